Source: an optimization exercise on an open RTL-to-GDS flow (aim: small area). Production flows keep margins and buffers that such runs may drop. Where RTL was checked, it was by simulation tests only, not by an equivalence proof against the original. The runs stand in the order in which they began. Some may have run side by side, so a run need not build on the results above it, and the first need not be the original design. Not every run is shown, and edits may drop behaviour that the tests do not exercise. For runs 1 to 7, 23 to 28, 30 and 31, only the layout was checked, not whether the RTL still works. Power figures rest on the tool's default switching activity, not on a simulated workload.

File: design/flow/design.v
module sequencer(
    input  logic CLK100MHZ,
    input  logic rst,
    input  logic BTNU, BTND, BTNL, BTNR, BTNC, CPU_RESETN,
    input  logic SW15,SW14,SW13,SW12,SW11,SW10,SW9,SW8,SW7,SW6,SW5,SW4,SW3,SW2,SW1,SW0,
    output logic [15:0] LED,
    output logic LED16_R,
    output logic LED17_R, LED17_G, LED17_B,
    output logic [7:0] AN,
    output logic DP,CG,CF,CE,CD,CC,CB,CA,
    output logic AUD_PWM,
    output logic AUD_SD
);
localparam logic PLAY = 1'b0, STOP = 1'b1;
localparam logic [1:0] STEP = 2'd0, SETTING_NAME = 2'd1, SETTING_VALUE = 2'd2;
localparam logic [2:0] SIGNAL = 3'd5, NOTE = 3'd6;
localparam logic[7:0] A_SSEG = 8'h77, B_SSEG = 8'h7C, C_SSEG = 8'h39, D_SSEG = 8'h5E,
                      E_SSEG = 8'h79, F_SSEG = 8'h71, G_SSEG = 8'h3D, H_SSEG = 8'h76,
                      I_SSEG = 8'h30, K_SSEG = 8'h75, N_SSEG = 8'h37, L_SSEG = 8'h38,
                      O_SSEG = 8'h3F, P_SSEG = 8'h73, Q_SSEG = 8'h6F, R_SSEG = 8'h33,
                      S_SSEG = 8'h6D, T_SSEG = 8'h78, U_SSEG = 8'h3E, V_SSEG = 8'h3E,
                      Y_SSEG = 8'h6E, DP_SSEG = 8'h80;
localparam logic[7:0] ZERO_SSEG = 8'h3F, ONE_SSEG = 8'h06, TWO_SSEG = 8'h5B, THREE_SSEG = 8'h4F,
                      FOUR_SSEG = 8'h66, FIVE_SSEG = 8'h6D, SIX_SSEG = 8'h7D, SEVEN_SSEG = 8'h07,
                      EIGHT_SSEG = 8'h7F, NINE_SSEG = 8'h6F;
logic meta, reset;
always_ff @(posedge CLK100MHZ) begin
  meta  <= rst;
  reset <= rst | meta;
end
logic [7:0] refresh;
always_ff @(posedge CLK100MHZ)
  if (rst) refresh <= 8'd0;
  else     refresh <= refresh + 8'd1;
wire tick0 = (refresh[3:0] == 4'd0);    
wire tick9 = (refresh[3:0] == 4'd9);    
wire [5:0] btn_in = {CPU_RESETN, BTNC, BTNR, BTNL, BTND, BTNU};
logic [5:0] db;
logic [1:0] wcnt [0:5];
logic [5:0] dn;
logic [5:0] pulse;
genvar gb;
generate
  for (gb = 0; gb < 6; gb = gb + 1) begin : g_btn
    wire d = btn_in[gb] ^ db[gb];
    always_ff @(posedge CLK100MHZ) begin
      if (rst) begin
        db[gb]   <= 1'b0;
        wcnt[gb] <= 2'd0;
      end
      else if (!d)
        wcnt[gb] <= 2'd0;
      else if (wcnt[gb] == 2'd0)
        wcnt[gb] <= 2'd1;
      else if (tick0) begin
        wcnt[gb] <= wcnt[gb] + 2'd1;
        if (wcnt[gb] == 2'd3) db[gb] <= ~db[gb];
      end
    end
    always_ff @(posedge CLK100MHZ)
      if (tick0) dn[gb] <= ~db[gb];
    assign pulse[gb] = db[gb] & dn[gb] & tick9;
  end
endgenerate
wire UP = pulse[0], DOWN = pulse[1], LEFT = pulse[2], RIGHT = pulse[3];
wire CENTER = pulse[4], RESET = pulse[5];
logic playState, playStateNext;
always_ff @(posedge CLK100MHZ) begin
  if (rst) begin
    playState     <= STOP;
    playStateNext <= STOP;
    LED16_R       <= 1'b1;
  end
  else begin
    playState <= RESET ? STOP : playStateNext;
    if (CENTER) playStateNext <= ~playState;
    LED16_R <= playState;
  end
end
wire playing = (playState == PLAY);
logic [11:0] tempoCnt;
logic [12:0] blinkCnt;
always_ff @(posedge CLK100MHZ) begin
  if (reset) begin
    tempoCnt <= 12'd0;
    blinkCnt <= 13'd0;
  end
  else begin
    tempoCnt <= (tempoCnt == 12'd4000) ? 12'd0 : tempoCnt + 12'd1;
    blinkCnt <= (blinkCnt == 13'd7164) ? 13'd0 : blinkCnt + 13'd1;
  end
end
wire tempoTick  = (tempoCnt == 12'd4000);
wire tempoTick4 = (tempoCnt == 12'd3);    
wire blinkTick  = (blinkCnt == 13'd7164);
logic [3:0] audioStepState;
always_ff @(posedge CLK100MHZ)
  if (rst) audioStepState <= 4'd0;
  else if (tempoTick && playing) audioStepState <= audioStepState + 4'd1;
logic [3:0] menuStepState;
logic [2:0] menuHorizontalState;
logic [1:0] menuVerticalState;
logic [4:0] noteIndex [0:15];
logic [15:0] sigArr;      
wire inValue = (menuVerticalState == SETTING_VALUE);
wire [4:0] curNote = noteIndex[menuStepState];
wire noteWr = inValue && (menuHorizontalState == NOTE) && (LEFT ^ RIGHT);
wire [4:0] noteWData = rst ? 5'd3 : (RIGHT ? curNote + 5'd1 : curNote - 5'd1);
wire sigTgl = inValue && (menuHorizontalState == SIGNAL) && (UP ^ DOWN);
always_ff @(posedge CLK100MHZ) begin
  if (rst) begin
    menuStepState       <= 4'd0;
    menuHorizontalState <= NOTE;
    menuVerticalState   <= STEP;
  end
  else begin
    case (menuVerticalState)
      STEP: begin
        if (LEFT)       menuStepState <= menuStepState - 4'd1;
        else if (RIGHT) menuStepState <= menuStepState + 4'd1;
        if (DOWN) menuVerticalState <= SETTING_NAME;
      end
      SETTING_NAME: begin
        if (DOWN)    menuVerticalState <= SETTING_VALUE;
        else if (UP) menuVerticalState <= STEP;
        if (RIGHT)     menuHorizontalState <= (menuHorizontalState == 3'd6) ? 3'd0 : menuHorizontalState + 3'd1;
        else if (LEFT) menuHorizontalState <= (menuHorizontalState == 3'd0) ? 3'd6 : menuHorizontalState - 3'd1;
      end
      default: begin
        if (UP) menuVerticalState <= SETTING_NAME;
      end
    endcase
  end
end
genvar gs;
generate
  for (gs = 0; gs < 16; gs = gs + 1) begin : g_step
    always_ff @(posedge CLK100MHZ)
      if (rst || (noteWr && menuStepState == gs)) noteIndex[gs] <= noteWData;
    always_ff @(posedge CLK100MHZ)
      if (rst) sigArr[gs] <= gs[0];
      else if (sigTgl && (4'd15 - menuStepState) == gs) sigArr[gs] <= ~sigArr[gs];
  end
endgenerate
logic [3:0] dispHi;
logic [4:0] dispLo;
always_ff @(posedge CLK100MHZ) begin
  if (rst) begin
    dispHi <= 4'd0;
    dispLo <= 5'd0;
  end
  else begin
    case (menuVerticalState)
      STEP: begin
        dispHi <= 4'd15;
        dispLo <= {1'b1, menuStepState};
      end
      SETTING_NAME: begin
        dispHi <= {1'b1, menuHorizontalState};
        dispLo <= 5'd0;
      end
      default: begin
        if (menuHorizontalState == NOTE) begin
          if (curNote < 5'd12) dispLo <= curNote + 5'd1;
        end
        else if (menuHorizontalState == SIGNAL)
          dispLo <= sigArr[menuStepState] ? 5'd14 : 5'd13;
      end
    endcase
  end
end
function automatic logic [7:0] hiSeg(input logic [3:0] c, input logic [1:0] p);
  hiSeg = 8'h00;
  if ({c, p} == 6'd32) hiSeg = 8'h80;
  else if ({c, p} == 6'd33) hiSeg = 8'h38;
  else if ({c, p} == 6'd34) hiSeg = 8'h3F;
  else if ({c, p} == 6'd35) hiSeg = 8'h3E;
  else if ({c, p} == 6'd36) hiSeg = 8'h75;
  else if ({c, p} == 6'd37) hiSeg = 8'h78;
  else if ({c, p} == 6'd38) hiSeg = 8'h78;
  else if ({c, p} == 6'd39) hiSeg = 8'h77;
  else if ({c, p} == 6'd40) hiSeg = 8'h6E;
  else if ({c, p} == 6'd41) hiSeg = 8'h39;
  else if ({c, p} == 6'd42) hiSeg = 8'h79;
  else if ({c, p} == 6'd43) hiSeg = 8'h5E;
  else if ({c, p} == 6'd44) hiSeg = 8'h80;
  else if ({c, p} == 6'd45) hiSeg = 8'h6D;
  else if ({c, p} == 6'd46) hiSeg = 8'h3E;
  else if ({c, p} == 6'd47) hiSeg = 8'h6D;
  else if ({c, p} == 6'd48) hiSeg = 8'h80;
  else if ({c, p} == 6'd49) hiSeg = 8'h38;
  else if ({c, p} == 6'd50) hiSeg = 8'h79;
  else if ({c, p} == 6'd51) hiSeg = 8'h33;
  else if ({c, p} == 6'd52) hiSeg = 8'h80;
  else if ({c, p} == 6'd53) hiSeg = 8'h3D;
  else if ({c, p} == 6'd54) hiSeg = 8'h30;
  else if ({c, p} == 6'd55) hiSeg = 8'h6D;
  else if ({c, p} == 6'd56) hiSeg = 8'h79;
  else if ({c, p} == 6'd57) hiSeg = 8'h78;
  else if ({c, p} == 6'd58) hiSeg = 8'h3F;
  else if ({c, p} == 6'd59) hiSeg = 8'h37;
  else if ({c, p} == 6'd60) hiSeg = 8'h73;
  else if ({c, p} == 6'd61) hiSeg = 8'h79;
  else if ({c, p} == 6'd62) hiSeg = 8'h78;
  else if ({c, p} == 6'd63) hiSeg = 8'h6D;
endfunction
function automatic logic [7:0] loSeg(input logic [4:0] c, input logic [1:0] p);
  loSeg = 8'h00;
  if ({c, p} == 7'd7) loSeg = 8'h77;
  else if ({c, p} == 7'd8) loSeg = 8'h73;
  else if ({c, p} == 7'd9) loSeg = 8'h76;
  else if ({c, p} == 7'd10) loSeg = 8'h6D;
  else if ({c, p} == 7'd11) loSeg = 8'h77;
  else if ({c, p} == 7'd15) loSeg = 8'h7C;
  else if ({c, p} == 7'd19) loSeg = 8'h39;
  else if ({c, p} == 7'd20) loSeg = 8'h73;
  else if ({c, p} == 7'd21) loSeg = 8'h76;
  else if ({c, p} == 7'd22) loSeg = 8'h6D;
  else if ({c, p} == 7'd23) loSeg = 8'h39;
  else if ({c, p} == 7'd27) loSeg = 8'h5E;
  else if ({c, p} == 7'd28) loSeg = 8'h73;
  else if ({c, p} == 7'd29) loSeg = 8'h76;
  else if ({c, p} == 7'd30) loSeg = 8'h6D;
  else if ({c, p} == 7'd31) loSeg = 8'h5E;
  else if ({c, p} == 7'd35) loSeg = 8'h79;
  else if ({c, p} == 7'd39) loSeg = 8'h71;
  else if ({c, p} == 7'd40) loSeg = 8'h73;
  else if ({c, p} == 7'd41) loSeg = 8'h76;
  else if ({c, p} == 7'd42) loSeg = 8'h6D;
  else if ({c, p} == 7'd43) loSeg = 8'h71;
  else if ({c, p} == 7'd47) loSeg = 8'h3D;
  else if ({c, p} == 7'd48) loSeg = 8'h73;
  else if ({c, p} == 7'd49) loSeg = 8'h76;
  else if ({c, p} == 7'd50) loSeg = 8'h6D;
  else if ({c, p} == 7'd51) loSeg = 8'h3D;
  else if ({c, p} == 7'd53) loSeg = 8'h37;
  else if ({c, p} == 7'd54) loSeg = 8'h30;
  else if ({c, p} == 7'd55) loSeg = 8'h6D;
  else if ({c, p} == 7'd57) loSeg = 8'h33;
  else if ({c, p} == 7'd58) loSeg = 8'h6F;
  else if ({c, p} == 7'd59) loSeg = 8'h6D;
  else if ({c, p} == 7'd64) loSeg = 8'h06;
  else if ({c, p} == 7'd65) loSeg = 8'h80;
  else if ({c, p} == 7'd66) loSeg = 8'h80;
  else if ({c, p} == 7'd67) loSeg = 8'h80;
  else if ({c, p} == 7'd68) loSeg = 8'h5B;
  else if ({c, p} == 7'd69) loSeg = 8'h80;
  else if ({c, p} == 7'd70) loSeg = 8'h80;
  else if ({c, p} == 7'd71) loSeg = 8'h80;
  else if ({c, p} == 7'd72) loSeg = 8'h4F;
  else if ({c, p} == 7'd73) loSeg = 8'h80;
  else if ({c, p} == 7'd74) loSeg = 8'h80;
  else if ({c, p} == 7'd75) loSeg = 8'h80;
  else if ({c, p} == 7'd76) loSeg = 8'h66;
  else if ({c, p} == 7'd77) loSeg = 8'h80;
  else if ({c, p} == 7'd78) loSeg = 8'h80;
  else if ({c, p} == 7'd79) loSeg = 8'h80;
  else if ({c, p} == 7'd80) loSeg = 8'h6D;
  else if ({c, p} == 7'd81) loSeg = 8'h80;
  else if ({c, p} == 7'd82) loSeg = 8'h80;
  else if ({c, p} == 7'd83) loSeg = 8'h80;
  else if ({c, p} == 7'd84) loSeg = 8'h7D;
  else if ({c, p} == 7'd85) loSeg = 8'h80;
  else if ({c, p} == 7'd86) loSeg = 8'h80;
  else if ({c, p} == 7'd87) loSeg = 8'h80;
  else if ({c, p} == 7'd88) loSeg = 8'h07;
  else if ({c, p} == 7'd89) loSeg = 8'h80;
  else if ({c, p} == 7'd90) loSeg = 8'h80;
  else if ({c, p} == 7'd91) loSeg = 8'h80;
  else if ({c, p} == 7'd92) loSeg = 8'h7F;
  else if ({c, p} == 7'd93) loSeg = 8'h80;
  else if ({c, p} == 7'd94) loSeg = 8'h80;
  else if ({c, p} == 7'd95) loSeg = 8'h80;
  else if ({c, p} == 7'd96) loSeg = 8'h6F;
  else if ({c, p} == 7'd97) loSeg = 8'h80;
  else if ({c, p} == 7'd98) loSeg = 8'h80;
  else if ({c, p} == 7'd99) loSeg = 8'h80;
  else if ({c, p} == 7'd100) loSeg = 8'h3F;
  else if ({c, p} == 7'd101) loSeg = 8'h06;
  else if ({c, p} == 7'd102) loSeg = 8'h80;
  else if ({c, p} == 7'd103) loSeg = 8'h80;
  else if ({c, p} == 7'd104) loSeg = 8'h06;
  else if ({c, p} == 7'd105) loSeg = 8'h06;
  else if ({c, p} == 7'd106) loSeg = 8'h80;
  else if ({c, p} == 7'd107) loSeg = 8'h80;
  else if ({c, p} == 7'd108) loSeg = 8'h5B;
  else if ({c, p} == 7'd109) loSeg = 8'h06;
  else if ({c, p} == 7'd110) loSeg = 8'h80;
  else if ({c, p} == 7'd111) loSeg = 8'h80;
  else if ({c, p} == 7'd112) loSeg = 8'h4F;
  else if ({c, p} == 7'd113) loSeg = 8'h06;
  else if ({c, p} == 7'd114) loSeg = 8'h80;
  else if ({c, p} == 7'd115) loSeg = 8'h80;
  else if ({c, p} == 7'd116) loSeg = 8'h66;
  else if ({c, p} == 7'd117) loSeg = 8'h06;
  else if ({c, p} == 7'd118) loSeg = 8'h80;
  else if ({c, p} == 7'd119) loSeg = 8'h80;
  else if ({c, p} == 7'd120) loSeg = 8'h6D;
  else if ({c, p} == 7'd121) loSeg = 8'h06;
  else if ({c, p} == 7'd122) loSeg = 8'h80;
  else if ({c, p} == 7'd123) loSeg = 8'h80;
  else if ({c, p} == 7'd124) loSeg = 8'h7D;
  else if ({c, p} == 7'd125) loSeg = 8'h06;
  else if ({c, p} == 7'd126) loSeg = 8'h80;
  else if ({c, p} == 7'd127) loSeg = 8'h80;
endfunction
logic [2:0] sel;
logic [7:0] seg;
assign sel = refresh[7:5];
assign seg = sel[2] ? hiSeg(dispHi, sel[1:0]) : loSeg(dispLo, sel[1:0]);
assign AN = ~(8'd1 << sel);
assign {DP,CG,CF,CE,CD,CC,CB,CA} = ~seg;
always_ff @(posedge CLK100MHZ)
  LED <= {SW15,SW14,SW13,SW12,SW11,SW10,SW9,SW8,SW7,SW6,SW5,SW4,SW3,SW2,SW1,SW0};
always_ff @(posedge CLK100MHZ) begin
  if (rst) begin
    LED17_R <= 1'b0;
    LED17_G <= 1'b0;
    LED17_B <= 1'b0;
  end
  else if (blinkTick) begin
    if (playing) begin
      LED17_R <= ~LED17_G;
      LED17_G <= ~LED17_B;
      LED17_B <= LED17_G;
    end
    else begin
      LED17_R <= 1'b0;
      LED17_G <= 1'b0;
      LED17_B <= 1'b0;
    end
  end
end
function automatic logic [18:0] fccwOf(input logic [3:0] c);
  fccwOf = 19'd0;
  if (c == 4'd0) fccwOf = 19'd4724;
  else if (c == 4'd1) fccwOf = 19'd5005;
  else if (c == 4'd2) fccwOf = 19'd5303;
  else if (c == 4'd3) fccwOf = 19'd5618;
  else if (c == 4'd4) fccwOf = 19'd5952;
  else if (c == 4'd5) fccwOf = 19'd6306;
  else if (c == 4'd6) fccwOf = 19'd6681;
  else if (c == 4'd7) fccwOf = 19'd7079;
  else if (c == 4'd8) fccwOf = 19'd7500;
  else if (c == 4'd9) fccwOf = 19'd7946;
  else if (c == 4'd10) fccwOf = 19'd8418;
  else if (c == 4'd11) fccwOf = 19'd8919;
  else if (c == 4'd15) fccwOf = 19'd514724;
endfunction
logic [3:0] fcode;       
logic [3:0] fcodeLag;    
wire [4:0] audNote = noteIndex[audioStepState];
always_ff @(posedge CLK100MHZ) begin
  if (rst) begin
    fcode    <= 4'd14;
    fcodeLag <= 4'd14;
  end
  else begin
    if (tempoTick)
      fcode <= LED[4'd15 - audioStepState] ? ((audNote < 5'd12) ? audNote[3:0] : 4'd12) : 4'd15;
    if (tempoTick4)
      fcodeLag <= fcode;
  end
end
wire soundOn = ~(fcode[3] & fcode[2] & fcode[1]);
logic [29:0] phase;
always_ff @(posedge CLK100MHZ)
  if (reset) phase <= 30'd0;
  else       phase <= phase + {11'd0, fccwOf(fcodeLag)};
logic [2:0] sigDly, enDly;
always_ff @(posedge CLK100MHZ) begin
  sigDly <= {sigDly[1:0], sigArr[audioStepState]};
  enDly  <= {enDly[1] , enDly[0] & ~reset, soundOn & playing};
end
function automatic logic [14:0] qsin(input logic [6:0] j);
  case (j)
    7'd0: qsin = 15'd0;
    7'd1: qsin = 15'd706;
    7'd2: qsin = 15'd1413;
    7'd3: qsin = 15'd2119;
    7'd4: qsin = 15'd2823;
    7'd5: qsin = 15'd3525;
    7'd6: qsin = 15'd4225;
    7'd7: qsin = 15'd4923;
    7'd8: qsin = 15'd5618;
    7'd9: qsin = 15'd6310;
    7'd10: qsin = 15'd6997;
    7'd11: qsin = 15'd7681;
    7'd12: qsin = 15'd8360;
    7'd13: qsin = 15'd9034;
    7'd14: qsin = 15'd9702;
    7'd15: qsin = 15'd10364;
    7'd16: qsin = 15'd11021;
    7'd17: qsin = 15'd11670;
    7'd18: qsin = 15'd12313;
    7'd19: qsin = 15'd12948;
    7'd20: qsin = 15'd13576;
    7'd21: qsin = 15'd14195;
    7'd22: qsin = 15'd14806;
    7'd23: qsin = 15'd15408;
    7'd24: qsin = 15'd16000;
    7'd25: qsin = 15'd16583;
    7'd26: qsin = 15'd17156;
    7'd27: qsin = 15'd17718;
    7'd28: qsin = 15'd18270;
    7'd29: qsin = 15'd18811;
    7'd30: qsin = 15'd19341;
    7'd31: qsin = 15'd19858;
    7'd32: qsin = 15'd20364;
    7'd33: qsin = 15'd20858;
    7'd34: qsin = 15'd21338;
    7'd35: qsin = 15'd21807;
    7'd36: qsin = 15'd22262;
    7'd37: qsin = 15'd22704;
    7'd38: qsin = 15'd23132;
    7'd39: qsin = 15'd23546;
    7'd40: qsin = 15'd23946;
    7'd41: qsin = 15'd24331;
    7'd42: qsin = 15'd24702;
    7'd43: qsin = 15'd25058;
    7'd44: qsin = 15'd25399;
    7'd45: qsin = 15'd25724;
    7'd46: qsin = 15'd26034;
    7'd47: qsin = 15'd26329;
    7'd48: qsin = 15'd26608;
    7'd49: qsin = 15'd26869;
    7'd50: qsin = 15'd27116;
    7'd51: qsin = 15'd27346;
    7'd52: qsin = 15'd27559;
    7'd53: qsin = 15'd27756;
    7'd54: qsin = 15'd27936;
    7'd55: qsin = 15'd28100;
    7'd56: qsin = 15'd28246;
    7'd57: qsin = 15'd28376;
    7'd58: qsin = 15'd28487;
    7'd59: qsin = 15'd28583;
    7'd60: qsin = 15'd28661;
    7'd61: qsin = 15'd28721;
    7'd62: qsin = 15'd28765;
    7'd63: qsin = 15'd28791;
    7'd64: qsin = 15'd28799;
    default: qsin = 15'd0;
  endcase
endfunction
wire [7:0] addr = phase[29:22];
wire [6:0] qidx = addr[6] ? (7'd64 - {1'b0, addr[5:0]}) : {1'b0, addr[5:0]};
wire [14:0] mag = sigDly[2] ? 15'd4394 : qsin(qidx);
wire zeroPt = ~sigDly[2] & (addr == 8'd128);
wire en = enDly[2] & ~zeroPt;
wire [15:0] dacIn = {~(en & addr[7]), en ? (mag ^ {15{addr[7]}}) : 15'd0};
logic [16:0] acc;
always_ff @(posedge CLK100MHZ)
  if (reset) acc <= 17'd0;
  else       acc <= {1'b0, acc[15:0]} + {1'b0, dacIn};
assign AUD_PWM = acc[16];
assign AUD_SD  = 1'b1;
endmodule
File: design/flow/run.sh
#!/bin/bash
# synth_recipe.tcl (not shown) runs the flow's synth.tcl, then flattens the netlist and writes it again
# the make line also repeats each setting of config.mk as NAME=value (left out here)
make -C /OpenROAD-flow-scripts/flow DESIGN_CONFIG=/design/flow/config.mk WORK_HOME=/design/flow/orfs CLKGATE_MAP_FILE= SYNTH_SCRIPT=/design/flow/synth_recipe.tcl finish
File: design/flow/config.mk
export PLATFORM = sky130hd
export DESIGN_NAME = sequencer
export DESIGN_NICKNAME = sequencer
export VERILOG_FILES = /design/flow/design.v
export SDC_FILE = /design/flow/constraint.sdc
export NUM_CORES = 4
export LEC_CHECK = 0
export CAP_MARGIN = 20
export CORE_AREA = 10 10 320 320
export DIE_AREA = 0 0 330 330
export SLEW_MARGIN = 20
File: design/flow/constraint.sdc
create_clock -name core_clock -period 10.0 [get_ports {CLK100MHZ}]
set_input_delay 2.0000 -clock core_clock [delete_from_list [all_inputs] [get_ports {CLK100MHZ}]]
set_output_delay 2.0000 -clock core_clock [all_outputs]
set_load 0.01 [all_outputs]
==> results of run 1 <==
[area by class of cell]
class | count | area, sq um
Clock buffer | 43 | 830
Fill cell | 10500 | 75800
Sequential cell | 260 | 6070
Timing Repair Buffer | 90 | 821
Tap cell | 1265 | 1580
Clock inverter | 11 | 173
Inverter | 69 | 259
Multi-Input combinational cell | 1485 | 9580
[per-layer routing]
metal  up-vias  share of wire (%)  global-route usage (%)
met5         -                  0                       0
met4         0                2.4                    2.19
met3        92                7.1                    1.57
met2       560                 46                    13.7
met1      6912                 45                    11.1
li1       7077                  -                       -
[worst max-delay path by stage]
stage | start | endpoint | slack [ps] | cells past startpoint
4_1_cts | phase[22]$_SDFF_PP0_ | acc[15]$_SDFF_PP0_ | 3530 | 21
3_5_place_dp | phase[22]$_SDFF_PP0_ | acc[15]$_SDFF_PP0_ | 3570 | 21
2_1_floorplan | phase[22]$_SDFF_PP0_ | acc[15]$_SDFF_PP0_ | 4800 | 24
3_3_place_gp | phase[22]$_SDFF_PP0_ | acc[15]$_SDFF_PP0_ | 3560 | 21
6_report | phase[22]$_SDFF_PP0_ | acc[15]$_SDFF_PP0_ | 3350 | 21
5_1_grt | phase[22]$_SDFF_PP0_ | acc[15]$_SDFF_PP0_ | 2930 | 21
[synthesized netlist by cell type (all sizes together) (55+ instances only)]
| master | number | share of area, % |
|---|---|---|
| a21oi | 144 | 4.4 |
| clkbuf | 99 | 2.3 |
| dfxtp | 174 | 21 |
| edfxtp | 86 | 16 |
| ha | 79 | 6.0 |
| inv | 66 | 1.5 |
| nand2 | 205 | 4.7 |
| nand3 | 65 | 2.0 |
| nor2 | 233 | 5.3 |
| nor3 | 56 | 1.7 |
| o21ai | 119 | 3.6 |
| xor2 | 55 | 3.1 |
[worst register-to-register path: stages, from the launching register on]
cell and delay (ps):
dfxtp_1 310, buf_4 320, clkinv_1 390, ha_1 620, and2b_2 400, xor2_2 130, buf_4 300, inv_1 410
nor2_1 430, o22ai_1 120, o311ai_0 460, and3_4 290, mux2i_1 180, ha_1 250, a21oi_1 190, o2111ai_1 260
o21ai_0 300, a31oi_1 170, a21o_1 220, a211o_1 290, a21oi_1 160, mux2_2 340
[power breakdown]
| group | switching [uW] | internal (uW) |
|---|---|---|
| logic | 69.5 | 44.9 |
| clock network | 452 | 679 |
| registers | 21.7 | 1130 |
[layout by cell type, fill, tap and decap left out, types with 10 or more instances in the layout]
cell	synthesis	layout
nand2_1	204	204
nor2b_1	31	31
a211oi_1	25	25
mux4_2	17	17
xnor2_1	36	36
xor2_1	52	52
ha_1	79	79
clkbuf_16	0	30
nand3b_1	12	12
buf_4	4	30
a21oi_1	144	144
clkbuf_1	98	10
o211ai_1	18	18
edfxtp_1	86	86
o21ai_0	116	116
and2_1	10	10
a21o_1	10	10
nand3_1	65	65
o22ai_1	17	17
mux2i_1	34	34
inv_1	65	65
nor3_1	56	56
o31ai_1	16	16
nand4_1	14	14
clkdlybuf4s50_1	0	59
nand2b_1	21	21
a22oi_1	25	25
dfxtp_1	174	173
and3_1	19	19
a31oi_1	23	23
a221oi_1	17	17
nor2_1	231	231
a222oi_1	14	14
[stage by stage]
stage	cell area, sq um	utilization [%]	power, uW	hold slack, ps	instances
floorplan	16500	-	1230	310	1955
global placement	18300	19.2	1280	316	3169
detailed placement	18300	19.2	1290	313	3169
CTS	19300	20.3	2430	327	3223
global route	19300	20.3	2490	329	3223
finish	19300	20.3	2390	326	3223
[sequential cells by signal (all words and copies together), names as in the netlist, 5 cells and up]
register,flops
noteIndex,80
phase,30
acc,17
LED,16
sigArr,16
blinkCnt,13
tempoCnt,12
wcnt,12
refresh,8
db,6
dn,6
dispLo,5
[logic make-up (layout without fill, tap and decap cells)]
family          count (synthesis)  count (layout)  share of synthesized area, %
simple gates                  711             711                          19.8
compound gates                539             539                          21.9
flops                         260             260                          36.8
buf+inv                       210             213                          5.10
xor+xnor                       92              92                          5.07
fa+ha+maj                      81              81                          6.24
mux                            61              61                          5.09
other cells                     1               1                        0.0227
==> results_dict.tcl, run 1 <==
set metrics [dict create \
    timing.fmax_mhz 150 \
    die-width_um 330 \
    yosysUniqueCellTypes 93 \
    min_delay_path_depth 0 \
    viasPerCell 4.54 \
    critical_path_required_ps 10460 \
    worst_pin_slew_ps 1060 \
    die_y_um 330 \
    drv_cap 0 \
    pre_cts_ws_ps 3570 \
    cp.arrival_ps 7110 \
    nNetsFinal 2040 \
    htreeDepth 1 \
    ys_seq_elements 260 \
    path_class "reg2reg" \
    maxSlewHeadroom_pct 29.1 \
    cts_buffers 29 \
    grt_pass1_vias 13800 \
    syn_nets 2060 \
    syn-cell-area_sq_mm 0.0165 \
    clk_path_buf_depth 3 \
    seq_area_frac_synth_pct 36.8 \
    setup_viol 0 \
    hp-class "reg2reg" \
    cts-hold-fix-buffers 0 \
    hpwl_mm 32.6 \
    grt_max_degree 59 \
    critical_path_buf_inv_count 4 \
    wl_mm 47.6 \
    ys.flop_type "dfxtp_1" \
    grtUsageTotal_pct 8.36 \
    syn_inst 1955 \
    syn2layout_area_growth_pct 17.2 \
    post_cts.repair.setup_buffers 0 \
    num_vias 14600 \
    synth-warning-count 3 \
    synth_edf_count 86 \
    crit_fanout 29 \
    power.density_mw_per_mm2 124 \
    async_reset_ff_share_pct 0 \
    timing.rr.end "acc[15]$_SDFF_PP0_" \
    drc_errors 0 \
    die_area_sq_mm 0.109 \
    hold_path_end "sigDly[2]$_DFF_P_" \
    antenna_found_initial 0 \
    start_util_pct 17.3 \
    grt_first_pass_wirelength_mm 76.2 \
    hp-start "sigDly[1]$_DFF_P_" \
    clockRootBuffer "clkbuf_16" \
    cp-end-kind "flop" \
    dr.pass1.iters 9 \
    clock_skew_ps 19.4 \
    wl_per_cell_um 14.8 \
    grt_setup_unrepaired "no" \
    clk_latency_ps 580 \
    outcome "complete, no violations" \
    drtIter0Drc 1614 \
    peakVddDrop_v 0.000131 \
    fin_crit_sh_pct 66.5 \
    rr_worst_depth 21 \
    core-area_sq_mm 0.0952 \
    start_kind "flop" \
    cpPeakStageDelay_ps 620 \
    reg2reg_from "phase[22]$_SDFF_PP0_" \
    cts.sinks 260 \
    slowest_stage "ha_1" \
    layout-drive-gt1-share_pct 6.95 \
    row_count 113 \
    final_antenna_net_count 0 \
    finalCriticalPeriod_ps 6650 \
    tns_ps 0 \
    clk_pin_slew_ps 60 \
    hold_viol_final 0 \
    cts_tree "built" \
    postSynthAreaPerCell_sq_um 8.43 \
    maxSlewViolCount 0 \
    rrSetupSlack_ps 3350 \
    p_leak_uw 0.00688 \
    cp_top_family "compound AO/OA/AOI/OAI gates" \
    cts_resized 0 \
    port_buffers 60 \
    gp_congestion 0.916 \
    crit_chain "buf_4 -> clkinv_1 -> ha_1 -> and2b_2 -> xor2_2 -> buf_4 -> inv_1 -> nor2_1 -> o22ai_1 -> o311ai_0 -> and3_4 -> mux2i_1 -> ha_1 -> a21oi_1 -> o2111ai_1 -> o21ai_0 -> a31oi_1 -> a21o_1 -> a211o_1 -> a21oi_1 -> mux2_2" \
    num_io_pins 62 \
    antenna_cells 0 \
    fin_ws_ps 3350 \
    grt_overflow_total 0 \
]
==> inputs of run 2 (changes only) <==
--- a/design/flow/design.v
+++ b/design/flow/design.v
@@ -31,5 +31,7 @@
 logic [7:0] refresh;
+wire [7:0] refreshInc;
+ha_chain #(8) u_refresh(.a(refresh), .ci(1'b1), .s(refreshInc), .co());
 always_ff @(posedge CLK100MHZ)
   if (rst) refresh <= 8'd0;
-  else     refresh <= refresh + 8'd1;
+  else     refresh <= refreshInc;
 wire tick0 = (refresh[3:0] == 4'd0);    
@@ -80,21 +82,22 @@
 wire playing = (playState == PLAY);
+localparam logic [11:0] TEMPO_LAST = 12'd105;     
+localparam logic [11:0] TEMPO_2    = 12'd2;       
+localparam logic [12:0] BLINK_LAST = 13'd5664;    
 logic [11:0] tempoCnt;
 logic [12:0] blinkCnt;
+wire tempoTick  = (tempoCnt == TEMPO_LAST);
+wire tempoTick3 = (tempoCnt == TEMPO_2);    
+wire blinkTick  = (blinkCnt == BLINK_LAST);
 always_ff @(posedge CLK100MHZ) begin
-  if (reset) begin
-    tempoCnt <= 12'd0;
-    blinkCnt <= 13'd0;
-  end
-  else begin
-    tempoCnt <= (tempoCnt == 12'd4000) ? 12'd0 : tempoCnt + 12'd1;
-    blinkCnt <= (blinkCnt == 13'd7164) ? 13'd0 : blinkCnt + 13'd1;
-  end
+  if (reset || tempoTick) tempoCnt <= 12'd0;
+  else tempoCnt <= {tempoCnt[10:0], ~(tempoCnt[11] ^ tempoCnt[5] ^ tempoCnt[3] ^ tempoCnt[0])};
+  if (reset || blinkTick) blinkCnt <= 13'd0;
+  else blinkCnt <= {blinkCnt[11:0], ~(blinkCnt[12] ^ blinkCnt[2])};
 end
-wire tempoTick  = (tempoCnt == 12'd4000);
-wire tempoTick4 = (tempoCnt == 12'd3);    
-wire blinkTick  = (blinkCnt == 13'd7164);
 logic [3:0] audioStepState;
+wire [3:0] audioStepInc;
+ha_chain #(4) u_astep(.a(audioStepState), .ci(tempoTick & playing), .s(audioStepInc), .co());
 always_ff @(posedge CLK100MHZ)
   if (rst) audioStepState <= 4'd0;
-  else if (tempoTick && playing) audioStepState <= audioStepState + 4'd1;
+  else     audioStepState <= audioStepInc;
 logic [3:0] menuStepState;
@@ -107,3 +110,12 @@
 wire noteWr = inValue && (menuHorizontalState == NOTE) && (LEFT ^ RIGHT);
-wire [4:0] noteWData = rst ? 5'd3 : (RIGHT ? curNote + 5'd1 : curNote - 5'd1);
+wire [4:0] noteT = curNote ^ {5{~RIGHT}};
+wire [4:0] noteU;
+ha_chain #(5) u_note(.a(noteT), .ci(1'b1), .s(noteU), .co());
+wire [4:0] noteWData = rst ? 5'd3 : (noteU ^ {5{~RIGHT}});
+wire inStep = (menuVerticalState == STEP);
+wire stepDec = inStep & LEFT;
+wire [3:0] stepT = menuStepState ^ {4{stepDec}};
+wire [3:0] stepU;
+ha_chain #(4) u_step(.a(stepT), .ci(inStep & (LEFT | RIGHT)), .s(stepU), .co());
+wire [3:0] stepNext = stepU ^ {4{stepDec}};
 wire sigTgl = inValue && (menuHorizontalState == SIGNAL) && (UP ^ DOWN);
@@ -116,6 +128,5 @@
   else begin
+    menuStepState <= stepNext;
     case (menuVerticalState)
       STEP: begin
-        if (LEFT)       menuStepState <= menuStepState - 4'd1;
-        else if (RIGHT) menuStepState <= menuStepState + 4'd1;
         if (DOWN) menuVerticalState <= SETTING_NAME;
@@ -360,3 +371,3 @@
       fcode <= LED[4'd15 - audioStepState] ? ((audNote < 5'd12) ? audNote[3:0] : 4'd12) : 4'd15;
-    if (tempoTick4)
+    if (tempoTick3)
       fcodeLag <= fcode;
@@ -365,6 +376,21 @@
 wire soundOn = ~(fcode[3] & fcode[2] & fcode[1]);
-logic [29:0] phase;
-always_ff @(posedge CLK100MHZ)
-  if (reset) phase <= 30'd0;
-  else       phase <= phase + {11'd0, fccwOf(fcodeLag)};
+logic [18:0] phaseLo;
+logic [10:0] phaseHi;
+logic phaseCy;
+wire [18:0] phaseLoSum;
+wire [10:0] phaseHiSum;
+wire phaseLoCo;
+fa_chain #(19) u_phlo(.a(phaseLo), .b(fccwOf(fcodeLag)), .ci(1'b0), .s(phaseLoSum), .co(phaseLoCo));
+ha_chain #(11) u_phhi(.a(phaseHi), .ci(phaseCy), .s(phaseHiSum), .co());
+always_ff @(posedge CLK100MHZ) begin
+  phaseCy <= phaseLoCo;
+  if (reset) begin
+    phaseLo <= 19'd0;
+    phaseHi <= 11'd0;
+  end
+  else begin
+    phaseLo <= phaseLoSum;
+    phaseHi <= phaseHiSum;
+  end
+end
 logic [2:0] sigDly, enDly;
@@ -444,3 +470,3 @@
 endfunction
-wire [7:0] addr = phase[29:22];
+wire [7:0] addr = phaseHi[10:3];
 wire [6:0] qidx = addr[6] ? (7'd64 - {1'b0, addr[5:0]}) : {1'b0, addr[5:0]};
@@ -451,5 +477,8 @@
 logic [16:0] acc;
+wire [15:0] accSum;
+wire accCo;
+fa_chain #(16) u_acc(.a(acc[15:0]), .b(dacIn), .ci(1'b0), .s(accSum), .co(accCo));
 always_ff @(posedge CLK100MHZ)
   if (reset) acc <= 17'd0;
-  else       acc <= {1'b0, acc[15:0]} + {1'b0, dacIn};
+  else       acc <= {accCo, accSum};
 assign AUD_PWM = acc[16];
@@ -457 +486,36 @@
 endmodule
+module ha_chain #(parameter W = 8) (
+  input  logic [W-1:0] a,
+  input  logic ci,
+  output logic [W-1:0] s,
+  output logic co
+);
+  logic [W:0] c;
+  assign c[0] = ci;
+  genvar i;
+  generate
+    for (i = 0; i < W; i = i + 1) begin : g
+      assign s[i]   = a[i] ^ c[i];
+      assign c[i+1] = a[i] & c[i];
+    end
+  endgenerate
+  assign co = c[W];
+endmodule
+module fa_chain #(parameter W = 8) (
+  input  logic [W-1:0] a,
+  input  logic [W-1:0] b,
+  input  logic ci,
+  output logic [W-1:0] s,
+  output logic co
+);
+  logic [W:0] c;
+  assign c[0] = ci;
+  genvar i;
+  generate
+    for (i = 0; i < W; i = i + 1) begin : g
+      assign s[i]   = a[i] ^ b[i] ^ c[i];
+      assign c[i+1] = (a[i] & b[i]) | (c[i] & (a[i] ^ b[i]));
+    end
+  endgenerate
+  assign co = c[W];
+endmodule
--- a/design/flow/config.mk
+++ b/design/flow/config.mk
@@ -7,2 +7,3 @@
 export LEC_CHECK = 0
+export ABC_AREA = 1
 export CAP_MARGIN = 20
==> results_dict.tcl, run 2 <==
set metrics [dict create \
    synth_most_common_cell "inv_1" \
    p_leak_uw 0.00733 \
    grt_first_pass_wirelength_mm 70.5 \
    clk_pin_slew_ps 60 \
    synth_fa_ha_area_share_pct 9.42 \
    seq_area_frac_synth_pct 40.3 \
    wl_per_cell_um 13.3 \
    syn_inst 2004 \
    port_buffers 60 \
    cp-end-kind "flop" \
    critical_path_required_ps 10450 \
    peakVddDrop_v 0.000116 \
    yosysUniqueCellTypes 61 \
    hpwl_mm 33.8 \
    synthXorXnorAreaFrac_pct 0.919 \
    synth_top_family_by_area "simple AND/OR/NAND/NOR gates" \
    holdWs_ps 332 \
    cts_resized 0 \
    core-area_sq_mm 0.0952 \
    final_util_pct 19.2 \
    grt_setup_unrepaired "no" \
    crit_top_cell "fa_1" \
    syn2layout_area_growth_pct 20.7 \
    die-width_um 330 \
    wl_mm 44.4 \
    hold_viol_final 0 \
    clk_latency_ps 580 \
    maxSlewViolCount 0 \
    outcome "complete, no violations" \
    clk_path_buf_depth 3 \
    crit_fanout 10 \
    power.density_mw_per_mm2 135 \
    synth_compound_area_share_pct 14.9 \
    largest-register "noteIndex" \
    synth_commonest_cells "inv_1 (340), nand2_1 (328), nor2_1 (276)" \
    timing.fmax_mhz 111 \
    final_antenna_net_count 0 \
    power_uw 2470 \
    start_kind "flop" \
    layout-drive-gt1-share_pct 4.86 \
    htreeDepth 1 \
    ys.flop_type "dfxtp_1" \
    grt_pass1_vias 13100 \
    setup_viol 0 \
    reg.largest.list "noteIndex (80), phaseLo (19), acc (17)" \
    grt_max_degree 49 \
    drc_errors 0 \
    synth_area_leaders "dfxtp_1 (23%), edfxtp_1 (17%), inv_1 (8.4%)" \
    dr.pass1.iters 6 \
    nNetsFinal 2170 \
    clockRootBuffer "clkbuf_16" \
    num_io_pins 62 \
    cts_tree "built" \
    fin_crit_sh_pct 90.1 \
    drtIter0Drc 1204 \
    synth-simple-area-share_pct 23.9 \
    synth_edf_count 86 \
    synth_top_cell_area_share_pct 23.2 \
    gp_congestion 0.937 \
    start_util_pct 15.9 \
    path_class "reg2reg" \
    finalCriticalPeriod_ps 9010 \
    grt_overflow_total 0 \
    cts.sinks 261 \
    slowest_stage "dfxtp_1" \
    maxSlewHeadroom_pct 44.0 \
    cts-hold-fix-buffers 0 \
    die_y_um 330 \
    postSynthAreaPerCell_sq_um 7.54 \
    cts_buffers 31 \
    final_cell_mix "inv_1 (340), nand2_1 (328), nor2_1 (276)" \
    drv_cap 0 \
    cp.arrival_ps 9460 \
    antenna_cells 0 \
    largest_reg_flops 80 \
    clock_skew_ps 19.9 \
    syn_nets 2122 \
    row_count 113 \
    num_vias 13700 \
    synth_mux_area_share_pct 0.132 \
    worst_pin_slew_ps 831 \
    synth-warning-count 3 \
    synth_top_area_cell "dfxtp_1" \
    post_cts.repair.setup_buffers 0 \
    mostFrequentLayoutCell "inv_1" \
    syn-cell-area_sq_mm 0.0151 \
    viasPerCell 4.10 \
    antenna_found_initial 5 \
    tns_ps 0 \
    ys_seq_elements 261 \
    grtUsageTotal_pct 7.88 \
    async_reset_ff_share_pct 0 \
    fillers 10600 \
    hp-class "reg2reg" \
    cpPeakStageDelay_ps 450 \
    die_area_sq_mm 0.109 \
]
==> run 2: power by group <==
group,total (uW),internal (uW),leakage (uW),switching [uW]
registers,1150,1130,0.00224,19.9
logic,121,39.8,0.00457,81.6
clock network,1190,713,0.000517,479
total,2470,1890,0.00733,580
==> run 2: per-layer routing <==
metal	global-route usage (%)	vias to the layer above	part of all wire, %
met3	1.35	101	6.9
met4	2.50	8	2.9
li1	-	6755	-
met5	0	-	0.083
met2	13.4	502	47
met1	9.99	6322	43
==> run 2: critical path, delay by kind of cell (launching register included) <==
family | cells | cell delay [ps]
simple gates | 9 | 750
flops | 1 | 450
buf+inv | 6 | 720
compound gates | 5 | 570
fa+ha+maj | 18 | 6400
==> run 2: cell type report <==
cell class              count  area, sq um  share of cell area (%)
clock buffers              33          793                    4.35
clock inverters            25          303                    1.66
inverters                 354         1330                    7.28
multi-input cells        1331         7450                    40.9
flip-flops and latches    261         6090                    33.4
well taps                1265         1580                    8.68
repair buffers             73          693                    3.80
==> run 2: worst paths after layout <==
path / from / endpoint / slack, ps / depth (start not counted)
worst min-delay path: enDly[1]$_DFF_P_ / enDly[2]$_DFF_P_ / 330 / 0
worst max register to register: phaseHi[3]$_SDFF_PP0_ / acc[15]$_SDFF_PP0_ / 990 / 38
worst min register to register: enDly[1]$_DFF_P_ / enDly[2]$_DFF_P_ / 330 / 0
worst max-delay path: phaseHi[3]$_SDFF_PP0_ / acc[15]$_SDFF_PP0_ / 990 / 38
==> run 2: logic make-up after synthesis <==
| logic type | after synthesis |
|---|---|
| and+or+nand+nor | 851 |
| buffers and inverters | 412 |
| AOI/OAI and AO/OA | 368 |
| DFF | 261 |
| adders and majority gates | 94 |
| xor gates and xnor gates | 15 |
| muxes | 2 |
| other | 1 |
==> run 2: per-stage QoR <==
step                setup slack (ps)  instances  area, sq um
global route                     406       3342        18200
global placement                1050       3284        17100
finish                           991       3342        18200
detailed placement               981       3284        17100
CTS                              954       3342        18200
floorplan                       1600       2004        15100
==> inputs of run 3 (changes only) <==
--- a/design/flow/config.mk
+++ b/design/flow/config.mk
@@ -9,4 +9,4 @@
 export CAP_MARGIN = 20
-export CORE_AREA = 10 10 320 320
-export DIE_AREA = 0 0 330 330
+export CORE_AREA = 10 10 190 190
+export DIE_AREA = 0 0 200 200
 export SLEW_MARGIN = 20
==> results_dict.tcl, run 3 <==
set metrics [dict create \
    reg.largest.list "noteIndex (80), phaseLo (19), acc (17)" \
    power.switching_uw 532 \
    yosysUniqueCellTypes 61 \
    maxSlewHeadroom_pct 30.7 \
    cts_tree "built" \
    p_leak_uw 0.00729 \
    peakVddDrop_v 0.000146 \
    clock_skew_ps 18.0 \
    hp-class "reg2reg" \
    wl_mm 43.0 \
    ys_seq_elements 261 \
    layout-drive-gt1-share_pct 4.21 \
    grt_first_pass_wirelength_mm 69.4 \
    rrSetupSlack_ps 620 \
    nNetsFinal 2165 \
    seqPwrFrac_pct 48.0 \
    syn_nets 2122 \
    slowest_stage "dfxtp_1" \
    crit_fanout 10 \
    mostFrequentLayoutCell "inv_1" \
    die_y_um 200 \
    num_vias 13700 \
    cts_resized 0 \
    cpPeakStageDelay_ps 470 \
    tns_ps 0 \
    synth_most_common_cell "inv_1" \
    pwr-share-clk_pct 47.1 \
    drtIter0Drc 1423 \
    largest-register "noteIndex" \
    postSynthAreaPerCell_sq_um 7.54 \
    antenna_cells 0 \
    path_class "reg2reg" \
    outcome "complete, no violations" \
    sw_frac_of_total_pct 22.1 \
    syn2layout_area_growth_pct 13.2 \
    start_kind "flop" \
    synth_edf_count 86 \
    htreeDepth 1 \
    cts_buffers 29 \
    async_reset_ff_share_pct 0 \
    core-area_sq_mm 0.0318 \
    synth_top_cell_area_share_pct 23.2 \
    final_cell_mix "inv_1 (340), nand2_1 (328), nor2_1 (276)" \
    fin_crit_sh_pct 93.8 \
    synth-warning-count 3 \
    drc_errors 0 \
    clk_pin_slew_ps 60 \
    timing.rr.end "acc[15]$_SDFF_PP0_" \
    cp_top_family "adder cells" \
    rr_worst_depth 37 \
    post_cts.repair.setup_buffers 0 \
    die_area_sq_mm 0.0400 \
    crit_top_cell "fa_1" \
    finalCriticalPeriod_ps 9380 \
    port_buffers 60 \
    clk_path_buf_depth 3 \
    syn_inst 2004 \
    grt_pass1_vias 13100 \
    dr.pass1.iters 7 \
    hp-start "sigDly[1]$_DFF_P_" \
    wl_per_cell_um 17.2 \
    min_delay_path_depth 0 \
    num_io_pins 62 \
    cts-hold-fix-buffers 0 \
    critical_path_buf_inv_count 5 \
    pre_cts_ws_ps 707 \
    start_util_pct 47.5 \
    grt_max_degree 50 \
    grt_overflow_total 0 \
    worst_pin_slew_ps 1030 \
    final_antenna_net_count 0 \
    maxSlewViolCount 0 \
    grt_setup_unrepaired "no" \
    combPwrFrac_pct 4.9 \
    power_uw 2410 \
    reg2reg_from "phaseHi[3]$_SDFF_PP0_" \
    intPower_uw 1870 \
    placed_cells 2451 \
    cts.sinks 261 \
    synth_top_area_cell "dfxtp_1" \
    row_count 65 \
    cp-end-kind "flop" \
    antenna_found_initial 0 \
    hold_path_end "sigDly[2]$_DFF_P_" \
    power.density_mw_per_mm2 141 \
    seq_area_frac_synth_pct 40.3 \
    grtUsageTotal_pct 21.5 \
    setup_viol 0 \
    timing.fmax_mhz 107 \
    ys.flop_type "dfxtp_1" \
    placed_area_sq_mm 0.0161 \
    synth_area_leaders "dfxtp_1 (23%), edfxtp_1 (17%), inv_1 (8.4%)" \
    fin_ws_ps 621 \
    hold_viol_final 0 \
    die-width_um 200 \
    viasPerCell 5.47 \
    clockRootBuffer "clkbuf_16" \
    syn-cell-area_sq_mm 0.0151 \
    fin_area_sq_mm 0.0171 \
    clk_latency_ps 540 \
    synth_commonest_cells "inv_1 (340), nand2_1 (328), nor2_1 (276)" \
    hpwl_mm 32.3 \
    drv_cap 0 \
    largest_reg_flops 80 \
    final_cells 2503 \
    critical_path_required_ps 10380 \
    cp.arrival_ps 9760 \
    gp_congestion 0.949 \
]
[run 3: cell count changes in the layout (fill, tap and decap cells not counted)]
cell / previous run / this run
clkinvlp_4: 7 / 0
clkinv_4: 3 / 1
inv_16: 1 / 0
inv_6: 3 / 4
clkbuf_1: 1 / 6
clkbuf_8: 1 / 3
clkbuf_16: 31 / 30
clkinv_2: 4 / 1
buf_4: 13 / 10
[run 3: cells by family after synthesis]
family	Yosys count	share of synthesized area (%)
AO/OA/AOI/OAI	368	14.9
AND/OR/NAND/NOR	851	23.9
buffers and inverters	412	10.4
adder cells (fa/ha/maj)	94	9.42
flip-flops	261	40.3
XOR/XNOR	15	0.919
multiplexers	2	0.132
other	1	0.0248
[run 3: area by class of cell]
cell class                 instances  area, sq um
tap                              435          544
fill                            3013        14700
inverter                         354         1330
sequential                       261         6090
clock inverter                    13          206
multi-input combinational       1331         7450
timing repair buffer              70          671
clock buffer                      39          815
[run 3: power by group through the flow]
stage	registers, uW	clock network [uW]	logic (uW)
CTS	1150	1160	118
global placement	1180	0	116
finish	1160	1130	117
global route	1160	1210	132
floorplan	1170	0	74.7
detailed placement	1180	0	118
[run 3: metal layers]
metal | vias to the layer above | share of wire (%) | track usage (%)
met3 | 104 | 6.7 | 2.88
met1 | 6349 | 44 | 28.5
met4 | 0 | 2.9 | 6.03
li1 | 6744 | - | -
met2 | 504 | 46 | 35.9
met5 | - | 0 | 0
[run 3: how the worst max path moves through the flow]
stage | start | to | slack, ps | cells after the start
final | phaseHi[3]$_SDFF_PP0_ | acc[15]$_SDFF_PP0_ | 620 | 37
after global routing | phaseHi[3]$_SDFF_PP0_ | acc[15]$_SDFF_PP0_ | 90 | 37
after CTS | phaseHi[3]$_SDFF_PP0_ | acc[15]$_SDFF_PP0_ | 690 | 37
after detailed placement | phaseHi[3]$_SDFF_PP0_ | acc[15]$_SDFF_PP0_ | 710 | 37
after global placement | phaseHi[3]$_SDFF_PP0_ | acc[15]$_SDFF_PP0_ | 790 | 37
after floorplan | phaseHi[3]$_SDFF_PP0_ | acc[15]$_SDFF_PP0_ | 1600 | 37
[run 3: per-stage QoR]
step           util, %  hold slack (ps)
3_3_place_gp      50.6              312
2_1_floorplan        -              310
5_1_grt           53.8              329
3_5_place_dp      50.6              314
4_1_cts           53.8              328
6_report          53.8              325
==> inputs of run 4 (changes only) <==
--- a/design/flow/design.v
+++ b/design/flow/design.v
@@ -46,16 +46,9 @@
   for (gb = 0; gb < 6; gb = gb + 1) begin : g_btn
-    wire d = btn_in[gb] ^ db[gb];
+    wire d  = (btn_in[gb] ^ db[gb]) & ~rst;
+    wire c1 = wcnt[gb][1];
+    wire c0 = wcnt[gb][0];
     always_ff @(posedge CLK100MHZ) begin
-      if (rst) begin
-        db[gb]   <= 1'b0;
-        wcnt[gb] <= 2'd0;
-      end
-      else if (!d)
-        wcnt[gb] <= 2'd0;
-      else if (wcnt[gb] == 2'd0)
-        wcnt[gb] <= 2'd1;
-      else if (tick0) begin
-        wcnt[gb] <= wcnt[gb] + 2'd1;
-        if (wcnt[gb] == 2'd3) db[gb] <= ~db[gb];
-      end
+      wcnt[gb][1] <= d & (c1 ^ (tick0 & c0));
+      wcnt[gb][0] <= d & (~(c1 | c0) | (c0 ^ tick0));
+      db[gb]      <= ~rst & (db[gb] ^ (d & tick0 & c1 & c0));
     end
@@ -105,6 +98,5 @@
 logic [1:0] menuVerticalState;
-logic [4:0] noteIndex [0:15];
 logic [15:0] sigArr;      
 wire inValue = (menuVerticalState == SETTING_VALUE);
-wire [4:0] curNote = noteIndex[menuStepState];
+logic [4:0] curNote;      
 wire noteWr = inValue && (menuHorizontalState == NOTE) && (LEFT ^ RIGHT);
@@ -113,3 +105,3 @@
 ha_chain #(5) u_note(.a(noteT), .ci(1'b1), .s(noteU), .co());
-wire [4:0] noteWData = rst ? 5'd3 : (noteU ^ {5{~RIGHT}});
+wire [4:0] noteNew = noteU ^ {5{~RIGHT}};
 wire inStep = (menuVerticalState == STEP);
@@ -149,4 +141,2 @@
     always_ff @(posedge CLK100MHZ)
-      if (rst || (noteWr && menuStepState == gs)) noteIndex[gs] <= noteWData;
-    always_ff @(posedge CLK100MHZ)
       if (rst) sigArr[gs] <= gs[0];
@@ -155,2 +145,34 @@
 endgenerate
+logic [4:0] ring [0:15];
+logic curNoteValid;
+logic ringClr;
+logic [4:0] audNote;
+wire [3:0] ringStep = refresh[3:0];
+wire hitM = (ringStep == menuStepState);
+wire hitA = (ringStep == audioStepState);
+wire [4:0] ringOut = ringClr ? 5'd3 : ring[0];
+wire ownM = hitM & curNoteValid;
+wire [4:0] ringIn = ownM ? (noteWr ? noteNew : curNote) : ringOut;
+wire stepMove = inStep & (LEFT | RIGHT);
+always_ff @(posedge CLK100MHZ) begin
+  for (int k = 0; k < 15; k = k + 1) ring[k] <= ring[k+1];
+  ring[15] <= ringIn;
+end
+always_ff @(posedge CLK100MHZ) begin
+  if (rst) begin
+    ringClr      <= 1'b1;
+    curNote      <= 5'd3;
+    curNoteValid <= 1'b1;
+    audNote      <= 5'd3;
+  end
+  else begin
+    if (ringStep == 4'd15) ringClr <= 1'b0;
+    if (noteWr) curNote <= noteNew;
+    else if (hitM & ~curNoteValid) curNote <= ringOut;
+    if (stepMove) curNoteValid <= 1'b0;
+    else if (hitM) curNoteValid <= 1'b1;
+    if (hitA) audNote <= ringIn;
+    else if (noteWr && menuStepState == audioStepState) audNote <= noteNew;
+  end
+end
 logic [3:0] dispHi;
@@ -362,3 +384,2 @@
 logic [3:0] fcodeLag;    
-wire [4:0] audNote = noteIndex[audioStepState];
 always_ff @(posedge CLK100MHZ) begin
--- a/design/flow/config.mk
+++ b/design/flow/config.mk
@@ -9,4 +9,4 @@
 export CAP_MARGIN = 20
-export CORE_AREA = 10 10 190 190
-export DIE_AREA = 0 0 200 200
+export CORE_AREA = 10 10 320 320
+export DIE_AREA = 0 0 330 330
 export SLEW_MARGIN = 20
==> results_dict.tcl, run 4 <==
set metrics [dict create \
    outcome "complete, no violations" \
    final_antenna_net_count 0 \
    worst_pin_slew_ps 870 \
    path_class "reg2reg" \
    wl_mm 35.0 \
    crit_fanout 9 \
    hold_viol_final 0 \
    port_buffers 60 \
    grt_max_degree 52 \
    ys_seq_elements 273 \
    tns_ps 0 \
    cts.sinks 273 \
    syn2layout_area_growth_pct 22.1 \
    maxSlewViolCount 0 \
    post_cts.repair.setup_buffers 0 \
    peakVddDrop_v 0.000122 \
    cts_resized 0 \
    timing.fmax_mhz 109 \
    cts_buffers 30 \
    synth_top_family_by_area "simple AND/OR/NAND/NOR gates" \
    power_uw 2400 \
    antenna_found_initial 5 \
    gp_congestion 0.896 \
    setup_viol 0 \
    slowest_stage "dfxtp_1" \
    power.density_mw_per_mm2 143 \
    synth_top_area_cell "dfxtp_1" \
    die-width_um 330 \
    row_count 113 \
    drc_errors 0 \
    synth_commonest_cells "inv_1 (290), dfxtp_1 (267), nor2_1 (263)" \
    num_vias 11800 \
    largest-register "ring" \
    synthXorXnorAreaFrac_pct 2.48 \
    synth_edf_count 6 \
    critical_path_buf_inv_count 7 \
    synth_mux_area_share_pct 0.438 \
    drtIter0Drc 706 \
    clock_skew_ps 56.5 \
    drv_cap 0 \
    finalCriticalPeriod_ps 9210 \
    wl_per_cell_um 11.1 \
    start_kind "flop" \
    reg.largest.list "ring (80), phaseLo (19), acc (17)" \
    hp-class "reg2reg" \
    p_leak_uw 0.00665 \
    die_area_sq_mm 0.109 \
    cts-hold-fix-buffers 0 \
    clockRootBuffer "clkbuf_16" \
    dr.pass1.iters 5 \
    postSynthAreaPerCell_sq_um 7.56 \
    synth_compound_area_share_pct 13.9 \
    cp.arrival_ps 9620 \
    fillers 10700 \
    mostFrequentLayoutCell "inv_1" \
    start_util_pct 14.4 \
    async_reset_ff_share_pct 0 \
    grt_first_pass_wirelength_mm 57.6 \
    synth_top_cell_area_share_pct 39.0 \
    fin_crit_sh_pct 92.1 \
    syn-cell-area_sq_mm 0.0137 \
    final_cell_mix "inv_1 (290), dfxtp_1 (267), nor2_1 (263)" \
    syn_inst 1812 \
    maxSlewHeadroom_pct 41.8 \
    core-area_sq_mm 0.0952 \
    cpPeakStageDelay_ps 570 \
    synth_most_common_cell "inv_1" \
    synth-warning-count 3 \
    viasPerCell 3.74 \
    seq_area_frac_synth_pct 40.3 \
    cts_tree "built" \
    die_y_um 330 \
    crit_top_cell "fa_1" \
    nNetsFinal 1968 \
    htreeDepth 1 \
    yosysUniqueCellTypes 59 \
    clk_pin_slew_ps 60 \
    hpwl_mm 26.3 \
    grt_setup_unrepaired "no" \
    largest_reg_flops 80 \
    synth_area_leaders "dfxtp_1 (39%), inv_1 (7.9%), nor2_1 (7.2%)" \
    syn_nets 1924 \
    grt_pass1_vias 11400 \
    synth_fa_ha_area_share_pct 9.85 \
    grt_overflow_total 0 \
    layout-drive-gt1-share_pct 4.63 \
    critical_path_required_ps 10410 \
    clk_path_buf_depth 3 \
    ys.flop_type "dfxtp_1" \
    cp-end-kind "flop" \
    num_io_pins 62 \
    antenna_cells 0 \
    synth-simple-area-share_pct 22.7 \
    grtUsageTotal_pct 6.29 \
    cp_top_family "adder cells" \
    clk_latency_ps 590 \
]
[run 4: final timing paths]
| check | slack [ps] | from | end | cells after the start |
|---|---|---|---|---|
| worst max-delay path | 790 | phaseHi[3]$_SDFF_PP0_ | acc[15]$_SDFF_PP0_ | 35 |
| worst max register to register | 790 | phaseHi[3]$_SDFF_PP0_ | acc[15]$_SDFF_PP0_ | 35 |
| worst min register to register | 320 | ring[6][4]$_DFF_P_ | ring[5][4]$_DFF_P_ | 0 |
| worst min-delay path | 320 | ring[6][4]$_DFF_P_ | ring[5][4]$_DFF_P_ | 0 |
[run 4: metal layers]
metal	vias to the layer above	global-route usage (%)	routed length [um]
met3	84	1.35	1860
met2	329	10.3	15700
met5	-	0	8
met1	5364	8.15	16300
li1	5981	-	-
met4	2	2.11	1090
[run 4: area by class of cell]
cell class                 instances  area, sq um  area share [%]
clock buffer                      38          801            4.79
clock inverter                    16          246            1.47
inverter                         301         1130            6.77
multi-input combinational       1180         6770            40.5
sequential                       273         5530            33.0
tap                             1265         1580            9.46
timing repair buffer              70          671            4.01
[run 4: metrics by stage]
stage / area (sq um) / hold WS, ps / instances / setup slack (ps) / util, %
after floorplan: 13700 / 310 / 1812 / 1490 / -
after global placement: 15700 / 310 / 3089 / 950 / 16.5
after detailed placement: 15700 / 312 / 3089 / 843 / 16.5
after CTS: 16700 / 325 / 3143 / 814 / 17.6
after global routing: 16700 / 329 / 3143 / 246 / 17.6
final: 16700 / 324 / 3143 / 795 / 17.6
[run 4: kinds of logic (layout without fill, tap and decap cells)]
logic type	count (synthesis)	after routing
other	1	1
buffers and inverters	359	425
xor gates and xnor gates	37	37
and+or+nand+nor	726	726
DFF	273	273
muxes	6	6
adders and majority gates	88	88
AOI/OAI and AO/OA	322	322
[run 4: worst register-to-register path: cells and delay by family (launching register included)]
kind | cells | cell delay [ps]
adders and majority gates | 18 | 6310
and+or+nand+nor | 6 | 610
buffers and inverters | 7 | 850
DFF | 1 | 570
AOI/OAI and AO/OA | 4 | 730
[run 4: power by group]
| part | internal, uW | leakage [uW] | switching (uW) |
|---|---|---|---|
| sequential | 1130 | 0.00222 | 15.0 |
| combinational | 38.7 | 0.00393 | 62.7 |
| clock | 699 | 0.000506 | 454 |
==> inputs of run 5 (changes only) <==
--- a/design/flow/config.mk
+++ b/design/flow/config.mk
@@ -9,4 +9,5 @@
 export CAP_MARGIN = 20
-export CORE_AREA = 10 10 320 320
-export DIE_AREA = 0 0 330 330
+export CORE_AREA = 10 10 190 190
+export CTS_BUF_LIST = sky130_fd_sc_hd__clkbuf_4
+export DIE_AREA = 0 0 200 200
 export SLEW_MARGIN = 20
==> results_dict.tcl, run 5 <==
set metrics [dict create \
    setup_viol 0 \
    seq_area_frac_synth_pct 40.3 \
    critical_path_required_ps 10500 \
    crit_top_cell "fa_1" \
    mostFrequentLayoutCell "inv_1" \
    cts_tree "built" \
    reg.largest.list "ring (80), phaseLo (19), acc (17)" \
    cts-hold-fix-buffers 0 \
    htreeDepth 3 \
    maxSlewViolCount 0 \
    core-area_sq_mm 0.0318 \
    hp-start "ring[10][1]$_DFF_P_" \
    timing.fmax_mhz 111 \
    power_uw 2210 \
    syn2layout_area_growth_pct 13.6 \
    synth-warning-count 3 \
    ys.flop_type "dfxtp_1" \
    yosysUniqueCellTypes 59 \
    viasPerCell 5.06 \
    postSynthAreaPerCell_sq_um 7.56 \
    path_class "reg2reg" \
    die_y_um 200 \
    clk_pin_slew_ps 70 \
    start_util_pct 43.1 \
    cp.arrival_ps 9540 \
    port_buffers 60 \
    synth_top_family_by_area "simple AND/OR/NAND/NOR gates" \
    synth_most_common_cell "inv_1" \
    grt_max_degree 52 \
    hpwl_mm 24.9 \
    ys_seq_elements 273 \
    nNetsFinal 2012 \
    maxSlewHeadroom_pct 48.0 \
    worst_pin_slew_ps 778 \
    cpPeakStageDelay_ps 560 \
    wl_per_cell_um 14.2 \
    drc_errors 0 \
    syn-cell-area_sq_mm 0.0137 \
    final_cell_mix "inv_1 (290), dfxtp_1 (266), nor2_1 (263)" \
    clockRootBuffer "clkbuf_4" \
    outcome "complete, no violations" \
    hp-class "reg2reg" \
    cts_buffers 73 \
    row_count 65 \
    grt_overflow_total 0 \
    synthXorXnorAreaFrac_pct 2.48 \
    largest_reg_flops 80 \
    synth_commonest_cells "inv_1 (290), dfxtp_1 (267), nor2_1 (263)" \
    slowest_stage "dfxtp_1" \
    grtUsageTotal_pct 17.3 \
    start_kind "flop" \
    grt_first_pass_wirelength_mm 57.6 \
    gp_congestion 0.925 \
    wl_mm 33.9 \
    die_area_sq_mm 0.0400 \
    startpoint "phaseHi[3]$_SDFF_PP0_" \
    syn_nets 1924 \
    synth_fa_ha_area_share_pct 9.85 \
    synth_mux_area_share_pct 0.438 \
    fin_crit_sh_pct 90.5 \
    num_io_pins 62 \
    finalCriticalPeriod_ps 9050 \
    die-width_um 200 \
    drv_cap 0 \
    cts_resized 0 \
    cts.sinks 273 \
    drtIter0Drc 970 \
    p_leak_uw 0.00669 \
    peakVddDrop_v 0.000104 \
    clk_path_buf_depth 3 \
    hold_viol_final 0 \
    syn_inst 1812 \
    clk_latency_ps 660 \
    synth_top_area_cell "dfxtp_1" \
    async_reset_ff_share_pct 0 \
    cp-end-kind "flop" \
    crit_fanout 9 \
    post_cts.repair.setup_buffers 0 \
    synth-simple-area-share_pct 22.7 \
    num_vias 12100 \
    largest-register "ring" \
    final_antenna_net_count 0 \
    grt_pass1_vias 12000 \
    power.density_mw_per_mm2 142 \
    synth_area_leaders "dfxtp_1 (39%), inv_1 (7.9%), nor2_1 (7.2%)" \
    antenna_found_initial 1 \
    dr.pass1.iters 5 \
    layout-drive-gt1-share_pct 7.85 \
    synth_compound_area_share_pct 13.9 \
    clock_skew_ps 38.9 \
    reg2reg_from "phaseHi[3]$_SDFF_PP0_" \
    tns_ps 0 \
    synth_edf_count 6 \
    synth_top_cell_area_share_pct 39.0 \
    grt_setup_unrepaired "no" \
]
## run 5: logic make-up after synthesis
logic type / after synthesis
AND/OR/NAND/NOR: 726
buffers and inverters: 359
AO/OA/AOI/OAI: 322
flip-flops: 273
adder cells (fa/ha/maj): 88
XOR/XNOR: 37
multiplexers: 6
other: 1
## run 5: cell type report
cell class / count / area (sq um)
Multi-Input combinational cell: 1180 / 6770
Clock buffer: 102 / 766
Clock inverter: 21 / 150
Timing Repair Buffer: 71 / 678
Sequential cell: 273 / 5530
Fill cell: 3163 / 16200
Antenna cell: 1 / 2.50
Tap cell: 435 / 544
Inverter: 301 / 1130
## run 5: power breakdown
| part | switching, uW | total (uW) | internal [uW] |
|---|---|---|---|
| clock | 439 | 962 | 523 |
| combinational | 60.2 | 98.8 | 38.6 |
| sequential | 16.5 | 1140 | 1130 |
| total | 516 | 2210 | 1690 |
## run 5: critical path: cells and delay by family (launching register included)
| family | cells | cell delay, ps |
|---|---|---|
| adders and majority gates | 18 | 6300 |
| DFF | 1 | 560 |
| and+or+nand+nor | 6 | 640 |
| buffers and inverters | 6 | 740 |
| AOI/OAI and AO/OA | 4 | 630 |
## run 5: layer usage
metal  GRT usage, %  part of all wire [%]  vias up
met5              0                     0        -
met4           7.43                   2.9        0
met3           4.29                   7.1       79
met2           27.7                    45      391
met1           21.8                    45     5490
li1               -                     -     6112
## run 5: path summary, 6_finish.rpt
path | to | slack, ps | depth (start not counted)
worst min-delay path | ring[9][1]$_DFF_P_ | 290 | 0
worst max-delay path | acc[15]$_SDFF_PP0_ | 950 | 34
worst min register to register | ring[9][1]$_DFF_P_ | 290 | 0
worst max register to register | acc[15]$_SDFF_PP0_ | 950 | 34
## run 5: per-stage QoR
step	instance area [sq um]	instances	worst slack [ps]	hold slack, ps	utilization, %
3_5_place_dp	14600	2260	935	312	46.1
2_1_floorplan	13700	1812	1490	310	-
5_1_grt	15600	2384	402	303	49.0
3_3_place_gp	14600	2260	1030	311	46.1
6_report	15600	2384	954	295	49.0
4_1_cts	15600	2383	900	299	48.9
==> inputs of run 6 (changes only) <==
--- a/design/flow/config.mk
+++ b/design/flow/config.mk
@@ -10,3 +10,5 @@
 export CORE_AREA = 10 10 190 190
-export CTS_BUF_LIST = sky130_fd_sc_hd__clkbuf_4
+export CTS_BUF_LIST = sky130_fd_sc_hd__clkbuf_8
+export CTS_CLUSTER_DIAMETER = 60
+export CTS_CLUSTER_SIZE = 15
 export DIE_AREA = 0 0 200 200
==> results_dict.tcl, run 6 <==
set metrics [dict create \
    port_buffers 60 \
    crit_top_cell "fa_1" \
    rr_worst_depth 34 \
    path_depth 34 \
    start_util_pct 43.1 \
    grt_max_degree 52 \
    critical_path_required_ps 10460 \
    ys.flop_type "dfxtp_1" \
    cts-hold-fix-buffers 0 \
    setup_viol 0 \
    maxSlewViolCount 0 \
    regArea_sq_mm 0.00553 \
    grtUsageTotal_pct 17.0 \
    power.density_mw_per_mm2 131 \
    fillers 3151 \
    nNetsFinal 1966 \
    clock_skew_ps 44.6 \
    reg2reg_from "phaseHi[3]$_SDFF_PP0_" \
    fin_area_sq_mm 0.0152 \
    syn2layout_area_growth_pct 11.2 \
    die_y_um 200 \
    die-width_um 200 \
    viasPerCell 5.11 \
    grt_overflow_total 0 \
    gp_congestion 0.925 \
    syn_inst 1812 \
    htreeDepth 1 \
    wl_per_cell_um 14.5 \
    clk_latency_ps 610 \
    fin_crit_sh_pct 90.1 \
    timing.fmax_mhz 111 \
    cp_top_family "adder cells" \
    hp-class "reg2reg" \
    p_leak_uw 0.00644 \
    startpoint "phaseHi[3]$_SDFF_PP0_" \
    cpPeakStageDelay_ps 570 \
    yosysUniqueCellTypes 59 \
    core-area_sq_mm 0.0318 \
    postSynthAreaPerCell_sq_um 7.56 \
    clockRootBuffer "clkbuf_8" \
    largest-register "ring" \
    post_cts.repair.setup_buffers 0 \
    synth_area_leaders "dfxtp_1 (39%), inv_1 (7.9%), nor2_1 (7.2%)" \
    drc_errors 0 \
    path_class "reg2reg" \
    cts_tree "built" \
    row_count 65 \
    synth_most_common_cell "inv_1" \
    syn_nets 1924 \
    rrSetupSlack_ps 990 \
    num_io_pins 62 \
    synth_edf_count 6 \
    peakVddDrop_v 0.000118 \
    slowest_stage "dfxtp_1" \
    final_cell_mix "inv_1 (292), dfxtp_1 (266), nor2_1 (263)" \
    antenna_cells 0 \
    maxSlewHeadroom_pct 46.7 \
    wl_mm 33.4 \
    antenna_found_initial 0 \
    seq_area_frac_synth_pct 40.3 \
    synth_top_cell_area_share_pct 39.0 \
    grt_setup_unrepaired "no" \
    worst_pin_slew_ps 796 \
    timing.rr.end "acc[15]$_SDFF_PP0_" \
    multiInputGateArea_sq_mm 0.00677 \
    outcome "complete, no violations" \
    largest_reg_flops 80 \
    tns_ps 0 \
    final_antenna_net_count 0 \
    cp-endpoint "acc[15]$_SDFF_PP0_" \
    async_reset_ff_share_pct 0 \
    finalCriticalPeriod_ps 9010 \
    cp-end-kind "flop" \
    syn-cell-area_sq_mm 0.0137 \
    reg.largest.list "ring (80), phaseLo (19), acc (17)" \
    critical_path_buf_inv_count 6 \
    drv_cap 0 \
    hpwl_mm 24.9 \
    clk_path_buf_depth 3 \
    cts_resized 0 \
    holdWs_ps 303 \
    grt_pass1_vias 11400 \
    mostFrequentLayoutCell "inv_1" \
    dr.pass1.iters 6 \
    cp.arrival_ps 9470 \
    die_area_sq_mm 0.0400 \
    layout-drive-gt1-share_pct 4.39 \
    num_vias 11800 \
    drtIter0Drc 1086 \
    grt_first_pass_wirelength_mm 56.5 \
    hold_viol_final 0 \
    placed_area_sq_mm 0.0146 \
    ys_seq_elements 273 \
    cts.sinks 273 \
    start_kind "flop" \
    synth_top_area_cell "dfxtp_1" \
    crit_fanout 9 \
    synth_commonest_cells "inv_1 (290), dfxtp_1 (267), nor2_1 (263)" \
    cts_buffers 27 \
    clk_pin_slew_ps 90 \
    synth-warning-count 3 \
]
==> run 6: worst min path at each step <==
stage	cells after the start	end	startpoint	slack [ps]
after floorplan	0	enDly[2]$_DFF_P_	enDly[1]$_DFF_P_	310
after global placement	0	enDly[2]$_DFF_P_	enDly[1]$_DFF_P_	310
after detailed placement	0	ring[10][3]$_DFF_P_	ring[11][3]$_DFF_P_	310
after CTS	0	ring[5][3]$_DFF_P_	ring[6][3]$_DFF_P_	300
after global routing	0	ring[5][3]$_DFF_P_	ring[6][3]$_DFF_P_	300
final	0	ring[5][3]$_DFF_P_	ring[6][3]$_DFF_P_	300
==> run 6: area by class of cell <==
| type | instances | share of cell area, % |
|---|---|---|
| well taps | 435 | 3.57 |
| multi-input cells | 1180 | 44.4 |
| clock buffers | 27 | 2.44 |
| inverters | 301 | 7.43 |
| flip-flops and latches | 273 | 36.3 |
| clock inverters | 16 | 1.38 |
| repair buffers | 71 | 4.45 |
==> run 6: cells by family after synthesis <==
group,after synthesis,synth area share (%)
compound gates,322,13.9
xor+xnor,37,2.48
fa+ha+maj,88,9.85
buf+inv,359,10.3
flops,273,40.3
mux,6,0.438
other cells,1,0.0274
simple gates,726,22.7
==> run 6: power by group <==
part | internal [uW] | switching [uW]
sequential | 1130 | 16.1
combinational | 38.6 | 60.4
clock | 344 | 403
==> run 6: routing by layer <==
layer  part of all wire [%]  routed length (um)  track usage [%]  vias up
met2                     45               15000             27.5      339
met5                      0                   0                0        -
met4                    3.1                1050             5.66        0
li1                       -                   -                -     5967
met1                     46               15400             22.3     5386
met3                    5.8                1950             3.25       75
==> run 6: per-stage QoR <==
stage / std cells / util [%] / total power, uW / setup slack, ps
floorplan: 1812 / - / 1230 / 1490
detailed placement: 2260 / 46.1 / 1270 / 935
finish: 2303 / 47.9 / 1990 / 988
global placement: 2260 / 46.1 / 1270 / 1030
CTS: 2303 / 47.9 / 2030 / 948
global route: 2303 / 47.9 / 2080 / 433
==> inputs of run 7 (changes only) <==
--- a/design/flow/config.mk
+++ b/design/flow/config.mk
@@ -10,5 +10,5 @@
 export CORE_AREA = 10 10 190 190
-export CTS_BUF_LIST = sky130_fd_sc_hd__clkbuf_8
-export CTS_CLUSTER_DIAMETER = 60
-export CTS_CLUSTER_SIZE = 15
+export CTS_BUF_LIST = sky130_fd_sc_hd__clkbuf_4 sky130_fd_sc_hd__clkbuf_8
+export CTS_CLUSTER_DIAMETER = 50
+export CTS_CLUSTER_SIZE = 10
 export DIE_AREA = 0 0 200 200
==> results_dict.tcl, run 7 <==
set metrics [dict create \
    outcome "complete, no violations" \
    path_class "reg2reg" \
    grt_overflow_total 0 \
    timing.fmax_mhz 111 \
    clockRootBuffer "clkbuf_8" \
    synth_most_common_cell "inv_1" \
    final_antenna_net_count 0 \
    maxSlewHeadroom_pct 46.7 \
    crit_top_cell "fa_1" \
    die_y_um 200 \
    crit_fanout 9 \
    async_reset_ff_share_pct 0 \
    setup_viol 0 \
    cts_tree "built" \
    layout-drive-gt1-share_pct 5.21 \
    cts-hold-fix-buffers 0 \
    nNetsFinal 1976 \
    synth-simple-area-share_pct 22.7 \
    synth_mux_area_share_pct 0.438 \
    start_kind "flop" \
    clk_path_buf_depth 3 \
    hpwl_mm 24.9 \
    synth_fa_ha_area_share_pct 9.85 \
    synth_top_cell_area_share_pct 39.0 \
    wl_mm 33.5 \
    p_leak_uw 0.00652 \
    power.density_mw_per_mm2 136 \
    syn_nets 1924 \
    postSynthAreaPerCell_sq_um 7.56 \
    cts_buffers 37 \
    synth-warning-count 3 \
    clock_skew_ps 29.8 \
    synthXorXnorAreaFrac_pct 2.48 \
    reg2reg_from "phaseHi[3]$_SDFF_PP0_" \
    core-area_sq_mm 0.0318 \
    cp.arrival_ps 9410 \
    clk_latency_ps 550 \
    grt_setup_unrepaired "no" \
    hp-class "reg2reg" \
    pre_cts_ws_ps 935 \
    fin_crit_sh_pct 90.1 \
    maxSlewViolCount 0 \
    grt_max_degree 52 \
    htreeDepth 2 \
    hold_viol_final 0 \
    fin_ws_ps 985 \
    synth_commonest_cells "inv_1 (290), dfxtp_1 (267), nor2_1 (263)" \
    peakVddDrop_v 0.000104 \
    synth_top_area_cell "dfxtp_1" \
    port_buffers 60 \
    synth_compound_area_share_pct 13.9 \
    grtUsageTotal_pct 17.1 \
    syn_inst 1812 \
    holdWs_ps 308 \
    num_vias 11800 \
    post_cts.repair.setup_buffers 0 \
    slowest_stage "dfxtp_1" \
    die_area_sq_mm 0.0400 \
    cpPeakStageDelay_ps 560 \
    drtIter0Drc 1041 \
    mostFrequentLayoutCell "inv_1" \
    synth_edf_count 6 \
    grt_pass1_vias 11500 \
    largest-register "ring" \
    dr.pass1.iters 5 \
    worst_pin_slew_ps 796 \
    tns_ps 0 \
    ys_seq_elements 273 \
    final_cell_mix "inv_1 (290), dfxtp_1 (266), nor2_1 (263)" \
    row_count 65 \
    syn2layout_area_growth_pct 12.2 \
    num_io_pins 62 \
    drv_cap 0 \
    clk_pin_slew_ps 70 \
    viasPerCell 5.09 \
    synth_area_leaders "dfxtp_1 (39%), inv_1 (7.9%), nor2_1 (7.2%)" \
    syn-cell-area_sq_mm 0.0137 \
    drc_errors 0 \
    finalCriticalPeriod_ps 9010 \
    antenna_cells 0 \
    hp-start "ring[6][3]$_DFF_P_" \
    gp_congestion 0.925 \
    antenna_found_initial 0 \
    grt_first_pass_wirelength_mm 56.8 \
    yosysUniqueCellTypes 59 \
    synth_top_family_by_area "simple AND/OR/NAND/NOR gates" \
    cts.sinks 273 \
    start_util_pct 43.1 \
    critical_path_required_ps 10400 \
    largest_reg_flops 80 \
    cts_resized 0 \
    reg.largest.list "ring (80), phaseLo (19), acc (17)" \
    startpoint "phaseHi[3]$_SDFF_PP0_" \
    seq_area_frac_synth_pct 40.3 \
    final_util_pct 48.3 \
    cp-end-kind "flop" \
    ys.flop_type "dfxtp_1" \
    wl_per_cell_um 14.5 \
    die-width_um 200 \
]
## run 7: changes by cell type in the layout (fill, tap and decap cells not counted), sizes merged
| cell | previous run | this run |
|---|---|---|
| clkbuf | 27 | 47 |
| clkinv | 10 | 8 |
| inv | 301 | 299 |
| bufinv | 3 | 2 |
| clkinvlp | 3 | 2 |
## run 7: where the power goes
group | leakage (uW) | internal, uW | switching, uW
sequential | 0.00221 | 1130 | 16.1
combinational | 0.00393 | 38.6 | 60.5
clock | 0.000375 | 450 | 405
total | 0.00652 | 1620 | 482
## run 7: logic make-up after synthesis
group	after synthesis
AO/OA/AOI/OAI	322
XOR/XNOR	37
adder cells (fa/ha/maj)	88
buffers and inverters	359
flip-flops	273
multiplexers	6
other	1
AND/OR/NAND/NOR	726
## run 7: final timing paths
check                             to  slack [ps]  cells after the start
setup / recovery  acc[15]$_SDFF_PP0_         990                     34
hold reg to reg   ring[5][3]$_DFF_P_         310                      0
setup reg to reg  acc[15]$_SDFF_PP0_         990                     34
hold / removal    ring[5][3]$_DFF_P_         310                      0
## run 7: cell type report
class / count / area, sq um
fillers: 3133 / 16400
multi-input cells: 1180 / 6770
flip-flops and latches: 273 / 5530
inverters: 301 / 1130
repair buffers: 71 / 678
clock buffers: 47 / 603
well taps: 435 / 544
clock inverters: 10 / 123
## run 7: per-layer routing
layer  vias to the layer above  global-route usage [%]  share of wire [%]  wire length [um]
met3                        72                    3.65                6.0              2020
met5                         -                       0                  0                 0
li1                       5991                       -                  -                 -
met1                      5405                    22.2                 47             15600
met2                       335                    27.7                 45             14900
met4                         0                    5.80                2.9               958
## run 7: stage by stage
step | cell area (sq um) | instances | power, uW
after global placement | 14600 | 2260 | 1270
final | 15400 | 2317 | 2100
after detailed placement | 14600 | 2260 | 1270
after global routing | 15400 | 2317 | 2200
after CTS | 15400 | 2317 | 2140
after floorplan | 13700 | 1812 | 1230
## run 7: critical path: cells and delay by family (launching register included)
| kind | cells | cell delay (ps) |
|---|---|---|
| buf+inv | 6 | 730 |
| simple gates | 6 | 640 |
| flops | 1 | 560 |
| compound gates | 4 | 620 |
| fa+ha+maj | 18 | 6300 |
==> inputs of run 8 (changes only) <==
--- a/design/flow/design.v
+++ b/design/flow/design.v
@@ -1 +1,288 @@
+module disp_dec(input logic [2:0] sel, input logic [3:0] hi, input logic [4:0] lo, output logic [7:0] seg);
+  wire new_n21, new_n22, new_n23, new_n24, new_n25, new_n26, new_n27, new_n28, new_n29, new_n30, new_n31, new_n32, new_n33, new_n34, new_n35, new_n36, new_n37, new_n38, new_n39, new_n40, new_n41, new_n42, new_n43, new_n44, new_n45, new_n46, new_n47, new_n48, new_n49, new_n50, new_n51, new_n52, new_n53, new_n54, new_n55, new_n56, new_n57, new_n58, new_n59, new_n60, new_n61, new_n62, new_n63, new_n64, new_n65, new_n66, new_n67, new_n68, new_n69, new_n70, new_n71, new_n72, new_n73, new_n74, new_n75, new_n76, new_n77, new_n78, new_n79, new_n80, new_n81, new_n82, new_n83, new_n84, new_n85, new_n86, new_n87, new_n88, new_n89, new_n90, new_n91, new_n92, new_n93, new_n94, new_n95, new_n96, new_n97, new_n98, new_n100, new_n101, new_n102, new_n103, new_n104, new_n105, new_n106, new_n107, new_n108, new_n109, new_n110, new_n111, new_n112, new_n113, new_n114, new_n115, new_n116, new_n117, new_n118, new_n119, new_n120, new_n121, new_n122, new_n123, new_n124, new_n125, new_n126, new_n127, new_n128, new_n129, new_n130, new_n131, new_n132, new_n133, new_n134, new_n135, new_n136, new_n137, new_n138, new_n139, new_n140, new_n141, new_n142, new_n143, new_n144, new_n145, new_n146, new_n147, new_n148, new_n149, new_n150, new_n151, new_n153, new_n154, new_n155, new_n156, new_n157, new_n158, new_n159, new_n160, new_n161, new_n162, new_n163, new_n164, new_n165, new_n166, new_n167, new_n168, new_n169, new_n170, new_n171, new_n172, new_n173, new_n174, new_n175, new_n176, new_n177, new_n178, new_n179, new_n180, new_n181, new_n182, new_n183, new_n184, new_n185, new_n187, new_n188, new_n189, new_n190, new_n191, new_n192, new_n193, new_n194, new_n195, new_n196, new_n197, new_n198, new_n199, new_n200, new_n201, new_n202, new_n203, new_n204, new_n205, new_n206, new_n207, new_n208, new_n210, new_n211, new_n212, new_n213, new_n214, new_n215, new_n216, new_n217, new_n218, new_n219, new_n220, new_n221, new_n222, new_n223, new_n224, new_n225, new_n226, new_n227, new_n228, new_n229, new_n230, new_n231, new_n232, new_n233, new_n234, new_n235, new_n236, new_n237, new_n238, new_n239, new_n240, new_n241, new_n242, new_n244, new_n245, new_n246, new_n247, new_n248, new_n249, new_n250, new_n251, new_n252, new_n253, new_n254, new_n255, new_n256, new_n257, new_n258, new_n259, new_n260, new_n261, new_n262, new_n263, new_n264, new_n266, new_n267, new_n268, new_n269, new_n270, new_n271, new_n272, new_n273, new_n274, new_n275, new_n276, new_n277, new_n278, new_n279, new_n280, new_n281, new_n282, new_n283, new_n284, new_n285, new_n286, new_n287, new_n288, new_n289, new_n290, new_n291, new_n292, new_n293, new_n294, new_n295, new_n296, new_n298, new_n299, new_n300, new_n301, new_n302, new_n303;
+  assign new_n21 = ~sel[2] & ~lo[4];
+  assign new_n22 = ~lo[2] & new_n21;
+  assign new_n23 = ~lo[1] & new_n22;
+  assign new_n24 = lo[3] & new_n21;
+  assign new_n25 = lo[0] & new_n24;
+  assign new_n26 = ~new_n23 & ~new_n25;
+  assign new_n27 = ~sel[0] & ~new_n26;
+  assign new_n28 = ~sel[2] & ~lo[2];
+  assign new_n29 = ~sel[0] & new_n21;
+  assign new_n30 = ~new_n28 & ~new_n29;
+  assign new_n31 = ~lo[0] & ~lo[1];
+  assign new_n32 = ~lo[3] & new_n31;
+  assign new_n33 = ~new_n30 & new_n32;
+  assign new_n34 = ~sel[2] & lo[4];
+  assign new_n35 = ~lo[0] & lo[1];
+  assign new_n36 = lo[3] & new_n35;
+  assign new_n37 = ~lo[2] & ~new_n36;
+  assign new_n38 = ~lo[1] & lo[3];
+  assign new_n39 = lo[0] & new_n38;
+  assign new_n40 = lo[2] & ~new_n39;
+  assign new_n41 = new_n34 & ~new_n37;
+  assign new_n42 = ~new_n40 & new_n41;
+  assign new_n43 = ~new_n27 & ~new_n33;
+  assign new_n44 = ~new_n42 & new_n43;
+  assign new_n45 = sel[2] & hi[1];
+  assign new_n46 = hi[0] & new_n45;
+  assign new_n47 = ~sel[0] & sel[1];
+  assign new_n48 = hi[2] & new_n47;
+  assign new_n49 = new_n46 & new_n48;
+  assign new_n50 = lo[3] & ~new_n31;
+  assign new_n51 = sel[0] & ~sel[1];
+  assign new_n52 = ~sel[2] & new_n51;
+  assign new_n53 = ~new_n50 & new_n52;
+  assign new_n54 = ~hi[0] & new_n45;
+  assign new_n55 = ~new_n47 & ~new_n51;
+  assign new_n56 = new_n54 & new_n55;
+  assign new_n57 = ~sel[2] & lo[2];
+  assign new_n58 = lo[1] & ~lo[3];
+  assign new_n59 = sel[0] & new_n57;
+  assign new_n60 = new_n58 & new_n59;
+  assign new_n61 = lo[2] & new_n21;
+  assign new_n62 = lo[1] & lo[3];
+  assign new_n63 = lo[0] & new_n62;
+  assign new_n64 = new_n61 & new_n63;
+  assign new_n65 = ~sel[0] & ~sel[1];
+  assign new_n66 = ~sel[2] & new_n65;
+  assign new_n67 = sel[2] & hi[3];
+  assign new_n68 = ~new_n21 & ~new_n67;
+  assign new_n69 = ~new_n66 & new_n68;
+  assign new_n70 = ~new_n64 & ~new_n69;
+  assign new_n71 = new_n57 & new_n65;
+  assign new_n72 = ~lo[4] & new_n62;
+  assign new_n73 = new_n71 & new_n72;
+  assign new_n74 = new_n70 & ~new_n73;
+  assign new_n75 = lo[0] & new_n58;
+  assign new_n76 = ~new_n51 & ~new_n75;
+  assign new_n77 = new_n28 & ~new_n76;
+  assign new_n78 = ~lo[3] & new_n35;
+  assign new_n79 = new_n61 & new_n78;
+  assign new_n80 = ~sel[1] & ~hi[2];
+  assign new_n81 = new_n45 & new_n80;
+  assign new_n82 = sel[2] & ~hi[1];
+  assign new_n83 = sel[0] & sel[1];
+  assign new_n84 = ~sel[0] & ~hi[2];
+  assign new_n85 = sel[1] & ~hi[0];
+  assign new_n86 = sel[0] & hi[2];
+  assign new_n87 = ~new_n84 & ~new_n85;
+  assign new_n88 = ~new_n86 & new_n87;
+  assign new_n89 = new_n82 & ~new_n83;
+  assign new_n90 = ~new_n88 & new_n89;
+  assign new_n91 = ~new_n49 & ~new_n81;
+  assign new_n92 = ~new_n53 & ~new_n56;
+  assign new_n93 = ~new_n60 & ~new_n79;
+  assign new_n94 = new_n92 & new_n93;
+  assign new_n95 = ~new_n77 & new_n91;
+  assign new_n96 = ~new_n90 & new_n95;
+  assign new_n97 = new_n74 & new_n94;
+  assign new_n98 = new_n96 & new_n97;
+  assign seg[0] = new_n44 & new_n98;
+  assign new_n100 = ~hi[2] & new_n67;
+  assign new_n101 = hi[1] & new_n100;
+  assign new_n102 = hi[2] & new_n67;
+  assign new_n103 = ~hi[0] & new_n102;
+  assign new_n104 = ~new_n101 & ~new_n103;
+  assign new_n105 = new_n83 & ~new_n104;
+  assign new_n106 = new_n38 & new_n51;
+  assign new_n107 = ~lo[0] & new_n38;
+  assign new_n108 = ~sel[1] & new_n107;
+  assign new_n109 = ~new_n106 & ~new_n108;
+  assign new_n110 = new_n57 & ~new_n109;
+  assign new_n111 = lo[0] & new_n23;
+  assign new_n112 = ~lo[3] & new_n83;
+  assign new_n113 = new_n111 & new_n112;
+  assign new_n114 = new_n22 & new_n35;
+  assign new_n115 = lo[0] & ~lo[3];
+  assign new_n116 = new_n61 & new_n115;
+  assign new_n117 = ~new_n114 & ~new_n116;
+  assign new_n118 = ~sel[1] & ~new_n117;
+  assign new_n119 = new_n85 & new_n101;
+  assign new_n120 = ~sel[0] & lo[1];
+  assign new_n121 = ~new_n50 & ~new_n120;
+  assign new_n122 = ~sel[0] & new_n62;
+  assign new_n123 = ~sel[1] & new_n34;
+  assign new_n124 = ~new_n122 & new_n123;
+  assign new_n125 = ~new_n121 & new_n124;
+  assign new_n126 = ~new_n119 & ~new_n125;
+  assign new_n127 = new_n36 & new_n52;
+  assign new_n128 = new_n34 & new_n65;
+  assign new_n129 = ~lo[2] & new_n128;
+  assign new_n130 = hi[1] & new_n65;
+  assign new_n131 = new_n102 & new_n130;
+  assign new_n132 = hi[0] & new_n67;
+  assign new_n133 = sel[1] & ~hi[1];
+  assign new_n134 = sel[0] & ~hi[2];
+  assign new_n135 = new_n133 & ~new_n134;
+  assign new_n136 = new_n132 & new_n135;
+  assign new_n137 = new_n22 & new_n78;
+  assign new_n138 = sel[0] & new_n137;
+  assign new_n139 = new_n36 & new_n47;
+  assign new_n140 = lo[1] & new_n112;
+  assign new_n141 = ~new_n139 & ~new_n140;
+  assign new_n142 = new_n61 & ~new_n141;
+  assign new_n143 = ~new_n127 & ~new_n129;
+  assign new_n144 = ~new_n131 & ~new_n136;
+  assign new_n145 = new_n143 & new_n144;
+  assign new_n146 = ~new_n138 & new_n145;
+  assign new_n147 = ~new_n105 & ~new_n110;
+  assign new_n148 = ~new_n113 & ~new_n118;
+  assign new_n149 = new_n126 & ~new_n142;
+  assign new_n150 = new_n148 & new_n149;
+  assign new_n151 = new_n146 & new_n147;
+  assign seg[1] = ~new_n150 | ~new_n151;
+  assign new_n153 = lo[0] & ~lo[2];
+  assign new_n154 = new_n34 & ~new_n153;
+  assign new_n155 = ~new_n103 & ~new_n154;
+  assign new_n156 = new_n65 & ~new_n155;
+  assign new_n157 = new_n21 & ~new_n141;
+  assign new_n158 = sel[1] & ~lo[0];
+  assign new_n159 = new_n61 & new_n158;
+  assign new_n160 = lo[2] & new_n34;
+  assign new_n161 = ~sel[1] & new_n160;
+  assign new_n162 = ~new_n159 & ~new_n161;
+  assign new_n163 = lo[3] & ~new_n162;
+  assign new_n164 = ~hi[1] & new_n100;
+  assign new_n165 = new_n38 & new_n61;
+  assign new_n166 = ~new_n164 & ~new_n165;
+  assign new_n167 = sel[0] & ~new_n166;
+  assign new_n168 = ~new_n65 & new_n137;
+  assign new_n169 = lo[0] & ~new_n38;
+  assign new_n170 = new_n21 & new_n83;
+  assign new_n171 = new_n169 & new_n170;
+  assign new_n172 = ~new_n127 & ~new_n171;
+  assign new_n173 = ~lo[2] & ~new_n172;
+  assign new_n174 = ~new_n55 & new_n116;
+  assign new_n175 = hi[0] & new_n133;
+  assign new_n176 = hi[2] & new_n83;
+  assign new_n177 = ~new_n175 & ~new_n176;
+  assign new_n178 = new_n67 & ~new_n177;
+  assign new_n179 = ~new_n168 & ~new_n174;
+  assign new_n180 = ~new_n178 & new_n179;
+  assign new_n181 = new_n126 & ~new_n156;
+  assign new_n182 = ~new_n157 & ~new_n163;
+  assign new_n183 = ~new_n167 & ~new_n173;
+  assign new_n184 = new_n182 & new_n183;
+  assign new_n185 = new_n180 & new_n181;
+  assign seg[2] = ~new_n184 | ~new_n185;
+  assign new_n187 = ~new_n65 & ~new_n84;
+  assign new_n188 = ~hi[0] & ~new_n187;
+  assign new_n189 = ~new_n176 & ~new_n188;
+  assign new_n190 = new_n82 & ~new_n189;
+  assign new_n191 = ~sel[0] & new_n57;
+  assign new_n192 = new_n78 & new_n191;
+  assign new_n193 = ~sel[1] & new_n21;
+  assign new_n194 = sel[2] & ~hi[2];
+  assign new_n195 = new_n65 & new_n194;
+  assign new_n196 = ~sel[0] & ~new_n75;
+  assign new_n197 = sel[0] & ~new_n35;
+  assign new_n198 = new_n28 & ~new_n197;
+  assign new_n199 = ~new_n196 & new_n198;
+  assign new_n200 = new_n46 & ~new_n86;
+  assign new_n201 = new_n55 & new_n200;
+  assign new_n202 = ~new_n193 & ~new_n195;
+  assign new_n203 = ~new_n192 & new_n202;
+  assign new_n204 = new_n70 & new_n203;
+  assign new_n205 = ~new_n111 & ~new_n199;
+  assign new_n206 = ~new_n201 & new_n205;
+  assign new_n207 = ~new_n190 & new_n204;
+  assign new_n208 = new_n206 & new_n207;
+  assign seg[3] = new_n44 & new_n208;
+  assign new_n210 = ~new_n47 & new_n114;
+  assign new_n211 = ~hi[1] & new_n102;
+  assign new_n212 = ~sel[1] & ~hi[0];
+  assign new_n213 = sel[0] & ~new_n212;
+  assign new_n214 = ~new_n65 & new_n67;
+  assign new_n215 = ~new_n213 & new_n214;
+  assign new_n216 = ~lo[4] & new_n127;
+  assign new_n217 = lo[2] & new_n38;
+  assign new_n218 = lo[0] & ~new_n58;
+  assign new_n219 = new_n128 & new_n218;
+  assign new_n220 = ~new_n217 & new_n219;
+  assign new_n221 = hi[0] & new_n102;
+  assign new_n222 = ~sel[1] & new_n221;
+  assign new_n223 = new_n22 & new_n83;
+  assign new_n224 = lo[3] & new_n223;
+  assign new_n225 = ~new_n71 & ~new_n170;
+  assign new_n226 = new_n115 & ~new_n225;
+  assign new_n227 = new_n104 & ~new_n116;
+  assign new_n228 = sel[0] & ~new_n227;
+  assign new_n229 = new_n39 & new_n47;
+  assign new_n230 = ~new_n47 & new_n107;
+  assign new_n231 = ~new_n106 & ~new_n112;
+  assign new_n232 = ~new_n229 & new_n231;
+  assign new_n233 = ~new_n230 & new_n232;
+  assign new_n234 = new_n61 & ~new_n233;
+  assign new_n235 = ~new_n211 & ~new_n215;
+  assign new_n236 = ~new_n210 & new_n235;
+  assign new_n237 = ~new_n216 & ~new_n220;
+  assign new_n238 = ~new_n222 & ~new_n224;
+  assign new_n239 = ~new_n226 & new_n238;
+  assign new_n240 = new_n236 & new_n237;
+  assign new_n241 = new_n239 & new_n240;
+  assign new_n242 = ~new_n228 & ~new_n234;
+  assign seg[4] = ~new_n241 | ~new_n242;
+  assign new_n244 = ~new_n25 & ~new_n194;
+  assign new_n245 = new_n65 & ~new_n244;
+  assign new_n246 = new_n21 & ~new_n83;
+  assign new_n247 = ~new_n35 & new_n246;
+  assign new_n248 = new_n34 & ~new_n38;
+  assign new_n249 = ~new_n58 & new_n248;
+  assign new_n250 = ~new_n247 & ~new_n249;
+  assign new_n251 = ~lo[2] & ~new_n250;
+  assign new_n252 = new_n54 & new_n176;
+  assign new_n253 = ~new_n28 & ~new_n246;
+  assign new_n254 = new_n32 & ~new_n253;
+  assign new_n255 = new_n57 & new_n140;
+  assign new_n256 = new_n107 & new_n160;
+  assign new_n257 = ~new_n34 & ~new_n57;
+  assign new_n258 = new_n78 & ~new_n257;
+  assign new_n259 = ~new_n252 & ~new_n256;
+  assign new_n260 = ~new_n258 & new_n259;
+  assign new_n261 = ~new_n254 & ~new_n255;
+  assign new_n262 = new_n260 & new_n261;
+  assign new_n263 = new_n74 & ~new_n245;
+  assign new_n264 = ~new_n251 & new_n263;
+  assign seg[5] = new_n262 & new_n264;
+  assign new_n266 = hi[1] & new_n51;
+  assign new_n267 = new_n103 & ~new_n266;
+  assign new_n268 = lo[2] & ~new_n58;
+  assign new_n269 = ~new_n169 & ~new_n268;
+  assign new_n270 = new_n128 & ~new_n269;
+  assign new_n271 = ~new_n39 & ~new_n58;
+  assign new_n272 = new_n170 & ~new_n271;
+  assign new_n273 = ~new_n83 & new_n116;
+  assign new_n274 = new_n61 & ~new_n83;
+  assign new_n275 = ~new_n128 & ~new_n274;
+  assign new_n276 = new_n107 & ~new_n275;
+  assign new_n277 = new_n28 & new_n65;
+  assign new_n278 = new_n78 & new_n277;
+  assign new_n279 = sel[1] & new_n35;
+  assign new_n280 = new_n24 & new_n279;
+  assign new_n281 = hi[1] & new_n47;
+  assign new_n282 = new_n132 & new_n281;
+  assign new_n283 = new_n164 & new_n213;
+  assign new_n284 = ~new_n133 & new_n221;
+  assign new_n285 = ~new_n38 & ~new_n115;
+  assign new_n286 = new_n223 & ~new_n285;
+  assign new_n287 = ~new_n114 & ~new_n278;
+  assign new_n288 = ~new_n280 & ~new_n282;
+  assign new_n289 = new_n287 & new_n288;
+  assign new_n290 = ~new_n267 & ~new_n270;
+  assign new_n291 = ~new_n272 & ~new_n273;
+  assign new_n292 = ~new_n283 & ~new_n284;
+  assign new_n293 = ~new_n286 & new_n292;
+  assign new_n294 = new_n290 & new_n291;
+  assign new_n295 = ~new_n276 & new_n289;
+  assign new_n296 = new_n294 & new_n295;
+  assign seg[6] = ~new_n293 | ~new_n296;
+  assign new_n298 = ~lo[2] & new_n31;
+  assign new_n299 = lo[3] & ~new_n298;
+  assign new_n300 = sel[0] & ~new_n299;
+  assign new_n301 = ~sel[1] & ~new_n300;
+  assign new_n302 = new_n34 & ~new_n301;
+  assign new_n303 = new_n65 & new_n100;
+  assign seg[7] = new_n302 | new_n303;
+endmodule
 module sequencer(
@@ -15,3 +302,3 @@
 localparam logic [1:0] STEP = 2'd0, SETTING_NAME = 2'd1, SETTING_VALUE = 2'd2;
-localparam logic [2:0] SIGNAL = 3'd5, NOTE = 3'd6;
+localparam logic [2:0] SIGNAL = 3'd0, NOTE = 3'd5;
 localparam logic[7:0] A_SSEG = 8'h77, B_SSEG = 8'h7C, C_SSEG = 8'h39, D_SSEG = 8'h5E,
@@ -113,2 +400,20 @@
 wire sigTgl = inValue && (menuHorizontalState == SIGNAL) && (UP ^ DOWN);
+function automatic logic [2:0] hNext(input logic [2:0] h);
+  if (h == 3'd2)      hNext = 3'd4;
+  else if (h == 3'd4) hNext = 3'd6;
+  else if (h == 3'd6) hNext = 3'd1;
+  else if (h == 3'd1) hNext = 3'd3;
+  else if (h == 3'd3) hNext = 3'd0;
+  else if (h == 3'd0) hNext = 3'd5;
+  else                hNext = 3'd2;
+endfunction
+function automatic logic [2:0] hPrev(input logic [2:0] h);
+  if (h == 3'd4)      hPrev = 3'd2;
+  else if (h == 3'd6) hPrev = 3'd4;
+  else if (h == 3'd1) hPrev = 3'd6;
+  else if (h == 3'd3) hPrev = 3'd1;
+  else if (h == 3'd0) hPrev = 3'd3;
+  else if (h == 3'd5) hPrev = 3'd0;
+  else                hPrev = 3'd5;
+endfunction
 always_ff @(posedge CLK100MHZ) begin
@@ -128,4 +433,4 @@
         else if (UP) menuVerticalState <= STEP;
-        if (RIGHT)     menuHorizontalState <= (menuHorizontalState == 3'd6) ? 3'd0 : menuHorizontalState + 3'd1;
-        else if (LEFT) menuHorizontalState <= (menuHorizontalState == 3'd0) ? 3'd6 : menuHorizontalState - 3'd1;
+        if (RIGHT)     menuHorizontalState <= hNext(menuHorizontalState);
+        else if (LEFT) menuHorizontalState <= hPrev(menuHorizontalState);
       end
@@ -204,137 +509,2 @@
 end
-function automatic logic [7:0] hiSeg(input logic [3:0] c, input logic [1:0] p);
-  hiSeg = 8'h00;
-  if ({c, p} == 6'd32) hiSeg = 8'h80;
-  else if ({c, p} == 6'd33) hiSeg = 8'h38;
-  else if ({c, p} == 6'd34) hiSeg = 8'h3F;
-  else if ({c, p} == 6'd35) hiSeg = 8'h3E;
-  else if ({c, p} == 6'd36) hiSeg = 8'h75;
-  else if ({c, p} == 6'd37) hiSeg = 8'h78;
-  else if ({c, p} == 6'd38) hiSeg = 8'h78;
-  else if ({c, p} == 6'd39) hiSeg = 8'h77;
-  else if ({c, p} == 6'd40) hiSeg = 8'h6E;
-  else if ({c, p} == 6'd41) hiSeg = 8'h39;
-  else if ({c, p} == 6'd42) hiSeg = 8'h79;
-  else if ({c, p} == 6'd43) hiSeg = 8'h5E;
-  else if ({c, p} == 6'd44) hiSeg = 8'h80;
-  else if ({c, p} == 6'd45) hiSeg = 8'h6D;
-  else if ({c, p} == 6'd46) hiSeg = 8'h3E;
-  else if ({c, p} == 6'd47) hiSeg = 8'h6D;
-  else if ({c, p} == 6'd48) hiSeg = 8'h80;
-  else if ({c, p} == 6'd49) hiSeg = 8'h38;
-  else if ({c, p} == 6'd50) hiSeg = 8'h79;
-  else if ({c, p} == 6'd51) hiSeg = 8'h33;
-  else if ({c, p} == 6'd52) hiSeg = 8'h80;
-  else if ({c, p} == 6'd53) hiSeg = 8'h3D;
-  else if ({c, p} == 6'd54) hiSeg = 8'h30;
-  else if ({c, p} == 6'd55) hiSeg = 8'h6D;
-  else if ({c, p} == 6'd56) hiSeg = 8'h79;
-  else if ({c, p} == 6'd57) hiSeg = 8'h78;
-  else if ({c, p} == 6'd58) hiSeg = 8'h3F;
-  else if ({c, p} == 6'd59) hiSeg = 8'h37;
-  else if ({c, p} == 6'd60) hiSeg = 8'h73;
-  else if ({c, p} == 6'd61) hiSeg = 8'h79;
-  else if ({c, p} == 6'd62) hiSeg = 8'h78;
-  else if ({c, p} == 6'd63) hiSeg = 8'h6D;
-endfunction
-function automatic logic [7:0] loSeg(input logic [4:0] c, input logic [1:0] p);
-  loSeg = 8'h00;
-  if ({c, p} == 7'd7) loSeg = 8'h77;
-  else if ({c, p} == 7'd8) loSeg = 8'h73;
-  else if ({c, p} == 7'd9) loSeg = 8'h76;
-  else if ({c, p} == 7'd10) loSeg = 8'h6D;
-  else if ({c, p} == 7'd11) loSeg = 8'h77;
-  else if ({c, p} == 7'd15) loSeg = 8'h7C;
-  else if ({c, p} == 7'd19) loSeg = 8'h39;
-  else if ({c, p} == 7'd20) loSeg = 8'h73;
-  else if ({c, p} == 7'd21) loSeg = 8'h76;
-  else if ({c, p} == 7'd22) loSeg = 8'h6D;
-  else if ({c, p} == 7'd23) loSeg = 8'h39;
-  else if ({c, p} == 7'd27) loSeg = 8'h5E;
-  else if ({c, p} == 7'd28) loSeg = 8'h73;
-  else if ({c, p} == 7'd29) loSeg = 8'h76;
-  else if ({c, p} == 7'd30) loSeg = 8'h6D;
-  else if ({c, p} == 7'd31) loSeg = 8'h5E;
-  else if ({c, p} == 7'd35) loSeg = 8'h79;
-  else if ({c, p} == 7'd39) loSeg = 8'h71;
-  else if ({c, p} == 7'd40) loSeg = 8'h73;
-  else if ({c, p} == 7'd41) loSeg = 8'h76;
-  else if ({c, p} == 7'd42) loSeg = 8'h6D;
-  else if ({c, p} == 7'd43) loSeg = 8'h71;
-  else if ({c, p} == 7'd47) loSeg = 8'h3D;
-  else if ({c, p} == 7'd48) loSeg = 8'h73;
-  else if ({c, p} == 7'd49) loSeg = 8'h76;
-  else if ({c, p} == 7'd50) loSeg = 8'h6D;
-  else if ({c, p} == 7'd51) loSeg = 8'h3D;
-  else if ({c, p} == 7'd53) loSeg = 8'h37;
-  else if ({c, p} == 7'd54) loSeg = 8'h30;
-  else if ({c, p} == 7'd55) loSeg = 8'h6D;
-  else if ({c, p} == 7'd57) loSeg = 8'h33;
-  else if ({c, p} == 7'd58) loSeg = 8'h6F;
-  else if ({c, p} == 7'd59) loSeg = 8'h6D;
-  else if ({c, p} == 7'd64) loSeg = 8'h06;
-  else if ({c, p} == 7'd65) loSeg = 8'h80;
-  else if ({c, p} == 7'd66) loSeg = 8'h80;
-  else if ({c, p} == 7'd67) loSeg = 8'h80;
-  else if ({c, p} == 7'd68) loSeg = 8'h5B;
-  else if ({c, p} == 7'd69) loSeg = 8'h80;
-  else if ({c, p} == 7'd70) loSeg = 8'h80;
-  else if ({c, p} == 7'd71) loSeg = 8'h80;
-  else if ({c, p} == 7'd72) loSeg = 8'h4F;
-  else if ({c, p} == 7'd73) loSeg = 8'h80;
-  else if ({c, p} == 7'd74) loSeg = 8'h80;
-  else if ({c, p} == 7'd75) loSeg = 8'h80;
-  else if ({c, p} == 7'd76) loSeg = 8'h66;
-  else if ({c, p} == 7'd77) loSeg = 8'h80;
-  else if ({c, p} == 7'd78) loSeg = 8'h80;
-  else if ({c, p} == 7'd79) loSeg = 8'h80;
-  else if ({c, p} == 7'd80) loSeg = 8'h6D;
-  else if ({c, p} == 7'd81) loSeg = 8'h80;
-  else if ({c, p} == 7'd82) loSeg = 8'h80;
-  else if ({c, p} == 7'd83) loSeg = 8'h80;
-  else if ({c, p} == 7'd84) loSeg = 8'h7D;
-  else if ({c, p} == 7'd85) loSeg = 8'h80;
-  else if ({c, p} == 7'd86) loSeg = 8'h80;
-  else if ({c, p} == 7'd87) loSeg = 8'h80;
-  else if ({c, p} == 7'd88) loSeg = 8'h07;
-  else if ({c, p} == 7'd89) loSeg = 8'h80;
-  else if ({c, p} == 7'd90) loSeg = 8'h80;
-  else if ({c, p} == 7'd91) loSeg = 8'h80;
-  else if ({c, p} == 7'd92) loSeg = 8'h7F;
-  else if ({c, p} == 7'd93) loSeg = 8'h80;
-  else if ({c, p} == 7'd94) loSeg = 8'h80;
-  else if ({c, p} == 7'd95) loSeg = 8'h80;
-  else if ({c, p} == 7'd96) loSeg = 8'h6F;
-  else if ({c, p} == 7'd97) loSeg = 8'h80;
-  else if ({c, p} == 7'd98) loSeg = 8'h80;
-  else if ({c, p} == 7'd99) loSeg = 8'h80;
-  else if ({c, p} == 7'd100) loSeg = 8'h3F;
-  else if ({c, p} == 7'd101) loSeg = 8'h06;
-  else if ({c, p} == 7'd102) loSeg = 8'h80;
-  else if ({c, p} == 7'd103) loSeg = 8'h80;
-  else if ({c, p} == 7'd104) loSeg = 8'h06;
-  else if ({c, p} == 7'd105) loSeg = 8'h06;
-  else if ({c, p} == 7'd106) loSeg = 8'h80;
-  else if ({c, p} == 7'd107) loSeg = 8'h80;
-  else if ({c, p} == 7'd108) loSeg = 8'h5B;
-  else if ({c, p} == 7'd109) loSeg = 8'h06;
-  else if ({c, p} == 7'd110) loSeg = 8'h80;
-  else if ({c, p} == 7'd111) loSeg = 8'h80;
-  else if ({c, p} == 7'd112) loSeg = 8'h4F;
-  else if ({c, p} == 7'd113) loSeg = 8'h06;
-  else if ({c, p} == 7'd114) loSeg = 8'h80;
-  else if ({c, p} == 7'd115) loSeg = 8'h80;
-  else if ({c, p} == 7'd116) loSeg = 8'h66;
-  else if ({c, p} == 7'd117) loSeg = 8'h06;
-  else if ({c, p} == 7'd118) loSeg = 8'h80;
-  else if ({c, p} == 7'd119) loSeg = 8'h80;
-  else if ({c, p} == 7'd120) loSeg = 8'h6D;
-  else if ({c, p} == 7'd121) loSeg = 8'h06;
-  else if ({c, p} == 7'd122) loSeg = 8'h80;
-  else if ({c, p} == 7'd123) loSeg = 8'h80;
-  else if ({c, p} == 7'd124) loSeg = 8'h7D;
-  else if ({c, p} == 7'd125) loSeg = 8'h06;
-  else if ({c, p} == 7'd126) loSeg = 8'h80;
-  else if ({c, p} == 7'd127) loSeg = 8'h80;
-endfunction
 logic [2:0] sel;
@@ -342,3 +512,3 @@
 assign sel = refresh[7:5];
-assign seg = sel[2] ? hiSeg(dispHi, sel[1:0]) : loSeg(dispLo, sel[1:0]);
+disp_dec u_dec(.sel(sel), .hi(dispHi), .lo(dispLo), .seg(seg));
 assign AN = ~(8'd1 << sel);
--- a/design/flow/config.mk
+++ b/design/flow/config.mk
@@ -10,5 +10,5 @@
 export CORE_AREA = 10 10 190 190
-export CTS_BUF_LIST = sky130_fd_sc_hd__clkbuf_4 sky130_fd_sc_hd__clkbuf_8
-export CTS_CLUSTER_DIAMETER = 50
-export CTS_CLUSTER_SIZE = 10
+export CTS_BUF_LIST = sky130_fd_sc_hd__clkbuf_8
+export CTS_CLUSTER_DIAMETER = 60
+export CTS_CLUSTER_SIZE = 15
 export DIE_AREA = 0 0 200 200
==> results_dict.tcl, run 8 <==
set metrics [dict create \
    wl_mm 33.0 \
    antenna_found_initial 0 \
    cts_tree "built" \
    ys.flop_type "dfxtp_1" \
    cp-end-kind "flop" \
    syn_nets 1842 \
    grt_pass1_vias 10800 \
    syn2layout_area_growth_pct 10.2 \
    grt_max_degree 49 \
    finalCriticalPeriod_ps 9350 \
    fin_crit_sh_pct 93.5 \
    start_kind "flop" \
    mostFrequentLayoutCell "nand2_1" \
    layout-drive-gt1-share_pct 4.84 \
    seq_area_frac_synth_pct 41.7 \
    core-area_sq_mm 0.0318 \
    tns_ps 0 \
    die-width_um 200 \
    synth_most_common_cell "nand2_1" \
    viasPerCell 5.10 \
    async_reset_ff_share_pct 0 \
    maxSlewHeadroom_pct 43.0 \
    grt_first_pass_wirelength_mm 54.9 \
    synth_area_leaders "dfxtp_1 (40%), nand2_1 (8.2%), inv_1 (7.3%)" \
    drc_errors 0 \
    synth_edf_count 6 \
    hp-class "reg2reg" \
    final_antenna_net_count 0 \
    cts-hold-fix-buffers 0 \
    syn-cell-area_sq_mm 0.0133 \
    final_cell_mix "nand2_1 (288), dfxtp_1 (265), inv_1 (260)" \
    final_cells 2211 \
    nNetsFinal 1877 \
    synth_top_area_cell "dfxtp_1" \
    timing.fmax_mhz 107 \
    drtIter0Drc 1061 \
    largest_reg_flops 80 \
    cp_top_family "adder cells" \
    clock_skew_ps 24.4 \
    slowest_stage "fa_1" \
    outcome "complete, no violations" \
    synth_top_cell_area_share_pct 40.3 \
    cts_buffers 24 \
    power.density_mw_per_mm2 127 \
    hold_viol_final 0 \
    cts.sinks 273 \
    die_area_sq_mm 0.0400 \
    drv_cap 0 \
    htreeDepth 1 \
    gp_congestion 0.971 \
    row_count 65 \
    clk_path_buf_depth 3 \
    cp.arrival_ps 9760 \
    p_leak_uw 0.00610 \
    placed_cells 2175 \
    num_vias 11300 \
    syn_inst 1731 \
    post_cts.repair.setup_buffers 0 \
    path_class "reg2reg" \
    largest-register "ring" \
    yosysUniqueCellTypes 57 \
    antenna_cells 0 \
    worst_pin_slew_ps 855 \
    reg.largest.list "ring (80), phaseLo (19), acc (17)" \
    clockRootBuffer "clkbuf_8" \
    synth-warning-count 3 \
    dr.pass1.iters 5 \
    start_util_pct 41.7 \
    num_io_pins 62 \
    die_y_um 200 \
    setup_viol 0 \
    critical_path_buf_inv_count 6 \
    postSynthAreaPerCell_sq_um 7.66 \
    hpwl_mm 24.3 \
    grt_overflow_total 0 \
    maxSlewViolCount 0 \
    grt_setup_unrepaired "no" \
    crit_top_cell "fa_1" \
    port_buffers 60 \
    ys_seq_elements 273 \
    critical_path_required_ps 10410 \
    cpPeakStageDelay_ps 440 \
    synth_commonest_cells "nand2_1 (288), dfxtp_1 (267), inv_1 (257)" \
    peakVddDrop_v 0.0000920 \
    fillers 3181 \
    clk_pin_slew_ps 90 \
    clk_latency_ps 550 \
    crit_fanout 12 \
    wl_per_cell_um 14.9 \
    grtUsageTotal_pct 16.6 \
]
-- run 8: layer usage --
| metal | track usage [%] | part of all wire, % | up-vias |
|---|---|---|---|
| met5 | 0 | 0 | - |
| met4 | 5.95 | 2.8 | 0 |
| met3 | 2.60 | 6.0 | 72 |
| met2 | 26.2 | 44 | 365 |
| met1 | 22.5 | 47 | 5179 |
| li1 | - | - | 5653 |
-- run 8: layout make-up --
type | instances | area [sq um] | area share [%]
multi-input combinational | 1128 | 6400 | 43.9
sequential | 273 | 5530 | 37.9
inverter | 271 | 1020 | 7.00
timing repair buffer | 68 | 656 | 4.49
tap | 435 | 544 | 3.73
clock buffer | 26 | 358 | 2.45
clock inverter | 10 | 90.1 | 0.617
-- run 8: path summary, 6_finish.rpt --
| kind | startpoint | endpoint | cells after the start | slack, ps |
|---|---|---|---|---|
| worst max-delay path | phaseHi[3]$_SDFF_PP0_ | acc[15]$_SDFF_PP0_ | 37 | 650 |
| worst min-delay path | ring[6][2]$_DFF_P_ | ring[5][2]$_DFF_P_ | 0 | 320 |
| worst max register to register | phaseHi[3]$_SDFF_PP0_ | acc[15]$_SDFF_PP0_ | 37 | 650 |
| worst min register to register | ring[6][2]$_DFF_P_ | ring[5][2]$_DFF_P_ | 0 | 320 |
-- run 8: repair_timing --
action	CTS	global route
hold endpoints to repair	0	0
endpoints found under the setup margin	0	1
resized for setup	0	1
-- run 8: per-stage QoR --
step           util, %  instance area [sq um]  power, uW  hold slack (ps)  setup WS, ps
2_1_floorplan        -                  13300       1210              310          1280
3_3_place_gp      44.5                  14200       1250              311           647
3_5_place_dp      44.5                  14200       1250              312           479
4_1_cts           45.9                  14600       1880              327           489
5_1_grt           45.9                  14600       1940              332          9.48
6_report          45.9                  14600       1860              325           653
-- run 8: power breakdown --
group          switching, uW  internal [uW]
Clock                    358            269
Sequential              15.7           1120
Combinational           58.6           38.0
-- run 8: cells by family (layout without fill, tap and decap cells) --
| kind of cell | Yosys count | after routing | share of synthesized area, % |
|---|---|---|---|
| xor gates and xnor gates | 29 | 29 | 1.92 |
| other | 1 | 1 | 0.0283 |
| and+or+nand+nor | 712 | 712 | 23.3 |
| adders and majority gates | 87 | 87 | 10.1 |
| AOI/OAI and AO/OA | 296 | 296 | 12.7 |
| DFF | 273 | 273 | 41.7 |
| muxes | 3 | 3 | 0.227 |
| buffers and inverters | 330 | 375 | 10.0 |
==> inputs of run 9 (changes only) <==
==> design/flow/flow/run.sh (new file) <==
#!/bin/bash
# Own layout flow: the standard flow (standard.sh, which runs the standard synthesis and
# ORFS's make targets) with two changes:
# - the port buffers are sky130_fd_sc_hd__buf_1 (buffer_ports would pick a larger cell);
# - clock tree synthesis uses the standard arguments, clkbuf_8 buffers, clusters of at most
#   15 sinks, and no dummy loads.
# Everything else (floorplan, power grid, placement, routing) is the standard flow.
set -euo pipefail
bash standard.sh \
  "BUFFER_PORTS_ARGS=-buffer_cell sky130_fd_sc_hd__buf_1" \
  "CTS_ARGS=-sink_clustering_enable -repair_clock_nets -dont_use_dummy_load -sink_clustering_size 15 -sink_clustering_max_diameter 60 -buf_list sky130_fd_sc_hd__clkbuf_8" \
  finish > make_finish.log 2>&1
==> design/flow/standard.sh (new file) <==
#!/bin/bash
# synth_recipe.tcl (not shown) runs the flow's synth.tcl, then flattens the netlist and writes it again
# the make line also repeats each setting of config.mk as NAME=value (left out here)
make -C /OpenROAD-flow-scripts/flow DESIGN_CONFIG=/design/flow/config.mk WORK_HOME=/design/flow/orfs CLKGATE_MAP_FILE= SYNTH_SCRIPT=/design/flow/synth_recipe.tcl "${@:-finish}"
removed: design/flow/run.sh
==> results_dict.tcl, run 9 <==
set metrics [dict create \
    num_io_pins 62 \
    clk_pin_slew_ps 90 \
    syn_inst 1731 \
    outcome "complete, no violations" \
    core-area_sq_mm 0.0318 \
    drv_cap 0 \
    num_vias 11200 \
    grt_overflow_total 0 \
    timing.fmax_mhz 108 \
    clock_skew_ps 94.6 \
    power.density_mw_per_mm2 125 \
    cp-end-kind "flop" \
    cts.sinks 273 \
    synth_most_common_cell "nand2_1" \
    dr.pass1.iters 5 \
    grt_max_degree 49 \
    final_cell_mix "nand2_1 (288), dfxtp_1 (266), inv_1 (257)" \
    setup_viol 0 \
    postSynthAreaPerCell_sq_um 7.66 \
    antenna_cells 0 \
    row_count 65 \
    htreeDepth 1 \
    multiInputGateArea_sq_mm 0.00641 \
    ys.flop_type "dfxtp_1" \
    placed_area_sq_mm 0.0138 \
    crit_top_cell "fa_1" \
    maxSlewHeadroom_pct 36.6 \
    critical_path_required_ps 10400 \
    ys_seq_elements 273 \
    hp-start "ring[15][1]$_DFF_P_" \
    reg.largest.list "ring (80), phaseLo (19), acc (17)" \
    viasPerCell 5.09 \
    rr_worst_depth 37 \
    synth_edf_count 6 \
    yosysUniqueCellTypes 57 \
    hpwl_mm 24.2 \
    cpPeakStageDelay_ps 470 \
    synth-warning-count 3 \
    crit_fanout 12 \
    wl_mm 33.0 \
    rrSetupSlack_ps 730 \
    synth_top_area_cell "dfxtp_1" \
    cp.arrival_ps 9670 \
    finalCriticalPeriod_ps 9270 \
    timing.rr.end "acc[15]$_SDFF_PP0_" \
    syn2layout_area_growth_pct 6.91 \
    start_kind "flop" \
    syn-cell-area_sq_mm 0.0133 \
    hold_viol_final 0 \
    largest_reg_flops 80 \
    cts-hold-fix-buffers 0 \
    reg2reg_from "phaseHi[3]$_SDFF_PP0_" \
    gp_congestion 0.941 \
    tns_ps 0 \
    largest-register "ring" \
    syn_nets 1842 \
    p_leak_uw 0.00591 \
    clk_path_buf_depth 3 \
    path_class "reg2reg" \
    hp-class "reg2reg" \
    port_buffers 60 \
    cts_tree "built" \
    cts_buffers 25 \
    grt_setup_unrepaired "no" \
    maxSlewViolCount 0 \
    holdWs_ps 294 \
    grt_pass1_vias 10600 \
    peakVddDrop_v 0.0000868 \
    regArea_sq_mm 0.00553 \
    die-width_um 200 \
    die_y_um 200 \
    clockRootBuffer "clkbuf_8" \
    synth_area_leaders "dfxtp_1 (40%), nand2_1 (8.2%), inv_1 (7.3%)" \
    antenna_found_initial 0 \
    slowest_stage "dfxtp_1" \
    drtIter0Drc 915 \
    fin_area_sq_mm 0.0142 \
    clk_latency_ps 570 \
    fin_crit_sh_pct 92.7 \
    drc_errors 0 \
    seq_area_frac_synth_pct 41.7 \
    min_delay_path_depth 0 \
    hold_path_end "ring[14][1]$_DFF_P_" \
    final_util_pct 44.6 \
    async_reset_ff_share_pct 0 \
    worst_pin_slew_ps 951 \
    fin_ws_ps 728 \
    mostFrequentLayoutCell "nand2_1" \
    grtUsageTotal_pct 16.6 \
    start_util_pct 41.7 \
    nNetsFinal 1883 \
    pre_cts_ws_ps 622 \
    fillers 3260 \
    grt_first_pass_wirelength_mm 54.6 \
    final_antenna_net_count 0 \
    layout-drive-gt1-share_pct 4.69 \
    synth_commonest_cells "nand2_1 (288), dfxtp_1 (267), inv_1 (257)" \
    wl_per_cell_um 14.9 \
    synth_top_cell_area_share_pct 40.3 \
    die_area_sq_mm 0.0400 \
]
[run 9: what timing repair did]
item | in CTS | in global routing
setup buffers | 0 | 0
endpoints found under the hold margin | 0 | 0
gates resized for setup | 0 | 1
setup endpoints to repair | 0 | 1
[run 9: how the worst max path moves through the flow]
stage / to / slack (ps) / start
floorplan: acc[15]$_SDFF_PP0_ / 1280 / phaseHi[3]$_SDFF_PP0_
global placement: acc[15]$_SDFF_PP0_ / 680 / phaseHi[3]$_SDFF_PP0_
detailed placement: acc[15]$_SDFF_PP0_ / 620 / phaseHi[3]$_SDFF_PP0_
CTS: acc[15]$_SDFF_PP0_ / 590 / phaseHi[3]$_SDFF_PP0_
global route: acc[15]$_SDFF_PP0_ / 8 / phaseHi[3]$_SDFF_PP0_
finish: acc[15]$_SDFF_PP0_ / 730 / phaseHi[3]$_SDFF_PP0_
[run 9: final cells by class]
| cell class | instances | share of cell area (%) |
|---|---|---|
| timing repair buffer | 73 | 2.29 |
| inverter | 271 | 7.21 |
| clock buffer | 25 | 2.43 |
| multi-input combinational | 1128 | 45.2 |
| tap | 435 | 3.84 |
| sequential | 273 | 39.0 |
[run 9: power by group]
part	internal, uW	leakage [uW]	switching, uW	total [uW]
registers	1120	0.00221	15.4	1130
logic	27.4	0.00352	58.8	86.2
clock network	222	0.000180	334	556
[run 9: cells by family after synthesis]
kind of cell | after synthesis | synth area share [%]
multiplexers | 3 | 0.227
AO/OA/AOI/OAI | 296 | 12.7
XOR/XNOR | 29 | 1.92
other | 1 | 0.0283
AND/OR/NAND/NOR | 712 | 23.3
flip-flops | 273 | 41.7
buffers and inverters | 330 | 10.0
adder cells (fa/ha/maj) | 87 | 10.1
[run 9: worst max-delay path, delay by kind of cell (launching register included)]
kind                       cells  cell delay, ps
DFF                            1             470
adders and majority gates     18            6760
and+or+nand+nor               12            1120
buffers and inverters          6             600
AOI/OAI and AO/OA              1             200
[run 9: layer usage]
| metal | up-vias | share of wire, % | GRT usage, % |
|---|---|---|---|
| met4 | 0 | 2.3 | 4.88 |
| met2 | 340 | 44 | 26.1 |
| met5 | - | 0 | 0 |
| met1 | 5165 | 48 | 23.4 |
| met3 | 67 | 5.1 | 1.84 |
| li1 | 5660 | - | - |
[run 9: through the flow]
step           std cells  total power [uW]
2_1_floorplan       1731              1210
3_3_place_gp        2180              1240
3_5_place_dp        2180              1240
4_1_cts             2205              1800
5_1_grt             2205              1860
6_report            2205              1770
==> inputs of run 10 (changes only) <==
--- a/design/flow/design.v
+++ b/design/flow/design.v
@@ -363,3 +363,2 @@
 localparam logic [11:0] TEMPO_LAST = 12'd105;     
-localparam logic [11:0] TEMPO_2    = 12'd2;       
 localparam logic [12:0] BLINK_LAST = 13'd5664;    
@@ -368,3 +367,2 @@
 wire tempoTick  = (tempoCnt == TEMPO_LAST);
-wire tempoTick3 = (tempoCnt == TEMPO_2);    
 wire blinkTick  = (blinkCnt == BLINK_LAST);
@@ -553,15 +551,6 @@
 logic [3:0] fcode;       
-logic [3:0] fcodeLag;    
-always_ff @(posedge CLK100MHZ) begin
-  if (rst) begin
-    fcode    <= 4'd14;
-    fcodeLag <= 4'd14;
-  end
-  else begin
-    if (tempoTick)
-      fcode <= LED[4'd15 - audioStepState] ? ((audNote < 5'd12) ? audNote[3:0] : 4'd12) : 4'd15;
-    if (tempoTick3)
-      fcodeLag <= fcode;
-  end
-end
+always_ff @(posedge CLK100MHZ)
+  if (rst) fcode <= 4'd14;
+  else if (tempoTick)
+    fcode <= LED[4'd15 - audioStepState] ? ((audNote < 5'd12) ? audNote[3:0] : 4'd12) : 4'd15;
 wire soundOn = ~(fcode[3] & fcode[2] & fcode[1]);
@@ -569,3 +558,3 @@
 logic [10:0] phaseHi;
-logic phaseCy;
+logic [3:0] phaseCy;
 wire [18:0] phaseLoSum;
@@ -573,8 +562,8 @@
 wire phaseLoCo;
-fa_chain #(19) u_phlo(.a(phaseLo), .b(fccwOf(fcodeLag)), .ci(1'b0), .s(phaseLoSum), .co(phaseLoCo));
-ha_chain #(11) u_phhi(.a(phaseHi), .ci(phaseCy), .s(phaseHiSum), .co());
+fa_chain #(19) u_phlo(.a(phaseLo), .b(fccwOf(fcode)), .ci(1'b0), .s(phaseLoSum), .co(phaseLoCo));
+ha_chain #(11) u_phhi(.a(phaseHi), .ci(phaseCy[3]), .s(phaseHiSum), .co());
 always_ff @(posedge CLK100MHZ) begin
-  phaseCy <= phaseLoCo;
   if (reset) begin
     phaseLo <= 19'd0;
+    phaseCy <= 4'd0;
     phaseHi <= 11'd0;
@@ -583,2 +572,3 @@
     phaseLo <= phaseLoSum;
+    phaseCy <= {phaseCy[2:0], phaseLoCo};
     phaseHi <= phaseHiSum;
==> results_dict.tcl, run 10 <==
set metrics [dict create \
    grtUsageTotal_pct 15.9 \
    antenna_found_initial 0 \
    met3_usage_pct 2.24 \
    row_count 65 \
    maxSlewHeadroom_pct 36.5 \
    use_met1_pct 21.5 \
    cts_buffers 24 \
    num_io_pins 62 \
    drv_cap 0 \
    critical_path_required_ps 10380 \
    wl_per_cell_um 14.6 \
    cts.sinks 272 \
    synth_area_leaders "dfxtp_1 (41%), nand2_1 (7.3%), inv_1 (6.9%)" \
    setup_viol 0 \
    gp_congestion 0.908 \
    largest_reg_flops 80 \
    clock_skew_ps 77.6 \
    tns_ps 0 \
    mostFrequentLayoutCell "dfxtp_1" \
    synth_most_common_cell "dfxtp_1" \
    cp.arrival_ps 9730 \
    htreeDepth 1 \
    rr_worst_depth 37 \
    clk_path_buf_depth 3 \
    clockRootBuffer "clkbuf_8" \
    dr.pass1.iters 6 \
    wl_mm 31.6 \
    start_kind "flop" \
    p_leak_uw 0.00564 \
    grt_max_degree 53 \
    fillers 3283 \
    clk_pin_slew_ps 80 \
    syn_nets 1811 \
    power.density_mw_per_mm2 125 \
    die-width_um 200 \
    cpPeakStageDelay_ps 430 \
    crit_fanout 10 \
    syn_inst 1700 \
    final_cell_mix "dfxtp_1 (264), nand2_1 (254), inv_1 (241)" \
    post_cts.repair.setup_buffers 0 \
    drc_errors 0 \
    ys_seq_elements 272 \
    clk_latency_ps 590 \
    start_util_pct 41.3 \
    top_usage_layer "met2" \
    final_cells 2164 \
    yosysUniqueCellTypes 60 \
    num_vias 11000 \
    port_buffers 60 \
    syn2layout_area_growth_pct 6.26 \
    async_reset_ff_share_pct 0 \
    peakVddDrop_v 0.000123 \
    worst_pin_slew_ps 953 \
    cp-end-kind "flop" \
    synth_commonest_cells "dfxtp_1 (266), nand2_1 (254), inv_1 (241)" \
    drtIter0Drc 1005 \
    fin_crit_sh_pct 93.5 \
    cts_tree "built" \
    ys.flop_type "dfxtp_1" \
    antenna_cells 0 \
    grt_pass1_vias 10500 \
    grt_first_pass_wirelength_mm 52.7 \
    slowest_stage "fa_1" \
    outcome "complete, no violations" \
    viasPerCell 5.08 \
    maxSlewViolCount 0 \
    largest-register "ring" \
    final_antenna_net_count 0 \
    reg.largest.list "ring (80), phaseLo (19), acc (17)" \
    grt_overflow_total 0 \
    nNetsFinal 1842 \
    seq_area_frac_synth_pct 41.9 \
    layout-drive-gt1-share_pct 4.40 \
    crit_top_cell "fa_1" \
    pre_cts_ws_ps 486 \
    hp-class "reg2reg" \
    core-area_sq_mm 0.0318 \
    placed_cells 2140 \
    hpwl_mm 23.3 \
    postSynthAreaPerCell_sq_um 7.73 \
    die_y_um 200 \
    die_area_sq_mm 0.0400 \
    finalCriticalPeriod_ps 9350 \
    grtUsageMet2_pct 25.9 \
    synth_top_cell_area_share_pct 40.5 \
    fin_ws_ps 650 \
    cts-hold-fix-buffers 0 \
    timing.fmax_mhz 107 \
    syn-cell-area_sq_mm 0.0131 \
    synth_edf_count 6 \
    synth-warning-count 3 \
    hold_viol_final 0 \
    synth_top_area_cell "dfxtp_1" \
    path_class "reg2reg" \
    grt_setup_unrepaired "no" \
    min_delay_path_depth 0 \
]
## run 10: cell types whose count changed after synthesis, moves of 4 or more
cell	delta
a21oi_1	+4
buf_2	+5
clkbuf_1	-4
inv_1	-16
nand2_1	-34
nor2_1	+5
nor3_1	+4
o211ai_1	-6
o21ai_0	+15
o21ai_1	-4
o22ai_1	+4
## run 10: final timing paths
path,startpoint,endpoint,slack [ps]
min,ring[2][2]$_DFF_P_,ring[1][2]$_DFF_P_,260
max,phaseHi[3]$_SDFF_PP0_,acc[15]$_SDFF_PP0_,650
min reg2reg,ring[2][2]$_DFF_P_,ring[1][2]$_DFF_P_,260
max reg2reg,phaseHi[3]$_SDFF_PP0_,acc[15]$_SDFF_PP0_,650
## run 10: per-layer routing
layer  vias up  share of wire (%)  wire length [um]
met2       314                 45             14300
met3        60                5.1              1600
met1      5067                 47             15000
met4         0                2.2               694
met5         -                  0                 0
li1       5559                  -                 -
## run 10: area by class of cell
class | instances | area (sq um) | area share, %
multi-input combinational | 1113 | 6340 | 45.4
sequential | 272 | 5510 | 39.4
inverter | 251 | 943 | 6.76
tap | 435 | 544 | 3.90
clock buffer | 24 | 330 | 2.37
timing repair buffer | 69 | 294 | 2.11
## run 10: critical path: cells and delay by family, from the launching register on
kind / cells / cell delay, ps
adder cells (fa/ha/maj): 18 / 6790
AND/OR/NAND/NOR: 12 / 1170
buffers and inverters: 6 / 650
flip-flops: 1 / 410
AO/OA/AOI/OAI: 1 / 170
## run 10: timing repair
action	in CTS	in global routing
resized for setup	0	1
hold endpoints to repair	0	0
setup endpoints to repair	0	1
## run 10: report_power, final
group / leakage, uW / total [uW] / switching (uW) / internal, uW
clock: 0.000173 / 546 / 332 / 214
combinational: 0.00327 / 74.4 / 52.0 / 22.4
sequential: 0.00220 / 1120 / 13.2 / 1110
total: 0.00564 / 1740 / 398 / 1350
## run 10: kinds of logic after synthesis
kind of cell / after synthesis / share of synthesized area (%)
buf+inv: 315 / 9.83
fa+ha+maj: 87 / 10.2
compound gates: 311 / 13.4
xor+xnor: 29 / 1.93
other cells: 1 / 0.0285
flops: 272 / 41.9
simple gates: 685 / 22.7
## run 10: stage by stage
stage                     area, sq um  total power (uW)  hold slack [ps]  utilization (%)
final                           14000              1740              265             43.9
after global routing            14000              1830              273             43.9
after CTS                       14000              1770              263             43.9
after detailed placement        13600              1220              312             42.9
after global placement          13600              1220              311             42.9
after floorplan                 13100              1200              310                -
==> inputs of run 11 (changes only) <==
==> design/flow/flow/run.sh (replaced) <==
#!/bin/bash
# Own layout flow: the standard flow (standard.sh: the standard synthesis script and ORFS's
# make targets) with three changes:
# - ABC maps the combinational logic for area (dch -f; map -a) instead of ORFS's area script
#   (dch; map -B 0.9; buffer).  It runs after the flip-flops are mapped, so the registers,
#   their names and cells are the standard synthesis's.
# - the port buffers are sky130_fd_sc_hd__buf_1 (buffer_ports would pick a larger cell);
# - clock tree synthesis uses the standard arguments, clkbuf_8 buffers, clusters of at most
#   15 sinks, and no dummy loads.
# Every tool's output goes to the ORFS logs under orfs/logs and to make_finish.log here.
set -euo pipefail
work=$(pwd)
rm -rf "$work/scripts_local"
cp -r "$FLOW_HOME/scripts" "$work/scripts_local"
printf 'strash\ndch -f\nmap -a\ntopo\nstime -c\nupsize -c\ndnsize -c\n' > "$work/scripts_local/abc_area.script"
bash standard.sh \
  "SCRIPTS_DIR=$work/scripts_local" \
  "BUFFER_PORTS_ARGS=-buffer_cell sky130_fd_sc_hd__buf_1" \
  "CTS_ARGS=-sink_clustering_enable -repair_clock_nets -dont_use_dummy_load -sink_clustering_size 15 -sink_clustering_max_diameter 60 -buf_list sky130_fd_sc_hd__clkbuf_8" \
  finish > make_finish.log 2>&1
==> results_dict.tcl, run 11 <==
set metrics [dict create \
    layout-drive-gt1-share_pct 5.28 \
    multiInputGateArea_sq_mm 0.00615 \
    final_antenna_net_count 0 \
    post_cts.repair.setup_buffers 0 \
    cpPeakStageDelay_ps 430 \
    grt_setup_unrepaired "no" \
    drtIter0Drc 876 \
    wl_per_cell_um 15.2 \
    power_uw 1800 \
    hpwl_mm 23.7 \
    async_reset_ff_share_pct 0 \
    synth_top_area_cell "dfxtp_1" \
    largest_reg_flops 80 \
    critical_path_required_ps 10380 \
    clockRootBuffer "clkbuf_8" \
    peakVddDrop_v 0.000103 \
    fillers 3255 \
    syn_inst 1575 \
    clock_skew_ps 36.5 \
    synth_edf_count 6 \
    finalCriticalPeriod_ps 9430 \
    cts-hold-fix-buffers 0 \
    synth_top_cell_area_share_pct 42.2 \
    postSynthAreaPerCell_sq_um 8.01 \
    clk_pin_slew_ps 90 \
    ys.flop_type "dfxtp_1" \
    timing.rr.end "acc[15]$_SDFF_PP0_" \
    cp-endpoint "acc[15]$_SDFF_PP0_" \
    power.density_mw_per_mm2 131 \
    htreeDepth 1 \
    path_class "reg2reg" \
    grt_first_pass_wirelength_mm 53.0 \
    tns_ps 0 \
    die_area_sq_mm 0.0400 \
    wl_mm 32.0 \
    crit_top_cell "fa_1" \
    synth_commonest_cells "dfxtp_1 (266), nor2_1 (266), clkinv_1 (231)" \
    p_leak_uw 0.00494 \
    core-area_sq_mm 0.0318 \
    regArea_sq_mm 0.00551 \
    rrSetupSlack_ps 570 \
    row_count 65 \
    synth_area_leaders "dfxtp_1 (42%), nor2_1 (7.9%), clkinv_1 (6.9%)" \
    port_buffers 60 \
    grt_overflow_total 0 \
    seq_area_frac_synth_pct 43.6 \
    yosysUniqueCellTypes 55 \
    num_io_pins 62 \
    hp-class "reg2reg" \
    syn-cell-area_sq_mm 0.0126 \
    reg2reg_from "phaseHi[4]$_SDFF_PP0_" \
    worst_pin_slew_ps 990 \
    syn2layout_area_growth_pct 9.42 \
    cts_buffers 26 \
    gp_congestion 0.930 \
    ys_seq_elements 272 \
    grt_max_degree 56 \
    antenna_cells 0 \
    die-width_um 200 \
    drc_errors 0 \
    start_kind "flop" \
    die_y_um 200 \
    cts_tree "built" \
    maxSlewViolCount 0 \
    outcome "complete, no violations" \
    antenna_found_initial 0 \
    slowest_stage "fa_1" \
    cp.arrival_ps 9820 \
    start_util_pct 39.7 \
    grtUsageTotal_pct 16.0 \
    timing.fmax_mhz 106 \
    setup_viol 0 \
    dr.pass1.iters 6 \
    rr_worst_depth 32 \
    cp-end-kind "flop" \
    syn_nets 1686 \
    final_cell_mix "dfxtp_1 (265), nor2_1 (265), clkinv_1 (231)" \
    num_vias 10900 \
    startpoint "phaseHi[4]$_SDFF_PP0_" \
    clk_path_buf_depth 3 \
    grt_pass1_vias 10400 \
    clk_latency_ps 560 \
    nNetsFinal 1781 \
    cts_resized 0 \
    viasPerCell 5.21 \
    maxSlewHeadroom_pct 34.0 \
    fin_crit_sh_pct 94.3 \
    crit_fanout 5 \
    hold_viol_final 0 \
    cts.sinks 272 \
    drv_cap 0 \
    synth-warning-count 3 \
    reg.largest.list "ring (80), phaseLo (19), acc (17)" \
    largest-register "ring" \
]
[run 11: cells by family after synthesis]
logic type	after synthesis	share of synthesized area (%)
AND/OR/NAND/NOR	565	19.2
AO/OA/AOI/OAI	374	17.1
flip-flops	272	43.6
buffers and inverters	253	7.71
adder cells (fa/ha/maj)	87	10.6
XOR/XNOR	22	1.68
other	1	0.0297
multiplexers	1	0.0793
[run 11: power by group]
part	internal, uW	switching (uW)
Combinational	25.2	55.2
Sequential	1130	22.0
Clock	231	337
Total	1390	414
[run 11: worst min-delay path by stage]
| stage | slack, ps | end | from | cells past startpoint |
|---|---|---|---|---|
| global placement | 310 | ring[7][1]$_DFF_P_ | ring[8][1]$_DFF_P_ | 0 |
| finish | 310 | ring[9][0]$_DFF_P_ | ring[10][0]$_DFF_P_ | 0 |
| global route | 320 | ring[14][0]$_DFF_P_ | ring[15][0]$_DFF_P_ | 0 |
| floorplan | 310 | enDly[2]$_DFF_P_ | enDly[1]$_DFF_P_ | 0 |
| detailed placement | 310 | ring[0][4]$_DFF_P_ | ring[1][4]$_DFF_P_ | 0 |
| CTS | 320 | ring[9][0]$_DFF_P_ | ring[10][0]$_DFF_P_ | 0 |
[run 11: final cells by class]
type	count	share of cell area [%]
clock buffers	26	2.59
inverters	252	7.00
multi-input cells	1050	44.5
flip-flops and latches	272	39.9
well taps	435	3.94
repair buffers	68	2.08
[run 11: worst max-delay path, delay by kind of cell (launching register included)]
kind	cells	cell delay, ps
AO/OA/AOI/OAI	6	1030
adder cells (fa/ha/maj)	18	6880
flip-flops	1	420
AND/OR/NAND/NOR	4	620
buffers and inverters	4	300
[run 11: stage by stage]
step / utilization (%) / worst slack (ps) / hold slack [ps] / instance area (sq um) / instances
2_1_floorplan: - / 503 / 310 / 12600 / 1575
3_3_place_gp: 42.3 / 465 / 310 / 13400 / 2077
3_5_place_dp: 42.3 / 268 / 312 / 13400 / 2077
4_1_cts: 43.4 / 240 / 318 / 13800 / 2103
5_1_grt: 43.4 / 33.4 / 316 / 13800 / 2103
6_report: 43.4 / 565 / 315 / 13800 / 2103
[run 11: layer usage]
metal  up-vias  track usage [%]  share of wire (%)
met5         -                0                  0
li1       5452                -                  -
met4         0             5.13                2.9
met2       387             25.6                 44
met3        79             1.99                5.7
met1      5031             21.8                 47
==> inputs of run 12 (changes only) <==
--- a/design/flow/flow/run.sh
+++ b/design/flow/flow/run.sh
@@ -3,4 +3,4 @@
 # make targets) with three changes:
-# - ABC maps the combinational logic for area (dch -f; map -a) instead of ORFS's area script
-#   (dch; map -B 0.9; buffer).  It runs after the flip-flops are mapped, so the registers,
+# - ABC maps the combinational logic for area (resyn2 twice, &dch -f, &nf) instead of ORFS's
+#   area script (dch; map -B 0.9; buffer).  It runs after the flip-flops are mapped, so the registers,
 #   their names and cells are the standard synthesis's.
@@ -14,3 +14,12 @@
 cp -r "$FLOW_HOME/scripts" "$work/scripts_local"
-printf 'strash\ndch -f\nmap -a\ntopo\nstime -c\nupsize -c\ndnsize -c\n' > "$work/scripts_local/abc_area.script"
+cat > "$work/scripts_local/abc_area.script" <<'ABC'
+strash
+balance; rewrite; refactor; balance; rewrite; rewrite -z; balance; refactor -z; rewrite -z; balance
+balance; rewrite; refactor; balance; rewrite; rewrite -z; balance; refactor -z; rewrite -z; balance
+&get -n
+&dch -f
+&nf -R 1000
+&put
+topo
+ABC
 bash standard.sh \
==> results_dict.tcl, run 12 <==
set metrics [dict create \
    start_util_pct 38.5 \
    critical_path_required_ps 10380 \
    placed_cells 1841 \
    yosysUniqueCellTypes 56 \
    hp-class "reg2reg" \
    clockRootBuffer "clkbuf_8" \
    largest-register "ring" \
    synth_commonest_cells "dfxtp_1 (266), nor2_1 (148), o21ai_0 (103)" \
    path_depth 33 \
    drtIter0Drc 742 \
    finalCriticalPeriod_ps 9440 \
    core-area_sq_mm 0.0318 \
    grt_max_degree 65 \
    crit_top_cell "fa_1" \
    antenna_found_initial 0 \
    clk_path_buf_depth 3 \
    gp_congestion 0.935 \
    dr.pass1.iters 7 \
    min_delay_path_depth 0 \
    synth_fa_ha_area_share_pct 10.9 \
    ys_seq_elements 272 \
    drc_errors 0 \
    grt_first_pass_wirelength_mm 49.1 \
    final_antenna_net_count 0 \
    cts_tree "built" \
    port_buffers 60 \
    synth_top_family_by_area "simple AND/OR/NAND/NOR gates" \
    die_y_um 200 \
    num_vias 9904 \
    final_cells 1867 \
    tns_ps 0 \
    grt_setup_unrepaired "no" \
    wl_mm 29.0 \
    final_util_pct 42.8 \
    largest_reg_flops 80 \
    reg.largest.list "ring (80), phaseLo (19), acc (17)" \
    maxSlewViolCount 0 \
    crit_fanout 7 \
    layout-drive-gt1-share_pct 4.82 \
    power.switching_uw 387 \
    syn_nets 1432 \
    die_area_sq_mm 0.0400 \
    drv_cap 0 \
    syn_inst 1321 \
    hold_viol_final 0 \
    pre_cts_ws_ps 512 \
    synth_most_common_cell "dfxtp_1" \
    fin_ws_ps 556 \
    slowest_stage "fa_1" \
    seq_area_frac_synth_pct 44.9 \
    async_reset_ff_share_pct 0 \
    final_cell_mix "dfxtp_1 (265), nor2_1 (148), o21ai_0 (101)" \
    die-width_um 200 \
    synth-warning-count 3 \
    postSynthAreaPerCell_sq_um 9.28 \
    fin_crit_sh_pct 94.4 \
    cp-end-kind "flop" \
    clk_pin_slew_ps 70 \
    syn-cell-area_sq_mm 0.0123 \
    p_leak_uw 0.00489 \
    synth_top_area_cell "dfxtp_1" \
    clock_skew_ps 80.1 \
    mostFrequentLayoutCell "dfxtp_1" \
    fillers 3155 \
    grt_overflow_total 0 \
    synth_top_cell_area_share_pct 43.5 \
    syn2layout_area_growth_pct 11.0 \
    num_io_pins 62 \
    viasPerCell 5.30 \
    synth_compound_area_share_pct 15.7 \
    cts_buffers 25 \
    synthXorXnorAreaFrac_pct 4.57 \
    power.density_mw_per_mm2 130 \
    peakVddDrop_v 0.000101 \
    maxSlewHeadroom_pct 41.6 \
    nNetsFinal 1544 \
    hpwl_mm 21.0 \
    combPwrFrac_pct 3.7 \
    cp_top_family "adder cells" \
    rr_worst_depth 33 \
    worst_pin_slew_ps 870 \
    grt_pass1_vias 9549 \
    seqPwrFrac_pct 65.2 \
    synth_area_leaders "dfxtp_1 (43%), ha_1 (5.5%), fa_1 (5.4%)" \
    cts.sinks 272 \
    synth-simple-area-share_pct 19.9 \
    ys.flop_type "dfxtp_1" \
    setup_viol 0 \
    path_class "reg2reg" \
    start_kind "flop" \
    row_count 65 \
    pwr-share-clk_pct 31.0 \
    sw_frac_of_total_pct 21.9 \
    timing.fmax_mhz 106 \
    htreeDepth 1 \
    cpPeakStageDelay_ps 440 \
    grtUsageTotal_pct 14.7 \
    critical_path_buf_inv_count 4 \
    synth_edf_count 6 \
    wl_per_cell_um 15.6 \
    cp.arrival_ps 9820 \
    intPower_uw 1380 \
    outcome "complete, no violations" \
    synth_mux_area_share_pct 2.07 \
    clk_latency_ps 570 \
]
run 12: cell count changes after synthesis, moves of 15 or more:
cell | before | now
clkinv_1 | 231 | 59
nor2_1 | 266 | 148
nor2b_1 | 0 | 59
nand2_1 | 147 | 99
a21oi_1 | 132 | 94
o21ai_0 | 133 | 103
xnor2_1 | 9 | 36
nand2b_1 | 0 | 23
nand3_1 | 66 | 45
and2_0 | 0 | 20
xor2_1 | 12 | 28
and3_1 | 0 | 15
inv_2 | 15 | 0
nor3_1 | 37 | 52
run 12: power groups by stage:
stage / Sequential [uW] / Combinational, uW / Clock [uW]
final: 1150 / 65.6 / 549
after global routing: 1160 / 75.9 / 620
after CTS: 1150 / 66.8 / 580
after detailed placement: 1180 / 66.4 / 0
after global placement: 1180 / 64.9 / 0
after floorplan: 1170 / 38.6 / 0
run 12: area by class of cell:
type	instances	area [sq um]	area share, %
repair buffers	86	422	3.10
flip-flops and latches	272	5510	40.5
well taps	435	544	4.00
multi-input cells	989	6560	48.2
inverters	59	224	1.65
clock buffers	25	344	2.53
diodes	1	2.50	0.0184
run 12: worst paths after layout:
kind,start,end,slack [ps]
max,phaseHi[3]$_SDFF_PP0_,acc[15]$_SDFF_PP0_,560
min,ring[3][3]$_DFF_P_,ring[2][3]$_DFF_P_,330
max reg2reg,phaseHi[3]$_SDFF_PP0_,acc[15]$_SDFF_PP0_,560
min reg2reg,ring[3][3]$_DFF_P_,ring[2][3]$_DFF_P_,330
run 12: layer usage:
metal | routed length, um | vias to the layer above | GRT usage (%)
met5 | 0 | - | 0
met4 | 795 | 0 | 4.23
met3 | 1870 | 58 | 2.78
met2 | 12500 | 309 | 22.5
met1 | 13900 | 4645 | 20.6
li1 | - | 4892 | -
run 12: worst register-to-register path, delay by kind of cell (launching register included):
kind / cells / cell delay (ps)
adders and majority gates: 18 / 6980
AOI/OAI and AO/OA: 7 / 1050
buffers and inverters: 4 / 540
and+or+nand+nor: 4 / 380
DFF: 1 / 330
run 12: cells by family after synthesis:
group,count (synthesis)
simple gates,506
compound gates,317
flops,272
fa+ha+maj,87
xor+xnor,64
buf+inv,60
mux,14
other cells,1
run 12: timing repair:
| item | CTS | global route |
|---|---|---|
| gates resized for setup | 0 | 4 |
| setup buffers | 0 | 0 |
| hold buffers | 0 | 0 |
| endpoints found under the hold margin | 0 | 0 |
| endpoints found under the setup margin | 0 | 1 |
run 12: through the flow:
stage          total power, uW  cell area, sq um  hold WS [ps]
5_1_grt                   1850             13600           335
2_1_floorplan             1210             12300           310
6_report                  1770             13600           326
4_1_cts                   1800             13600           330
3_3_place_gp              1240             13200           310
3_5_place_dp              1240             13200           312
==> inputs of run 13 (changes only) <==
--- a/design/flow/design.v
+++ b/design/flow/design.v
@@ -581,69 +581,68 @@
 end
-function automatic logic [14:0] qsin(input logic [6:0] j);
+function automatic logic [14:0] qsin(input logic [5:0] j);
   case (j)
-    7'd0: qsin = 15'd0;
-    7'd1: qsin = 15'd706;
-    7'd2: qsin = 15'd1413;
-    7'd3: qsin = 15'd2119;
-    7'd4: qsin = 15'd2823;
-    7'd5: qsin = 15'd3525;
-    7'd6: qsin = 15'd4225;
-    7'd7: qsin = 15'd4923;
-    7'd8: qsin = 15'd5618;
-    7'd9: qsin = 15'd6310;
-    7'd10: qsin = 15'd6997;
-    7'd11: qsin = 15'd7681;
-    7'd12: qsin = 15'd8360;
-    7'd13: qsin = 15'd9034;
-    7'd14: qsin = 15'd9702;
-    7'd15: qsin = 15'd10364;
-    7'd16: qsin = 15'd11021;
-    7'd17: qsin = 15'd11670;
-    7'd18: qsin = 15'd12313;
-    7'd19: qsin = 15'd12948;
-    7'd20: qsin = 15'd13576;
-    7'd21: qsin = 15'd14195;
-    7'd22: qsin = 15'd14806;
-    7'd23: qsin = 15'd15408;
-    7'd24: qsin = 15'd16000;
-    7'd25: qsin = 15'd16583;
-    7'd26: qsin = 15'd17156;
-    7'd27: qsin = 15'd17718;
-    7'd28: qsin = 15'd18270;
-    7'd29: qsin = 15'd18811;
-    7'd30: qsin = 15'd19341;
-    7'd31: qsin = 15'd19858;
-    7'd32: qsin = 15'd20364;
-    7'd33: qsin = 15'd20858;
-    7'd34: qsin = 15'd21338;
-    7'd35: qsin = 15'd21807;
-    7'd36: qsin = 15'd22262;
-    7'd37: qsin = 15'd22704;
-    7'd38: qsin = 15'd23132;
-    7'd39: qsin = 15'd23546;
-    7'd40: qsin = 15'd23946;
-    7'd41: qsin = 15'd24331;
-    7'd42: qsin = 15'd24702;
-    7'd43: qsin = 15'd25058;
-    7'd44: qsin = 15'd25399;
-    7'd45: qsin = 15'd25724;
-    7'd46: qsin = 15'd26034;
-    7'd47: qsin = 15'd26329;
-    7'd48: qsin = 15'd26608;
-    7'd49: qsin = 15'd26869;
-    7'd50: qsin = 15'd27116;
-    7'd51: qsin = 15'd27346;
-    7'd52: qsin = 15'd27559;
-    7'd53: qsin = 15'd27756;
-    7'd54: qsin = 15'd27936;
-    7'd55: qsin = 15'd28100;
-    7'd56: qsin = 15'd28246;
-    7'd57: qsin = 15'd28376;
-    7'd58: qsin = 15'd28487;
-    7'd59: qsin = 15'd28583;
-    7'd60: qsin = 15'd28661;
-    7'd61: qsin = 15'd28721;
-    7'd62: qsin = 15'd28765;
-    7'd63: qsin = 15'd28791;
-    7'd64: qsin = 15'd28799;
+    6'd0: qsin = 15'd0;
+    6'd1: qsin = 15'd706;
+    6'd2: qsin = 15'd1413;
+    6'd3: qsin = 15'd2119;
+    6'd4: qsin = 15'd2823;
+    6'd5: qsin = 15'd3525;
+    6'd6: qsin = 15'd4225;
+    6'd7: qsin = 15'd4923;
+    6'd8: qsin = 15'd5618;
+    6'd9: qsin = 15'd6310;
+    6'd10: qsin = 15'd6997;
+    6'd11: qsin = 15'd7681;
+    6'd12: qsin = 15'd8360;
+    6'd13: qsin = 15'd9034;
+    6'd14: qsin = 15'd9702;
+    6'd15: qsin = 15'd10364;
+    6'd16: qsin = 15'd11021;
+    6'd17: qsin = 15'd11670;
+    6'd18: qsin = 15'd12313;
+    6'd19: qsin = 15'd12948;
+    6'd20: qsin = 15'd13576;
+    6'd21: qsin = 15'd14195;
+    6'd22: qsin = 15'd14806;
+    6'd23: qsin = 15'd15408;
+    6'd24: qsin = 15'd16000;
+    6'd25: qsin = 15'd16583;
+    6'd26: qsin = 15'd17156;
+    6'd27: qsin = 15'd17718;
+    6'd28: qsin = 15'd18270;
+    6'd29: qsin = 15'd18811;
+    6'd30: qsin = 15'd19341;
+    6'd31: qsin = 15'd19858;
+    6'd32: qsin = 15'd20364;
+    6'd33: qsin = 15'd20858;
+    6'd34: qsin = 15'd21338;
+    6'd35: qsin = 15'd21807;
+    6'd36: qsin = 15'd22262;
+    6'd37: qsin = 15'd22704;
+    6'd38: qsin = 15'd23132;
+    6'd39: qsin = 15'd23546;
+    6'd40: qsin = 15'd23946;
+    6'd41: qsin = 15'd24331;
+    6'd42: qsin = 15'd24702;
+    6'd43: qsin = 15'd25058;
+    6'd44: qsin = 15'd25399;
+    6'd45: qsin = 15'd25724;
+    6'd46: qsin = 15'd26034;
+    6'd47: qsin = 15'd26329;
+    6'd48: qsin = 15'd26608;
+    6'd49: qsin = 15'd26869;
+    6'd50: qsin = 15'd27116;
+    6'd51: qsin = 15'd27346;
+    6'd52: qsin = 15'd27559;
+    6'd53: qsin = 15'd27756;
+    6'd54: qsin = 15'd27936;
+    6'd55: qsin = 15'd28100;
+    6'd56: qsin = 15'd28246;
+    6'd57: qsin = 15'd28376;
+    6'd58: qsin = 15'd28487;
+    6'd59: qsin = 15'd28583;
+    6'd60: qsin = 15'd28661;
+    6'd61: qsin = 15'd28721;
+    6'd62: qsin = 15'd28765;
+    6'd63: qsin = 15'd28791;
     default: qsin = 15'd0;
@@ -651,5 +650,7 @@
 endfunction
+localparam logic [14:0] QPEAK = 15'd28799;
 wire [7:0] addr = phaseHi[10:3];
-wire [6:0] qidx = addr[6] ? (7'd64 - {1'b0, addr[5:0]}) : {1'b0, addr[5:0]};
-wire [14:0] mag = sigDly[2] ? 15'd4394 : qsin(qidx);
+wire [5:0] qidx = addr[6] ? (6'd0 - addr[5:0]) : addr[5:0];
+wire qpeak = addr[6] & (addr[5:0] == 6'd0);
+wire [14:0] mag = sigDly[2] ? 15'd4394 : (qpeak ? QPEAK : qsin(qidx));
 wire zeroPt = ~sigDly[2] & (addr == 8'd128);
==> results_dict.tcl, run 13 <==
set metrics [dict create \
    mostFrequentLayoutCell "dfxtp_1" \
    gp_congestion 0.937 \
    use_met1_pct 20.0 \
    synth_top_area_cell "dfxtp_1" \
    start_util_pct 38.3 \
    syn_inst 1316 \
    critical_path_required_ps 10340 \
    clk_pin_slew_ps 90 \
    drc_errors 0 \
    maxSlewViolCount 0 \
    wl_per_cell_um 15.5 \
    die-width_um 200 \
    clk_latency_ps 580 \
    ys.flop_type "dfxtp_1" \
    power.density_mw_per_mm2 132 \
    num_vias 9759 \
    grt_pass1_vias 9536 \
    antenna_found_initial 0 \
    postSynthAreaPerCell_sq_um 9.27 \
    layout-drive-gt1-share_pct 5.40 \
    synth_most_common_cell "dfxtp_1" \
    grt_first_pass_wirelength_mm 48.7 \
    maxSlewHeadroom_pct 39.6 \
    largest-register "ring" \
    multiInputGateArea_sq_mm 0.00657 \
    final_util_pct 42.8 \
    grtUsageMet2_pct 23.1 \
    clockRootBuffer "clkbuf_8" \
    slowest_stage "fa_1" \
    cp.arrival_ps 9800 \
    largest_reg_flops 80 \
    row_count 65 \
    critical_path_buf_inv_count 4 \
    grt_overflow_total 0 \
    clock_skew_ps 120 \
    port_buffers 60 \
    cts_tree "built" \
    synth_top_cell_area_share_pct 43.7 \
    cts.sinks 272 \
    nNetsFinal 1534 \
    hp-class "reg2reg" \
    setup_viol 0 \
    path_class "reg2reg" \
    crit_top_cell "fa_1" \
    antenna_cells 0 \
    fillers 3133 \
    cpPeakStageDelay_ps 430 \
    ys_seq_elements 272 \
    syn_nets 1422 \
    core-area_sq_mm 0.0318 \
    synth-warning-count 3 \
    num_io_pins 62 \
    crit_fanout 14 \
    syn2layout_area_growth_pct 11.7 \
    grtUsageTotal_pct 14.5 \
    synth_area_leaders "dfxtp_1 (44%), fa_1 (5.4%), ha_1 (5.0%)" \
    dr.pass1.iters 5 \
    timing.fmax_mhz 106 \
    drtIter0Drc 592 \
    hpwl_mm 20.6 \
    cp-end-kind "flop" \
    drv_cap 0 \
    power_uw 1790 \
    reg.largest.list "ring (80), phaseLo (19), acc (17)" \
    yosysUniqueCellTypes 60 \
    syn-cell-area_sq_mm 0.0122 \
    regArea_sq_mm 0.00551 \
    seq_area_frac_synth_pct 45.2 \
    p_leak_uw 0.00484 \
    htreeDepth 1 \
    synth_commonest_cells "dfxtp_1 (266), nor2_1 (154), nand2_1 (106)" \
    async_reset_ff_share_pct 0 \
    clk_path_buf_depth 3 \
    outcome "complete, no violations" \
    met3_usage_pct 2.53 \
    wl_mm 28.8 \
    worst_pin_slew_ps 906 \
    start_kind "flop" \
    finalCriticalPeriod_ps 9460 \
    hold_viol_final 0 \
    die_area_sq_mm 0.0400 \
    cp_top_family "adder cells" \
    grt_max_degree 89 \
    peakVddDrop_v 0.000101 \
    fin_crit_sh_pct 94.6 \
    synth_edf_count 6 \
    top_usage_layer "met2" \
    die_y_um 200 \
    final_cell_mix "dfxtp_1 (264), nor2_1 (152), nand2_1 (106)" \
    cts_buffers 25 \
    viasPerCell 5.24 \
    final_antenna_net_count 0 \
]
run 13: cell count changes after synthesis, sizes merged, moves of 5 or more:
cell   change
o21ai     -26
or3       -11
a21oi      -9
nand2      +7
nand3      +7
nor3       +7
nor2       +6
ha         -5
run 13: cell families after synthesis:
family,synth area share [%]
other,0.0308
AO/OA/AOI/OAI,15.4
adder cells (fa/ha/maj),10.4
multiplexers,1.93
buffers and inverters,1.97
flip-flops,45.2
AND/OR/NAND/NOR,20.7
XOR/XNOR,4.38
run 13: repair_timing:
action | CTS | global route
hold buffers | 0 | 0
resized for setup | 0 | 7
hold endpoints to repair | 0 | 0
setup buffers | 0 | 0
setup endpoints to repair | 0 | 1
run 13: cell type report:
type,count,area share (%)
Multi-Input combinational cell,981,48.2
Tap cell,435,3.99
Timing Repair Buffer,86,3.09
Clock buffer,25,2.53
Sequential cell,272,40.4
Inverter,62,1.74
run 13: power by group:
part | total [uW] | internal [uW] | switching, uW
Sequential | 1180 | 1150 | 24.6
Combinational | 68.8 | 26.4 | 42.3
Clock | 548 | 222 | 326
run 13: layer usage:
| metal | wire (um) | vias to the layer above |
|---|---|---|
| met5 | 0 | - |
| met4 | 541 | 0 |
| met3 | 1790 | 45 |
| met2 | 12800 | 312 |
| met1 | 13700 | 4541 |
| li1 | - | 4861 |
run 13: worst paths after layout:
kind / start / to / slack [ps] / depth (start not counted)
max: phaseHi[3]$_SDFF_PP0_ / acc[15]$_SDFF_PP0_ / 540 / 33
min: ring[7][0]$_DFF_P_ / ring[6][0]$_DFF_P_ / 230 / 0
max reg2reg: phaseHi[3]$_SDFF_PP0_ / acc[15]$_SDFF_PP0_ / 540 / 33
min reg2reg: ring[7][0]$_DFF_P_ / ring[6][0]$_DFF_P_ / 230 / 0
run 13: worst reg2reg max path, delay by kind of cell (launching register included):
kind            cells  cell delay, ps
fa+ha+maj          17            6520
compound gates      5             830
simple gates        5             720
buf+inv             4             500
xor+xnor            2             430
flops               1             320
run 13: per-stage QoR:
stage | TNS [ps] | hold WS (ps) | std cells | area, sq um | setup WS [ps]
CTS | 0 | 223 | 1861 | 13600 | 307
global placement | 0 | 310 | 1836 | 13200 | 423
detailed placement | 0 | 312 | 1836 | 13200 | 318
finish | 0 | 225 | 1861 | 13600 | 544
floorplan | 0 | 310 | 1316 | 12200 | 35.0
global route | -16.7 | 236 | 1861 | 13600 | -16.7
==> inputs of run 14 (changes only) <==
--- a/design/flow/flow/run.sh
+++ b/design/flow/flow/run.sh
@@ -27,3 +27,3 @@
   "BUFFER_PORTS_ARGS=-buffer_cell sky130_fd_sc_hd__buf_1" \
-  "CTS_ARGS=-sink_clustering_enable -repair_clock_nets -dont_use_dummy_load -sink_clustering_size 15 -sink_clustering_max_diameter 60 -buf_list sky130_fd_sc_hd__clkbuf_8" \
+  "CTS_ARGS=-sink_clustering_enable -repair_clock_nets -dont_use_dummy_load -sink_clustering_size 18 -sink_clustering_max_diameter 60 -buf_list sky130_fd_sc_hd__clkbuf_8" \
   finish > make_finish.log 2>&1
==> design/flow/config.mk (replaced) <==
export PLATFORM = sky130hd
export DESIGN_NAME = sequencer
export DESIGN_NICKNAME = sequencer
export VERILOG_FILES = /design/flow/design.v
export SDC_FILE = /design/flow/constraint.sdc
export NUM_CORES = 4
export LEC_CHECK = 0
export ABC_AREA = 1
export CAP_MARGIN = 5
export CORE_AREA = 10 10 190 190
export DIE_AREA = 0 0 200 200
export SLEW_MARGIN = 5
==> results_dict.tcl, run 14 <==
set metrics [dict create \
    hp-class "reg2reg" \
    final_cells 1860 \
    maxSlewViolCount 0 \
    synth_top_area_cell "dfxtp_1" \
    path_class "reg2reg" \
    start_kind "flop" \
    num_vias 9802 \
    synth_area_leaders "dfxtp_1 (44%), fa_1 (5.4%), ha_1 (5.0%)" \
    pwr-share-clk_pct 30.2 \
    grt_overflow_total 0 \
    gp_congestion 0.937 \
    row_count 65 \
    cpPeakStageDelay_ps 430 \
    wl_per_cell_um 15.5 \
    num_io_pins 62 \
    clockRootBuffer "clkbuf_8" \
    timing.fmax_mhz 105 \
    seq_area_frac_synth_pct 45.2 \
    cp_top_family "adder cells" \
    wl_mm 28.8 \
    peakVddDrop_v 0.000109 \
    syn-cell-area_sq_mm 0.0122 \
    fillers 3143 \
    hold_path_end "ring[12][2]$_DFF_P_" \
    post_cts.repair.setup_buffers 0 \
    async_reset_ff_share_pct 0 \
    hpwl_mm 20.6 \
    synth_commonest_cells "dfxtp_1 (266), nor2_1 (154), nand2_1 (106)" \
    drtIter0Drc 637 \
    clk_latency_ps 600 \
    sw_frac_of_total_pct 22.0 \
    grtUsageTotal_pct 14.5 \
    cts_tree "built" \
    synth-warning-count 3 \
    seqPwrFrac_pct 66.0 \
    hp-start "ring[13][2]$_DFF_P_" \
    clk_pin_slew_ps 80 \
    cp.arrival_ps 9790 \
    syn_inst 1316 \
    rr_worst_depth 31 \
    viasPerCell 5.27 \
    layout-drive-gt1-share_pct 5.40 \
    power.switching_uw 393 \
    nNetsFinal 1533 \
    maxSlewHeadroom_pct 19.2 \
    min_delay_path_depth 0 \
    critical_path_required_ps 10310 \
    antenna_found_initial 0 \
    reg2reg_from "phaseHi[4]$_SDFF_PP0_" \
    fin_crit_sh_pct 94.8 \
    ys.flop_type "dfxtp_1" \
    clock_skew_ps 147 \
    core-area_sq_mm 0.0318 \
    cts.sinks 272 \
    crit_fanout 14 \
    port_buffers 60 \
    drc_errors 0 \
    rrSetupSlack_ps 520 \
    die_y_um 200 \
    placed_cells 1836 \
    timing.rr.end "acc[15]$_SDFF_PP0_" \
    start_util_pct 38.3 \
    cts_buffers 24 \
    die-width_um 200 \
    synth_most_common_cell "dfxtp_1" \
    final_cell_mix "dfxtp_1 (264), nor2_1 (152), nand2_1 (106)" \
    ys_seq_elements 272 \
    combPwrFrac_pct 3.9 \
    finalCriticalPeriod_ps 9480 \
    synth_edf_count 6 \
    power.density_mw_per_mm2 131 \
    crit_top_cell "fa_1" \
    largest-register "ring" \
    die_area_sq_mm 0.0400 \
    mostFrequentLayoutCell "dfxtp_1" \
    syn2layout_area_growth_pct 11.7 \
    holdWs_ps 200 \
    worst_pin_slew_ps 1200 \
    intPower_uw 1390 \
    yosysUniqueCellTypes 60 \
    slowest_stage "fa_1" \
    critical_path_buf_inv_count 5 \
    reg.largest.list "ring (80), phaseLo (19), acc (17)" \
    htreeDepth 1 \
    cp-end-kind "flop" \
    largest_reg_flops 80 \
    p_leak_uw 0.00484 \
    grt_pass1_vias 9551 \
    final_antenna_net_count 0 \
    postSynthAreaPerCell_sq_um 9.27 \
    drv_cap 0 \
    setup_viol 0 \
    hold_viol_final 0 \
    grt_max_degree 89 \
    clk_path_buf_depth 3 \
    grt_first_pass_wirelength_mm 48.6 \
    syn_nets 1422 \
    dr.pass1.iters 5 \
    antenna_cells 0 \
    synth_top_cell_area_share_pct 43.7 \
    outcome "complete, no violations" \
]
-- run 14: how the worst max path moves through the flow --
| stage | depth (start not counted) | from | slack (ps) | to |
|---|---|---|---|---|
| CTS | 33 | phaseHi[4]$_SDFF_PP0_ | 290 | acc[15]$_SDFF_PP0_ |
| floorplan | 32 | phaseHi[3]$_SDFF_PP0_ | 30 | acc[15]$_SDFF_PP0_ |
| finish | 31 | phaseHi[4]$_SDFF_PP0_ | 520 | acc[15]$_SDFF_PP0_ |
| detailed placement | 33 | phaseHi[4]$_SDFF_PP0_ | 320 | acc[15]$_SDFF_PP0_ |
| global route | 31 | phaseHi[4]$_SDFF_PP0_ | -8 | acc[15]$_SDFF_PP0_ |
| global placement | 32 | phaseHi[4]$_SDFF_PP0_ | 420 | acc[15]$_SDFF_PP0_ |
-- run 14: layer usage --
metal / vias up / global-route usage (%) / wire length, um / part of all wire (%)
li1: 4859 / - / - / -
met1: 4548 / 19.9 / 13600 / 47
met2: 347 / 23.0 / 12700 / 44
met3: 48 / 2.66 / 1970 / 6.8
met4: 0 / 3.45 / 496 / 1.7
met5: - / 0 / 0 / 0
-- run 14: final cells by class --
type                            instances  area (sq um)  share of cell area, %
Clock buffer                           24           330                   2.43
Inverter                               62           241                   1.77
Multi-Input combinational cell        981          6570                   48.2
Sequential cell                       272          5510                   40.5
Tap cell                              435           544                   4.00
Timing Repair Buffer                   86           422                   3.10
-- run 14: stage by stage --
stage	util [%]	setup slack (ps)	setup TNS [ps]	instance area [sq um]	power, uW
after floorplan	-	35.0	0	12200	1240
after global placement	41.6	423	0	13200	1270
after detailed placement	41.6	318	0	13200	1270
after CTS	42.7	290	0	13600	1820
after global routing	42.8	-7.74	-7.74	13600	1870
final	42.8	520	0	13600	1790
-- run 14: kinds of logic (layout without fill, tap and decap cells) --
logic type,after synthesis,after routing,share of synthesized area [%]
AOI/OAI and AO/OA,299,299,15.4
other,1,1,0.0308
and+or+nand+nor,527,527,20.7
buffers and inverters,63,172,1.97
DFF,272,272,45.2
muxes,11,11,1.93
adders and majority gates,82,82,10.4
xor gates and xnor gates,61,61,4.38
-- run 14: power by group through the flow --
stage | sequential (uW) | combinational (uW) | clock, uW
floorplan | 1200 | 40.5 | 0
global placement | 1200 | 68.1 | 0
detailed placement | 1200 | 69.6 | 0
CTS | 1180 | 69.9 | 568
global route | 1190 | 78.8 | 605
finish | 1180 | 68.8 | 539
-- run 14: repair_timing --
| item | 4_1_cts | 5_1_grt |
|---|---|---|
| hold buffers | 0 | 0 |
| resized for setup | 0 | 9 |
| endpoints found under the setup margin | 0 | 1 |
==> inputs of run 15 (changes only) <==
--- a/design/flow/config.mk
+++ b/design/flow/config.mk
@@ -8,5 +8,6 @@
 export ABC_AREA = 1
-export CAP_MARGIN = 5
+export CAP_MARGIN = 20
 export CORE_AREA = 10 10 190 190
 export DIE_AREA = 0 0 200 200
-export SLEW_MARGIN = 5
+export GPL_TIMING_DRIVEN = 0
+export SLEW_MARGIN = 20
==> results_dict.tcl, run 15 <==
set metrics [dict create \
    outcome "complete, no violations" \
    synth_fa_ha_area_share_pct 10.4 \
    placed_cells 1819 \
    synth-simple-area-share_pct 20.7 \
    power.switching_uw 392 \
    power_uw 1790 \
    drtIter0Drc 648 \
    synth_compound_area_share_pct 15.4 \
    power.density_mw_per_mm2 129 \
    rr_worst_depth 34 \
    rrSetupSlack_ps 460 \
    core-area_sq_mm 0.0318 \
    grt_pass1_vias 9545 \
    synth_top_cell_area_share_pct 43.7 \
    ys.flop_type "dfxtp_1" \
    drv_cap 0 \
    fin_area_sq_mm 0.0138 \
    hold_path_end "ring[1][1]$_DFF_P_" \
    holdWs_ps 283 \
    reg.largest.list "ring (80), phaseLo (19), acc (17)" \
    largest_reg_flops 80 \
    pwr-share-clk_pct 30.1 \
    grt_overflow_total 0 \
    row_count 65 \
    clk_pin_slew_ps 100 \
    die-width_um 200 \
    worst_pin_slew_ps 941 \
    final_cells 1865 \
    peakVddDrop_v 0.0000988 \
    maxSlewViolCount 0 \
    nNetsFinal 1538 \
    synth_top_area_cell "dfxtp_1" \
    start_util_pct 38.3 \
    synthXorXnorAreaFrac_pct 4.38 \
    seq_area_frac_synth_pct 45.2 \
    finalCriticalPeriod_ps 9540 \
    wl_per_cell_um 15.1 \
    grt_setup_unrepaired "no" \
    clock_skew_ps 114 \
    slowest_stage "fa_1" \
    mostFrequentLayoutCell "dfxtp_1" \
    antenna_cells 0 \
    min_delay_path_depth 0 \
    die_y_um 200 \
    htreeDepth 1 \
    sw_frac_of_total_pct 21.9 \
    intPower_uw 1390 \
    clk_path_buf_depth 3 \
    setup_viol 0 \
    num_vias 9855 \
    critical_path_required_ps 10360 \
    async_reset_ff_share_pct 0 \
    cts_buffers 24 \
    syn-cell-area_sq_mm 0.0122 \
    reg2reg_from "phaseHi[3]$_SDFF_PP0_" \
    syn2layout_area_growth_pct 13.2 \
    grt_max_degree 65 \
    fillers 3131 \
    synth_most_common_cell "dfxtp_1" \
    clockRootBuffer "clkbuf_8" \
    hp-start "ring[2][1]$_DFF_P_" \
    hp-class "reg2reg" \
    p_leak_uw 0.00490 \
    start_kind "flop" \
    cpPeakStageDelay_ps 440 \
    combPwrFrac_pct 3.8 \
    num_io_pins 62 \
    synth_mux_area_share_pct 1.93 \
    hpwl_mm 19.5 \
    port_buffers 60 \
    fin_crit_sh_pct 95.4 \
    final_antenna_net_count 0 \
    dr.pass1.iters 5 \
    wl_mm 28.1 \
    yosysUniqueCellTypes 60 \
    cp.arrival_ps 9890 \
    drc_errors 0 \
    maxSlewHeadroom_pct 37.2 \
    synth_top_family_by_area "simple AND/OR/NAND/NOR gates" \
    hold_viol_final 0 \
    synth_edf_count 6 \
    cts_tree "built" \
    die_area_sq_mm 0.0400 \
    grt_first_pass_wirelength_mm 48.2 \
    cts.sinks 272 \
    synth_area_leaders "dfxtp_1 (44%), fa_1 (5.4%), ha_1 (5.0%)" \
    synth-warning-count 3 \
    cp-end-kind "flop" \
    syn_inst 1316 \
    crit_top_cell "fa_1" \
    crit_fanout 7 \
    timing.rr.end "acc[15]$_SDFF_PP0_" \
    placed_area_sq_mm 0.0132 \
    path_class "reg2reg" \
    synth_commonest_cells "dfxtp_1 (266), nor2_1 (154), nand2_1 (106)" \
    viasPerCell 5.28 \
    timing.fmax_mhz 105 \
    final_cell_mix "dfxtp_1 (263), nor2_1 (152), nand2_1 (105)" \
    clk_latency_ps 570 \
    syn_nets 1422 \
    grtUsageTotal_pct 14.3 \
    layout-drive-gt1-share_pct 6.57 \
    gp_congestion 0.914 \
    largest-register "ring" \
    seqPwrFrac_pct 66.1 \
    antenna_found_initial 0 \
    postSynthAreaPerCell_sq_um 9.27 \
    ys_seq_elements 272 \
]
-- run 15: through the flow --
step / TNS [ps] / setup slack [ps] / utilization, %
finish: 0 / 462 / 43.4
global route: 0 / 2.78 / 43.4
CTS: 0 / 44.2 / 43.0
detailed placement: -3700 / -1340 / 41.4
global placement: -4780 / -1570 / 40.9
floorplan: 0 / 35.0 / -
-- run 15: worst max-delay path by stage --
stage,from,to,slack [ps]
2_1_floorplan,phaseHi[3]$_SDFF_PP0_,acc[15]$_SDFF_PP0_,30
3_3_place_gp,phaseHi[3]$_SDFF_PP0_,acc[15]$_SDFF_PP0_,-1570
3_5_place_dp,phaseHi[3]$_SDFF_PP0_,acc[15]$_SDFF_PP0_,-1340
4_1_cts,phaseHi[4]$_SDFF_PP0_,acc[15]$_SDFF_PP0_,40
5_1_grt,phaseHi[4]$_SDFF_PP0_,acc[15]$_SDFF_PP0_,3
6_report,phaseHi[3]$_SDFF_PP0_,acc[15]$_SDFF_PP0_,460
-- run 15: cell type report --
| type | count | area, sq um | area share (%) |
|---|---|---|---|
| Buffer | 1 | 7.51 | 0.0544 |
| Clock buffer | 24 | 330 | 2.39 |
| Inverter | 62 | 241 | 1.75 |
| Multi-Input combinational cell | 984 | 6670 | 48.4 |
| Sequential cell | 272 | 5510 | 40.0 |
| Tap cell | 435 | 544 | 3.94 |
| Timing Repair Buffer | 87 | 488 | 3.54 |
-- run 15: power by group through the flow --
stage / logic (uW) / registers (uW) / clock network, uW
global placement: 63.3 / 1200 / 0
finish: 67.4 / 1180 / 538
global route: 77.7 / 1190 / 610
CTS: 68.1 / 1180 / 570
detailed placement: 67.6 / 1210 / 0
floorplan: 40.5 / 1200 / 0
-- run 15: metal layers --
layer  track usage (%)  routed length (um)  part of all wire, %
met5                 0                   0                    0
met4              4.32                 695                  2.5
met3              2.70                2000                  7.1
met2              22.0               12300                   44
met1              19.8               13100                   47
-- run 15: critical path: cells and delay by family, from the launching register on --
kind / cells / cell delay [ps]
fa+ha+maj: 17 / 6670
compound gates: 7 / 1150
simple gates: 5 / 600
buf+inv: 5 / 550
flops: 1 / 360
-- run 15: cell families after synthesis --
group / count (synthesis)
AND/OR/NAND/NOR: 527
flip-flops: 272
other: 1
adder cells (fa/ha/maj): 82
XOR/XNOR: 61
buffers and inverters: 63
AO/OA/AOI/OAI: 299
multiplexers: 11
-- run 15: repair_timing --
item	in CTS	in global routing
endpoints found under the hold margin	0	0
hold buffers	0	0
gates resized for setup	14	11
pin swaps	4	4
cloned	3	0
endpoints found under the setup margin	5	2
buffers inserted	9	10
==> inputs of run 16 (changes only) <==
--- a/design/flow/flow/run.sh
+++ b/design/flow/flow/run.sh
@@ -3,3 +3,3 @@
 # make targets) with three changes:
-# - ABC maps the combinational logic for area (resyn2 twice, &dch -f, &nf) instead of ORFS's
+# - ABC maps the combinational logic for area (resyn2 twice, &deepsyn, &dch -f, &nf) instead of ORFS's
 #   area script (dch; map -B 0.9; buffer).  It runs after the flip-flops are mapped, so the registers,
@@ -19,2 +19,3 @@
 &get -n
+&deepsyn -T 30
 &dch -f
@@ -27,3 +28,3 @@
   "BUFFER_PORTS_ARGS=-buffer_cell sky130_fd_sc_hd__buf_1" \
-  "CTS_ARGS=-sink_clustering_enable -repair_clock_nets -dont_use_dummy_load -sink_clustering_size 18 -sink_clustering_max_diameter 60 -buf_list sky130_fd_sc_hd__clkbuf_8" \
+  "CTS_ARGS=-sink_clustering_enable -repair_clock_nets -dont_use_dummy_load -sink_clustering_size 15 -sink_clustering_max_diameter 60 -buf_list sky130_fd_sc_hd__clkbuf_8" \
   finish > make_finish.log 2>&1
--- a/design/flow/config.mk
+++ b/design/flow/config.mk
@@ -10,4 +10,6 @@
 export CORE_AREA = 10 10 190 190
+export CTS_BUF_LIST = sky130_fd_sc_hd__clkbuf_8
+export CTS_CLUSTER_DIAMETER = 60
+export CTS_CLUSTER_SIZE = 15
 export DIE_AREA = 0 0 200 200
-export GPL_TIMING_DRIVEN = 0
 export SLEW_MARGIN = 20
==> results_dict.tcl, run 16 <==
set metrics [dict create \
    cp-end-kind "flop" \
    cts_buffers 25 \
    clk_latency_ps 560 \
    core-area_sq_mm 0.0318 \
    start_util_pct 37.3 \
    cp_top_family "adder cells" \
    synth_edf_count 6 \
    power_uw 1760 \
    clockRootBuffer "clkbuf_8" \
    largest_reg_flops 80 \
    final_cells 1840 \
    maxSlewViolCount 0 \
    async_reset_ff_share_pct 0 \
    crit_fanout 10 \
    syn_nets 1398 \
    viasPerCell 5.23 \
    ys.flop_type "dfxtp_1" \
    seq_area_frac_synth_pct 46.4 \
    layout-drive-gt1-share_pct 4.20 \
    cts_tree "built" \
    dr.pass1.iters 5 \
    final_antenna_net_count 0 \
    clock_skew_ps 52.5 \
    grt_setup_unrepaired "no" \
    grt_pass1_vias 9208 \
    clk_pin_slew_ps 90 \
    wl_mm 29.7 \
    syn-cell-area_sq_mm 0.0119 \
    htreeDepth 1 \
    gp_congestion 0.912 \
    maxSlewHeadroom_pct 30.6 \
    crit_top_cell "fa_1" \
    drtIter0Drc 595 \
    grtUsageTotal_pct 14.7 \
    grt_overflow_total 0 \
    peakVddDrop_v 0.000103 \
    tns_ps 0 \
    synth_most_common_cell "dfxtp_1" \
    antenna_found_initial 0 \
    start_kind "flop" \
    final_util_pct 41.6 \
    die-width_um 200 \
    finalCriticalPeriod_ps 9400 \
    ys_seq_elements 272 \
    port_buffers 60 \
    num_vias 9632 \
    mostFrequentLayoutCell "dfxtp_1" \
    critical_path_required_ps 10380 \
    timing.fmax_mhz 106 \
    die_y_um 200 \
    syn_inst 1292 \
    cpPeakStageDelay_ps 590 \
    path_class "reg2reg" \
    yosysUniqueCellTypes 61 \
    antenna_cells 0 \
    nNetsFinal 1513 \
    fin_crit_sh_pct 94.0 \
    min_delay_path_depth 0 \
    hpwl_mm 22.0 \
    slowest_stage "nor2_1" \
    largest-register "ring" \
    postSynthAreaPerCell_sq_um 9.19 \
    die_area_sq_mm 0.0400 \
    num_io_pins 62 \
    cts-hold-fix-buffers 0 \
    drc_errors 0 \
    grt_first_pass_wirelength_mm 48.2 \
    outcome "complete, no violations" \
    setup_viol 0 \
    clk_path_buf_depth 3 \
    rr_worst_depth 30 \
    synth_commonest_cells "dfxtp_1 (266), nor2_1 (169), nand2_1 (108)" \
    placed_cells 1813 \
    power.density_mw_per_mm2 133 \
    reg.largest.list "ring (80), phaseLo (19), acc (17)" \
    row_count 65 \
    drv_cap 0 \
    final_cell_mix "dfxtp_1 (265), nor2_1 (169), nand2_1 (108)" \
    cp.arrival_ps 9780 \
    grt_max_degree 68 \
    hp-class "reg2reg" \
    critical_path_buf_inv_count 5 \
    holdWs_ps 305 \
    cts.sinks 272 \
    wl_per_cell_um 16.1 \
    p_leak_uw 0.00472 \
    synth-warning-count 3 \
    hold_viol_final 0 \
    syn2layout_area_growth_pct 11.3 \
    path_depth 30 \
    worst_pin_slew_ps 1030 \
    synth_top_area_cell "dfxtp_1" \
    synth_top_cell_area_share_pct 44.8 \
    synth_area_leaders "dfxtp_1 (45%), fa_1 (5.6%), nor2_1 (5.3%)" \
]
[run 16: cell families after synthesis]
kind of cell               share of synthesized area, %
AOI/OAI and AO/OA                                  15.9
muxes                                             0.590
adders and majority gates                          10.7
xor gates and xnor gates                           3.69
and+or+nand+nor                                    20.4
buffers and inverters                              2.31
DFF                                                46.4
other                                            0.0316
[run 16: where the power goes]
part	switching (uW)	internal (uW)
clock network	329	222
logic	54.1	34.4
registers	21.2	1100
[run 16: worst paths after layout]
check | start | endpoint | slack [ps]
worst max-delay path | phaseHi[3]$_SDFF_PP0_ | acc[15]$_SDFF_PP0_ | 600
worst min-delay path | ring[6][0]$_DFF_P_ | ring[5][0]$_DFF_P_ | 300
worst max register to register | phaseHi[3]$_SDFF_PP0_ | acc[15]$_SDFF_PP0_ | 600
worst min register to register | ring[6][0]$_DFF_P_ | ring[5][0]$_DFF_P_ | 300
[run 16: repair_timing]
item                                    4_1_cts  5_1_grt
resized for setup                             0        1
setup buffers                                 0        2
endpoints found under the setup margin        0        1
[run 16: cell type report]
class                           instances  area, sq um
Fill cell                            3220        18600
Multi-Input combinational cell        948         6110
Sequential cell                       272         5510
Tap cell                              435          544
Timing Repair Buffer                   89          444
Clock buffer                           25          344
Inverter                               71          270
[run 16: stage by stage]
stage | area, sq um | setup WS (ps)
finish | 13200 | 596
global route | 13200 | 22.6
CTS | 13200 | 479
detailed placement | 12900 | 549
global placement | 12900 | 706
floorplan | 11900 | 78.4
[run 16: metal layers]
layer | vias up | wire [um] | global-route usage [%]
li1 | 4778 | - | -
met1 | 4536 | 13600 | 19.1
met2 | 259 | 14000 | 25.0
met3 | 59 | 1220 | 1.89
met4 | 0 | 772 | 3.95
met5 | - | 0 | 0
==> inputs of run 17 (changes only) <==
--- a/design/flow/flow/run.sh
+++ b/design/flow/flow/run.sh
@@ -28,3 +28,3 @@
   "BUFFER_PORTS_ARGS=-buffer_cell sky130_fd_sc_hd__buf_1" \
-  "CTS_ARGS=-sink_clustering_enable -repair_clock_nets -dont_use_dummy_load -sink_clustering_size 15 -sink_clustering_max_diameter 60 -buf_list sky130_fd_sc_hd__clkbuf_8" \
+  "CTS_ARGS=-sink_clustering_enable -repair_clock_nets -dont_use_dummy_load -sink_clustering_size 8 -sink_clustering_max_diameter 40 -buf_list sky130_fd_sc_hd__clkbuf_4" \
   finish > make_finish.log 2>&1
==> results_dict.tcl, run 17 <==
set metrics [dict create \
    drv_cap 0 \
    seqPwrFrac_pct 63.5 \
    port_buffers 60 \
    cts_buffers 45 \
    synth_edf_count 6 \
    die-width_um 200 \
    grtUsageTotal_pct 15.0 \
    setup_viol 0 \
    crit_fanout 10 \
    reg.largest.list "ring (80), phaseLo (19), acc (17)" \
    post_cts.repair.setup_buffers 0 \
    antenna_found_initial 1 \
    hpwl_mm 22.0 \
    synth-warning-count 3 \
    power.switching_uw 425 \
    viasPerCell 5.24 \
    cts_tree "built" \
    syn-cell-area_sq_mm 0.0119 \
    start_kind "flop" \
    clockRootBuffer "clkbuf_4" \
    final_antenna_net_count 0 \
    clock_skew_ps 74.3 \
    largest-register "ring" \
    grt_setup_unrepaired "no" \
    mostFrequentLayoutCell "dfxtp_1" \
    ys.flop_type "dfxtp_1" \
    die_area_sq_mm 0.0400 \
    postSynthAreaPerCell_sq_um 9.19 \
    drtIter0Drc 553 \
    hp-class "reg2reg" \
    final_cell_mix "dfxtp_1 (265), nor2_1 (169), nand2_1 (108)" \
    dr.pass1.iters 5 \
    tns_ps 0 \
    wl_mm 30.1 \
    drc_errors 0 \
    cts.sinks 272 \
    gp_congestion 0.912 \
    fin_crit_sh_pct 94.0 \
    row_count 65 \
    outcome "complete, no violations" \
    maxSlewHeadroom_pct 30.8 \
    hold_viol_final 0 \
    clk_path_buf_depth 3 \
    maxSlewViolCount 0 \
    nNetsFinal 1531 \
    synth_commonest_cells "dfxtp_1 (266), nor2_1 (169), nand2_1 (108)" \
    crit_top_cell "fa_1" \
    die_y_um 200 \
    sw_frac_of_total_pct 24.1 \
    p_leak_uw 0.00474 \
    clk_pin_slew_ps 80 \
    start_util_pct 37.3 \
    cp.arrival_ps 9900 \
    syn_nets 1398 \
    ys_seq_elements 272 \
    cp-end-kind "flop" \
    syn2layout_area_growth_pct 11.1 \
    grt_first_pass_wirelength_mm 48.7 \
    synth_area_leaders "dfxtp_1 (45%), fa_1 (5.6%), nor2_1 (5.3%)" \
    critical_path_required_ps 10490 \
    peakVddDrop_v 0.000118 \
    power_uw 1760 \
    htreeDepth 2 \
    worst_pin_slew_ps 1030 \
    intPower_uw 1340 \
    synth_top_area_cell "dfxtp_1" \
    grt_max_degree 68 \
    finalCriticalPeriod_ps 9400 \
    grt_pass1_vias 9423 \
    pwr-share-clk_pct 31.5 \
    synth_most_common_cell "dfxtp_1" \
    slowest_stage "fa_1" \
    largest_reg_flops 80 \
    clk_latency_ps 700 \
    synth_top_cell_area_share_pct 44.8 \
    async_reset_ff_share_pct 0 \
    combPwrFrac_pct 5.0 \
    path_class "reg2reg" \
    layout-drive-gt1-share_pct 5.41 \
    seq_area_frac_synth_pct 46.4 \
    core-area_sq_mm 0.0318 \
    yosysUniqueCellTypes 61 \
    grt_overflow_total 0 \
    num_vias 9746 \
    num_io_pins 62 \
    syn_inst 1292 \
    cts-hold-fix-buffers 0 \
    cpPeakStageDelay_ps 430 \
    power.density_mw_per_mm2 134 \
    wl_per_cell_um 16.2 \
    timing.fmax_mhz 106 \
]
[run 17: cell count changes in the layout (fill, tap and decap cells not counted), sizes merged]
cell and delta:
buf -2, diode +1, clkbuf +20
[run 17: final timing paths]
path,from,endpoint,slack (ps),cells after the start
setup / recovery,phaseHi[3]$_SDFF_PP0_,acc[15]$_SDFF_PP0_,600,31
hold / removal,ring[8][1]$_DFF_P_,ring[7][1]$_DFF_P_,280,0
setup reg to reg,phaseHi[3]$_SDFF_PP0_,acc[15]$_SDFF_PP0_,600,31
hold reg to reg,ring[8][1]$_DFF_P_,ring[7][1]$_DFF_P_,280,0
[run 17: area by class of cell]
class | count | area [sq um]
clock buffer | 45 | 338
fill | 3224 | 18600
multi-input combinational | 948 | 6110
timing repair buffer | 87 | 429
tap | 435 | 544
inverter | 71 | 270
antenna | 1 | 2.50
sequential | 272 | 5510
[run 17: power by group through the flow]
stage	registers [uW]	logic, uW	clock network (uW)
2_1_floorplan	1140	56.2	0
3_3_place_gp	1150	87.8	0
3_5_place_dp	1150	89.2	0
4_1_cts	1120	89.8	589
5_1_grt	1120	101	629
6_report	1120	89.0	556
[run 17: worst max-delay path, delay by kind of cell, from the launching register on]
family          cells  cell delay, ps
compound gates      5             930
fa+ha+maj          17            6480
buf+inv             4             580
flops               1             340
xor+xnor            1             240
simple gates        4             700
[run 17: repair_timing]
item,4_1_cts,5_1_grt
hold endpoints to repair,0,0
gates resized for setup,0,1
setup endpoints to repair,0,1
[run 17: metal layers]
layer / routed length (um) / vias up / GRT usage, % / part of all wire (%)
li1: - / 4832 / - / -
met1: 13600 / 4563 / 19.0 / 45
met2: 14200 / 286 / 25.4 / 47
met3: 1400 / 65 / 2.41 / 4.7
met4: 811 / 0 / 4.94 / 2.7
met5: 0 / - / 0 / 0
[run 17: through the flow]
| stage | utilization (%) | worst slack, ps | hold slack, ps | instances | area, sq um |
|---|---|---|---|---|---|
| floorplan | - | 78.4 | 310 | 1292 | 11900 |
| global placement | 40.4 | 706 | 310 | 1813 | 12900 |
| detailed placement | 40.4 | 549 | 312 | 1813 | 12900 |
| CTS | 41.5 | 512 | 287 | 1858 | 13200 |
| global route | 41.5 | 3.91 | 295 | 1859 | 13200 |
| finish | 41.5 | 596 | 282 | 1859 | 13200 |
[run 17: cell families (layout without fill, tap and decap cells)]
group                    after synthesis  count (layout)  share of synthesized area [%]
AO/OA/AOI/OAI                        294             294                           15.9
XOR/XNOR                              50              50                           3.69
adder cells (fa/ha/maj)               82              82                           10.7
buffers and inverters                 72             203                           2.31
flip-flops                           272             272                           46.4
multiplexers                           7               7                          0.590
other                                  1               2                         0.0316
AND/OR/NAND/NOR                      514             514                           20.4
==> inputs of run 18 (changes only) <==
--- a/design/flow/flow/run.sh
+++ b/design/flow/flow/run.sh
@@ -28,3 +28,3 @@
   "BUFFER_PORTS_ARGS=-buffer_cell sky130_fd_sc_hd__buf_1" \
-  "CTS_ARGS=-sink_clustering_enable -repair_clock_nets -dont_use_dummy_load -sink_clustering_size 8 -sink_clustering_max_diameter 40 -buf_list sky130_fd_sc_hd__clkbuf_4" \
+  "CTS_ARGS=-sink_clustering_enable -repair_clock_nets -dont_use_dummy_load -sink_clustering_size 30 -sink_clustering_max_diameter 80 -buf_list sky130_fd_sc_hd__clkbuf_16" \
   finish > make_finish.log 2>&1
==> results_dict.tcl, run 18 <==
set metrics [dict create \
    outcome "complete, no violations" \
    die-width_um 200 \
    reg.largest.list "ring (80), phaseLo (19), acc (17)" \
    final_cell_mix "dfxtp_1 (265), nor2_1 (169), nand2_1 (108)" \
    antenna_found_initial 0 \
    grtUsageTotal_pct 14.7 \
    fin_ws_ps 671 \
    critical_path_required_ps 10360 \
    grt_overflow_total 0 \
    final_util_pct 41.7 \
    mostFrequentLayoutCell "dfxtp_1" \
    timing.rr.end "acc[15]$_SDFF_PP0_" \
    crit_fanout 10 \
    largest_reg_flops 80 \
    synth-warning-count 3 \
    clk_latency_ps 510 \
    drc_errors 0 \
    placed_cells 1813 \
    antenna_cells 0 \
    wl_per_cell_um 16.2 \
    syn-cell-area_sq_mm 0.0119 \
    maxSlewViolCount 0 \
    postSynthAreaPerCell_sq_um 9.19 \
    clock_skew_ps 63.2 \
    start_kind "flop" \
    wl_mm 29.6 \
    synth_top_cell_area_share_pct 44.8 \
    power.switching_uw 409 \
    drtIter0Drc 650 \
    pwr-share-clk_pct 33.9 \
    synth_area_leaders "dfxtp_1 (45%), fa_1 (5.6%), nor2_1 (5.3%)" \
    num_vias 9605 \
    row_count 65 \
    combPwrFrac_pct 4.8 \
    nNetsFinal 1504 \
    reg2reg_from "phaseHi[3]$_SDFF_PP0_" \
    path_depth 30 \
    cts_buffers 16 \
    seqPwrFrac_pct 61.2 \
    num_io_pins 62 \
    path_class "reg2reg" \
    die_area_sq_mm 0.0400 \
    p_leak_uw 0.00474 \
    port_buffers 60 \
    final_cells 1831 \
    hpwl_mm 22.0 \
    cp-endpoint "acc[15]$_SDFF_PP0_" \
    cp-end-kind "flop" \
    drv_cap 0 \
    rr_worst_depth 30 \
    sw_frac_of_total_pct 22.4 \
    synth_top_area_cell "dfxtp_1" \
    ys_seq_elements 272 \
    die_y_um 200 \
    final_antenna_net_count 0 \
    worst_pin_slew_ps 1030 \
    intPower_uw 1420 \
    viasPerCell 5.25 \
    clk_path_buf_depth 3 \
    cts.sinks 272 \
    grt_pass1_vias 9117 \
    synth_edf_count 6 \
    setup_viol 0 \
    timing.fmax_mhz 107 \
    cp_top_family "adder cells" \
    dr.pass1.iters 5 \
    start_util_pct 37.3 \
    fin_crit_sh_pct 93.3 \
    largest-register "ring" \
    slowest_stage "nor2_1" \
    cts_tree "built" \
    yosysUniqueCellTypes 61 \
    seq_area_frac_synth_pct 46.4 \
    grt_first_pass_wirelength_mm 48.1 \
    finalCriticalPeriod_ps 9330 \
    syn2layout_area_growth_pct 11.8 \
    ys.flop_type "dfxtp_1" \
    grt_setup_unrepaired "no" \
    synth_commonest_cells "dfxtp_1 (266), nor2_1 (169), nand2_1 (108)" \
    tns_ps 0 \
    critical_path_buf_inv_count 5 \
    syn_nets 1398 \
    gp_congestion 0.912 \
    clk_pin_slew_ps 100 \
    peakVddDrop_v 0.000135 \
    crit_top_cell "fa_1" \
    htreeDepth 1 \
    hp-class "reg2reg" \
    power.density_mw_per_mm2 138 \
    startpoint "phaseHi[3]$_SDFF_PP0_" \
    rrSetupSlack_ps 670 \
    layout-drive-gt1-share_pct 3.58 \
    syn_inst 1292 \
    core-area_sq_mm 0.0318 \
    hold_viol_final 0 \
    pre_cts_ws_ps 549 \
    async_reset_ff_share_pct 0 \
    synth_most_common_cell "dfxtp_1" \
    maxSlewHeadroom_pct 30.6 \
    cp.arrival_ps 9690 \
    power_uw 1830 \
    clockRootBuffer "clkbuf_16" \
    grt_max_degree 68 \
    cpPeakStageDelay_ps 540 \
]
-- run 18: cell counts after synthesis --
Identical to the previous run, type by type.
-- run 18: repair_timing --
| action | in CTS | in global routing |
|---|---|---|
| setup endpoints to repair | 0 | 1 |
| setup buffers | 0 | 2 |
| hold buffers | 0 | 0 |
| gates resized for setup | 0 | 1 |
-- run 18: power groups by stage --
| stage | logic (uW) | registers (uW) | clock network [uW] |
|---|---|---|---|
| 2_1_floorplan | 56.2 | 1140 | 0 |
| 3_3_place_gp | 87.8 | 1150 | 0 |
| 3_5_place_dp | 89.2 | 1150 | 0 |
| 4_1_cts | 89.8 | 1120 | 646 |
| 5_1_grt | 101 | 1120 | 683 |
| 6_report | 88.7 | 1120 | 620 |
-- run 18: through the flow --
| step | hold slack [ps] | cell area (sq um) |
|---|---|---|
| floorplan | 310 | 11900 |
| global placement | 310 | 12900 |
| detailed placement | 312 | 12900 |
| CTS | 325 | 13300 |
| global route | 329 | 13300 |
| finish | 323 | 13300 |
-- run 18: cells by family after synthesis --
group	synth area share, %
other	0.0316
DFF	46.4
AOI/OAI and AO/OA	15.9
and+or+nand+nor	20.4
xor gates and xnor gates	3.69
buffers and inverters	2.31
muxes	0.590
adders and majority gates	10.7
-- run 18: area by class of cell --
class | instances | area, sq um
timing repair buffer | 89 | 444
fill | 3210 | 18500
multi-input combinational | 948 | 6110
inverter | 71 | 270
clock buffer | 16 | 400
sequential | 272 | 5510
tap | 435 | 544
-- run 18: layer usage --
layer / global-route usage, % / share of wire (%) / vias to the layer above
met2: 25.0 / 47 / 246
met5: 0 / 0 / -
li1: - / - / 4758
met4: 3.70 / 2.5 / 0
met1: 19.3 / 46 / 4553
met3: 1.77 / 4.1 / 48
-- run 18: worst min path at each step --
stage                   startpoint                  end  slack (ps)  depth (start not counted)
6_report        ring[6][0]$_DFF_P_   ring[5][0]$_DFF_P_         320                          0
5_1_grt         ring[5][4]$_DFF_P_   ring[4][4]$_DFF_P_         330                          0
4_1_cts         ring[5][4]$_DFF_P_   ring[4][4]$_DFF_P_         330                          0
3_5_place_dp   ring[11][0]$_DFF_P_  ring[10][0]$_DFF_P_         310                          0
3_3_place_gp   ring[10][0]$_DFF_P_   ring[9][0]$_DFF_P_         310                          0
2_1_floorplan     enDly[1]$_DFF_P_     enDly[2]$_DFF_P_         310                          0
==> inputs of run 19 (changes only) <==
--- a/design/flow/flow/run.sh
+++ b/design/flow/flow/run.sh
@@ -28,3 +28,3 @@
   "BUFFER_PORTS_ARGS=-buffer_cell sky130_fd_sc_hd__buf_1" \
-  "CTS_ARGS=-sink_clustering_enable -repair_clock_nets -dont_use_dummy_load -sink_clustering_size 30 -sink_clustering_max_diameter 80 -buf_list sky130_fd_sc_hd__clkbuf_16" \
+  "CTS_ARGS=-sink_clustering_enable -repair_clock_nets -dont_use_dummy_load -sink_clustering_size 15 -sink_clustering_max_diameter 60 -buf_list sky130_fd_sc_hd__clkbuf_8" \
   finish > make_finish.log 2>&1
==> design/flow/config.mk (replaced) <==
export PLATFORM = sky130hd
export DESIGN_NAME = sequencer
export DESIGN_NICKNAME = sequencer
export VERILOG_FILES = /design/flow/design.v
export SDC_FILE = /design/flow/constraint.sdc
export NUM_CORES = 4
export LEC_CHECK = 0
export ABC_AREA = 1
export CAP_MARGIN = 20
export CORE_AREA = 8 8 157 157
export DIE_AREA = 0 0 165 165
export SLEW_MARGIN = 20
==> results_dict.tcl, run 19 <==
set metrics [dict create \
    htreeDepth 1 \
    antenna_cells 0 \
    num_io_pins 62 \
    num_vias 9741 \
    viasPerCell 5.81 \
    clockRootBuffer "clkbuf_8" \
    reg.largest.list "ring (80), phaseLo (19), acc (17)" \
    hpwl_mm 20.4 \
    hold_viol_final 0 \
    cp-end-kind "flop" \
    grt_max_degree 71 \
    synth_edf_count 6 \
    synth_most_common_cell "dfxtp_1" \
    fin_area_sq_mm 0.0130 \
    drv_cap 0 \
    placed_area_sq_mm 0.0126 \
    yosysUniqueCellTypes 61 \
    nNetsFinal 1505 \
    dr.pass1.iters 8 \
    largest-register "ring" \
    wl_mm 27.9 \
    syn_nets 1398 \
    fin_crit_sh_pct 93.6 \
    syn-cell-area_sq_mm 0.0119 \
    path_class "reg2reg" \
    drc_errors 0 \
    critical_path_required_ps 10360 \
    drtIter0Drc 770 \
    synth_top_area_cell "dfxtp_1" \
    final_cell_mix "dfxtp_1 (265), nor2_1 (169), nand2_1 (108)" \
    grt_first_pass_wirelength_mm 46.2 \
    power_uw 1740 \
    cp.arrival_ps 9720 \
    clk_path_buf_depth 3 \
    start_kind "flop" \
    final_antenna_net_count 0 \
    setup_viol 0 \
    antenna_found_initial 0 \
    synth-warning-count 3 \
    syn_inst 1292 \
    hp-class "reg2reg" \
    power.switching_uw 393 \
    maxSlewViolCount 0 \
    seqPwrFrac_pct 64.2 \
    synth_commonest_cells "dfxtp_1 (266), nor2_1 (169), nand2_1 (108)" \
    ys.flop_type "dfxtp_1" \
    cts.sinks 272 \
    cts_tree "built" \
    finalCriticalPeriod_ps 9360 \
    start_util_pct 54.4 \
    syn2layout_area_growth_pct 9.19 \
    p_leak_uw 0.00468 \
    gp_congestion 0.988 \
    timing.fmax_mhz 107 \
    mostFrequentLayoutCell "dfxtp_1" \
    synth_top_cell_area_share_pct 44.8 \
    fin_ws_ps 642 \
    clk_pin_slew_ps 80 \
    worst_pin_slew_ps 814 \
    postSynthAreaPerCell_sq_um 9.19 \
    die-width_um 165 \
    clock_skew_ps 79.1 \
    outcome "complete, no violations" \
    tns_ps 0 \
    grt_overflow_total 0 \
    crit_fanout 9 \
    row_count 54 \
    ys_seq_elements 272 \
    pre_cts_ws_ps 557 \
    synth_area_leaders "dfxtp_1 (45%), fa_1 (5.6%), nor2_1 (5.3%)" \
    intPower_uw 1350 \
    cts-hold-fix-buffers 0 \
    pwr-share-clk_pct 30.7 \
    seq_area_frac_synth_pct 46.4 \
    async_reset_ff_share_pct 0 \
    grt_setup_unrepaired "no" \
    peakVddDrop_v 0.000158 \
    maxSlewHeadroom_pct 45.3 \
    cts_buffers 24 \
    die_area_sq_mm 0.0272 \
    grtUsageTotal_pct 20.5 \
    port_buffers 60 \
    core-area_sq_mm 0.0218 \
    die_y_um 165 \
    layout-drive-gt1-share_pct 3.65 \
    largest_reg_flops 80 \
    grt_pass1_vias 9346 \
    sw_frac_of_total_pct 22.6 \
    combPwrFrac_pct 5.1 \
    clk_latency_ps 560 \
    power.density_mw_per_mm2 134 \
    wl_per_cell_um 16.6 \
]
==> run 19: cell types whose count changed in the layout (fill, tap and decap cells not counted), sizes merged <==
cell,before,now
inv,0,1
clkinvlp,1,0
buf,88,81
clkbuf,17,25
==> run 19: cells by family after synthesis <==
logic type | Yosys count | share of synthesized area, %
compound gates | 294 | 15.9
xor+xnor | 50 | 3.69
fa+ha+maj | 82 | 10.7
buf+inv | 72 | 2.31
flops | 272 | 46.4
mux | 7 | 0.590
other cells | 1 | 0.0316
simple gates | 514 | 20.4
==> run 19: repair_timing <==
action,4_1_cts,5_1_grt
endpoints found under the setup margin,0,1
gates resized for setup,0,1
setup buffers,0,0
==> run 19: stage by stage <==
step           hold slack [ps]  instances  util [%]
2_1_floorplan              310       1292         -
3_3_place_gp               310       1653      57.9
3_5_place_dp               312       1653      57.9
4_1_cts                    280       1677      59.4
5_1_grt                    287       1677      59.4
6_report                   280       1677      59.4
==> run 19: final timing paths <==
kind                         start                  to  slack [ps]  cells after the start
max reg2reg  phaseHi[9]$_SDFF_PP0_  acc[15]$_SDFF_PP0_         640                     27
min             ring[8][3]$_DFF_P_  ring[7][3]$_DFF_P_         280                      0
min reg2reg     ring[8][3]$_DFF_P_  ring[7][3]$_DFF_P_         280                      0
max          phaseHi[9]$_SDFF_PP0_  acc[15]$_SDFF_PP0_         640                     27
==> run 19: final cells by class <==
cell class | instances | area (sq um)
timing repair buffer | 82 | 404
fill | 1928 | 8860
clock buffer | 24 | 330
sequential | 272 | 5510
tap | 280 | 350
multi-input combinational | 948 | 6110
inverter | 71 | 267
==> run 19: layer usage <==
metal	vias to the layer above	track usage (%)	part of all wire (%)
met3	89	3.22	7.1
met4	0	7.99	3.4
met1	4522	26.3	43
li1	4769	-	-
met5	-	0	0
met2	361	34.1	47
==> run 19: power groups by stage <==
| stage | clock [uW] | sequential, uW | combinational, uW |
|---|---|---|---|
| 6_report | 534 | 1120 | 87.9 |
| 5_1_grt | 595 | 1120 | 98.7 |
| 4_1_cts | 557 | 1120 | 88.3 |
| 3_5_place_dp | 0 | 1140 | 88.1 |
| 3_3_place_gp | 0 | 1140 | 86.5 |
| 2_1_floorplan | 0 | 1140 | 56.2 |
==> run 19: critical path: stages, from the launching register on <==
cell and delay (ps):
dfxtp_1 520, o31ai_1 210, xnor2_1 690, a22oi_1 270, a22oi_1 250, nand3_1 170, o221ai_1 250, a21oi_1 90
a31oi_1 160, ha_1 200, fa_1 190, clkinv_1 80, fa_1 420, fa_1 420, fa_1 420, fa_1 420
fa_1 420, fa_1 430, fa_1 420, fa_1 420, fa_1 430, fa_1 430, fa_1 420, fa_1 440
fa_1 400, clkinv_1 70, fa_1 390, nor2b_1 130
==> inputs of run 20 (changes only) <==
--- a/design/flow/config.mk
+++ b/design/flow/config.mk
@@ -9,4 +9,5 @@
 export CAP_MARGIN = 20
-export CORE_AREA = 8 8 157 157
-export DIE_AREA = 0 0 165 165
+export CORE_AREA = 6 6 144 144
+export DIE_AREA = 0 0 150 150
+export PLACE_DENSITY = 0.8
 export SLEW_MARGIN = 20
==> results_dict.tcl, run 20 <==
set metrics [dict create \
    tns_ps 0 \
    final_antenna_net_count 0 \
    viasPerCell 6.06 \
    start_kind "flop" \
    fin_area_sq_mm 0.0129 \
    antenna_found_initial 0 \
    hold_viol_final 0 \
    pwr-share-clk_pct 30.2 \
    die_area_sq_mm 0.0225 \
    holdWs_ps 275 \
    dr.pass1.iters 6 \
    yosysUniqueCellTypes 61 \
    die-width_um 150 \
    final_util_pct 70.5 \
    synth_edf_count 6 \
    seqPwrFrac_pct 64.5 \
    syn2layout_area_growth_pct 8.80 \
    grt_setup_unrepaired "no" \
    final_cell_mix "dfxtp_1 (265), nor2_1 (168), nand2_1 (108)" \
    reg.largest.list "ring (80), phaseLo (19), acc (17)" \
    sw_frac_of_total_pct 22.6 \
    startpoint "phaseHi[3]$_SDFF_PP0_" \
    cp-endpoint "acc[15]$_SDFF_PP0_" \
    placed_cells 1604 \
    num_vias 9871 \
    worst_pin_slew_ps 783 \
    start_util_pct 64.8 \
    grt_max_degree 70 \
    combPwrFrac_pct 5.3 \
    placed_area_sq_mm 0.0126 \
    multiInputGateArea_sq_mm 0.00611 \
    clockRootBuffer "clkbuf_8" \
    syn_inst 1292 \
    timing.rr.end "acc[15]$_SDFF_PP0_" \
    core-area_sq_mm 0.0183 \
    hp-class "reg2reg" \
    final_cells 1630 \
    grtUsageTotal_pct 25.0 \
    crit_top_cell "fa_1" \
    clk_latency_ps 570 \
    gp_congestion 1.01 \
    cp.arrival_ps 9800 \
    mostFrequentLayoutCell "dfxtp_1" \
    syn_nets 1398 \
    wl_mm 28.5 \
    postSynthAreaPerCell_sq_um 9.19 \
    fin_crit_sh_pct 94.3 \
    antenna_cells 0 \
    hpwl_mm 20.6 \
    crit_fanout 12 \
    layout-drive-gt1-share_pct 4.00 \
    maxSlewHeadroom_pct 47.4 \
    outcome "complete, no violations" \
    wl_per_cell_um 17.5 \
    finalCriticalPeriod_ps 9430 \
    cts.sinks 272 \
    rr_worst_depth 31 \
    synth_top_area_cell "dfxtp_1" \
    power.switching_uw 392 \
    clk_pin_slew_ps 90 \
    ys.flop_type "dfxtp_1" \
    fillers 1351 \
    port_buffers 60 \
    maxSlewViolCount 0 \
    drv_cap 0 \
    rrSetupSlack_ps 570 \
    peakVddDrop_v 0.000156 \
    timing.fmax_mhz 106 \
    num_io_pins 62 \
    seq_area_frac_synth_pct 46.4 \
    intPower_uw 1340 \
    slowest_stage "fa_1" \
    largest_reg_flops 80 \
    synth_most_common_cell "dfxtp_1" \
    grt_first_pass_wirelength_mm 46.7 \
    clock_skew_ps 118 \
    nNetsFinal 1509 \
    drtIter0Drc 850 \
    synth_top_cell_area_share_pct 44.8 \
    row_count 49 \
    grt_pass1_vias 9440 \
    power.density_mw_per_mm2 134 \
    p_leak_uw 0.00469 \
    die_y_um 150 \
    grt_overflow_total 0 \
    cpPeakStageDelay_ps 450 \
    async_reset_ff_share_pct 0 \
    path_class "reg2reg" \
    cts_tree "built" \
    cp-end-kind "flop" \
    synth_area_leaders "dfxtp_1 (45%), fa_1 (5.6%), nor2_1 (5.3%)" \
    drc_errors 0 \
    reg2reg_from "phaseHi[3]$_SDFF_PP0_" \
    htreeDepth 1 \
    syn-cell-area_sq_mm 0.0119 \
    largest-register "ring" \
    cts_buffers 23 \
    critical_path_required_ps 10370 \
    setup_viol 0 \
    regArea_sq_mm 0.00551 \
    synth-warning-count 3 \
    synth_commonest_cells "dfxtp_1 (266), nor2_1 (169), nand2_1 (108)" \
    clk_path_buf_depth 3 \
    ys_seq_elements 272 \
]
run 20: cell counts after synthesis:
Identical to the previous run, type by type.
run 20: worst min-delay path by stage:
stage | to | slack [ps] | cells past startpoint | from
final | ring[5][1]$_DFF_P_ | 270 | 0 | ring[6][1]$_DFF_P_
after global routing | ring[9][1]$_DFF_P_ | 290 | 0 | ring[10][1]$_DFF_P_
after CTS | ring[5][1]$_DFF_P_ | 270 | 0 | ring[6][1]$_DFF_P_
after detailed placement | ring[1][4]$_DFF_P_ | 310 | 0 | ring[2][4]$_DFF_P_
after global placement | ring[0][0]$_DFF_P_ | 310 | 0 | ring[1][0]$_DFF_P_
after floorplan | enDly[2]$_DFF_P_ | 310 | 0 | enDly[1]$_DFF_P_
run 20: metal layers:
| metal | vias to the layer above | wire length, um | track usage, % | share of wire (%) |
|---|---|---|---|---|
| li1 | 4772 | - | - | - |
| met1 | 4597 | 11900 | 33.3 | 42 |
| met4 | 0 | 1100 | 9.48 | 3.8 |
| met5 | - | 0 | 0 | 0 |
| met2 | 420 | 13800 | 41.8 | 48 |
| met3 | 82 | 1750 | 3.11 | 6.1 |
run 20: timing repair:
item / 4_1_cts / 5_1_grt
endpoints found under the setup margin: 0 / 1
hold endpoints to repair: 0 / 0
hold buffers: 0 / 0
resized for setup: 0 / 2
setup buffers: 0 / 3
run 20: kinds of logic (layout without fill, tap and decap cells):
kind of cell / after synthesis / count (layout) / share of synthesized area [%]
AOI/OAI and AO/OA: 294 / 294 / 15.9
xor gates and xnor gates: 50 / 50 / 3.69
adders and majority gates: 82 / 82 / 10.7
buffers and inverters: 72 / 181 / 2.31
DFF: 272 / 272 / 46.4
muxes: 7 / 7 / 0.590
other: 1 / 1 / 0.0316
and+or+nand+nor: 514 / 514 / 20.4
run 20: final cells by class:
class / count / share of cell area, %
inverters: 71 / 2.09
flip-flops and latches: 272 / 42.6
repair buffers: 87 / 3.32
clock buffers: 23 / 2.45
multi-input cells: 948 / 47.3
well taps: 229 / 2.22
run 20: through the flow:
stage	total power [uW]	setup WS (ps)
4_1_cts	1740	342
2_1_floorplan	1200	78.4
3_5_place_dp	1230	358
5_1_grt	1810	13.0
6_report	1730	572
3_3_place_gp	1230	592
run 20: power groups by stage:
stage / Sequential [uW] / Clock (uW) / Combinational (uW)
floorplan: 1140 / 0 / 56.2
global placement: 1140 / 0 / 86.7
detailed placement: 1140 / 0 / 90.1
CTS: 1120 / 536 / 91.1
global route: 1120 / 585 / 102
finish: 1120 / 522 / 91.6
run 20: worst max-delay path: cells and delay by family (launching register included):
kind / cells / cell delay, ps
compound gates: 4 / 700
xor+xnor: 1 / 170
fa+ha+maj: 17 / 6580
buf+inv: 4 / 520
flops: 1 / 370
simple gates: 5 / 960
==> inputs of run 21 (changes only) <==
--- a/design/flow/flow/run.sh
+++ b/design/flow/flow/run.sh
@@ -28,3 +28,3 @@
   "BUFFER_PORTS_ARGS=-buffer_cell sky130_fd_sc_hd__buf_1" \
-  "CTS_ARGS=-sink_clustering_enable -repair_clock_nets -dont_use_dummy_load -sink_clustering_size 15 -sink_clustering_max_diameter 60 -buf_list sky130_fd_sc_hd__clkbuf_8" \
+  "CTS_ARGS=-sink_clustering_enable -repair_clock_nets -dont_use_dummy_load -sink_clustering_size 8 -sink_clustering_max_diameter 40 -buf_list sky130_fd_sc_hd__clkbuf_4" \
   finish > make_finish.log 2>&1
--- a/design/flow/config.mk
+++ b/design/flow/config.mk
@@ -9,5 +9,4 @@
 export CAP_MARGIN = 20
-export CORE_AREA = 6 6 144 144
-export DIE_AREA = 0 0 150 150
-export PLACE_DENSITY = 0.8
+export CORE_AREA = 8 8 157 157
+export DIE_AREA = 0 0 165 165
 export SLEW_MARGIN = 20
==> results_dict.tcl, run 21 <==
set metrics [dict create \
    outcome "complete, no violations" \
    clk_pin_slew_ps 90 \
    viasPerCell 5.79 \
    mostFrequentLayoutCell "dfxtp_1" \
    wl_mm 28.2 \
    peakVddDrop_v 0.000106 \
    synth_commonest_cells "dfxtp_1 (266), nor2_1 (169), nand2_1 (108)" \
    rr_worst_depth 30 \
    dr.pass1.iters 5 \
    fin_area_sq_mm 0.0130 \
    syn-cell-area_sq_mm 0.0119 \
    cts_buffers 42 \
    syn_nets 1398 \
    holdWs_ps 287 \
    intPower_uw 1330 \
    reg.largest.list "ring (80), phaseLo (19), acc (17)" \
    drtIter0Drc 837 \
    largest_reg_flops 80 \
    num_io_pins 62 \
    yosysUniqueCellTypes 61 \
    syn_inst 1292 \
    power.switching_uw 404 \
    drc_errors 0 \
    cts-hold-fix-buffers 0 \
    min_delay_path_depth 0 \
    final_cell_mix "dfxtp_1 (265), nor2_1 (169), nand2_1 (108)" \
    synth-warning-count 3 \
    seqPwrFrac_pct 64.6 \
    reg2reg_from "phaseHi[3]$_SDFF_PP0_" \
    clk_latency_ps 640 \
    synth_top_cell_area_share_pct 44.8 \
    cp-end-kind "flop" \
    cts.sinks 272 \
    sw_frac_of_total_pct 23.3 \
    final_util_pct 59.4 \
    synth_most_common_cell "dfxtp_1" \
    tns_ps 0 \
    combPwrFrac_pct 5.1 \
    timing.fmax_mhz 106 \
    grt_first_pass_wirelength_mm 46.6 \
    synth_top_area_cell "dfxtp_1" \
    grtUsageTotal_pct 20.8 \
    ys_seq_elements 272 \
    hpwl_mm 20.4 \
    final_antenna_net_count 0 \
    cts_tree "built" \
    cp.arrival_ps 9930 \
    cpPeakStageDelay_ps 510 \
    largest-register "ring" \
    grt_overflow_total 0 \
    synth_area_leaders "dfxtp_1 (45%), fa_1 (5.6%), nor2_1 (5.3%)" \
    hp-start "ring[7][3]$_DFF_P_" \
    slowest_stage "nor2_1" \
    port_buffers 60 \
    maxSlewViolCount 0 \
    clock_skew_ps 106 \
    hp-class "reg2reg" \
    p_leak_uw 0.00470 \
    async_reset_ff_share_pct 0 \
    die_area_sq_mm 0.0272 \
    drv_cap 0 \
    syn2layout_area_growth_pct 9.08 \
    seq_area_frac_synth_pct 46.4 \
    grt_setup_unrepaired "no" \
    maxSlewHeadroom_pct 45.7 \
    path_class "reg2reg" \
    setup_viol 0 \
    gp_congestion 0.988 \
    start_kind "flop" \
    htreeDepth 2 \
    synth_edf_count 6 \
    ys.flop_type "dfxtp_1" \
    antenna_found_initial 2 \
    start_util_pct 54.4 \
    core-area_sq_mm 0.0218 \
    die_y_um 165 \
    placed_area_sq_mm 0.0126 \
    crit_fanout 10 \
    grt_pass1_vias 9484 \
    clk_path_buf_depth 3 \
    critical_path_required_ps 10500 \
    worst_pin_slew_ps 809 \
    finalCriticalPeriod_ps 9440 \
    wl_per_cell_um 16.6 \
    layout-drive-gt1-share_pct 4.81 \
    num_vias 9825 \
    grt_max_degree 71 \
    clockRootBuffer "clkbuf_4" \
    postSynthAreaPerCell_sq_um 9.19 \
    fin_crit_sh_pct 94.4 \
    nNetsFinal 1523 \
    die-width_um 165 \
    pwr-share-clk_pct 30.3 \
    crit_top_cell "fa_1" \
    startpoint "phaseHi[3]$_SDFF_PP0_" \
    power.density_mw_per_mm2 134 \
    post_cts.repair.setup_buffers 0 \
    row_count 54 \
    hold_viol_final 0 \
]
run 21: cell count changes in the layout (fill, tap and decap cells not counted), sizes merged:
| cell | change |
|---|---|
| clkbuf | +19 |
| clkinv | +1 |
| clkinvlp | -1 |
| diode | +1 |
| buf | -5 |
run 21: cell families after synthesis:
group,count (synthesis),share of synthesized area [%]
mux,7,0.590
compound gates,294,15.9
xor+xnor,50,3.69
other cells,1,0.0316
flops,272,46.4
simple gates,514,20.4
buf+inv,72,2.31
fa+ha+maj,82,10.7
run 21: area by class of cell:
type | instances | area, sq um
Antenna cell | 1 | 2.50
Clock buffer | 42 | 315
Fill cell | 1943 | 8870
Inverter | 71 | 267
Multi-Input combinational cell | 948 | 6110
Sequential cell | 272 | 5510
Tap cell | 280 | 350
Timing Repair Buffer | 82 | 404
run 21: worst paths after layout:
| kind | to | slack, ps |
|---|---|---|
| max | acc[15]$_SDFF_PP0_ | 560 |
| min | ring[6][3]$_DFF_P_ | 290 |
| max reg2reg | acc[15]$_SDFF_PP0_ | 560 |
| min reg2reg | ring[6][3]$_DFF_P_ | 290 |
run 21: worst max-delay path, delay by kind of cell, from the launching register on:
family / cells / cell delay [ps]
compound gates: 4 / 620
flops: 1 / 390
simple gates: 4 / 850
buf+inv: 5 / 830
fa+ha+maj: 17 / 6610
run 21: metal layers:
layer	vias to the layer above	share of wire [%]	GRT usage (%)
li1	4824	-	-
met1	4533	43	26.1
met2	379	47	34.3
met3	87	7.1	4.06
met4	2	3.3	8.93
met5	-	0.039	0
run 21: power groups by stage:
stage	logic, uW	registers [uW]	clock network (uW)
detailed placement	88.1	1140	0
finish	88.2	1120	524
global placement	86.5	1140	0
CTS	88.4	1120	549
global route	98.8	1120	590
floorplan	56.2	1140	0
run 21: per-stage QoR:
stage | power (uW) | worst slack (ps) | instances
global placement | 1230 | 644 | 1653
CTS | 1750 | 552 | 1695
detailed placement | 1230 | 557 | 1653
global route | 1810 | 13.4 | 1696
finish | 1730 | 563 | 1696
floorplan | 1200 | 78.4 | 1292
run 21: what timing repair did:
item / in CTS / in global routing
endpoints found under the hold margin: 0 / 0
setup endpoints to repair: 0 / 1
gates resized for setup: 0 / 0
==> inputs of run 22 (changes only) <==
--- a/design/flow/flow/run.sh
+++ b/design/flow/flow/run.sh
@@ -7,4 +7,4 @@
 # - the port buffers are sky130_fd_sc_hd__buf_1 (buffer_ports would pick a larger cell);
-# - clock tree synthesis uses the standard arguments, clkbuf_8 buffers, clusters of at most
-#   15 sinks, and no dummy loads.
+# - clock tree synthesis uses the standard arguments, clkbuf_4 buffers, clusters of at most
+#   8 sinks, and no dummy loads.
 # Every tool's output goes to the ORFS logs under orfs/logs and to make_finish.log here.
==> results_dict.tcl, run 22 <==
set metrics [dict create \
    syn_inst 1292 \
    power.density_mw_per_mm2 134 \
    wl_met3_mm 2.01 \
    rr_worst_depth 30 \
    largest_reg_flops 80 \
    yosysUniqueCellTypes 61 \
    clk_pin_slew_ps 90 \
    clk_path_buf_depth 3 \
    slowest_stage "nor2_1" \
    hp-start "ring[7][3]$_DFF_P_" \
    grtUsageTotal_pct 20.8 \
    setup_viol 0 \
    start_kind "flop" \
    hp-class "reg2reg" \
    p_leak_uw 0.00470 \
    syn_nets 1398 \
    finalCriticalPeriod_ps 9440 \
    clk_latency_ps 640 \
    drt-met1-wl_mm 12.1 \
    drv_cap 0 \
    clockRootBuffer "clkbuf_4" \
    rrSetupSlack_ps 560 \
    gp_congestion 0.988 \
    synth_edf_count 6 \
    final_cells 1696 \
    startpoint "phaseHi[3]$_SDFF_PP0_" \
    regArea_sq_mm 0.00551 \
    synth_commonest_cells "dfxtp_1 (266), nor2_1 (169), nand2_1 (108)" \
    cts-hold-fix-buffers 0 \
    reg.largest.list "ring (80), phaseLo (19), acc (17)" \
    crit_fanout 10 \
    die_y_um 165 \
    wl_mm 28.2 \
    num_io_pins 62 \
    cpPeakStageDelay_ps 510 \
    cts_resized 0 \
    timing.fmax_mhz 106 \
    mostFrequentLayoutCell "dfxtp_1" \
    path_class "reg2reg" \
    synth-warning-count 3 \
    antenna_found_initial 2 \
    nNetsFinal 1523 \
    async_reset_ff_share_pct 0 \
    fillers 1943 \
    drc_errors 0 \
    hold_viol_final 0 \
    viasPerCell 5.79 \
    final_util_pct 59.4 \
    grt_first_pass_wirelength_mm 46.6 \
    die-width_um 165 \
    syn2layout_area_growth_pct 9.08 \
    syn-cell-area_sq_mm 0.0119 \
    fin_crit_sh_pct 94.4 \
    htreeDepth 2 \
    core-area_sq_mm 0.0218 \
    hpwl_mm 20.4 \
    ys.flop_type "dfxtp_1" \
    clock_skew_ps 106 \
    synth_area_leaders "dfxtp_1 (45%), fa_1 (5.6%), nor2_1 (5.3%)" \
    dr.pass1.iters 5 \
    final_antenna_net_count 0 \
    drtIter0Drc 837 \
    cp-endpoint "acc[15]$_SDFF_PP0_" \
    dr.max_layer_used "met5" \
    start_util_pct 54.4 \
    grt_overflow_total 0 \
    wl_per_cell_um 16.6 \
    largest-register "ring" \
    placed_cells 1653 \
    grt_setup_unrepaired "no" \
    cts.sinks 272 \
    timing.rr.end "acc[15]$_SDFF_PP0_" \
    outcome "complete, no violations" \
    die_area_sq_mm 0.0272 \
    holdWs_ps 287 \
    cp.arrival_ps 9930 \
    crit_top_cell "fa_1" \
    worst_pin_slew_ps 809 \
    reg2reg_from "phaseHi[3]$_SDFF_PP0_" \
    critical_path_required_ps 10500 \
    seq_area_frac_synth_pct 46.4 \
    ys_seq_elements 272 \
    row_count 54 \
    route.met2.wl_mm 13.2 \
    final_cell_mix "dfxtp_1 (265), nor2_1 (169), nand2_1 (108)" \
    port_buffers 60 \
    postSynthAreaPerCell_sq_um 9.19 \
    grt_pass1_vias 9484 \
    maxSlewViolCount 0 \
    layout-drive-gt1-share_pct 4.81 \
    peakVddDrop_v 0.000106 \
    synth_most_common_cell "dfxtp_1" \
    tns_ps 0 \
    synth_top_area_cell "dfxtp_1" \
    cts_tree "built" \
    post_cts.repair.setup_buffers 0 \
    num_vias 9825 \
    multiInputGateArea_sq_mm 0.00611 \
    synth_top_cell_area_share_pct 44.8 \
    cts_buffers 42 \
    maxSlewHeadroom_pct 45.7 \
    cp-end-kind "flop" \
    grt_max_degree 71 \
]
==> run 22: final cells by class <==
cell class	instances	share of cell area [%]
Multi-Input combinational cell	948	47.2
Sequential cell	272	42.5
Tap cell	280	2.70
Inverter	71	2.06
Timing Repair Buffer	82	3.12
Clock buffer	42	2.43
Antenna cell	1	0.0193
==> run 22: per-stage QoR <==
step	power, uW	setup WS (ps)	area, sq um
final	1730	563	13000
after detailed placement	1230	557	12600
after global routing	1810	13.4	13000
after global placement	1230	644	12600
after floorplan	1200	78.4	11900
after CTS	1750	552	13000
==> run 22: worst max-delay path, delay by kind of cell, from the launching register on <==
| family | cells | cell delay (ps) |
|---|---|---|
| AOI/OAI and AO/OA | 4 | 620 |
| adders and majority gates | 17 | 6610 |
| buffers and inverters | 5 | 830 |
| DFF | 1 | 390 |
| and+or+nand+nor | 4 | 850 |
==> run 22: logic make-up (layout without fill, tap and decap cells) <==
| kind of cell | after synthesis | count (layout) | share of synthesized area [%] |
|---|---|---|---|
| AOI/OAI and AO/OA | 294 | 294 | 15.9 |
| xor gates and xnor gates | 50 | 50 | 3.69 |
| adders and majority gates | 82 | 82 | 10.7 |
| buffers and inverters | 72 | 195 | 2.31 |
| DFF | 272 | 272 | 46.4 |
| muxes | 7 | 7 | 0.590 |
| other | 1 | 2 | 0.0316 |
| and+or+nand+nor | 514 | 514 | 20.4 |
==> run 22: metal layers <==
metal | up-vias | GRT usage, %
met1 | 4533 | 26.1
met4 | 2 | 8.93
li1 | 4824 | -
met5 | - | 0
met3 | 87 | 4.06
met2 | 379 | 34.3
==> run 22: worst min-delay path by stage <==
| stage | slack (ps) | depth (start not counted) | endpoint |
|---|---|---|---|
| floorplan | 310 | 0 | enDly[2]$_DFF_P_ |
| global placement | 310 | 0 | ring[3][1]$_DFF_P_ |
| detailed placement | 310 | 0 | ring[7][3]$_DFF_P_ |
| CTS | 290 | 0 | ring[6][3]$_DFF_P_ |
| global route | 290 | 0 | ring[6][3]$_DFF_P_ |
| finish | 290 | 0 | ring[6][3]$_DFF_P_ |
==> run 22: power breakdown <==
part	internal [uW]	switching (uW)
Combinational	34.3	53.9
Clock	193	331
Sequential	1100	18.7
==> inputs of run 23 (changes only) <==
--- a/design/flow/design.v
+++ b/design/flow/design.v
@@ -383,3 +383,2 @@
 logic [1:0] menuVerticalState;
-logic [15:0] sigArr;      
 wire inValue = (menuVerticalState == SETTING_VALUE);
@@ -440,11 +439,4 @@
 end
-genvar gs;
-generate
-  for (gs = 0; gs < 16; gs = gs + 1) begin : g_step
-    always_ff @(posedge CLK100MHZ)
-      if (rst) sigArr[gs] <= gs[0];
-      else if (sigTgl && (4'd15 - menuStepState) == gs) sigArr[gs] <= ~sigArr[gs];
-  end
-endgenerate
 logic [4:0] ring [0:15];
+logic [15:0] sring;       
 logic curNoteValid;
@@ -462,2 +454,36 @@
   ring[15] <= ringIn;
+  sring <= {sIn, sring[15:1]};
+end
+logic sigW, sigWValid, sigM, sigA, sigN, hitAq;
+wire [3:0] stepW = ~menuStepState;                  
+wire hitW = (ringStep == stepW);
+wire sOut = ringClr ? ringStep[0] : sring[0];       
+wire ownW = hitW & sigWValid;
+wire sigWNext = sigW ^ sigTgl;
+wire sIn = ownW ? sigWNext : sOut;
+wire [3:0] audioStepP1;
+ha_chain #(4) u_astep1(.a(audioStepState), .ci(1'b1), .s(audioStepP1), .co());
+wire tglA = sigTgl & (stepW == audioStepState);
+wire tglN = sigTgl & (stepW == audioStepP1);
+wire stepAdvance = tempoTick & playing;
+always_ff @(posedge CLK100MHZ) begin
+  hitAq <= hitA;           
+  if (rst) begin
+    sigW      <= 1'b1;     
+    sigWValid <= 1'b1;
+    sigM      <= 1'b0;     
+    sigA      <= 1'b0;     
+    sigN      <= 1'b1;     
+  end
+  else begin
+    if (sigTgl) sigW <= sigWNext;
+    else if (hitW & ~sigWValid) sigW <= sOut;
+    if (stepMove) sigWValid <= 1'b0;
+    else if (hitW) sigWValid <= 1'b1;
+    if (hitM) sigM <= sOut;
+    if (stepAdvance) sigA <= sigN ^ tglN;
+    else sigA <= sigA ^ tglA;
+    if (hitAq) sigN <= sIn;
+    else sigN <= sigN ^ tglN;
+  end
 end
@@ -502,3 +528,3 @@
         else if (menuHorizontalState == SIGNAL)
-          dispLo <= sigArr[menuStepState] ? 5'd14 : 5'd13;
+          dispLo <= sigM ? 5'd14 : 5'd13;
       end
@@ -578,3 +604,3 @@
 always_ff @(posedge CLK100MHZ) begin
-  sigDly <= {sigDly[1:0], sigArr[audioStepState]};
+  sigDly <= {sigDly[1:0], sigA};
   enDly  <= {enDly[1] , enDly[0] & ~reset, soundOn & playing};
==> results_dict.tcl, run 23 <==
set metrics [dict create \
    outcome "complete, no violations" \
    finalCriticalPeriod_ps 9400 \
    htreeDepth 2 \
    postSynthAreaPerCell_sq_um 9.63 \
    critical_path_required_ps 10490 \
    timing.fmax_mhz 106 \
    synth_top_cell_area_share_pct 46.7 \
    hp-class "reg2reg" \
    cp_top_family "adder cells" \
    drtIter0Drc 723 \
    clock_skew_ps 103 \
    syn_inst 1210 \
    num_vias 9185 \
    fin_crit_sh_pct 94.0 \
    worst_pin_slew_ps 792 \
    hold_viol_final 0 \
    holdWs_ps 298 \
    wl_per_cell_um 16.4 \
    die_area_sq_mm 0.0272 \
    clk_path_buf_depth 3 \
    grt_overflow_total 0 \
    nNetsFinal 1471 \
    cts_tree "built" \
    synthXorXnorAreaFrac_pct 3.98 \
    die_y_um 165 \
    maxSlewHeadroom_pct 46.7 \
    cp-end-kind "flop" \
    ys.flop_type "dfxtp_1" \
    crit_fanout 5 \
    synth-simple-area-share_pct 18.6 \
    synth_top_area_cell "dfxtp_1" \
    num_io_pins 62 \
    drc_errors 0 \
    grt_max_degree 72 \
    ys_seq_elements 278 \
    port_buffers 60 \
    cts_buffers 43 \
    synth_area_leaders "dfxtp_1 (47%), fa_1 (5.7%), ha_1 (5.5%)" \
    hpwl_mm 19.7 \
    synth-warning-count 3 \
    clk_pin_slew_ps 90 \
    cp.arrival_ps 9890 \
    mostFrequentLayoutCell "dfxtp_1" \
    fin_ws_ps 603 \
    grtUsageTotal_pct 20.3 \
    slowest_stage "fa_1" \
    critical_path_buf_inv_count 3 \
    power.density_mw_per_mm2 136 \
    clk_latency_ps 670 \
    setup_viol 0 \
    viasPerCell 5.59 \
    start_util_pct 53.4 \
    path_class "reg2reg" \
    synth_fa_ha_area_share_pct 11.1 \
    cpPeakStageDelay_ps 430 \
    grt_first_pass_wirelength_mm 45.0 \
    synth_top_family_by_area "simple AND/OR/NAND/NOR gates" \
    synth_commonest_cells "dfxtp_1 (272), nor2_1 (152), nand2_1 (103)" \
    gp_congestion 0.957 \
    drv_cap 0 \
    wl_mm 26.9 \
    seq_area_frac_synth_pct 48.3 \
    largest_reg_flops 80 \
    core-area_sq_mm 0.0218 \
    grt_setup_unrepaired "no" \
    grt_pass1_vias 8869 \
    cts-hold-fix-buffers 0 \
    cts.sinks 278 \
    crit_top_cell "fa_1" \
    async_reset_ff_share_pct 0 \
    clockRootBuffer "clkbuf_4" \
    tns_ps 0 \
    reg.largest.list "ring (80), phaseLo (19), acc (17)" \
    largest-register "ring" \
    p_leak_uw 0.00482 \
    pre_cts_ws_ps 218 \
    synth_edf_count 6 \
    dr.pass1.iters 7 \
    final_antenna_net_count 0 \
    synth_most_common_cell "dfxtp_1" \
    start_kind "flop" \
    layout-drive-gt1-share_pct 7.94 \
    peakVddDrop_v 0.000136 \
    die-width_um 165 \
    synth_mux_area_share_pct 2.09 \
    syn_nets 1318 \
    final_util_pct 59.4 \
    syn-cell-area_sq_mm 0.0116 \
    antenna_found_initial 1 \
    yosysUniqueCellTypes 62 \
    maxSlewViolCount 0 \
    row_count 54 \
    syn2layout_area_growth_pct 11.3 \
    synth_compound_area_share_pct 13.6 \
    final_cell_mix "dfxtp_1 (271), nor2_1 (152), nand2_1 (103)" \
]
-- run 23: repair_timing --
item                       in CTS  in global routing
hold endpoints to repair        0                  0
setup endpoints to repair       0                  2
gates resized for setup         0                  8
setup buffers                   0                  2
-- run 23: final timing paths --
path,from,end,slack [ps],cells past startpoint
worst min register to register,ring[11][1]$_DFF_P_,ring[10][1]$_DFF_P_,300,0
worst max register to register,phaseHi[4]$_SDFF_PP0_,acc[15]$_SDFF_PP0_,600,35
worst max-delay path,phaseHi[4]$_SDFF_PP0_,acc[15]$_SDFF_PP0_,600,35
worst min-delay path,ring[11][1]$_DFF_P_,ring[10][1]$_DFF_P_,300,0
-- run 23: final cells by class --
type,count,area [sq um]
diodes,2,5.00
flip-flops and latches,278,5630
clock buffers,43,323
repair buffers,109,594
multi-input cells,863,5810
fillers,1936,8860
inverters,68,255
well taps,280,350
-- run 23: cell families (layout without fill, tap and decap cells) --
family                     count (synthesis)  in the layout
muxes                                     19             19
and+or+nand+nor                          459            459
other                                      1              3
AOI/OAI and AO/OA                        247            247
buffers and inverters                     69            220
adders and majority gates                 84             84
xor gates and xnor gates                  53             53
DFF                                      278            278
-- run 23: report_power, final --
part | internal (uW) | total [uW] | switching (uW)
combinational | 32.9 | 82.6 | 49.7
sequential | 1130 | 1150 | 18.4
clock | 197 | 535 | 337
-- run 23: layer usage --
| layer | GRT usage [%] | share of wire (%) |
|---|---|---|
| met2 | 29.8 | 43 |
| met3 | 3.96 | 6.9 |
| met5 | 0 | 0 |
| met1 | 28.6 | 48 |
| met4 | 8.23 | 2.8 |
-- run 23: per-stage QoR --
step	std cells	power [uW]	instance area (sq um)
final	1643	1770	13000
after global routing	1643	1860	13000
after CTS	1639	1800	12900
after detailed placement	1596	1260	12600
after global placement	1596	1250	12600
after floorplan	1210	1220	11700
==> inputs of run 24 (changes only) <==
--- a/design/flow/flow/run.sh
+++ b/design/flow/flow/run.sh
@@ -25,3 +25,5 @@
 ABC
+DONT_USE_CELLS="sky130_fd_sc_hd__buf_4 sky130_fd_sc_hd__buf_6 sky130_fd_sc_hd__buf_8 sky130_fd_sc_hd__buf_12 sky130_fd_sc_hd__buf_16" \
 bash standard.sh \
+  "MIN_BUF_CELL_AND_PORTS=sky130_fd_sc_hd__buf_2 A X" \
   "SCRIPTS_DIR=$work/scripts_local" \
==> results_dict.tcl, run 24 <==
set metrics [dict create \
    seq_area_frac_synth_pct 48.3 \
    layout-drive-gt1-share_pct 8.24 \
    power.density_mw_per_mm2 136 \
    mostFrequentLayoutCell "dfxtp_1" \
    syn-cell-area_sq_mm 0.0116 \
    die_area_sq_mm 0.0272 \
    cp-end-kind "flop" \
    setup_viol 0 \
    synth_most_common_cell "dfxtp_1" \
    postSynthAreaPerCell_sq_um 9.62 \
    critical_path_required_ps 10500 \
    timing.fmax_mhz 105 \
    syn_nets 1318 \
    async_reset_ff_share_pct 0 \
    outcome "complete, no violations" \
    crit_fanout 5 \
    antenna_found_initial 3 \
    wl_mm 26.4 \
    grt_pass1_vias 8725 \
    drc_errors 0 \
    reg.largest.list "ring (80), phaseLo (19), acc (17)" \
    placed_cells 1592 \
    num_io_pins 62 \
    hpwl_mm 19.1 \
    cts.sinks 278 \
    path_class "reg2reg" \
    ys_seq_elements 278 \
    maxSlewViolCount 0 \
    cp.arrival_ps 10050 \
    clk_pin_slew_ps 80 \
    synth-warning-count 3 \
    cts-hold-fix-buffers 0 \
    crit_top_cell "fa_1" \
    row_count 54 \
    ys.flop_type "dfxtp_1" \
    syn_inst 1210 \
    slowest_stage "fa_1" \
    p_leak_uw 0.00482 \
    clock_skew_ps 72.0 \
    largest_reg_flops 80 \
    hp-class "reg2reg" \
    maxSlewHeadroom_pct 43.3 \
    synth_commonest_cells "dfxtp_1 (272), nor2_1 (152), nand2_1 (103)" \
    grt_first_pass_wirelength_mm 44.2 \
    htreeDepth 2 \
    start_util_pct 53.4 \
    final_cell_mix "dfxtp_1 (269), nor2_1 (151), nand2_1 (103)" \
    dr.pass1.iters 5 \
    cp_top_family "adder cells" \
    grt_max_degree 72 \
    wl_per_cell_um 16.1 \
    peakVddDrop_v 0.000126 \
    viasPerCell 5.56 \
    die-width_um 165 \
    synth_top_cell_area_share_pct 46.8 \
    grtUsageTotal_pct 19.8 \
    final_antenna_net_count 0 \
    die_y_um 165 \
    finalCriticalPeriod_ps 9550 \
    cts_tree "built" \
    clk_latency_ps 630 \
    synth_top_area_cell "dfxtp_1" \
    synth_edf_count 6 \
    cts_buffers 43 \
    critical_path_buf_inv_count 4 \
    fin_crit_sh_pct 95.5 \
    gp_congestion 0.955 \
    largest-register "ring" \
    yosysUniqueCellTypes 62 \
    final_util_pct 59.5 \
    cpPeakStageDelay_ps 430 \
    num_vias 9139 \
    grt_overflow_total 0 \
    syn2layout_area_growth_pct 11.5 \
    drtIter0Drc 708 \
    hold_viol_final 0 \
    clockRootBuffer "clkbuf_4" \
    synth_area_leaders "dfxtp_1 (47%), fa_1 (5.7%), ha_1 (5.5%)" \
    core-area_sq_mm 0.0218 \
    final_cells 1643 \
    drv_cap 0 \
    clk_path_buf_depth 3 \
    port_buffers 60 \
    worst_pin_slew_ps 843 \
    start_kind "flop" \
    nNetsFinal 1470 \
]
-- run 24: changes by cell type in the layout (fill, tap and decap cells not counted), moves of 2 or more --
cell / delta
a21oi_1: -2
a21oi_2: +2
dfxtp_1: -2
dfxtp_2: +2
-- run 24: layer usage --
metal  GRT usage (%)  wire length (um)  up-vias
met5               0                 0        -
met4            7.04               674        0
met3            3.96              1820       56
met2            28.2             11000      284
met1            29.0             13000     4254
li1                -                 -     4545
-- run 24: cell type report --
cell class,count,area [sq um]
well taps,280,350
clock buffers,43,323
flip-flops and latches,278,5630
fillers,1961,8840
inverters,68,255
diodes,3,7.51
multi-input cells,863,5830
repair buffers,108,587
-- run 24: through the flow --
step                total power (uW)  setup slack (ps)  hold slack (ps)  cell area [sq um]  TNS [ps]
floorplan                       1220              24.7              310              11700         0
global placement                1250               317              310              12600         0
detailed placement              1260               174              312              12600         0
CTS                             1790               216              315              12900         0
global route                    1860             -47.8              322              13000     -47.8
finish                          1760               453              314              13000         0
-- run 24: timing repair --
item,4_1_cts,5_1_grt
buffers inserted,0,5
endpoints found under the setup margin,0,3
endpoints found under the hold margin,0,0
resized for setup,0,17
-- run 24: path summary, 6_finish.rpt --
kind                    startpoint                 end  slack, ps  depth (start not counted)
min reg2reg     ring[5][3]$_DFF_P_  ring[4][3]$_DFF_P_        310                          0
min             ring[5][3]$_DFF_P_  ring[4][3]$_DFF_P_        310                          0
max          phaseHi[4]$_SDFF_PP0_  acc[15]$_SDFF_PP0_        450                         34
max reg2reg  phaseHi[4]$_SDFF_PP0_  acc[15]$_SDFF_PP0_        450                         34
-- run 24: worst register-to-register path: cells and delay by family, from the launching register on --
kind,cells,cell delay [ps]
buffers and inverters,4,460
adders and majority gates,16,6230
xor gates and xnor gates,1,280
AOI/OAI and AO/OA,10,1730
DFF,1,370
and+or+nand+nor,3,370
-- run 24: report_power, final --
| part | total, uW | switching, uW | internal (uW) |
|---|---|---|---|
| Combinational | 81.7 | 48.7 | 32.9 |
| Sequential | 1150 | 19.3 | 1130 |
| Clock | 533 | 335 | 198 |
-- run 24: cell families after synthesis --
family	after synthesis	synth area share, %
and+or+nand+nor	459	18.6
DFF	278	48.3
AOI/OAI and AO/OA	247	13.6
adders and majority gates	84	11.2
buffers and inverters	69	2.23
xor gates and xnor gates	53	3.99
muxes	19	2.10
other	1	0.0322
==> inputs of run 25 (changes only) <==
--- a/design/flow/flow/run.sh
+++ b/design/flow/flow/run.sh
@@ -25,5 +25,3 @@
 ABC
-DONT_USE_CELLS="sky130_fd_sc_hd__buf_4 sky130_fd_sc_hd__buf_6 sky130_fd_sc_hd__buf_8 sky130_fd_sc_hd__buf_12 sky130_fd_sc_hd__buf_16" \
 bash standard.sh \
-  "MIN_BUF_CELL_AND_PORTS=sky130_fd_sc_hd__buf_2 A X" \
   "SCRIPTS_DIR=$work/scripts_local" \
--- a/design/flow/config.mk
+++ b/design/flow/config.mk
@@ -11,2 +11,3 @@
 export DIE_AREA = 0 0 165 165
+export GPL_TIMING_DRIVEN = 0
 export SLEW_MARGIN = 20
==> results_dict.tcl, run 25 <==
set metrics [dict create \
    outcome "complete, no violations" \
    die-width_um 165 \
    hpwl_mm 17.9 \
    drc_errors 0 \
    final_cell_mix "dfxtp_1 (269), nor2_1 (146), nand2_1 (100)" \
    start_util_pct 53.4 \
    antenna_found_initial 2 \
    synth_edf_count 6 \
    grt_max_degree 67 \
    mostFrequentLayoutCell "dfxtp_1" \
    final_util_pct 59.7 \
    cts_tree "built" \
    postSynthAreaPerCell_sq_um 9.63 \
    seq_area_frac_synth_pct 48.3 \
    critical_path_required_ps 10490 \
    slowest_stage "fa_1" \
    layout-drive-gt1-share_pct 8.25 \
    num_vias 9019 \
    drtIter0Drc 590 \
    dr.pass1.iters 4 \
    tns_ps 0 \
    grtUsageTotal_pct 19.1 \
    regArea_sq_mm 0.00563 \
    maxSlewHeadroom_pct 40.8 \
    fin_crit_sh_pct 95.1 \
    syn-cell-area_sq_mm 0.0116 \
    gp_congestion 0.945 \
    path_class "reg2reg" \
    clk_pin_slew_ps 80 \
    peakVddDrop_v 0.000114 \
    multiInputGateArea_sq_mm 0.00602 \
    nNetsFinal 1443 \
    syn2layout_area_growth_pct 11.8 \
    grt_pass1_vias 8574 \
    clk_latency_ps 620 \
    placed_cells 1554 \
    ys.flop_type "dfxtp_1" \
    grt_first_pass_wirelength_mm 42.8 \
    p_leak_uw 0.00474 \
    finalCriticalPeriod_ps 9510 \
    clockRootBuffer "clkbuf_4" \
    synth_top_area_cell "dfxtp_1" \
    cts.sinks 278 \
    setup_viol 0 \
    ys_seq_elements 278 \
    cpPeakStageDelay_ps 440 \
    final_cells 1614 \
    synth_commonest_cells "dfxtp_1 (272), nor2_1 (152), nand2_1 (103)" \
    synth_most_common_cell "dfxtp_1" \
    final_antenna_net_count 0 \
    yosysUniqueCellTypes 62 \
    start_kind "flop" \
    cts_buffers 43 \
    hp-class "reg2reg" \
    clk_path_buf_depth 3 \
    hold_viol_final 0 \
    fillers 1938 \
    cp.arrival_ps 10000 \
    cp-end-kind "flop" \
    synth_area_leaders "dfxtp_1 (47%), fa_1 (5.7%), ha_1 (5.5%)" \
    row_count 54 \
    clock_skew_ps 87.3 \
    reg.largest.list "ring (80), phaseLo (19), acc (17)" \
    worst_pin_slew_ps 879 \
    syn_inst 1210 \
    syn_nets 1318 \
    synth-warning-count 3 \
    async_reset_ff_share_pct 0 \
    num_io_pins 62 \
    wl_mm 25.7 \
    die_y_um 165 \
    die_area_sq_mm 0.0272 \
    synth_top_cell_area_share_pct 46.7 \
    viasPerCell 5.59 \
    port_buffers 60 \
    maxSlewViolCount 0 \
    crit_fanout 7 \
    wl_per_cell_um 15.9 \
    timing.fmax_mhz 105 \
    cts-hold-fix-buffers 0 \
    largest-register "ring" \
    largest_reg_flops 80 \
    grt_overflow_total 0 \
    core-area_sq_mm 0.0218 \
    drv_cap 0 \
    power.density_mw_per_mm2 136 \
    htreeDepth 2 \
    crit_top_cell "fa_1" \
]
run 25: metal layers:
| layer | global-route usage, % | up-vias | routed length [um] |
|---|---|---|---|
| li1 | - | 4500 | - |
| met1 | 27.1 | 4152 | 12300 |
| met2 | 28.2 | 306 | 11000 |
| met3 | 4.09 | 59 | 1830 |
| met4 | 6.39 | 2 | 597 |
| met5 | 0 | - | 13 |
run 25: worst paths after layout:
path | startpoint | endpoint | slack, ps | cells after the start
hold reg to reg | ring[10][1]$_DFF_P_ | ring[9][1]$_DFF_P_ | 280 | 0
setup reg to reg | phaseHi[3]$_SDFF_PP0_ | acc[15]$_SDFF_PP0_ | 490 | 35
hold / removal | ring[10][1]$_DFF_P_ | ring[9][1]$_DFF_P_ | 280 | 0
setup / recovery | phaseHi[3]$_SDFF_PP0_ | acc[15]$_SDFF_PP0_ | 490 | 35
run 25: per-stage QoR:
stage / power, uW / hold WS (ps) / worst slack [ps] / instance area, sq um
after global placement: 1250 / 310 / -1700 / 12200
after global routing: 1860 / 286 / -3.56 / 13000
final: 1770 / 276 / 493 / 13000
after floorplan: 1220 / 310 / 24.7 / 11700
after CTS: 1800 / 279 / 26.4 / 12900
after detailed placement: 1260 / 312 / -1610 / 12300
run 25: repair_timing:
action / in CTS / in global routing
resized for setup: 37 / 20
endpoints found under the setup margin: 5 / 3
pin swaps: 4 / 8
setup buffers: 6 / 10
run 25: final cells by class:
type | count | share of cell area [%]
flip-flops and latches | 278 | 43.3
well taps | 280 | 2.69
repair buffers | 80 | 3.17
plain buffers | 1 | 0.0577
inverters | 68 | 2.06
multi-input cells | 863 | 46.2
diodes | 1 | 0.0192
clock buffers | 43 | 2.48
run 25: logic make-up after synthesis:
| family | synth area share (%) |
|---|---|
| xor gates and xnor gates | 3.98 |
| adders and majority gates | 11.1 |
| and+or+nand+nor | 18.6 |
| muxes | 2.09 |
| DFF | 48.3 |
| buffers and inverters | 2.26 |
| other | 0.0322 |
| AOI/OAI and AO/OA | 13.6 |
run 25: critical path, delay by kind of cell (launching register included):
family,cells,cell delay (ps)
compound gates,10,1540
buf+inv,5,530
fa+ha+maj,16,6160
simple gates,4,750
flops,1,400
run 25: power breakdown:
group / internal [uW] / switching, uW / total [uW]
clock network: 198 / 340 / 538
logic: 35.4 / 47.5 / 82.9
registers: 1130 / 21.3 / 1150
total: 1360 / 409 / 1770
==> inputs of run 26 (changes only) <==
--- a/design/flow/flow/run.sh
+++ b/design/flow/flow/run.sh
@@ -7,4 +7,4 @@
 # - the port buffers are sky130_fd_sc_hd__buf_1 (buffer_ports would pick a larger cell);
-# - clock tree synthesis uses the standard arguments, clkbuf_4 buffers, clusters of at most
-#   8 sinks, and no dummy loads.
+# - clock tree synthesis uses the standard arguments, clkbuf_8 buffers, clusters of at most
+#   15 sinks, and no dummy loads.
 # Every tool's output goes to the ORFS logs under orfs/logs and to make_finish.log here.
@@ -28,3 +28,3 @@
   "BUFFER_PORTS_ARGS=-buffer_cell sky130_fd_sc_hd__buf_1" \
-  "CTS_ARGS=-sink_clustering_enable -repair_clock_nets -dont_use_dummy_load -sink_clustering_size 8 -sink_clustering_max_diameter 40 -buf_list sky130_fd_sc_hd__clkbuf_4" \
+  "CTS_ARGS=-sink_clustering_enable -repair_clock_nets -dont_use_dummy_load -sink_clustering_size 15 -sink_clustering_max_diameter 60 -buf_list sky130_fd_sc_hd__clkbuf_8" \
   finish > make_finish.log 2>&1
--- a/design/flow/config.mk
+++ b/design/flow/config.mk
@@ -9,5 +9,7 @@
 export CAP_MARGIN = 20
-export CORE_AREA = 8 8 157 157
-export DIE_AREA = 0 0 165 165
-export GPL_TIMING_DRIVEN = 0
+export CORE_AREA = 10 10 190 190
+export CTS_BUF_LIST = sky130_fd_sc_hd__clkbuf_8
+export CTS_CLUSTER_DIAMETER = 60
+export CTS_CLUSTER_SIZE = 15
+export DIE_AREA = 0 0 200 200
 export SLEW_MARGIN = 20
==> results_dict.tcl, run 26 <==
set metrics [dict create \
    ys.flop_type "dfxtp_1" \
    port_buffers 60 \
    cts_buffers 23 \
    worst_pin_slew_ps 868 \
    layout-drive-gt1-share_pct 7.00 \
    holdWs_ps 309 \
    synth_top_area_cell "dfxtp_1" \
    synth_most_common_cell "dfxtp_1" \
    maxSlewHeadroom_pct 41.6 \
    wl_mm 27.8 \
    clk_latency_ps 520 \
    cp.arrival_ps 9710 \
    hold_viol_final 0 \
    rr_worst_depth 35 \
    peakVddDrop_v 0.000140 \
    grt_first_pass_wirelength_mm 45.7 \
    multiInputGateArea_sq_mm 0.00582 \
    start_kind "flop" \
    syn_nets 1318 \
    clk_pin_slew_ps 90 \
    cpPeakStageDelay_ps 430 \
    nNetsFinal 1452 \
    postSynthAreaPerCell_sq_um 9.63 \
    async_reset_ff_share_pct 0 \
    fin_ws_ps 674 \
    syn2layout_area_growth_pct 13.1 \
    cts.sinks 278 \
    crit_fanout 7 \
    reg.largest.list "ring (80), phaseLo (19), acc (17)" \
    fin_area_sq_mm 0.0132 \
    hpwl_mm 20.7 \
    die-width_um 200 \
    drv_cap 0 \
    gp_congestion 0.968 \
    seq_area_frac_synth_pct 48.3 \
    outcome "complete, no violations" \
    htreeDepth 1 \
    grt_overflow_total 0 \
    hp-class "reg2reg" \
    timing.rr.end "acc[15]$_SDFF_PP0_" \
    largest_reg_flops 80 \
    fin_crit_sh_pct 93.3 \
    clk_path_buf_depth 3 \
    die_area_sq_mm 0.0400 \
    pre_cts_ws_ps 385 \
    rrSetupSlack_ps 670 \
    drtIter0Drc 666 \
    hp-start "ring[6][1]$_DFF_P_" \
    antenna_found_initial 0 \
    timing.fmax_mhz 107 \
    start_util_pct 36.6 \
    antenna_cells 0 \
    num_vias 9039 \
    final_antenna_net_count 0 \
    placed_area_sq_mm 0.0128 \
    row_count 65 \
    num_io_pins 62 \
    finalCriticalPeriod_ps 9330 \
    cp-end-kind "flop" \
    tns_ps 0 \
    slowest_stage "fa_1" \
    setup_viol 0 \
    grtUsageTotal_pct 13.9 \
    die_y_um 200 \
    regArea_sq_mm 0.00563 \
    dr.pass1.iters 5 \
    path_class "reg2reg" \
    drc_errors 0 \
    synth-warning-count 3 \
    largest-register "ring" \
    syn_inst 1210 \
    reg2reg_from "phaseHi[4]$_SDFF_PP0_" \
    power.density_mw_per_mm2 134 \
    synth_commonest_cells "dfxtp_1 (272), nor2_1 (152), nand2_1 (103)" \
    crit_top_cell "fa_1" \
    clockRootBuffer "clkbuf_8" \
    hold_path_end "ring[5][1]$_DFF_P_" \
    wl_per_cell_um 15.6 \
    critical_path_required_ps 10390 \
    cts_tree "built" \
    syn-cell-area_sq_mm 0.0116 \
    yosysUniqueCellTypes 62 \
    p_leak_uw 0.00479 \
    core-area_sq_mm 0.0318 \
    synth_edf_count 6 \
    min_delay_path_depth 0 \
    grt_max_degree 72 \
    ys_seq_elements 278 \
    synth_area_leaders "dfxtp_1 (47%), fa_1 (5.7%), ha_1 (5.5%)" \
    synth_top_cell_area_share_pct 46.7 \
    maxSlewViolCount 0 \
    final_cell_mix "dfxtp_1 (269), nor2_1 (151), nand2_1 (102)" \
    fillers 3142 \
    clock_skew_ps 34.8 \
    grt_pass1_vias 8819 \
    viasPerCell 5.09 \
    final_util_pct 41.4 \
    mostFrequentLayoutCell "dfxtp_1" \
]
run 26: how the worst max path moves through the flow:
| stage | startpoint | endpoint | slack (ps) | cells past startpoint |
|---|---|---|---|---|
| 2_1_floorplan | phaseHi[3]$_SDFF_PP0_ | acc[15]$_SDFF_PP0_ | 20 | 31 |
| 3_3_place_gp | phaseHi[4]$_SDFF_PP0_ | acc[15]$_SDFF_PP0_ | 490 | 33 |
| 3_5_place_dp | phaseHi[4]$_SDFF_PP0_ | acc[15]$_SDFF_PP0_ | 380 | 35 |
| 4_1_cts | phaseHi[4]$_SDFF_PP0_ | acc[15]$_SDFF_PP0_ | 440 | 35 |
| 5_1_grt | phaseHi[4]$_SDFF_PP0_ | acc[15]$_SDFF_PP0_ | -30 | 35 |
| 6_report | phaseHi[4]$_SDFF_PP0_ | acc[15]$_SDFF_PP0_ | 670 | 35 |
run 26: repair_timing:
action / in CTS / in global routing
setup endpoints to repair: 0 / 1
hold buffers: 0 / 0
gates resized for setup: 0 / 15
setup buffers: 0 / 1
run 26: worst max-delay path: cells and delay by family, from the launching register on:
| family | cells | cell delay, ps |
|---|---|---|
| AND/OR/NAND/NOR | 3 | 470 |
| XOR/XNOR | 1 | 220 |
| adder cells (fa/ha/maj) | 16 | 6230 |
| flip-flops | 1 | 340 |
| AO/OA/AOI/OAI | 10 | 1460 |
| buffers and inverters | 5 | 500 |
run 26: cells by family after synthesis:
family,share of synthesized area [%]
muxes,2.09
adders and majority gates,11.1
DFF,48.3
buffers and inverters,2.26
and+or+nand+nor,18.6
AOI/OAI and AO/OA,13.6
other,0.0322
xor gates and xnor gates,3.98
run 26: metal layers:
layer / wire length (um) / share of wire, % / track usage, % / vias up
met5: 0 / 0 / 0 / -
met4: 818 / 2.9 / 4.77 / 0
met3: 1460 / 5.3 / 2.08 / 69
met2: 12300 / 44 / 21.8 / 246
met1: 13200 / 48 / 19.2 / 4239
li1: - / - / - / 4485
run 26: stage by stage:
step | instances | total power [uW]
final | 1777 | 1760
after global routing | 1777 | 1850
after CTS | 1776 | 1800
after detailed placement | 1753 | 1260
after global placement | 1753 | 1260
after floorplan | 1210 | 1220
run 26: cell type report:
| class | instances | share of cell area (%) |
|---|---|---|
| multi-input cells | 863 | 44.2 |
| flip-flops and latches | 278 | 42.7 |
| repair buffers | 110 | 4.57 |
| well taps | 435 | 4.13 |
| clock buffers | 23 | 2.40 |
| inverters | 68 | 1.94 |
run 26: report_power, final:
| group | switching [uW] | total, uW | leakage (uW) | internal, uW |
|---|---|---|---|---|
| logic | 50.3 | 83.3 | 0.00237 | 32.9 |
| registers | 18.3 | 1150 | 0.00225 | 1130 |
| clock network | 326 | 532 | 0.000165 | 206 |
| total | 395 | 1760 | 0.00479 | 1370 |
==> inputs of run 27 (changes only) <==
==> design/flow/config.mk (replaced) <==
export PLATFORM = sky130hd
export DESIGN_NAME = sequencer
export DESIGN_NICKNAME = sequencer
export VERILOG_FILES = /design/flow/design.v
export SDC_FILE = /design/flow/constraint.sdc
export NUM_CORES = 4
export LEC_CHECK = 0
export ABC_AREA = 1
export CAP_MARGIN = 20
export CORE_AREA = 8 8 157 157
export DIE_AREA = 0 0 165 165
export SLEW_MARGIN = 20
==> results_dict.tcl, run 27 <==
set metrics [dict create \
    clk_path_buf_depth 3 \
    yosysUniqueCellTypes 62 \
    path_class "reg2reg" \
    p_leak_uw 0.00480 \
    postSynthAreaPerCell_sq_um 9.63 \
    wl_per_cell_um 16.5 \
    drv_cap 0 \
    cts.sinks 278 \
    crit_top_cell "fa_1" \
    start_util_pct 53.4 \
    min_delay_path_depth 0 \
    power.density_mw_per_mm2 137 \
    antenna_cells 0 \
    die_area_sq_mm 0.0272 \
    fillers 1938 \
    multiInputGateArea_sq_mm 0.00581 \
    maxSlewViolCount 0 \
    hp-class "reg2reg" \
    drc_errors 0 \
    drtIter0Drc 739 \
    mostFrequentLayoutCell "dfxtp_1" \
    ys.flop_type "dfxtp_1" \
    clk_pin_slew_ps 80 \
    finalCriticalPeriod_ps 9380 \
    dr.pass1.iters 7 \
    nNetsFinal 1453 \
    core-area_sq_mm 0.0218 \
    synth-warning-count 3 \
    gp_congestion 0.957 \
    grt_overflow_total 0 \
    grt_pass1_vias 8730 \
    regArea_sq_mm 0.00563 \
    grt_max_degree 72 \
    timing.fmax_mhz 107 \
    maxSlewHeadroom_pct 47.2 \
    rr_worst_depth 35 \
    cts_buffers 25 \
    clk_latency_ps 560 \
    peakVddDrop_v 0.000136 \
    cp.arrival_ps 9760 \
    syn_inst 1210 \
    fin_area_sq_mm 0.0130 \
    async_reset_ff_share_pct 0 \
    setup_viol 0 \
    path_depth 35 \
    seq_area_frac_synth_pct 48.3 \
    num_vias 9048 \
    crit_fanout 5 \
    num_io_pins 62 \
    cp_top_family "adder cells" \
    grt_first_pass_wirelength_mm 44.6 \
    worst_pin_slew_ps 785 \
    slowest_stage "fa_1" \
    layout-drive-gt1-share_pct 6.70 \
    final_cell_mix "dfxtp_1 (271), nor2_1 (152), nand2_1 (103)" \
    final_util_pct 59.5 \
    syn_nets 1318 \
    synth_edf_count 6 \
    placed_area_sq_mm 0.0126 \
    clockRootBuffer "clkbuf_8" \
    hpwl_mm 19.7 \
    grt_setup_unrepaired "no" \
    cpPeakStageDelay_ps 430 \
    hold_viol_final 0 \
    synth_area_leaders "dfxtp_1 (47%), fa_1 (5.7%), ha_1 (5.5%)" \
    tns_ps 0 \
    synth_top_cell_area_share_pct 46.7 \
    die-width_um 165 \
    wl_mm 26.8 \
    row_count 54 \
    largest_reg_flops 80 \
    port_buffers 60 \
    synth_top_area_cell "dfxtp_1" \
    grtUsageTotal_pct 20.0 \
    die_y_um 165 \
    start_kind "flop" \
    synth_most_common_cell "dfxtp_1" \
    clock_skew_ps 110 \
    syn2layout_area_growth_pct 11.4 \
    reg.largest.list "ring (80), phaseLo (19), acc (17)" \
    htreeDepth 1 \
    largest-register "ring" \
    critical_path_buf_inv_count 3 \
    final_antenna_net_count 0 \
    critical_path_required_ps 10380 \
    cts-hold-fix-buffers 0 \
    cts_tree "built" \
    synth_commonest_cells "dfxtp_1 (272), nor2_1 (152), nand2_1 (103)" \
    fin_crit_sh_pct 93.8 \
    viasPerCell 5.57 \
    outcome "complete, no violations" \
    syn-cell-area_sq_mm 0.0116 \
    ys_seq_elements 278 \
    power_uw 1780 \
    antenna_found_initial 0 \
    cp-end-kind "flop" \
]
## run 27: logic make-up (layout without fill, tap and decap cells)
family / Yosys count / count (layout) / share of synthesized area, %
buf+inv: 69 / 202 / 2.26
compound gates: 247 / 247 / 13.6
other cells: 1 / 1 / 0.0322
fa+ha+maj: 84 / 84 / 11.1
xor+xnor: 53 / 53 / 3.98
mux: 19 / 19 / 2.09
simple gates: 459 / 459 / 18.6
flops: 278 / 278 / 48.3
## run 27: metal layers
| layer | vias up | track usage (%) | wire length, um |
|---|---|---|---|
| li1 | 4490 | - | - |
| met2 | 300 | 30.1 | 11500 |
| met4 | 0 | 6.63 | 651 |
| met5 | - | 0 | 0 |
| met3 | 57 | 3.41 | 1850 |
| met1 | 4201 | 28.6 | 12800 |
## run 27: final cells by class
type | count | area share (%)
Multi-Input combinational cell | 863 | 44.7
Clock buffer | 25 | 2.65
Inverter | 68 | 1.97
Tap cell | 280 | 2.70
Timing Repair Buffer | 109 | 4.58
Sequential cell | 278 | 43.4
## run 27: worst register-to-register path, delay by kind of cell, from the launching register on
family                     cells  cell delay [ps]
AOI/OAI and AO/OA             11             1820
DFF                            1              340
adders and majority gates     16             6240
xor gates and xnor gates       1              260
buffers and inverters          3              230
and+or+nand+nor                4              420
## run 27: worst paths after layout
kind | start | end | slack (ps)
setup / recovery | phaseHi[4]$_SDFF_PP0_ | acc[15]$_SDFF_PP0_ | 620
hold / removal | ring[7][4]$_DFF_P_ | ring[6][4]$_DFF_P_ | 270
setup reg to reg | phaseHi[4]$_SDFF_PP0_ | acc[15]$_SDFF_PP0_ | 620
hold reg to reg | ring[7][4]$_DFF_P_ | ring[6][4]$_DFF_P_ | 270
## run 27: per-stage QoR
| step | worst slack [ps] | hold WS (ps) | instances |
|---|---|---|---|
| floorplan | 24.7 | 310 | 1210 |
| global placement | 375 | 310 | 1596 |
| detailed placement | 218 | 312 | 1596 |
| CTS | 290 | 277 | 1621 |
| global route | 1.51 | 270 | 1623 |
| finish | 617 | 268 | 1623 |
## run 27: what timing repair did
item,4_1_cts,5_1_grt
endpoints found under the hold margin,0,0
buffers inserted,0,2
resized for setup,0,8
setup endpoints to repair,0,2
## run 27: power by group
part / internal, uW / leakage (uW) / switching, uW
sequential: 1130 / 0.00225 / 18.6
clock: 222 / 0.000180 / 324
combinational: 33.0 / 0.00237 / 49.9
==> inputs of run 28 (changes only) <==
--- a/design/flow/flow/run.sh
+++ b/design/flow/flow/run.sh
@@ -7,4 +7,4 @@
 # - the port buffers are sky130_fd_sc_hd__buf_1 (buffer_ports would pick a larger cell);
-# - clock tree synthesis uses the standard arguments, clkbuf_8 buffers, clusters of at most
-#   15 sinks, and no dummy loads.
+# - clock tree synthesis uses the standard arguments, clkbuf_4 buffers, clusters of at most
+#   8 sinks, and no dummy loads.
 # Every tool's output goes to the ORFS logs under orfs/logs and to make_finish.log here.
@@ -24,2 +24,5 @@
 topo
+stime -c
+upsize -c
+dnsize -c
 ABC
@@ -28,3 +31,3 @@
   "BUFFER_PORTS_ARGS=-buffer_cell sky130_fd_sc_hd__buf_1" \
-  "CTS_ARGS=-sink_clustering_enable -repair_clock_nets -dont_use_dummy_load -sink_clustering_size 15 -sink_clustering_max_diameter 60 -buf_list sky130_fd_sc_hd__clkbuf_8" \
+  "CTS_ARGS=-sink_clustering_enable -repair_clock_nets -dont_use_dummy_load -sink_clustering_size 8 -sink_clustering_max_diameter 40 -buf_list sky130_fd_sc_hd__clkbuf_4" \
   finish > make_finish.log 2>&1
==> results_dict.tcl, run 28 <==
set metrics [dict create \
    cp_top_family "adder cells" \
    critical_path_required_ps 10480 \
    met3_usage_pct 4.14 \
    clock_skew_ps 60.2 \
    placed_area_sq_mm 0.0127 \
    pre_cts_ws_ps 319 \
    syn-cell-area_sq_mm 0.0118 \
    num_io_pins 62 \
    mostFrequentLayoutCell "dfxtp_1" \
    gp_congestion 0.965 \
    final_antenna_net_count 0 \
    die-width_um 165 \
    grtUsageTotal_pct 20.2 \
    nNetsFinal 1459 \
    reg.largest.list "ring (80), phaseLo (19), acc (17)" \
    die_y_um 165 \
    wl_per_cell_um 16.4 \
    cts-hold-fix-buffers 0 \
    cts_buffers 43 \
    hpwl_mm 19.5 \
    yosysUniqueCellTypes 79 \
    setup_viol 0 \
    clockRootBuffer "clkbuf_4" \
    placed_cells 1586 \
    synth_top_cell_area_share_pct 46.0 \
    timing.fmax_mhz 106 \
    rr_worst_depth 35 \
    regArea_sq_mm 0.00563 \
    drc_errors 0 \
    power.density_mw_per_mm2 136 \
    post_cts.repair.setup_buffers 0 \
    final_util_pct 59.7 \
    cts_tree "built" \
    layout-drive-gt1-share_pct 8.30 \
    syn2layout_area_growth_pct 10.2 \
    path_depth 35 \
    grt_pass1_vias 8825 \
    top_usage_layer "met2" \
    clk_path_buf_depth 3 \
    syn_inst 1210 \
    fin_ws_ps 559 \
    use_met1_pct 28.9 \
    cts_resized 0 \
    start_kind "flop" \
    grtUsageMet2_pct 29.4 \
    peakVddDrop_v 0.000154 \
    clk_latency_ps 640 \
    wl_mm 26.8 \
    syn_nets 1318 \
    multiInputGateArea_sq_mm 0.00596 \
    fin_crit_sh_pct 94.4 \
    die_area_sq_mm 0.0272 \
    async_reset_ff_share_pct 0 \
    synth_commonest_cells "dfxtp_1 (272), nor2_1 (151), nand2_1 (101)" \
    dr.pass1.iters 5 \
    port_buffers 60 \
    final_cells 1630 \
    synth_most_common_cell "dfxtp_1" \
    start_util_pct 54.2 \
    grt_max_degree 72 \
    viasPerCell 5.62 \
    maxSlewViolCount 0 \
    maxSlewHeadroom_pct 42.0 \
    antenna_found_initial 1 \
    synth_top_area_cell "dfxtp_1" \
    outcome "complete, no violations" \
    p_leak_uw 0.00480 \
    largest_reg_flops 80 \
    htreeDepth 2 \
    min_delay_path_depth 0 \
    ys.flop_type "dfxtp_1" \
    hp-class "reg2reg" \
    synth-warning-count 3 \
    finalCriticalPeriod_ps 9440 \
    crit_fanout 9 \
    final_cell_mix "dfxtp_1 (271), nor2_1 (150), nand2_1 (101)" \
    cts.sinks 278 \
    row_count 54 \
    path_class "reg2reg" \
    core-area_sq_mm 0.0218 \
    synth_edf_count 6 \
    synth_area_leaders "dfxtp_1 (46%), fa_1 (5.6%), ha_1 (5.4%)" \
    clk_pin_slew_ps 80 \
    fillers 1915 \
    crit_top_cell "fa_1" \
    drtIter0Drc 604 \
    num_vias 9168 \
    ys_seq_elements 278 \
    cp.arrival_ps 9920 \
    grt_setup_unrepaired "no" \
    critical_path_buf_inv_count 5 \
    drv_cap 0 \
    cpPeakStageDelay_ps 430 \
    hold_viol_final 0 \
    fin_area_sq_mm 0.0130 \
    seq_area_frac_synth_pct 47.6 \
    grt_first_pass_wirelength_mm 44.7 \
    tns_ps 0 \
    cp-end-kind "flop" \
    grt_overflow_total 0 \
    worst_pin_slew_ps 862 \
    largest-register "ring" \
    slowest_stage "fa_1" \
    postSynthAreaPerCell_sq_um 9.77 \
]
run 28: changes by cell type in the layout (fill, tap and decap cells not counted), moves of 3 or more:
cell	previous run	this run
clkbuf_8	25	0
buf_4	49	36
o21ai_0	49	46
clkbuf_4	0	43
xnor2_1	35	32
run 28: path summary, 6_finish.rpt:
check / from / slack (ps) / endpoint
worst max-delay path: phaseHi[4]$_SDFF_PP0_ / 560 / acc[15]$_SDFF_PP0_
worst min-delay path: ring[4][1]$_DFF_P_ / 280 / ring[3][1]$_DFF_P_
worst max register to register: phaseHi[4]$_SDFF_PP0_ / 560 / acc[15]$_SDFF_PP0_
worst min register to register: ring[4][1]$_DFF_P_ / 280 / ring[3][1]$_DFF_P_
run 28: cells by family after synthesis:
kind of cell	Yosys count	share of synthesized area [%]
AND/OR/NAND/NOR	459	18.6
flip-flops	278	47.6
AO/OA/AOI/OAI	247	14.2
adder cells (fa/ha/maj)	84	11.0
buffers and inverters	69	2.22
XOR/XNOR	53	4.37
multiplexers	19	2.06
other	1	0.0317
run 28: final cells by class:
cell class	instances	area share, %
sequential	278	43.2
inverter	68	1.96
multi-input combinational	863	45.7
antenna	1	0.0192
timing repair buffer	97	3.97
clock buffer	43	2.48
tap	280	2.69
run 28: metrics by stage:
stage                     power (uW)  hold slack (ps)
after global routing            1860              296
after CTS                       1800              289
after detailed placement        1260              312
final                           1770              284
after floorplan                 1220              310
after global placement          1250              310
run 28: power by group:
part	total, uW	leakage, uW	switching (uW)	internal [uW]
Sequential	1150	0.00225	19.3	1130
Combinational	82.6	0.00235	49.4	33.2
Clock	537	0.000198	340	197
run 28: routing by layer:
metal | vias to the layer above | part of all wire [%]
li1 | 4530 | -
met1 | 4224 | 47
met2 | 352 | 43
met3 | 62 | 7.9
met4 | 0 | 2.8
met5 | - | 0
==> inputs of run 29 (changes only) <==
--- a/design/flow/design.v
+++ b/design/flow/design.v
@@ -383,2 +383,3 @@
 logic [1:0] menuVerticalState;
+logic [15:0] sigArr;      
 wire inValue = (menuVerticalState == SETTING_VALUE);
@@ -439,4 +440,11 @@
 end
+genvar gs;
+generate
+  for (gs = 0; gs < 16; gs = gs + 1) begin : g_step
+    always_ff @(posedge CLK100MHZ)
+      if (rst) sigArr[gs] <= gs[0];
+      else if (sigTgl && (4'd15 - menuStepState) == gs) sigArr[gs] <= ~sigArr[gs];
+  end
+endgenerate
 logic [4:0] ring [0:15];
-logic [15:0] sring;       
 logic curNoteValid;
@@ -454,36 +462,2 @@
   ring[15] <= ringIn;
-  sring <= {sIn, sring[15:1]};
-end
-logic sigW, sigWValid, sigM, sigA, sigN, hitAq;
-wire [3:0] stepW = ~menuStepState;                  
-wire hitW = (ringStep == stepW);
-wire sOut = ringClr ? ringStep[0] : sring[0];       
-wire ownW = hitW & sigWValid;
-wire sigWNext = sigW ^ sigTgl;
-wire sIn = ownW ? sigWNext : sOut;
-wire [3:0] audioStepP1;
-ha_chain #(4) u_astep1(.a(audioStepState), .ci(1'b1), .s(audioStepP1), .co());
-wire tglA = sigTgl & (stepW == audioStepState);
-wire tglN = sigTgl & (stepW == audioStepP1);
-wire stepAdvance = tempoTick & playing;
-always_ff @(posedge CLK100MHZ) begin
-  hitAq <= hitA;           
-  if (rst) begin
-    sigW      <= 1'b1;     
-    sigWValid <= 1'b1;
-    sigM      <= 1'b0;     
-    sigA      <= 1'b0;     
-    sigN      <= 1'b1;     
-  end
-  else begin
-    if (sigTgl) sigW <= sigWNext;
-    else if (hitW & ~sigWValid) sigW <= sOut;
-    if (stepMove) sigWValid <= 1'b0;
-    else if (hitW) sigWValid <= 1'b1;
-    if (hitM) sigM <= sOut;
-    if (stepAdvance) sigA <= sigN ^ tglN;
-    else sigA <= sigA ^ tglA;
-    if (hitAq) sigN <= sIn;
-    else sigN <= sigN ^ tglN;
-  end
 end
@@ -528,3 +502,3 @@
         else if (menuHorizontalState == SIGNAL)
-          dispLo <= sigM ? 5'd14 : 5'd13;
+          dispLo <= sigArr[menuStepState] ? 5'd14 : 5'd13;
       end
@@ -604,3 +578,3 @@
 always_ff @(posedge CLK100MHZ) begin
-  sigDly <= {sigDly[1:0], sigA};
+  sigDly <= {sigDly[1:0], sigArr[audioStepState]};
   enDly  <= {enDly[1] , enDly[0] & ~reset, soundOn & playing};
==> results_dict.tcl, run 29 <==
set metrics [dict create \
    maxSlewViolCount 0 \
    syn_inst 1292 \
    cts_tree "built" \
    die-width_um 165 \
    row_count 54 \
    path_class "reg2reg" \
    htreeDepth 2 \
    final_antenna_net_count 0 \
    crit_fanout 8 \
    p_leak_uw 0.00474 \
    cpPeakStageDelay_ps 440 \
    finalCriticalPeriod_ps 9410 \
    setup_viol 0 \
    cts-hold-fix-buffers 0 \
    yosysUniqueCellTypes 72 \
    num_vias 9886 \
    drtIter0Drc 687 \
    grtUsageTotal_pct 21.2 \
    cts_buffers 42 \
    grt_setup_unrepaired "no" \
    critical_path_required_ps 10480 \
    grt_overflow_total 0 \
    seq_area_frac_synth_pct 46.0 \
    cts.sinks 272 \
    tns_ps 0 \
    syn_nets 1398 \
    drv_cap 0 \
    gp_congestion 0.923 \
    core-area_sq_mm 0.0218 \
    clk_pin_slew_ps 80 \
    timing.fmax_mhz 106 \
    antenna_found_initial 1 \
    final_cell_mix "dfxtp_1 (265), nor2_1 (167), nand2_1 (108)" \
    synth_edf_count 6 \
    layout-drive-gt1-share_pct 5.92 \
    peakVddDrop_v 0.000114 \
    async_reset_ff_share_pct 0 \
    cp-end-kind "flop" \
    largest-register "ring" \
    fin_crit_sh_pct 94.1 \
    clk_path_buf_depth 3 \
    hpwl_mm 20.4 \
    grt_max_degree 70 \
    synth_top_area_cell "dfxtp_1" \
    synth_commonest_cells "dfxtp_1 (266), nor2_1 (168), nand2_1 (108)" \
    worst_pin_slew_ps 996 \
    syn2layout_area_growth_pct 9.19 \
    fillers 1956 \
    slowest_stage "dfxtp_1" \
    hold_viol_final 0 \
    synth-warning-count 3 \
    nNetsFinal 1527 \
    clock_skew_ps 61.9 \
    crit_top_cell "fa_1" \
    synth_most_common_cell "dfxtp_1" \
    wl_per_cell_um 16.6 \
    hp-class "reg2reg" \
    start_kind "flop" \
    synth_area_leaders "dfxtp_1 (44%), fa_1 (5.5%), nor2_1 (5.3%)" \
    port_buffers 60 \
    power.density_mw_per_mm2 133 \
    outcome "complete, no violations" \
    postSynthAreaPerCell_sq_um 9.27 \
    maxSlewHeadroom_pct 33.1 \
    power_uw 1740 \
    wl_mm 28.2 \
    mostFrequentLayoutCell "dfxtp_1" \
    ys.flop_type "dfxtp_1" \
    die_area_sq_mm 0.0272 \
    grt_first_pass_wirelength_mm 47.2 \
    dr.pass1.iters 6 \
    num_io_pins 62 \
    die_y_um 165 \
    grt_pass1_vias 9473 \
    synth_top_cell_area_share_pct 44.5 \
    clockRootBuffer "clkbuf_4" \
    largest_reg_flops 80 \
    drc_errors 0 \
    viasPerCell 5.82 \
    reg.largest.list "ring (80), phaseLo (19), acc (17)" \
    clk_latency_ps 650 \
    ys_seq_elements 272 \
    cp.arrival_ps 9890 \
    syn-cell-area_sq_mm 0.0120 \
    start_util_pct 54.9 \
]
run 29: cell count changes after synthesis, moves of 8 or more:
cell,before,now
o21ai_0,46,62
a21oi_1,69,89
nor2b_1,55,68
nand3_1,31,47
o22ai_1,10,18
nor2_1,151,168
run 29: worst max-delay path, delay by kind of cell, from the launching register on:
| kind | cells | cell delay, ps |
|---|---|---|
| AND/OR/NAND/NOR | 4 | 690 |
| buffers and inverters | 4 | 540 |
| adder cells (fa/ha/maj) | 17 | 6470 |
| AO/OA/AOI/OAI | 5 | 810 |
| XOR/XNOR | 1 | 280 |
| flip-flops | 1 | 440 |
run 29: kinds of logic (layout without fill, tap and decap cells):
| logic type | Yosys count | in the layout | synth area share, % |
|---|---|---|---|
| AO/OA/AOI/OAI | 294 | 294 | 15.8 |
| XOR/XNOR | 50 | 50 | 4.09 |
| adder cells (fa/ha/maj) | 82 | 82 | 10.6 |
| buffers and inverters | 72 | 199 | 2.51 |
| flip-flops | 272 | 272 | 46.0 |
| multiplexers | 7 | 7 | 0.585 |
| other | 1 | 2 | 0.0313 |
| AND/OR/NAND/NOR | 514 | 514 | 20.3 |
run 29: final cells by class:
cell class,count,area [sq um],area share (%)
Tap cell,280,350,2.68
Sequential cell,272,5510,42.1
Timing Repair Buffer,86,422,3.22
Antenna cell,1,2.50,0.0191
Clock buffer,42,315,2.41
Inverter,71,297,2.27
Multi-Input combinational cell,948,6190,47.3
run 29: what timing repair did:
item / in CTS / in global routing
hold endpoints to repair: 0 / 0
setup endpoints to repair: 0 / 1
gates resized for setup: 0 / 4
buffers inserted: 0 / 5
run 29: final timing paths:
kind                                             from                  end  slack [ps]  depth (start not counted)
worst max-delay path            phaseHi[4]$_SDFF_PP0_   acc[15]$_SDFF_PP0_         590                         31
worst max register to register  phaseHi[4]$_SDFF_PP0_   acc[15]$_SDFF_PP0_         590                         31
worst min register to register    ring[14][4]$_DFF_P_  ring[13][4]$_DFF_P_         300                          0
worst min-delay path              ring[14][4]$_DFF_P_  ring[13][4]$_DFF_P_         300                          0
run 29: where the power goes:
part | switching, uW | leakage, uW | internal [uW]
Sequential | 18.3 | 0.00220 | 1100
Combinational | 54.5 | 0.00235 | 36.0
Clock | 339 | 0.000193 | 193
run 29: per-layer routing:
layer / GRT usage [%] / part of all wire, %
met3: 3.71 / 6.3
met2: 34.2 / 47
met4: 10.8 / 3.9
met5: 0 / 0
met1: 26.9 / 43
run 29: metrics by stage:
stage	std cells	setup WS, ps	hold WS (ps)	instance area (sq um)	util, %
after floorplan	1292	241	310	12000	-
after global placement	1652	508	310	12700	58.2
after detailed placement	1652	390	312	12700	58.2
after CTS	1694	387	286	13000	59.7
after global routing	1700	43.8	284	13100	59.9
final	1700	590	295	13100	59.9
==> inputs of run 30 (changes only) <==
--- a/design/flow/design.v
+++ b/design/flow/design.v
@@ -383,3 +383,2 @@
 logic [1:0] menuVerticalState;
-logic [15:0] sigArr;      
 wire inValue = (menuVerticalState == SETTING_VALUE);
@@ -440,11 +439,4 @@
 end
-genvar gs;
-generate
-  for (gs = 0; gs < 16; gs = gs + 1) begin : g_step
-    always_ff @(posedge CLK100MHZ)
-      if (rst) sigArr[gs] <= gs[0];
-      else if (sigTgl && (4'd15 - menuStepState) == gs) sigArr[gs] <= ~sigArr[gs];
-  end
-endgenerate
 logic [4:0] ring [0:15];
+logic [15:0] sring;       
 logic curNoteValid;
@@ -462,2 +454,36 @@
   ring[15] <= ringIn;
+  sring <= {sIn, sring[15:1]};
+end
+logic sigW, sigWValid, sigM, sigA, sigN, hitAq;
+wire [3:0] stepW = ~menuStepState;                  
+wire hitW = (ringStep == stepW);
+wire sOut = ringClr ? ringStep[0] : sring[0];       
+wire ownW = hitW & sigWValid;
+wire sigWNext = sigW ^ sigTgl;
+wire sIn = ownW ? sigWNext : sOut;
+wire [3:0] audioStepP1;
+ha_chain #(4) u_astep1(.a(audioStepState), .ci(1'b1), .s(audioStepP1), .co());
+wire tglA = sigTgl & (stepW == audioStepState);
+wire tglN = sigTgl & (stepW == audioStepP1);
+wire stepAdvance = tempoTick & playing;
+always_ff @(posedge CLK100MHZ) begin
+  hitAq <= hitA;           
+  if (rst) begin
+    sigW      <= 1'b1;     
+    sigWValid <= 1'b1;
+    sigM      <= 1'b0;     
+    sigA      <= 1'b0;     
+    sigN      <= 1'b1;     
+  end
+  else begin
+    if (sigTgl) sigW <= sigWNext;
+    else if (hitW & ~sigWValid) sigW <= sOut;
+    if (stepMove) sigWValid <= 1'b0;
+    else if (hitW) sigWValid <= 1'b1;
+    if (hitM) sigM <= sOut;
+    if (stepAdvance) sigA <= sigN ^ tglN;
+    else sigA <= sigA ^ tglA;
+    if (hitAq) sigN <= sIn;
+    else sigN <= sigN ^ tglN;
+  end
 end
@@ -502,3 +528,3 @@
         else if (menuHorizontalState == SIGNAL)
-          dispLo <= sigArr[menuStepState] ? 5'd14 : 5'd13;
+          dispLo <= sigM ? 5'd14 : 5'd13;
       end
@@ -578,3 +604,3 @@
 always_ff @(posedge CLK100MHZ) begin
-  sigDly <= {sigDly[1:0], sigArr[audioStepState]};
+  sigDly <= {sigDly[1:0], sigA};
   enDly  <= {enDly[1] , enDly[0] & ~reset, soundOn & playing};
--- a/design/flow/flow/run.sh
+++ b/design/flow/flow/run.sh
@@ -19,3 +19,2 @@
 &get -n
-&deepsyn -T 30
 &dch -f
@@ -24,5 +23,2 @@
 topo
-stime -c
-upsize -c
-dnsize -c
 ABC
==> results_dict.tcl, run 30 <==
set metrics [dict create \
    worst_pin_slew_ps 969 \
    cp-end-kind "flop" \
    hold_viol_final 0 \
    cts-hold-fix-buffers 0 \
    die-width_um 165 \
    hpwl_mm 19.0 \
    syn-cell-area_sq_mm 0.0120 \
    port_buffers 60 \
    nNetsFinal 1509 \
    wl_mm 26.6 \
    synth_area_leaders "dfxtp_1 (45%), fa_1 (5.5%), ha_1 (5.3%)" \
    maxSlewViolCount 0 \
    tns_ps 0 \
    cts_tree "built" \
    yosysUniqueCellTypes 59 \
    crit_top_cell "fa_1" \
    postSynthAreaPerCell_sq_um 9.44 \
    p_leak_uw 0.00488 \
    largest-register "ring" \
    peakVddDrop_v 0.000140 \
    syn_nets 1377 \
    drv_cap 0 \
    wl_per_cell_um 15.8 \
    die_y_um 165 \
    async_reset_ff_share_pct 0 \
    cpPeakStageDelay_ps 430 \
    clk_path_buf_depth 3 \
    num_io_pins 62 \
    final_util_pct 60.4 \
    setup_viol 0 \
    clock_skew_ps 102 \
    outcome "complete, no violations" \
    path_class "reg2reg" \
    rr_worst_depth 34 \
    mostFrequentLayoutCell "dfxtp_1" \
    reg2reg_from "phaseHi[4]$_SDFF_PP0_" \
    syn_inst 1269 \
    antenna_found_initial 1 \
    drtIter0Drc 741 \
    grtUsageTotal_pct 19.9 \
    clk_latency_ps 630 \
    synth-warning-count 3 \
    grt_pass1_vias 9084 \
    ys.flop_type "dfxtp_1" \
    row_count 54 \
    gp_congestion 0.988 \
    core-area_sq_mm 0.0218 \
    layout-drive-gt1-share_pct 6.65 \
    clockRootBuffer "clkbuf_4" \
    critical_path_required_ps 10440 \
    grt_overflow_total 0 \
    power.density_mw_per_mm2 136 \
    start_kind "flop" \
    grt_max_degree 78 \
    maxSlewHeadroom_pct 35.1 \
    viasPerCell 5.62 \
    cp.arrival_ps 9830 \
    timing.rr.end "acc[15]$_SDFF_PP0_" \
    drc_errors 0 \
    synth_edf_count 6 \
    synth_top_cell_area_share_pct 45.4 \
    synth_most_common_cell "dfxtp_1" \
    timing.fmax_mhz 107 \
    min_delay_path_depth 0 \
    cts.sinks 278 \
    start_util_pct 54.9 \
    slowest_stage "fa_1" \
    ys_seq_elements 278 \
    final_cell_mix "dfxtp_1 (269), nor2_1 (157), nand2_1 (103)" \
    die_area_sq_mm 0.0272 \
    seq_area_frac_synth_pct 46.9 \
    grt_first_pass_wirelength_mm 44.7 \
    cts_buffers 43 \
    hp-class "reg2reg" \
    synth_commonest_cells "dfxtp_1 (272), nor2_1 (158), nand2_1 (103)" \
    htreeDepth 2 \
    finalCriticalPeriod_ps 9390 \
    final_antenna_net_count 0 \
    dr.pass1.iters 7 \
    largest_reg_flops 80 \
    clk_pin_slew_ps 80 \
    syn2layout_area_growth_pct 10.0 \
    synth_top_area_cell "dfxtp_1" \
    reg.largest.list "ring (80), phaseLo (19), acc (17)" \
    rrSetupSlack_ps 610 \
    num_vias 9436 \
    fin_crit_sh_pct 93.9 \
    crit_fanout 8 \
    grt_setup_unrepaired "no" \
    hp-start "ring[1][0]$_DFF_P_" \
    hold_path_end "ring[0][0]$_DFF_P_" \
]
==> run 30: cell type report <==
class	instances	area, sq um
Antenna cell	1	2.50
Clock buffer	43	323
Fill cell	1962	8640
Inverter	55	213
Multi-Input combinational cell	935	6220
Sequential cell	278	5630
Tap cell	280	350
Timing Repair Buffer	88	449
==> run 30: worst max-delay path by stage <==
stage	start	end	slack (ps)	cells past startpoint
2_1_floorplan	phaseHi[3]$_SDFF_PP0_	acc[15]$_SDFF_PP0_	100	32
3_3_place_gp	phaseHi[4]$_SDFF_PP0_	acc[15]$_SDFF_PP0_	540	31
3_5_place_dp	phaseHi[4]$_SDFF_PP0_	acc[15]$_SDFF_PP0_	420	31
4_1_cts	phaseHi[4]$_SDFF_PP0_	acc[15]$_SDFF_PP0_	360	31
5_1_grt	phaseHi[5]$_SDFF_PP0_	acc[15]$_SDFF_PP0_	0.9	27
6_report	phaseHi[4]$_SDFF_PP0_	acc[15]$_SDFF_PP0_	610	34
==> run 30: logic make-up (layout without fill, tap and decap cells) <==
group	after synthesis	after routing	share of synthesized area, %
XOR/XNOR	72	72	5.26
AO/OA/AOI/OAI	265	265	13.8
AND/OR/NAND/NOR	503	503	20.0
buffers and inverters	56	186	1.79
adder cells (fa/ha/maj)	84	84	10.8
multiplexers	10	10	1.36
flip-flops	278	278	46.9
other	1	2	0.0313
==> run 30: repair_timing <==
item,in CTS,in global routing
buffers inserted,0,0
setup endpoints to repair,0,1
resized for setup,0,5
==> run 30: metal layers <==
| metal | part of all wire, % | global-route usage, % | up-vias | wire (um) |
|---|---|---|---|---|
| met5 | 0 | 0 | - | 0 |
| met4 | 3.2 | 7.99 | 0 | 837 |
| met1 | 46 | 27.3 | 4337 | 12300 |
| met2 | 43 | 29.9 | 323 | 11500 |
| met3 | 7.3 | 4.56 | 64 | 1930 |
| li1 | - | - | 4712 | - |
==> run 30: power breakdown <==
part           switching (uW)  leakage (uW)  internal [uW]
clock                     333      0.000198            198
sequential               24.2       0.00227           1170
combinational            42.9       0.00241           27.7
==> run 30: worst max-delay path: cells and delay by family, from the launching register on <==
kind,cells,cell delay (ps)
compound gates,6,790
xor+xnor,2,400
buf+inv,6,740
flops,1,370
fa+ha+maj,17,6450
simple gates,3,440
==> run 30: through the flow <==
step	hold slack [ps]	area (sq um)	cells	worst slack, ps	power (uW)
global route	279	13200	1680	0.909	1890
global placement	310	12800	1636	543	1290
floorplan	310	12000	1269	103	1260
CTS	285	13200	1679	358	1830
detailed placement	312	12800	1636	423	1290
finish	289	13200	1680	612	1800
==> inputs of run 31 (changes only) <==
--- a/design/flow/flow/run.sh
+++ b/design/flow/flow/run.sh
@@ -19,2 +19,3 @@
 &get -n
+&deepsyn -T 30
 &dch -f
--- a/design/flow/config.mk
+++ b/design/flow/config.mk
@@ -8,5 +8,5 @@
 export ABC_AREA = 1
-export CAP_MARGIN = 20
+export CAP_MARGIN = 0
 export CORE_AREA = 8 8 157 157
 export DIE_AREA = 0 0 165 165
-export SLEW_MARGIN = 20
+export SLEW_MARGIN = 0
==> results_dict.tcl, run 31 <==
set metrics [dict create \
    power.switching_uw 406 \
    yosysUniqueCellTypes 62 \
    hold_viol_final 0 \
    dr.pass1.iters 7 \
    postSynthAreaPerCell_sq_um 9.63 \
    maxSlewHeadroom_pct 46.7 \
    syn-cell-area_sq_mm 0.0116 \
    final_cells 1643 \
    timing.fmax_mhz 106 \
    power.density_mw_per_mm2 136 \
    mostFrequentLayoutCell "dfxtp_1" \
    cpPeakStageDelay_ps 430 \
    synth_edf_count 6 \
    wl_met3_mm 1.85 \
    synth_area_leaders "dfxtp_1 (47%), fa_1 (5.7%), ha_1 (5.5%)" \
    wl_mm 26.9 \
    synth-simple-area-share_pct 18.6 \
    grt_max_degree 72 \
    pwr-share-clk_pct 30.3 \
    placed_cells 1596 \
    peakVddDrop_v 0.000136 \
    synth_most_common_cell "dfxtp_1" \
    largest_reg_flops 80 \
    path_class "reg2reg" \
    sw_frac_of_total_pct 23.0 \
    port_buffers 60 \
    cp_top_family "adder cells" \
    route.met2.wl_mm 11.5 \
    seqPwrFrac_pct 65.0 \
    maxSlewViolCount 0 \
    intPower_uw 1360 \
    hp-class "reg2reg" \
    grt_pass1_vias 8869 \
    synth-warning-count 3 \
    setup_viol 0 \
    syn_nets 1318 \
    critical_path_buf_inv_count 3 \
    core-area_sq_mm 0.0218 \
    grt_overflow_total 0 \
    clock_skew_ps 103 \
    seq_area_frac_synth_pct 48.3 \
    synth_top_cell_area_share_pct 46.7 \
    crit_top_cell "fa_1" \
    num_vias 9185 \
    outcome "complete, no violations" \
    hpwl_mm 19.7 \
    cp-end-kind "flop" \
    worst_pin_slew_ps 792 \
    start_kind "flop" \
    die-width_um 165 \
    drc_errors 0 \
    cts_tree "built" \
    drv_cap 0 \
    grt_first_pass_wirelength_mm 45.0 \
    final_cell_mix "dfxtp_1 (271), nor2_1 (152), nand2_1 (103)" \
    die_area_sq_mm 0.0272 \
    finalCriticalPeriod_ps 9400 \
    synth_top_area_cell "dfxtp_1" \
    ys_seq_elements 278 \
    nNetsFinal 1471 \
    htreeDepth 2 \
    final_antenna_net_count 0 \
    clockRootBuffer "clkbuf_4" \
    grtUsageTotal_pct 20.3 \
    async_reset_ff_share_pct 0 \
    largest-register "ring" \
    reg.largest.list "ring (80), phaseLo (19), acc (17)" \
    start_util_pct 53.4 \
    power_uw 1770 \
    synth_compound_area_share_pct 13.6 \
    p_leak_uw 0.00482 \
    combPwrFrac_pct 4.7 \
    clk_pin_slew_ps 90 \
    tns_ps 0 \
    crit_fanout 5 \
    synthXorXnorAreaFrac_pct 3.98 \
    die_y_um 165 \
    drtIter0Drc 723 \
    cts-hold-fix-buffers 0 \
    num_io_pins 62 \
    layout-drive-gt1-share_pct 7.94 \
    synth_top_family_by_area "simple AND/OR/NAND/NOR gates" \
    slowest_stage "fa_1" \
    wl_per_cell_um 16.4 \
    synth_fa_ha_area_share_pct 11.1 \
    critical_path_required_ps 10490 \
    gp_congestion 0.957 \
    fin_crit_sh_pct 94.0 \
    syn_inst 1210 \
    ys.flop_type "dfxtp_1" \
    clk_latency_ps 670 \
    synth_commonest_cells "dfxtp_1 (272), nor2_1 (152), nand2_1 (103)" \
    clk_path_buf_depth 3 \
    dr.max_layer_used "met4" \
    drt-met1-wl_mm 12.8 \
    viasPerCell 5.59 \
    antenna_found_initial 1 \
    cts.sinks 278 \
    cts_buffers 43 \
    syn2layout_area_growth_pct 11.3 \
    row_count 54 \
    cp.arrival_ps 9890 \
    grt_setup_unrepaired "no" \
    synth_mux_area_share_pct 2.09 \
]
[run 31: changes by cell type in the layout (fill, tap and decap cells not counted), sizes merged, moves of 5 or more]
cell / previous run / this run
nor3: 55 / 39
o21ai: 65 / 52
a21oi: 76 / 71
mux2i: 5 / 12
clkinv: 54 / 67
a31oi: 28 / 21
a211oi: 25 / 17
nor2: 158 / 152
o31ai: 3 / 9
o21bai: 7 / 2
nand2b: 24 / 17
nand3: 42 / 31
xor2: 35 / 18
buf: 87 / 108
[run 31: power by group through the flow]
stage                     Sequential (uW)  Combinational [uW]  Clock [uW]
after floorplan                      1170                52.8           0
after global placement               1170                81.4           0
after detailed placement             1170                82.6           0
after CTS                            1150                83.0         565
after global routing                 1150                94.4         610
final                                1150                82.6         535
[run 31: final cells by class]
class	count	area, sq um
flip-flops and latches	278	5630
inverters	68	255
repair buffers	109	594
fillers	1936	8860
diodes	2	5.00
well taps	280	350
multi-input cells	863	5810
clock buffers	43	323
[run 31: cells by family after synthesis]
| family | after synthesis |
|---|---|
| flip-flops | 278 |
| AND/OR/NAND/NOR | 459 |
| buffers and inverters | 69 |
| other | 1 |
| adder cells (fa/ha/maj) | 84 |
| multiplexers | 19 |
| XOR/XNOR | 53 |
| AO/OA/AOI/OAI | 247 |
[run 31: metal layers]
layer / GRT usage [%] / vias to the layer above
met1: 28.6 / 4273
met5: 0 / -
met3: 3.96 / 66
met2: 29.8 / 294
met4: 8.23 / 0
li1: - / 4552
[run 31: path summary, 6_finish.rpt]
path                               from                  end  slack [ps]  cells after the start
setup reg to reg  phaseHi[4]$_SDFF_PP0_   acc[15]$_SDFF_PP0_         600                     35
hold reg to reg     ring[11][1]$_DFF_P_  ring[10][1]$_DFF_P_         300                      0
hold / removal      ring[11][1]$_DFF_P_  ring[10][1]$_DFF_P_         300                      0
setup / recovery  phaseHi[4]$_SDFF_PP0_   acc[15]$_SDFF_PP0_         600                     35
[run 31: what timing repair did]
item,in CTS,in global routing
buffers inserted,0,2
gates resized for setup,0,8
endpoints found under the setup margin,0,2
[run 31: metrics by stage]
step           utilization, %  hold WS (ps)  area [sq um]  setup WS, ps
2_1_floorplan               -           310         11700          24.7
5_1_grt                  59.4           299         13000          13.6
4_1_cts                  59.2           304         12900           292
6_report                 59.4           298         13000           603
3_5_place_dp             57.7           312         12600           218
3_3_place_gp             57.7           310         12600           375
==> inputs of run 32 (changes only) <==
--- a/design/flow/design.v
+++ b/design/flow/design.v
@@ -383,2 +383,3 @@
 logic [1:0] menuVerticalState;
+logic [15:0] sigArr;      
 wire inValue = (menuVerticalState == SETTING_VALUE);
@@ -439,4 +440,11 @@
 end
+genvar gs;
+generate
+  for (gs = 0; gs < 16; gs = gs + 1) begin : g_step
+    always_ff @(posedge CLK100MHZ)
+      if (rst) sigArr[gs] <= gs[0];
+      else if (sigTgl && (4'd15 - menuStepState) == gs) sigArr[gs] <= ~sigArr[gs];
+  end
+endgenerate
 logic [4:0] ring [0:15];
-logic [15:0] sring;       
 logic curNoteValid;
@@ -454,36 +462,2 @@
   ring[15] <= ringIn;
-  sring <= {sIn, sring[15:1]};
-end
-logic sigW, sigWValid, sigM, sigA, sigN, hitAq;
-wire [3:0] stepW = ~menuStepState;                  
-wire hitW = (ringStep == stepW);
-wire sOut = ringClr ? ringStep[0] : sring[0];       
-wire ownW = hitW & sigWValid;
-wire sigWNext = sigW ^ sigTgl;
-wire sIn = ownW ? sigWNext : sOut;
-wire [3:0] audioStepP1;
-ha_chain #(4) u_astep1(.a(audioStepState), .ci(1'b1), .s(audioStepP1), .co());
-wire tglA = sigTgl & (stepW == audioStepState);
-wire tglN = sigTgl & (stepW == audioStepP1);
-wire stepAdvance = tempoTick & playing;
-always_ff @(posedge CLK100MHZ) begin
-  hitAq <= hitA;           
-  if (rst) begin
-    sigW      <= 1'b1;     
-    sigWValid <= 1'b1;
-    sigM      <= 1'b0;     
-    sigA      <= 1'b0;     
-    sigN      <= 1'b1;     
-  end
-  else begin
-    if (sigTgl) sigW <= sigWNext;
-    else if (hitW & ~sigWValid) sigW <= sOut;
-    if (stepMove) sigWValid <= 1'b0;
-    else if (hitW) sigWValid <= 1'b1;
-    if (hitM) sigM <= sOut;
-    if (stepAdvance) sigA <= sigN ^ tglN;
-    else sigA <= sigA ^ tglA;
-    if (hitAq) sigN <= sIn;
-    else sigN <= sigN ^ tglN;
-  end
 end
@@ -528,3 +502,3 @@
         else if (menuHorizontalState == SIGNAL)
-          dispLo <= sigM ? 5'd14 : 5'd13;
+          dispLo <= sigArr[menuStepState] ? 5'd14 : 5'd13;
       end
@@ -604,3 +578,3 @@
 always_ff @(posedge CLK100MHZ) begin
-  sigDly <= {sigDly[1:0], sigA};
+  sigDly <= {sigDly[1:0], sigArr[audioStepState]};
   enDly  <= {enDly[1] , enDly[0] & ~reset, soundOn & playing};
==> results_dict.tcl, run 32 <==
set metrics [dict create \
    row_count 54 \
    hold_path_end "ring[6][3]$_DFF_P_" \
    die-width_um 165 \
    die_y_um 165 \
    sw_frac_of_total_pct 23.3 \
    hp-class "reg2reg" \
    yosysUniqueCellTypes 61 \
    outcome "complete, no violations" \
    synth_commonest_cells "dfxtp_1 (266), nor2_1 (169), nand2_1 (108)" \
    fin_crit_sh_pct 94.4 \
    path_class "reg2reg" \
    worst_pin_slew_ps 809 \
    cts.sinks 272 \
    grt_max_degree 71 \
    reg.largest.list "ring (80), phaseLo (19), acc (17)" \
    viasPerCell 5.79 \
    num_vias 9825 \
    cts_resized 0 \
    ys.flop_type "dfxtp_1" \
    start_kind "flop" \
    syn_nets 1398 \
    wl_per_cell_um 16.6 \
    synth_edf_count 6 \
    drv_cap 0 \
    cts-hold-fix-buffers 0 \
    gp_congestion 0.988 \
    synth_top_area_cell "dfxtp_1" \
    cts_buffers 42 \
    syn_inst 1292 \
    grt_setup_unrepaired "no" \
    cp-end-kind "flop" \
    power.density_mw_per_mm2 134 \
    combPwrFrac_pct 5.1 \
    largest_reg_flops 80 \
    cts_tree "built" \
    die_area_sq_mm 0.0272 \
    clk_latency_ps 640 \
    crit_top_cell "fa_1" \
    mostFrequentLayoutCell "dfxtp_1" \
    port_buffers 60 \
    maxSlewViolCount 0 \
    synth_most_common_cell "dfxtp_1" \
    seq_area_frac_synth_pct 46.4 \
    cpPeakStageDelay_ps 510 \
    holdWs_ps 287 \
    finalCriticalPeriod_ps 9440 \
    final_antenna_net_count 0 \
    async_reset_ff_share_pct 0 \
    clockRootBuffer "clkbuf_4" \
    seqPwrFrac_pct 64.6 \
    rr_worst_depth 30 \
    antenna_found_initial 2 \
    ys_seq_elements 272 \
    nNetsFinal 1523 \
    peakVddDrop_v 0.000106 \
    dr.pass1.iters 5 \
    slowest_stage "nor2_1" \
    core-area_sq_mm 0.0218 \
    syn2layout_area_growth_pct 9.08 \
    timing.rr.end "acc[15]$_SDFF_PP0_" \
    largest-register "ring" \
    reg2reg_from "phaseHi[3]$_SDFF_PP0_" \
    grtUsageTotal_pct 20.8 \
    layout-drive-gt1-share_pct 4.81 \
    num_io_pins 62 \
    start_util_pct 54.4 \
    final_cell_mix "dfxtp_1 (265), nor2_1 (169), nand2_1 (108)" \
    postSynthAreaPerCell_sq_um 9.19 \
    hp-start "ring[7][3]$_DFF_P_" \
    p_leak_uw 0.00470 \
    htreeDepth 2 \
    tns_ps 0 \
    synth_top_cell_area_share_pct 44.8 \
    setup_viol 0 \
    wl_mm 28.2 \
    grt_first_pass_wirelength_mm 46.6 \
    grt_pass1_vias 9484 \
    syn-cell-area_sq_mm 0.0119 \
    critical_path_required_ps 10500 \
    power.switching_uw 404 \
    synth_area_leaders "dfxtp_1 (45%), fa_1 (5.6%), nor2_1 (5.3%)" \
    synth-warning-count 3 \
    grt_overflow_total 0 \
    drtIter0Drc 837 \
    maxSlewHeadroom_pct 45.7 \
    intPower_uw 1330 \
    cp.arrival_ps 9930 \
    hpwl_mm 20.4 \
    min_delay_path_depth 0 \
    clock_skew_ps 106 \
    clk_pin_slew_ps 90 \
    crit_fanout 10 \
    clk_path_buf_depth 3 \
    pwr-share-clk_pct 30.3 \
    drc_errors 0 \
    hold_viol_final 0 \
    post_cts.repair.setup_buffers 0 \
    timing.fmax_mhz 106 \
    rrSetupSlack_ps 560 \
]
## run 32: changes by cell type after synthesis, moves of 7 or more
cell,change
a21oi_1,+18
o22ai_1,+8
a222oi_1,+7
nor2_1,+17
o21ai_0,+11
nand3_1,+16
nor2b_1,+14
## run 32: worst max-delay path: cells and delay by family, from the launching register on
kind / cells / cell delay [ps]
AOI/OAI and AO/OA: 4 / 620
adders and majority gates: 17 / 6610
buffers and inverters: 5 / 830
DFF: 1 / 390
and+or+nand+nor: 4 / 850
## run 32: worst max path at each step
stage	to	cells past startpoint	slack, ps	start
6_report	acc[15]$_SDFF_PP0_	30	560	phaseHi[3]$_SDFF_PP0_
5_1_grt	acc[15]$_SDFF_PP0_	33	10	phaseHi[3]$_SDFF_PP0_
4_1_cts	acc[15]$_SDFF_PP0_	33	550	phaseHi[3]$_SDFF_PP0_
3_5_place_dp	acc[15]$_SDFF_PP0_	33	560	phaseHi[3]$_SDFF_PP0_
3_3_place_gp	acc[15]$_SDFF_PP0_	33	640	phaseHi[3]$_SDFF_PP0_
2_1_floorplan	acc[15]$_SDFF_PP0_	31	80	phaseHi[3]$_SDFF_PP0_
## run 32: logic make-up after synthesis
kind of cell               after synthesis  share of synthesized area [%]
and+or+nand+nor                        514                           20.4
buffers and inverters                   72                           2.31
DFF                                    272                           46.4
adders and majority gates               82                           10.7
AOI/OAI and AO/OA                      294                           15.9
muxes                                    7                          0.590
xor gates and xnor gates                50                           3.69
other                                    1                         0.0316
## run 32: layer usage
layer | up-vias | global-route usage (%) | share of wire (%)
met5 | - | 0 | 0.039
met1 | 4533 | 26.1 | 43
li1 | 4824 | - | -
met3 | 87 | 4.06 | 7.1
met4 | 2 | 8.93 | 3.3
met2 | 379 | 34.3 | 47
## run 32: final cells by class
type / count / area [sq um]
fill: 1943 / 8870
multi-input combinational: 948 / 6110
sequential: 272 / 5510
timing repair buffer: 82 / 404
tap: 280 / 350
clock buffer: 42 / 315
inverter: 71 / 267
antenna: 1 / 2.50
## run 32: power groups by stage
stage / clock network, uW / logic, uW / registers [uW]
2_1_floorplan: 0 / 56.2 / 1140
3_3_place_gp: 0 / 86.5 / 1140
3_5_place_dp: 0 / 88.1 / 1140
4_1_cts: 549 / 88.4 / 1120
5_1_grt: 590 / 98.8 / 1120
6_report: 524 / 88.2 / 1120
## run 32: through the flow
| step | power, uW | setup WS [ps] | cells | instance area, sq um | utilization [%] |
|---|---|---|---|---|---|
| floorplan | 1200 | 78.4 | 1292 | 11900 | - |
| global placement | 1230 | 644 | 1653 | 12600 | 57.9 |
| detailed placement | 1230 | 557 | 1653 | 12600 | 57.9 |
| CTS | 1750 | 552 | 1695 | 13000 | 59.3 |
| global route | 1810 | 13.4 | 1696 | 13000 | 59.4 |
| finish | 1730 | 563 | 1696 | 13000 | 59.4 |

-- afterwards: timing with drivers on the ports --
Ports are ideal in the flow. The routed layouts listed here were re-timed in OpenROAD.
Step 1 (the two cells are an assumption about what drives the block):
set clk [get_ports {CLK100MHZ}]
set_driving_cell -lib_cell sky130_fd_sc_hd__clkbuf_16 $clk
set_driving_cell -lib_cell sky130_fd_sc_hd__buf_2 [delete_from_list [all_inputs] $clk]
Step 2 also shifts input and output timing later by t, the mid clock arrival at the registers, as if the neighbouring blocks saw the same clock.
Three values: no drivers, after step 1, after step 2; two values: the first two.
| run | t, ns | setup WS [ns] | worst setup path at the end | worst register clock-pin slew, ns | worst data-port slew with drivers (ns) |
|---|---|---|---|---|---|
| run 1 | 0.629 | 3.347 / 3.347 / 3.347 | register to register | 0.06 / 0.06 | 0.09 |
| run 2 | 0.627 | 0.991 / 0.991 / 0.991 | register to register | 0.07 / 0.07 | 0.07 |
| run 3 | 0.587 | 0.621 / 0.621 / 0.621 | register to register | 0.07 / 0.07 | 0.05 |
| run 4 | 0.621 | 0.795 / 0.795 / 0.795 | register to register | 0.07 / 0.07 | 0.10 |
| run 5 | 0.686 | 0.954 / 0.954 / 0.954 | register to register | 0.07 / 0.07 | 0.05 |
| run 6 | 0.633 | 0.988 / 0.988 / 0.988 | register to register | 0.10 / 0.10 | 0.05 |
| run 7 | 0.579 | 0.985 / 0.985 / 0.985 | register to register | 0.07 / 0.07 | 0.05 |
| run 8 | 0.584 | 0.653 / 0.653 / 0.653 | register to register | 0.10 / 0.10 | 0.04 |
| run 9 | 0.571 | 0.728 / 0.728 / 0.728 | register to register | 0.09 / 0.09 | 0.04 |
| run 10 | 0.581 | 0.650 / 0.650 / 0.650 | register to register | 0.10 / 0.10 | 0.04 |
| run 11 | 0.580 | 0.565 / 0.565 / 0.565 | register to register | 0.09 / 0.09 | 0.05 |
| run 12 | 0.573 | 0.556 / 0.556 / 0.556 | register to register | 0.09 / 0.09 | 0.04 |
| run 13 | 0.561 | 0.544 / 0.544 / 0.544 | register to register | 0.09 / 0.09 | 0.04 |
| run 14 | 0.565 | 0.520 / 0.520 / 0.520 | register to register | 0.10 / 0.10 | 0.04 |
| run 15 | 0.564 | 0.462 / 0.462 / 0.462 | register to register | 0.10 / 0.10 | 0.03 |
| run 16 | 0.576 | 0.596 / 0.596 / 0.596 | register to register | 0.09 / 0.09 | 0.04 |
| run 17 | 0.686 | 0.596 / 0.596 / 0.596 | register to register | 0.09 / 0.09 | 0.04 |
| run 18 | 0.523 | 0.671 / 0.671 / 0.671 | register to register | 0.11 / 0.11 | 0.04 |
| run 19 | 0.564 | 0.642 / 0.642 / 0.642 | register to register | 0.09 / 0.09 | 0.04 |
| run 20 | 0.547 | 0.572 / 0.572 / 0.572 | register to register | 0.10 / 0.10 | 0.04 |
| run 21 | 0.631 | 0.563 / 0.563 / 0.563 | register to register | 0.09 / 0.09 | 0.04 |
| run 22 | 0.631 | 0.563 / 0.563 / 0.563 | register to register | 0.09 / 0.09 | 0.04 |
| run 23 | 0.652 | 0.603 / 0.603 / 0.603 | register to register | 0.09 / 0.09 | 0.04 |
| run 24 | 0.638 | 0.453 / 0.453 / 0.453 | register to register | 0.09 / 0.09 | 0.04 |
| run 25 | 0.627 | 0.493 / 0.493 / 0.493 | register to register | 0.10 / 0.10 | 0.07 |
| run 26 | 0.554 | 0.674 / 0.674 / 0.674 | register to register | 0.10 / 0.10 | 0.07 |
| run 27 | 0.548 | 0.617 / 0.617 / 0.617 | register to register | 0.09 / 0.09 | 0.04 |
| run 28 | 0.644 | 0.559 / 0.559 / 0.559 | register to register | 0.09 / 0.09 | 0.06 |
| run 29 | 0.654 | 0.590 / 0.590 / 0.590 | register to register | 0.10 / 0.10 | 0.05 |
| run 30 | 0.619 | 0.612 / 0.612 / 0.612 | register to register | 0.09 / 0.09 | 0.04 |
| run 31 | 0.652 | 0.603 / 0.603 / 0.603 | register to register | 0.09 / 0.09 | 0.04 |
| run 32 | 0.631 | 0.563 / 0.563 / 0.563 | register to register | 0.09 / 0.09 | 0.04 |
After both steps setup and hold are still met in every run listed.
